From an optimization exercise on the open Yosys and OpenROAD flow, aimed at small area and a short achievable clock period; shortcuts taken in it are not production practice.
At most, simulation tests tie the RTL to the original design; equivalence was not proved.
Runs are listed by start time; runs that overlapped did not see each other's results, and the first one shown may already differ from the original design.
Some runs may be left out. An edit can pass the tests and still lose a function that they never use.
For runs 2 to 9, 14, 15, 21, 29 to 32, 35, 37, 42 and 43, only the layout was checked, not whether the RTL still works.
No activity file was given, so power comes from the tool's default toggle rates.

<file path="config.mk">
export PLATFORM = sky130hd
export DESIGN_NAME = fp_multiplier
export DESIGN_NICKNAME = fp_multiplier
export VERILOG_FILES = /design/flow/design.v
export SDC_FILE = /design/flow/constraint.sdc
export NUM_CORES = 4
export LEC_CHECK = 0
export CAP_MARGIN = 20
export CORE_MARGIN = 2
export CORE_UTILIZATION = 40
export SLEW_MARGIN = 20
</file>
<file path="constraint.sdc">
create_clock -name core_clock -period 8.0 [get_ports {clk}]
set_input_delay 1.6000 -clock core_clock [delete_from_list [all_inputs] [get_ports {clk}]]
set_output_delay 1.6000 -clock core_clock [all_outputs]
set_load 0.01 [all_outputs]
</file>
<file path="design.v">
module fp_multiplier #(parameter
   INTEGER_WIDTH_A = 3,
   FRACTION_WIDTH_A = 14,
   INTEGER_WIDTH_B = 3,
   FRACTION_WIDTH_B = 14,
   TEMP_INT_WIDTH = 6,
   TEMP_FRAC_WIDTH = 28,
   O_INT_WIDTH = 4,
   O_FRAC_WIDTH = 14
    )(input sign,
      input clk,
      input rst,
      input [((INTEGER_WIDTH_A+FRACTION_WIDTH_A)-1):0]a,
      input [((INTEGER_WIDTH_B+FRACTION_WIDTH_B)-1):0]b,
      output [((O_INT_WIDTH+O_FRAC_WIDTH)-1):0]out, 
      output reg overflow,
      output reg underflow);
      reg [((TEMP_INT_WIDTH+TEMP_FRAC_WIDTH)-1):0]temp_out;
      reg signed [((INTEGER_WIDTH_A+FRACTION_WIDTH_A)-1):0]a_sign;
      reg signed [((INTEGER_WIDTH_A+FRACTION_WIDTH_A)-1):0]b_sign;
      reg [O_INT_WIDTH-1:0]mult_i;
      reg [O_FRAC_WIDTH-1:0]mult_f;
      localparam I_EXT = (O_INT_WIDTH>TEMP_INT_WIDTH) ? (O_INT_WIDTH-TEMP_INT_WIDTH) : 1;
      localparam F_EXT = (O_FRAC_WIDTH>TEMP_FRAC_WIDTH) ? (O_FRAC_WIDTH-TEMP_FRAC_WIDTH) : 1;
      reg sign_s1;
      reg sign_s2;
      always@(posedge clk)begin
        a_sign<=a;
        b_sign<=b;
        sign_s1<=sign;
      end
      always@(posedge clk)begin
        if(rst) begin
            temp_out<=0;
            sign_s2<=0;
        end
        else begin
            sign_s2<=sign_s1;
            if(sign_s1)
                temp_out<=$signed(a_sign) * $signed(b_sign);
            else
                temp_out<=$unsigned(a_sign)*$unsigned(b_sign);
        end
     end
     always@(posedge clk)begin
        if(rst)
            overflow<=0;
        else begin
            if(sign_s2)begin
                if(O_INT_WIDTH>=TEMP_INT_WIDTH)
                    overflow<=0;
                else begin
                    if(temp_out[(TEMP_INT_WIDTH+TEMP_FRAC_WIDTH)-1])
                        overflow<= ~(&temp_out[(TEMP_INT_WIDTH+TEMP_FRAC_WIDTH)-1:(((TEMP_INT_WIDTH+TEMP_FRAC_WIDTH)-1)+(TEMP_INT_WIDTH))-(O_FRAC_WIDTH)]);
                    else
                        overflow <= (|temp_out[(TEMP_INT_WIDTH+TEMP_FRAC_WIDTH)-1:((TEMP_INT_WIDTH+TEMP_FRAC_WIDTH)-(TEMP_INT_WIDTH)-O_INT_WIDTH)]);
                end
           end
           else begin
                if(O_INT_WIDTH>=TEMP_INT_WIDTH)
                    overflow<=0;
                else
                    overflow <= (|temp_out[(TEMP_INT_WIDTH+TEMP_FRAC_WIDTH)-1:((TEMP_INT_WIDTH+TEMP_FRAC_WIDTH)-(TEMP_INT_WIDTH)-O_INT_WIDTH)]);
          end
      end    
   end
   always@(posedge clk) begin
    if(rst)
        underflow<=0;
    else begin
        if(sign_s2)begin
            if(O_FRAC_WIDTH>=TEMP_FRAC_WIDTH)
                underflow<=0;
            else if(temp_out[(TEMP_INT_WIDTH+TEMP_FRAC_WIDTH)-1]==1)
                underflow <= ~(&temp_out[TEMP_FRAC_WIDTH-(O_FRAC_WIDTH-1):0]);
            else if(temp_out[(TEMP_INT_WIDTH+TEMP_FRAC_WIDTH)-1]==0)
                underflow <= |temp_out[TEMP_FRAC_WIDTH-(O_FRAC_WIDTH-1):0];
        end
        else begin
            if(O_FRAC_WIDTH>=TEMP_FRAC_WIDTH)
                underflow<=0;
            else
                underflow <= |temp_out[TEMP_FRAC_WIDTH-(O_FRAC_WIDTH-1):0];
        end
    end
  end
  always@(posedge clk)begin
  if(rst)
    mult_i<=0;
  else begin
    if(sign_s2)begin
        if(O_INT_WIDTH == TEMP_INT_WIDTH)
            mult_i<=temp_out[(TEMP_INT_WIDTH+TEMP_FRAC_WIDTH)-1:TEMP_FRAC_WIDTH];
        else if(O_INT_WIDTH>TEMP_INT_WIDTH)
            mult_i<={{I_EXT{temp_out[(TEMP_INT_WIDTH+TEMP_FRAC_WIDTH)-1]}},temp_out[((TEMP_INT_WIDTH+TEMP_FRAC_WIDTH)-1):TEMP_FRAC_WIDTH]};
        else if(O_INT_WIDTH<TEMP_INT_WIDTH)
            mult_i<=temp_out[INTEGER_WIDTH_A+TEMP_FRAC_WIDTH:TEMP_FRAC_WIDTH];
    end
    else begin
        if(O_INT_WIDTH == TEMP_INT_WIDTH)
            mult_i<=temp_out[(TEMP_INT_WIDTH+TEMP_FRAC_WIDTH)-1:TEMP_FRAC_WIDTH];
        else if(O_INT_WIDTH>TEMP_INT_WIDTH)
            mult_i<={{I_EXT{1'b0}},temp_out[((TEMP_INT_WIDTH+TEMP_FRAC_WIDTH)-1):TEMP_FRAC_WIDTH]};
        else if(O_INT_WIDTH<TEMP_INT_WIDTH)
            mult_i<=temp_out[INTEGER_WIDTH_A+TEMP_FRAC_WIDTH:TEMP_FRAC_WIDTH];
    end
  end
  end
  always@(posedge clk)begin
    if(rst)
        mult_f<=0;
    else begin
        if(O_FRAC_WIDTH>TEMP_FRAC_WIDTH)
            mult_f <= {temp_out[TEMP_FRAC_WIDTH-1:0],{F_EXT{1'b0}}};
        else if(O_FRAC_WIDTH<TEMP_FRAC_WIDTH)
            mult_f <= temp_out[(TEMP_FRAC_WIDTH-1):(TEMP_FRAC_WIDTH-O_FRAC_WIDTH)];
        else if(O_FRAC_WIDTH==TEMP_FRAC_WIDTH)
            mult_f <= temp_out[TEMP_FRAC_WIDTH-1:0];
    end
 end
 assign out = {mult_i,mult_f};
endmodule
</file>
<file path="run.sh">
#!/bin/bash
# synth_recipe.tcl (not shown) runs the flow's synth.tcl, then flattens the netlist and writes it again
# the make line also repeats each setting of config.mk as NAME=value (left out here)
make -C /OpenROAD-flow-scripts/flow DESIGN_CONFIG=/design/flow/config.mk WORK_HOME=/design/flow/orfs CLKGATE_MAP_FILE= SYNTH_SCRIPT=/design/flow/synth_recipe.tcl finish
</file>
==> qor.csv, run 1 <==
metric,value,unit
total vias in the final route,12983,
"FFs w/ async S/R, synth",0,%
proportion of layout cells with a drive suffix above 1,2.21,%
largest area contributor in the netlist,fa_1,
IO Port Bufs,56,
share of the yosys chip area belonging to registers,9.59,%
hold crit path type,reg2reg,
die area,48700,um^2
"Setup violations, final",0,
Post-Syn Instances,2004,
Slew HR,44.9,%
Starting Density,40.4,%
Total GRT Usage,20.7,%
Die Ht,221,um
antenna-violating nets left,0,
DIE WIDTH,221,um
worst skew pair latency,0.40,ns
fmax,145,MHz
crit path DAT,7.21,ns
Bufs on Longest Clock Path,2,
clk slew on worst S/H paths,0.08,ns
number of global-route vias before repair,15304,
Layout area overhead,8.25,%
first-pass GRT wire length,77000,um
Final period util,86.3,%
Synth cell types,64,
Antenna Cells,0,
hold buffer count at cts,0,
post-CTS setup repair buffer count,0,
Worst-Margin Slew,0.825,ns
total congestion overflow,0,
RSZ-0062 raised after global routing,no,
GP Congestion,0.840,
Synth Warn #,1,
"Top FF cell, synth",dfxtp_1,
"Req. time, crit path",8.30,ns
final WL,45100,um
Setup Skew,0.0253,ns
maximum fanout along the worst path,18,
number of max-cap violations,0,
Synth Cell Area,18800,um^2
Final min period,6.90,ns
First DRT Iteration DRCs,631,
Critical Path End Type,flip-flop,
Routed WL per cell,17.1,um
root buffer cell,clkbuf_16,
Row Count,79,
CTS buffer count,9,
CP Launch Type,flip-flop,
DRT Pass-1 Iters,5,
CTS tree,built,
Final Max Tran Viols,0,
post-synthesis average cell area,9.37,um^2
status,finished clean,
initial antenna violation count,0,
Sink Count,90,
Layout Nets,2649,
endpoints failing hold,0,
critical path class,reg2reg,
setup TNS,0,ns
"Gates resized, CTS repair",0,
Core Area,46500,um^2
# DRC,0,
filler cell count,4574,
vias per cell,4.92,
synth cell count leaders,"inv_1 (537), fa_1 (421), nand2_1 (188)",
area share of the largest cell type after synthesis,44.9,%
# IOs,57,
hpwl dp,38800,um
most frequent cell after synthesis,inv_1,
Area contributors post-synth,"fa_1 (45%), ha_1 (11%), inv_1 (11%)",
post-synthesis register bit count,90,
Post-synth EDFFs,0,
largest net degree at the start of global routing,58,
H-tree Lvls,3,
[critical path, stage by stage (launching register included)]
cell     delay (ns)
dfxtp_1        0.82
nand2_1        0.18
fa_1           0.56
fa_1           0.56
inv_1          0.06
fa_1           0.50
inv_1          0.06
fa_1           0.60
inv_1          0.07
fa_1           0.48
inv_1          0.05
fa_1           0.48
inv_1          0.04
ha_1           0.38
nand2_1        0.14
or3_1          0.40
nor3_1         0.44
or2_4          0.24
a221o_1        0.19
a21oi_1        0.09
xnor2_1        0.24
nand2_1        0.09
a21oi_1        0.16
[cell families after synthesis]
| group | synth area share [%] |
|---|---|
| flip-flops | 9.59 |
| AO/OA/AOI/OAI | 6.62 |
| adder cells (fa/ha/maj) | 55.8 |
| XOR/XNOR | 2.61 |
| buffers and inverters | 11.9 |
| multiplexers | 0.480 |
| AND/OR/NAND/NOR | 13.0 |
[registers in the layout (all words and copies together), names as in the netlist]
name       flops
a_sign        17
b_sign        17
mult_f        14
mult_i         4
overflow       1
sign_s1        1
sign_s2        1
temp_out      34
underflow      1
[layer usage]
| layer | GRT usage (%) | wire length, um | vias up |
|---|---|---|---|
| met2 | 40.4 | 25200 | 185 |
| met4 | 8.33 | 1860 | 0 |
| li1 | - | - | 6022 |
| met5 | 0 | 0 | - |
| met3 | 2.75 | 1060 | 81 |
| met1 | 22.3 | 17000 | 6695 |
[through the flow]
step                cells  utilization (%)  hold slack (ns)  setup WS, ns  area, um^2
finish               2639             43.8            0.439          1.10       20300
global placement     2623             43.0            0.433          1.18       20000
detailed placement   2623             43.0            0.429          1.10       20000
global route         2639             43.8            0.462         0.634       20300
floorplan            2004                -            0.414          1.64       18800
CTS                  2639             43.8            0.446          1.09       20300
[placed cells by master (no fill, tap or decap), drive strengths merged, types with 36 or more instances in the layout]
cell type	count
fa	421
clkdlybuf4s50	55
nor2	71
xnor2	36
ha	164
and2	132
dfxtp	90
a21oi	48
nand2	188
inv	539
[layout make-up]
class                   instances  area (um^2)  area share (%)
clock buffers                   9          225            1.11
clock inverters                 7          124           0.609
inverters                     538         2020            9.93
flip-flops and latches         90         1800            8.87
multi-input cells            1319        14700            72.5
repair buffers                 69          653            3.21
well taps                     607          759            3.74
[final timing paths]
check	start	endpoint	slack [ns]	cells past startpoint
worst min register to register	temp_out[17]	mult_f[3]	0.44	1
worst min-delay path	temp_out[17]	mult_f[3]	0.44	1
worst max-delay path	a_sign[11]	temp_out[29]	1.10	22
worst max register to register	a_sign[11]	temp_out[29]	1.10	22
Power of run 1 is left out: the tool's default activity adds up to more than one toggle a clock period on the data nets, which glitch-free logic cannot reach.
==> run 2, diff against run 1 <==
==> design.v (replaced) <==
module fp_multiplier (
    input         sign,
    input         clk,
    input         rst,
    input  [16:0] a,
    input  [16:0] b,
    output [17:0] out,
    output reg    overflow,
    output reg    underflow
);
  reg [17:0] xr, yr;
  reg        s1, s2, rst_d;
  reg [19:0] p2;
  reg [1:0]  lo2;
  reg [17:0] out_r;
  always @(posedge clk) begin
    xr <= {sign & a[16], a};
    yr <= {sign & b[16], b};
    s1 <= sign;
  end
  wire signed [35:0] pf = $signed(xr) * $signed(yr);
  wire [33:0] p = pf[33:0];
  always @(posedge clk) begin
    s2    <= s1;
    rst_d <= rst;
    p2    <= p[33:14];
    lo2   <= {|p[13:0], &p[13:0]};
  end
  wire neg   = s2 & p2[19];
  wire ovf_w = neg ? ~&p2[19:11] : |p2[19:10];
  wire unf_w = neg ? ~(&p2[1:0] & lo2[0]) : (|p2[1:0] | lo2[1]);
  wire clr   = rst | rst_d;
  always @(posedge clk) begin
    out_r     <= clr ? 18'd0 : p2[17:0];
    overflow  <= clr ? 1'b0 : ovf_w;
    underflow <= clr ? 1'b0 : unf_w;
  end
  assign out = out_r;
endmodule
==> qor.csv, run 2 <==
metric,value,unit,change
critical path class,reg2reg,,
H-tree Lvls,3,,unchanged
# IOs,57,,unchanged
"Req. time, crit path",8.23,ns,-0.07 ns
Setup Skew,0.00773,ns,-0.0175 ns
post-synthesis register bit count,81,,-10%
final WL,31500,um,-30%
most frequent cells in the layout,"inv_1 (351), fa_1 (315), and2_1 (184)",,
"FFs w/ async S/R, synth",0,%,unchanged
most frequent cell after synthesis,inv_1,,
post-CTS setup repair buffer count,0,,unchanged
fmax,151,MHz,+4.5%
first-pass GRT wire length,54200,um,-30%
"most used cell, CP",fa_1,,
maximum fanout along the worst path,18,,unchanged
RSZ-0062 raised after global routing,no,,
largest area contributor in the netlist,fa_1,,
Worst-Margin Slew,0.920,ns,+0.0958 ns
worst skew pair latency,0.35,ns,-0.05 ns
# DRC,0,,unchanged
largest net degree at the start of global routing,21,,-64%
clk slew on worst S/H paths,0.06,ns,-0.02 ns
Post-Syn Instances,1437,,-28%
Die Ht,189,um,-15%
"leading cell type in the layout, fill and taps excluded",inv_1,,
Final min period,6.61,ns,-0.295 ns
"Top FF cell, synth",dfxtp_1,,
max reg flops,20,,-41%
total vias in the final route,9299,,-28%
Layout Nets,1901,,-28%
Bufs on Longest Clock Path,2,,unchanged
Biggest register,p2,,
synth cell count leaders,"inv_1 (351), fa_1 (315), and2_1 (184)",,
"Gates resized, CTS repair",0,,unchanged
hold crit path type,reg2reg,,
CP Launch Type,flip-flop,,
Starting Density,40.7,%,+0.25 points
hold buffer count at cts,0,,unchanged
Antenna Cells,0,,unchanged
status,finished clean,,
Final period util,82.6,%,-3.7 points
DRT Pass-1 Iters,5,,unchanged
Routed WL per cell,16.5,um,-3.4%
hpwl dp,26300,um,-32%
Critical Path End Type,flip-flop,,
number of global-route vias before repair,10611,,-31%
Synth Warn #,1,,unchanged
GP Congestion,0.859,,+2.2%
crit path DAT,6.84,ns,-0.37 ns
crit path max-delay cell type,dfxtp_1,,
setup TNS,0,ns,unchanged
antenna-violating nets left,0,,unchanged
IO Port Bufs,56,,unchanged
DIE WIDTH,189,um,-15%
number of max-cap violations,0,,unchanged
Post-synth EDFFs,0,,unchanged
Row Count,67,,-15%
proportion of layout cells with a drive suffix above 1,1.64,%,-0.58 points
Synth Cell Area,13600,um^2,-27%
endpoints failing hold,0,,unchanged
CP Cell Sequence,nand2_1 > fa_1 > fa_1 > inv_1 > fa_1 > fa_1 > fa_1 > fa_1 > ha_1 > a21o_1 > a221o_1 > o21bai_1 > a31o_2 > a21oi_1 > o21ai_0 > xnor2_1,,
post-synthesis average cell area,9.49,um^2,+1.3%
initial antenna violation count,0,,unchanged
total congestion overflow,0,,unchanged
share of the yosys chip area belonging to registers,11.9,%,+2.3 points
vias per cell,4.86,,-1.1%
area share of the largest cell type after synthesis,46.2,%,+1.4 points
CTS tree,built,,
"Setup violations, final",0,,unchanged
CTS buffer count,9,,unchanged
Area contributors post-synth,"fa_1 (46%), dfxtp_1 (12%), inv_1 (9.7%)",,
Core Area,33500,um^2,-28%
Slew HR,38.1,%,-6.8 points
filler cell count,3300,,-28%
Synth cell types,44,,-31%
CP max stage delay,0.80,ns,-0.02 ns
Sink Count,81,,-10%
First DRT Iteration DRCs,304,,-52%
Final Max Tran Viols,0,,unchanged
Total GRT Usage,19.6,%,-1.1 points
Layout area overhead,9.37,%,
die area,35600,um^2,-27%
root buffer cell,clkbuf_16,,
[run 2: cell count changes after synthesis, moves of 9 or more]
cell / before / now
a21o_1: 24 / 9
nor2_1: 70 / 32
xor2_1: 20 / 10
nand2_1: 188 / 156
inv_1: 537 / 351
and2_1: 132 / 184
dfxtp_1: 90 / 81
a21oi_1: 48 / 31
nor2b_1: 27 / 5
fa_1: 421 / 315
ha_1: 164 / 90
[run 2: worst paths after layout]
path                            start     end  slack, ns  cells past startpoint
worst max-delay path            yr[3]  p2[19]       1.39                     16
worst max register to register  yr[3]  p2[19]       1.39                     16
worst min-delay path               s1      s2       0.33                      0
worst min register to register     s1      s2       0.33                      0
[run 2: area by class of cell]
cell class | instances | area (um^2) | share of cell area (%)
Tap cell | 448 | 561 | 3.76
Clock inverter | 3 | 47.5 | 0.319
Timing Repair Buffer | 60 | 591 | 3.96
Clock buffer | 13 | 260 | 1.74
Multi-Input combinational cell | 956 | 10500 | 70.5
Inverter | 351 | 1320 | 8.83
Sequential cell | 81 | 1620 | 10.9
[run 2: cell families after synthesis]
| kind of cell | count (synthesis) | synth area share (%) |
|---|---|---|
| adder cells (fa/ha/maj) | 405 | 54.5 |
| flip-flops | 81 | 11.9 |
| XOR/XNOR | 38 | 2.44 |
| AND/OR/NAND/NOR | 431 | 16.3 |
| buffers and inverters | 400 | 11.0 |
| multiplexers | 1 | 0.0734 |
| AO/OA/AOI/OAI | 81 | 3.79 |
[run 2: metal layers]
layer	up-vias	global-route usage (%)	wire (um)	part of all wire, %
li1	4235	-	-	-
met1	4818	23.0	12500	40
met2	180	35.6	16500	52
met3	66	2.33	1040	3.3
met4	0	9.31	1520	4.8
met5	-	0	0	0
[run 2: critical path, delay by kind of cell (launching register included)]
| family | cells | cell delay [ns] |
|---|---|---|
| simple gates | 1 | 0.28 |
| compound gates | 6 | 1.36 |
| xor+xnor | 1 | 0.14 |
| buf+inv | 1 | 0.19 |
| fa+ha+maj | 7 | 3.70 |
| flops | 1 | 0.80 |
[run 2: metrics by stage]
stage               instance area [um^2]  hold WS [ns]  utilization (%)  setup WS, ns  instances
global route                       14900         0.347             44.5          1.05       1912
CTS                                14900         0.338             44.5          1.40       1912
global placement                   14600         0.322             43.6          1.54       1896
finish                             14900         0.334             44.5          1.39       1912
detailed placement                 14600         0.323             43.6          1.41       1896
floorplan                          13600         0.310                -          2.05       1437
Power of run 2 is left out for the same reason.
==> run 3, diff against run 2 <==
==> design.v (replaced) <==
module fp_multiplier (
    input         sign,
    input         clk,
    input         rst,
    input  [16:0] a,
    input  [16:0] b,
    output [17:0] out,
    output reg    overflow,
    output reg    underflow
);
  wire [17:0] xa = {sign & a[16], a};
  wire [17:0] yb = {sign & b[16], b};
  wire [8:0] neg_d, one_d, two_d;
  wire [18:0] ybz = {yb, 1'b0};
  genvar gi;
  generate for (gi = 0; gi < 9; gi = gi + 1) begin : benc
    wire y2 = ybz[2*gi+2], y1 = ybz[2*gi+1], y0 = ybz[2*gi];
    assign neg_d[gi] = y2 & ~(y1 & y0);
    assign one_d[gi] = y1 ^ y0;
    assign two_d[gi] = (y2 & ~y1 & ~y0) | (~y2 & y1 & y0);
  end endgenerate
  reg [17:0] xr;
  reg [8:0] negr, oner, twor;
  reg s1;
  always @(posedge clk) begin
    xr <= xa; negr <= neg_d; oner <= one_d; twor <= two_d; s1 <= sign;
  end
  wire pp1, pp2, pp3, pp4, pp5, pp6, pp7, pp8, pp9, pp10, pp11, pp12;
  wire pp13, pp14, pp15, pp16, pp17, pp18, pp19, pp20, pp21, pp22, pp23, pp24;
  wire pp25, pp26, pp27, pp28, pp29, pp30, pp31, pp32, pp33, pp34, pp35, pp36;
  wire pp37, pp38, pp39, pp40, pp41, pp42, pp43, pp44, pp45, pp46, pp47, pp48;
  wire pp49, pp50, pp51, pp52, pp53, pp54, pp55, pp56, pp57, pp58, pp59, pp60;
  wire pp61, pp62, pp63, pp64, pp65, pp66, pp67, pp68, pp69, pp70, pp71, pp72;
  wire pp73, pp74, pp75, pp76, pp77, pp78, pp79, pp80, pp81, pp82, pp83, pp84;
  wire pp85, pp86, pp87, pp88, pp89, pp90, pp91, pp92, pp93, pp94, pp95, pp96;
  wire pp97, pp98, pp99, pp100, pp101, pp102, pp103, pp104, pp105, pp106, pp107, pp108;
  wire pp109, pp110, pp111, pp112, pp113, pp114, pp115, pp116, pp117, pp118, pp119, pp120;
  wire pp121, pp122, pp123, pp124, pp125, pp126, pp127, pp128, pp129, pp130, pp131, pp132;
  wire pp133, pp134, pp135, pp136, pp137, pp138, pp139, pp140, pp141, pp142, pp143, pp144;
  wire pp145, pp146, pp147, pp148, pp149, pp150, pp151, pp152, pp153, pp154, pp155, pp156;
  wire pp157, pp158, pp159, pp160, pp161, pp162, pp163, pp164, pp165, pp166, pp167, pp168;
  wire pp169, pp170, s171, c172, s173, c174, s175, c176, s177, c178, s179, c180;
  wire s181, c182, s183, c184, s185, c186, s187, c188, s189, c190, s191, c192;
  wire s193, c194, s195, c196, s197, c198, s199, c200, s201, c202, s203, c204;
  wire s205, c206, s207, c208, s209, c210, s211, c212, s213, c214, s215, c216;
  wire s217, c218, s219, c220, s221, c222, s223, c224, s225, c226, s227, c228;
  wire s229, c230, s231, c232, s233, c234, s235, c236, s237, c238, s239, c240;
  wire s241, c242, s243, c244, s245, c246, s247, c248, s249, c250, s251, c252;
  wire s253, c254, s255, c256, s257, c258, s259, c260, s261, c262, s263, c264;
  wire s265, c266, s267, c268, s269, c270, s271, c272, s273, c274, s275, c276;
  wire s277, c278, s279, c280, s281, c282, s283, c284, s285, c286, s287, c288;
  wire s289, c290, s291, c292, s293, c294, s295, c296, s297, c298, s299, c300;
  wire s301, c302, s303, c304, s305, c306, s307, c308, s309, c310, s311, c312;
  wire s313, c314, s315, c316, s317, c318, s319, c320, s321, c322, s323, c324;
  wire s325, c326, s327, c328, s329, c330, s331, c332, s333, c334, s335, c336;
  wire s337, c338, s339, c340, s341, c342, s343, c344, s345, c346, s347, c348;
  wire s349, c350, s351, c352, s353, c354, s355, c356, s357, c358, s359, c360;
  wire s361, c362, s363, c364, s365, c366, s367, c368, s369, c370, s371, c372;
  wire s373, c374, s375, c376, s377, c378, s379, c380, s381, c382, s383, c384;
  wire s385, c386, s387, c388, s389, c390, s391, c392, s393, c394, s395, c396;
  wire s397, c398, s399, c400, s401, c402, s403, c404, s405, c406, s407, c408;
  wire s409, c410, s411, c412, s413, c414, s415, c416, s417, c418, s419, c420;
  wire s421, c422, s423, c424, s425, c426, s427, c428, s429, c430, s431, c432;
  wire s433, c434, s435, c436, s437, c438, s439, c440, s441, c442, s443, c444;
  wire s445, c446, s447, c448, s449, c450, s451, c452, s453, c454, s455, c456;
  wire s457, c458, lg459, lp460, lg461, lp462, lg463, lp464, lg465, lp466, lg467, lp468;
  wire lg469, lp470, lg471, lp472, lg473, lp474, lg475, lp476, lg477, lp478, lg479, lp480;
  wire lg481, lp482, lG483, lP484, lG485, lP486, lG487, lP488, lG489, lP490, lG491, lP492;
  wire lG493, lP494, lG495, lP496, lG497, lP498, lG499, lP500, lG501, lP502, lG503, lP504;
  wire lG505, lP506, lG507, lP508, lG509, lP510, lG511, lP512, lG513, lP514, lG515, lP516;
  wire lG517, lP518, lG519, lP520, lG521, lP522, hg524, hp525, hg526, hp527, hg528, hp529;
  wire hg530, hp531, hg532, hp533, hg534, hp535, hg536, hp537, hg538, hp539, hg540, hp541;
  wire hg542, hp543, hg544, hp545, hg546, hp547, hg548, hp549, hg550, hp551, hg552, hp553;
  wire hg554, hp555, hg556, hp557, hg558, hp559, hg560, hp561, hg562, hp563, hg564, hp565;
  wire hg566, hp567, hg568, hp569, hG570, hP571, hG572, hP573, hG574, hP575, hG576, hP577;
  wire hG578, hP579, hG580, hP581, hG582, hP583, hG584, hP585, hG586, hP587, hG588, hP589;
  wire hG590, hP591, hG592, hP593, hG594, hP595, hG596, hP597, hG598, hP599, hG600, hP601;
  wire hG602, hP603, hG604, hP605, hG606, hP607, hG608, hP609, hG610, hP611, hG612, hP613;
  wire hG614, hP615, hG616, hP617, hG618, hP619, hG620, hP621, hG622, hP623, hG624, hP625;
  wire hG626, hP627, hG628, hP629, hG630, hP631, hG632, hP633, hG634, hP635, hG636, hP637;
  wire hG638, hP639, hG640, hP641, hG642, hP643, hG644, hP645, hG646, hP647, hG648, hP649;
  wire hG650, hP651, hG652, hP653, hG654, hP655, hG656, hP657, hG658, hP659, hG660, hP661;
  wire hG662, hP663, hG664, hP665;
  assign pp1 = ((oner[0] & xr[0])) ^ negr[0];
  assign pp2 = ((oner[0] & xr[1]) | (twor[0] & xr[0])) ^ negr[0];
  assign pp3 = ((oner[0] & xr[2]) | (twor[0] & xr[1])) ^ negr[0];
  assign pp4 = ((oner[0] & xr[3]) | (twor[0] & xr[2])) ^ negr[0];
  assign pp5 = ((oner[0] & xr[4]) | (twor[0] & xr[3])) ^ negr[0];
  assign pp6 = ((oner[0] & xr[5]) | (twor[0] & xr[4])) ^ negr[0];
  assign pp7 = ((oner[0] & xr[6]) | (twor[0] & xr[5])) ^ negr[0];
  assign pp8 = ((oner[0] & xr[7]) | (twor[0] & xr[6])) ^ negr[0];
  assign pp9 = ((oner[0] & xr[8]) | (twor[0] & xr[7])) ^ negr[0];
  assign pp10 = ((oner[0] & xr[9]) | (twor[0] & xr[8])) ^ negr[0];
  assign pp11 = ((oner[0] & xr[10]) | (twor[0] & xr[9])) ^ negr[0];
  assign pp12 = ((oner[0] & xr[11]) | (twor[0] & xr[10])) ^ negr[0];
  assign pp13 = ((oner[0] & xr[12]) | (twor[0] & xr[11])) ^ negr[0];
  assign pp14 = ((oner[0] & xr[13]) | (twor[0] & xr[12])) ^ negr[0];
  assign pp15 = ((oner[0] & xr[14]) | (twor[0] & xr[13])) ^ negr[0];
  assign pp16 = ((oner[0] & xr[15]) | (twor[0] & xr[14])) ^ negr[0];
  assign pp17 = ((oner[0] & xr[16]) | (twor[0] & xr[15])) ^ negr[0];
  assign pp18 = ((oner[0] & xr[17]) | (twor[0] & xr[16])) ^ negr[0];
  assign pp19 = ~(((oner[0] & xr[17]) | (twor[0] & xr[17])) ^ negr[0]);
  assign pp20 = ((oner[1] & xr[0])) ^ negr[1];
  assign pp21 = ((oner[1] & xr[1]) | (twor[1] & xr[0])) ^ negr[1];
  assign pp22 = ((oner[1] & xr[2]) | (twor[1] & xr[1])) ^ negr[1];
  assign pp23 = ((oner[1] & xr[3]) | (twor[1] & xr[2])) ^ negr[1];
  assign pp24 = ((oner[1] & xr[4]) | (twor[1] & xr[3])) ^ negr[1];
  assign pp25 = ((oner[1] & xr[5]) | (twor[1] & xr[4])) ^ negr[1];
  assign pp26 = ((oner[1] & xr[6]) | (twor[1] & xr[5])) ^ negr[1];
  assign pp27 = ((oner[1] & xr[7]) | (twor[1] & xr[6])) ^ negr[1];
  assign pp28 = ((oner[1] & xr[8]) | (twor[1] & xr[7])) ^ negr[1];
  assign pp29 = ((oner[1] & xr[9]) | (twor[1] & xr[8])) ^ negr[1];
  assign pp30 = ((oner[1] & xr[10]) | (twor[1] & xr[9])) ^ negr[1];
  assign pp31 = ((oner[1] & xr[11]) | (twor[1] & xr[10])) ^ negr[1];
  assign pp32 = ((oner[1] & xr[12]) | (twor[1] & xr[11])) ^ negr[1];
  assign pp33 = ((oner[1] & xr[13]) | (twor[1] & xr[12])) ^ negr[1];
  assign pp34 = ((oner[1] & xr[14]) | (twor[1] & xr[13])) ^ negr[1];
  assign pp35 = ((oner[1] & xr[15]) | (twor[1] & xr[14])) ^ negr[1];
  assign pp36 = ((oner[1] & xr[16]) | (twor[1] & xr[15])) ^ negr[1];
  assign pp37 = ((oner[1] & xr[17]) | (twor[1] & xr[16])) ^ negr[1];
  assign pp38 = ~(((oner[1] & xr[17]) | (twor[1] & xr[17])) ^ negr[1]);
  assign pp39 = ((oner[2] & xr[0])) ^ negr[2];
  assign pp40 = ((oner[2] & xr[1]) | (twor[2] & xr[0])) ^ negr[2];
  assign pp41 = ((oner[2] & xr[2]) | (twor[2] & xr[1])) ^ negr[2];
  assign pp42 = ((oner[2] & xr[3]) | (twor[2] & xr[2])) ^ negr[2];
  assign pp43 = ((oner[2] & xr[4]) | (twor[2] & xr[3])) ^ negr[2];
  assign pp44 = ((oner[2] & xr[5]) | (twor[2] & xr[4])) ^ negr[2];
  assign pp45 = ((oner[2] & xr[6]) | (twor[2] & xr[5])) ^ negr[2];
  assign pp46 = ((oner[2] & xr[7]) | (twor[2] & xr[6])) ^ negr[2];
  assign pp47 = ((oner[2] & xr[8]) | (twor[2] & xr[7])) ^ negr[2];
  assign pp48 = ((oner[2] & xr[9]) | (twor[2] & xr[8])) ^ negr[2];
  assign pp49 = ((oner[2] & xr[10]) | (twor[2] & xr[9])) ^ negr[2];
  assign pp50 = ((oner[2] & xr[11]) | (twor[2] & xr[10])) ^ negr[2];
  assign pp51 = ((oner[2] & xr[12]) | (twor[2] & xr[11])) ^ negr[2];
  assign pp52 = ((oner[2] & xr[13]) | (twor[2] & xr[12])) ^ negr[2];
  assign pp53 = ((oner[2] & xr[14]) | (twor[2] & xr[13])) ^ negr[2];
  assign pp54 = ((oner[2] & xr[15]) | (twor[2] & xr[14])) ^ negr[2];
  assign pp55 = ((oner[2] & xr[16]) | (twor[2] & xr[15])) ^ negr[2];
  assign pp56 = ((oner[2] & xr[17]) | (twor[2] & xr[16])) ^ negr[2];
  assign pp57 = ~(((oner[2] & xr[17]) | (twor[2] & xr[17])) ^ negr[2]);
  assign pp58 = ((oner[3] & xr[0])) ^ negr[3];
  assign pp59 = ((oner[3] & xr[1]) | (twor[3] & xr[0])) ^ negr[3];
  assign pp60 = ((oner[3] & xr[2]) | (twor[3] & xr[1])) ^ negr[3];
  assign pp61 = ((oner[3] & xr[3]) | (twor[3] & xr[2])) ^ negr[3];
  assign pp62 = ((oner[3] & xr[4]) | (twor[3] & xr[3])) ^ negr[3];
  assign pp63 = ((oner[3] & xr[5]) | (twor[3] & xr[4])) ^ negr[3];
  assign pp64 = ((oner[3] & xr[6]) | (twor[3] & xr[5])) ^ negr[3];
  assign pp65 = ((oner[3] & xr[7]) | (twor[3] & xr[6])) ^ negr[3];
  assign pp66 = ((oner[3] & xr[8]) | (twor[3] & xr[7])) ^ negr[3];
  assign pp67 = ((oner[3] & xr[9]) | (twor[3] & xr[8])) ^ negr[3];
  assign pp68 = ((oner[3] & xr[10]) | (twor[3] & xr[9])) ^ negr[3];
  assign pp69 = ((oner[3] & xr[11]) | (twor[3] & xr[10])) ^ negr[3];
  assign pp70 = ((oner[3] & xr[12]) | (twor[3] & xr[11])) ^ negr[3];
  assign pp71 = ((oner[3] & xr[13]) | (twor[3] & xr[12])) ^ negr[3];
  assign pp72 = ((oner[3] & xr[14]) | (twor[3] & xr[13])) ^ negr[3];
  assign pp73 = ((oner[3] & xr[15]) | (twor[3] & xr[14])) ^ negr[3];
  assign pp74 = ((oner[3] & xr[16]) | (twor[3] & xr[15])) ^ negr[3];
  assign pp75 = ((oner[3] & xr[17]) | (twor[3] & xr[16])) ^ negr[3];
  assign pp76 = ~(((oner[3] & xr[17]) | (twor[3] & xr[17])) ^ negr[3]);
  assign pp77 = ((oner[4] & xr[0])) ^ negr[4];
  assign pp78 = ((oner[4] & xr[1]) | (twor[4] & xr[0])) ^ negr[4];
  assign pp79 = ((oner[4] & xr[2]) | (twor[4] & xr[1])) ^ negr[4];
  assign pp80 = ((oner[4] & xr[3]) | (twor[4] & xr[2])) ^ negr[4];
  assign pp81 = ((oner[4] & xr[4]) | (twor[4] & xr[3])) ^ negr[4];
  assign pp82 = ((oner[4] & xr[5]) | (twor[4] & xr[4])) ^ negr[4];
  assign pp83 = ((oner[4] & xr[6]) | (twor[4] & xr[5])) ^ negr[4];
  assign pp84 = ((oner[4] & xr[7]) | (twor[4] & xr[6])) ^ negr[4];
  assign pp85 = ((oner[4] & xr[8]) | (twor[4] & xr[7])) ^ negr[4];
  assign pp86 = ((oner[4] & xr[9]) | (twor[4] & xr[8])) ^ negr[4];
  assign pp87 = ((oner[4] & xr[10]) | (twor[4] & xr[9])) ^ negr[4];
  assign pp88 = ((oner[4] & xr[11]) | (twor[4] & xr[10])) ^ negr[4];
  assign pp89 = ((oner[4] & xr[12]) | (twor[4] & xr[11])) ^ negr[4];
  assign pp90 = ((oner[4] & xr[13]) | (twor[4] & xr[12])) ^ negr[4];
  assign pp91 = ((oner[4] & xr[14]) | (twor[4] & xr[13])) ^ negr[4];
  assign pp92 = ((oner[4] & xr[15]) | (twor[4] & xr[14])) ^ negr[4];
  assign pp93 = ((oner[4] & xr[16]) | (twor[4] & xr[15])) ^ negr[4];
  assign pp94 = ((oner[4] & xr[17]) | (twor[4] & xr[16])) ^ negr[4];
  assign pp95 = ~(((oner[4] & xr[17]) | (twor[4] & xr[17])) ^ negr[4]);
  assign pp96 = ((oner[5] & xr[0])) ^ negr[5];
  assign pp97 = ((oner[5] & xr[1]) | (twor[5] & xr[0])) ^ negr[5];
  assign pp98 = ((oner[5] & xr[2]) | (twor[5] & xr[1])) ^ negr[5];
  assign pp99 = ((oner[5] & xr[3]) | (twor[5] & xr[2])) ^ negr[5];
  assign pp100 = ((oner[5] & xr[4]) | (twor[5] & xr[3])) ^ negr[5];
  assign pp101 = ((oner[5] & xr[5]) | (twor[5] & xr[4])) ^ negr[5];
  assign pp102 = ((oner[5] & xr[6]) | (twor[5] & xr[5])) ^ negr[5];
  assign pp103 = ((oner[5] & xr[7]) | (twor[5] & xr[6])) ^ negr[5];
  assign pp104 = ((oner[5] & xr[8]) | (twor[5] & xr[7])) ^ negr[5];
  assign pp105 = ((oner[5] & xr[9]) | (twor[5] & xr[8])) ^ negr[5];
  assign pp106 = ((oner[5] & xr[10]) | (twor[5] & xr[9])) ^ negr[5];
  assign pp107 = ((oner[5] & xr[11]) | (twor[5] & xr[10])) ^ negr[5];
  assign pp108 = ((oner[5] & xr[12]) | (twor[5] & xr[11])) ^ negr[5];
  assign pp109 = ((oner[5] & xr[13]) | (twor[5] & xr[12])) ^ negr[5];
  assign pp110 = ((oner[5] & xr[14]) | (twor[5] & xr[13])) ^ negr[5];
  assign pp111 = ((oner[5] & xr[15]) | (twor[5] & xr[14])) ^ negr[5];
  assign pp112 = ((oner[5] & xr[16]) | (twor[5] & xr[15])) ^ negr[5];
  assign pp113 = ((oner[5] & xr[17]) | (twor[5] & xr[16])) ^ negr[5];
  assign pp114 = ~(((oner[5] & xr[17]) | (twor[5] & xr[17])) ^ negr[5]);
  assign pp115 = ((oner[6] & xr[0])) ^ negr[6];
  assign pp116 = ((oner[6] & xr[1]) | (twor[6] & xr[0])) ^ negr[6];
  assign pp117 = ((oner[6] & xr[2]) | (twor[6] & xr[1])) ^ negr[6];
  assign pp118 = ((oner[6] & xr[3]) | (twor[6] & xr[2])) ^ negr[6];
  assign pp119 = ((oner[6] & xr[4]) | (twor[6] & xr[3])) ^ negr[6];
  assign pp120 = ((oner[6] & xr[5]) | (twor[6] & xr[4])) ^ negr[6];
  assign pp121 = ((oner[6] & xr[6]) | (twor[6] & xr[5])) ^ negr[6];
  assign pp122 = ((oner[6] & xr[7]) | (twor[6] & xr[6])) ^ negr[6];
  assign pp123 = ((oner[6] & xr[8]) | (twor[6] & xr[7])) ^ negr[6];
  assign pp124 = ((oner[6] & xr[9]) | (twor[6] & xr[8])) ^ negr[6];
  assign pp125 = ((oner[6] & xr[10]) | (twor[6] & xr[9])) ^ negr[6];
  assign pp126 = ((oner[6] & xr[11]) | (twor[6] & xr[10])) ^ negr[6];
  assign pp127 = ((oner[6] & xr[12]) | (twor[6] & xr[11])) ^ negr[6];
  assign pp128 = ((oner[6] & xr[13]) | (twor[6] & xr[12])) ^ negr[6];
  assign pp129 = ((oner[6] & xr[14]) | (twor[6] & xr[13])) ^ negr[6];
  assign pp130 = ((oner[6] & xr[15]) | (twor[6] & xr[14])) ^ negr[6];
  assign pp131 = ((oner[6] & xr[16]) | (twor[6] & xr[15])) ^ negr[6];
  assign pp132 = ((oner[6] & xr[17]) | (twor[6] & xr[16])) ^ negr[6];
  assign pp133 = ~(((oner[6] & xr[17]) | (twor[6] & xr[17])) ^ negr[6]);
  assign pp134 = ((oner[7] & xr[0])) ^ negr[7];
  assign pp135 = ((oner[7] & xr[1]) | (twor[7] & xr[0])) ^ negr[7];
  assign pp136 = ((oner[7] & xr[2]) | (twor[7] & xr[1])) ^ negr[7];
  assign pp137 = ((oner[7] & xr[3]) | (twor[7] & xr[2])) ^ negr[7];
  assign pp138 = ((oner[7] & xr[4]) | (twor[7] & xr[3])) ^ negr[7];
  assign pp139 = ((oner[7] & xr[5]) | (twor[7] & xr[4])) ^ negr[7];
  assign pp140 = ((oner[7] & xr[6]) | (twor[7] & xr[5])) ^ negr[7];
  assign pp141 = ((oner[7] & xr[7]) | (twor[7] & xr[6])) ^ negr[7];
  assign pp142 = ((oner[7] & xr[8]) | (twor[7] & xr[7])) ^ negr[7];
  assign pp143 = ((oner[7] & xr[9]) | (twor[7] & xr[8])) ^ negr[7];
  assign pp144 = ((oner[7] & xr[10]) | (twor[7] & xr[9])) ^ negr[7];
  assign pp145 = ((oner[7] & xr[11]) | (twor[7] & xr[10])) ^ negr[7];
  assign pp146 = ((oner[7] & xr[12]) | (twor[7] & xr[11])) ^ negr[7];
  assign pp147 = ((oner[7] & xr[13]) | (twor[7] & xr[12])) ^ negr[7];
  assign pp148 = ((oner[7] & xr[14]) | (twor[7] & xr[13])) ^ negr[7];
  assign pp149 = ((oner[7] & xr[15]) | (twor[7] & xr[14])) ^ negr[7];
  assign pp150 = ((oner[7] & xr[16]) | (twor[7] & xr[15])) ^ negr[7];
  assign pp151 = ((oner[7] & xr[17]) | (twor[7] & xr[16])) ^ negr[7];
  assign pp152 = ~(((oner[7] & xr[17]) | (twor[7] & xr[17])) ^ negr[7]);
  assign pp153 = ((oner[8] & xr[0])) ^ negr[8];
  assign pp154 = ((oner[8] & xr[1]) | (twor[8] & xr[0])) ^ negr[8];
  assign pp155 = ((oner[8] & xr[2]) | (twor[8] & xr[1])) ^ negr[8];
  assign pp156 = ((oner[8] & xr[3]) | (twor[8] & xr[2])) ^ negr[8];
  assign pp157 = ((oner[8] & xr[4]) | (twor[8] & xr[3])) ^ negr[8];
  assign pp158 = ((oner[8] & xr[5]) | (twor[8] & xr[4])) ^ negr[8];
  assign pp159 = ((oner[8] & xr[6]) | (twor[8] & xr[5])) ^ negr[8];
  assign pp160 = ((oner[8] & xr[7]) | (twor[8] & xr[6])) ^ negr[8];
  assign pp161 = ((oner[8] & xr[8]) | (twor[8] & xr[7])) ^ negr[8];
  assign pp162 = ((oner[8] & xr[9]) | (twor[8] & xr[8])) ^ negr[8];
  assign pp163 = ((oner[8] & xr[10]) | (twor[8] & xr[9])) ^ negr[8];
  assign pp164 = ((oner[8] & xr[11]) | (twor[8] & xr[10])) ^ negr[8];
  assign pp165 = ((oner[8] & xr[12]) | (twor[8] & xr[11])) ^ negr[8];
  assign pp166 = ((oner[8] & xr[13]) | (twor[8] & xr[12])) ^ negr[8];
  assign pp167 = ((oner[8] & xr[14]) | (twor[8] & xr[13])) ^ negr[8];
  assign pp168 = ((oner[8] & xr[15]) | (twor[8] & xr[14])) ^ negr[8];
  assign pp169 = ((oner[8] & xr[16]) | (twor[8] & xr[15])) ^ negr[8];
  assign pp170 = ((oner[8] & xr[17]) | (twor[8] & xr[16])) ^ negr[8];
  assign s171 = negr[8] ^ pp17;
  assign c172 = negr[8] & pp17;
  assign s173 = pp18 ^ pp35;
  assign c174 = pp18 & pp35;
  assign s175 = 1'b1 ^ pp19 ^ pp36;
  assign c176 = (1'b1 & pp19) | (pp36 & (1'b1 ^ pp19));
  assign s177 = 1'b1 ^ pp37;
  assign c178 = 1'b1 & pp37;
  assign s179 = negr[5] ^ pp11;
  assign c180 = negr[5] & pp11;
  assign s181 = pp12 ^ pp29;
  assign c182 = pp12 & pp29;
  assign s183 = negr[6] ^ pp13 ^ pp30;
  assign c184 = (negr[6] & pp13) | (pp30 & (negr[6] ^ pp13));
  assign s185 = pp47 ^ pp64;
  assign c186 = pp47 & pp64;
  assign s187 = pp14 ^ pp31 ^ pp48;
  assign c188 = (pp14 & pp31) | (pp48 & (pp14 ^ pp31));
  assign s189 = pp65 ^ pp82;
  assign c190 = pp65 & pp82;
  assign s191 = negr[7] ^ pp15 ^ pp32;
  assign c192 = (negr[7] & pp15) | (pp32 & (negr[7] ^ pp15));
  assign s193 = pp49 ^ pp66 ^ pp83;
  assign c194 = (pp49 & pp66) | (pp83 & (pp49 ^ pp66));
  assign s195 = pp100 ^ pp117;
  assign c196 = pp100 & pp117;
  assign s197 = pp16 ^ pp33 ^ pp50;
  assign c198 = (pp16 & pp33) | (pp50 & (pp16 ^ pp33));
  assign s199 = pp67 ^ pp84 ^ pp101;
  assign c200 = (pp67 & pp84) | (pp101 & (pp67 ^ pp84));
  assign s201 = pp118 ^ pp135;
  assign c202 = pp118 & pp135;
  assign s203 = pp34 ^ pp51 ^ pp68;
  assign c204 = (pp34 & pp51) | (pp68 & (pp34 ^ pp51));
  assign s205 = pp85 ^ pp102 ^ pp119;
  assign c206 = (pp85 & pp102) | (pp119 & (pp85 ^ pp102));
  assign s207 = pp136 ^ pp153 ^ s171;
  assign c208 = (pp136 & pp153) | (s171 & (pp136 ^ pp153));
  assign s209 = pp52 ^ pp69 ^ pp86;
  assign c210 = (pp52 & pp69) | (pp86 & (pp52 ^ pp69));
  assign s211 = pp103 ^ pp120 ^ pp137;
  assign c212 = (pp103 & pp120) | (pp137 & (pp103 ^ pp120));
  assign s213 = pp154 ^ c172 ^ s173;
  assign c214 = (pp154 & c172) | (s173 & (pp154 ^ c172));
  assign s215 = pp53 ^ pp70 ^ pp87;
  assign c216 = (pp53 & pp70) | (pp87 & (pp53 ^ pp70));
  assign s217 = pp104 ^ pp121 ^ pp138;
  assign c218 = (pp104 & pp121) | (pp138 & (pp104 ^ pp121));
  assign s219 = pp155 ^ c174 ^ s175;
  assign c220 = (pp155 & c174) | (s175 & (pp155 ^ c174));
  assign s221 = pp54 ^ pp71 ^ pp88;
  assign c222 = (pp54 & pp71) | (pp88 & (pp54 ^ pp71));
  assign s223 = pp105 ^ pp122 ^ pp139;
  assign c224 = (pp105 & pp122) | (pp139 & (pp105 ^ pp122));
  assign s225 = pp156 ^ s177 ^ c176;
  assign c226 = (pp156 & s177) | (c176 & (pp156 ^ s177));
  assign s227 = pp38 ^ pp55 ^ pp72;
  assign c228 = (pp38 & pp55) | (pp72 & (pp38 ^ pp55));
  assign s229 = pp89 ^ pp106 ^ pp123;
  assign c230 = (pp89 & pp106) | (pp123 & (pp89 ^ pp106));
  assign s231 = pp140 ^ pp157 ^ c178;
  assign c232 = (pp140 & pp157) | (c178 & (pp140 ^ pp157));
  assign s233 = 1'b1 ^ pp56 ^ pp73;
  assign c234 = (1'b1 & pp56) | (pp73 & (1'b1 ^ pp56));
  assign s235 = pp90 ^ pp107 ^ pp124;
  assign c236 = (pp90 & pp107) | (pp124 & (pp90 ^ pp107));
  assign s237 = pp141 ^ pp158;
  assign c238 = pp141 & pp158;
  assign s239 = pp57 ^ pp74 ^ pp91;
  assign c240 = (pp57 & pp74) | (pp91 & (pp57 ^ pp74));
  assign s241 = pp108 ^ pp125 ^ pp142;
  assign c242 = (pp108 & pp125) | (pp142 & (pp108 ^ pp125));
  assign s243 = 1'b1 ^ pp75 ^ pp92;
  assign c244 = (1'b1 & pp75) | (pp92 & (1'b1 ^ pp75));
  assign s245 = pp109 ^ pp126;
  assign c246 = pp109 & pp126;
  assign s247 = pp76 ^ pp93 ^ pp110;
  assign c248 = (pp76 & pp93) | (pp110 & (pp76 ^ pp93));
  assign s249 = 1'b1 ^ pp94;
  assign c250 = 1'b1 & pp94;
  assign s251 = negr[3] ^ pp7;
  assign c252 = negr[3] & pp7;
  assign s253 = pp8 ^ pp25;
  assign c254 = pp8 & pp25;
  assign s255 = negr[4] ^ pp9 ^ pp26;
  assign c256 = (negr[4] & pp9) | (pp26 & (negr[4] ^ pp9));
  assign s257 = pp43 ^ pp60;
  assign c258 = pp43 & pp60;
  assign s259 = pp10 ^ pp27 ^ pp44;
  assign c260 = (pp10 & pp27) | (pp44 & (pp10 ^ pp27));
  assign s261 = pp61 ^ pp78;
  assign c262 = pp61 & pp78;
  assign s263 = pp28 ^ pp45 ^ pp62;
  assign c264 = (pp28 & pp45) | (pp62 & (pp28 ^ pp45));
  assign s265 = pp79 ^ pp96 ^ s179;
  assign c266 = (pp79 & pp96) | (s179 & (pp79 ^ pp96));
  assign s267 = pp46 ^ pp63 ^ pp80;
  assign c268 = (pp46 & pp63) | (pp80 & (pp46 ^ pp63));
  assign s269 = pp97 ^ c180 ^ s181;
  assign c270 = (pp97 & c180) | (s181 & (pp97 ^ c180));
  assign s271 = pp81 ^ pp98 ^ pp115;
  assign c272 = (pp81 & pp98) | (pp115 & (pp81 ^ pp98));
  assign s273 = c182 ^ s185 ^ s183;
  assign c274 = (c182 & s185) | (s183 & (c182 ^ s185));
  assign s275 = pp99 ^ pp116 ^ c186;
  assign c276 = (pp99 & pp116) | (c186 & (pp99 ^ pp116));
  assign s277 = s189 ^ c184 ^ s187;
  assign c278 = (s189 & c184) | (s187 & (s189 ^ c184));
  assign s279 = pp134 ^ c190 ^ s195;
  assign c280 = (pp134 & c190) | (s195 & (pp134 ^ c190));
  assign s281 = c188 ^ s191 ^ s193;
  assign c282 = (c188 & s191) | (s193 & (c188 ^ s191));
  assign s283 = c196 ^ s201 ^ c192;
  assign c284 = (c196 & s201) | (c192 & (c196 ^ s201));
  assign s285 = c194 ^ s197 ^ s199;
  assign c286 = (c194 & s197) | (s199 & (c194 ^ s197));
  assign s287 = c202 ^ c198 ^ c200;
  assign c288 = (c202 & c198) | (c200 & (c202 ^ c198));
  assign s289 = s203 ^ s205 ^ s207;
  assign c290 = (s203 & s205) | (s207 & (s203 ^ s205));
  assign s291 = c204 ^ c206 ^ s209;
  assign c292 = (c204 & c206) | (s209 & (c204 ^ c206));
  assign s293 = s211 ^ c208 ^ s213;
  assign c294 = (s211 & c208) | (s213 & (s211 ^ c208));
  assign s295 = c210 ^ c212 ^ s215;
  assign c296 = (c210 & c212) | (s215 & (c210 ^ c212));
  assign s297 = s217 ^ c214 ^ s219;
  assign c298 = (s217 & c214) | (s219 & (s217 ^ c214));
  assign s299 = c216 ^ c218 ^ s221;
  assign c300 = (c216 & c218) | (s221 & (c216 ^ c218));
  assign s301 = s223 ^ c220 ^ s225;
  assign c302 = (s223 & c220) | (s225 & (s223 ^ c220));
  assign s303 = c222 ^ c224 ^ s227;
  assign c304 = (c222 & c224) | (s227 & (c222 ^ c224));
  assign s305 = s229 ^ s231 ^ c226;
  assign c306 = (s229 & s231) | (c226 & (s229 ^ s231));
  assign s307 = s237 ^ c228 ^ c230;
  assign c308 = (s237 & c228) | (c230 & (s237 ^ c228));
  assign s309 = s233 ^ s235 ^ c232;
  assign c310 = (s233 & s235) | (c232 & (s233 ^ s235));
  assign s311 = pp159 ^ c238 ^ c234;
  assign c312 = (pp159 & c238) | (c234 & (pp159 ^ c238));
  assign s313 = c236 ^ s239 ^ s241;
  assign c314 = (c236 & s239) | (s241 & (c236 ^ s239));
  assign s315 = pp143 ^ pp160 ^ s245;
  assign c316 = (pp143 & pp160) | (s245 & (pp143 ^ pp160));
  assign s317 = c240 ^ c242 ^ s243;
  assign c318 = (c240 & c242) | (s243 & (c240 ^ c242));
  assign s319 = pp127 ^ pp144 ^ pp161;
  assign c320 = (pp127 & pp144) | (pp161 & (pp127 ^ pp144));
  assign s321 = c246 ^ c244 ^ s247;
  assign c322 = (c246 & c244) | (s247 & (c246 ^ c244));
  assign s323 = pp111 ^ pp128 ^ pp145;
  assign c324 = (pp111 & pp128) | (pp145 & (pp111 ^ pp128));
  assign s325 = pp162 ^ s249 ^ c248;
  assign c326 = (pp162 & s249) | (c248 & (pp162 ^ s249));
  assign s327 = pp95 ^ pp112 ^ pp129;
  assign c328 = (pp95 & pp112) | (pp129 & (pp95 ^ pp112));
  assign s329 = pp146 ^ pp163 ^ c250;
  assign c330 = (pp146 & pp163) | (c250 & (pp146 ^ pp163));
  assign s331 = 1'b1 ^ pp113 ^ pp130;
  assign c332 = (1'b1 & pp113) | (pp130 & (1'b1 ^ pp113));
  assign s333 = pp147 ^ pp164;
  assign c334 = pp147 & pp164;
  assign s335 = pp114 ^ pp131 ^ pp148;
  assign c336 = (pp114 & pp131) | (pp148 & (pp114 ^ pp131));
  assign s337 = 1'b1 ^ pp132;
  assign c338 = 1'b1 & pp132;
  assign s339 = negr[2] ^ pp5;
  assign c340 = negr[2] & pp5;
  assign s341 = pp6 ^ pp23;
  assign c342 = pp6 & pp23;
  assign s343 = pp24 ^ pp41 ^ pp58;
  assign c344 = (pp24 & pp41) | (pp58 & (pp24 ^ pp41));
  assign s345 = pp42 ^ pp59 ^ c252;
  assign c346 = (pp42 & pp59) | (c252 & (pp42 ^ pp59));
  assign s347 = pp77 ^ c254 ^ s257;
  assign c348 = (pp77 & c254) | (s257 & (pp77 ^ c254));
  assign s349 = c258 ^ s261 ^ c256;
  assign c350 = (c258 & s261) | (c256 & (c258 ^ s261));
  assign s351 = c262 ^ c260 ^ s263;
  assign c352 = (c262 & c260) | (s263 & (c262 ^ c260));
  assign s353 = c264 ^ s267 ^ c266;
  assign c354 = (c264 & s267) | (c266 & (c264 ^ s267));
  assign s355 = c268 ^ s271 ^ c270;
  assign c356 = (c268 & s271) | (c270 & (c268 ^ s271));
  assign s357 = c272 ^ s275 ^ c274;
  assign c358 = (c272 & s275) | (c274 & (c272 ^ s275));
  assign s359 = c276 ^ s279 ^ c278;
  assign c360 = (c276 & s279) | (c278 & (c276 ^ s279));
  assign s361 = c280 ^ c282 ^ s283;
  assign c362 = (c280 & c282) | (s283 & (c280 ^ c282));
  assign s363 = c284 ^ c286 ^ s287;
  assign c364 = (c284 & c286) | (s287 & (c284 ^ c286));
  assign s365 = c288 ^ s291 ^ c290;
  assign c366 = (c288 & s291) | (c290 & (c288 ^ s291));
  assign s367 = c292 ^ s295 ^ c294;
  assign c368 = (c292 & s295) | (c294 & (c292 ^ s295));
  assign s369 = c296 ^ s299 ^ c298;
  assign c370 = (c296 & s299) | (c298 & (c296 ^ s299));
  assign s371 = c300 ^ s303 ^ s305;
  assign c372 = (c300 & s303) | (s305 & (c300 ^ s303));
  assign s373 = c304 ^ s307 ^ s309;
  assign c374 = (c304 & s307) | (s309 & (c304 ^ s307));
  assign s375 = c308 ^ s311 ^ s313;
  assign c376 = (c308 & s311) | (s313 & (c308 ^ s311));
  assign s377 = s315 ^ c312 ^ c314;
  assign c378 = (s315 & c312) | (c314 & (s315 ^ c312));
  assign s379 = s319 ^ c316 ^ c318;
  assign c380 = (s319 & c316) | (c318 & (s319 ^ c316));
  assign s381 = c320 ^ s323 ^ c322;
  assign c382 = (c320 & s323) | (c322 & (c320 ^ s323));
  assign s383 = c324 ^ s327 ^ s329;
  assign c384 = (c324 & s327) | (s329 & (c324 ^ s327));
  assign s385 = s333 ^ c328 ^ s331;
  assign c386 = (s333 & c328) | (s331 & (s333 ^ c328));
  assign s387 = pp165 ^ c334 ^ c332;
  assign c388 = (pp165 & c334) | (c332 & (pp165 ^ c334));
  assign s389 = pp149 ^ pp166 ^ s337;
  assign c390 = (pp149 & pp166) | (s337 & (pp149 ^ pp166));
  assign s391 = pp133 ^ pp150 ^ pp167;
  assign c392 = (pp133 & pp150) | (pp167 & (pp133 ^ pp150));
  assign s393 = 1'b1 ^ pp151;
  assign c394 = 1'b1 & pp151;
  assign s395 = negr[1] ^ pp3;
  assign c396 = negr[1] & pp3;
  assign s397 = pp4 ^ pp21;
  assign c398 = pp4 & pp21;
  assign s399 = pp22 ^ pp39 ^ s339;
  assign c400 = (pp22 & pp39) | (s339 & (pp22 ^ pp39));
  assign s401 = pp40 ^ c340 ^ s341;
  assign c402 = (pp40 & c340) | (s341 & (pp40 ^ c340));
  assign s403 = c342 ^ s251 ^ s343;
  assign c404 = (c342 & s251) | (s343 & (c342 ^ s251));
  assign s405 = s253 ^ c344 ^ s345;
  assign c406 = (s253 & c344) | (s345 & (s253 ^ c344));
  assign s407 = s255 ^ c346 ^ s347;
  assign c408 = (s255 & c346) | (s347 & (s255 ^ c346));
  assign s409 = s259 ^ c348 ^ s349;
  assign c410 = (s259 & c348) | (s349 & (s259 ^ c348));
  assign s411 = s265 ^ c350 ^ s351;
  assign c412 = (s265 & c350) | (s351 & (s265 ^ c350));
  assign s413 = s269 ^ c352 ^ s353;
  assign c414 = (s269 & c352) | (s353 & (s269 ^ c352));
  assign s415 = s273 ^ c354 ^ s355;
  assign c416 = (s273 & c354) | (s355 & (s273 ^ c354));
  assign s417 = s277 ^ c356 ^ s357;
  assign c418 = (s277 & c356) | (s357 & (s277 ^ c356));
  assign s419 = s281 ^ c358 ^ s359;
  assign c420 = (s281 & c358) | (s359 & (s281 ^ c358));
  assign s421 = s285 ^ c360 ^ s361;
  assign c422 = (s285 & c360) | (s361 & (s285 ^ c360));
  assign s423 = s289 ^ c362 ^ s363;
  assign c424 = (s289 & c362) | (s363 & (s289 ^ c362));
  assign s425 = s293 ^ c364 ^ s365;
  assign c426 = (s293 & c364) | (s365 & (s293 ^ c364));
  assign s427 = s297 ^ c366 ^ s367;
  assign c428 = (s297 & c366) | (s367 & (s297 ^ c366));
  assign s429 = s301 ^ c368 ^ s369;
  assign c430 = (s301 & c368) | (s369 & (s301 ^ c368));
  assign s431 = c302 ^ s371 ^ c370;
  assign c432 = (c302 & s371) | (c370 & (c302 ^ s371));
  assign s433 = c306 ^ s373 ^ c372;
  assign c434 = (c306 & s373) | (c372 & (c306 ^ s373));
  assign s435 = c310 ^ s375 ^ c374;
  assign c436 = (c310 & s375) | (c374 & (c310 ^ s375));
  assign s437 = s317 ^ c376 ^ s377;
  assign c438 = (s317 & c376) | (s377 & (s317 ^ c376));
  assign s439 = s321 ^ c378 ^ s379;
  assign c440 = (s321 & c378) | (s379 & (s321 ^ c378));
  assign s441 = s325 ^ c380 ^ s381;
  assign c442 = (s325 & c380) | (s381 & (s325 ^ c380));
  assign s443 = c326 ^ s383 ^ c382;
  assign c444 = (c326 & s383) | (c382 & (c326 ^ s383));
  assign s445 = c330 ^ s385 ^ c384;
  assign c446 = (c330 & s385) | (c384 & (c330 ^ s385));
  assign s447 = s335 ^ c386 ^ s387;
  assign c448 = (s335 & c386) | (s387 & (s335 ^ c386));
  assign s449 = c336 ^ s389 ^ c388;
  assign c450 = (c336 & s389) | (c388 & (c336 ^ s389));
  assign s451 = c338 ^ s391 ^ c390;
  assign c452 = (c338 & s391) | (c390 & (c338 ^ s391));
  assign s453 = pp168 ^ s393 ^ c392;
  assign c454 = (pp168 & s393) | (c392 & (pp168 ^ s393));
  assign s455 = pp152 ^ pp169 ^ c394;
  assign c456 = (pp152 & pp169) | (c394 & (pp152 ^ pp169));
  assign s457 = 1'b1 ^ pp170;
  assign c458 = 1'b1 & pp170;
  assign lg459 = (negr[0] & pp1);
  assign lp460 = (negr[0] ^ pp1);
  assign lg461 = (pp2 & 1'b0);
  assign lp462 = (pp2 ^ 1'b0);
  assign lg463 = (s395 & pp20);
  assign lp464 = (s395 ^ pp20);
  assign lg465 = (c396 & s397);
  assign lp466 = (c396 ^ s397);
  assign lg467 = (c398 & s399);
  assign lp468 = (c398 ^ s399);
  assign lg469 = (c400 & s401);
  assign lp470 = (c400 ^ s401);
  assign lg471 = (c402 & s403);
  assign lp472 = (c402 ^ s403);
  assign lg473 = (c404 & s405);
  assign lp474 = (c404 ^ s405);
  assign lg475 = (c406 & s407);
  assign lp476 = (c406 ^ s407);
  assign lg477 = (c408 & s409);
  assign lp478 = (c408 ^ s409);
  assign lg479 = (c410 & s411);
  assign lp480 = (c410 ^ s411);
  assign lg481 = (c412 & s413);
  assign lp482 = (c412 ^ s413);
  assign lG483 = lg461 | (lp462 & lg459);
  assign lP484 = lp462 & lp460;
  assign lG485 = lg465 | (lp466 & lg463);
  assign lP486 = lp466 & lp464;
  assign lG487 = lg469 | (lp470 & lg467);
  assign lP488 = lp470 & lp468;
  assign lG489 = lg473 | (lp474 & lg471);
  assign lP490 = lp474 & lp472;
  assign lG491 = lg477 | (lp478 & lg475);
  assign lP492 = lp478 & lp476;
  assign lG493 = lg481 | (lp482 & lg479);
  assign lP494 = lp482 & lp480;
  assign lG495 = lg463 | (lp464 & lG483);
  assign lP496 = lp464 & lP484;
  assign lG497 = lG485 | (lP486 & lG483);
  assign lP498 = lP486 & lP484;
  assign lG499 = lg471 | (lp472 & lG487);
  assign lP500 = lp472 & lP488;
  assign lG501 = lG489 | (lP490 & lG487);
  assign lP502 = lP490 & lP488;
  assign lG503 = lg479 | (lp480 & lG491);
  assign lP504 = lp480 & lP492;
  assign lG505 = lG493 | (lP494 & lG491);
  assign lP506 = lP494 & lP492;
  assign lG507 = lg467 | (lp468 & lG497);
  assign lP508 = lp468 & lP498;
  assign lG509 = lG487 | (lP488 & lG497);
  assign lP510 = lP488 & lP498;
  assign lG511 = lG499 | (lP500 & lG497);
  assign lP512 = lP500 & lP498;
  assign lG513 = lG501 | (lP502 & lG497);
  assign lP514 = lP502 & lP498;
  assign lG515 = lg475 | (lp476 & lG513);
  assign lP516 = lp476 & lP514;
  assign lG517 = lG491 | (lP492 & lG513);
  assign lP518 = lP492 & lP514;
  assign lG519 = lG503 | (lP504 & lG513);
  assign lP520 = lP504 & lP514;
  assign lG521 = lG505 | (lP506 & lG513);
  assign lP522 = lP506 & lP514;
  wire [11:0] plow = {(lp482 ^ lG519), (lp480 ^ lG517), (lp478 ^ lG515), (lp476 ^ lG513), (lp474 ^ lG511), (lp472 ^ lG509), (lp470 ^ lG507), (lp468 ^ lG497), (lp466 ^ lG495), (lp464 ^ lG483), (lp462 ^ lg459), lp460};
  wire ck_w = lG521;
  wire [21:0] ha_w = {c456, c454, c452, c450, c448, c446, c444, c442, c440, c438, c436, c434, c432, c430, c428, c426, c424, c422, c420, c418, c416, c414};
  wire [21:0] hb_w = {s457, s455, s453, s451, s449, s447, s445, s443, s441, s439, s437, s435, s433, s431, s429, s427, s425, s423, s421, s419, s417, s415};
  reg [21:0] ra, rb;
  reg lor, land, ck, s2, rst_d;
  always @(posedge clk) begin
    ra <= ha_w; rb <= hb_w; s2 <= s1; rst_d <= rst;
    lor <= |plow; land <= &plow; ck <= ck_w;
  end
  assign hg524 = (ck & ck);
  assign hp525 = (ck ^ ck);
  assign hg526 = (ra[0] & rb[0]);
  assign hp527 = (ra[0] ^ rb[0]);
  assign hg528 = (ra[1] & rb[1]);
  assign hp529 = (ra[1] ^ rb[1]);
  assign hg530 = (ra[2] & rb[2]);
  assign hp531 = (ra[2] ^ rb[2]);
  assign hg532 = (ra[3] & rb[3]);
  assign hp533 = (ra[3] ^ rb[3]);
  assign hg534 = (ra[4] & rb[4]);
  assign hp535 = (ra[4] ^ rb[4]);
  assign hg536 = (ra[5] & rb[5]);
  assign hp537 = (ra[5] ^ rb[5]);
  assign hg538 = (ra[6] & rb[6]);
  assign hp539 = (ra[6] ^ rb[6]);
  assign hg540 = (ra[7] & rb[7]);
  assign hp541 = (ra[7] ^ rb[7]);
  assign hg542 = (ra[8] & rb[8]);
  assign hp543 = (ra[8] ^ rb[8]);
  assign hg544 = (ra[9] & rb[9]);
  assign hp545 = (ra[9] ^ rb[9]);
  assign hg546 = (ra[10] & rb[10]);
  assign hp547 = (ra[10] ^ rb[10]);
  assign hg548 = (ra[11] & rb[11]);
  assign hp549 = (ra[11] ^ rb[11]);
  assign hg550 = (ra[12] & rb[12]);
  assign hp551 = (ra[12] ^ rb[12]);
  assign hg552 = (ra[13] & rb[13]);
  assign hp553 = (ra[13] ^ rb[13]);
  assign hg554 = (ra[14] & rb[14]);
  assign hp555 = (ra[14] ^ rb[14]);
  assign hg556 = (ra[15] & rb[15]);
  assign hp557 = (ra[15] ^ rb[15]);
  assign hg558 = (ra[16] & rb[16]);
  assign hp559 = (ra[16] ^ rb[16]);
  assign hg560 = (ra[17] & rb[17]);
  assign hp561 = (ra[17] ^ rb[17]);
  assign hg562 = (ra[18] & rb[18]);
  assign hp563 = (ra[18] ^ rb[18]);
  assign hg564 = (ra[19] & rb[19]);
  assign hp565 = (ra[19] ^ rb[19]);
  assign hg566 = (ra[20] & rb[20]);
  assign hp567 = (ra[20] ^ rb[20]);
  assign hg568 = (ra[21] & rb[21]);
  assign hp569 = (ra[21] ^ rb[21]);
  assign hG570 = hg526 | (hp527 & hg524);
  assign hP571 = hp527 & hp525;
  assign hG572 = hg530 | (hp531 & hg528);
  assign hP573 = hp531 & hp529;
  assign hG574 = hg534 | (hp535 & hg532);
  assign hP575 = hp535 & hp533;
  assign hG576 = hg538 | (hp539 & hg536);
  assign hP577 = hp539 & hp537;
  assign hG578 = hg542 | (hp543 & hg540);
  assign hP579 = hp543 & hp541;
  assign hG580 = hg546 | (hp547 & hg544);
  assign hP581 = hp547 & hp545;
  assign hG582 = hg550 | (hp551 & hg548);
  assign hP583 = hp551 & hp549;
  assign hG584 = hg554 | (hp555 & hg552);
  assign hP585 = hp555 & hp553;
  assign hG586 = hg558 | (hp559 & hg556);
  assign hP587 = hp559 & hp557;
  assign hG588 = hg562 | (hp563 & hg560);
  assign hP589 = hp563 & hp561;
  assign hG590 = hg566 | (hp567 & hg564);
  assign hP591 = hp567 & hp565;
  assign hG592 = hg528 | (hp529 & hG570);
  assign hP593 = hp529 & hP571;
  assign hG594 = hG572 | (hP573 & hG570);
  assign hP595 = hP573 & hP571;
  assign hG596 = hg536 | (hp537 & hG574);
  assign hP597 = hp537 & hP575;
  assign hG598 = hG576 | (hP577 & hG574);
  assign hP599 = hP577 & hP575;
  assign hG600 = hg544 | (hp545 & hG578);
  assign hP601 = hp545 & hP579;
  assign hG602 = hG580 | (hP581 & hG578);
  assign hP603 = hP581 & hP579;
  assign hG604 = hg552 | (hp553 & hG582);
  assign hP605 = hp553 & hP583;
  assign hG606 = hG584 | (hP585 & hG582);
  assign hP607 = hP585 & hP583;
  assign hG608 = hg560 | (hp561 & hG586);
  assign hP609 = hp561 & hP587;
  assign hG610 = hG588 | (hP589 & hG586);
  assign hP611 = hP589 & hP587;
  assign hG612 = hg568 | (hp569 & hG590);
  assign hP613 = hp569 & hP591;
  assign hG614 = hg532 | (hp533 & hG594);
  assign hP615 = hp533 & hP595;
  assign hG616 = hG574 | (hP575 & hG594);
  assign hP617 = hP575 & hP595;
  assign hG618 = hG596 | (hP597 & hG594);
  assign hP619 = hP597 & hP595;
  assign hG620 = hG598 | (hP599 & hG594);
  assign hP621 = hP599 & hP595;
  assign hG622 = hg548 | (hp549 & hG602);
  assign hP623 = hp549 & hP603;
  assign hG624 = hG582 | (hP583 & hG602);
  assign hP625 = hP583 & hP603;
  assign hG626 = hG604 | (hP605 & hG602);
  assign hP627 = hP605 & hP603;
  assign hG628 = hG606 | (hP607 & hG602);
  assign hP629 = hP607 & hP603;
  assign hG630 = hg564 | (hp565 & hG610);
  assign hP631 = hp565 & hP611;
  assign hG632 = hG590 | (hP591 & hG610);
  assign hP633 = hP591 & hP611;
  assign hG634 = hG612 | (hP613 & hG610);
  assign hP635 = hP613 & hP611;
  assign hG636 = hg540 | (hp541 & hG620);
  assign hP637 = hp541 & hP621;
  assign hG638 = hG578 | (hP579 & hG620);
  assign hP639 = hP579 & hP621;
  assign hG640 = hG600 | (hP601 & hG620);
  assign hP641 = hP601 & hP621;
  assign hG642 = hG602 | (hP603 & hG620);
  assign hP643 = hP603 & hP621;
  assign hG644 = hG622 | (hP623 & hG620);
  assign hP645 = hP623 & hP621;
  assign hG646 = hG624 | (hP625 & hG620);
  assign hP647 = hP625 & hP621;
  assign hG648 = hG626 | (hP627 & hG620);
  assign hP649 = hP627 & hP621;
  assign hG650 = hG628 | (hP629 & hG620);
  assign hP651 = hP629 & hP621;
  assign hG652 = hg556 | (hp557 & hG650);
  assign hP653 = hp557 & hP651;
  assign hG654 = hG586 | (hP587 & hG650);
  assign hP655 = hP587 & hP651;
  assign hG656 = hG608 | (hP609 & hG650);
  assign hP657 = hP609 & hP651;
  assign hG658 = hG610 | (hP611 & hG650);
  assign hP659 = hP611 & hP651;
  assign hG660 = hG630 | (hP631 & hG650);
  assign hP661 = hP631 & hP651;
  assign hG662 = hG632 | (hP633 & hG650);
  assign hP663 = hP633 & hP651;
  assign hG664 = hG634 | (hP635 & hG650);
  assign hP665 = hP635 & hP651;
  wire [33:12] ph = {(hp569 ^ hG662), (hp567 ^ hG660), (hp565 ^ hG658), (hp563 ^ hG656), (hp561 ^ hG654), (hp559 ^ hG652), (hp557 ^ hG650), (hp555 ^ hG648), (hp553 ^ hG646), (hp551 ^ hG644), (hp549 ^ hG642), (hp547 ^ hG640), (hp545 ^ hG638), (hp543 ^ hG636), (hp541 ^ hG620), (hp539 ^ hG618), (hp537 ^ hG616), (hp535 ^ hG614), (hp533 ^ hG594), (hp531 ^ hG592), (hp529 ^ hG570), (hp527 ^ hg524)};
  wire neg = s2 & ph[33];
  wire ovf_w = neg ? ~&ph[33:25] : |ph[33:24];
  wire unf_w = neg ? ~(&ph[15:12] & land) : (|ph[15:12] | lor);
  wire clr = rst | rst_d;
  reg [17:0] out_r;
  always @(posedge clk) begin
    out_r     <= clr ? 18'd0 : ph[31:14];
    overflow  <= clr ? 1'b0 : ovf_w;
    underflow <= clr ? 1'b0 : unf_w;
  end
  assign out = out_r;
endmodule
==> qor.csv, run 3 <==
metric,value,unit,change
status,finished clean,,
Die Ht,164,um,-13%
clk slew on worst S/H paths,0.06,ns,about the same
Routed WL per cell,17.7,um,+7.5%
hold buffer count at cts,0,,unchanged
Synth Cell Area,10300,um^2,-25%
synth cell count leaders,"a22oi_1 (153), inv_1 (146), fa_1 (124)",,
proportion of layout cells with a drive suffix above 1,5.09,%,+3.5 points
Worst-Margin Slew,1.06,ns,+0.141 ns
power per standard cell area,368,nW/um^2,
initial antenna violation count,0,,unchanged
Finished Core Util,45.7,%,+1.2 points
final WL,24700,um,-22%
worst reg2reg startpoint,xr[3],,
Setup Skew,0.0144,ns,+0.00669 ns
Starting Density,40.8,%,+0.088 points
"leading cell type in the layout, fill and taps excluded",a22oi_1,,
sw frac,44.0,%,
most frequent cell after synthesis,a22oi_1,,
share of the yosys chip area belonging to registers,22.4,%,+10 points
post-synthesis average cell area,9.72,um^2,+2.4%
Post-Syn Instances,1059,,-26%
Worst R2R Setup Slack,3.67,ns,+2.28 ns
most frequent cells in the layout,"a22oi_1 (153), inv_1 (146), fa_1 (124)",,
Core Area,25300,um^2,-25%
Layout area overhead,12.0,%,
# DRC,0,,unchanged
Row Count,58,,-13%
"Cell Count, Final, Fillers Out",1390,,-27%
RSZ-0062 raised after global routing,no,,
die area,27000,um^2,-24%
clock power share,17.5,%,
DRT Pass-1 Iters,6,,+1
static leakage,4.94,nW,
number of global-route vias before repair,7118,,-33%
Final min period,4.33,ns,-2.28 ns
"Top FF cell, synth",dfxtp_1,,
"Req. time, crit path",8.32,ns,+0.09 ns
Post-synth EDFFs,0,,unchanged
post-CTS setup repair buffer count,0,,unchanged
Power Total,0.00424,W,
"Setup violations, final",0,,unchanged
Hold WS,0.447,ns,+0.112 ns
total vias in the final route,7232,,-22%
busiest grt layer,met1,,
met3 Use GR,4.47,%,+2.1 points
Worst Hold End,s2,,
Bufs on Longest Clock Path,2,,unchanged
worst skew pair latency,0.42,ns,+0.07 ns
met1 Use GR,28.9,%,+5.9 points
area share of the largest cell type after synthesis,24.1,%,-22 points
Layout Nets,1270,,-33%
CTS tree,built,,
IO Port Bufs,56,,unchanged
Final period util,54.2,%,-28 points
CTS buffer count,17,,+8
total congestion overflow,0,,unchanged
"FFs w/ async S/R, synth",0,%,unchanged
Sink Count,115,,+42%
dpl cells,1358,,-28%
endpoints failing hold,0,,unchanged
critical path class,reg2reg,,
GP Congestion,0.860,,+0.20%
Area contributors post-synth,"fa_1 (24%), dfxtp_1 (22%), a22oi_1 (11%)",,
VDD IR max,0.000146,V,
Synth Warn #,1,,unchanged
reg2reg path depth,16,,unchanged
hold_sp,s1,,
Largest regs,"ra x22, rb x22",,
crit path DAT,4.65,ns,-2.19 ns
hold path cells,0,,unchanged
Final Max Tran Viols,0,,unchanged
H-tree Lvls,4,,+1
Critical Path End Type,flip-flop,,
CP Launch Type,flip-flop,,
root buffer cell,clkbuf_16,,
DIE WIDTH,164,um,-13%
Synth cell types,49,,+11%
First DRT Iteration DRCs,756,,+150%
"Gates resized, CTS repair",0,,unchanged
Critical R2R Capture,land,,
Logic pwr share,60.9,%,
hold crit path type,reg2reg,,
maximum fanout along the worst path,18,,unchanged
vias per cell,5.20,,+7.0%
number of max-cap violations,0,,unchanged
Sequential Power Share,21.6,%,
first-pass GRT wire length,39600,um,-27%
hpwl dp,18200,um,-31%
Total GRT Usage,19.2,%,-0.40 points
fmax,231,MHz,+53%
setup TNS,0,ns,unchanged
antenna-violating nets left,0,,unchanged
Slew HR,29.1,%,-9.0 points
Antenna Cells,0,,unchanged
post-synthesis register bit count,115,,+42%
Net Sw Power,0.00187,W,
largest area contributor in the netlist,fa_1,,
M2 GR Usage,27.0,%,-8.6 points
# IOs,57,,unchanged
cell internal pwr,0.00237,W,
largest net degree at the start of global routing,21,,unchanged
## run 3: logic make-up after synthesis
logic type	after synthesis	synth area share (%)
buffers and inverters	238	8.68
DFF	115	22.4
xor gates and xnor gates	194	16.6
adders and majority gates	186	31.7
and+or+nand+nor	116	5.65
AOI/OAI and AO/OA	210	15.1
## run 3: worst max-delay path by stage
stage | from | end | slack [ns] | cells after the start
3_3_place_gp | xr[3] | land | 3.85 | 16
4_1_cts | xr[3] | land | 3.65 | 16
3_5_place_dp | negr[0] | land | 3.66 | 15
5_1_grt | xr[3] | land | 3.26 | 16
2_1_floorplan | negr[4] | land | 3.95 | 13
6_report | xr[3] | land | 3.67 | 16
## run 3: area by class of cell
class / count / area (um^2)
fill: 2435 / 13700
multi-input combinational: 706 / 7100
sequential: 115 / 2310
timing repair buffer: 61 / 598
inverter: 146 / 548
clock buffer: 19 / 443
tap: 330 / 413
clock inverter: 13 / 126
## run 3: power groups by stage
stage	logic [W]	registers, W	clock network [W]
after floorplan	0.00200	0.000837	0
after global placement	0.00254	0.000918	0
after detailed placement	0.00260	0.000923	0
after CTS	0.00261	0.000912	0.000759
after global routing	0.00299	0.000932	0.000786
final	0.00258	0.000915	0.000744
## run 3: metrics by stage
step | cell area, um^2 | setup WS (ns)
floorplan | 10300 | 3.95
global placement | 11000 | 3.85
detailed placement | 11000 | 3.66
CTS | 11500 | 3.65
global route | 11500 | 3.26
finish | 11500 | 3.67
## run 3: critical path, cell delays in order (launching register included)
cell	delay (ns)
dfxtp_1	0.81
a22oi_1	0.21
xnor2_1	0.17
ha_1	0.31
inv_1	0.04
fa_1	0.52
inv_1	0.06
ha_1	0.27
inv_1	0.05
o21bai_1	0.07
a21oi_1	0.30
o21bai_1	0.10
a21oi_1	0.27
fa_1	0.46
nor3_1	0.21
nand4_1	0.11
nor4_1	0.25
## run 3: metal layers
metal | vias up | share of wire [%] | wire length, um
met5 | - | 0 | 0
met4 | 0 | 2.1 | 511
met3 | 35 | 8.8 | 2180
met2 | 329 | 42 | 10400
met1 | 3438 | 47 | 11600
li1 | 3430 | - | -
==> run 4: too many edits to list; what changed since run 3 <==
design.v: 770 -> 797 lines; modules unchanged: 0
  fp_multiplier: edited, 770 -> 797 lines, shown in part
==> module fp_multiplier, changes in run 4, first 12 of 511 lines <==
@@ -63,24 +63,26 @@
   wire s421, c422, s423, c424, s425, c426, s427, c428, s429, c430, s431, c432;
   wire s433, c434, s435, c436, s437, c438, s439, c440, s441, c442, s443, c444;
   wire s445, c446, s447, c448, s449, c450, s451, c452, s453, c454, s455, c456;
-  wire s457, c458, lg459, lp460, lg461, lp462, lg463, lp464, lg465, lp466, lg467, lp468;
-  wire lg469, lp470, lg471, lp472, lg473, lp474, lg475, lp476, lg477, lp478, lg479, lp480;
-  wire lg481, lp482, lG483, lP484, lG485, lP486, lG487, lP488, lG489, lP490, lG491, lP492;
-  wire lG493, lP494, lG495, lP496, lG497, lP498, lG499, lP500, lG501, lP502, lG503, lP504;
-  wire lG505, lP506, lG507, lP508, lG509, lP510, lG511, lP512, lG513, lP514, lG515, lP516;
-  wire lG517, lP518, lG519, lP520, lG521, lP522, hg524, hp525, hg526, hp527, hg528, hp529;
-  wire hg530, hp531, hg532, hp533, hg534, hp535, hg536, hp537, hg538, hp539, hg540, hp541;
-  wire hg542, hp543, hg544, hp545, hg546, hp547, hg548, hp549, hg550, hp551, hg552, hp553;
==> qor.csv, run 4 <==
metric,value,unit,change
Worst-Margin Slew,0.984,ns,-0.0772 ns
post-CTS setup repair buffer count,0,,unchanged
fmax,212,MHz,-8.0%
compound-cell area share of the yosys netlist,15.9,%,+0.82 points
proportion of layout cells with a drive suffix above 1,4.95,%,-0.14 points
crit path launch,ra[5],,
Final min period,4.71,ns,+0.376 ns
Synth Warn #,1,,unchanged
hold buffer count at cts,0,,unchanged
DIE WIDTH,169,um,+2.6%
max reg flops,34,,
DR top layer,met4,,
area share of the largest cell type after synthesis,24.9,%,+0.81 points
GP Congestion,0.855,,-0.64%
largest area contributor in the netlist,dfxtp_1,,
hpwl dp,18400,um,+1.0%
Largest regs,"ra x34, rb x33",,
initial antenna violation count,0,,unchanged
IO Port Bufs,56,,unchanged
VDD IR max,0.000148,V,+1.7%
Area contributors post-synth,"dfxtp_1 (25%), fa_1 (22%), a22oi_1 (11%)",,
hold crit path type,reg2reg,,
total vias in the final route,7656,,+5.9%
worst skew pair latency,0.43,ns,about the same
CTS tree,built,,
Layout area overhead,11.6,%,
Post-Syn Instances,1108,,+4.6%
setup TNS,0,ns,unchanged
clk slew on worst S/H paths,0.07,ns,about the same
H-tree Lvls,4,,unchanged
Core Area,26800,um^2,+6.1%
Post-synth EDFFs,0,,unchanged
share of the yosys chip area belonging to registers,24.9,%,+2.6 points
largest net degree at the start of global routing,21,,unchanged
total congestion overflow,0,,unchanged
adder-cell share of the synthesized area,29.6,%,-2.0 points
maximum fanout along the worst path,5,,-13
"FFs w/ async S/R, synth",0,%,unchanged
"Gates resized, CTS repair",0,,unchanged
area occupied by registers,2700,um^2,+17%
Routed WL per cell,17.9,um,+0.97%
pre-CTS setup slack,3.28,ns,-0.388 ns
most frequent cell after synthesis,a22oi_1,,
antenna-violating nets left,0,,unchanged
number of max-cap violations,0,,unchanged
Worst R2R Setup Slack,3.29,ns,-0.38 ns
critical path class,reg2reg,,
multiplexer area fraction after synthesis,0.0923,%,+0.092 points
Sink Count,135,,+17%
First DRT Iteration DRCs,557,,-26%
"Cell Count, Final, Fillers Out",1452,,+4.5%
largest family of logic cells by synthesized area,adder cells,,
"Req. time, crit path",8.30,ns,-0.02 ns
Final period util,58.9,%,+4.7 points
synth cell count leaders,"a22oi_1 (153), dfxtp_1 (135), inv_1 (132)",,
Final Max Tran Viols,0,,unchanged
met3 routed WL,1910,um,-12%
"Top FF cell, synth",dfxtp_1,,
Critical Path End Type,flip-flop,,
CP Launch Type,flip-flop,,
Multi-input gate area,7280,um^2,+2.5%
static leakage,5.07,nW,+2.6%
RSZ-0062 raised after global routing,no,,
die area,28400,um^2,+5.2%
power per standard cell area,377,nW/um^2,+2.5%
# DRC,0,,unchanged
Synth cell types,58,,+18%
XOR/XNOR Fraction of Synth Area,15.3,%,-1.2 points
Critical path destination,underflow,,
root buffer cell,clkbuf_16,,
Row Count,60,,+3.4%
Bufs on Longest Clock Path,2,,unchanged
Power Total,0.00456,W,+7.6%
Biggest register,ra,,
crit path DAT,5.01,ns,+0.36 ns
Antenna Cells,0,,unchanged
"leading cell type in the layout, fill and taps excluded",a22oi_1,,
Synth Cell Area,10800,um^2,+5.3%
post-synthesis register bit count,135,,+17%
Setup Skew,0.0140,ns,-0.000450 ns
# IOs,57,,unchanged
met2 wire len,11300,um,+8.8%
post-synthesis average cell area,9.79,um^2,+0.69%
worst reg2reg startpoint,ra[5],,
"Setup violations, final",0,,unchanged
first-pass GRT wire length,42700,um,+7.9%
Starting Density,40.5,%,-0.30 points
Total GRT Usage,19.3,%,+0.085 points
number of global-route vias before repair,7817,,+9.8%
vias per cell,5.27,,+1.3%
dpl cells,1420,,+4.6%
Hold WS,0.428,ns,-0.0182 ns
reg2reg path depth,18,,+2
Die Ht,169,um,+2.6%
simple-gate share of the synthesized area,6.18,%,+0.53 points
DRT Pass-1 Iters,5,,-1
wl on met1,12400,um,+7.0%
Critical R2R Capture,underflow,,
final WL,26000,um,+5.5%
filler cell count,2566,,+5.4%
Layout Nets,1319,,+3.9%
Slew HR,34.3,%,+5.2 points
CTS buffer count,17,,unchanged
Final Worst Setup Slack,3.29,ns,-0.376 ns
endpoints failing hold,0,,unchanged
status,finished clean,,
most frequent cells in the layout,"a22oi_1 (153), dfxtp_1 (135), inv_1 (132)",,
run 4: cell families after synthesis:
logic type,after synthesis
compound gates,239
buf+inv,229
xor+xnor,190
fa+ha+maj,184
flops,135
simple gates,130
mux,1
run 4: worst min-delay path by stage:
| stage | from | endpoint | slack [ns] | cells past startpoint |
|---|---|---|---|---|
| 2_1_floorplan | s1 | s2 | 0.31 | 0 |
| 3_3_place_gp | s1 | s2 | 0.40 | 0 |
| 3_5_place_dp | s1 | s2 | 0.39 | 0 |
| 4_1_cts | s1 | s2 | 0.41 | 0 |
| 5_1_grt | s1 | s2 | 0.41 | 0 |
| 6_report | s1 | s2 | 0.43 | 0 |
run 4: final cells by class:
type,count,share of cell area (%)
timing repair buffer,66,5.25
clock inverter,15,1.10
tap,341,3.52
sequential,135,22.3
inverter,134,4.16
multi-input combinational,744,60.1
clock buffer,17,3.51
run 4: where the power goes:
part	switching, W	leakage, nW	total (W)	internal (W)
clock network	0.000347	0.272	0.000756	0.000409
logic	0.00156	3.67	0.00275	0.00119
registers	0.000144	1.13	0.00105	0.000911
total	0.00205	5.07	0.00456	0.00251
run 4: metal layers:
layer  track usage (%)  up-vias
met5                 0        -
met4              5.88        0
met3              3.67       28
met2              29.3      317
met1              27.9     3654
li1                  -     3657
run 4: per-stage QoR:
step / util (%) / cell area [um^2]
after floorplan: - / 10800
after detailed placement: 43.1 / 11500
after global placement: 43.1 / 11500
final: 45.2 / 12100
after CTS: 45.2 / 12100
after global routing: 45.2 / 12100
run 4: critical path, cell delays in order (launching register included):
cell,delay (ns)
dfxtp_1,0.31
ha_1,0.32
o211ai_1,0.14
o211ai_2,0.22
nand4_1,0.23
a211oi_2,0.44
o2111ai_2,0.22
a211oi_2,0.28
nand2_1,0.10
nand2b_1,0.07
a21oi_1,0.07
fa_1,0.38
xor2_1,0.16
xnor2_1,0.17
nand2_1,0.18
or4_1,0.53
or4_1,0.42
o41ai_1,0.27
a31oi_1,0.07
## Run 5: large edit since run 4, in outline
design.v: 797 -> 772 lines; modules unchanged: 0
  fp_multiplier: edited, 797 -> 772 lines, shown in part
==> module fp_multiplier, changes in run 5, first 10 of 513 lines <==
@@ -63,26 +63,24 @@
   wire s421, c422, s423, c424, s425, c426, s427, c428, s429, c430, s431, c432;
   wire s433, c434, s435, c436, s437, c438, s439, c440, s441, c442, s443, c444;
   wire s445, c446, s447, c448, s449, c450, s451, c452, s453, c454, s455, c456;
-  wire s457, c458, hg459, hp460, hg461, hp462, hg463, hp464, hg465, hp466, hg467, hp468;
-  wire hg469, hp470, hg471, hp472, hg473, hp474, hg475, hp476, hg477, hp478, hg479, hp480;
-  wire hg481, hp482, hg483, hp484, hg485, hp486, hg487, hp488, hg489, hp490, hg491, hp492;
-  wire hg493, hp494, hg495, hp496, hg497, hp498, hg499, hp500, hg501, hp502, hg503, hp504;
-  wire hg505, hp506, hg507, hp508, hg509, hp510, hg511, hp512, hg513, hp514, hg515, hp516;
-  wire hg517, hp518, hg519, hp520, hg521, hp522, hg523, hp524, hg525, hp526, hG527, hP528;
--- a/config.mk
+++ b/config.mk
@@ -8,4 +8,5 @@
 export CAP_MARGIN = 20
 export CORE_MARGIN = 2
 export CORE_UTILIZATION = 40
+export SETUP_SLACK_MARGIN = 5
 export SLEW_MARGIN = 20
==> qor.csv, run 5 <==
metric,value,unit,change
Finished Core Util,52.0,%,+6.9 points
"FFs w/ async S/R, synth",0,%,unchanged
number of global-route vias before repair,8199,,+4.9%
dpl cells,1393,,-1.9%
crit path DAT,3.81,ns,-1.20 ns
root buffer cell,clkbuf_16,,
first-pass GRT wire length,44900,um,+5.2%
Routed WL per cell,18.5,um,+3.3%
Setup Skew,0.0151,ns,+0.00115 ns
Post-Syn Instances,1089,,-1.7%
"leading cell type in the layout, fill and taps excluded",inv_1,,
busiest grt layer,met2,,
Final Max Tran Viols,0,,unchanged
Core Area,26000,um^2,-3.0%
proportion of layout cells with a drive suffix above 1,29.9,%,+25 points
most frequent cell after synthesis,a22oi_1,,
hold_sp,s1,,
Slew HR,60.1,%,+26 points
met3 Use GR,5.15,%,+1.5 points
worst reg2reg startpoint,twor[0],,
DRT Pass-1 Iters,6,,+1
Final Worst Setup Slack,4.51,ns,+1.22 ns
Largest regs,"ra x24, rb x24",,
filler cell count,2277,,-11%
Hold WS,0.399,ns,-0.0290 ns
# DRC,0,,unchanged
Layout area overhead,28.4,%,
Worst R2R Setup Slack,4.51,ns,+1.22 ns
met1 Use GR,28.4,%,+0.51 points
clk slew on worst S/H paths,0.07,ns,about the same
Bufs on Longest Clock Path,2,,unchanged
final WL,28200,um,+8.4%
CTS buffer count,17,,unchanged
H-tree Lvls,4,,unchanged
Area contributors post-synth,"fa_1 (24%), dfxtp_1 (23%), a22oi_1 (11%)",,
Die Ht,166,um,-1.4%
die area,27600,um^2,-2.9%
area share of the largest cell type after synthesis,23.6,%,-1.3 points
endpoints failing hold,0,,unchanged
synth cell count leaders,"a22oi_1 (153), inv_1 (148), fa_1 (124)",,
Total GRT Usage,20.7,%,+1.4 points
Worst Hold End,s2,,
Post-synth EDFFs,0,,unchanged
"Req. time, crit path",8.32,ns,+0.02 ns
# IOs,57,,unchanged
hold crit path type,reg2reg,,
area occupied by registers,2530,um^2,-6.5%
Critical Path End Type,flip-flop,,
fmax,286,MHz,+35%
hold path cells,0,,unchanged
post-synthesis register bit count,119,,-12%
critical path class,reg2reg,,
CP Launch Type,flip-flop,,
crit path max-delay cell type,fa_1,,
static leakage,5.64,nW,+11%
VDD IR max,0.000156,V,+5.1%
RSZ-0062 raised after global routing,yes,,
hpwl dp,18400,um,about the same
total congestion overflow,0,,unchanged
crit-path leading delay family,adder cells,,
power per standard cell area,361,nW/um^2,-4.2%
Synth cell types,56,,-3.4%
CTS tree,built,,
most frequent cells in the layout,"inv_1 (115), a22oi_1 (104), xor2_1 (95)",,
pre-CTS setup slack,3.98,ns,+0.701 ns
Layout Nets,1399,,+6.1%
"Cell Count, Final, Fillers Out",1524,,+5.0%
IO Port Bufs,56,,unchanged
total vias in the final route,8010,,+4.6%
post-synthesis average cell area,9.67,um^2,-1.2%
M2 GR Usage,31.7,%,+2.4 points
Synth Warn #,1,,unchanged
"Top FF cell, synth",dfxtp_1,,
largest net degree at the start of global routing,21,,unchanged
setup TNS,0,ns,unchanged
number of max-cap violations,0,,unchanged
Critical R2R Capture,land,,
worst skew pair latency,0.44,ns,about the same
Final period util,43.7,%,-15 points
status,finished clean,,
worst path bufs/invs,3,,+3
CP max stage delay,0.53,ns,about the same
reg2reg path depth,14,,-4
DIE WIDTH,166,um,-1.4%
maximum fanout along the worst path,4,,-1
Row Count,59,,-1.7%
share of the yosys chip area belonging to registers,22.6,%,-2.3 points
"Setup violations, final",0,,unchanged
Antenna Cells,0,,unchanged
Multi-input gate area,7900,um^2,+8.5%
First DRT Iteration DRCs,699,,+25%
Final min period,3.49,ns,-1.22 ns
Sink Count,119,,-12%
initial antenna violation count,0,,unchanged
vias per cell,5.26,,-0.32%
antenna-violating nets left,0,,unchanged
GP Congestion,0.865,,+1.1%
CP Cell Sequence,buf_6 > a22oi_2 > xnor2_1 > ha_2 > inv_2 > fa_1 > fa_1 > inv_2 > ha_4 > a21o_1 > fa_2 > xor2_2 > nand4_1 > nor4_1,,
Worst-Margin Slew,0.591,ns,-0.393 ns
Starting Density,40.5,%,+0.047 points
largest area contributor in the netlist,fa_1,,
Synth Cell Area,10500,um^2,-2.9%
[run 5: cell types whose count changed after synthesis, moves of 4 or more]
| cell | before | now |
|---|---|---|
| buf_1 | 19 | 24 |
| clkbuf_1 | 73 | 69 |
| dfxtp_1 | 135 | 119 |
| a21oi_1 | 23 | 15 |
| nor2_1 | 30 | 35 |
| o21ai_0 | 24 | 17 |
| xnor2_1 | 102 | 85 |
| and3_1 | 0 | 4 |
| inv_1 | 132 | 148 |
| nor2b_1 | 13 | 9 |
| xor2_1 | 88 | 104 |
| nand2b_1 | 7 | 3 |
[run 5: power breakdown]
group          total, W  leakage [nW]  internal [W]  switching [W]
Sequential     0.000927          1.01      0.000805       0.000122
Clock          0.000774         0.298      0.000424       0.000351
Combinational   0.00318          4.33       0.00147        0.00171
[run 5: final cells by class]
type,count,area share (%)
repair buffers,161,11.2
multi-input cells,729,58.4
flip-flops and latches,119,18.7
inverters,148,4.11
clock inverters,15,1.36
clock buffers,17,3.15
well taps,335,3.10
[run 5: timing repair]
action	in CTS	in global routing
cloned	1	0
pin swaps	93	69
hold buffers	0	0
buffers inserted	83	15
setup endpoints to repair	40	38
resized for setup	189	68
[run 5: per-stage QoR]
step | instance area (um^2) | total power [W]
5_1_grt | 13500 | 0.00537
4_1_cts | 13100 | 0.00473
2_1_floorplan | 11100 | 0.00296
6_report | 13500 | 0.00488
3_5_place_dp | 11300 | 0.00369
3_3_place_gp | 11300 | 0.00364
[run 5: cell families after synthesis]
family                     synth area share, %
adders and majority gates                 31.0
buffers and inverters                     8.59
and+or+nand+nor                           6.11
muxes                                    0.190
AOI/OAI and AO/OA                         15.8
xor gates and xnor gates                  15.7
DFF                                       22.6
[run 5: metal layers]
| metal | part of all wire, % | wire length (um) |
|---|---|---|
| met5 | 0 | 0 |
| met4 | 3.0 | 836 |
| met3 | 8.4 | 2360 |
| met2 | 45 | 12600 |
| met1 | 44 | 12400 |
[run 5: how the worst max path moves through the flow]
stage,from,endpoint,slack (ns),depth (start not counted)
after floorplan,xr[4],land,4.57,17
after global placement,negr[0],land,4.12,15
after detailed placement,xr[3],lor,3.98,16
after CTS,twor[2],lor,4.54,12
after global routing,twor[0],land,4.40,14
final,twor[0],land,4.51,14
[run 5: worst reg2reg max path, delay by kind of cell, from the launching register on]
family,cells,cell delay [ns]
AOI/OAI and AO/OA,2,0.33
DFF,1,0.36
and+or+nand+nor,2,0.39
adders and majority gates,5,1.79
buffers and inverters,3,0.21
xor gates and xnor gates,2,0.32
==> run 6, diff against run 5 <==
--- a/config.mk
+++ b/config.mk
@@ -5,8 +5,8 @@
 export SDC_FILE = /design/flow/constraint.sdc
 export NUM_CORES = 4
 export LEC_CHECK = 0
+export ABC_CLOCK_PERIOD_IN_PS = 2500
 export CAP_MARGIN = 20
 export CORE_MARGIN = 2
 export CORE_UTILIZATION = 40
-export SETUP_SLACK_MARGIN = 5
 export SLEW_MARGIN = 20
==> qor.csv, run 6 <==
metric,value,unit,change
share of the yosys chip area belonging to registers,22.6,%,unchanged
Sequential Power Share,21.6,%,+2.6 points
setup TNS,0,ns,unchanged
Setup Skew,0.00963,ns,-0.00551 ns
"Setup violations, final",0,,unchanged
largest area contributor in the netlist,fa_1,,
sw frac,44.1,%,-0.64 points
"FFs w/ async S/R, synth",0,%,unchanged
initial antenna violation count,0,,unchanged
Post-Syn Instances,1089,,unchanged
hold buffer count at cts,0,,unchanged
antenna-violating nets left,0,,unchanged
vias per cell,5.26,,+0.16%
cell internal pwr,0.00246,W,-8.9%
clock power share,17.8,%,+1.9 points
synth cell count leaders,"a22oi_1 (153), inv_1 (148), fa_1 (124)",,
Final min period,4.24,ns,+0.750 ns
Critical Path End Type,flip-flop,,
most frequent cells in the layout,"a22oi_1 (153), inv_1 (148), fa_1 (124)",,
Largest regs,"ra x24, rb x24",,
Hold WS,0.383,ns,-0.0167 ns
crit path DAT,4.55,ns,+0.74 ns
Logic pwr share,60.6,%,-4.5 points
Final Max Tran Viols,0,,unchanged
largest net degree at the start of global routing,21,,unchanged
Synth Cell Area,10500,um^2,unchanged
hpwl dp,18800,um,+2.4%
Final Worst Setup Slack,3.76,ns,-0.750 ns
critical path class,reg2reg,,
Worst-Margin Slew,1.00,ns,+0.410 ns
proportion of layout cells with a drive suffix above 1,4.67,%,-25 points
final WL,25300,um,-10%
Layout Nets,1301,,-7.0%
die area,27600,um^2,unchanged
Starting Density,40.5,%,unchanged
DIE WIDTH,166,um,unchanged
post-synthesis register bit count,119,,unchanged
area occupied by registers,2380,um^2,-5.6%
CTS buffer count,17,,unchanged
maximum fanout along the worst path,19,,+15
RSZ-0062 raised after global routing,no,,
Final period util,53.0,%,+9.4 points
post-CTS setup repair buffer count,0,,-100%
fmax,236,MHz,-18%
GP Congestion,0.873,,+0.96%
filler cell count,2522,,+11%
H-tree Lvls,4,,unchanged
Layout area overhead,12.4,%,
"Cell Count, Final, Fillers Out",1426,,-6.4%
Die Ht,166,um,unchanged
Multi-input gate area,7240,um^2,-8.3%
CTS tree,built,,
Synth cell types,56,,unchanged
# DRC,0,,unchanged
dpl cells,1393,,unchanged
hold crit path type,reg2reg,,
Slew HR,33.2,%,-27 points
most frequent cell after synthesis,a22oi_1,,
Routed WL per cell,17.8,um,-3.9%
"leading cell type in the layout, fill and taps excluded",a22oi_1,,
total congestion overflow,0,,unchanged
First DRT Iteration DRCs,679,,-2.9%
endpoints failing hold,0,,unchanged
number of global-route vias before repair,7850,,-4.3%
Core Area,26000,um^2,unchanged
Bufs on Longest Clock Path,2,,unchanged
Post-synth EDFFs,0,,unchanged
Area contributors post-synth,"fa_1 (24%), dfxtp_1 (23%), a22oi_1 (11%)",,
Row Count,59,,unchanged
Worst R2R Setup Slack,3.76,ns,-0.75 ns
Total GRT Usage,19.2,%,-1.5 points
clk slew on worst S/H paths,0.06,ns,about the same
worst skew pair latency,0.42,ns,-0.02 ns
"Req. time, crit path",8.31,ns,about the same
Synth Warn #,1,,unchanged
DRT Pass-1 Iters,5,,-1
Net Sw Power,0.00194,W,-11%
post-synthesis average cell area,9.67,um^2,unchanged
"Top FF cell, synth",dfxtp_1,,
status,finished clean,,
IO Port Bufs,56,,unchanged
root buffer cell,clkbuf_16,,
first-pass GRT wire length,42200,um,-6.1%
pre-CTS setup slack,3.81,ns,-0.170 ns
area share of the largest cell type after synthesis,23.6,%,unchanged
Sink Count,119,,unchanged
VDD IR max,0.000145,V,-7.4%
CP Launch Type,flip-flop,,
total vias in the final route,7507,,-6.3%
# IOs,57,,unchanged
"Gates resized, CTS repair",0,,-100%
power per standard cell area,372,nW/um^2,+2.9%
static leakage,5.07,nW,-10%
number of max-cap violations,0,,unchanged
Antenna Cells,0,,unchanged
Finished Core Util,45.5,%,-6.5 points
run 6: cell families (layout without fill, tap and decap cells):
logic type,count (synthesis),after routing,synth area share [%]
flops,119,119,22.6
fa+ha+maj,186,186,31.0
compound gates,224,224,15.8
xor+xnor,189,189,15.7
simple gates,128,128,6.11
buf+inv,241,243,8.59
mux,2,2,0.190
run 6: layer usage:
layer | vias to the layer above | global-route usage, % | wire length, um
met2 | 303 | 28.1 | 10800
met4 | 0 | 6.63 | 673
met3 | 48 | 5.17 | 1980
li1 | 3559 | - | -
met1 | 3597 | 27.3 | 11900
met5 | - | 0 | 0
run 6: worst paths after layout:
kind	startpoint	to	cells after the start
worst max-delay path	negr[0]	land	15
worst min register to register	s1	s2	0
worst max register to register	negr[0]	land	15
worst min-delay path	s1	s2	0
run 6: per-stage QoR:
stage	area (um^2)	total power, W
finish	11800	0.00440
global route	11800	0.00489
CTS	11800	0.00444
detailed placement	11200	0.00364
global placement	11200	0.00358
floorplan	10500	0.00289
run 6: power groups by stage:
| stage | combinational [W] | clock, W | sequential (W) |
|---|---|---|---|
| CTS | 0.00269 | 0.000800 | 0.000951 |
| global route | 0.00309 | 0.000826 | 0.000971 |
| global placement | 0.00262 | 0 | 0.000960 |
| finish | 0.00266 | 0.000783 | 0.000950 |
| floorplan | 0.00201 | 0 | 0.000884 |
| detailed placement | 0.00268 | 0 | 0.000963 |
run 6: worst max-delay path, stage by stage, from the launching register on:
cell      delay (ns)
dfxtp_1         0.98
xnor2_1         0.18
ha_1            0.31
inv_1           0.05
fa_1            0.52
inv_1           0.06
ha_1            0.27
inv_1           0.05
o21bai_1        0.06
a21oi_1         0.29
o21bai_1        0.10
a21o_1          0.22
fa_1            0.44
xor2_1          0.20
nand4_1         0.11
nor4_1          0.28
run 6: layout make-up:
cell class	count	area share, %
clock buffers	18	3.71
clock inverters	14	1.37
inverters	148	4.69
multi-input cells	729	61.2
flip-flops and latches	119	20.1
well taps	335	3.54
repair buffers	63	5.35
--- run 7: outline of the changes from run 6 ---
design.v: 772 -> 636 lines; modules unchanged: 0
  fp_multiplier: edited, 772 -> 628 lines, shown in part
  fp_fa: new, 4 lines
  fp_ha: new, 4 lines
==> module fp_multiplier, changes in run 7, first 9 of 439 lines <==
@@ -251,294 +251,150 @@
   assign pp168 = ((oner[8] & xr[15]) | (twor[8] & xr[14])) ^ negr[8];
   assign pp169 = ((oner[8] & xr[16]) | (twor[8] & xr[15])) ^ negr[8];
   assign pp170 = ((oner[8] & xr[17]) | (twor[8] & xr[16])) ^ negr[8];
-  assign s171 = negr[8] ^ pp17;
-  assign c172 = negr[8] & pp17;
-  assign s173 = pp18 ^ pp35;
-  assign c174 = pp18 & pp35;
-  assign s175 = 1'b1 ^ pp19 ^ pp36;
==> module fp_fa as of run 7 <==
module fp_fa (input a, input b, input c, output s, output co);
  assign s = a ^ b ^ c;
  assign co = (a & b) | (c & (a ^ b));
endmodule
==> module fp_ha as of run 7 <==
module fp_ha (input a, input b, output s, output co);
  assign s = a ^ b;
  assign co = a & b;
endmodule
--- a/config.mk
+++ b/config.mk
@@ -5,8 +5,8 @@
 export SDC_FILE = /design/flow/constraint.sdc
 export NUM_CORES = 4
 export LEC_CHECK = 0
-export ABC_CLOCK_PERIOD_IN_PS = 2500
 export CAP_MARGIN = 20
 export CORE_MARGIN = 2
 export CORE_UTILIZATION = 40
 export SLEW_MARGIN = 20
+export SYNTH_HIERARCHICAL = 1
==> qor.csv, run 7 <==
metric,value,unit,change
Synth Cell Area,10000,um^2,-4.6%
worst reg2reg startpoint,xr[5],,
area share of the largest cell type after synthesis,25.5,%,+1.9 points
critical path class,reg2reg,,
vias per cell,5.49,,+4.4%
Net Sw Power,0.00179,W,-7.5%
endpoints failing hold,0,,unchanged
CTS tree,built,,
Synth Warn #,7,,+6
DIE WIDTH,162,um,-2.3%
# DRC,0,,unchanged
Final min period,4.21,ns,-0.0341 ns
Slew HR,30.3,%,-2.9 points
antenna-violating nets left,0,,unchanged
setup TNS,0,ns,unchanged
number of max-cap violations,0,,unchanged
initial antenna violation count,0,,unchanged
CP Cell Sequence,a22oi_1 > xnor2_1 > ha_1 > fa_1 > fa_1 > ha_1 > inv_1 > o21ba_2 > fa_1 > nor4bb_1 > nand3_1 > nor4_1,,
"Gates resized, CTS repair",0,,unchanged
"leading cell type in the layout, fill and taps excluded",xnor2_1,,
sw frac,42.8,%,-1.3 points
Starting Density,41.1,%,+0.54 points
Final period util,52.6,%,-0.43 points
post-synthesis average cell area,10.6,um^2,+10%
number of global-route vias before repair,7113,,-9.4%
hpwl dp,17900,um,-4.9%
total vias in the final route,7021,,-6.5%
H-tree Lvls,4,,unchanged
Bufs on Longest Clock Path,2,,unchanged
hold crit path type,reg2reg,,
final instance area,11300,um^2,-4.2%
post-CTS setup repair buffer count,0,,unchanged
hold_sp,s1,,
worst skew pair latency,0.43,ns,about the same
CP max stage delay,0.80,ns,-0.18 ns
worst path bufs/invs,1,,-2
Routed WL per cell,18.9,um,+6.6%
Logic pwr share,58.8,%,-1.8 points
cell internal pwr,0.00240,W,-2.5%
Worst Hold End,s2,,
"Top FF cell, synth",dfxtp_1,,
clk slew on worst S/H paths,0.06,ns,about the same
largest area contributor in the netlist,fa_1,,
Final Max Tran Viols,0,,unchanged
"Setup violations, final",0,,unchanged
Die Ht,162,um,-2.3%
Multi-input gate area,7290,um^2,+0.66%
post-synthesis register bit count,119,,unchanged
Antenna Cells,0,,unchanged
crit path DAT,4.54,ns,about the same
"most used cell, CP",fa_1,,
proportion of layout cells with a drive suffix above 1,5.03,%,+0.36 points
Area contributors post-synth,"fa_1 (26%), dfxtp_1 (24%), xnor2_1 (15%)",,
fmax,238,MHz,+0.81%
area occupied by registers,2380,um^2,about the same
DRT Pass-1 Iters,5,,unchanged
Critical R2R Capture,land,,
first-pass GRT wire length,39200,um,-7.0%
Largest regs,"ra x24, rb x24",,
static leakage,4.30,nW,-15%
VDD IR max,0.000175,V,+21%
First DRT Iteration DRCs,570,,-16%
Critical Path End Type,flip-flop,,
largest net degree at the start of global routing,21,,unchanged
synth cell count leaders,"xnor2_1 (175), a22oi_1 (153), fa_1 (128)",,
Post-synth EDFFs,0,,unchanged
# IOs,57,,unchanged
"FFs w/ async S/R, synth",0,%,unchanged
root buffer cell,clkbuf_16,,
Worst-Margin Slew,1.04,ns,+0.0432 ns
most frequent cells in the layout,"xnor2_1 (175), a22oi_1 (153), fa_1 (128)",,
final WL,24200,um,-4.5%
GP Congestion,0.844,,-3.3%
maximum fanout along the worst path,18,,-1
Post-Syn Instances,944,,-13%
hold path cells,0,,unchanged
power per standard cell area,370,nW/um^2,-0.55%
total congestion overflow,0,,unchanged
Row Count,57,,-3.4%
Worst R2R Setup Slack,3.79,ns,+0.03 ns
Layout Nets,1169,,-10%
CTS buffer count,17,,unchanged
Synth cell types,49,,-13%
status,finished clean,,
hold buffer count at cts,0,,unchanged
IO Port Bufs,56,,unchanged
die area,26400,um^2,-4.5%
Setup Skew,0.0119,ns,+0.00229 ns
share of the yosys chip area belonging to registers,23.7,%,+1.1 points
Sequential Power Share,22.5,%,+0.9 points
RSZ-0062 raised after global routing,no,,
Post-Place Cell Area,10700,um^2,-4.1%
crit-path leading delay family,adder cells,,
reg2reg path depth,12,,-3
crit path max-delay cell type,dfxtp_1,,
clock power share,18.7,%,+0.9 points
Core Area,24500,um^2,-5.9%
Sink Count,119,,unchanged
CP Launch Type,flip-flop,,
most frequent cell after synthesis,xnor2_1,,
Layout area overhead,12.9,%,
Total GRT Usage,19.2,%,+0.051 points
"Req. time, crit path",8.33,ns,+0.02 ns
filler cell count,2302,,-8.7%
[run 7: cells by family (layout without fill, tap and decap cells)]
group | Yosys count | after routing | synth area share (%)
buffers and inverters | 107 | 109 | 4.01
adders and majority gates | 191 | 191 | 33.4
DFF | 119 | 119 | 23.7
other | 1 | 9 | 0.0373
xor gates and xnor gates | 190 | 190 | 16.6
and+or+nand+nor | 113 | 113 | 5.99
AOI/OAI and AO/OA | 223 | 223 | 16.3
[run 7: layout make-up]
cell class | count | area share [%]
multi-input cells | 726 | 64.3
flip-flops and latches | 119 | 21.0
repair buffers | 63 | 5.41
clock buffers | 17 | 3.75
well taps | 324 | 3.58
clock inverters | 15 | 1.52
inverters | 14 | 0.463
[run 7: worst register-to-register path, stage by stage, from the launching register on]
cell	delay, ns
dfxtp_1	0.80
a22oi_1	0.22
xnor2_1	0.18
ha_1	0.25
fa_1	0.52
fa_1	0.42
ha_1	0.34
inv_1	0.06
o21ba_2	0.23
fa_1	0.45
nor4bb_1	0.28
nand3_1	0.11
nor4_1	0.26
[run 7: Yosys stat by module (local to each module, per instance)]
module	cells inside	area [um^2]	flip-flops and latches	times used
fp_ha	1	12.5	0	24
fp_fa	1	20.0	0	120
fp_multiplier	800	7340	119	1
[run 7: worst max-delay path by stage]
| stage | from | endpoint | slack, ns | cells after the start |
|---|---|---|---|---|
| detailed placement | negr[0] | land | 3.86 | 11 |
| global placement | negr[0] | land | 3.98 | 11 |
| global route | negr[0] | land | 3.66 | 11 |
| CTS | negr[0] | land | 3.85 | 11 |
| floorplan | negr[0] | land | 3.95 | 13 |
| finish | xr[5] | land | 3.79 | 12 |
[run 7: power by group through the flow]
stage,Clock (W),Sequential (W),Combinational (W)
finish,0.000784,0.000941,0.00246
global placement,0,0.000950,0.00243
global route,0.000833,0.000962,0.00283
CTS,0.000806,0.000940,0.00249
floorplan,0,0.000877,0.00186
detailed placement,0,0.000953,0.00247
[run 7: metrics by stage]
| stage | total power, W | util (%) | hold slack, ns | setup slack [ns] | instances |
|---|---|---|---|---|---|
| final | 0.00419 | 46.4 | 0.333 | 3.79 | 1278 |
| after floorplan | 0.00274 | - | 0.310 | 3.95 | 952 |
| after detailed placement | 0.00342 | 43.9 | 0.320 | 3.86 | 1246 |
| after CTS | 0.00424 | 46.4 | 0.334 | 3.85 | 1278 |
| after global placement | 0.00338 | 43.9 | 0.317 | 3.98 | 1246 |
| after global routing | 0.00462 | 46.4 | 0.345 | 3.66 | 1278 |
[run 7: routing by layer]
layer  vias up  part of all wire, %  global-route usage (%)
met5         -                    0                       0
met4         0                  1.3                    5.27
met3        28                  7.6                    3.95
met2       281                   44                    29.5
met1      3450                   47                    27.6
li1       3262                    -                       -
==> run 8, diff against run 7 <==
--- a/config.mk
+++ b/config.mk
@@ -8,5 +8,6 @@
 export CAP_MARGIN = 20
 export CORE_MARGIN = 2
 export CORE_UTILIZATION = 40
+export SETUP_SLACK_MARGIN = 5
 export SLEW_MARGIN = 20
 export SYNTH_HIERARCHICAL = 1
==> qor.csv, run 8 <==
metric,value,unit,change
die area,26400,um^2,unchanged
share of the yosys chip area belonging to registers,23.7,%,unchanged
DRT Pass-1 Iters,5,,unchanged
DIE WIDTH,162,um,unchanged
most frequent cell after synthesis,xnor2_1,,
Core Area,24500,um^2,unchanged
"Cell Count, Final, Fillers Out",1328,,+3.9%
hold_sp,s1,,
largest area contributor in the netlist,fa_1,,
CP Cell Sequence,a22oi_2 > xnor2_1 > ha_2 > fa_1 > fa_1 > ha_4 > inv_1 > o21ba_2 > fa_1 > nor4bb_1 > nand3_1 > nor4_2,,
"most used cell, CP",fa_1,,
crit-path leading delay family,adder cells,,
number of max-cap violations,0,,unchanged
setup TNS,0,ns,unchanged
Total GRT Usage,19.2,%,+0.041 points
CP Launch Type,flip-flop,,
Critical R2R Capture,land,,
fmax,276,MHz,+16%
VDD IR max,0.000147,V,-16%
Sink Count,119,,unchanged
Synth cell types,49,,unchanged
total vias in the final route,7217,,+2.8%
Starting Density,41.1,%,unchanged
Largest regs,"ra x24, rb x24",,
proportion of layout cells with a drive suffix above 1,20.3,%,+15 points
status,finished clean,,
final WL,25100,um,+3.5%
CTS tree,built,,
number of global-route vias before repair,6996,,-1.6%
synth cell count leaders,"xnor2_1 (175), a22oi_1 (153), fa_1 (128)",,
"Req. time, crit path",8.34,ns,about the same
Setup Skew,0.00782,ns,-0.00409 ns
CP max stage delay,0.49,ns,-0.31 ns
crit path DAT,3.96,ns,-0.58 ns
Worst R2R Setup Slack,4.38,ns,+0.59 ns
Synth Warn #,7,,unchanged
most frequent cells in the layout,"xnor2_1 (165), a22oi_1 (133), fa_1 (99)",,
largest net degree at the start of global routing,21,,unchanged
Final period util,45.3,%,-7.3 points
initial antenna violation count,0,,unchanged
H-tree Lvls,4,,unchanged
GP Congestion,0.857,,+1.6%
# DRC,0,,unchanged
"Top FF cell, synth",dfxtp_1,,
Post-synth EDFFs,0,,unchanged
Bufs on Longest Clock Path,2,,unchanged
post-synthesis average cell area,10.6,um^2,unchanged
Worst-Margin Slew,0.666,ns,-0.378 ns
Final Max Tran Viols,0,,unchanged
"FFs w/ async S/R, synth",0,%,unchanged
power per standard cell area,354,nW/um^2,-4.1%
RSZ-0062 raised after global routing,yes,,
CTS buffer count,17,,unchanged
Final min period,3.62,ns,-0.586 ns
first-pass GRT wire length,39200,um,-0.23%
"Setup violations, final",0,,unchanged
hpwl dp,17500,um,-2.1%
endpoints failing hold,0,,unchanged
total congestion overflow,0,,unchanged
"leading cell type in the layout, fill and taps excluded",xnor2_1,,
Worst Hold End,s2,,
# IOs,57,,unchanged
Critical Path End Type,flip-flop,,
Row Count,57,,unchanged
Layout Nets,1219,,+4.3%
Area contributors post-synth,"fa_1 (26%), dfxtp_1 (24%), xnor2_1 (15%)",,
hold path cells,0,,unchanged
reg2reg path depth,12,,unchanged
IO Port Bufs,56,,unchanged
antenna-violating nets left,0,,unchanged
worst path bufs/invs,1,,unchanged
dpl cells,1248,,+0.16%
Routed WL per cell,18.9,um,-0.36%
hold crit path type,reg2reg,,
area share of the largest cell type after synthesis,25.5,%,unchanged
critical path class,reg2reg,,
vias per cell,5.43,,-1.1%
Die Ht,162,um,unchanged
post-synthesis register bit count,119,,unchanged
Slew HR,55.0,%,+25 points
Post-Syn Instances,944,,unchanged
crit path max-delay cell type,fa_1,,
Antenna Cells,0,,unchanged
root buffer cell,clkbuf_16,,
maximum fanout along the worst path,4,,-14
clk slew on worst S/H paths,0.06,ns,about the same
Layout area overhead,21.7,%,
First DRT Iteration DRCs,571,,+0.18%
worst skew pair latency,0.42,ns,about the same
Finished Core Util,50.0,%,+3.6 points
Hold WS,0.341,ns,+0.00814 ns
worst reg2reg startpoint,xr[5],,
Synth Cell Area,10000,um^2,unchanged
static leakage,4.63,nW,+7.6%
==> run 8: per-stage QoR <==
step | total power, W | setup WS [ns] | cell area (um^2)
2_1_floorplan | 0.00277 | 4.43 | 10300
3_3_place_gp | 0.00339 | 3.87 | 10800
3_5_place_dp | 0.00343 | 3.85 | 10800
4_1_cts | 0.00425 | 4.46 | 11800
5_1_grt | 0.00474 | 4.26 | 12200
6_report | 0.00433 | 4.38 | 12200
==> run 8: what timing repair did <==
| item | CTS | global route |
|---|---|---|
| gates resized for setup | 95 | 58 |
| endpoints found under the setup margin | 34 | 25 |
| buffers inserted | 30 | 17 |
| hold buffers | 0 | 0 |
| pin swaps | 19 | 30 |
| gates cloned | 0 | 1 |
==> run 8: routing by layer <==
layer,track usage [%],vias up,wire length [um]
li1,-,3364,-
met1,27.7,3553,11400
met2,29.7,278,11500
met3,3.79,22,1870
met4,5.03,0,327
met5,0,-,0
==> run 8: worst max path at each step <==
stage / from / to / slack, ns / cells past startpoint
finish: xr[5] / land / 4.38 / 12
global placement: negr[0] / land / 3.87 / 11
CTS: xr[5] / land / 4.46 / 12
detailed placement: negr[0] / land / 3.85 / 11
global route: xr[5] / land / 4.26 / 12
floorplan: twor[0] / land / 4.43 / 14
==> run 8: cell type report <==
| type | count | area, um^2 |
|---|---|---|
| clock buffer | 17 | 425 |
| clock inverter | 15 | 156 |
| fill | 2157 | 12200 |
| sequential | 119 | 2510 |
| timing repair buffer | 113 | 1090 |
| inverter | 14 | 52.6 |
| tap | 324 | 405 |
| multi-input combinational | 726 | 7580 |
==> run 8: per-module statistics from Yosys (local to each module, per instance) <==
module | times used | area (um^2)
fp_ha | 24 | 12.5
fp_fa | 120 | 20.0
fp_multiplier | 1 | 7340
==> run 8: report_power, final <==
group | switching (W) | leakage [nW] | internal [W]
Sequential | 0.000123 | 1.01 | 0.000801
Clock | 0.000320 | 0.283 | 0.000441
Combinational | 0.00139 | 3.33 | 0.00126
Total | 0.00183 | 4.63 | 0.00250
==> run 8: cell families (layout without fill, tap and decap cells) <==
group | after synthesis | in the layout | share of synthesized area [%]
fa+ha+maj | 191 | 191 | 33.4
simple gates | 113 | 113 | 5.99
buf+inv | 107 | 159 | 4.01
flops | 119 | 119 | 23.7
compound gates | 223 | 223 | 16.3
other cells | 1 | 9 | 0.0373
xor+xnor | 190 | 190 | 16.6
--- run 9: outline of the changes from run 8 ---
design.v: 636 -> 641 lines; modules unchanged: 2
  fp_multiplier: edited, 628 -> 633 lines, shown in part
==> module fp_multiplier, changes in run 9, first 16 of 1134 lines <==
@@ -25,6 +25,10 @@
   always @(posedge clk) begin
     xr <= xa; negr <= neg_d; oner <= one_d; twor <= two_d; s1 <= sign;
   end
+  wire [4:0] r8sel = one_d[8] ? xa[4:0] : two_d[8] ? {xa[3:0], 1'b0} : 5'd0;
+  wire [5:0] r8sum = {1'b0, r8sel ^ {5{neg_d[8]}}} + neg_d[8];
+  reg [5:0] r8r;
+  always @(posedge clk) r8r <= r8sum;
   wire pp1, pp2, pp3, pp4, pp5, pp6, pp7, pp8, pp9, pp10, pp11, pp12;
   wire pp13, pp14, pp15, pp16, pp17, pp18, pp19, pp20, pp21, pp22, pp23, pp24;
   wire pp25, pp26, pp27, pp28, pp29, pp30, pp31, pp32, pp33, pp34, pp35, pp36;
@@ -38,49 +42,48 @@
   wire pp121, pp122, pp123, pp124, pp125, pp126, pp127, pp128, pp129, pp130, pp131, pp132;
   wire pp133, pp134, pp135, pp136, pp137, pp138, pp139, pp140, pp141, pp142, pp143, pp144;
   wire pp145, pp146, pp147, pp148, pp149, pp150, pp151, pp152, pp153, pp154, pp155, pp156;
-  wire pp157, pp158, pp159, pp160, pp161, pp162, pp163, pp164, pp165, pp166, pp167, pp168;
==> qor.csv, run 9 <==
metric,value,unit,change
Post-Syn Instances,983,,+4.1%
Layout Nets,1285,,+5.4%
total vias in the final route,7527,,+4.3%
area share of the largest cell type after synthesis,25.1,%,-0.40 points
"FFs w/ async S/R, synth",0,%,unchanged
synth cell count leaders,"xnor2_1 (172), a22oi_1 (149), dfxtp_1 (129)",,
Slew HR,69.8,%,+15 points
Synth Warn #,7,,unchanged
antenna-violating nets left,0,,unchanged
endpoints failing hold,0,,unchanged
Starting Density,40.8,%,-0.23 points
DRT Pass-1 Iters,5,,unchanged
"Top FF cell, synth",dfxtp_1,,
setup TNS,0,ns,unchanged
Row Count,58,,+1.8%
Final Max Tran Viols,0,,unchanged
number of global-route vias before repair,7516,,+7.4%
Multi-input gate area,7380,um^2,-2.6%
CTS tree,built,,
IO Port Bufs,56,,unchanged
CTS buffer count,17,,unchanged
largest net degree at the start of global routing,22,,+4.8%
most frequent cells in the layout,"xnor2_1 (167), a22oi_1 (143), fa_1 (116)",,
Area contributors post-synth,"dfxtp_1 (25%), fa_1 (24%), xnor2_1 (15%)",,
die area,27000,um^2,+2.3%
H-tree Lvls,4,,unchanged
total congestion overflow,0,,unchanged
crit-path leading delay family,adder cells,,
filler cell count,2212,,+2.5%
DIE WIDTH,164,um,+1.1%
largest area contributor in the netlist,dfxtp_1,,
Routed WL per cell,19.1,um,+1.3%
Post-synth EDFFs,0,,unchanged
area occupied by registers,2710,um^2,+7.9%
CP max stage delay,0.60,ns,+0.11 ns
Core Area,25200,um^2,+2.9%
worst path bufs/invs,1,,unchanged
# IOs,57,,unchanged
power per standard cell area,345,nW/um^2,-2.5%
static leakage,5.03,nW,+8.7%
maximum fanout along the worst path,7,,+3
initial antenna violation count,0,,unchanged
number of max-cap violations,0,,unchanged
crit path max-delay cell type,fa_1,,
worst skew pair latency,0.44,ns,+0.02 ns
"Req. time, crit path",8.29,ns,-0.05 ns
Layout area overhead,23.7,%,
Synth Cell Area,10300,um^2,+2.4%
VDD IR max,0.000154,V,+4.9%
pre-CTS setup slack,4.34,ns,+0.498 ns
hold crit path type,reg2reg,,
Critical Path End Type,flip-flop,,
RSZ-0062 raised after global routing,yes,,
hpwl dp,17500,um,+0.11%
Worst-Margin Slew,0.454,ns,-0.212 ns
proportion of layout cells with a drive suffix above 1,19.0,%,-1.3 points
status,finished clean,,
first-pass GRT wire length,41600,um,+6.1%
Total GRT Usage,20.2,%,+0.94 points
Bufs on Longest Clock Path,2,,unchanged
"Setup violations, final",0,,unchanged
critical path class,reg2reg,,
fmax,332,MHz,+20%
Final period util,37.7,%,-7.6 points
clk slew on worst S/H paths,0.07,ns,about the same
share of the yosys chip area belonging to registers,25.1,%,+1.4 points
GP Congestion,0.844,,-1.5%
Final min period,3.01,ns,-0.607 ns
crit path DAT,3.31,ns,-0.65 ns
# DRC,0,,unchanged
post-synthesis average cell area,10.5,um^2,-1.7%
Antenna Cells,0,,unchanged
Largest regs,"ra x26, rb x26",,
"leading cell type in the layout, fill and taps excluded",xnor2_1,,
Synth cell types,52,,+6.1%
"most used cell, CP",fa_1,,
vias per cell,5.36,,-1.4%
final WL,26800,um,+7.1%
CP Launch Type,flip-flop,,
First DRT Iteration DRCs,701,,+23%
Sink Count,129,,+8.4%
Final Worst Setup Slack,4.99,ns,+0.607 ns
Setup Skew,0.0230,ns,+0.0152 ns
most frequent cell after synthesis,xnor2_1,,
Die Ht,164,um,+1.1%
post-synthesis register bit count,129,,+8.4%
CP Cell Sequence,buf_4 > a22oi_1 > xnor2_1 > fa_1 > fa_1 > fa_1 > fa_1,,
root buffer cell,clkbuf_16,,
## run 9: changes by cell type in the layout (fill, tap and decap cells not counted), moves of 10 or more
cell     change
buf_4       +34
fa_2        -23
inv_1       +20
fa_1        +17
a22oi_2     -14
dfxtp_1     +11
xor2_1      +11
a22oi_1     +10
## run 9: cell type report
| class | instances | share of cell area [%] |
|---|---|---|
| clock buffer | 18 | 3.38 |
| timing repair buffer | 151 | 11.3 |
| multi-input combinational | 726 | 58.1 |
| sequential | 129 | 21.3 |
| inverter | 36 | 1.06 |
| clock inverter | 14 | 1.60 |
| tap | 330 | 3.25 |
## run 9: metrics by stage
| stage | util [%] | instance area [um^2] | hold slack (ns) | cells | total power, W |
|---|---|---|---|---|---|
| after floorplan | - | 10300 | 0.310 | 983 | 0.00274 |
| after global placement | 43.6 | 11000 | 0.315 | 1285 | 0.00333 |
| after detailed placement | 43.6 | 11000 | 0.314 | 1285 | 0.00341 |
| after CTS | 46.8 | 11800 | 0.329 | 1322 | 0.00429 |
| after global routing | 50.5 | 12700 | 0.335 | 1404 | 0.00482 |
| final | 50.5 | 12700 | 0.327 | 1404 | 0.00439 |
## run 9: per-layer routing
metal / global-route usage, % / part of all wire, %
met2: 30.4 / 45
met5: 0 / 0
met1: 28.9 / 46
met4: 7.38 / 1.5
met3: 3.64 / 7.3
## run 9: per-module statistics from Yosys, one instance, submodules excluded
module | copies in the design | flops+latches | cells
fp_multiplier | 1 | 129 | 850
fp_fa | 117 | 0 | 1
fp_ha | 16 | 0 | 1
## run 9: where the power goes
group	internal, W	total (W)	switching [W]
Combinational	0.00121	0.00256	0.00135
Sequential	0.000866	0.000994	0.000128
Clock	0.000526	0.000841	0.000314
Total	0.00260	0.00439	0.00179
## run 9: cells by family after synthesis
kind of cell             Yosys count  synth area share [%]
buffers and inverters            128                  4.67
multiplexers                       1                0.0974
flip-flops                       129                  25.1
AND/OR/NAND/NOR                  122                  6.21
XOR/XNOR                         198                  16.9
AO/OA/AOI/OAI                    218                  15.4
adder cells (fa/ha/maj)          187                  31.7
## run 9: worst paths after layout
check / start / endpoint / slack [ns] / cells after the start
max reg2reg: xr[4] / rb[10] / 4.99 / 7
min: s1 / s2 / 0.33 / 0
min reg2reg: s1 / s2 / 0.33 / 0
max: xr[4] / rb[10] / 4.99 / 7
## run 9: what timing repair did
item                       CTS  global route
pin swaps                    5            28
setup endpoints to repair   38            23
buffers inserted             5            82
resized for setup           73            51
hold buffers                 0             0
==> run 10: too many edits to list; what changed since run 9 <==
design.v: 641 -> 635 lines; modules unchanged: 2
  fp_multiplier: edited, 633 -> 627 lines, shown in part
==> module fp_multiplier, changes in run 10, first 9 of 448 lines <==
@@ -67,14 +67,14 @@
   wire c421, s422, c423, s424, c425, s426, c427, s428, c429, s430, c431, s432;
   wire c433, s434, c435, s436, c437, s438, c439, s440, c441, s442, lg443, lp444;
   wire lg445, lp446, lg447, lp448, lg449, lp450, lg451, lp452, lg453, lp454, lg455, lp456;
-  wire lg457, lp458, lG459, lP460, lG461, lP462, lG463, lP464, lG465, lP466, lG467, lP468;
+  wire lg457, lp458, lg459, lp460, lg461, lp462, lG463, lP464, lG465, lP466, lG467, lP468;
   wire lG469, lP470, lG471, lP472, lG473, lP474, lG475, lP476, lG477, lP478, lG479, lP480;
-  wire lG481, lP482, hg483, hp484, hg485, hp486, hg487, hp488, hg489, hp490, hg491, hp492;
+  wire lG481, lP482, lG483, lP484, lG485, lP486, lG487, lP488, lG489, lP490, lG491, lP492;
--- a/config.mk
+++ b/config.mk
@@ -5,6 +5,7 @@
 export SDC_FILE = /design/flow/constraint.sdc
 export NUM_CORES = 4
 export LEC_CHECK = 0
+export ABC_AREA = 1
 export CAP_MARGIN = 20
 export CORE_MARGIN = 2
 export CORE_UTILIZATION = 40
==> qor.csv, run 10 <==
metric,value,unit,change
met3 Use GR,5.83,%,+2.2 points
Routed WL per cell,19.5,um,+2.3%
IO Port Bufs,56,,unchanged
DRT Pass-1 Iters,8,,+3
hpwl dp,19100,um,+8.9%
critical path class,reg2reg,,
"FFs w/ async S/R, synth",0,%,unchanged
CTS buffer count,17,,unchanged
CTS tree,built,,
Post-synth EDFFs,0,,unchanged
worst skew pair latency,0.43,ns,about the same
area share of the largest cell type after synthesis,24.4,%,-0.68 points
GP Congestion,0.859,,+1.7%
# DRC,0,,unchanged
final WL,31300,um,+17%
# IOs,57,,unchanged
pre-CTS setup slack,4.37,ns,+0.0239 ns
static leakage,6.09,nW,+21%
crit path DAT,3.43,ns,+0.12 ns
first-pass GRT wire length,44500,um,+7.1%
Core Area,25200,um^2,unchanged
share of the yosys chip area belonging to registers,24.4,%,-0.68 points
Worst-Margin Slew,0.599,ns,+0.145 ns
Area contributors post-synth,"dfxtp_1 (24%), fa_1 (24%), xor2_1 (15%)",,
synth cell count leaders,"xor2_1 (172), o22ai_1 (150), dfxtp_1 (125)",,
die area,26900,um^2,-0.38%
total congestion overflow,0,,unchanged
M2 GR Usage,33.4,%,+3.0 points
endpoints failing hold,0,,unchanged
total vias in the final route,8809,,+17%
number of max-cap violations,0,,unchanged
fmax,319,MHz,-3.8%
Final period util,39.2,%,+1.5 points
Antenna Cells,0,,unchanged
Sink Count,125,,-3.1%
clk slew on worst S/H paths,0.06,ns,about the same
Largest regs,"ra x24, rb x24",,
Total GRT Usage,21.5,%,+1.3 points
post-synthesis register bit count,125,,-3.1%
root buffer cell,clkbuf_16,,
antenna-violating nets left,0,,unchanged
Die Ht,164,um,-0.19%
Synth cell types,41,,-21%
largest net degree at the start of global routing,21,,-4.5%
"Top FF cell, synth",dfxtp_1,,
Final Max Tran Viols,0,,unchanged
VDD IR max,0.000157,V,+2.1%
Post-Syn Instances,1083,,+10%
"leading cell type in the layout, fill and taps excluded",xor2_1,,
maximum fanout along the worst path,5,,-2
CP Launch Type,flip-flop,,
met1 Use GR,28.3,%,-0.60 points
Final Worst Setup Slack,4.87,ns,-0.118 ns
Final min period,3.13,ns,+0.118 ns
most frequent cell after synthesis,xor2_1,,
number of global-route vias before repair,8235,,+9.6%
initial antenna violation count,0,,unchanged
Logic pwr share,62.4,%,+4.2 points
Net Sw Power,0.00197,W,+10%
RSZ-0062 raised after global routing,yes,,
vias per cell,5.50,,+2.6%
H-tree Lvls,4,,unchanged
First DRT Iteration DRCs,1002,,+43%
proportion of layout cells with a drive suffix above 1,30.0,%,+11 points
cell internal pwr,0.00255,W,-2.1%
largest area contributor in the netlist,dfxtp_1,,
busiest grt layer,met2,,
clock power share,16.5,%,-2.6 points
post-synthesis average cell area,9.46,um^2,-9.6%
Row Count,58,,unchanged
"Req. time, crit path",8.30,ns,about the same
Layout area overhead,33.5,%,
DIE WIDTH,164,um,-0.19%
power per standard cell area,331,nW/um^2,-4.2%
Layout Nets,1485,,+16%
Critical Path End Type,flip-flop,,
sw frac,43.6,%,+2.9 points
setup TNS,0,ns,unchanged
Slew HR,60.0,%,-9.8 points
status,finished clean,,
"Setup violations, final",0,,unchanged
most frequent cells in the layout,"xor2_1 (158), buf_4 (128), o22ai_1 (103)",,
Bufs on Longest Clock Path,2,,unchanged
Sequential Power Share,21.0,%,-1.6 points
Synth Warn #,7,,unchanged
Synth Cell Area,10200,um^2,-0.39%
Setup Skew,0.0110,ns,-0.0120 ns
Starting Density,40.7,%,-0.16 points
hold crit path type,reg2reg,,
==> run 10: cell types whose count changed after synthesis, sizes merged, moves of 30 or more <==
cell,change
a22oi,-149
xnor2,-164
clkinv,+30
inv,+52
xor2,+146
nand2,+81
clkbuf,-45
nor2,+32
o22ai,+149
==> run 10: cell type report <==
type | instances | area, um^2
Clock inverter | 13 | 116
Clock buffer | 19 | 453
Tap cell | 330 | 413
Fill cell | 2103 | 11500
Multi-Input combinational cell | 786 | 7660
Timing Repair inverter | 13 | 71.3
Sequential cell | 125 | 2590
Timing Repair Buffer | 198 | 1740
Inverter | 118 | 633
==> run 10: logic make-up (layout without fill, tap and decap cells) <==
group                      after synthesis  in the layout  synth area share [%]
xor gates and xnor gates               180            180                  15.4
AOI/OAI and AO/OA                      201            201                  12.0
and+or+nand+nor                        216            216                  9.67
DFF                                    125            125                  24.4
buffers and inverters                  172            361                  6.46
adders and majority gates              189            189                  32.0
==> run 10: stage by stage <==
step	total power (W)	instance area [um^2]	utilization (%)	hold WS, ns	cells
after CTS	0.00443	12700	50.4	0.341	1531
after detailed placement	0.00352	11100	43.9	0.324	1419
after floorplan	0.00285	10300	-	0.310	1083
final	0.00452	13700	54.3	0.339	1602
after global placement	0.00345	11100	43.9	0.319	1419
after global routing	0.00498	13700	54.3	0.358	1602
==> run 10: final timing paths <==
path	startpoint	to	cells past startpoint	slack, ns
setup / recovery	xr[16]	rb[13]	9	4.87
hold / removal	s1	s2	0	0.34
setup reg to reg	xr[16]	rb[13]	9	4.87
hold reg to reg	s1	s2	0	0.34
==> run 10: worst max-delay path, stage by stage (launching register included) <==
cell and delay [ns]:
dfxtp_4 0.37, clkinv_4 0.09, buf_4 0.14, o22ai_1 0.20, xor2_1 0.41, ha_1 0.32
inv_1 0.08, fa_1 0.43, fa_1 0.54, fa_1 0.41
==> run 10: timing repair <==
| action | CTS | global route |
|---|---|---|
| buffers inserted | 78 | 60 |
| pin swaps | 26 | 46 |
| gates cloned | 2 | 11 |
| hold buffers | 0 | 0 |
| endpoints found under the hold margin | 0 | 0 |
| gates resized for setup | 134 | 104 |
| endpoints found under the setup margin | 40 | 31 |
==> run 10: power groups by stage <==
| stage | registers, W | logic [W] | clock network [W] |
|---|---|---|---|
| floorplan | 0.000937 | 0.00191 | 0 |
| global placement | 0.000950 | 0.00250 | 0 |
| detailed placement | 0.000955 | 0.00257 | 0 |
| CTS | 0.000947 | 0.00272 | 0.000760 |
| global route | 0.000973 | 0.00321 | 0.000790 |
| finish | 0.000951 | 0.00282 | 0.000747 |
==> run 10: layer usage <==
metal | vias to the layer above | share of wire (%) | wire (um)
li1 | 3940 | - | -
met1 | 4204 | 41 | 12700
met2 | 534 | 45 | 14000
met3 | 131 | 10 | 3150
met4 | 0 | 4.8 | 1490
met5 | - | 0 | 0
==> run 10: Yosys stat by module (local to each module, per instance) <==
module	times used	cell area [um^2]
fp_fa	117	20.0
fp_ha	16	12.5
fp_multiplier	1	7700
==> run 11, diff against run 10 <==
--- a/config.mk
+++ b/config.mk
@@ -5,10 +5,11 @@
 export SDC_FILE = /design/flow/constraint.sdc
 export NUM_CORES = 4
 export LEC_CHECK = 0
-export ABC_AREA = 1
 export CAP_MARGIN = 20
 export CORE_MARGIN = 2
 export CORE_UTILIZATION = 40
+export CTS_BUF_LIST = sky130_fd_sc_hd__clkbuf_4 sky130_fd_sc_hd__clkbuf_8
+export CTS_CLUSTER_SIZE = 30
 export SETUP_SLACK_MARGIN = 5
 export SLEW_MARGIN = 20
 export SYNTH_HIERARCHICAL = 1
==> qor.csv, run 11 <==
metric,value,unit,change
Die Ht,164,um,+0.15%
die area,27000,um^2,+0.31%
IO Port Bufs,56,,unchanged
"Setup violations, final",0,,unchanged
synth cell count leaders,"xnor2_1 (173), a22oi_1 (149), dfxtp_1 (125)",,
endpoints failing hold,0,,unchanged
Final period util,39.0,%,-0.19 points
Largest regs,"ra x24, rb x24",,
Worst-Margin Slew,0.548,ns,-0.0510 ns
hold buffer count at cts,0,,unchanged
Post-Syn Instances,980,,-9.5%
static leakage,4.71,nW,-23%
First DRT Iteration DRCs,728,,-27%
root buffer cell,clkbuf_8,,
Core Area,25200,um^2,unchanged
area share of the largest cell type after synthesis,24.4,%,-0.077 points
RSZ-0062 raised after global routing,yes,,
fmax,321,MHz,+0.49%
CP Launch Type,flip-flop,,
Final min period,3.12,ns,-0.0153 ns
Final Max Tran Viols,0,,unchanged
"FFs w/ async S/R, synth",0,%,unchanged
total congestion overflow,0,,unchanged
met2 wire len,11900,um,-15%
Layout area overhead,20.4,%,
"Req. time, crit path",8.40,ns,+0.10 ns
final WL,26400,um,-16%
Final Worst Setup Slack,4.88,ns,+0.0153 ns
Total GRT Usage,19.9,%,-1.5 points
vias per cell,5.38,,-2.1%
Power Total,0.00434,W,-4.0%
status,finished clean,,
Synth Warn #,7,,unchanged
most frequent cell after synthesis,xnor2_1,,
Starting Density,40.8,%,+0.13 points
largest area contributor in the netlist,dfxtp_1,,
hpwl dp,17600,um,-7.7%
Layout Nets,1257,,-15%
most frequent cells in the layout,"xnor2_1 (170), a22oi_1 (137), fa_1 (94)",,
worst skew pair latency,0.47,ns,+0.04 ns
"Top FF cell, synth",dfxtp_1,,
hold crit path type,reg2reg,,
# IOs,57,,unchanged
Sink Count,125,,unchanged
Row Count,58,,unchanged
DR top layer,met4,,
post-synthesis average cell area,10.5,um^2,+11%
Area contributors post-synth,"dfxtp_1 (24%), fa_1 (24%), xnor2_1 (15%)",,
CTS tree,built,,
Synth Cell Area,10300,um^2,+0.32%
maximum fanout along the worst path,6,,+1
power per standard cell area,351,nW/um^2,+6.0%
largest net degree at the start of global routing,21,,unchanged
GP Congestion,0.862,,+0.44%
proportion of layout cells with a drive suffix above 1,20.1,%,-9.9 points
pre-CTS setup slack,4.45,ns,+0.0817 ns
number of max-cap violations,0,,unchanged
setup TNS,0,ns,unchanged
Setup Skew,0.0314,ns,+0.0204 ns
Slew HR,63.2,%,+3.2 points
met3 routed WL,2030,um,-36%
Finished Core Util,49.1,%,-5.2 points
"leading cell type in the layout, fill and taps excluded",xnor2_1,,
clk slew on worst S/H paths,0.10,ns,+0.04 ns
total vias in the final route,7393,,-16%
wl on met1,12100,um,-4.9%
share of the yosys chip area belonging to registers,24.4,%,-0.077 points
first-pass GRT wire length,41300,um,-7.2%
crit path DAT,3.51,ns,+0.08 ns
post-synthesis register bit count,125,,unchanged
Post-synth EDFFs,0,,unchanged
VDD IR max,0.000137,V,-13%
# DRC,0,,unchanged
Bufs on Longest Clock Path,2,,unchanged
initial antenna violation count,0,,unchanged
antenna-violating nets left,0,,unchanged
H-tree Lvls,4,,unchanged
DRT Pass-1 Iters,5,,-3
critical path class,reg2reg,,
CTS buffer count,17,,unchanged
DIE WIDTH,164,um,+0.15%
Synth cell types,51,,+24%
Critical Path End Type,flip-flop,,
number of global-route vias before repair,7447,,-9.6%
Antenna Cells,0,,unchanged
Routed WL per cell,19.2,um,-1.5%
[run 11: changes by cell type in the layout (fill, tap and decap cells not counted), moves of 17 or more]
| cell | delta |
|---|---|
| xor2_1 | -136 |
| clkinv_4 | -27 |
| a22oi_1 | +137 |
| dfxtp_4 | +17 |
| nand2_1 | -72 |
| xnor2_1 | +162 |
| clkbuf_16 | -17 |
| nand3_1 | -19 |
| nor2_1 | -29 |
| o22ai_2 | -44 |
| inv_1 | -44 |
| buf_4 | -76 |
| o22ai_1 | -103 |
[run 11: final timing paths]
path,to,startpoint,slack (ns),depth (start not counted)
worst max-delay path,rb[7],oner[0],4.88,8
worst min-delay path,s2,s1,0.41,0
worst max register to register,rb[7],oner[0],4.88,8
worst min register to register,s2,s1,0.41,0
[run 11: final cells by class]
cell class | instances | area (um^2)
clock buffers | 18 | 248
clock inverters | 14 | 135
fillers | 2277 | 12800
inverters | 36 | 135
multi-input cells | 726 | 7550
flip-flops and latches | 125 | 2640
well taps | 330 | 413
repair buffers | 125 | 1250
[run 11: modules after synthesis, one instance, submodules excluded]
module	cells	flops+latches
fp_fa	1	0
fp_multiplier	847	125
fp_ha	1	0
[run 11: report_power, final]
part           internal [W]  switching, W  total, W
clock network      0.000259      0.000286  0.000545
registers          0.000831      0.000132  0.000963
logic               0.00138       0.00145   0.00283
[run 11: logic make-up after synthesis]
logic type	synth area share, %
AO/OA/AOI/OAI	15.9
XOR/XNOR	16.7
adder cells (fa/ha/maj)	31.9
buffers and inverters	4.71
flip-flops	24.4
AND/OR/NAND/NOR	6.09
multiplexers	0.292
[run 11: what timing repair did]
item	CTS	global route
resized for setup	83	70
buffers inserted	31	28
setup endpoints to repair	37	26
gates cloned	1	0
pin swaps	6	46
[run 11: worst max-delay path: stages, from the launching register on]
cell     delay, ns
dfxtp_2       0.35
buf_8         0.13
buf_4         0.17
a22oi_1       0.23
xnor2_1       0.14
fa_2          0.44
fa_2          0.61
fa_1          0.43
fa_2          0.53
[run 11: through the flow]
step | hold slack, ns | std cells | area [um^2]
finish | 0.407 | 1374 | 12400
global route | 0.400 | 1374 | 12400
CTS | 0.392 | 1346 | 11900
floorplan | 0.310 | 980 | 10400
global placement | 0.401 | 1282 | 11000
detailed placement | 0.399 | 1282 | 11000
[run 11: layer usage]
layer	up-vias	global-route usage [%]
met5	-	0
met4	0	5.38
met3	37	3.41
met2	329	30.6
met1	3582	29.0
li1	3445	-
==> run 12, diff against run 11 <==
--- a/config.mk
+++ b/config.mk
@@ -8,8 +8,5 @@
 export CAP_MARGIN = 20
 export CORE_MARGIN = 2
 export CORE_UTILIZATION = 40
-export CTS_BUF_LIST = sky130_fd_sc_hd__clkbuf_4 sky130_fd_sc_hd__clkbuf_8
-export CTS_CLUSTER_SIZE = 30
-export SETUP_SLACK_MARGIN = 5
 export SLEW_MARGIN = 20
 export SYNTH_HIERARCHICAL = 1
==> qor.csv, run 12 <==
metric,value,unit,change
status,finished clean,,
Synth Warn #,7,,unchanged
endpoints failing hold,0,,unchanged
die area,27000,um^2,unchanged
initial antenna violation count,0,,unchanged
Post-Place Cell Area,11000,um^2,-0.20%
# DRC,0,,unchanged
first-pass GRT wire length,40000,um,-3.2%
hold buffer count at cts,0,,unchanged
Die Ht,164,um,unchanged
Critical R2R Capture,rb[9],,
number of max-cap violations,0,,unchanged
Critical Path End Type,flip-flop,,
Final Max Tran Viols,0,,unchanged
Routed WL per cell,18.9,um,-1.9%
Bufs on Longest Clock Path,2,,unchanged
Power Total,0.00421,W,-3.1%
Worst R2R Setup Slack,4.34,ns,-0.55 ns
"leading cell type in the layout, fill and taps excluded",xnor2_1,,
Sequential Power Share,23.2,%,+1.0 points
static leakage,4.42,nW,-6.1%
critical path class,reg2reg,,
First DRT Iteration DRCs,759,,+4.3%
area share of the largest cell type after synthesis,24.4,%,unchanged
Worst-Margin Slew,0.893,ns,+0.346 ns
total congestion overflow,0,,unchanged
RSZ-0062 raised after global routing,no,,
"FFs w/ async S/R, synth",0,%,unchanged
# IOs,57,,unchanged
power per standard cell area,365,nW/um^2,+4.0%
vias per cell,5.38,,about the same
dpl cells,1282,,unchanged
cell internal pwr,0.00245,W,-0.99%
Slew HR,40.4,%,-23 points
number of global-route vias before repair,7128,,-4.3%
Synth cell types,51,,unchanged
CTS buffer count,17,,unchanged
DIE WIDTH,164,um,unchanged
Logic pwr share,59.3,%,-5.9 points
Total GRT Usage,19.3,%,-0.60 points
worst reg2reg startpoint,oner[0],,
clock power share,17.5,%,+4.9 points
Final period util,45.8,%,+6.8 points
antenna-violating nets left,0,,unchanged
Post-Syn Instances,980,,unchanged
Area contributors post-synth,"dfxtp_1 (24%), fa_1 (24%), xnor2_1 (15%)",,
Setup Skew,0.00780,ns,-0.0236 ns
maximum fanout along the worst path,21,,+15
most frequent cells in the layout,"xnor2_1 (173), a22oi_1 (149), dfxtp_1 (124)",,
share of the yosys chip area belonging to registers,24.4,%,unchanged
VDD IR max,0.000127,V,-7.8%
"Setup violations, final",0,,unchanged
Post-synth EDFFs,0,,unchanged
synth cell count leaders,"xnor2_1 (173), a22oi_1 (149), dfxtp_1 (125)",,
Core Area,25200,um^2,unchanged
largest area contributor in the netlist,dfxtp_1,,
hpwl dp,17600,um,-0.24%
Synth Cell Area,10300,um^2,unchanged
Starting Density,40.8,%,unchanged
final WL,24800,um,-6.3%
final instance area,11500,um^2,-6.8%
proportion of layout cells with a drive suffix above 1,5.70,%,-14 points
crit path DAT,3.97,ns,+0.46 ns
Layout area overhead,12.2,%,
setup TNS,0,ns,unchanged
"Req. time, crit path",8.30,ns,-0.10 ns
Net Sw Power,0.00176,W,-5.8%
Antenna Cells,0,,unchanged
hold crit path type,reg2reg,,
worst skew pair latency,0.43,ns,-0.04 ns
fmax,273,MHz,-15%
reg2reg path depth,6,,-2
post-synthesis register bit count,125,,unchanged
DRT Pass-1 Iters,6,,+1
Row Count,58,,unchanged
most frequent cell after synthesis,xnor2_1,,
"Gates resized, CTS repair",0,,-100%
Final min period,3.66,ns,+0.546 ns
clk slew on worst S/H paths,0.06,ns,-0.04 ns
CP Launch Type,flip-flop,,
Largest regs,"ra x24, rb x24",,
"Cell Count, Final, Fillers Out",1313,,-4.4%
IO Port Bufs,56,,unchanged
post-CTS setup repair buffer count,0,,-100%
Sink Count,125,,unchanged
Layout Nets,1197,,-4.8%
hold_sp,s1,,
H-tree Lvls,4,,unchanged
post-synthesis average cell area,10.5,um^2,unchanged
total vias in the final route,7068,,-4.4%
sw frac,41.8,%,-1.2 points
CTS tree,built,,
Worst Hold End,s2,,
GP Congestion,0.831,,-3.7%
largest net degree at the start of global routing,22,,+4.8%
"Top FF cell, synth",dfxtp_1,,
Hold WS,0.397,ns,-0.0104 ns
hold path cells,0,,unchanged
root buffer cell,clkbuf_16,,
## run 12: cell count changes in the layout (fill, tap and decap cells not counted), moves of 10 or more
cell / delta
a22oi_1: +12
a22oi_2: -12
buf_12: -10
buf_4: -43
clkbuf_16: +17
clkbuf_8: -17
dfxtp_1: +37
dfxtp_4: -34
fa_1: +28
fa_2: -28
## run 12: modules after synthesis (local to each module, per instance)
module | cell area, um^2 | cells | times used
fp_ha | 12.5 | 1 | 16
fp_multiplier | 7730 | 847 | 1
fp_fa | 20.0 | 1 | 117
## run 12: final cells by class
type | count | area [um^2]
Tap cell | 330 | 413
Clock buffer | 18 | 439
Fill cell | 2369 | 13700
Timing Repair Buffer | 65 | 628
Sequential cell | 125 | 2500
Inverter | 36 | 135
Clock inverter | 13 | 120
Multi-Input combinational cell | 726 | 7290
## run 12: cells by family (layout without fill, tap and decap cells)
| logic type | count (synthesis) | count (layout) | share of synthesized area, % |
|---|---|---|---|
| AO/OA/AOI/OAI | 220 | 220 | 15.9 |
| XOR/XNOR | 196 | 196 | 16.7 |
| adder cells (fa/ha/maj) | 189 | 189 | 31.9 |
| buffers and inverters | 129 | 132 | 4.71 |
| flip-flops | 125 | 125 | 24.4 |
| AND/OR/NAND/NOR | 118 | 118 | 6.09 |
| multiplexers | 3 | 3 | 0.292 |
## run 12: critical path, cell delays in order, from the launching register on
cell and delay, ns:
dfxtp_1 0.80, o21ai_0 0.25, xnor2_1 0.52, fa_1 0.56, fa_1 0.46, fa_1 0.53, fa_1 0.40
## run 12: per-stage QoR
| step | util, % | worst slack, ns |
|---|---|---|
| 2_1_floorplan | - | 4.46 |
| 3_3_place_gp | 43.5 | 4.43 |
| 3_5_place_dp | 43.5 | 4.38 |
| 4_1_cts | 45.8 | 4.36 |
| 5_1_grt | 45.8 | 4.18 |
| 6_report | 45.8 | 4.34 |
## run 12: worst max-delay path by stage
stage	start	to	slack (ns)	cells past startpoint
2_1_floorplan	negr[2]	ck	4.46	11
3_3_place_gp	oner[0]	rb[9]	4.43	6
3_5_place_dp	oner[0]	rb[9]	4.38	6
6_report	oner[0]	rb[9]	4.34	6
4_1_cts	oner[0]	rb[9]	4.36	6
5_1_grt	oner[0]	rb[9]	4.18	6
## run 12: power groups by stage
| stage | clock (W) | sequential, W | combinational, W |
|---|---|---|---|
| 6_report | 0.000734 | 0.000976 | 0.00249 |
| 2_1_floorplan | 0 | 0.000910 | 0.00195 |
| 3_3_place_gp | 0 | 0.000987 | 0.00246 |
| 3_5_place_dp | 0 | 0.000988 | 0.00250 |
| 4_1_cts | 0.000752 | 0.000975 | 0.00252 |
| 5_1_grt | 0.000779 | 0.000996 | 0.00286 |
## run 12: per-layer routing
layer | vias to the layer above | global-route usage, % | routed length (um)
li1 | 3330 | - | -
met3 | 35 | 3.79 | 1800
met1 | 3410 | 28.4 | 11900
met5 | - | 0 | 0
met2 | 293 | 28.5 | 10700
met4 | 0 | 5.90 | 386
==> run 13, diff against run 12 <==
--- a/config.mk
+++ b/config.mk
@@ -8,5 +8,6 @@
 export CAP_MARGIN = 20
 export CORE_MARGIN = 2
 export CORE_UTILIZATION = 40
+export SETUP_SLACK_MARGIN = 4.5
 export SLEW_MARGIN = 20
 export SYNTH_HIERARCHICAL = 1
==> qor.csv, run 13 <==
metric,value,unit,change
total congestion overflow,0,,unchanged
Post-Place Cell Area,10900,um^2,-0.21%
"most used cell, CP",fa_1,,
area share of the largest cell type after synthesis,24.4,%,unchanged
Final min period,3.37,ns,-0.295 ns
worst path bufs/invs,0,,unchanged
VDD IR max,0.000134,V,+5.7%
Layout Nets,1194,,-0.25%
Net Sw Power,0.00177,W,+0.74%
Synth cell types,51,,unchanged
first-pass GRT wire length,40700,um,+1.7%
final WL,24900,um,+0.35%
Sequential Power Share,23.1,%,about the same
Core Area,25200,um^2,unchanged
Row Count,58,,unchanged
number of max-cap violations,0,,unchanged
post-CTS setup repair buffer count,0,,unchanged
sw frac,41.5,%,-0.28 points
Area contributors post-synth,"dfxtp_1 (24%), fa_1 (24%), xnor2_1 (15%)",,
synth cell count leaders,"xnor2_1 (173), a22oi_1 (149), dfxtp_1 (125)",,
CP Cell Sequence,a22oi_1 > xnor2_1 > fa_1 > fa_1 > fa_1 > fa_1,,
total vias in the final route,7044,,-0.34%
"Setup violations, final",0,,unchanged
filler cell count,2331,,-1.6%
Worst-Margin Slew,0.890,ns,-0.00284 ns
die area,27000,um^2,unchanged
Antenna Cells,0,,unchanged
clk slew on worst S/H paths,0.06,ns,about the same
power per standard cell area,369,nW/um^2,+1.0%
GP Congestion,0.847,,+1.9%
Layout area overhead,12.6,%,
initial antenna violation count,1,,+1
final instance area,11600,um^2,+0.37%
Sink Count,125,,unchanged
Largest regs,"ra x24, rb x24",,
post-synthesis register bit count,125,,unchanged
"leading cell type in the layout, fill and taps excluded",xnor2_1,,
proportion of layout cells with a drive suffix above 1,8.37,%,+2.7 points
endpoints failing hold,0,,unchanged
status,finished clean,,
crit-path leading delay family,adder cells,,
CP max stage delay,0.85,ns,+0.05 ns
Post-synth EDFFs,0,,unchanged
# IOs,57,,unchanged
vias per cell,5.38,,-0.11%
RSZ-0062 raised after global routing,yes,,
hold crit path type,reg2reg,,
CTS buffer count,17,,unchanged
Routed WL per cell,19.0,um,+0.58%
Post-Syn Instances,980,,unchanged
post-synthesis average cell area,10.5,um^2,unchanged
Critical Path End Type,flip-flop,,
First DRT Iteration DRCs,677,,-11%
"Top FF cell, synth",dfxtp_1,,
most frequent cell after synthesis,xnor2_1,,
worst skew pair latency,0.42,ns,about the same
maximum fanout along the worst path,18,,-14%
"Req. time, crit path",8.29,ns,about the same
Logic pwr share,59.3,%,about the same
crit path max-delay cell type,dfxtp_1,,
"Cell Count, Final, Fillers Out",1310,,-0.23%
Setup Skew,0.0104,ns,+0.00262 ns
Synth Warn #,7,,unchanged
Final period util,42.1,%,-3.7 points
# DRC,0,,unchanged
dpl cells,1279,,-0.23%
hpwl dp,17700,um,+0.59%
fmax,297,MHz,+8.8%
Bufs on Longest Clock Path,2,,unchanged
DIE WIDTH,164,um,unchanged
setup TNS,0,ns,unchanged
clock power share,17.6,%,about the same
root buffer cell,clkbuf_16,,
Total GRT Usage,19.5,%,+0.19 points
Synth Cell Area,10300,um^2,unchanged
Slew HR,40.6,%,+0.19 points
Final Max Tran Viols,0,,unchanged
CTS tree,built,,
H-tree Lvls,4,,unchanged
IO Port Bufs,56,,unchanged
CP Launch Type,flip-flop,,
most frequent cells in the layout,"xnor2_1 (172), a22oi_1 (149), fa_1 (122)",,
static leakage,4.41,nW,-0.29%
antenna-violating nets left,0,,unchanged
Die Ht,164,um,unchanged
largest net degree at the start of global routing,22,,unchanged
crit path DAT,3.66,ns,-0.31 ns
share of the yosys chip area belonging to registers,24.4,%,unchanged
hold buffer count at cts,0,,unchanged
largest area contributor in the netlist,dfxtp_1,,
DRT Pass-1 Iters,5,,-1
Starting Density,40.8,%,unchanged
"FFs w/ async S/R, synth",0,%,unchanged
number of global-route vias before repair,7267,,+2.0%
cell internal pwr,0.00249,W,+1.9%
critical path class,reg2reg,,
run 13: kinds of logic (layout without fill, tap and decap cells):
group / Yosys count / count (layout) / synth area share, %
multiplexers: 3 / 3 / 0.292
buffers and inverters: 129 / 129 / 4.71
adder cells (fa/ha/maj): 189 / 189 / 31.9
XOR/XNOR: 196 / 196 / 16.7
AND/OR/NAND/NOR: 118 / 118 / 6.09
AO/OA/AOI/OAI: 220 / 220 / 15.9
flip-flops: 125 / 125 / 24.4
run 13: final timing paths:
path | from | end | slack (ns) | depth (start not counted)
worst min register to register | s1 | s2 | 0.41 | 0
worst min-delay path | s1 | s2 | 0.41 | 0
worst max-delay path | xr[14] | rb[11] | 4.63 | 6
worst max register to register | xr[14] | rb[11] | 4.63 | 6
run 13: cell type report:
class,instances,area [um^2],area share (%)
Tap cell,330,413,3.57
Timing Repair Buffer,62,606,5.24
Multi-Input combinational cell,726,7300,63.1
Clock inverter,13,145,1.25
Clock buffer,18,429,3.71
Inverter,36,135,1.17
Sequential cell,125,2540,21.9
run 13: power groups by stage:
stage	Combinational [W]	Sequential (W)	Clock, W
2_1_floorplan	0.00195	0.000910	0
3_3_place_gp	0.00246	0.000993	0
3_5_place_dp	0.00253	0.000994	0
4_1_cts	0.00254	0.000981	0.000770
5_1_grt	0.00290	0.00100	0.000799
6_report	0.00253	0.000984	0.000750
run 13: what timing repair did:
action | CTS | global route
setup endpoints to repair | 11 | 14
resized for setup | 7 | 24
pin swaps | 0 | 1
run 13: per-stage QoR:
stage / power [W] / setup slack [ns] / utilization [%] / hold slack, ns
2_1_floorplan: 0.00286 / 4.52 / - / 0.310
3_3_place_gp: 0.00345 / 4.41 / 43.5 / 0.400
3_5_place_dp: 0.00353 / 4.30 / 43.5 / 0.402
4_1_cts: 0.00429 / 4.52 / 45.8 / 0.404
5_1_grt: 0.00471 / 4.46 / 45.9 / 0.406
6_report: 0.00426 / 4.63 / 45.9 / 0.409
run 13: Yosys stat by module, one instance, submodules excluded:
module,flops+latches,cells inside,times used,area [um^2]
fp_fa,0,1,117,20.0
fp_ha,0,1,16,12.5
fp_multiplier,125,847,1,7730
run 13: metal layers:
layer | global-route usage (%) | part of all wire, %
met1 | 28.5 | 47
met2 | 29.3 | 44
met3 | 4.24 | 7.2
met4 | 4.94 | 1.2
met5 | 0 | 0.040
run 13: worst reg2reg max path, stage by stage, from the launching register on:
cell	delay (ns)
dfxtp_1	0.85
a22oi_1	0.23
xnor2_1	0.19
fa_1	0.44
fa_1	0.55
fa_1	0.56
fa_1	0.41
==> run 14, diff against run 13 <==
--- a/design.v
+++ b/design.v
@@ -70,20 +70,22 @@
   wire lg457, lp458, lg459, lp460, lg461, lp462, lG463, lP464, lG465, lP466, lG467, lP468;
   wire lG469, lP470, lG471, lP472, lG473, lP474, lG475, lP476, lG477, lP478, lG479, lP480;
   wire lG481, lP482, lG483, lP484, lG485, lP486, lG487, lP488, lG489, lP490, lG491, lP492;
-  wire hg493, hp494, hg495, hp496, hg497, hp498, hg499, hp500, hg501, hp502, hg503, hp504;
-  wire hg505, hp506, hg507, hp508, hg509, hp510, hg511, hp512, hg513, hp514, hg515, hp516;
-  wire hg517, hp518, hg519, hp520, hg521, hp522, hg523, hp524, hg525, hp526, hg527, hp528;
+  wire tg493, tp494, tg495, tp496, tg497, tp498, tg499, tp500, tg501, tp502, tg503, tp504;
+  wire tG505, tP506, tG507, tP508, tG509, tP510, tG511, tP512, tG513, tP514, tG515, tP516;
+  wire tG517, tP518, hg519, hp520, hg521, hp522, hg523, hp524, hg525, hp526, hg527, hp528;
   wire hg529, hp530, hg531, hp532, hg533, hp534, hg535, hp536, hg537, hp538, hg539, hp540;
-  wire hg541, hp542, hG543, hP544, hG545, hP546, hG547, hP548, hG549, hP550, hG551, hP552;
-  wire hG553, hP554, hG555, hP556, hG557, hP558, hG559, hP560, hG561, hP562, hG563, hP564;
-  wire hG565, hP566, hG567, hP568, hG569, hP570, hG571, hP572, hG573, hP574, hG575, hP576;
+  wire hg541, hp542, hg543, hp544, hg545, hp546, hg547, hp548, hg549, hp550, hg551, hp552;
+  wire hg553, hp554, hg555, hp556, hg557, hp558, hg559, hp560, hg561, hp562, hg563, hp564;
+  wire hg565, hp566, hg567, hp568, hG569, hP570, hG571, hP572, hG573, hP574, hG575, hP576;
   wire hG577, hP578, hG579, hP580, hG581, hP582, hG583, hP584, hG585, hP586, hG587, hP588;
   wire hG589, hP590, hG591, hP592, hG593, hP594, hG595, hP596, hG597, hP598, hG599, hP600;
   wire hG601, hP602, hG603, hP604, hG605, hP606, hG607, hP608, hG609, hP610, hG611, hP612;
   wire hG613, hP614, hG615, hP616, hG617, hP618, hG619, hP620, hG621, hP622, hG623, hP624;
   wire hG625, hP626, hG627, hP628, hG629, hP630, hG631, hP632, hG633, hP634, hG635, hP636;
   wire hG637, hP638, hG639, hP640, hG641, hP642, hG643, hP644, hG645, hP646, hG647, hP648;
-  wire hG649, hP650;
+  wire hG649, hP650, hG651, hP652, hG653, hP654, hG655, hP656, hG657, hP658, hG659, hP660;
+  wire hG661, hP662, hG663, hP664, hG665, hP666, hG667, hP668, hG669, hP670, hG671, hP672;
+  wire hG673, hP674, hG675, hP676;
   assign pp1 = ((oner[0] & xr[0])) ^ negr[0];
   assign pp2 = ((oner[0] & xr[1]) | (twor[0] & xr[0])) ^ negr[0];
   assign pp3 = ((oner[0] & xr[2]) | (twor[0] & xr[1])) ^ negr[0];
@@ -446,173 +448,200 @@
   wire ck_w = lG491;
   wire [9:0] lzt = {((c393 ^ s394) ~^ (c391 | s392)), ((c391 ^ s392) ~^ (c389 | s390)), ((c389 ^ s390) ~^ (c387 | s388)), ((c387 ^ s388) ~^ (c385 | s386)), ((c385 ^ s386) ~^ (c383 | s384)), ((c383 ^ s384) ~^ (c381 | s382)), ((c381 ^ s382) ~^ (s380 | pp21)), ((s380 ^ pp21) ~^ (pp2 | 1'b0)), ((pp2 ^ 1'b0) ~^ (negr[0] | pp1)), ~(negr[0] ^ pp1)};
   wire [9:0] lot = {(c393 ^ s394), (c391 ^ s392), (c389 ^ s390), (c387 ^ s388), (c385 ^ s386), (c383 ^ s384), (c381 ^ s382), (s380 ^ pp21), (pp2 ^ 1'b0), (negr[0] ^ pp1)};
-  wire [23:0] ha_w = {c441, c439, c437, c435, c433, c431, c429, c427, c425, c423, c421, c419, c417, c415, c413, c411, c409, c407, c405, c403, c401, c399, c397, c395};
-  wire [23:0] hb_w = {s442, s440, s438, s436, s434, s432, s430, s428, s426, s424, s422, s420, s418, s416, s414, s412, s410, s408, s406, s404, s402, s400, s398, s396};
-  reg [23:0] ra, rb;
+  assign tg493 = (c431 & s432);
+  assign tp494 = (c431 ^ s432);
+  assign tg495 = (c433 & s434);
+  assign tp496 = (c433 ^ s434);
+  assign tg497 = (c435 & s436);
+  assign tp498 = (c435 ^ s436);
+  assign tg499 = (c437 & s438);
+  assign tp500 = (c437 ^ s438);
+  assign tg501 = (c439 & s440);
+  assign tp502 = (c439 ^ s440);
+  assign tg503 = (c441 & s442);
+  assign tp504 = (c441 ^ s442);
+  assign tG505 = tg495 | (tp496 & tg493);
+  assign tP506 = tp496 & tp494;
+  assign tG507 = tg499 | (tp500 & tg497);
+  assign tP508 = tp500 & tp498;
+  assign tG509 = tg503 | (tp504 & tg501);
+  assign tP510 = tp504 & tp502;
+  assign tG511 = tg497 | (tp498 & tG505);
+  assign tP512 = tp498 & tP506;
+  assign tG513 = tG507 | (tP508 & tG505);
+  assign tP514 = tP508 & tP506;
+  assign tG515 = tg501 | (tp502 & tG513);
+  assign tP516 = tp502 & tP514;
+  assign tG517 = tG509 | (tP510 & tG513);
+  assign tP518 = tP510 & tP514;
+  wire [23:0] ha_w = {(tp504 ^ tG515), (tp502 ^ tG513), (tp500 ^ tG511), (tp498 ^ tG505), (tp496 ^ tg493), tp494, c429, c427, c425, c423, c421, c419, c417, c415, c413, c411, c409, c407, c405, c403, c401, c399, c397, c395};
+  wire [17:0] hb_w = {s430, s428, s426, s424, s422, s420, s418, s416, s414, s412, s410, s408, s406, s404, s402, s400, s398, s396};
+  reg [23:0] ra;
+  reg [17:0] rb;
   reg lor, land, ck, s2, rst_d;
   always @(posedge clk) begin
     ra <= ha_w; rb <= hb_w; s2 <= s1; rst_d <= rst;
     lor <= ~&lzt; land <= &lot; ck <= ck_w;
   end
-  assign hg493 = (ck & ck);
-  assign hp494 = (ck ^ ck);
-  assign hg495 = (ra[0] & rb[0]);
-  assign hp496 = (ra[0] ^ rb[0]);
-  assign hg497 = (ra[1] & rb[1]);
-  assign hp498 = (ra[1] ^ rb[1]);
-  assign hg499 = (ra[2] & rb[2]);
-  assign hp500 = (ra[2] ^ rb[2]);
-  assign hg501 = (ra[3] & rb[3]);
-  assign hp502 = (ra[3] ^ rb[3]);
-  assign hg503 = (ra[4] & rb[4]);
-  assign hp504 = (ra[4] ^ rb[4]);
-  assign hg505 = (ra[5] & rb[5]);
-  assign hp506 = (ra[5] ^ rb[5]);
-  assign hg507 = (ra[6] & rb[6]);
-  assign hp508 = (ra[6] ^ rb[6]);
-  assign hg509 = (ra[7] & rb[7]);
-  assign hp510 = (ra[7] ^ rb[7]);
-  assign hg511 = (ra[8] & rb[8]);
-  assign hp512 = (ra[8] ^ rb[8]);
-  assign hg513 = (ra[9] & rb[9]);
-  assign hp514 = (ra[9] ^ rb[9]);
-  assign hg515 = (ra[10] & rb[10]);
-  assign hp516 = (ra[10] ^ rb[10]);
-  assign hg517 = (ra[11] & rb[11]);
-  assign hp518 = (ra[11] ^ rb[11]);
-  assign hg519 = (ra[12] & rb[12]);
-  assign hp520 = (ra[12] ^ rb[12]);
-  assign hg521 = (ra[13] & rb[13]);
-  assign hp522 = (ra[13] ^ rb[13]);
-  assign hg523 = (ra[14] & rb[14]);
-  assign hp524 = (ra[14] ^ rb[14]);
-  assign hg525 = (ra[15] & rb[15]);
-  assign hp526 = (ra[15] ^ rb[15]);
-  assign hg527 = (ra[16] & rb[16]);
-  assign hp528 = (ra[16] ^ rb[16]);
-  assign hg529 = (ra[17] & rb[17]);
-  assign hp530 = (ra[17] ^ rb[17]);
-  assign hg531 = (ra[18] & rb[18]);
-  assign hp532 = (ra[18] ^ rb[18]);
-  assign hg533 = (ra[19] & rb[19]);
-  assign hp534 = (ra[19] ^ rb[19]);
-  assign hg535 = (ra[20] & rb[20]);
-  assign hp536 = (ra[20] ^ rb[20]);
-  assign hg537 = (ra[21] & rb[21]);
-  assign hp538 = (ra[21] ^ rb[21]);
-  assign hg539 = (ra[22] & rb[22]);
-  assign hp540 = (ra[22] ^ rb[22]);
-  assign hg541 = (ra[23] & rb[23]);
-  assign hp542 = (ra[23] ^ rb[23]);
-  assign hG543 = hg495 | (hp496 & hg493);
-  assign hP544 = hp496 & hp494;
-  assign hG545 = hg499 | (hp500 & hg497);
-  assign hP546 = hp500 & hp498;
-  assign hG547 = hg503 | (hp504 & hg501);
-  assign hP548 = hp504 & hp502;
-  assign hG549 = hg507 | (hp508 & hg505);
-  assign hP550 = hp508 & hp506;
-  assign hG551 = hg511 | (hp512 & hg509);
-  assign hP552 = hp512 & hp510;
-  assign hG553 = hg515 | (hp516 & hg513);
-  assign hP554 = hp516 & hp514;
-  assign hG555 = hg519 | (hp520 & hg517);
-  assign hP556 = hp520 & hp518;
-  assign hG557 = hg523 | (hp524 & hg521);
-  assign hP558 = hp524 & hp522;
-  assign hG559 = hg527 | (hp528 & hg525);
-  assign hP560 = hp528 & hp526;
-  assign hG561 = hg531 | (hp532 & hg529);
-  assign hP562 = hp532 & hp530;
-  assign hG563 = hg535 | (hp536 & hg533);
-  assign hP564 = hp536 & hp534;
-  assign hG565 = hg539 | (hp540 & hg537);
-  assign hP566 = hp540 & hp538;
-  assign hG567 = hg497 | (hp498 & hG543);
-  assign hP568 = hp498 & hP544;
-  assign hG569 = hG545 | (hP546 & hG543);
-  assign hP570 = hP546 & hP544;
-  assign hG571 = hg505 | (hp506 & hG547);
-  assign hP572 = hp506 & hP548;
-  assign hG573 = hG549 | (hP550 & hG547);
-  assign hP574 = hP550 & hP548;
-  assign hG575 = hg513 | (hp514 & hG551);
-  assign hP576 = hp514 & hP552;
-  assign hG577 = hG553 | (hP554 & hG551);
-  assign hP578 = hP554 & hP552;
-  assign hG579 = hg521 | (hp522 & hG555);
-  assign hP580 = hp522 & hP556;
-  assign hG581 = hG557 | (hP558 & hG555);
-  assign hP582 = hP558 & hP556;
-  assign hG583 = hg529 | (hp530 & hG559);
-  assign hP584 = hp530 & hP560;
-  assign hG585 = hG561 | (hP562 & hG559);
-  assign hP586 = hP562 & hP560;
-  assign hG587 = hg537 | (hp538 & hG563);
-  assign hP588 = hp538 & hP564;
-  assign hG589 = hG565 | (hP566 & hG563);
-  assign hP590 = hP566 & hP564;
-  assign hG591 = hg501 | (hp502 & hG569);
-  assign hP592 = hp502 & hP570;
-  assign hG593 = hG547 | (hP548 & hG569);
-  assign hP594 = hP548 & hP570;
+  assign hg519 = (ck & ck);
+  assign hp520 = (ck ^ ck);
+  assign hg521 = (ra[0] & rb[0]);
+  assign hp522 = (ra[0] ^ rb[0]);
+  assign hg523 = (ra[1] & rb[1]);
+  assign hp524 = (ra[1] ^ rb[1]);
+  assign hg525 = (ra[2] & rb[2]);
+  assign hp526 = (ra[2] ^ rb[2]);
+  assign hg527 = (ra[3] & rb[3]);
+  assign hp528 = (ra[3] ^ rb[3]);
+  assign hg529 = (ra[4] & rb[4]);
+  assign hp530 = (ra[4] ^ rb[4]);
+  assign hg531 = (ra[5] & rb[5]);
+  assign hp532 = (ra[5] ^ rb[5]);
+  assign hg533 = (ra[6] & rb[6]);
+  assign hp534 = (ra[6] ^ rb[6]);
+  assign hg535 = (ra[7] & rb[7]);
+  assign hp536 = (ra[7] ^ rb[7]);
+  assign hg537 = (ra[8] & rb[8]);
+  assign hp538 = (ra[8] ^ rb[8]);
+  assign hg539 = (ra[9] & rb[9]);
+  assign hp540 = (ra[9] ^ rb[9]);
+  assign hg541 = (ra[10] & rb[10]);
+  assign hp542 = (ra[10] ^ rb[10]);
+  assign hg543 = (ra[11] & rb[11]);
+  assign hp544 = (ra[11] ^ rb[11]);
+  assign hg545 = (ra[12] & rb[12]);
+  assign hp546 = (ra[12] ^ rb[12]);
+  assign hg547 = (ra[13] & rb[13]);
+  assign hp548 = (ra[13] ^ rb[13]);
+  assign hg549 = (ra[14] & rb[14]);
+  assign hp550 = (ra[14] ^ rb[14]);
+  assign hg551 = (ra[15] & rb[15]);
+  assign hp552 = (ra[15] ^ rb[15]);
+  assign hg553 = (ra[16] & rb[16]);
+  assign hp554 = (ra[16] ^ rb[16]);
+  assign hg555 = (ra[17] & rb[17]);
+  assign hp556 = (ra[17] ^ rb[17]);
+  assign hg557 = (ra[18] & 1'b0);
+  assign hp558 = (ra[18] ^ 1'b0);
+  assign hg559 = (ra[19] & 1'b0);
+  assign hp560 = (ra[19] ^ 1'b0);
+  assign hg561 = (ra[20] & 1'b0);
+  assign hp562 = (ra[20] ^ 1'b0);
+  assign hg563 = (ra[21] & 1'b0);
+  assign hp564 = (ra[21] ^ 1'b0);
+  assign hg565 = (ra[22] & 1'b0);
+  assign hp566 = (ra[22] ^ 1'b0);
+  assign hg567 = (ra[23] & 1'b0);
+  assign hp568 = (ra[23] ^ 1'b0);
+  assign hG569 = hg521 | (hp522 & hg519);
+  assign hP570 = hp522 & hp520;
+  assign hG571 = hg525 | (hp526 & hg523);
+  assign hP572 = hp526 & hp524;
+  assign hG573 = hg529 | (hp530 & hg527);
+  assign hP574 = hp530 & hp528;
+  assign hG575 = hg533 | (hp534 & hg531);
+  assign hP576 = hp534 & hp532;
+  assign hG577 = hg537 | (hp538 & hg535);
+  assign hP578 = hp538 & hp536;
+  assign hG579 = hg541 | (hp542 & hg539);
+  assign hP580 = hp542 & hp540;
+  assign hG581 = hg545 | (hp546 & hg543);
+  assign hP582 = hp546 & hp544;
+  assign hG583 = hg549 | (hp550 & hg547);
+  assign hP584 = hp550 & hp548;
+  assign hG585 = hg553 | (hp554 & hg551);
+  assign hP586 = hp554 & hp552;
+  assign hG587 = hg557 | (hp558 & hg555);
+  assign hP588 = hp558 & hp556;
+  assign hG589 = hg561 | (hp562 & hg559);
+  assign hP590 = hp562 & hp560;
+  assign hG591 = hg565 | (hp566 & hg563);
+  assign hP592 = hp566 & hp564;
+  assign hG593 = hg523 | (hp524 & hG569);
+  assign hP594 = hp524 & hP570;
   assign hG595 = hG571 | (hP572 & hG569);
   assign hP596 = hP572 & hP570;
-  assign hG597 = hG573 | (hP574 & hG569);
-  assign hP598 = hP574 & hP570;
-  assign hG599 = hg517 | (hp518 & hG577);
-  assign hP600 = hp518 & hP578;
-  assign hG601 = hG555 | (hP556 & hG577);
-  assign hP602 = hP556 & hP578;
+  assign hG597 = hg531 | (hp532 & hG573);
+  assign hP598 = hp532 & hP574;
+  assign hG599 = hG575 | (hP576 & hG573);
+  assign hP600 = hP576 & hP574;
+  assign hG601 = hg539 | (hp540 & hG577);
+  assign hP602 = hp540 & hP578;
   assign hG603 = hG579 | (hP580 & hG577);
   assign hP604 = hP580 & hP578;
-  assign hG605 = hG581 | (hP582 & hG577);
-  assign hP606 = hP582 & hP578;
-  assign hG607 = hg533 | (hp534 & hG585);
-  assign hP608 = hp534 & hP586;
-  assign hG609 = hG563 | (hP564 & hG585);
-  assign hP610 = hP564 & hP586;
+  assign hG605 = hg547 | (hp548 & hG581);
+  assign hP606 = hp548 & hP582;
+  assign hG607 = hG583 | (hP584 & hG581);
+  assign hP608 = hP584 & hP582;
+  assign hG609 = hg555 | (hp556 & hG585);
+  assign hP610 = hp556 & hP586;
   assign hG611 = hG587 | (hP588 & hG585);
   assign hP612 = hP588 & hP586;
-  assign hG613 = hG589 | (hP590 & hG585);
-  assign hP614 = hP590 & hP586;
-  assign hG615 = hg509 | (hp510 & hG597);
-  assign hP616 = hp510 & hP598;
-  assign hG617 = hG551 | (hP552 & hG597);
-  assign hP618 = hP552 & hP598;
-  assign hG619 = hG575 | (hP576 & hG597);
-  assign hP620 = hP576 & hP598;
-  assign hG621 = hG577 | (hP578 & hG597);
-  assign hP622 = hP578 & hP598;
-  assign hG623 = hG599 | (hP600 & hG597);
-  assign hP624 = hP600 & hP598;
-  assign hG625 = hG601 | (hP602 & hG597);
-  assign hP626 = hP602 & hP598;
-  assign hG627 = hG603 | (hP604 & hG597);
-  assign hP628 = hP604 & hP598;
-  assign hG629 = hG605 | (hP606 & hG597);
-  assign hP630 = hP606 & hP598;
-  assign hG631 = hg541 | (hp542 & hG613);
-  assign hP632 = hp542 & hP614;
-  assign hG633 = hg525 | (hp526 & hG629);
-  assign hP634 = hp526 & hP630;
-  assign hG635 = hG559 | (hP560 & hG629);
-  assign hP636 = hP560 & hP630;
-  assign hG637 = hG583 | (hP584 & hG629);
-  assign hP638 = hP584 & hP630;
-  assign hG639 = hG585 | (hP586 & hG629);
-  assign hP640 = hP586 & hP630;
-  assign hG641 = hG607 | (hP608 & hG629);
-  assign hP642 = hP608 & hP630;
-  assign hG643 = hG609 | (hP610 & hG629);
-  assign hP644 = hP610 & hP630;
-  assign hG645 = hG611 | (hP612 & hG629);
-  assign hP646 = hP612 & hP630;
-  assign hG647 = hG613 | (hP614 & hG629);
-  assign hP648 = hP614 & hP630;
-  assign hG649 = hG631 | (hP632 & hG629);
-  assign hP650 = hP632 & hP630;
-  wire [33:10] ph = {(hp542 ^ hG647), (hp540 ^ hG645), (hp538 ^ hG643), (hp536 ^ hG641), (hp534 ^ hG639), (hp532 ^ hG637), (hp530 ^ hG635), (hp528 ^ hG633), (hp526 ^ hG629), (hp524 ^ hG627), (hp522 ^ hG625), (hp520 ^ hG623), (hp518 ^ hG621), (hp516 ^ hG619), (hp514 ^ hG617), (hp512 ^ hG615), (hp510 ^ hG597), (hp508 ^ hG595), (hp506 ^ hG593), (hp504 ^ hG591), (hp502 ^ hG569), (hp500 ^ hG567), (hp498 ^ hG543), (hp496 ^ hg493)};
+  assign hG613 = hg563 | (hp564 & hG589);
+  assign hP614 = hp564 & hP590;
+  assign hG615 = hG591 | (hP592 & hG589);
+  assign hP616 = hP592 & hP590;
+  assign hG617 = hg527 | (hp528 & hG595);
+  assign hP618 = hp528 & hP596;
+  assign hG619 = hG573 | (hP574 & hG595);
+  assign hP620 = hP574 & hP596;
+  assign hG621 = hG597 | (hP598 & hG595);
+  assign hP622 = hP598 & hP596;
+  assign hG623 = hG599 | (hP600 & hG595);
+  assign hP624 = hP600 & hP596;
+  assign hG625 = hg543 | (hp544 & hG603);
+  assign hP626 = hp544 & hP604;
+  assign hG627 = hG581 | (hP582 & hG603);
+  assign hP628 = hP582 & hP604;
+  assign hG629 = hG605 | (hP606 & hG603);
+  assign hP630 = hP606 & hP604;
+  assign hG631 = hG607 | (hP608 & hG603);
+  assign hP632 = hP608 & hP604;
+  assign hG633 = hg559 | (hp560 & hG611);
+  assign hP634 = hp560 & hP612;
+  assign hG635 = hG589 | (hP590 & hG611);
+  assign hP636 = hP590 & hP612;
+  assign hG637 = hG613 | (hP614 & hG611);
+  assign hP638 = hP614 & hP612;
+  assign hG639 = hG615 | (hP616 & hG611);
+  assign hP640 = hP616 & hP612;
+  assign hG641 = hg535 | (hp536 & hG623);
+  assign hP642 = hp536 & hP624;
+  assign hG643 = hG577 | (hP578 & hG623);
+  assign hP644 = hP578 & hP624;
+  assign hG645 = hG601 | (hP602 & hG623);
+  assign hP646 = hP602 & hP624;
+  assign hG647 = hG603 | (hP604 & hG623);
+  assign hP648 = hP604 & hP624;
+  assign hG649 = hG625 | (hP626 & hG623);
+  assign hP650 = hP626 & hP624;
+  assign hG651 = hG627 | (hP628 & hG623);
+  assign hP652 = hP628 & hP624;
+  assign hG653 = hG629 | (hP630 & hG623);
+  assign hP654 = hP630 & hP624;
+  assign hG655 = hG631 | (hP632 & hG623);
+  assign hP656 = hP632 & hP624;
+  assign hG657 = hg567 | (hp568 & hG639);
+  assign hP658 = hp568 & hP640;
+  assign hG659 = hg551 | (hp552 & hG655);
+  assign hP660 = hp552 & hP656;
+  assign hG661 = hG585 | (hP586 & hG655);
+  assign hP662 = hP586 & hP656;
+  assign hG663 = hG609 | (hP610 & hG655);
+  assign hP664 = hP610 & hP656;
+  assign hG665 = hG611 | (hP612 & hG655);
+  assign hP666 = hP612 & hP656;
+  assign hG667 = hG633 | (hP634 & hG655);
+  assign hP668 = hP634 & hP656;
+  assign hG669 = hG635 | (hP636 & hG655);
+  assign hP670 = hP636 & hP656;
+  assign hG671 = hG637 | (hP638 & hG655);
+  assign hP672 = hP638 & hP656;
+  assign hG673 = hG639 | (hP640 & hG655);
+  assign hP674 = hP640 & hP656;
+  assign hG675 = hG657 | (hP658 & hG655);
+  assign hP676 = hP658 & hP656;
+  wire [33:10] ph = {(hp568 ^ hG673), (hp566 ^ hG671), (hp564 ^ hG669), (hp562 ^ hG667), (hp560 ^ hG665), (hp558 ^ hG663), (hp556 ^ hG661), (hp554 ^ hG659), (hp552 ^ hG655), (hp550 ^ hG653), (hp548 ^ hG651), (hp546 ^ hG649), (hp544 ^ hG647), (hp542 ^ hG645), (hp540 ^ hG643), (hp538 ^ hG641), (hp536 ^ hG623), (hp534 ^ hG621), (hp532 ^ hG619), (hp530 ^ hG617), (hp528 ^ hG595), (hp526 ^ hG593), (hp524 ^ hG569), (hp522 ^ hg519)};
   wire neg = s2 & ph[33];
   wire ovf_w = neg ? ~&ph[33:25] : |ph[33:24];
   wire unf_w = neg ? ~(&ph[15:10] & land) : (|ph[15:10] | lor);
--- a/config.mk
+++ b/config.mk
@@ -8,6 +8,6 @@
 export CAP_MARGIN = 20
 export CORE_MARGIN = 2
 export CORE_UTILIZATION = 40
-export SETUP_SLACK_MARGIN = 4.5
+export SETUP_SLACK_MARGIN = 5
 export SLEW_MARGIN = 20
 export SYNTH_HIERARCHICAL = 1
==> qor.csv, run 14 <==
metric,value,unit,change
synth cell count leaders,"xnor2_1 (175), a22oi_1 (149), fa_1 (125)",,
Slew HR,70.3,%,+30 points
Worst-Margin Slew,0.443,ns,-0.448 ns
post-synthesis register bit count,119,,-4.8%
worst skew pair latency,0.43,ns,about the same
hpwl dp,18700,um,+5.9%
setup TNS,0,ns,unchanged
share of the yosys chip area belonging to registers,23.5,%,-0.81 points
final instance area,12700,um^2,+10%
H-tree Lvls,4,,unchanged
Starting Density,40.4,%,-0.39 points
most frequent cells in the layout,"xnor2_1 (167), a22oi_1 (126), fa_1 (82), dfxtp_1 (82), buf_4 (65)",,
area share of the largest cell type after synthesis,24.7,%,+0.38 points
max reg flops,24,,
dpl cells,1274,,-0.39%
Post-Place Cell Area,10900,um^2,-0.15%
Post-Syn Instances,970,,-1.0%
DRT Pass-1 Iters,6,,+1
Final Worst Setup Slack,4.36,ns,-0.276 ns
first-pass GRT wire length,41900,um,+2.9%
DIE WIDTH,163,um,-0.75%
Synth cell types,50,,-2.0%
filler cell count,2258,,-3.1%
Setup Skew,0.0159,ns,+0.00549 ns
Row Count,58,,unchanged
# DRC,0,,unchanged
Area contributors post-synth,"fa_1 (25%), dfxtp_1 (24%), xnor2_1 (15%)",,
Routed WL per cell,19.4,um,+2.3%
critical path class,reg2reg,,
root buffer cell,clkbuf_16,,
proportion of layout cells with a drive suffix above 1,24.5,%,+16 points
IO Port Bufs,56,,unchanged
maximum fanout along the worst path,18,,unchanged
Synth Warn #,7,,unchanged
status,finished clean,,
CTS buffer count,17,,unchanged
CP Cell Sequence,a22oi_2 > xnor2_2 > fa_1 > fa_2 > fa_2 > ha_2 > inv_2 > fa_2 > inv_2 > a21o_1 > a21o_1 > fa_2 > xor2_1 > xnor2_1 > xnor2_1,,
Final period util,45.6,%,+3.5 points
largest area contributor in the netlist,fa_1,,
# IOs,57,,unchanged
Antenna Cells,0,,unchanged
most frequent cell after synthesis,xnor2_1,,
Layout area overhead,25.7,%,
Total GRT Usage,20.7,%,+1.2 points
die area,26600,um^2,-1.5%
hold buffer count at cts,0,,unchanged
number of max-cap violations,0,,unchanged
CP Launch Type,flip-flop,,
CP max stage delay,0.53,ns,-0.32 ns
crit path DAT,3.95,ns,+0.29 ns
GP Congestion,0.876,,+3.4%
RSZ-0062 raised after global routing,yes,,
antenna-violating nets left,0,,unchanged
"most used cell, CP",fa_2,,
crit path max-delay cell type,fa_1,,
"FFs w/ async S/R, synth",0,%,unchanged
Layout Nets,1269,,+6.3%
Synth Cell Area,10100,um^2,-1.5%
static leakage,4.86,nW,+10%
hold crit path type,reg2reg,,
area occupied by registers,2510,um^2,-1.1%
fmax,274,MHz,-7.6%
clk slew on worst S/H paths,0.07,ns,about the same
First DRT Iteration DRCs,618,,-8.7%
"Setup violations, final",0,,unchanged
"leading cell type in the layout, fill and taps excluded",xnor2_1,,
Biggest register,ra,,
number of global-route vias before repair,7395,,+1.8%
vias per cell,5.30,,-1.4%
post-synthesis average cell area,10.4,um^2,-0.51%
total congestion overflow,0,,unchanged
VDD IR max,0.000139,V,+3.9%
pre-CTS setup slack,3.88,ns,-0.426 ns
total vias in the final route,7342,,+4.2%
Critical Path End Type,flip-flop,,
largest net degree at the start of global routing,21,,-4.5%
"Req. time, crit path",8.31,ns,+0.02 ns
Multi-input gate area,7600,um^2,+4.1%
"Top FF cell, synth",dfxtp_1,,
Bufs on Longest Clock Path,2,,unchanged
final WL,26900,um,+8.1%
Final Max Tran Viols,0,,unchanged
Post-synth EDFFs,0,,unchanged
Die Ht,163,um,-0.75%
CTS tree,built,,
Final min period,3.64,ns,+0.276 ns
Sink Count,119,,-4.8%
endpoints failing hold,0,,unchanged
Core Area,25000,um^2,-0.58%
initial antenna violation count,0,,-1
power per standard cell area,346,nW/um^2,-6.1%
"Cell Count, Final, Fillers Out",1385,,+5.7%
## run 14: cell families after synthesis
family	count (synthesis)	share of synthesized area (%)
buffers and inverters	131	4.90
adders and majority gates	190	32.8
AOI/OAI and AO/OA	215	15.6
and+or+nand+nor	116	5.94
DFF	119	23.5
xor gates and xnor gates	199	17.2
## run 14: metrics by stage
| stage | hold slack (ns) | util, % | total power, W |
|---|---|---|---|
| final | 0.449 | 50.8 | 0.00440 |
| after global routing | 0.439 | 50.8 | 0.00486 |
| after CTS | 0.421 | 48.8 | 0.00432 |
| after detailed placement | 0.408 | 43.6 | 0.00342 |
| after global placement | 0.405 | 43.6 | 0.00336 |
| after floorplan | 0.310 | - | 0.00277 |
## run 14: cell type report
cell class                 instances  area share, %
inverter                          37           1.09
sequential                       119           19.7
tap                              330           3.25
clock inverter                    15           1.31
multi-input combinational        720           59.7
timing repair buffer             147           11.5
clock buffer                      17           3.34
## run 14: final timing paths
kind                            depth (start not counted)  slack (ns)    start  endpoint
worst max register to register                         15        4.36  twor[6]    ra[23]
worst min register to register                          0        0.45       s1        s2
worst max-delay path                                   15        4.36  twor[6]    ra[23]
worst min-delay path                                    0        0.45       s1        s2
## run 14: repair_timing
action | in CTS | in global routing
setup buffers | 37 | 40
pin swaps | 37 | 52
resized for setup | 123 | 55
cloned | 1 | 1
endpoints found under the setup margin | 41 | 33
## run 14: layer usage
| metal | part of all wire [%] | vias up | track usage (%) |
|---|---|---|---|
| li1 | - | 3453 | - |
| met1 | 46 | 3552 | 29.2 |
| met2 | 45 | 300 | 31.4 |
| met3 | 7.6 | 37 | 5.28 |
| met4 | 1.5 | 0 | 6.40 |
| met5 | 0 | - | 0 |
## run 14: per-module statistics from Yosys (local to each module, per instance)
module	cells inside	times used	area, um^2
fp_multiplier	837	1	7570
fp_ha	1	16	12.5
fp_fa	1	117	20.0
## run 14: power by group
group	internal, W	switching (W)	total [W]
registers	0.000797	0.000135	0.000932
logic	0.00130	0.00138	0.00268
clock network	0.000466	0.000323	0.000789
## run 14: worst max-delay path: cells and delay by family, from the launching register on
family | cells | cell delay, ns
AOI/OAI and AO/OA | 3 | 0.43
buffers and inverters | 2 | 0.09
adders and majority gates | 6 | 1.95
DFF | 1 | 0.48
xor gates and xnor gates | 4 | 0.58
==> run 15, diff against run 14 <==
--- a/config.mk
+++ b/config.mk
@@ -7,7 +7,8 @@
 export LEC_CHECK = 0
 export CAP_MARGIN = 20
 export CORE_MARGIN = 2
-export CORE_UTILIZATION = 40
+export CORE_UTILIZATION = 65
+export PLACE_DENSITY = 0.75
 export SETUP_SLACK_MARGIN = 5
 export SLEW_MARGIN = 20
 export SYNTH_HIERARCHICAL = 1
==> qor.csv, run 15 <==
metric,value,unit,change
Row Count,45,,-22%
area occupied by registers,2520,um^2,+0.40%
most frequent cells in the layout,"xnor2_1 (150), a22oi_1 (96), dfxtp_1 (80)",,
Die Ht,129,um,-21%
post-synthesis average cell area,10.4,um^2,unchanged
XOR/XNOR Fraction of Synth Area,17.2,%,unchanged
largest family of logic cells by synthesized area,adder cells,,
crit-path leading delay family,adder cells,,
H-tree Lvls,4,,unchanged
DIE WIDTH,129,um,-21%
Synth Warn #,7,,unchanged
Setup Skew,0.00893,ns,-0.00699 ns
crit path max-delay cell type,fa_2,,
post-synthesis register bit count,119,,unchanged
Layout Nets,1273,,+0.32%
first-pass GRT wire length,45200,um,+7.8%
Biggest register,ra,,
multiplexer area fraction after synthesis,0,%,unchanged
"Top FF cell, synth",dfxtp_1,,
synth cell count leaders,"xnor2_1 (175), a22oi_1 (149), fa_1 (125)",,
GP Congestion,0.945,,+7.9%
hold_sp,s1,,
endpoints failing hold,0,,unchanged
# IOs,57,,unchanged
worst reg2reg startpoint,xr[17],,
"leading cell type in the layout, fill and taps excluded",xnor2_1,,
Starting Density,66.5,%,+26 points
static leakage,5.00,nW,+2.9%
fmax,266,MHz,-3.0%
Worst-Margin Slew,0.497,ns,+0.0544 ns
Final min period,3.76,ns,+0.114 ns
Worst R2R Setup Slack,4.24,ns,-0.11 ns
reg2reg path depth,16,,+1
final WL,30900,um,+15%
"most used cell, CP",fa_2,,
share of the yosys chip area belonging to registers,23.5,%,unchanged
CP max stage delay,0.43,ns,-0.10 ns
Layout area overhead,27.7,%,
max reg flops,24,,unchanged
worst path bufs/invs,3,,+1
Routed WL per cell,24.8,um,+28%
First DRT Iteration DRCs,699,,+13%
hold path cells,0,,unchanged
power per standard cell area,351,nW/um^2,+1.4%
root buffer cell,clkbuf_16,,
crit path DAT,4.12,ns,+0.17 ns
Critical Path End Type,flip-flop,,
initial antenna violation count,1,,+1
maximum fanout along the worst path,5,,-13
DRT Pass-1 Iters,7,,+1
Multi-input gate area,7930,um^2,+4.4%
IO Port Bufs,56,,unchanged
critical path class,reg2reg,,
Final Max Tran Viols,0,,unchanged
VDD IR max,0.000230,V,+66%
vias per cell,6.60,,+25%
setup TNS,0,ns,unchanged
antenna-violating nets left,0,,unchanged
hold crit path type,reg2reg,,
Core Area,15200,um^2,-39%
hpwl dp,18800,um,+0.26%
simple-gate share of the synthesized area,5.94,%,unchanged
most frequent cell after synthesis,xnor2_1,,
CTS buffer count,17,,unchanged
number of max-cap violations,0,,unchanged
Final period util,47.0,%,+1.4 points
Post-Syn Instances,970,,unchanged
Total GRT Usage,36.5,%,+16 points
worst skew pair latency,0.43,ns,about the same
Finished Core Util,85.0,%,+34 points
status,finished clean,,
number of global-route vias before repair,8233,,+11%
largest area contributor in the netlist,fa_1,,
total vias in the final route,8232,,+12%
largest net degree at the start of global routing,21,,unchanged
CTS tree,built,,
compound-cell area share of the yosys netlist,15.6,%,unchanged
Antenna Cells,0,,unchanged
Synth Cell Area,10100,um^2,unchanged
Critical R2R Capture,ra[23],,
Area contributors post-synth,"fa_1 (25%), dfxtp_1 (24%), xnor2_1 (15%)",,
RSZ-0062 raised after global routing,yes,,
hold buffer count at cts,0,,unchanged
Post-synth EDFFs,0,,unchanged
Synth cell types,50,,unchanged
area share of the largest cell type after synthesis,24.7,%,unchanged
CP Cell Sequence,a22oi_2 > xor2_1 > ha_2 > inv_1 > fa_2 > fa_2 > ha_2 > inv_2 > fa_2 > inv_2 > a21o_1 > a21o_1 > fa_2 > xor2_1 > xnor2_1 > xnor2_1,,
# DRC,0,,unchanged
adder-cell share of the synthesized area,32.8,%,unchanged
Sink Count,119,,unchanged
"Setup violations, final",0,,unchanged
filler cell count,747,,-67%
CP Launch Type,flip-flop,,
Bufs on Longest Clock Path,2,,unchanged
proportion of layout cells with a drive suffix above 1,29.8,%,+5.4 points
Slew HR,66.9,%,-3.4 points
clk slew on worst S/H paths,0.06,ns,about the same
Worst Hold End,s2,,
"FFs w/ async S/R, synth",0,%,unchanged
die area,16600,um^2,-38%
"Req. time, crit path",8.36,ns,+0.05 ns
total congestion overflow,0,,unchanged
run 15: cell counts after synthesis:
Identical to the previous run, type by type.
run 15: area by class of cell:
cell class              count  share of cell area, %
clock inverters             8                  0.939
well taps                 188                   1.82
clock buffers              24                   3.65
inverters                  37                   1.08
repair buffers            151                   11.6
flip-flops and latches    119                   19.5
multi-input cells         720                   61.4
run 15: logic make-up (layout without fill, tap and decap cells):
logic type      count (synthesis)  in the layout
fa+ha+maj                     190            190
flops                         119            119
simple gates                  116            116
buf+inv                       131            220
xor+xnor                      199            199
compound gates                215            215
run 15: what timing repair did:
item,CTS,global route
resized for setup,170,80
pin swaps,71,57
setup endpoints to repair,44,35
gates cloned,1,1
setup buffers,68,16
run 15: metal layers:
layer	vias to the layer above	track usage, %	routed length, um
met3	123	8.32	2790
met5	-	0	0
met1	4100	47.5	11900
met4	0	11.8	1080
met2	539	60.8	15100
li1	3470	-	-
run 15: how the worst max path moves through the flow:
stage	to	slack, ns	start	cells after the start
3_5_place_dp	ra[23]	3.75	negr[6]	14
6_report	ra[23]	4.24	xr[17]	16
4_1_cts	ra[23]	4.37	xr[17]	15
2_1_floorplan	ra[23]	4.35	xr[10]	17
3_3_place_gp	ra[23]	3.83	negr[6]	14
5_1_grt	ra[23]	4.14	xr[17]	16
run 15: modules after synthesis, one instance, submodules excluded:
module	times used	area, um^2
fp_ha	16	12.5
fp_multiplier	1	7570
fp_fa	117	20.0
run 15: where the power goes:
group | switching, W | internal, W | total [W]
Sequential | 0.000130 | 0.000798 | 0.000928
Clock | 0.000276 | 0.000504 | 0.000781
Combinational | 0.00150 | 0.00133 | 0.00283
run 15: metrics by stage:
step / hold slack, ns / area, um^2 / power [W] / cells / setup WS (ns)
6_report: 0.409 / 12900 / 0.00453 / 1247 / 4.24
5_1_grt: 0.403 / 12900 / 0.00487 / 1247 / 4.14
4_1_cts: 0.397 / 12400 / 0.00437 / 1230 / 4.37
3_5_place_dp: 0.388 / 10700 / 0.00344 / 1129 / 3.75
3_3_place_gp: 0.380 / 10700 / 0.00329 / 1129 / 3.83
2_1_floorplan: 0.310 / 10500 / 0.00277 / 970 / 4.35
==> run 16, diff against run 15 <==
==> design.v: back to that of run 10 <==
--- a/config.mk
+++ b/config.mk
@@ -7,8 +7,7 @@
 export LEC_CHECK = 0
 export CAP_MARGIN = 20
 export CORE_MARGIN = 2
-export CORE_UTILIZATION = 65
-export PLACE_DENSITY = 0.75
+export CORE_UTILIZATION = 40
 export SETUP_SLACK_MARGIN = 5
 export SLEW_MARGIN = 20
 export SYNTH_HIERARCHICAL = 1
==> qor.csv, run 16 <==
metric,value,unit,change
status,finished clean,,
M2 GR Usage,29.9,%,-31 points
Synth cell types,51,,+2.0%
Area contributors post-synth,"dfxtp_1 (24%), fa_1 (24%), xnor2_1 (15%)",,
worst skew pair latency,0.43,ns,about the same
# IOs,57,,unchanged
Layout Nets,1245,,-2.2%
RSZ-0062 raised after global routing,yes,,
Final min period,3.03,ns,-0.723 ns
setup TNS,0,ns,unchanged
most frequent cells in the layout,"xnor2_1 (170), a22oi_1 (140), fa_1 (107)",,
crit path DAT,3.33,ns,-0.79 ns
most frequent cell after synthesis,xnor2_1,,
fmax,330,MHz,+24%
synth cell count leaders,"xnor2_1 (173), a22oi_1 (149), dfxtp_1 (125)",,
Post-synth EDFFs,0,,unchanged
Hold WS,0.418,ns,+0.00916 ns
total vias in the final route,7390,,-10%
Die Ht,164,um,+28%
largest area contributor in the netlist,dfxtp_1,,
hold buffer count at cts,0,,unchanged
Row Count,58,,+29%
vias per cell,5.43,,-18%
IO Port Bufs,56,,unchanged
Power Total,0.00446,W,-1.7%
clk slew on worst S/H paths,0.07,ns,about the same
endpoints failing hold,0,,unchanged
die area,27000,um^2,+63%
Final period util,37.9,%,-9.0 points
Critical Path End Type,flip-flop,,
total congestion overflow,0,,unchanged
Synth Warn #,7,,unchanged
Layout area overhead,20.6,%,
share of the yosys chip area belonging to registers,24.4,%,+0.81 points
Antenna Cells,0,,unchanged
hold crit path type,reg2reg,,
first-pass GRT wire length,41100,um,-9.0%
hold_sp,s1,,
First DRT Iteration DRCs,798,,+14%
"Top FF cell, synth",dfxtp_1,,
Largest regs,"ra x24, rb x24",,
Setup Skew,0.0165,ns,+0.00756 ns
number of global-route vias before repair,7449,,-9.5%
largest net degree at the start of global routing,21,,unchanged
critical path class,reg2reg,,
"Setup violations, final",0,,unchanged
final instance area,12400,um^2,-4.1%
Starting Density,40.8,%,-26 points
VDD IR max,0.000148,V,-36%
CTS tree,built,,
post-synthesis average cell area,10.5,um^2,+0.51%
antenna-violating nets left,0,,unchanged
proportion of layout cells with a drive suffix above 1,17.2,%,-13 points
"leading cell type in the layout, fill and taps excluded",xnor2_1,,
worst reg2reg startpoint,oner[2],,
number of max-cap violations,0,,unchanged
Worst-Margin Slew,0.549,ns,+0.0520 ns
Post-Place Cell Area,11000,um^2,+2.4%
DRT Pass-1 Iters,6,,-1
Sink Count,125,,+5.0%
static leakage,4.75,nW,-5.0%
Final Max Tran Viols,0,,unchanged
maximum fanout along the worst path,7,,+2
CTS buffer count,17,,unchanged
area share of the largest cell type after synthesis,24.4,%,-0.38 points
# DRC,0,,unchanged
met3 Use GR,5.13,%,-3.2 points
H-tree Lvls,4,,unchanged
power per standard cell area,360,nW/um^2,+2.5%
crit path launch,oner[2],,
DIE WIDTH,164,um,+28%
final WL,26100,um,-16%
initial antenna violation count,0,,-1
Routed WL per cell,19.2,um,-23%
Post-Syn Instances,980,,+1.0%
Bufs on Longest Clock Path,2,,unchanged
Slew HR,63.1,%,-3.8 points
busiest grt layer,met2,,
post-synthesis register bit count,125,,+5.0%
CP Launch Type,flip-flop,,
"FFs w/ async S/R, synth",0,%,unchanged
GP Congestion,0.862,,-8.7%
met1 Use GR,28.2,%,-19 points
"Req. time, crit path",8.29,ns,-0.07 ns
Synth Cell Area,10300,um^2,+1.5%
Core Area,25200,um^2,+66%
root buffer cell,clkbuf_16,,
Total GRT Usage,19.8,%,-17 points
hpwl dp,17600,um,-6.2%
## run 16: worst max-delay path, stage by stage, from the launching register on
cell,delay (ns)
dfxtp_4,0.39
buf_12,0.14
buf_4,0.13
a22oi_1,0.21
xnor2_1,0.17
fa_1,0.49
fa_1,0.44
fa_1,0.52
fa_1,0.41
## run 16: layer usage
layer | up-vias | routed length [um]
li1 | 3426 | -
met1 | 3582 | 11800
met2 | 332 | 11500
met3 | 50 | 2250
met4 | 0 | 484
met5 | - | 0
## run 16: cells by family after synthesis
kind of cell	Yosys count	share of synthesized area, %
muxes	3	0.292
xor gates and xnor gates	196	16.7
AOI/OAI and AO/OA	220	15.9
adders and majority gates	189	31.9
and+or+nand+nor	118	6.09
DFF	125	24.4
buffers and inverters	129	4.71
## run 16: final timing paths
| kind | endpoint | slack (ns) | depth (start not counted) |
|---|---|---|---|
| min | s2 | 0.42 | 0 |
| min reg2reg | s2 | 0.42 | 0 |
| max | rb[4] | 4.97 | 8 |
| max reg2reg | rb[4] | 4.97 | 8 |
## run 16: power breakdown
part	switching (W)	internal [W]	total (W)
Combinational	0.00142	0.00133	0.00275
Clock	0.000308	0.000441	0.000749
Sequential	0.000132	0.000833	0.000965
## run 16: cell type report
cell class / count / area [um^2]
multi-input cells: 726 / 7470
clock inverters: 14 / 135
well taps: 330 / 413
flip-flops and latches: 125 / 2630
fillers: 2260 / 12800
inverters: 36 / 135
clock buffers: 18 / 439
repair buffers: 113 / 1160
## run 16: timing repair
item | 4_1_cts | 5_1_grt
cloned | 1 | 0
pin swaps | 7 | 24
resized for setup | 86 | 40
setup buffers | 32 | 15
endpoints found under the setup margin | 37 | 21
## run 16: modules after synthesis (local to each module, per instance)
module | copies in the design | flip-flops and latches | cells inside | cell area (um^2)
fp_ha | 16 | 0 | 1 | 12.5
fp_fa | 117 | 0 | 1 | 20.0
fp_multiplier | 1 | 125 | 847 | 7730
## run 16: through the flow
stage	utilization, %	std cells	setup slack, ns
2_1_floorplan	-	980	4.99
3_3_place_gp	43.6	1282	4.49
3_5_place_dp	43.6	1282	4.45
4_1_cts	48.0	1347	5.00
5_1_grt	49.2	1362	4.90
6_report	49.2	1362	4.97
==> run 17, diff against run 16 <==
--- a/config.mk
+++ b/config.mk
@@ -5,9 +5,9 @@
 export SDC_FILE = /design/flow/constraint.sdc
 export NUM_CORES = 4
 export LEC_CHECK = 0
-export CAP_MARGIN = 20
+export CAP_MARGIN = 0
 export CORE_MARGIN = 2
 export CORE_UTILIZATION = 40
 export SETUP_SLACK_MARGIN = 5
-export SLEW_MARGIN = 20
+export SLEW_MARGIN = 0
 export SYNTH_HIERARCHICAL = 1
==> qor.csv, run 17 <==
metric,value,unit,change
Total GRT Usage,19.8,%,unchanged
# DRC,0,,unchanged
Area contributors post-synth,"dfxtp_1 (24%), fa_1 (24%), xnor2_1 (15%)",,
proportion of layout cells with a drive suffix above 1,17.2,%,unchanged
Largest regs,"ra x24, rb x24",,
Power Total,0.00446,W,unchanged
RSZ-0062 raised after global routing,yes,,
Antenna Cells,0,,unchanged
met1 Use GR,28.2,%,unchanged
most frequent cells in the layout,"xnor2_1 (170), a22oi_1 (140), fa_1 (107)",,
Layout Nets,1245,,unchanged
worst skew pair latency,0.43,ns,about the same
final WL,26100,um,unchanged
area share of the largest cell type after synthesis,24.4,%,unchanged
die area,27000,um^2,unchanged
CTS tree,built,,
Starting Density,40.8,%,unchanged
Slew HR,63.1,%,unchanged
first-pass GRT wire length,41100,um,unchanged
hold buffer count at cts,0,,unchanged
hold path cells,0,,unchanged
hpwl dp,17600,um,unchanged
share of the yosys chip area belonging to registers,24.4,%,unchanged
"Top FF cell, synth",dfxtp_1,,
simple-gate share of the synthesized area,6.09,%,unchanged
post-synthesis average cell area,10.5,um^2,unchanged
IO Port Bufs,56,,unchanged
Bufs on Longest Clock Path,2,,unchanged
total vias in the final route,7390,,unchanged
"Setup violations, final",0,,unchanged
fmax,330,MHz,unchanged
GP Congestion,0.862,,unchanged
met3 Use GR,5.13,%,unchanged
DRT Pass-1 Iters,6,,unchanged
hold crit path type,reg2reg,,
CP Launch Type,flip-flop,,
maximum fanout along the worst path,7,,unchanged
clk slew on worst S/H paths,0.07,ns,about the same
largest area contributor in the netlist,dfxtp_1,,
VDD IR max,0.000148,V,unchanged
Row Count,58,,unchanged
worst reg2reg startpoint,oner[2],,
post-synthesis register bit count,125,,unchanged
status,finished clean,,
synth cell count leaders,"xnor2_1 (173), a22oi_1 (149), dfxtp_1 (125)",,
Final Max Tran Viols,0,,unchanged
Post-synth EDFFs,0,,unchanged
# IOs,57,,unchanged
critical path class,reg2reg,,
initial antenna violation count,0,,unchanged
busiest grt layer,met2,,
root buffer cell,clkbuf_16,,
"Req. time, crit path",8.29,ns,about the same
Die Ht,164,um,unchanged
Core Area,25200,um^2,unchanged
H-tree Lvls,4,,unchanged
total congestion overflow,0,,unchanged
Post-Syn Instances,980,,unchanged
antenna-violating nets left,0,,unchanged
hold_sp,s1,,
adder-cell share of the synthesized area,31.9,%,unchanged
Setup Skew,0.0165,ns,unchanged
"leading cell type in the layout, fill and taps excluded",xnor2_1,,
M2 GR Usage,29.9,%,unchanged
"FFs w/ async S/R, synth",0,%,unchanged
number of max-cap violations,0,,unchanged
largest net degree at the start of global routing,21,,unchanged
Critical R2R Capture,rb[4],,
crit path DAT,3.33,ns,about the same
Worst-Margin Slew,0.549,ns,unchanged
endpoints failing hold,0,,unchanged
Worst R2R Setup Slack,4.97,ns,about the same
largest family of logic cells by synthesized area,adder cells,,
Final period util,37.9,%,unchanged
setup TNS,0,ns,unchanged
Routed WL per cell,19.2,um,unchanged
power per standard cell area,360,nW/um^2,unchanged
Synth cell types,51,,unchanged
Layout area overhead,20.6,%,unchanged
Synth Warn #,7,,unchanged
static leakage,4.75,nW,unchanged
Sink Count,125,,unchanged
compound-cell area share of the yosys netlist,15.9,%,unchanged
Synth Cell Area,10300,um^2,unchanged
First DRT Iteration DRCs,798,,unchanged
Critical Path End Type,flip-flop,,
Final min period,3.03,ns,unchanged
most frequent cell after synthesis,xnor2_1,,
reg2reg path depth,8,,unchanged
vias per cell,5.43,,unchanged
XOR/XNOR Fraction of Synth Area,16.7,%,unchanged
CTS buffer count,17,,unchanged
multiplexer area fraction after synthesis,0.292,%,unchanged
number of global-route vias before repair,7449,,unchanged
DIE WIDTH,164,um,unchanged
Worst Hold End,s2,,
-- run 17: cell counts after synthesis --
No cell type changed its count.
-- run 17: stage by stage --
stage | worst slack, ns | utilization (%) | hold WS [ns] | area, um^2 | cells
global placement | 4.49 | 43.6 | 0.401 | 11000 | 1282
finish | 4.97 | 49.2 | 0.418 | 12400 | 1362
global route | 4.90 | 49.2 | 0.407 | 12400 | 1362
CTS | 5.00 | 48.0 | 0.397 | 12100 | 1347
detailed placement | 4.45 | 43.6 | 0.399 | 11000 | 1282
floorplan | 4.99 | - | 0.310 | 10400 | 980
-- run 17: modules after synthesis, one instance, submodules excluded --
module,cell area [um^2],cells inside,flops+latches,times used
fp_fa,20.0,1,0,117
fp_ha,12.5,1,0,16
fp_multiplier,7730,847,125,1
-- run 17: final cells by class --
cell class	count	area, um^2
clock inverters	14	135
repair buffers	113	1160
clock buffers	18	439
inverters	36	135
well taps	330	413
fillers	2260	12800
multi-input cells	726	7470
flip-flops and latches	125	2630
-- run 17: repair_timing --
action | 4_1_cts | 5_1_grt
gates resized for setup | 86 | 40
pin swaps | 7 | 24
setup endpoints to repair | 37 | 21
cloned | 1 | 0
setup buffers | 32 | 15
-- run 17: layer usage --
layer  wire length, um  up-vias  share of wire (%)
li1                  -     3426                  -
met1             11800     3582                 45
met2             11500      332                 44
met3              2250       50                8.6
met4               484        0                1.9
met5                 0        -                  0
-- run 17: cells by family (layout without fill, tap and decap cells) --
family	Yosys count	in the layout
compound gates	220	220
fa+ha+maj	189	189
mux	3	3
flops	125	125
simple gates	118	118
xor+xnor	196	196
buf+inv	129	181
-- run 17: critical path, cell delays in order, from the launching register on --
cell	delay, ns
dfxtp_4	0.39
buf_12	0.14
buf_4	0.13
a22oi_1	0.21
xnor2_1	0.17
fa_1	0.49
fa_1	0.44
fa_1	0.52
fa_1	0.41
-- run 17: worst max path at each step --
stage          startpoint     end  slack, ns  cells after the start
2_1_floorplan       xr[3]      ck       4.99                     12
3_3_place_gp      twor[0]  rb[12]       4.49                      7
3_5_place_dp      negr[0]     lor       4.45                      8
4_1_cts           oner[0]  rb[12]       5.00                      8
5_1_grt           oner[2]   rb[5]       4.90                      8
6_report          oner[2]   rb[4]       4.97                      8
-- run 17: power by group --
part           internal (W)  switching [W]  total (W)
Clock              0.000441       0.000308   0.000749
Sequential         0.000833       0.000132   0.000965
Combinational       0.00133        0.00142    0.00275
Total               0.00260        0.00186    0.00446
==> run 18, diff against run 17 <==
--- a/config.mk
+++ b/config.mk
@@ -5,9 +5,11 @@
 export SDC_FILE = /design/flow/constraint.sdc
 export NUM_CORES = 4
 export LEC_CHECK = 0
-export CAP_MARGIN = 0
+export CAP_MARGIN = 20
 export CORE_MARGIN = 2
 export CORE_UTILIZATION = 40
+export CTS_CLUSTER_DIAMETER = 150
+export CTS_CLUSTER_SIZE = 60
 export SETUP_SLACK_MARGIN = 5
-export SLEW_MARGIN = 0
+export SLEW_MARGIN = 20
 export SYNTH_HIERARCHICAL = 1
==> qor.csv, run 18 <==
metric,value,unit,change
worst reg2reg startpoint,oner[2],,
GP Congestion,0.862,,unchanged
Hold WS,0.418,ns,unchanged
proportion of layout cells with a drive suffix above 1,17.2,%,unchanged
Worst R2R Setup Slack,4.97,ns,about the same
hold crit path type,reg2reg,,
clk slew on worst S/H paths,0.07,ns,about the same
Final Max Tran Viols,0,,unchanged
post-synthesis register bit count,125,,unchanged
final WL,26100,um,unchanged
critical path class,reg2reg,,
Worst-Margin Slew,0.549,ns,unchanged
Finished Core Util,49.2,%,unchanged
share of the yosys chip area belonging to registers,24.4,%,unchanged
compound-cell area share of the yosys netlist,15.9,%,unchanged
largest net degree at the start of global routing,21,,unchanged
most frequent cell after synthesis,xnor2_1,,
Antenna Cells,0,,unchanged
total vias in the final route,7390,,unchanged
power per standard cell area,360,nW/um^2,unchanged
Post-Syn Instances,980,,unchanged
largest area contributor in the netlist,dfxtp_1,,
Starting Density,40.8,%,unchanged
die area,27000,um^2,unchanged
synth cell count leaders,"xnor2_1 (173), a22oi_1 (149), dfxtp_1 (125)",,
Critical R2R Capture,rb[4],,
Sink Count,125,,unchanged
Largest regs,"ra x24, rb x24",,
"Top FF cell, synth",dfxtp_1,,
DIE WIDTH,164,um,unchanged
crit path launch,oner[2],,
Die Ht,164,um,unchanged
worst skew pair latency,0.43,ns,about the same
initial antenna violation count,0,,unchanged
static leakage,4.75,nW,unchanged
"Cell Count, Final, Fillers Out",1362,,unchanged
vias per cell,5.43,,unchanged
Final period util,37.9,%,unchanged
Final min period,3.03,ns,unchanged
Slew HR,63.1,%,unchanged
crit path DAT,3.33,ns,about the same
DRT Pass-1 Iters,6,,unchanged
Synth Cell Area,10300,um^2,unchanged
dpl cells,1282,,unchanged
Bufs on Longest Clock Path,2,,unchanged
number of max-cap violations,0,,unchanged
Critical Path End Type,flip-flop,,
reg2reg path depth,8,,unchanged
Routed WL per cell,19.2,um,unchanged
"most used cell, CP",fa_1,,
"leading cell type in the layout, fill and taps excluded",xnor2_1,,
multiplexer area fraction after synthesis,0.292,%,unchanged
Layout Nets,1245,,unchanged
status,finished clean,,
hpwl dp,17600,um,unchanged
CTS tree,built,,
VDD IR max,0.000148,V,unchanged
Row Count,58,,unchanged
hold buffer count at cts,0,,unchanged
Area contributors post-synth,"dfxtp_1 (24%), fa_1 (24%), xnor2_1 (15%)",,
antenna-violating nets left,0,,unchanged
H-tree Lvls,4,,unchanged
"Req. time, crit path",8.29,ns,about the same
adder-cell share of the synthesized area,31.9,%,unchanged
filler cell count,2260,,unchanged
number of global-route vias before repair,7449,,unchanged
# IOs,57,,unchanged
Core Area,25200,um^2,unchanged
Critical Path Stages,8,,unchanged
post-synthesis average cell area,10.5,um^2,unchanged
total congestion overflow,0,,unchanged
fmax,330,MHz,unchanged
CP max stage delay,0.52,ns,about the same
IO Port Bufs,56,,unchanged
"FFs w/ async S/R, synth",0,%,unchanged
First DRT Iteration DRCs,798,,unchanged
most frequent cells in the layout,"xnor2_1 (170), a22oi_1 (140), fa_1 (107)",,
"Setup violations, final",0,,unchanged
CP Launch Type,flip-flop,,
endpoints failing hold,0,,unchanged
Critical path destination,rb[4],,
Synth cell types,51,,unchanged
maximum fanout along the worst path,7,,unchanged
Layout area overhead,20.6,%,unchanged
Total GRT Usage,19.8,%,unchanged
XOR/XNOR Fraction of Synth Area,16.7,%,unchanged
CP Cell Sequence,buf_12 > buf_4 > a22oi_1 > xnor2_1 > fa_1 > fa_1 > fa_1 > fa_1,,
RSZ-0062 raised after global routing,yes,,
CTS buffer count,17,,unchanged
worst path bufs/invs,2,,unchanged
first-pass GRT wire length,41100,um,unchanged
area share of the largest cell type after synthesis,24.4,%,unchanged
# DRC,0,,unchanged
Post-synth EDFFs,0,,unchanged
largest family of logic cells by synthesized area,adder cells,,
crit path max-delay cell type,fa_1,,
Synth Warn #,7,,unchanged
Setup Skew,0.0165,ns,unchanged
crit-path leading delay family,adder cells,,
simple-gate share of the synthesized area,6.09,%,unchanged
setup TNS,0,ns,unchanged
root buffer cell,clkbuf_16,,
Power Total,0.00446,W,unchanged
run 18: cell counts after synthesis:
Identical to the previous run, type by type.
run 18: timing repair:
item	in CTS	in global routing
setup endpoints to repair	37	21
pin swaps	7	24
resized for setup	86	40
setup buffers	32	15
cloned	1	0
run 18: worst min path at each step:
stage | slack, ns | endpoint | depth (start not counted) | startpoint
after floorplan | 0.31 | s2 | 0 | s1
after global placement | 0.40 | s2 | 0 | s1
after detailed placement | 0.40 | s2 | 0 | s1
after CTS | 0.40 | s2 | 0 | s1
after global routing | 0.41 | s2 | 0 | s1
final | 0.42 | s2 | 0 | s1
run 18: stage by stage:
step | setup slack [ns] | area, um^2
6_report | 4.97 | 12400
4_1_cts | 5.00 | 12100
2_1_floorplan | 4.99 | 10400
5_1_grt | 4.90 | 12400
3_5_place_dp | 4.45 | 11000
3_3_place_gp | 4.49 | 11000
run 18: report_power, final:
group	switching (W)	total, W	internal [W]
sequential	0.000132	0.000965	0.000833
combinational	0.00142	0.00275	0.00133
clock	0.000308	0.000749	0.000441
run 18: per-module statistics from Yosys (local to each module, per instance):
module | times used | flip-flops and latches | cells | cell area [um^2]
fp_fa | 117 | 0 | 1 | 20.0
fp_ha | 16 | 0 | 1 | 12.5
fp_multiplier | 1 | 125 | 847 | 7730
run 18: layer usage:
layer / part of all wire [%] / vias up / GRT usage [%]
met5: 0 / - / 0
met2: 44 / 332 / 29.9
met3: 8.6 / 50 / 5.13
met1: 45 / 3582 / 28.2
met4: 1.9 / 0 / 5.02
li1: - / 3426 / -
run 18: final cells by class:
cell class / count / area [um^2] / share of cell area (%)
Tap cell: 330 / 413 / 3.33
Timing Repair Buffer: 113 / 1160 / 9.37
Inverter: 36 / 135 / 1.09
Sequential cell: 125 / 2630 / 21.2
Clock inverter: 14 / 135 / 1.09
Multi-Input combinational cell: 726 / 7470 / 60.3
Clock buffer: 18 / 439 / 3.54
run 18: kinds of logic after synthesis:
| group | count (synthesis) |
|---|---|
| multiplexers | 3 |
| buffers and inverters | 129 |
| XOR/XNOR | 196 |
| flip-flops | 125 |
| AND/OR/NAND/NOR | 118 |
| adder cells (fa/ha/maj) | 189 |
| AO/OA/AOI/OAI | 220 |
==> run 19, diff against run 18 <==
==> flow/run.sh (new file) <==
#!/bin/bash
# Standard layout, with a plain buffer (buf_2) on every input and output port.
set -euo pipefail
bash standard.sh "BUFFER_PORTS_ARGS=-buffer_cell sky130_fd_sc_hd__buf_2" finish > make_finish.log 2>&1
==> standard.sh (new file) <==
#!/bin/bash
# synth_recipe.tcl (not shown) runs the flow's synth.tcl, then flattens the netlist and writes it again
# the make line also repeats each setting of config.mk as NAME=value (left out here)
make -C /OpenROAD-flow-scripts/flow DESIGN_CONFIG=/design/flow/config.mk WORK_HOME=/design/flow/orfs CLKGATE_MAP_FILE= SYNTH_SCRIPT=/design/flow/synth_recipe.tcl "${@:-finish}"
--- a/config.mk
+++ b/config.mk
@@ -8,8 +8,6 @@
 export CAP_MARGIN = 20
 export CORE_MARGIN = 2
 export CORE_UTILIZATION = 40
-export CTS_CLUSTER_DIAMETER = 150
-export CTS_CLUSTER_SIZE = 60
 export SETUP_SLACK_MARGIN = 5
 export SLEW_MARGIN = 20
 export SYNTH_HIERARCHICAL = 1
removed: run.sh
==> qor.csv, run 19 <==
metric,value,unit,change
fmax,337,MHz,+2.4%
DIE WIDTH,164,um,unchanged
final instance area,12200,um^2,-1.4%
# DRC,0,,unchanged
"Cell Count, Final, Fillers Out",1368,,+0.44%
Worst R2R Setup Slack,5.04,ns,+0.07 ns
first-pass GRT wire length,40100,um,-2.5%
post-synthesis average cell area,10.5,um^2,unchanged
static leakage,4.83,nW,+1.6%
Die Ht,164,um,unchanged
setup TNS,0,ns,unchanged
area share of the largest cell type after synthesis,24.4,%,unchanged
worst skew pair latency,0.42,ns,about the same
Synth Warn #,7,,unchanged
endpoints failing hold,0,,unchanged
number of global-route vias before repair,7152,,-4.0%
power per standard cell area,367,nW/um^2,+2.0%
largest area contributor in the netlist,dfxtp_1,,
post-synthesis register bit count,125,,unchanged
share of the yosys chip area belonging to registers,24.4,%,unchanged
CTS tree,built,,
Worst-Margin Slew,0.501,ns,-0.0483 ns
Setup Skew,0.00808,ns,-0.00840 ns
Post-Syn Instances,980,,unchanged
final WL,25900,um,-0.65%
RSZ-0062 raised after global routing,yes,,
hpwl dp,17600,um,-0.34%
reg2reg path depth,7,,-1
Area contributors post-synth,"dfxtp_1 (24%), fa_1 (24%), xnor2_1 (15%)",,
CP Cell Sequence,buf_4 > a22oi_1 > xnor2_1 > fa_1 > fa_1 > fa_1 > fa_1,,
hold buffer count at cts,0,,unchanged
Total GRT Usage,19.3,%,-0.55 points
Worst Hold End,s2,,
Layout area overhead,18.9,%,
Final min period,2.96,ns,-0.0705 ns
worst reg2reg startpoint,twor[3],,
Critical Path End Type,flip-flop,,
total vias in the final route,7370,,-0.27%
proportion of layout cells with a drive suffix above 1,23.5,%,+6.3 points
Synth Cell Area,10300,um^2,unchanged
maximum fanout along the worst path,7,,unchanged
Largest regs,"ra x24, rb x24",,
total congestion overflow,0,,unchanged
Post-synth EDFFs,0,,unchanged
Routed WL per cell,19.0,um,-1.1%
IO Port Bufs,56,,unchanged
"Top FF cell, synth",dfxtp_1,,
hold crit path type,reg2reg,,
vias per cell,5.39,,-0.71%
root buffer cell,clkbuf_16,,
status,finished clean,,
Layout Nets,1252,,+0.56%
critical path class,reg2reg,,
Row Count,58,,unchanged
clk slew on worst S/H paths,0.06,ns,about the same
CTS buffer count,17,,unchanged
Antenna Cells,0,,unchanged
Synth cell types,51,,unchanged
CP Launch Type,flip-flop,,
First DRT Iteration DRCs,604,,-24%
Sink Count,125,,unchanged
"most used cell, CP",fa_1,,
VDD IR max,0.000157,V,+6.0%
most frequent cells in the layout,"xnor2_1 (168), a22oi_1 (138), fa_1 (105)",,
Final Max Tran Viols,0,,unchanged
die area,27000,um^2,unchanged
crit path DAT,3.27,ns,-0.06 ns
CP max stage delay,0.52,ns,about the same
initial antenna violation count,0,,unchanged
Critical R2R Capture,rb[13],,
DRT Pass-1 Iters,6,,unchanged
Bufs on Longest Clock Path,2,,unchanged
dpl cells,1280,,-0.16%
"Setup violations, final",0,,unchanged
Starting Density,40.8,%,unchanged
GP Congestion,0.829,,-3.9%
largest net degree at the start of global routing,22,,+4.8%
Final period util,37.0,%,-0.88 points
"FFs w/ async S/R, synth",0,%,unchanged
Slew HR,66.3,%,+3.3 points
Core Area,25200,um^2,unchanged
synth cell count leaders,"xnor2_1 (173), a22oi_1 (149), dfxtp_1 (125)",,
number of max-cap violations,0,,unchanged
most frequent cell after synthesis,xnor2_1,,
H-tree Lvls,4,,unchanged
"leading cell type in the layout, fill and taps excluded",xnor2_1,,
hold path cells,0,,unchanged
crit path max-delay cell type,fa_1,,
"Req. time, crit path",8.30,ns,about the same
# IOs,57,,unchanged
antenna-violating nets left,0,,unchanged
Post-Place Cell Area,10700,um^2,-2.7%
hold_sp,s1,,
[run 19: cell counts after synthesis]
No cell type changed its count.
[run 19: worst max path at each step]
stage                  from     end  depth (start not counted)
finish              twor[3]  rb[13]                          7
global route        twor[3]  rb[13]                          7
CTS                   xr[3]      ck                         10
detailed placement  negr[2]      ck                          9
global placement    negr[2]      ck                          9
floorplan             xr[3]      ck                         12
[run 19: cells by family after synthesis]
logic type	after synthesis	synth area share [%]
and+or+nand+nor	118	6.09
muxes	3	0.292
AOI/OAI and AO/OA	220	15.9
DFF	125	24.4
buffers and inverters	129	4.71
xor gates and xnor gates	196	16.7
adders and majority gates	189	31.9
[run 19: cell type report]
| type | count | area [um^2] |
|---|---|---|
| flip-flops and latches | 125 | 2640 |
| inverters | 36 | 135 |
| fillers | 2281 | 13000 |
| well taps | 330 | 413 |
| repair buffers | 120 | 902 |
| clock buffers | 22 | 474 |
| clock inverters | 9 | 136 |
| multi-input cells | 726 | 7510 |
[run 19: modules after synthesis (local to each module, per instance)]
module / cells / cell area (um^2) / flip-flops and latches
fp_ha: 1 / 12.5 / 0
fp_fa: 1 / 20.0 / 0
fp_multiplier: 847 / 7730 / 125
[run 19: through the flow]
| step | total power (W) | hold slack (ns) | utilization [%] | worst slack [ns] |
|---|---|---|---|---|
| after global placement | 0.00343 | 0.397 | 42.5 | 4.46 |
| after floorplan | 0.00288 | 0.310 | - | 4.99 |
| final | 0.00448 | 0.402 | 48.5 | 5.04 |
| after global routing | 0.00491 | 0.418 | 48.5 | 4.95 |
| after detailed placement | 0.00347 | 0.398 | 42.5 | 4.39 |
| after CTS | 0.00435 | 0.397 | 45.9 | 4.98 |
[run 19: critical path, delay by kind of cell, from the launching register on]
kind | cells | cell delay, ns
flip-flops | 1 | 0.43
AO/OA/AOI/OAI | 1 | 0.09
buffers and inverters | 1 | 0.18
adder cells (fa/ha/maj) | 4 | 1.88
XOR/XNOR | 1 | 0.26
[run 19: timing repair]
item | CTS | global route
resized for setup | 73 | 58
endpoints found under the setup margin | 34 | 21
pin swaps | 3 | 42
endpoints found under the hold margin | 0 | 0
buffers inserted | 10 | 47
[run 19: layer usage]
| metal | GRT usage (%) | vias up | wire length [um] |
|---|---|---|---|
| li1 | - | 3439 | - |
| met1 | 28.1 | 3620 | 11900 |
| met2 | 28.3 | 288 | 11500 |
| met3 | 4.87 | 23 | 2230 |
| met4 | 5.30 | 0 | 299 |
| met5 | 0 | - | 0 |
[run 19: report_power, final]
part | switching (W) | internal [W]
clock | 0.000284 | 0.000514
combinational | 0.00142 | 0.00130
sequential | 0.000129 | 0.000833
total | 0.00183 | 0.00265
==> run 20, diff against run 19 <==
==> flow/run.sh (replaced) <==
#!/bin/bash
# Standard layout, with a plain buffer (buf_2) on every input and output port
# and no dummy clock loads in the clock tree.
set -euo pipefail
bash standard.sh "BUFFER_PORTS_ARGS=-buffer_cell sky130_fd_sc_hd__buf_2" \
  "CTS_ARGS=-sink_clustering_enable -repair_clock_nets -dont_use_dummy_load" finish > make_finish.log 2>&1
==> qor.csv, run 20 <==
metric,value,unit,change
"most used cell, CP",fa_1,,
hpwl dp,17600,um,unchanged
hold crit path type,reg2reg,,
Post-synth EDFFs,0,,unchanged
status,finished clean,,
"Top FF cell, synth",dfxtp_1,,
first-pass GRT wire length,39800,um,-0.65%
crit-path leading delay family,adder cells,,
Layout area overhead,17.2,%,
Critical path destination,rb[9],,
post-synthesis register bit count,125,,unchanged
largest area contributor in the netlist,dfxtp_1,,
"FFs w/ async S/R, synth",0,%,unchanged
Die Ht,164,um,unchanged
Post-Place Cell Area,10700,um^2,unchanged
Worst R2R Setup Slack,5.04,ns,about the same
# DRC,0,,unchanged
final instance area,12000,um^2,-1.4%
Post-Syn Instances,980,,unchanged
IO Port Bufs,56,,unchanged
CP Cell Sequence,buf_4 > a22oi_1 > xnor2_1 > fa_1 > fa_2 > fa_1 > fa_1,,
Critical Path Stages,7,,unchanged
Synth Cell Area,10300,um^2,unchanged
H-tree Lvls,4,,unchanged
Final period util,37.0,%,-0.079 points
area share of the largest cell type after synthesis,24.4,%,unchanged
crit path max-delay cell type,fa_1,,
Synth Warn #,7,,unchanged
Starting Density,40.8,%,unchanged
final WL,25900,um,-0.17%
endpoints failing hold,0,,unchanged
Synth cell types,51,,unchanged
DIE WIDTH,164,um,unchanged
Antenna Cells,0,,unchanged
CTS buffer count,17,,unchanged
hold buffer count at cts,0,,unchanged
# IOs,57,,unchanged
total congestion overflow,0,,unchanged
Routed WL per cell,19.1,um,+0.49%
post-synthesis average cell area,10.5,um^2,unchanged
die area,27000,um^2,unchanged
proportion of layout cells with a drive suffix above 1,23.0,%,-0.47 points
Worst-Margin Slew,0.533,ns,+0.0321 ns
static leakage,4.75,nW,-1.6%
antenna-violating nets left,0,,unchanged
fmax,338,MHz,+0.21%
Sink Count,125,,unchanged
Critical R2R Capture,rb[9],,
DRT Pass-1 Iters,5,,-1
RSZ-0062 raised after global routing,yes,,
total vias in the final route,7339,,-0.42%
Largest regs,"ra x24, rb x24",,
largest net degree at the start of global routing,22,,unchanged
Slew HR,64.1,%,-2.2 points
critical path class,reg2reg,,
VDD IR max,0.000135,V,-14%
clk slew on worst S/H paths,0.06,ns,about the same
CP Launch Type,flip-flop,,
root buffer cell,clkbuf_16,,
First DRT Iteration DRCs,583,,-3.5%
number of global-route vias before repair,7116,,-0.50%
GP Congestion,0.829,,unchanged
area occupied by registers,2640,um^2,about the same
Bufs on Longest Clock Path,2,,unchanged
setup TNS,0,ns,unchanged
"Req. time, crit path",8.28,ns,-0.02 ns
Hold WS,0.401,ns,-0.00148 ns
Multi-input gate area,7510,um^2,unchanged
most frequent cells in the layout,"xnor2_1 (169), a22oi_1 (137), fa_1 (104)",,
CTS tree,built,,
Total GRT Usage,19.1,%,-0.18 points
"Setup violations, final",0,,unchanged
reg2reg path depth,7,,unchanged
number of max-cap violations,0,,unchanged
synth cell count leaders,"xnor2_1 (173), a22oi_1 (149), dfxtp_1 (125)",,
CP max stage delay,0.53,ns,about the same
crit path DAT,3.24,ns,-0.03 ns
Final Max Tran Viols,0,,unchanged
share of the yosys chip area belonging to registers,24.4,%,unchanged
worst reg2reg startpoint,oner[1],,
maximum fanout along the worst path,9,,+2
crit path launch,oner[1],,
Row Count,58,,unchanged
Critical Path End Type,flip-flop,,
Setup Skew,0.0182,ns,+0.0101 ns
worst skew pair latency,0.41,ns,about the same
Final min period,2.96,ns,-0.00634 ns
Final Worst Setup Slack,5.04,ns,+0.00634 ns
power per standard cell area,356,nW/um^2,-3.0%
worst path bufs/invs,1,,unchanged
pre-CTS setup slack,4.39,ns,unchanged
Area contributors post-synth,"dfxtp_1 (24%), fa_1 (24%), xnor2_1 (15%)",,
Core Area,25200,um^2,unchanged
initial antenna violation count,0,,unchanged
Layout Nets,1257,,+0.40%
"leading cell type in the layout, fill and taps excluded",xnor2_1,,
filler cell count,2304,,+1.0%
vias per cell,5.40,,+0.24%
most frequent cell after synthesis,xnor2_1,,
## run 20: cell counts after synthesis
Identical to the previous run, type by type.
## run 20: kinds of logic after synthesis
kind of cell	share of synthesized area [%]
multiplexers	0.292
adder cells (fa/ha/maj)	31.9
buffers and inverters	4.71
flip-flops	24.4
AO/OA/AOI/OAI	15.9
XOR/XNOR	16.7
AND/OR/NAND/NOR	6.09
## run 20: area by class of cell
class                      count  area share, %
clock buffer                  17           3.53
inverter                      36           1.12
multi-input combinational    726           62.4
sequential                   125           21.9
tap                          330           3.43
timing repair buffer         125           7.60
## run 20: where the power goes
| group | switching [W] | internal, W |
|---|---|---|
| clock network | 0.000236 | 0.000366 |
| registers | 0.000131 | 0.000833 |
| logic | 0.00142 | 0.00130 |
| total | 0.00178 | 0.00250 |
## run 20: worst min path at each step
| stage | startpoint | to | slack (ns) | cells after the start |
|---|---|---|---|---|
| 4_1_cts | s1 | s2 | 0.38 | 0 |
| 5_1_grt | s1 | s2 | 0.39 | 0 |
| 2_1_floorplan | s1 | s2 | 0.31 | 0 |
| 3_5_place_dp | s1 | s2 | 0.40 | 0 |
| 3_3_place_gp | s1 | s2 | 0.40 | 0 |
| 6_report | s1 | s2 | 0.40 | 0 |
## run 20: through the flow
stage	utilization (%)	std cells	total power, W
2_1_floorplan	-	980	0.00288
3_3_place_gp	42.5	1280	0.00343
3_5_place_dp	42.5	1280	0.00347
4_1_cts	45.3	1311	0.00416
5_1_grt	47.8	1359	0.00471
6_report	47.8	1359	0.00429
## run 20: timing repair
item | 4_1_cts | 5_1_grt
endpoints found under the setup margin | 34 | 21
hold endpoints to repair | 0 | 0
resized for setup | 71 | 60
buffers inserted | 14 | 48
pin swaps | 3 | 43
## run 20: per-module statistics from Yosys, one instance, submodules excluded
module | cells inside | flip-flops and latches | times used | area (um^2)
fp_multiplier | 847 | 125 | 1 | 7730
fp_ha | 1 | 0 | 16 | 12.5
fp_fa | 1 | 0 | 117 | 20.0
## run 20: routing by layer
metal | track usage [%] | share of wire [%]
met2 | 28.4 | 44
met4 | 4.15 | 0.87
met3 | 4.65 | 8.4
met5 | 0 | 0
met1 | 28.1 | 47
==> run 21, diff against run 20 <==
--- a/design.v
+++ b/design.v
@@ -5,8 +5,8 @@
     input  [16:0] a,
     input  [16:0] b,
     output [17:0] out,
-    output reg    overflow,
-    output reg    underflow
+    output        overflow,
+    output        underflow
 );
   wire [17:0] xa = {sign & a[16], a};
   wire [17:0] yb = {sign & b[16], b};
@@ -448,7 +448,8 @@
   wire [9:0] lot = {(c393 ^ s394), (c391 ^ s392), (c389 ^ s390), (c387 ^ s388), (c385 ^ s386), (c383 ^ s384), (c381 ^ s382), (s380 ^ pp21), (pp2 ^ 1'b0), (negr[0] ^ pp1)};
   wire [23:0] ha_w = {c441, c439, c437, c435, c433, c431, c429, c427, c425, c423, c421, c419, c417, c415, c413, c411, c409, c407, c405, c403, c401, c399, c397, c395};
   wire [23:0] hb_w = {s442, s440, s438, s436, s434, s432, s430, s428, s426, s424, s422, s420, s418, s416, s414, s412, s410, s408, s406, s404, s402, s400, s398, s396};
-  reg [23:0] ra, rb;
+  reg [23:0] ra;
+  reg [23:0] rb;
   reg lor, land, ck, s2, rst_d;
   always @(posedge clk) begin
     ra <= ha_w; rb <= hb_w; s2 <= s1; rst_d <= rst;
@@ -618,11 +619,21 @@
   wire unf_w = neg ? ~(&ph[15:10] & land) : (|ph[15:10] | lor);
   wire clr = rst | rst_d;
   reg [17:0] out_r;
+  wire ovf0_w = |ph[32:24];
+  wire ovf1_w = ~s2 | ~&ph[32:25];
+  wire unf0_w = (|ph[15:10] | lor);
+  wire unf1_w = s2 ? ~(&ph[15:10] & land) : (|ph[15:10] | lor);
+  reg ovf0_r, ovf1_r, unf0_r, unf1_r, p33_r;
   always @(posedge clk) begin
-    out_r     <= clr ? 18'd0 : ph[31:14];
-    overflow  <= clr ? 1'b0 : ovf_w;
-    underflow <= clr ? 1'b0 : unf_w;
+    out_r  <= clr ? 18'd0 : ph[31:14];
+    ovf0_r <= clr ? 1'b0 : ovf0_w;
+    ovf1_r <= clr ? 1'b0 : ovf1_w;
+    unf0_r <= clr ? 1'b0 : unf0_w;
+    unf1_r <= clr ? 1'b0 : unf1_w;
+    p33_r  <= ph[33];
   end
+  assign overflow = p33_r ? ovf1_r : ovf0_r;
+  assign underflow = p33_r ? unf1_r : unf0_r;
   assign out = out_r;
 endmodule
 module fp_fa (input a, input b, input c, output s, output co);
==> flow/run.sh (replaced) <==
#!/bin/bash
# Standard layout, with a plain buffer (buf_2) on every input and output port.
set -euo pipefail
bash standard.sh "BUFFER_PORTS_ARGS=-buffer_cell sky130_fd_sc_hd__buf_2" finish > make_finish.log 2>&1
==> qor.csv, run 21 <==
metric,value,unit,change
IO Port Bufs,56,,unchanged
hpwl dp,17700,um,+0.88%
Sequential Power Share,22.9,%,+0.4 points
Sink Count,128,,+2.4%
"Setup violations, final",0,,unchanged
DR top layer,met4,,
Die Ht,164,um,about the same
final WL,25800,um,-0.37%
post-synthesis average cell area,10.5,um^2,+0.21%
met2 wire len,11300,um,-0.82%
Net Sw Power,0.00181,W,+1.6%
Largest regs,"ra x24, rb x24",,
met3 routed WL,2230,um,+2.1%
H-tree Lvls,4,,unchanged
multiplexer area fraction after synthesis,0.220,%,-0.073 points
share of the yosys chip area belonging to registers,25.0,%,+0.63 points
Synth Warn #,7,,unchanged
total vias in the final route,7336,,-0.041%
"Req. time, crit path",8.28,ns,about the same
"leading cell type in the layout, fill and taps excluded",xnor2_1,,
setup TNS,0,ns,unchanged
largest family of logic cells by synthesized area,adder cells,,
filler cell count,2275,,-1.3%
status,finished clean,,
DRT Pass-1 Iters,5,,unchanged
area share of the largest cell type after synthesis,25.0,%,+0.63 points
Area contributors post-synth,"dfxtp_1 (25%), fa_1 (24%), xnor2_1 (15%)",,
XOR/XNOR Fraction of Synth Area,16.7,%,+0.033 points
simple-gate share of the synthesized area,5.91,%,-0.18 points
total congestion overflow,0,,unchanged
Antenna Cells,0,,unchanged
Slew HR,69.9,%,+5.8 points
GP Congestion,0.847,,+2.2%
CP Launch Type,flip-flop,,
VDD IR max,0.000146,V,+7.8%
DIE WIDTH,164,um,about the same
Synth Cell Area,10300,um^2,-0.19%
Core Area,25200,um^2,unchanged
die area,26900,um^2,-0.19%
power per standard cell area,356,nW/um^2,about the same
most frequent cells in the layout,"xnor2_1 (169), a22oi_1 (135), fa_1 (105)",,
largest area contributor in the netlist,dfxtp_1,,
Setup Skew,0.0105,ns,-0.00769 ns
Final min period,3.07,ns,+0.110 ns
fmax,326,MHz,-3.6%
worst skew pair latency,0.43,ns,+0.02 ns
Logic pwr share,59.3,%,-4.2 points
clock power share,17.8,%,+3.8 points
endpoints failing hold,0,,unchanged
vias per cell,5.41,,+0.25%
number of max-cap violations,0,,unchanged
Synth cell types,47,,-7.8%
Row Count,58,,unchanged
cell internal pwr,0.00249,W,-0.54%
CTS buffer count,17,,unchanged
"Top FF cell, synth",dfxtp_1,,
crit path DAT,3.34,ns,+0.10 ns
sw frac,42.1,%,+0.53 points
Final Max Tran Viols,0,,unchanged
initial antenna violation count,0,,unchanged
First DRT Iteration DRCs,619,,+6.2%
Layout area overhead,17.8,%,
Hold WS,0.428,ns,+0.0272 ns
most frequent cell after synthesis,xnor2_1,,
Post-synth EDFFs,0,,unchanged
Final Worst Setup Slack,4.93,ns,-0.110 ns
first-pass GRT wire length,40500,um,+1.9%
wl on met1,11900,um,-1.4%
critical path class,reg2reg,,
Bufs on Longest Clock Path,2,,unchanged
Critical Path End Type,flip-flop,,
Total GRT Usage,19.5,%,+0.39 points
Layout Nets,1238,,-1.5%
"FFs w/ async S/R, synth",0,%,unchanged
static leakage,4.75,nW,-0.11%
Final period util,38.3,%,+1.4 points
Worst-Margin Slew,0.445,ns,-0.0881 ns
adder-cell share of the synthesized area,32.0,%,+0.062 points
# IOs,57,,unchanged
number of global-route vias before repair,7315,,+2.8%
clk slew on worst S/H paths,0.06,ns,about the same
maximum fanout along the worst path,7,,-2
Routed WL per cell,19.0,um,about the same
antenna-violating nets left,0,,unchanged
hold crit path type,reg2reg,,
pre-CTS setup slack,4.38,ns,-0.00729 ns
Post-Syn Instances,976,,-0.41%
RSZ-0062 raised after global routing,yes,,
compound-cell area share of the yosys netlist,15.6,%,-0.34 points
CTS tree,built,,
root buffer cell,clkbuf_16,,
hold buffer count at cts,0,,unchanged
synth cell count leaders,"xnor2_1 (175), a22oi_1 (149), dfxtp_1 (128)",,
post-synthesis register bit count,128,,+2.4%
# DRC,0,,unchanged
largest net degree at the start of global routing,21,,-4.5%
proportion of layout cells with a drive suffix above 1,23.7,%,+0.68 points
Starting Density,40.7,%,-0.079 points
## run 21: cell types whose count changed after synthesis, sizes merged, moves of 3 or more
cell	change
nand2	+5
clkbuf	+4
o21bai	-5
nor2b	-3
inv	-3
dfxtp	+3
and2	+5
buf	-5
mux2i	-3
## run 21: timing repair
| action | CTS | global route |
|---|---|---|
| pin swaps | 1 | 32 |
| buffers inserted | 15 | 32 |
| endpoints found under the setup margin | 35 | 24 |
| resized for setup | 75 | 63 |
| hold endpoints to repair | 0 | 0 |
## run 21: critical path, stage by stage (launching register included)
cell and delay [ns]:
dfxtp_4 0.38, a22oi_2 0.21, xnor2_1 0.12, fa_2 0.37, fa_1 0.49, fa_1 0.57
ha_4 0.23, xnor2_2 0.14, nor4_2 0.26, nand3_1 0.13
## run 21: final timing paths
kind,startpoint,endpoint,slack [ns],depth (start not counted)
setup / recovery,twor[1],lor,4.93,9
hold / removal,s1,s2,0.43,0
setup reg to reg,twor[1],lor,4.93,9
hold reg to reg,s1,s2,0.43,0
## run 21: per-module statistics from Yosys (local to each module, per instance)
module / cell area, um^2 / cells / copies in the design / flip-flops and latches
fp_fa: 20.0 / 1 / 117 / 0
fp_ha: 12.5 / 1 / 16 / 0
fp_multiplier: 7710 / 843 / 1 / 128
## run 21: power by group through the flow
stage	logic [W]	registers [W]	clock network, W
2_1_floorplan	0.00189	0.000930	0
3_3_place_gp	0.00234	0.00102	0
3_5_place_dp	0.00241	0.00102	0
4_1_cts	0.00244	0.000999	0.000784
5_1_grt	0.00293	0.00100	0.000812
6_report	0.00255	0.000985	0.000766
## run 21: cell families after synthesis
family	Yosys count
compound gates	218
xor+xnor	196
fa+ha+maj	189
flops	128
buf+inv	125
simple gates	118
mux	2
## run 21: through the flow
step | cell area [um^2] | total power, W | utilization, % | std cells
after global placement | 10700 | 0.00336 | 42.4 | 1276
final | 12100 | 0.00430 | 48.0 | 1355
after detailed placement | 10700 | 0.00343 | 42.4 | 1276
after global routing | 12100 | 0.00475 | 48.0 | 1355
after floorplan | 10400 | 0.00282 | - | 976
after CTS | 11600 | 0.00422 | 45.9 | 1323
## run 21: per-layer routing
metal  vias to the layer above  GRT usage [%]
met5                         -              0
met4                         0           5.50
met3                        36           5.38
met2                       334           29.0
met1                      3553           27.7
li1                       3413              -
## run 21: cell type report
cell class	count	area, um^2	area share (%)
Sequential cell	128	2700	22.4
Tap cell	330	413	3.42
Multi-Input combinational cell	723	7440	61.6
Timing Repair Buffer	109	825	6.82
Clock buffer	17	425	3.52
Clock inverter	15	150	1.24
Inverter	33	124	1.03
==> run 22, diff against run 21 <==
--- a/design.v
+++ b/design.v
@@ -5,8 +5,8 @@
     input  [16:0] a,
     input  [16:0] b,
     output [17:0] out,
-    output        overflow,
-    output        underflow
+    output reg    overflow,
+    output reg    underflow
 );
   wire [17:0] xa = {sign & a[16], a};
   wire [17:0] yb = {sign & b[16], b};
@@ -448,8 +448,7 @@
   wire [9:0] lot = {(c393 ^ s394), (c391 ^ s392), (c389 ^ s390), (c387 ^ s388), (c385 ^ s386), (c383 ^ s384), (c381 ^ s382), (s380 ^ pp21), (pp2 ^ 1'b0), (negr[0] ^ pp1)};
   wire [23:0] ha_w = {c441, c439, c437, c435, c433, c431, c429, c427, c425, c423, c421, c419, c417, c415, c413, c411, c409, c407, c405, c403, c401, c399, c397, c395};
   wire [23:0] hb_w = {s442, s440, s438, s436, s434, s432, s430, s428, s426, s424, s422, s420, s418, s416, s414, s412, s410, s408, s406, s404, s402, s400, s398, s396};
-  reg [23:0] ra;
-  reg [23:0] rb;
+  reg [23:0] ra, rb;
   reg lor, land, ck, s2, rst_d;
   always @(posedge clk) begin
     ra <= ha_w; rb <= hb_w; s2 <= s1; rst_d <= rst;
@@ -619,21 +618,11 @@
   wire unf_w = neg ? ~(&ph[15:10] & land) : (|ph[15:10] | lor);
   wire clr = rst | rst_d;
   reg [17:0] out_r;
-  wire ovf0_w = |ph[32:24];
-  wire ovf1_w = ~s2 | ~&ph[32:25];
-  wire unf0_w = (|ph[15:10] | lor);
-  wire unf1_w = s2 ? ~(&ph[15:10] & land) : (|ph[15:10] | lor);
-  reg ovf0_r, ovf1_r, unf0_r, unf1_r, p33_r;
   always @(posedge clk) begin
-    out_r  <= clr ? 18'd0 : ph[31:14];
-    ovf0_r <= clr ? 1'b0 : ovf0_w;
-    ovf1_r <= clr ? 1'b0 : ovf1_w;
-    unf0_r <= clr ? 1'b0 : unf0_w;
-    unf1_r <= clr ? 1'b0 : unf1_w;
-    p33_r  <= ph[33];
+    out_r     <= clr ? 18'd0 : ph[31:14];
+    overflow  <= clr ? 1'b0 : ovf_w;
+    underflow <= clr ? 1'b0 : unf_w;
   end
-  assign overflow = p33_r ? ovf1_r : ovf0_r;
-  assign underflow = p33_r ? unf1_r : unf0_r;
   assign out = out_r;
 endmodule
 module fp_fa (input a, input b, input c, output s, output co);
==> flow/run.sh (replaced) <==
#!/bin/bash
# Standard layout, with a plain buffer (buf_2) on every input and output port
# and no dummy clock loads in the clock tree.
set -euo pipefail
bash standard.sh "BUFFER_PORTS_ARGS=-buffer_cell sky130_fd_sc_hd__buf_2" \
  "SETUP_SLACK_MARGIN=5.3" "CTS_ARGS=-sink_clustering_enable -repair_clock_nets -dont_use_dummy_load" finish > make_finish.log 2>&1
==> qor.csv, run 22 <==
metric,value,unit,change
power per standard cell area,340,nW/um^2,-4.6%
"Setup violations, final",0,,unchanged
maximum fanout along the worst path,7,,unchanged
multiplexer area fraction after synthesis,0.292,%,+0.073 points
worst reg2reg startpoint,twor[1],,
Row Count,58,,unchanged
Layout area overhead,31.5,%,
Layout Nets,1316,,+6.3%
Multi-input gate area,8310,um^2,+12%
crit path DAT,3.25,ns,-0.09 ns
Synth Warn #,7,,unchanged
Starting Density,40.8,%,+0.079 points
root buffer cell,clkbuf_16,,
Bufs on Longest Clock Path,2,,unchanged
Synth Cell Area,10300,um^2,+0.20%
crit path max-delay cell type,fa_2,,
Total GRT Usage,21.4,%,+1.9 points
Critical path destination,rb[3],,
CTS buffer count,17,,unchanged
crit path launch,twor[1],,
clk slew on worst S/H paths,0.05,ns,about the same
status,finished clean,,
DIE WIDTH,164,um,about the same
most frequent cell after synthesis,xnor2_1,,
Worst R2R Setup Slack,5.04,ns,+0.10 ns
setup TNS,0,ns,unchanged
adder-cell share of the synthesized area,31.9,%,-0.062 points
final WL,29200,um,+13%
Critical Path End Type,flip-flop,,
Routed WL per cell,20.6,um,+8.1%
number of global-route vias before repair,7773,,+6.3%
worst skew pair latency,0.42,ns,about the same
RSZ-0062 raised after global routing,yes,,
"FFs w/ async S/R, synth",0,%,unchanged
hpwl dp,18000,um,+1.6%
post-synthesis register bit count,125,,-2.3%
"most used cell, CP",fa_2,,
hold buffer count at cts,0,,unchanged
"Req. time, crit path",8.29,ns,about the same
Critical Path Stages,8,,-1
total congestion overflow,0,,unchanged
# DRC,0,,unchanged
CTS tree,built,,
area share of the largest cell type after synthesis,24.4,%,-0.63 points
crit-path leading delay family,adder cells,,
Final Max Tran Viols,0,,unchanged
GP Congestion,0.831,,-1.9%
largest net degree at the start of global routing,21,,unchanged
total vias in the final route,7822,,+6.6%
Post-synth EDFFs,0,,unchanged
Final min period,2.96,ns,-0.104 ns
largest area contributor in the netlist,dfxtp_1,,
endpoints failing hold,0,,unchanged
First DRT Iteration DRCs,819,,+32%
post-synthesis average cell area,10.5,um^2,-0.21%
Antenna Cells,0,,unchanged
largest family of logic cells by synthesized area,adder cells,,
dpl cells,1280,,+0.31%
VDD IR max,0.000161,V,+11%
fmax,337,MHz,+3.5%
# IOs,57,,unchanged
simple-gate share of the synthesized area,6.09,%,+0.18 points
DRT Pass-1 Iters,5,,unchanged
Post-Syn Instances,980,,+0.41%
CP max stage delay,0.54,ns,-0.03 ns
hold_sp,s1,,
critical path class,reg2reg,,
CP Launch Type,flip-flop,,
reg2reg path depth,8,,-1
compound-cell area share of the yosys netlist,15.9,%,+0.34 points
die area,27000,um^2,+0.19%
proportion of layout cells with a drive suffix above 1,42.7,%,+19 points
vias per cell,5.52,,+1.9%
H-tree Lvls,4,,unchanged
Setup Skew,0.0150,ns,+0.00454 ns
share of the yosys chip area belonging to registers,24.4,%,-0.63 points
number of max-cap violations,0,,unchanged
Slew HR,56.4,%,-14 points
worst path bufs/invs,2,,+2
XOR/XNOR Fraction of Synth Area,16.7,%,-0.033 points
Sink Count,125,,-2.3%
Final period util,37.0,%,-1.3 points
"Cell Count, Final, Fillers Out",1418,,+4.6%
filler cell count,2128,,-6.5%
Worst-Margin Slew,0.648,ns,+0.204 ns
static leakage,5.30,nW,+12%
most frequent cells in the layout,"xnor2_1 (136), buf_4 (87), dfxtp_1 (84)",,
Area contributors post-synth,"dfxtp_1 (24%), fa_1 (24%), xnor2_1 (15%)",,
Critical R2R Capture,rb[3],,
Largest regs,"ra x24, rb x24",,
synth cell count leaders,"xnor2_1 (173), a22oi_1 (149), dfxtp_1 (125)",,
Core Area,25200,um^2,unchanged
Synth cell types,51,,+8.5%
IO Port Bufs,56,,unchanged
hold crit path type,reg2reg,,
Finished Core Util,53.7,%,+5.7 points
"Top FF cell, synth",dfxtp_1,,
CP Cell Sequence,buf_6 > buf_6 > a22oi_2 > xnor2_2 > fa_2 > fa_2 > fa_2 > fa_2,,
first-pass GRT wire length,43500,um,+7.3%
antenna-violating nets left,0,,unchanged
Die Ht,164,um,about the same
"leading cell type in the layout, fill and taps excluded",xnor2_1,,
initial antenna violation count,0,,unchanged
area occupied by registers,2640,um^2,-2.3%
## run 22: worst reg2reg max path, cell delays in order, from the launching register on
cell     delay [ns]
dfxtp_4        0.39
buf_6          0.15
buf_6          0.12
a22oi_2        0.21
xnor2_2        0.16
fa_2           0.48
fa_2           0.37
fa_2           0.54
fa_2           0.42
## run 22: per-layer routing
layer	track usage, %	vias up	routed length [um]
li1	-	3553	-
met1	29.1	3791	12800
met2	32.6	407	13100
met3	5.56	71	2480
met4	7.97	0	869
met5	0	-	0
## run 22: kinds of logic after synthesis
group	Yosys count
compound gates	220
simple gates	118
buf+inv	129
xor+xnor	196
mux	3
fa+ha+maj	189
flops	125
## run 22: worst min-delay path by stage
stage / end / slack (ns) / cells after the start
4_1_cts: s2 / 0.42 / 0
6_report: s2 / 0.43 / 0
2_1_floorplan: s2 / 0.31 / 0
3_5_place_dp: s2 / 0.40 / 0
3_3_place_gp: s2 / 0.40 / 0
5_1_grt: s2 / 0.44 / 0
## run 22: modules after synthesis, one instance, submodules excluded
module         copies in the design  cell area [um^2]  flip-flops and latches
fp_multiplier                     1              7730                     125
fp_fa                           117              20.0                       0
fp_ha                            16              12.5                       0
## run 22: cell type report
class | count | share of cell area (%)
Inverter | 36 | 1.00
Timing Repair Buffer | 184 | 11.8
Tap cell | 330 | 3.06
Sequential cell | 125 | 19.5
Multi-Input combinational cell | 726 | 61.5
Clock buffer | 17 | 3.15
## run 22: power by group
group / internal [W] / switching [W] / total [W] / leakage, nW
Sequential: 0.000834 / 0.000131 / 0.000965 / 1.06
Combinational: 0.00148 / 0.00154 / 0.00302 / 4.03
Clock: 0.000366 / 0.000242 / 0.000608 / 0.209
## run 22: through the flow
stage	area [um^2]	setup WS [ns]	total power (W)	hold slack, ns
finish	13500	5.04	0.00459	0.426
global route	13500	4.92	0.00501	0.442
CTS	12800	5.07	0.00447	0.417
detailed placement	11000	4.44	0.00359	0.401
global placement	11000	4.45	0.00354	0.405
floorplan	11000	5.03	0.00298	0.310
## run 22: repair_timing
item,CTS,global route
pin swaps,74,56
resized for setup,179,84
setup endpoints to repair,44,39
setup buffers,82,37
gates cloned,0,2
==> run 23, diff against run 22 <==
==> flow/run.sh (replaced) <==
#!/bin/bash
# Standard layout, with a plain buffer (buf_1) on every input and output port,
# a clock tree of clkbuf_8 cells and no dummy clock loads.
set -euo pipefail
bash standard.sh "BUFFER_PORTS_ARGS=-buffer_cell sky130_fd_sc_hd__buf_1" \
  "CTS_ARGS=-sink_clustering_enable -repair_clock_nets -dont_use_dummy_load -buf_list sky130_fd_sc_hd__clkbuf_8" \
  finish > make_finish.log 2>&1
==> qor.csv, run 23 <==
metric,value,unit,change
DRT Pass-1 Iters,6,,+1
largest net degree at the start of global routing,22,,+4.8%
power per standard cell area,343,nW/um^2,+0.98%
"Cell Count, Final, Fillers Out",1351,,-4.7%
GP Congestion,0.849,,+2.3%
root buffer cell,clkbuf_8,,
VDD IR max,0.000131,V,-19%
CP Launch Type,flip-flop,,
# DRC,0,,unchanged
final WL,25500,um,-13%
First DRT Iteration DRCs,553,,-32%
H-tree Lvls,4,,unchanged
Layout Nets,1249,,-5.1%
hold crit path type,reg2reg,,
area share of the largest cell type after synthesis,24.4,%,unchanged
proportion of layout cells with a drive suffix above 1,15.2,%,-28 points
Worst-Margin Slew,0.555,ns,-0.0938 ns
RSZ-0062 raised after global routing,yes,,
worst skew pair latency,0.46,ns,+0.04 ns
# IOs,57,,unchanged
Starting Density,40.8,%,unchanged
hold buffer count at cts,0,,unchanged
most frequent cell after synthesis,xnor2_1,,
Setup Skew,0.0325,ns,+0.0174 ns
Bufs on Longest Clock Path,2,,unchanged
vias per cell,5.40,,-2.1%
crit path DAT,3.34,ns,+0.09 ns
Slew HR,62.7,%,+6.3 points
Post-synth EDFFs,0,,unchanged
maximum fanout along the worst path,10,,+3
"Top FF cell, synth",dfxtp_1,,
die area,27000,um^2,unchanged
Synth Cell Area,10300,um^2,unchanged
Row Count,58,,unchanged
"FFs w/ async S/R, synth",0,%,unchanged
pre-CTS setup slack,4.40,ns,-0.0404 ns
Synth Warn #,7,,unchanged
Layout area overhead,13.2,%,
Antenna Cells,0,,unchanged
Final min period,3.04,ns,+0.0739 ns
endpoints failing hold,0,,unchanged
post-synthesis average cell area,10.5,um^2,unchanged
Synth cell types,51,,unchanged
setup TNS,0,ns,unchanged
Sink Count,125,,unchanged
"leading cell type in the layout, fill and taps excluded",xnor2_1,,
CTS buffer count,17,,unchanged
Final period util,38.0,%,+0.92 points
Routed WL per cell,18.8,um,-8.4%
DIE WIDTH,164,um,unchanged
most frequent cells in the layout,"xnor2_1 (171), a22oi_1 (142), fa_1 (111)",,
first-pass GRT wire length,40400,um,-7.0%
Area contributors post-synth,"dfxtp_1 (24%), fa_1 (24%), xnor2_1 (15%)",,
"Req. time, crit path",8.30,ns,about the same
largest area contributor in the netlist,dfxtp_1,,
antenna-violating nets left,0,,unchanged
synth cell count leaders,"xnor2_1 (173), a22oi_1 (149), dfxtp_1 (125)",,
"Setup violations, final",0,,unchanged
critical path class,reg2reg,,
Final Max Tran Viols,0,,unchanged
fmax,329,MHz,-2.4%
number of max-cap violations,0,,unchanged
total congestion overflow,0,,unchanged
clk slew on worst S/H paths,0.08,ns,+0.03 ns
Post-Place Cell Area,10600,um^2,-3.3%
total vias in the final route,7298,,-6.7%
Post-Syn Instances,980,,unchanged
number of global-route vias before repair,7394,,-4.9%
CTS tree,built,,
Final Worst Setup Slack,4.96,ns,-0.0739 ns
dpl cells,1280,,unchanged
Core Area,25200,um^2,unchanged
status,finished clean,,
Largest regs,"ra x24, rb x24",,
static leakage,4.45,nW,-16%
Total GRT Usage,19.4,%,-1.9 points
initial antenna violation count,0,,unchanged
hpwl dp,17600,um,-2.2%
Die Ht,164,um,unchanged
Finished Core Util,46.2,%,-7.5 points
Critical Path End Type,flip-flop,,
IO Port Bufs,56,,unchanged
post-synthesis register bit count,125,,unchanged
final instance area,11600,um^2,-14%
share of the yosys chip area belonging to registers,24.4,%,unchanged
## run 23: cell counts after synthesis
Identical to the previous run, type by type.
## run 23: final timing paths
check / slack, ns / startpoint / end / cells past startpoint
max reg2reg: 4.96 / twor[1] / rb[11] / 7
min reg2reg: 0.38 / s1 / s2 / 0
max: 4.96 / twor[1] / rb[11] / 7
min: 0.38 / s1 / s2 / 0
## run 23: logic make-up after synthesis
family	count (synthesis)	synth area share, %
AOI/OAI and AO/OA	220	15.9
xor gates and xnor gates	196	16.7
adders and majority gates	189	31.9
buffers and inverters	129	4.71
DFF	125	24.4
and+or+nand+nor	118	6.09
muxes	3	0.292
## run 23: final cells by class
cell class              count  area [um^2]
multi-input cells         726         7410
flip-flops and latches    125         2640
repair buffers            117          798
inverters                  36          135
fillers                  2361        13600
clock buffers              17          234
well taps                 330          413
## run 23: per-stage QoR
stage | total power [W] | hold WS [ns]
after floorplan | 0.00288 | 0.310
after global placement | 0.00342 | 0.397
after detailed placement | 0.00346 | 0.396
after CTS | 0.00395 | 0.377
after global routing | 0.00441 | 0.380
final | 0.00399 | 0.384
## run 23: worst max-delay path, stage by stage (launching register included)
cell and delay, ns:
dfxtp_4 0.40, buf_12 0.15, o21ai_0 0.18, xor2_1 0.22, fa_1 0.53, fa_1 0.48
fa_1 0.52, fa_1 0.40
## run 23: repair_timing
| item | CTS | global route |
|---|---|---|
| endpoints found under the setup margin | 34 | 23 |
| pin swaps | 7 | 12 |
| endpoints found under the hold margin | 0 | 0 |
| gates resized for setup | 73 | 35 |
| setup buffers | 30 | 24 |
## run 23: Yosys stat by module, one instance, submodules excluded
| module | times used | flops+latches |
|---|---|---|
| fp_multiplier | 1 | 125 |
| fp_fa | 117 | 0 |
| fp_ha | 16 | 0 |
## run 23: where the power goes
| group | internal (W) | switching (W) | total [W] |
|---|---|---|---|
| combinational | 0.00125 | 0.00138 | 0.00263 |
| clock | 0.000186 | 0.000216 | 0.000402 |
| sequential | 0.000832 | 0.000128 | 0.000960 |
## run 23: routing by layer
| metal | share of wire [%] | wire length [um] | GRT usage (%) |
|---|---|---|---|
| met1 | 46 | 11800 | 27.5 |
| met4 | 1.9 | 476 | 5.86 |
| met3 | 8.2 | 2090 | 5.08 |
| met2 | 44 | 11100 | 29.1 |
| met5 | 0 | 0 | 0 |
==> run 24, diff against run 23 <==
==> flow/run.sh (replaced) <==
#!/bin/bash
# Standard layout, with a plain buffer (buf_2) on every input and output port,
# a clock tree of clkbuf_8 cells and no dummy clock loads.
set -euo pipefail
bash standard.sh "BUFFER_PORTS_ARGS=-buffer_cell sky130_fd_sc_hd__buf_2" \
  "CTS_ARGS=-sink_clustering_enable -repair_clock_nets -dont_use_dummy_load -buf_list sky130_fd_sc_hd__clkbuf_8" \
  finish > make_finish.log 2>&1
==> qor.csv, run 24 <==
metric,value,unit,change
status,finished clean,,
total congestion overflow,0,,unchanged
worst skew pair latency,0.44,ns,-0.02 ns
CP max stage delay,0.54,ns,about the same
sw frac,43.0,%,-0.22 points
most frequent cell after synthesis,xnor2_1,,
Setup Skew,0.0242,ns,-0.00830 ns
largest net degree at the start of global routing,22,,unchanged
compound-cell area share of the yosys netlist,15.9,%,unchanged
crit-path leading delay family,adder cells,,
Total GRT Usage,19.1,%,-0.32 points
M2 GR Usage,28.7,%,-0.36 points
Synth Warn #,7,,unchanged
CP Cell Sequence,buf_12 > a22oi_2 > xnor2_1 > fa_1 > fa_1 > fa_1 > fa_1,,
Core Area,25200,um^2,unchanged
die area,27000,um^2,unchanged
vias per cell,5.39,,-0.17%
final WL,25600,um,+0.66%
Synth Cell Area,10300,um^2,unchanged
Antenna Cells,0,,unchanged
busiest grt layer,met2,,
fmax,337,MHz,+2.3%
Final min period,2.97,ns,-0.0678 ns
total vias in the final route,7302,,+0.055%
Logic pwr share,66.5,%,+0.6 points
largest area contributor in the netlist,dfxtp_1,,
synth cell count leaders,"xnor2_1 (173), a22oi_1 (149), dfxtp_1 (125)",,
antenna-violating nets left,0,,unchanged
clk slew on worst S/H paths,0.07,ns,about the same
number of max-cap violations,0,,unchanged
proportion of layout cells with a drive suffix above 1,22.6,%,+7.4 points
H-tree Lvls,4,,unchanged
met3 Use GR,4.39,%,-0.68 points
Bufs on Longest Clock Path,2,,unchanged
adder-cell share of the synthesized area,31.9,%,unchanged
Layout Nets,1252,,+0.24%
static leakage,4.64,nW,+4.4%
"FFs w/ async S/R, synth",0,%,unchanged
Worst-Margin Slew,0.490,ns,-0.0645 ns
First DRT Iteration DRCs,628,,+14%
most frequent cells in the layout,"xnor2_1 (170), a22oi_1 (134), fa_1 (108)",,
Sink Count,125,,unchanged
number of global-route vias before repair,7118,,-3.7%
VDD IR max,0.000123,V,-5.9%
Critical Path End Type,flip-flop,,
"Top FF cell, synth",dfxtp_1,,
simple-gate share of the synthesized area,6.09,%,unchanged
crit path DAT,3.28,ns,-0.06 ns
# DRC,0,,unchanged
hpwl dp,17600,um,-0.18%
RSZ-0062 raised after global routing,yes,,
area share of the largest cell type after synthesis,24.4,%,unchanged
Power Total,0.00406,W,+1.7%
Slew HR,67.0,%,+4.3 points
cell internal pwr,0.00231,W,+2.1%
DRT Pass-1 Iters,6,,unchanged
CTS buffer count,17,,unchanged
met1 Use GR,28.0,%,+0.45 points
maximum fanout along the worst path,12,,+2
clock power share,9.7,%,-0.4 points
hold crit path type,reg2reg,,
final instance area,11800,um^2,+1.7%
largest family of logic cells by synthesized area,adder cells,,
worst path bufs/invs,1,,unchanged
endpoints failing hold,0,,unchanged
post-synthesis average cell area,10.5,um^2,unchanged
"Setup violations, final",0,,unchanged
GP Congestion,0.829,,-2.4%
"most used cell, CP",fa_1,,
first-pass GRT wire length,39800,um,-1.5%
"leading cell type in the layout, fill and taps excluded",xnor2_1,,
XOR/XNOR Fraction of Synth Area,16.7,%,unchanged
Die Ht,164,um,unchanged
initial antenna violation count,0,,unchanged
post-synthesis register bit count,125,,unchanged
power per standard cell area,343,nW/um^2,about the same
Starting Density,40.8,%,unchanged
CP Launch Type,flip-flop,,
Synth cell types,51,,unchanged
CTS tree,built,,
crit path max-delay cell type,fa_1,,
DIE WIDTH,164,um,unchanged
Layout area overhead,15.1,%,
# IOs,57,,unchanged
Final Max Tran Viols,0,,unchanged
Row Count,58,,unchanged
Largest regs,"ra x24, rb x24",,
share of the yosys chip area belonging to registers,24.4,%,unchanged
Final period util,37.1,%,-0.85 points
Post-Place Cell Area,10700,um^2,+0.66%
Post-synth EDFFs,0,,unchanged
hold buffer count at cts,0,,unchanged
IO Port Bufs,56,,unchanged
Sequential Power Share,23.8,%,-0.3 points
Net Sw Power,0.00175,W,+1.2%
critical path class,reg2reg,,
root buffer cell,clkbuf_8,,
setup TNS,0,ns,unchanged
Area contributors post-synth,"dfxtp_1 (24%), fa_1 (24%), xnor2_1 (15%)",,
Post-Syn Instances,980,,unchanged
Routed WL per cell,18.9,um,+0.43%
"Req. time, crit path",8.31,ns,about the same
multiplexer area fraction after synthesis,0.292,%,unchanged
[run 24: cell count changes in the layout (fill, tap and decap cells not counted), sizes merged]
cell	change
buf	+3
[run 24: kinds of logic after synthesis]
group,after synthesis
compound gates,220
fa+ha+maj,189
mux,3
buf+inv,129
flops,125
simple gates,118
xor+xnor,196
[run 24: timing repair]
item                                    4_1_cts  5_1_grt
resized for setup                            72       56
pin swaps                                     3       32
endpoints found under the setup margin       34       23
setup buffers                                14       43
[run 24: final timing paths]
check | startpoint | end | slack (ns) | cells after the start
worst max-delay path | twor[1] | rb[10] | 5.03 | 7
worst min-delay path | s1 | s2 | 0.37 | 0
worst max register to register | twor[1] | rb[10] | 5.03 | 7
worst min register to register | s1 | s2 | 0.37 | 0
[run 24: cell type report]
type                    count  area, um^2
fillers                  2341       13400
repair buffers            120         892
flip-flops and latches    125        2640
clock buffers              17         234
well taps                 330         413
inverters                  36         135
multi-input cells         726        7510
[run 24: per-stage QoR]
stage               utilization [%]  std cells  hold slack, ns  setup WS (ns)
finish                         46.9       1354           0.371           5.03
floorplan                         -        980           0.310           4.99
detailed placement             42.5       1280           0.398           4.39
global placement               42.5       1280           0.397           4.46
global route                   46.9       1354           0.389           4.95
CTS                            44.6       1311           0.370           4.98
[run 24: modules after synthesis, one instance, submodules excluded]
module         times used  cells  area [um^2]
fp_multiplier           1    847         7730
fp_fa                 117      1         20.0
fp_ha                  16      1         12.5
[run 24: power groups by stage]
stage | Clock (W) | Sequential [W] | Combinational (W)
final | 0.000394 | 0.000965 | 0.00270
after global routing | 0.000438 | 0.000985 | 0.00306
after CTS | 0.000415 | 0.000975 | 0.00256
after detailed placement | 0 | 0.000993 | 0.00248
after global placement | 0 | 0.000991 | 0.00243
after floorplan | 0 | 0.000910 | 0.00197
[run 24: layer usage]
layer  vias to the layer above  wire length (um)
met5                         -                 0
met1                      3541             11700
met3                        28              2330
li1                       3418                 -
met2                       315             11300
met4                         0               277
==> run 25, diff against run 24 <==
--- a/config.mk
+++ b/config.mk
@@ -8,6 +8,6 @@
 export CAP_MARGIN = 20
 export CORE_MARGIN = 2
 export CORE_UTILIZATION = 40
-export SETUP_SLACK_MARGIN = 5
+export SETUP_SLACK_MARGIN = 4.9
 export SLEW_MARGIN = 20
 export SYNTH_HIERARCHICAL = 1
==> qor.csv, run 25 <==
metric,value,unit,change
largest net degree at the start of global routing,22,,unchanged
critical path class,reg2reg,,
vias per cell,5.40,,about the same
Core Area,25200,um^2,unchanged
antenna-violating nets left,0,,unchanged
wl on met1,12100,um,+3.0%
post-synthesis average cell area,10.5,um^2,unchanged
Area contributors post-synth,"dfxtp_1 (24%), fa_1 (24%), xnor2_1 (15%)",,
most frequent cells in the layout,"xnor2_1 (171), a22oi_1 (142), fa_1 (118)",,
First DRT Iteration DRCs,574,,-8.6%
dpl cells,1280,,unchanged
Die Ht,164,um,unchanged
crit path DAT,3.33,ns,+0.05 ns
Synth Warn #,7,,unchanged
"Req. time, crit path",8.30,ns,about the same
initial antenna violation count,0,,unchanged
IO Port Bufs,56,,unchanged
Layout area overhead,13.6,%,
worst skew pair latency,0.45,ns,about the same
final WL,25900,um,+0.89%
hold crit path type,reg2reg,,
Bufs on Longest Clock Path,2,,unchanged
met3 routed WL,2100,um,-9.8%
status,finished clean,,
hold_sp,s1,,
Total GRT Usage,19.3,%,+0.19 points
H-tree Lvls,4,,unchanged
total vias in the final route,7290,,-0.16%
number of max-cap violations,0,,unchanged
share of the yosys chip area belonging to registers,24.4,%,unchanged
Post-Syn Instances,980,,unchanged
Starting Density,40.8,%,unchanged
"FFs w/ async S/R, synth",0,%,unchanged
Worst R2R Setup Slack,4.97,ns,-0.06 ns
CTS buffer count,17,,unchanged
root buffer cell,clkbuf_8,,
Final min period,3.03,ns,+0.0565 ns
Critical R2R Capture,rb[7],,
"Top FF cell, synth",dfxtp_1,,
filler cell count,2328,,-0.56%
power per standard cell area,344,nW/um^2,+0.11%
pre-CTS setup slack,4.41,ns,+0.0168 ns
Slew HR,61.0,%,-6.0 points
Worst-Margin Slew,0.579,ns,+0.0894 ns
Post-Place Cell Area,10700,um^2,-0.21%
hold buffer count at cts,0,,unchanged
synth cell count leaders,"xnor2_1 (173), a22oi_1 (149), dfxtp_1 (125)",,
DIE WIDTH,164,um,unchanged
worst reg2reg startpoint,xr[3],,
first-pass GRT wire length,40100,um,+0.63%
maximum fanout along the worst path,8,,-4
largest area contributor in the netlist,dfxtp_1,,
final instance area,11700,um^2,-1.3%
"leading cell type in the layout, fill and taps excluded",xnor2_1,,
RSZ-0062 raised after global routing,yes,,
# DRC,0,,unchanged
Worst Hold End,s2,,
most frequent cell after synthesis,xnor2_1,,
"Setup violations, final",0,,unchanged
Routed WL per cell,19.1,um,+1.1%
post-synthesis register bit count,125,,unchanged
CP Launch Type,flip-flop,,
number of global-route vias before repair,7195,,+1.1%
GP Congestion,0.830,,+0.19%
Final period util,37.8,%,+0.71 points
Final Max Tran Viols,0,,unchanged
# IOs,57,,unchanged
VDD IR max,0.000114,V,-7.9%
Post-synth EDFFs,0,,unchanged
Final Worst Setup Slack,4.97,ns,-0.0565 ns
Synth cell types,51,,unchanged
Antenna Cells,0,,unchanged
Finished Core Util,46.3,%,-0.61 points
endpoints failing hold,0,,unchanged
fmax,330,MHz,-1.9%
CTS tree,built,,
Sink Count,125,,unchanged
die area,27000,um^2,unchanged
Setup Skew,0.0316,ns,+0.00745 ns
clk slew on worst S/H paths,0.08,ns,about the same
reg2reg path depth,8,,+1
proportion of layout cells with a drive suffix above 1,20.1,%,-2.5 points
Largest regs,"ra x24, rb x24",,
area share of the largest cell type after synthesis,24.4,%,unchanged
total congestion overflow,0,,unchanged
DRT Pass-1 Iters,5,,-1
hpwl dp,18000,um,+2.7%
static leakage,4.62,nW,-0.46%
DR top layer,met4,,
met2 wire len,11400,um,+1.2%
setup TNS,0,ns,unchanged
"Cell Count, Final, Fillers Out",1351,,-0.22%
Synth Cell Area,10300,um^2,unchanged
hold path cells,0,,unchanged
Critical Path End Type,flip-flop,,
Row Count,58,,unchanged
Layout Nets,1249,,-0.24%
[run 25: cell count changes in the layout (fill, tap and decap cells not counted), sizes merged]
cell	before	now
buf	119	115
clkbuf	18	19
[run 25: how the worst max path moves through the flow]
stage	depth (start not counted)	slack, ns	start	endpoint
floorplan	12	4.90	xr[3]	ck
global placement	7	4.44	oner[0]	rb[12]
detailed placement	6	4.41	oner[0]	rb[9]
CTS	12	4.92	ra[0]	overflow
global route	12	4.86	ra[0]	overflow
finish	8	4.97	xr[3]	rb[7]
[run 25: cells by family after synthesis]
family | after synthesis | share of synthesized area, %
compound gates | 220 | 15.9
buf+inv | 129 | 4.71
fa+ha+maj | 189 | 31.9
xor+xnor | 196 | 16.7
mux | 3 | 0.292
simple gates | 118 | 6.09
flops | 125 | 24.4
[run 25: metal layers]
layer,global-route usage (%),vias to the layer above
li1,-,3413
met2,28.8,301
met5,0,-
met4,4.63,0
met1,28.0,3553
met3,4.92,23
[run 25: Yosys stat by module, one instance, submodules excluded]
module / flip-flops and latches / cell area (um^2)
fp_fa: 0 / 20.0
fp_ha: 0 / 12.5
fp_multiplier: 125 / 7730
[run 25: metrics by stage]
stage / hold slack (ns) / total power [W]
global placement: 0.403 / 0.00340
CTS: 0.386 / 0.00392
detailed placement: 0.397 / 0.00347
floorplan: 0.310 / 0.00286
global route: 0.416 / 0.00446
finish: 0.406 / 0.00401
[run 25: power by group]
part	internal [W]	total [W]	switching [W]
Clock	0.000186	0.000397	0.000211
Combinational	0.00125	0.00265	0.00141
Sequential	0.000832	0.000958	0.000126
[run 25: timing repair]
action,in CTS,in global routing
pin swaps,1,20
endpoints found under the setup margin,32,15
gates resized for setup,60,47
buffers inserted,2,52
hold endpoints to repair,0,0
[run 25: cell type report]
class | instances | area, um^2 | share of cell area [%]
Clock buffer | 17 | 234 | 2.01
Inverter | 36 | 135 | 1.16
Multi-Input combinational cell | 726 | 7410 | 63.5
Sequential cell | 125 | 2640 | 22.6
Tap cell | 330 | 413 | 3.54
Timing Repair Buffer | 117 | 841 | 7.21
[run 25: critical path, stage by stage, from the launching register on]
cell and delay, ns:
dfxtp_4 0.37, buf_4 0.15, buf_4 0.16, a22oi_1 0.21, xnor2_1 0.17, fa_1 0.47, fa_1 0.40, fa_1 0.53
fa_1 0.41
==> run 26, diff against run 25 <==
--- a/config.mk
+++ b/config.mk
@@ -8,6 +8,6 @@
 export CAP_MARGIN = 20
 export CORE_MARGIN = 2
 export CORE_UTILIZATION = 40
-export SETUP_SLACK_MARGIN = 4.9
+export SETUP_SLACK_MARGIN = 4.6
 export SLEW_MARGIN = 20
 export SYNTH_HIERARCHICAL = 1
==> qor.csv, run 26 <==
metric,value,unit,change
Final Worst Setup Slack,4.71,ns,-0.260 ns
hold crit path type,reg2reg,,
Post-Syn Instances,980,,unchanged
First DRT Iteration DRCs,532,,-7.3%
Layout Nets,1194,,-4.4%
hold path cells,0,,unchanged
Die Ht,164,um,unchanged
power per standard cell area,350,nW/um^2,+1.7%
post-synthesis register bit count,125,,unchanged
# IOs,57,,unchanged
reg2reg path depth,6,,-2
share of the yosys chip area belonging to registers,24.4,%,unchanged
"Req. time, crit path",8.30,ns,about the same
die area,27000,um^2,unchanged
CTS buffer count,17,,unchanged
"FFs w/ async S/R, synth",0,%,unchanged
Routed WL per cell,18.6,um,-2.7%
first-pass GRT wire length,39800,um,-0.78%
setup TNS,0,ns,unchanged
Bufs on Longest Clock Path,2,,unchanged
most frequent cell after synthesis,xnor2_1,,
"leading cell type in the layout, fill and taps excluded",xnor2_1,,
IO Port Bufs,56,,unchanged
maximum fanout along the worst path,19,,+11
proportion of layout cells with a drive suffix above 1,13.6,%,-6.5 points
clk slew on worst S/H paths,0.07,ns,about the same
Final min period,3.29,ns,+0.260 ns
pre-CTS setup slack,4.40,ns,-0.00513 ns
Starting Density,40.8,%,unchanged
Area contributors post-synth,"dfxtp_1 (24%), fa_1 (24%), xnor2_1 (15%)",,
Worst-Margin Slew,0.862,ns,+0.282 ns
worst path bufs/invs,0,,-2
hpwl dp,17800,um,-1.4%
largest net degree at the start of global routing,22,,unchanged
Row Count,58,,unchanged
status,finished clean,,
H-tree Lvls,4,,unchanged
CP max stage delay,0.86,ns,+0.33 ns
Post-Place Cell Area,10700,um^2,about the same
Antenna Cells,0,,unchanged
Synth cell types,51,,unchanged
post-CTS setup repair buffer count,0,,-2
crit path max-delay cell type,dfxtp_1,,
worst skew pair latency,0.45,ns,about the same
Post-synth EDFFs,0,,unchanged
Core Area,25200,um^2,unchanged
vias per cell,5.36,,-0.73%
Setup Skew,0.0254,ns,-0.00625 ns
Layout area overhead,6.67,%,
"Setup violations, final",0,,unchanged
VDD IR max,0.000136,V,+20%
fmax,304,MHz,-7.9%
number of global-route vias before repair,7092,,-1.4%
initial antenna violation count,0,,unchanged
Total GRT Usage,19.0,%,-0.26 points
RSZ-0062 raised after global routing,yes,,
# DRC,0,,unchanged
post-synthesis average cell area,10.5,um^2,unchanged
static leakage,4.30,nW,-6.9%
GP Congestion,0.809,,-2.6%
crit path DAT,3.59,ns,+0.26 ns
Final Max Tran Viols,0,,unchanged
Slew HR,42.5,%,-19 points
"Top FF cell, synth",dfxtp_1,,
Synth Warn #,7,,unchanged
final WL,24100,um,-6.7%
Final period util,41.1,%,+3.3 points
total congestion overflow,0,,unchanged
Sink Count,125,,unchanged
number of max-cap violations,0,,unchanged
root buffer cell,clkbuf_8,,
Critical Path Stages,6,,-2
total vias in the final route,6942,,-4.8%
synth cell count leaders,"xnor2_1 (173), a22oi_1 (149), dfxtp_1 (125)",,
crit-path leading delay family,adder cells,,
DRT Pass-1 Iters,5,,unchanged
Synth Cell Area,10300,um^2,unchanged
CP Cell Sequence,a22oi_1 > xnor2_1 > fa_1 > fa_1 > fa_1 > fa_1,,
antenna-violating nets left,0,,unchanged
DIE WIDTH,164,um,unchanged
endpoints failing hold,0,,unchanged
CP Launch Type,flip-flop,,
final instance area,11000,um^2,-6.1%
Largest regs,"ra x24, rb x24",,
CTS tree,built,,
largest area contributor in the netlist,dfxtp_1,,
Critical Path End Type,flip-flop,,
"most used cell, CP",fa_1,,
most frequent cells in the layout,"xnor2_1 (172), a22oi_1 (149), fa_1 (122)",,
area share of the largest cell type after synthesis,24.4,%,unchanged
critical path class,reg2reg,,
run 26: stage by stage:
step / utilization [%] / total power [W] / hold slack [ns] / instances
floorplan: - / 0.00286 / 0.310 / 980
global placement: 42.3 / 0.00339 / 0.405 / 1279
detailed placement: 42.3 / 0.00345 / 0.397 / 1279
CTS: 43.3 / 0.00387 / 0.404 / 1296
global route: 43.5 / 0.00428 / 0.418 / 1296
finish: 43.5 / 0.00383 / 0.408 / 1296
run 26: final cells by class:
cell class                 instances  area, um^2
multi-input combinational        726        7300
sequential                       125        2550
timing repair buffer              62         325
fill                            2435       14200
tap                              330         413
inverter                          36         135
clock buffer                      17         234
run 26: metal layers:
layer  vias to the layer above  track usage, %  share of wire, %
li1                       3304               -                 -
met1                      3344            28.5                48
met2                       266            27.0                42
met3                        28            4.57               7.8
met4                         0            5.70               1.5
met5                         -               0                 0
run 26: worst paths after layout:
kind / end / slack [ns] / start
worst max register to register: rb[7] / 4.71 / oner[6]
worst max-delay path: rb[7] / 4.71 / oner[6]
worst min-delay path: s2 / 0.41 / s1
worst min register to register: s2 / 0.41 / s1
run 26: repair_timing:
| item | in CTS | in global routing |
|---|---|---|
| endpoints found under the setup margin | 14 | 16 |
| hold endpoints to repair | 0 | 0 |
| hold buffers | 0 | 0 |
| resized for setup | 16 | 23 |
| pin swaps | 0 | 1 |
run 26: Yosys stat by module (local to each module, per instance):
module | cell area, um^2 | times used | cells
fp_multiplier | 7730 | 1 | 847
fp_fa | 20.0 | 117 | 1
fp_ha | 12.5 | 16 | 1
run 26: power by group:
part	internal (W)	switching [W]	leakage, nW
Clock	0.000186	0.000212	0.122
Combinational	0.00115	0.00130	3.13
Sequential	0.000836	0.000147	1.05
run 26: logic make-up (layout without fill, tap and decap cells):
family | after synthesis | in the layout | synth area share [%]
compound gates | 220 | 220 | 15.9
flops | 125 | 125 | 24.4
xor+xnor | 196 | 196 | 16.7
buf+inv | 129 | 115 | 4.71
mux | 3 | 3 | 0.292
fa+ha+maj | 189 | 189 | 31.9
simple gates | 118 | 118 | 6.09
==> run 27, diff against run 26 <==
--- a/config.mk
+++ b/config.mk
@@ -8,6 +8,6 @@
 export CAP_MARGIN = 20
 export CORE_MARGIN = 2
 export CORE_UTILIZATION = 40
-export SETUP_SLACK_MARGIN = 4.6
+export SETUP_SLACK_MARGIN = 4.7
 export SLEW_MARGIN = 20
 export SYNTH_HIERARCHICAL = 1
==> qor.csv, run 27 <==
metric,value,unit,change
status,finished clean,,
CTS buffer count,17,,unchanged
post-synthesis register bit count,125,,unchanged
DIE WIDTH,164,um,unchanged
IO Port Bufs,56,,unchanged
largest net degree at the start of global routing,22,,unchanged
Total GRT Usage,19.1,%,+0.037 points
Layout Nets,1194,,unchanged
# DRC,0,,unchanged
Core Area,25200,um^2,unchanged
# IOs,57,,unchanged
final WL,24600,um,+1.8%
post-synthesis average cell area,10.5,um^2,unchanged
clk slew on worst S/H paths,0.07,ns,about the same
Synth cell types,51,,unchanged
"Setup violations, final",0,,unchanged
VDD IR max,0.000126,V,-7.7%
hold crit path type,reg2reg,,
most frequent cells in the layout,"xnor2_1 (172), a22oi_1 (149), fa_1 (122)",,
number of max-cap violations,0,,unchanged
GP Congestion,0.816,,+0.88%
most frequent cell after synthesis,xnor2_1,,
worst skew pair latency,0.45,ns,about the same
RSZ-0062 raised after global routing,yes,,
crit path max-delay cell type,dfxtp_2,,
CP max stage delay,0.54,ns,-0.32 ns
first-pass GRT wire length,39700,um,-0.12%
root buffer cell,clkbuf_8,,
area share of the largest cell type after synthesis,24.4,%,unchanged
hpwl dp,17900,um,+0.67%
"Top FF cell, synth",dfxtp_1,,
Starting Density,40.8,%,unchanged
Largest regs,"ra x24, rb x24",,
Post-Syn Instances,980,,unchanged
CTS tree,built,,
setup TNS,0,ns,unchanged
filler cell count,2445,,+0.41%
proportion of layout cells with a drive suffix above 1,13.7,%,+0.10 points
Bufs on Longest Clock Path,2,,unchanged
largest area contributor in the netlist,dfxtp_1,,
Final min period,3.16,ns,-0.127 ns
synth cell count leaders,"xnor2_1 (173), a22oi_1 (149), dfxtp_1 (125)",,
Multi-input gate area,7300,um^2,unchanged
simple-gate share of the synthesized area,6.09,%,unchanged
Row Count,58,,unchanged
Finished Core Util,43.7,%,+0.16 points
Worst R2R Setup Slack,4.84,ns,+0.13 ns
H-tree Lvls,4,,unchanged
crit path DAT,3.46,ns,-0.13 ns
Synth Cell Area,10300,um^2,unchanged
dpl cells,1279,,unchanged
"Req. time, crit path",8.30,ns,about the same
Worst-Margin Slew,0.801,ns,-0.0603 ns
compound-cell area share of the yosys netlist,15.9,%,unchanged
multiplexer area fraction after synthesis,0.292,%,unchanged
Final Max Tran Viols,0,,unchanged
critical path class,reg2reg,,
Sink Count,125,,unchanged
CP Cell Sequence,a22oi_1 > xnor2_1 > ha_1 > fa_1 > fa_1 > inv_1 > ha_1 > xnor2_1 > nor4_1 > nand3_1,,
area occupied by registers,2590,um^2,+1.6%
XOR/XNOR Fraction of Synth Area,16.7,%,unchanged
share of the yosys chip area belonging to registers,24.4,%,unchanged
fmax,317,MHz,+4.0%
Hold WS,0.396,ns,-0.0117 ns
Synth Warn #,7,,unchanged
Antenna Cells,0,,unchanged
"leading cell type in the layout, fill and taps excluded",xnor2_1,,
hold buffer count at cts,0,,unchanged
endpoints failing hold,0,,unchanged
maximum fanout along the worst path,16,,-3
CP Launch Type,flip-flop,,
Area contributors post-synth,"dfxtp_1 (24%), fa_1 (24%), xnor2_1 (15%)",,
total congestion overflow,0,,unchanged
number of global-route vias before repair,7126,,+0.48%
static leakage,4.31,nW,+0.12%
Critical Path End Type,flip-flop,,
total vias in the final route,7004,,+0.89%
initial antenna violation count,0,,unchanged
Final period util,39.5,%,-1.6 points
Layout area overhead,7.08,%,
DRT Pass-1 Iters,5,,unchanged
Setup Skew,0.0263,ns,+0.000929 ns
worst path bufs/invs,1,,+1
crit-path leading delay family,adder cells,,
vias per cell,5.40,,+0.89%
largest family of logic cells by synthesized area,adder cells,,
Routed WL per cell,18.9,um,+1.8%
Die Ht,164,um,unchanged
die area,27000,um^2,unchanged
power per standard cell area,349,nW/um^2,-0.30%
Post-synth EDFFs,0,,unchanged
"Cell Count, Final, Fillers Out",1296,,unchanged
adder-cell share of the synthesized area,31.9,%,unchanged
antenna-violating nets left,0,,unchanged
First DRT Iteration DRCs,766,,+44%
"FFs w/ async S/R, synth",0,%,unchanged
Slew HR,46.5,%,+4.0 points
run 27: final timing paths:
path	from	to	cells past startpoint
worst max register to register	xr[2]	lor	10
worst min register to register	s1	s2	0
worst max-delay path	xr[2]	lor	10
worst min-delay path	s1	s2	0
run 27: area by class of cell:
type,instances,area share [%]
clock buffer,17,2.13
inverter,36,1.23
multi-input combinational,726,66.4
sequential,125,23.5
tap,330,3.75
timing repair buffer,62,2.96
run 27: routing by layer:
metal / GRT usage [%] / wire length (um) / up-vias
met1: 28.4 / 11800 / 3368
li1: - / - / 3302
met2: 27.7 / 10500 / 307
met5: 0 / 0 / -
met4: 4.74 / 285 / 0
met3: 4.44 / 1920 / 27
run 27: logic make-up after synthesis:
logic type / after synthesis
AO/OA/AOI/OAI: 220
XOR/XNOR: 196
adder cells (fa/ha/maj): 189
buffers and inverters: 129
flip-flops: 125
AND/OR/NAND/NOR: 118
multiplexers: 3
run 27: per-module statistics from Yosys (local to each module, per instance):
module / times used / flip-flops and latches / cell area [um^2]
fp_multiplier: 1 / 125 / 7730
fp_fa: 117 / 0 / 20.0
fp_ha: 16 / 0 / 12.5
run 27: metrics by stage:
stage          cell area (um^2)  setup WS, ns  power, W
5_1_grt                   11000          4.56   0.00427
2_1_floorplan             10300          4.71   0.00286
3_3_place_gp              10700          4.44   0.00338
3_5_place_dp              10700          4.38   0.00345
6_report                  11000          4.84   0.00383
4_1_cts                   10900          4.71   0.00387
run 27: worst register-to-register path, delay by kind of cell, from the launching register on:
family	cells	cell delay (ns)
compound gates	1	0.14
simple gates	2	0.40
fa+ha+maj	4	1.59
buf+inv	1	0.05
flops	1	0.54
xor+xnor	2	0.30
run 27: what timing repair did:
action	4_1_cts	5_1_grt
setup endpoints to repair	23	30
gates resized for setup	27	29
pin swaps	1	0
setup buffers	0	0
run 27: report_power, final:
group | total (W) | switching [W] | internal (W)
combinational | 0.00245 | 0.00130 | 0.00115
sequential | 0.000982 | 0.000148 | 0.000834
clock | 0.000402 | 0.000216 | 0.000186
total | 0.00383 | 0.00167 | 0.00217
==> run 28, diff against run 27 <==
--- a/config.mk
+++ b/config.mk
@@ -8,6 +8,6 @@
 export CAP_MARGIN = 20
 export CORE_MARGIN = 2
 export CORE_UTILIZATION = 40
-export SETUP_SLACK_MARGIN = 4.7
+export SETUP_SLACK_MARGIN = 4.8
 export SLEW_MARGIN = 20
 export SYNTH_HIERARCHICAL = 1
==> qor.csv, run 28 <==
metric,value,unit,change
setup TNS,0,ns,unchanged
Setup Skew,0.0233,ns,-0.00296 ns
most frequent cells in the layout,"xnor2_1 (172), a22oi_1 (148), fa_1 (122)",,
reg2reg path depth,9,,-1
filler cell count,2437,,-0.33%
Synth cell types,51,,unchanged
Sink Count,125,,unchanged
# DRC,0,,unchanged
Critical Path Stages,9,,-1
"Req. time, crit path",8.29,ns,about the same
root buffer cell,clkbuf_8,,
endpoints failing hold,0,,unchanged
total vias in the final route,7072,,+0.97%
Final Max Tran Viols,0,,unchanged
Finished Core Util,44.1,%,+0.43 points
CTS buffer count,17,,unchanged
"Top FF cell, synth",dfxtp_1,,
synth cell count leaders,"xnor2_1 (173), a22oi_1 (149), dfxtp_1 (125)",,
Layout Nets,1205,,+0.92%
final WL,24200,um,-1.5%
die area,27000,um^2,unchanged
Die Ht,164,um,unchanged
initial antenna violation count,1,,+1
CP Launch Type,flip-flop,,
DIE WIDTH,164,um,unchanged
Worst Hold End,s2,,
"Setup violations, final",0,,unchanged
proportion of layout cells with a drive suffix above 1,14.9,%,+1.3 points
Critical Path End Type,flip-flop,,
antenna-violating nets left,0,,unchanged
Final period util,38.8,%,-0.66 points
GP Congestion,0.861,,+5.5%
largest area contributor in the netlist,dfxtp_1,,
"leading cell type in the layout, fill and taps excluded",xnor2_1,,
worst skew pair latency,0.45,ns,about the same
hpwl dp,17700,um,-1.1%
post-synthesis register bit count,125,,unchanged
CP Cell Sequence,a22oi_1 > xnor2_1 > ha_1 > fa_1 > fa_1 > ha_1 > xnor2_1 > nor4_1 > nand3_1,,
fmax,322,MHz,+1.7%
Synth Warn #,7,,unchanged
maximum fanout along the worst path,18,,+2
crit-path leading delay family,adder cells,,
hold_sp,s1,,
Post-Syn Instances,980,,unchanged
Slew HR,44.5,%,-2.0 points
Row Count,58,,unchanged
critical path class,reg2reg,,
post-synthesis average cell area,10.5,um^2,unchanged
hold crit path type,reg2reg,,
IO Port Bufs,56,,unchanged
Layout area overhead,8.14,%,
Starting Density,40.8,%,unchanged
Worst-Margin Slew,0.832,ns,+0.0302 ns
Post-synth EDFFs,0,,unchanged
Bufs on Longest Clock Path,2,,unchanged
Total GRT Usage,18.9,%,-0.22 points
crit path max-delay cell type,dfxtp_2,,
Core Area,25200,um^2,unchanged
Critical R2R Capture,lor,,
crit path DAT,3.40,ns,-0.06 ns
clk slew on worst S/H paths,0.07,ns,about the same
Worst R2R Setup Slack,4.89,ns,+0.05 ns
hold buffer count at cts,0,,unchanged
CP max stage delay,0.59,ns,+0.05 ns
Antenna Cells,0,,unchanged
share of the yosys chip area belonging to registers,24.4,%,unchanged
largest net degree at the start of global routing,22,,unchanged
# IOs,57,,unchanged
power per standard cell area,346,nW/um^2,-0.65%
RSZ-0062 raised after global routing,yes,,
worst reg2reg startpoint,twor[4],,
status,finished clean,,
first-pass GRT wire length,39100,um,-1.5%
hold path cells,0,,unchanged
Largest regs,"ra x24, rb x24",,
most frequent cell after synthesis,xnor2_1,,
Routed WL per cell,18.5,um,-2.4%
"FFs w/ async S/R, synth",0,%,unchanged
total congestion overflow,0,,unchanged
CTS tree,built,,
VDD IR max,0.000117,V,-6.5%
Synth Cell Area,10300,um^2,unchanged
number of global-route vias before repair,7143,,+0.24%
static leakage,4.37,nW,+1.4%
number of max-cap violations,0,,unchanged
First DRT Iteration DRCs,664,,-13%
Final min period,3.11,ns,-0.0525 ns
area share of the largest cell type after synthesis,24.4,%,unchanged
Area contributors post-synth,"dfxtp_1 (24%), fa_1 (24%), xnor2_1 (15%)",,
H-tree Lvls,4,,unchanged
worst path bufs/invs,0,,-1
vias per cell,5.41,,+0.12%
DRT Pass-1 Iters,5,,unchanged
-- run 28: cell counts after synthesis --
Identical to the previous run, type by type.
-- run 28: per-module statistics from Yosys (local to each module, per instance) --
| module | cells | area, um^2 |
|---|---|---|
| fp_fa | 1 | 20.0 |
| fp_ha | 1 | 12.5 |
| fp_multiplier | 847 | 7730 |
-- run 28: what timing repair did --
action,in CTS,in global routing
setup buffers,0,11
pin swaps,1,1
gates resized for setup,40,24
endpoints found under the setup margin,31,10
-- run 28: area by class of cell --
type / instances / area [um^2] / area share (%)
Timing Repair Buffer: 73 / 415 / 3.74
Tap cell: 330 / 413 / 3.72
Clock buffer: 17 / 234 / 2.11
Inverter: 36 / 135 / 1.22
Multi-Input combinational cell: 726 / 7310 / 65.8
Sequential cell: 125 / 2600 / 23.4
-- run 28: power breakdown --
| group | total [W] | switching, W | leakage, nW | internal, W |
|---|---|---|---|---|
| registers | 0.000978 | 0.000144 | 1.06 | 0.000834 |
| logic | 0.00247 | 0.00131 | 3.19 | 0.00116 |
| clock network | 0.000395 | 0.000209 | 0.122 | 0.000186 |
| total | 0.00385 | 0.00167 | 4.37 | 0.00218 |
-- run 28: worst max path at each step --
| stage | end | start | slack (ns) |
|---|---|---|---|
| floorplan | ck | xr[7] | 4.80 |
| global placement | rb[9] | oner[0] | 4.44 |
| detailed placement | rb[10] | oner[0] | 4.38 |
| CTS | lor | negr[3] | 4.80 |
| global route | overflow | ra[0] | 4.72 |
| finish | lor | twor[4] | 4.89 |
-- run 28: per-layer routing --
metal,global-route usage [%],vias up,share of wire [%]
met3,4.19,16,7.1
met4,4.78,0,0.89
met1,28.0,3474,49
li1,-,3324,-
met5,0,-,0
met2,27.7,258,43
-- run 28: through the flow --
stage	cells	setup WS [ns]	total power, W	instance area (um^2)	hold WS (ns)
2_1_floorplan	980	4.80	0.00286	10300	0.310
3_3_place_gp	1279	4.44	0.00340	10700	0.401
3_5_place_dp	1279	4.38	0.00345	10700	0.406
4_1_cts	1296	4.80	0.00387	11000	0.414
5_1_grt	1307	4.72	0.00429	11100	0.426
6_report	1307	4.89	0.00385	11100	0.415
-- run 28: cells by family after synthesis --
logic type	synth area share (%)
multiplexers	0.292
XOR/XNOR	16.7
AO/OA/AOI/OAI	15.9
adder cells (fa/ha/maj)	31.9
buffers and inverters	4.71
AND/OR/NAND/NOR	6.09
flip-flops	24.4
--- run 29: outline of the changes from run 28 ---
design.v: 635 -> 522 lines; modules unchanged: 2
  fp_multiplier: edited, 627 -> 514 lines, shown in part
==> module fp_multiplier, changes in run 29, first 26 of 1107 lines <==
@@ -5,623 +5,510 @@
     input  [16:0] a,
     input  [16:0] b,
     output [17:0] out,
-    output reg    overflow,
-    output reg    underflow
+    output        overflow,
+    output        underflow
 );
   wire [17:0] xa = {sign & a[16], a};
   wire [17:0] yb = {sign & b[16], b};
-  wire [8:0] neg_d, one_d, two_d;
+  wire [19:0] x3 = {{2{xa[17]}}, xa} + {xa[17], xa, 1'b0};
+  wire [5:0] neg_d, m1_d, m2_d, m3_d, m4_d;
   wire [18:0] ybz = {yb, 1'b0};
   genvar gi;
-  generate for (gi = 0; gi < 9; gi = gi + 1) begin : benc
-    wire y2 = ybz[2*gi+2], y1 = ybz[2*gi+1], y0 = ybz[2*gi];
-    assign neg_d[gi] = y2 & ~(y1 & y0);
-    assign one_d[gi] = y1 ^ y0;
-    assign two_d[gi] = (y2 & ~y1 & ~y0) | (~y2 & y1 & y0);
+  generate for (gi = 0; gi < 6; gi = gi + 1) begin : benc
+    wire y2 = ybz[3*gi+3], y1 = ybz[3*gi+2], y0 = ybz[3*gi+1], ym = ybz[3*gi];
+    assign neg_d[gi] = y2 & ~(y1 & y0 & ym);
+    assign m1_d[gi] = ~(y2 ^ y1) & (y0 ^ ym);
+    assign m2_d[gi] = ~(y0 ^ ym) & (y1 ^ y0);
==> qor.csv, run 29 <==
metric,value,unit,change
area share of the largest cell type after synthesis,27.8,%,+3.4 points
Final period util,44.3,%,+5.5 points
hpwl dp,20200,um,+14%
DRT Pass-1 Iters,7,,+2
post-synthesis average cell area,10.0,um^2,-4.5%
static leakage,4.73,nW,+8.3%
number of global-route vias before repair,8003,,+12%
Total GRT Usage,19.3,%,+0.39 points
Antenna Cells,0,,unchanged
antenna-violating nets left,0,,unchanged
critical path class,in2reg,,
pre-CTS setup slack,3.70,ns,-0.687 ns
Layout area overhead,10.2,%,
Area contributors post-synth,"dfxtp_1 (28%), fa_1 (14%), xnor2_1 (11%)",,
crit path DAT,3.89,ns,+0.49 ns
Die Ht,168,um,+2.2%
worst path bufs/invs,2,,+2
VDD IR max,0.000111,V,-5.3%
Final Worst Setup Slack,4.45,ns,-0.439 ns
dpl cells,1379,,+7.8%
maximum fanout along the worst path,6,,-12
CTS buffer count,17,,unchanged
Synth cell types,61,,+20%
setup TNS,0,ns,unchanged
crit-path leading delay family,compound AO/OA/AOI/OAI gates,,
RSZ-0062 raised after global routing,yes,,
most frequent cell after synthesis,dfxtp_1,,
Routed WL per cell,18.7,um,+1.1%
"FFs w/ async S/R, synth",0,%,unchanged
area occupied by registers,3020,um^2,+16%
Starting Density,41.0,%,+0.16 points
post-synthesis register bit count,149,,+19%
"Top FF cell, synth",dfxtp_1,,
proportion of layout cells with a drive suffix above 1,15.3,%,+0.38 points
endpoints failing hold,0,,unchanged
Post-synth EDFFs,0,,unchanged
total vias in the final route,8108,,+15%
number of max-cap violations,0,,unchanged
initial antenna violation count,0,,-1
share of the yosys chip area belonging to registers,27.8,%,+3.4 points
Core Area,26200,um^2,+4.1%
CP Launch Type,input pin,,
first-pass GRT wire length,43800,um,+12%
"most used cell, CP",a21oi_2,,
H-tree Lvls,4,,unchanged
Worst-Margin Slew,0.854,ns,+0.0230 ns
worst skew pair latency,0.45,ns,about the same
# IOs,57,,unchanged
First DRT Iteration DRCs,743,,+12%
die area,28200,um^2,+4.4%
Row Count,59,,+1.7%
crit path max-delay cell type,or3_1,,
Final Max Tran Viols,0,,unchanged
DIE WIDTH,168,um,+2.2%
clk slew on worst S/H paths,0.08,ns,about the same
CP max stage delay,0.39,ns,-0.20 ns
Slew HR,43.0,%,-1.5 points
Setup Skew,0.0404,ns,+0.0171 ns
status,finished clean,,
vias per cell,5.72,,+5.7%
root buffer cell,clkbuf_8,,
largest net degree at the start of global routing,22,,unchanged
# DRC,0,,unchanged
CTS tree,built,,
power per standard cell area,318,nW/um^2,-8.2%
"Req. time, crit path",8.35,ns,+0.06 ns
hold crit path type,reg2reg,,
Final min period,3.55,ns,+0.439 ns
CP Cell Sequence,buf_12 > buf_6 > fa_2 > a21o_1 > a21oi_2 > o21bai_1 > a211o_1 > a31oi_4 > a211oi_2 > or3_1 > a21oi_2 > xnor2_1,,
most frequent cells in the layout,"xnor2_1 (130), dfxtp_1 (128), a22o_1 (88)",,
Finished Core Util,45.1,%,+1.0 points
Sink Count,149,,+19%
Post-Syn Instances,1072,,+9.4%
largest area contributor in the netlist,dfxtp_1,,
"leading cell type in the layout, fill and taps excluded",xnor2_1,,
Bufs on Longest Clock Path,2,,unchanged
GP Congestion,0.870,,+1.1%
Multi-input gate area,7510,um^2,+2.7%
Largest regs,"ra x24, rb x24, tr x19",,
Critical Path End Type,flip-flop,,
IO Port Bufs,56,,unchanged
Synth Warn #,7,,unchanged
synth cell count leaders,"dfxtp_1 (149), xnor2_1 (135), a221oi_1 (88), a22o_1 (88)",,
"Cell Count, Final, Fillers Out",1418,,+8.5%
"Setup violations, final",0,,unchanged
total congestion overflow,0,,unchanged
Layout Nets,1273,,+5.6%
fmax,282,MHz,-12%
Synth Cell Area,10700,um^2,+4.5%
filler cell count,2474,,+1.5%
final WL,26500,um,+9.7%
## run 29: changes by cell type in the layout (fill, tap and decap cells not counted), moves of 40 or more
cell | before | now
fa_1 | 122 | 70
a221oi_1 | 0 | 84
a22o_1 | 0 | 88
dfxtp_1 | 88 | 128
a22oi_1 | 148 | 13
xnor2_1 | 172 | 130
## run 29: cell families (layout without fill, tap and decap cells)
group | count (synthesis) | count (layout) | synth area share [%]
buffers and inverters | 125 | 136 | 4.38
flip-flops | 149 | 149 | 27.8
multiplexers | 6 | 6 | 0.560
AO/OA/AOI/OAI | 309 | 309 | 22.9
adder cells (fa/ha/maj) | 151 | 151 | 22.7
AND/OR/NAND/NOR | 160 | 160 | 7.62
XOR/XNOR | 172 | 172 | 14.0
## run 29: worst reg2reg max path, delay by kind of cell (launching register included)
kind                       cells  cell delay (ns)
AOI/OAI and AO/OA              2             0.65
DFF                            1             0.45
and+or+nand+nor                2             0.38
buffers and inverters          1             0.05
xor gates and xnor gates       2             0.32
adders and majority gates      3             1.08
## run 29: cell type report
cell class	instances	area share (%)
Sequential cell	149	25.5
Multi-Input combinational cell	798	63.5
Tap cell	335	3.54
Timing Repair Buffer	84	4.39
Inverter	35	1.11
Clock buffer	17	1.98
## run 29: worst paths after layout
check | from | end | slack (ns) | cells after the start
min | s1 | s2 | 0.40 | 0
max | a[1] | tr[17] | 4.45 | 12
min reg2reg | s1 | s2 | 0.40 | 0
max reg2reg | m3r[0] | lor | 4.92 | 10
## run 29: power breakdown
group	switching, W	internal, W	leakage (nW)
registers	0.000205	0.000970	1.25
logic	0.00114	0.00102	3.36
clock network	0.000237	0.000187	0.122
## run 29: timing repair
item,4_1_cts,5_1_grt
setup endpoints to repair,15,26
hold buffers,0,0
gates resized for setup,35,30
pin swaps,21,22
setup buffers,11,11
gates cloned,0,0
## run 29: stage by stage
step	total power, W	area, um^2	hold slack (ns)
global placement	0.00323	11200	0.401
detailed placement	0.00327	11200	0.395
floorplan	0.00275	10800	0.310
global route	0.00416	11800	0.403
finish	0.00376	11800	0.402
CTS	0.00375	11600	0.397
## run 29: layer usage
layer / GRT usage, % / vias to the layer above / wire length, um
li1: - / 3910 / -
met1: 27.8 / 3859 / 12800
met2: 30.3 / 299 / 11500
met3: 3.13 / 40 / 1830
met4: 4.23 / 0 / 368
met5: 0 / - / 0
## run 29: per-module statistics from Yosys (local to each module, per instance)
module         cells  copies in the design  flip-flops and latches  area, um^2
fp_multiplier    992                     1                     149        9230
fp_fa              1                    67                       0        20.0
fp_ha              1                    13                       0        12.5
==> run 30: too many edits to list; what changed since run 29 <==
design.v: 522 -> 645 lines; modules unchanged: 2
  fp_multiplier: edited, 514 -> 637 lines, not shown
==> qor.csv, run 30 <==
metric,value,unit,change
status,finished clean,,
Post-Syn Instances,1063,,-0.84%
post-synthesis register bit count,149,,unchanged
Largest regs,"ra x24, rb x24, tr x19",,
die area,27900,um^2,-0.75%
DRT Pass-1 Iters,16,,+9
GP Congestion,0.898,,+3.2%
proportion of layout cells with a drive suffix above 1,16.5,%,+1.2 points
root buffer cell,clkbuf_8,,
Slew HR,46.7,%,+3.7 points
power per standard cell area,324,nW/um^2,+1.8%
# IOs,57,,unchanged
worst reg2reg startpoint,ck,,
CTS tree,built,,
CP max stage delay,0.39,ns,about the same
"Top FF cell, synth",dfxtp_1,,
Worst-Margin Slew,0.799,ns,-0.0559 ns
hold path cells,0,,unchanged
Final min period,3.60,ns,+0.0582 ns
Worst Hold End,s2,,
met3 routed WL,1630,um,-11%
most frequent cells in the layout,"xnor2_1 (126), dfxtp_1 (126), a22o_1 (87)",,
antenna-violating nets left,0,,unchanged
share of the yosys chip area belonging to registers,28.0,%,+0.22 points
# DRC,0,,unchanged
post-synthesis average cell area,10.0,um^2,about the same
Final Max Tran Viols,0,,unchanged
total vias in the final route,8049,,-0.73%
Critical R2R Capture,overflow_r,,
crit path DAT,3.95,ns,+0.06 ns
area share of the largest cell type after synthesis,28.0,%,+0.22 points
Starting Density,40.7,%,-0.20 points
worst skew pair latency,0.46,ns,about the same
First DRT Iteration DRCs,762,,+2.6%
IO Port Bufs,56,,unchanged
filler cell count,2571,,+3.9%
most frequent cell after synthesis,dfxtp_1,,
first-pass GRT wire length,42100,um,-3.8%
RSZ-0062 raised after global routing,yes,,
Bufs on Longest Clock Path,2,,unchanged
endpoints failing hold,0,,unchanged
number of max-cap violations,0,,unchanged
Synth cell types,59,,-3.3%
DIE WIDTH,167,um,-0.38%
critical path class,in2reg,,
largest net degree at the start of global routing,22,,unchanged
H-tree Lvls,4,,unchanged
maximum fanout along the worst path,3,,-3
fmax,278,MHz,-1.6%
total congestion overflow,0,,unchanged
number of global-route vias before repair,7921,,-1.0%
vias per cell,5.73,,+0.19%
wl on met1,12400,um,-3.4%
Worst R2R Setup Slack,4.90,ns,-0.02 ns
CTS buffer count,17,,unchanged
Total GRT Usage,18.5,%,-0.72 points
Setup Skew,0.0346,ns,-0.00577 ns
reg2reg path depth,11,,+1
final WL,25700,um,-3.1%
Final period util,45.0,%,+0.73 points
"Req. time, crit path",8.35,ns,about the same
Layout Nets,1263,,-0.79%
crit path max-delay cell type,o41a_1,,
hold_sp,s1,,
CP Launch Type,input pin,,
synth cell count leaders,"dfxtp_1 (149), xnor2_1 (130), a221oi_1 (87), a22o_1 (87), ha_1 (78)",,
Sink Count,149,,unchanged
static leakage,4.66,nW,-1.6%
Hold WS,0.371,ns,-0.0305 ns
"FFs w/ async S/R, synth",0,%,unchanged
Area contributors post-synth,"dfxtp_1 (28%), fa_1 (14%), xnor2_1 (11%)",,
clk slew on worst S/H paths,0.09,ns,about the same
Routed WL per cell,18.3,um,-2.2%
Antenna Cells,0,,unchanged
"Setup violations, final",0,,unchanged
setup TNS,0,ns,unchanged
Critical Path End Type,flip-flop,,
initial antenna violation count,0,,unchanged
VDD IR max,0.000116,V,+4.3%
CP Cell Sequence,buf_8 > ha_4 > inv_2 > fa_2 > nor2b_2 > o21ai_2 > a21boi_2 > o41a_1 > o211a_1 > o21ai_2 > a21oi_2 > a41oi_2 > nand2b_1 > ha_2 > or2_4,,
largest area contributor in the netlist,dfxtp_1,,
Synth Warn #,7,,unchanged
"most used cell, CP",o21ai_2,,
Row Count,59,,unchanged
Die Ht,167,um,-0.38%
Post-synth EDFFs,0,,unchanged
Core Area,26100,um^2,-0.28%
DR top layer,met4,,
Synth Cell Area,10600,um^2,-0.77%
Layout area overhead,9.98,%,
met2 wire len,11100,um,-3.5%
hpwl dp,19700,um,-2.7%
hold crit path type,reg2reg,,
==> run 30: cell count changes in the layout (fill, tap and decap cells not counted), moves of 5 or more <==
cell / previous run / this run
inv_1: 35 / 41
a21o_1: 13 / 4
mux2i_1: 6 / 0
o21a_1: 2 / 10
nand2_1: 39 / 33
nor2_1: 37 / 42
==> run 30: routing by layer <==
metal,vias up,GRT usage [%]
met5,-,0
li1,3844,-
met3,47,3.62
met2,314,28.2
met4,0,6.47
met1,3844,26.3
==> run 30: kinds of logic after synthesis <==
kind of cell / after synthesis / synth area share (%)
AND/OR/NAND/NOR: 163 / 7.72
AO/OA/AOI/OAI: 294 / 22.1
adder cells (fa/ha/maj): 154 / 23.5
flip-flops: 149 / 28.0
XOR/XNOR: 167 / 13.7
buffers and inverters: 136 / 4.93
==> run 30: worst max-delay path by stage <==
| stage | startpoint | end | depth (start not counted) |
|---|---|---|---|
| after detailed placement | a[1] | tr[18] | 15 |
| final | a[1] | tr[18] | 15 |
| after global routing | a[1] | tr[18] | 15 |
| after global placement | a[1] | tr[18] | 15 |
| after CTS | a[0] | tr[18] | 15 |
| after floorplan | a[0] | tr[18] | 14 |
==> run 30: critical path, delay by kind of cell <==
family                   cells  cell delay (ns)
buffers and inverters        2             0.14
adder cells (fa/ha/maj)      3             0.53
AO/OA/AOI/OAI                7             1.34
AND/OR/NAND/NOR              3             0.35
==> run 30: where the power goes <==
part           leakage [nW]  switching [W]  internal (W)  total, W
clock                 0.122       0.000238      0.000187  0.000425
sequential             1.25       0.000193      0.000964   0.00116
combinational          3.28        0.00116       0.00105   0.00221
total                  4.66        0.00159       0.00220   0.00379
==> run 30: metrics by stage <==
stage               area, um^2  cells  worst slack, ns  power (W)  utilization, %
floorplan                10700   1063             4.12    0.00276               -
global placement         11000   1366             3.71    0.00322            42.3
detailed placement       11000   1366             3.69    0.00325            42.3
CTS                      11500   1391             4.38    0.00373            43.8
global route             11700   1405             4.32    0.00418            44.8
finish                   11700   1405             4.40    0.00379            44.8
==> run 30: final cells by class <==
class	instances	area, um^2	share of cell area [%]
inverter	43	161	1.38
timing repair buffer	83	505	4.32
clock buffer	17	234	2.00
sequential	149	3020	25.8
multi-input combinational	778	7370	62.9
tap	335	419	3.58
==> run 30: timing repair <==
action / 4_1_cts / 5_1_grt
endpoints found under the setup margin: 18 / 28
gates cloned: 0 / 0
hold endpoints to repair: 0 / 0
setup buffers: 8 / 14
gates resized for setup: 38 / 35
hold buffers: 0 / 0
pin swaps: 20 / 30
==> run 30: modules after synthesis (local to each module, per instance) <==
module | cell area (um^2) | copies in the design | flops+latches
fp_multiplier | 9150 | 1 | 149
fp_fa | 20.0 | 67 | 0
fp_ha | 12.5 | 13 | 0
==> run 31: too many edits to list; what changed since run 30 <==
design.v: 645 -> 647 lines; modules unchanged: 2
  fp_multiplier: edited, 637 -> 639 lines, shown in part
==> module fp_multiplier, changes in run 31, first 22 of 1233 lines <==
@@ -10,450 +10,444 @@
 );
   wire [17:0] xa = {sign & a[16], a};
   wire [17:0] yb = {sign & b[16], b};
-  wire [19:0] x3;
-  wire [5:0] neg_d, m1_d, m2_d, m3_d, m4_d;
+  wire [8:0] neg_d, one_d, two_d;
   wire [18:0] ybz = {yb, 1'b0};
   genvar gi;
-  generate for (gi = 0; gi < 6; gi = gi + 1) begin : benc
-    wire y2 = ybz[3*gi+3], y1 = ybz[3*gi+2], y0 = ybz[3*gi+1], ym = ybz[3*gi];
-    assign neg_d[gi] = y2 & ~(y1 & y0 & ym);
-    assign m1_d[gi] = ~(y2 ^ y1) & (y0 ^ ym);
-    assign m2_d[gi] = ~(y0 ^ ym) & (y1 ^ y0);
-    assign m3_d[gi] = (y2 ^ y1) & (y0 ^ ym);
-    assign m4_d[gi] = (y2 ^ y1) & ~(y1 ^ y0) & ~(y0 ^ ym);
+  generate for (gi = 0; gi < 9; gi = gi + 1) begin : benc
+    wire y2 = ybz[2*gi+2], y1 = ybz[2*gi+1], y0 = ybz[2*gi];
+    assign neg_d[gi] = y2 & ~(y1 & y0);
+    assign one_d[gi] = y1 ^ y0;
+    assign two_d[gi] = (y2 & ~y1 & ~y0) | (~y2 & y1 & y0);
   end endgenerate
==> qor.csv, run 31 <==
metric,value,unit,change
first-pass GRT wire length,38300,um,-9.2%
H-tree Lvls,4,,unchanged
Layout Nets,1213,,-4.0%
Finished Core Util,44.5,%,-0.28 points
clk slew on worst S/H paths,0.09,ns,about the same
Total GRT Usage,18.6,%,+0.032 points
Routed WL per cell,18.3,um,about the same
most frequent cell after synthesis,xnor2_1,,
Row Count,58,,-1.7%
Starting Density,40.7,%,about the same
fmax,322,MHz,+16%
CTS tree,built,,
proportion of layout cells with a drive suffix above 1,15.8,%,-0.70 points
crit path DAT,3.43,ns,-0.52 ns
Post-Syn Instances,976,,-8.2%
"Req. time, crit path",8.32,ns,-0.03 ns
DIE WIDTH,164,um,-1.8%
status,finished clean,,
hold path cells,0,,unchanged
Multi-input gate area,7230,um^2,-1.8%
VDD IR max,0.000113,V,-2.9%
Layout area overhead,9.40,%,
power per standard cell area,337,nW/um^2,+4.1%
number of global-route vias before repair,6871,,-13%
DRT Pass-1 Iters,6,,-10
Synth cell types,47,,-20%
endpoints failing hold,0,,unchanged
total vias in the final route,7008,,-13%
"FFs w/ async S/R, synth",0,%,unchanged
# DRC,0,,unchanged
Post-synth EDFFs,0,,unchanged
hold buffer count at cts,0,,unchanged
"leading cell type in the layout, fill and taps excluded",xnor2_1,,
CTS buffer count,17,,unchanged
vias per cell,5.33,,-7.0%
hold crit path type,reg2reg,,
compound-cell area share of the yosys netlist,15.6,%,-6.6 points
setup TNS,0,ns,unchanged
# IOs,57,,unchanged
Final Max Tran Viols,0,,unchanged
XOR/XNOR Fraction of Synth Area,16.7,%,+3.0 points
worst skew pair latency,0.45,ns,about the same
total congestion overflow,0,,unchanged
Synth Cell Area,10300,um^2,-3.7%
Worst Hold End,s2,,
Setup Skew,0.0358,ns,+0.00111 ns
post-synthesis register bit count,128,,-14%
adder-cell share of the synthesized area,32.0,%,+8.5 points
root buffer cell,clkbuf_8,,
final WL,24000,um,-6.4%
critical path class,reg2reg,,
simple-gate share of the synthesized area,5.91,%,-1.8 points
antenna-violating nets left,0,,unchanged
largest net degree at the start of global routing,22,,unchanged
Largest regs,"ra x24, rb x24",,
area share of the largest cell type after synthesis,25.0,%,-3.0 points
Power Total,0.00378,W,-0.35%
Synth Warn #,7,,unchanged
most frequent cells in the layout,"xnor2_1 (174), a22oi_1 (148), fa_1 (122)",,
Final min period,3.11,ns,-0.495 ns
reg2reg path depth,6,,-5
CP Launch Type,flip-flop,,
Sink Count,128,,-14%
Critical R2R Capture,rb[9],,
RSZ-0062 raised after global routing,no,,
largest area contributor in the netlist,dfxtp_1,,
Bufs on Longest Clock Path,2,,unchanged
Worst-Margin Slew,0.823,ns,+0.0244 ns
Slew HR,45.1,%,-1.6 points
share of the yosys chip area belonging to registers,25.0,%,-3.0 points
Antenna Cells,0,,unchanged
IO Port Bufs,56,,unchanged
worst reg2reg startpoint,xr[15],,
Core Area,25200,um^2,-3.6%
post-synthesis average cell area,10.5,um^2,+4.9%
Worst R2R Setup Slack,4.89,ns,about the same
synth cell count leaders,"xnor2_1 (175), a22oi_1 (149), dfxtp_1 (128)",,
First DRT Iteration DRCs,643,,-16%
initial antenna violation count,0,,unchanged
"Setup violations, final",0,,unchanged
Final period util,38.9,%,-6.2 points
number of max-cap violations,0,,unchanged
hold_sp,s1,,
hpwl dp,17700,um,-10%
maximum fanout along the worst path,18,,+15
GP Congestion,0.844,,-6.0%
Area contributors post-synth,"dfxtp_1 (25%), fa_1 (24%), xnor2_1 (15%)",,
"Top FF cell, synth",dfxtp_1,,
Critical Path End Type,flip-flop,,
static leakage,4.42,nW,-5.1%
die area,26900,um^2,-3.6%
largest family of logic cells by synthesized area,adder cells,,
multiplexer area fraction after synthesis,0.220,%,+0.22 points
area occupied by registers,2670,um^2,-12%
Die Ht,164,um,-1.8%
filler cell count,2372,,-7.7%
run 31: cell types whose count changed after synthesis, sizes merged, moves of 8 or more:
cell / before / now
xnor2: 130 / 175
a221oi: 87 / 1
ha: 78 / 67
nor2: 42 / 22
a22o: 87 / 0
nor3: 15 / 7
o21a: 10 / 2
xor2: 37 / 21
inv: 43 / 33
a21oi: 25 / 15
a22oi: 15 / 149
dfxtp: 149 / 128
fa: 76 / 122
run 31: modules after synthesis (local to each module, per instance):
module,cell area (um^2),cells,flip-flops and latches,times used
fp_ha,12.5,1,0,16
fp_fa,20.0,1,0,117
fp_multiplier,7710,843,128,1
run 31: per-layer routing:
metal	wire, um	track usage [%]
met1	11300	26.9
met2	10400	27.8
met3	2070	5.03
met4	209	3.63
met5	0	0
run 31: cell type report:
type | instances | share of cell area [%]
timing repair buffer | 84 | 4.85
sequential | 128 | 23.8
inverter | 33 | 1.10
clock buffer | 17 | 2.09
multi-input combinational | 723 | 64.5
tap | 330 | 3.68
run 31: where the power goes:
group          internal (W)  switching (W)  leakage [nW]
sequential         0.000852       0.000142          1.08
clock              0.000186       0.000214         0.122
combinational       0.00111        0.00127          3.21
total               0.00215        0.00163          4.42
run 31: cells by family (layout without fill, tap and decap cells):
group                      count (synthesis)  after routing
DFF                                      128            128
AOI/OAI and AO/OA                        218            218
buffers and inverters                    125            134
and+or+nand+nor                          118            118
adders and majority gates                189            189
xor gates and xnor gates                 196            196
muxes                                      2              2
run 31: how the worst max path moves through the flow:
stage / to / slack [ns] / cells after the start / from
floorplan: ck / 4.77 / 12 / xr[6]
global placement: rb[9] / 4.43 / 6 / oner[0]
detailed placement: lor / 4.41 / 9 / negr[3]
CTS: ck / 4.76 / 9 / twor[0]
global route: rb[12] / 4.80 / 5 / negr[8]
finish: rb[9] / 4.89 / 6 / xr[15]
run 31: per-stage QoR:
step / cell area (um^2) / cells / setup WS, ns / hold WS, ns
2_1_floorplan: 10300 / 976 / 4.77 / 0.310
3_3_place_gp: 10600 / 1276 / 4.43 / 0.413
3_5_place_dp: 10600 / 1276 / 4.41 / 0.409
4_1_cts: 10900 / 1293 / 4.76 / 0.390
5_1_grt: 11200 / 1315 / 4.80 / 0.417
6_report: 11200 / 1315 / 4.89 / 0.398
run 31: critical path: stages (launching register included):
cell and delay [ns]:
dfxtp_2 0.61, a22oi_1 0.15, xnor2_1 0.33, fa_1 0.51, fa_1 0.46, fa_1 0.54
fa_1 0.40
run 31: what timing repair did:
action,CTS,global route
pin swaps,0,1
resized for setup,43,27
setup buffers,0,22
setup endpoints to repair,29,9
--- run 32: outline of the changes from run 31 ---
design.v: 647 -> 638 lines; modules unchanged: 2
  fp_multiplier: edited, 639 -> 630 lines, not shown
==> qor.csv, run 32 <==
metric,value,unit,change
"leading cell type in the layout, fill and taps excluded",xnor2_1,,
Post-Syn Instances,972,,-0.41%
largest area contributor in the netlist,dfxtp_1,,
CTS buffer count,17,,unchanged
pre-CTS setup slack,4.13,ns,-0.280 ns
Layout area overhead,11.8,%,
Final Worst Setup Slack,4.79,ns,-0.0978 ns
H-tree Lvls,4,,unchanged
DRT Pass-1 Iters,6,,unchanged
Routed WL per cell,18.9,um,+3.6%
die area,26400,um^2,-1.8%
Total GRT Usage,19.5,%,+0.95 points
VDD IR max,0.000130,V,+15%
First DRT Iteration DRCs,655,,+1.9%
post-synthesis average cell area,10.3,um^2,-1.5%
critical path class,reg2reg,,
endpoints failing hold,0,,unchanged
worst path bufs/invs,0,,unchanged
maximum fanout along the worst path,6,,-12
Setup Skew,0.0289,ns,-0.00686 ns
# IOs,57,,unchanged
static leakage,4.36,nW,-1.4%
setup TNS,0,ns,unchanged
RSZ-0062 raised after global routing,yes,,
CP max stage delay,0.57,ns,-0.04 ns
Core Area,25000,um^2,-0.86%
Synth cell types,49,,+4.3%
Row Count,58,,unchanged
Largest regs,"ra x22, rb x22",,
power per standard cell area,334,nW/um^2,-0.91%
CP Cell Sequence,a22oi_2 > xnor2_1 > ha_1 > fa_2 > fa_1 > fa_1 > ha_4 > and4_1 > a221oi_2 > o21ai_1,,
IO Port Bufs,56,,unchanged
crit path DAT,3.51,ns,+0.08 ns
Antenna Cells,0,,unchanged
crit-path leading delay family,adder cells,,
total vias in the final route,7247,,+3.4%
DIE WIDTH,163,um,-0.92%
initial antenna violation count,0,,unchanged
final instance area,11200,um^2,+0.30%
Bufs on Longest Clock Path,2,,unchanged
"Top FF cell, synth",dfxtp_1,,
Worst-Margin Slew,0.763,ns,-0.0603 ns
Synth Warn #,7,,unchanged
Slew HR,49.1,%,+4.0 points
proportion of layout cells with a drive suffix above 1,18.6,%,+2.8 points
number of global-route vias before repair,7110,,+3.5%
Starting Density,40.3,%,-0.42 points
Sink Count,122,,-4.7%
largest net degree at the start of global routing,21,,-4.5%
GP Congestion,0.880,,+4.2%
CTS tree,built,,
total congestion overflow,0,,unchanged
hpwl dp,18100,um,+2.3%
Final min period,3.21,ns,+0.0978 ns
hold crit path type,reg2reg,,
antenna-violating nets left,0,,unchanged
post-synthesis register bit count,122,,-4.7%
fmax,312,MHz,-3.1%
Hold WS,0.396,ns,-0.00258 ns
final WL,25200,um,+4.7%
CP Launch Type,flip-flop,,
"Setup violations, final",0,,unchanged
Post-synth EDFFs,0,,unchanged
Final Max Tran Viols,0,,unchanged
synth cell count leaders,"xnor2_1 (165), a22oi_1 (148), dfxtp_1 (122), fa_1 (122), clkbuf_1 (74)",,
clk slew on worst S/H paths,0.08,ns,about the same
"Req. time, crit path",8.30,ns,-0.02 ns
# DRC,0,,unchanged
"FFs w/ async S/R, synth",0,%,unchanged
Die Ht,163,um,-0.92%
Layout Nets,1218,,+0.41%
Worst R2R Setup Slack,4.79,ns,-0.10 ns
vias per cell,5.45,,+2.3%
filler cell count,2392,,+0.84%
Final period util,40.1,%,+1.2 points
crit path max-delay cell type,fa_1,,
number of max-cap violations,0,,unchanged
worst skew pair latency,0.45,ns,about the same
area share of the largest cell type after synthesis,24.3,%,-0.72 points
most frequent cell after synthesis,xnor2_1,,
Critical Path End Type,flip-flop,,
status,finished clean,,
first-pass GRT wire length,39700,um,+3.6%
Post-Place Cell Area,10500,um^2,-1.8%
Synth Cell Area,10100,um^2,-1.9%
root buffer cell,clkbuf_8,,
most frequent cells in the layout,"xnor2_1 (163), a22oi_1 (143), fa_1 (118)",,
Area contributors post-synth,"dfxtp_1 (24%), fa_1 (24%), xnor2_1 (14%)",,
share of the yosys chip area belonging to registers,24.3,%,-0.72 points
"most used cell, CP",fa_1,,
==> run 32: changes by cell type after synthesis, moves of 4 or more <==
cell / previous run / this run
nor2_1: 22 / 33
a21oi_1: 12 / 20
inv_1: 33 / 19
a211oi_1: 1 / 8
dfxtp_1: 128 / 122
xnor2_1: 175 / 165
ha_1: 67 / 58
o21ai_0: 26 / 30
or3_1: 0 / 5
==> run 32: logic make-up after synthesis <==
| logic type | count (synthesis) | share of synthesized area [%] |
|---|---|---|
| multiplexers | 2 | 0.211 |
| flip-flops | 122 | 24.3 |
| XOR/XNOR | 183 | 15.9 |
| adder cells (fa/ha/maj) | 180 | 31.5 |
| buffers and inverters | 113 | 4.29 |
| AO/OA/AOI/OAI | 241 | 17.2 |
| AND/OR/NAND/NOR | 131 | 6.62 |
==> run 32: report_power, final <==
part | internal [W] | switching (W)
registers | 0.000807 | 0.000122
clock network | 0.000187 | 0.000217
logic | 0.00112 | 0.00130
total | 0.00212 | 0.00164
==> run 32: area by class of cell <==
class / count / area [um^2] / area share (%)
clock buffers: 17 / 234 / 2.08
inverters: 19 / 71.3 / 0.634
multi-input cells: 737 / 7300 / 64.9
flip-flops and latches: 122 / 2550 / 22.6
well taps: 330 / 413 / 3.67
repair buffers: 104 / 681 / 6.05
==> run 32: path summary, 6_finish.rpt <==
path                start  endpoint  depth (start not counted)
setup / recovery  twor[0]        ck                         10
hold / removal         s1        s2                          0
setup reg to reg  twor[0]        ck                         10
hold reg to reg        s1        s2                          0
==> run 32: what timing repair did <==
action                                 4_1_cts  5_1_grt
pin swaps                                    4        9
gates cloned                                 0        0
setup endpoints to repair                   30        5
buffers inserted                            25       15
endpoints found under the hold margin        0        0
gates resized for setup                     71       21
hold buffers                                 0        0
==> run 32: through the flow <==
stage	total power (W)	cells	util (%)
floorplan	0.00265	972	-
global placement	0.00320	1272	41.9
detailed placement	0.00323	1272	41.9
CTS	0.00374	1314	44.2
global route	0.00415	1329	45.1
finish	0.00375	1329	45.1
==> run 32: metal layers <==
metal  GRT usage, %  share of wire, %  up-vias
met4           5.99               1.7        0
met1           28.2                48     3495
met3           5.35               8.5       25
met2           28.4                42      315
met5              0                 0        -
li1               -                 -     3412
==> run 32: per-module statistics from Yosys, one instance, submodules excluded <==
module,copies in the design,cells,flip-flops and latches
fp_multiplier,1,839,122
fp_fa,117,1,0
fp_ha,16,1,0
## Run 33: large edit since run 32, in outline
design.v: 638 -> 641 lines; modules unchanged: 2
  fp_multiplier: edited, 630 -> 633 lines, not shown
==> qor.csv, run 33 <==
metric,value,unit,change
maximum fanout along the worst path,18,,+12
synth cell count leaders,"xnor2_1 (167), a22oi_1 (149), dfxtp_1 (126)",,
critical path class,reg2reg,,
Hold WS,0.375,ns,-0.0207 ns
hold_sp,s1,,
"leading cell type in the layout, fill and taps excluded",xnor2_1,,
final WL,25200,um,about the same
"Req. time, crit path",8.30,ns,about the same
Net Sw Power,0.00157,W,-3.9%
setup TNS,0,ns,unchanged
hold path cells,0,,unchanged
Core Area,25100,um^2,+0.58%
GP Congestion,0.858,,-2.4%
vias per cell,5.56,,+2.0%
CTS buffer count,17,,unchanged
Antenna Cells,0,,unchanged
most frequent cell after synthesis,xnor2_1,,
largest area contributor in the netlist,dfxtp_1,,
dpl cells,1272,,unchanged
"Setup violations, final",0,,unchanged
endpoints failing hold,0,,unchanged
hold crit path type,reg2reg,,
Synth Warn #,7,,unchanged
Critical Path End Type,flip-flop,,
# IOs,57,,unchanged
Slew HR,46.9,%,-2.2 points
number of max-cap violations,0,,unchanged
Post-Syn Instances,973,,+0.10%
status,finished clean,,
area share of the largest cell type after synthesis,24.8,%,+0.48 points
cell internal pwr,0.00209,W,-1.4%
First DRT Iteration DRCs,572,,-13%
Area contributors post-synth,"dfxtp_1 (25%), fa_1 (24%), xnor2_1 (14%)",,
hpwl dp,17700,um,-2.2%
Bufs on Longest Clock Path,2,,unchanged
"Top FF cell, synth",dfxtp_1,,
met2 wire len,10900,um,+2.8%
Power Total,0.00366,W,-2.5%
Synth cell types,61,,+24%
post-synthesis average cell area,10.5,um^2,+1.2%
Worst Hold End,s2,,
first-pass GRT wire length,40600,um,+2.4%
static leakage,4.24,nW,-2.7%
proportion of layout cells with a drive suffix above 1,13.8,%,-4.9 points
VDD IR max,0.000109,V,-16%
initial antenna violation count,0,,unchanged
Starting Density,40.6,%,+0.27 points
clock power share,11.1,%,+0.3 points
RSZ-0062 raised after global routing,no,,
CTS tree,built,,
sw frac,43.0,%,-0.63 points
antenna-violating nets left,0,,unchanged
crit path DAT,3.39,ns,-0.12 ns
Synth Cell Area,10200,um^2,+1.3%
DRT Pass-1 Iters,6,,unchanged
post-synthesis register bit count,126,,+3.3%
reg2reg path depth,6,,-4
Routed WL per cell,19.5,um,+3.0%
total vias in the final route,7174,,-1.0%
met3 routed WL,2070,um,-3.7%
Row Count,58,,unchanged
IO Port Bufs,56,,unchanged
Layout Nets,1179,,-3.2%
Final min period,3.09,ns,-0.118 ns
# DRC,0,,unchanged
Largest regs,"ra x24, rb x24",,
Worst R2R Setup Slack,4.91,ns,+0.12 ns
Setup Skew,0.0250,ns,-0.00391 ns
Final period util,38.6,%,-1.5 points
Sink Count,126,,+3.3%
H-tree Lvls,4,,unchanged
worst skew pair latency,0.45,ns,about the same
Layout area overhead,7.21,%,
Post-synth EDFFs,0,,unchanged
Logic pwr share,61.7,%,-2.8 points
CP Launch Type,flip-flop,,
die area,26800,um^2,+1.2%
wl on met1,11600,um,-2.8%
number of global-route vias before repair,7165,,+0.77%
"Cell Count, Final, Fillers Out",1290,,-2.9%
largest net degree at the start of global routing,21,,unchanged
total congestion overflow,0,,unchanged
Worst-Margin Slew,0.795,ns,+0.0324 ns
Total GRT Usage,19.7,%,+0.14 points
clk slew on worst S/H paths,0.08,ns,about the same
Critical R2R Capture,rb[8],,
share of the yosys chip area belonging to registers,24.8,%,+0.48 points
root buffer cell,clkbuf_8,,
"FFs w/ async S/R, synth",0,%,unchanged
most frequent cells in the layout,"xnor2_1 (165), a22oi_1 (149), fa_1 (121)",,
Multi-input gate area,7260,um^2,-0.62%
power per standard cell area,335,nW/um^2,+0.41%
filler cell count,2483,,+3.8%
fmax,324,MHz,+3.8%
DR top layer,met4,,
Finished Core Util,43.5,%,-1.6 points
worst reg2reg startpoint,xr[15],,
area occupied by registers,2610,um^2,+2.4%
Sequential Power Share,27.2,%,+2.5 points
Die Ht,164,um,+0.61%
DIE WIDTH,164,um,+0.61%
Final Max Tran Viols,0,,unchanged
-- run 33: logic make-up after synthesis --
| logic type | share of synthesized area (%) |
|---|---|
| flip-flops | 24.8 |
| adder cells (fa/ha/maj) | 31.1 |
| XOR/XNOR | 15.9 |
| multiplexers | 0.418 |
| buffers and inverters | 4.16 |
| AND/OR/NAND/NOR | 6.69 |
| AO/OA/AOI/OAI | 17.0 |
-- run 33: what timing repair did --
action,in CTS,in global routing
hold buffers,0,0
setup endpoints to repair,28,7
pin swaps,0,3
buffers inserted,0,1
gates resized for setup,36,20
-- run 33: power by group through the flow --
stage                     clock [W]  combinational, W  sequential (W)
final                      0.000406           0.00226        0.000994
after global routing       0.000453           0.00261         0.00101
after CTS                  0.000426           0.00227        0.000995
after detailed placement          0           0.00226         0.00101
after global placement            0           0.00220         0.00101
after floorplan                   0           0.00176        0.000920
-- run 33: stage by stage --
stage / setup slack, ns / area (um^2)
floorplan: 4.78 / 10200
global placement: 4.53 / 10600
detailed placement: 4.51 / 10600
CTS: 4.84 / 10900
global route: 4.80 / 10900
finish: 4.91 / 10900
-- run 33: area by class of cell --
cell class / instances / area share [%]
Multi-Input combinational cell: 734 / 66.5
Sequential cell: 126 / 23.9
Tap cell: 330 / 3.78
Timing Repair Buffer: 63 / 3.05
Clock buffer: 17 / 2.14
Inverter: 20 / 0.687
-- run 33: worst max-delay path by stage --
stage	cells after the start	endpoint	from	slack, ns
6_report	6	rb[8]	xr[15]	4.91
3_3_place_gp	9	ck	negr[1]	4.53
5_1_grt	6	rb[8]	xr[6]	4.80
3_5_place_dp	5	rb[10]	negr[0]	4.51
4_1_cts	13	overflow_r	ra[0]	4.84
2_1_floorplan	11	ck	negr[1]	4.78
-- run 33: critical path, stage by stage, from the launching register on --
cell	delay (ns)
dfxtp_2	0.60
a22oi_1	0.18
xnor2_1	0.20
fa_1	0.47
fa_1	0.47
fa_1	0.60
fa_1	0.42
-- run 33: layer usage --
metal  vias to the layer above  global-route usage [%]
li1                       3330                       -
met1                      3508                    27.9
met2                       292                    29.3
met3                        44                    4.85
met4                         0                    6.46
met5                         -                       0
-- run 33: per-module statistics from Yosys, one instance, submodules excluded --
module | copies in the design | area, um^2
fp_multiplier | 1 | 7640
fp_ha | 16 | 12.5
fp_fa | 117 | 20.0
==> run 34, diff against run 33 <==
--- a/config.mk
+++ b/config.mk
@@ -8,6 +8,6 @@
 export CAP_MARGIN = 20
 export CORE_MARGIN = 2
 export CORE_UTILIZATION = 40
-export SETUP_SLACK_MARGIN = 4.8
+export SETUP_SLACK_MARGIN = 5
 export SLEW_MARGIN = 20
 export SYNTH_HIERARCHICAL = 1
==> qor.csv, run 34 <==
metric,value,unit,change
most frequent cells in the layout,"xnor2_1 (164), a22oi_1 (144), fa_1 (113)",,
Final min period,2.99,ns,-0.0950 ns
Setup Skew,0.0270,ns,+0.00199 ns
Worst-Margin Slew,0.484,ns,-0.311 ns
maximum fanout along the worst path,8,,-10
"Setup violations, final",0,,unchanged
total vias in the final route,7421,,+3.4%
critical path class,reg2reg,,
hpwl dp,18100,um,+2.1%
Core Area,25100,um^2,unchanged
DIE WIDTH,164,um,unchanged
RSZ-0062 raised after global routing,yes,,
"Top FF cell, synth",dfxtp_1,,
largest net degree at the start of global routing,21,,unchanged
Final period util,37.4,%,-1.2 points
"Cell Count, Final, Fillers Out",1334,,+3.4%
"most used cell, CP",fa_1,,
endpoints failing hold,0,,unchanged
status,finished clean,,
# DRC,0,,unchanged
Final Max Tran Viols,0,,unchanged
post-synthesis register bit count,126,,unchanged
share of the yosys chip area belonging to registers,24.8,%,unchanged
Layout area overhead,12.5,%,
adder-cell share of the synthesized area,31.1,%,unchanged
root buffer cell,clkbuf_8,,
total congestion overflow,0,,unchanged
sw frac,43.0,%,about the same
initial antenna violation count,0,,unchanged
Net Sw Power,0.00161,W,+2.4%
fmax,334,MHz,+3.2%
IO Port Bufs,56,,unchanged
clk slew on worst S/H paths,0.08,ns,about the same
synth cell count leaders,"xnor2_1 (167), a22oi_1 (149), dfxtp_1 (126)",,
Starting Density,40.6,%,unchanged
crit path DAT,3.30,ns,-0.09 ns
Worst R2R Setup Slack,5.01,ns,+0.10 ns
CP Cell Sequence,buf_2 > a22oi_1 > xnor2_1 > fa_1 > fa_1 > fa_1 > fa_1,,
largest area contributor in the netlist,dfxtp_1,,
worst reg2reg startpoint,twor[0],,
dpl cells,1272,,unchanged
"Req. time, crit path",8.30,ns,about the same
GP Congestion,0.858,,about the same
Row Count,58,,unchanged
"leading cell type in the layout, fill and taps excluded",xnor2_1,,
Routed WL per cell,20.0,um,+2.3%
first-pass GRT wire length,41200,um,+1.4%
simple-gate share of the synthesized area,6.69,%,unchanged
crit path launch,twor[0],,
Finished Core Util,45.6,%,+2.2 points
"FFs w/ async S/R, synth",0,%,unchanged
pre-CTS setup slack,4.41,ns,-0.0954 ns
antenna-violating nets left,0,,unchanged
CTS tree,built,,
cell internal pwr,0.00214,W,+2.4%
hold buffer count at cts,0,,unchanged
met3 Use GR,5.69,%,+0.84 points
Post-synth EDFFs,0,,unchanged
filler cell count,2428,,-2.2%
Die Ht,164,um,unchanged
number of global-route vias before repair,7288,,+1.7%
static leakage,4.50,nW,+6.2%
compound-cell area share of the yosys netlist,17.0,%,unchanged
CTS buffer count,17,,unchanged
area share of the largest cell type after synthesis,24.8,%,unchanged
M2 GR Usage,30.3,%,+1.1 points
First DRT Iteration DRCs,627,,+9.6%
XOR/XNOR Fraction of Synth Area,15.9,%,unchanged
Critical Path End Type,flip-flop,,
# IOs,57,,unchanged
most frequent cell after synthesis,xnor2_1,,
Synth Warn #,7,,unchanged
final WL,26600,um,+5.8%
Worst Hold End,s2,,
met1 Use GR,27.9,%,-0.064 points
busiest grt layer,met2,,
power per standard cell area,327,nW/um^2,-2.4%
die area,26800,um^2,unchanged
Logic pwr share,63.1,%,+1.4 points
post-synthesis average cell area,10.5,um^2,unchanged
VDD IR max,0.000120,V,+9.9%
CP max stage delay,0.59,ns,about the same
Sequential Power Share,26.2,%,-1.0 points
vias per cell,5.56,,about the same
Slew HR,67.3,%,+20 points
Synth cell types,61,,unchanged
reg2reg path depth,7,,+1
DRT Pass-1 Iters,6,,unchanged
H-tree Lvls,4,,unchanged
crit path max-delay cell type,fa_1,,
Post-Syn Instances,973,,unchanged
Total GRT Usage,20.1,%,+0.43 points
Synth Cell Area,10200,um^2,unchanged
Antenna Cells,0,,unchanged
Largest regs,"ra x24, rb x24",,
hold path cells,0,,unchanged
number of max-cap violations,0,,unchanged
multiplexer area fraction after synthesis,0.418,%,unchanged
CP Launch Type,flip-flop,,
hold crit path type,reg2reg,,
proportion of layout cells with a drive suffix above 1,19.6,%,+5.9 points
Critical R2R Capture,rb[7],,
setup TNS,0,ns,unchanged
Final Worst Setup Slack,5.01,ns,+0.0950 ns
Layout Nets,1223,,+3.7%
Area contributors post-synth,"dfxtp_1 (25%), fa_1 (24%), xnor2_1 (14%)",,
largest family of logic cells by synthesized area,adder cells,,
Sink Count,126,,unchanged
worst skew pair latency,0.44,ns,about the same
clock power share,10.7,%,-0.4 points
hold_sp,s1,,
Bufs on Longest Clock Path,2,,unchanged
[run 34: cell counts after synthesis]
No cell type changed its count.
[run 34: Yosys stat by module (local to each module, per instance)]
module / cells / flip-flops and latches / area (um^2) / times used
fp_multiplier: 840 / 126 / 7640 / 1
fp_fa: 1 / 0 / 20.0 / 117
fp_ha: 1 / 0 / 12.5 / 16
[run 34: cell type report]
cell class / instances / area, um^2 / share of cell area [%]
well taps: 330 / 413 / 3.60
clock buffers: 17 / 234 / 2.04
repair buffers: 107 / 739 / 6.45
inverters: 20 / 75.1 / 0.655
flip-flops and latches: 126 / 2660 / 23.2
multi-input cells: 734 / 7340 / 64.0
[run 34: cell families (layout without fill, tap and decap cells)]
family / Yosys count / in the layout
AND/OR/NAND/NOR: 132 / 132
buffers and inverters: 113 / 144
flip-flops: 126 / 126
AO/OA/AOI/OAI: 233 / 233
XOR/XNOR: 185 / 185
adder cells (fa/ha/maj): 180 / 180
multiplexers: 4 / 4
[run 34: how the worst max path moves through the flow]
stage / endpoint / slack, ns / cells past startpoint
global route: rb[3] / 4.95 / 7
floorplan: ck / 4.97 / 12
global placement: land / 4.41 / 8
CTS: rb[6] / 5.01 / 6
finish: rb[7] / 5.01 / 7
detailed placement: land / 4.41 / 8
[run 34: worst max-delay path, delay by kind of cell, from the launching register on]
kind,cells,cell delay [ns]
compound gates,1,0.11
xor+xnor,1,0.17
fa+ha+maj,4,1.94
buf+inv,1,0.22
flops,1,0.42
[run 34: metrics by stage]
step	cell area (um^2)	total power [W]	hold WS, ns
5_1_grt	11500	0.00416	0.388
3_5_place_dp	10600	0.00328	0.384
4_1_cts	11000	0.00372	0.384
2_1_floorplan	10300	0.00269	0.310
6_report	11500	0.00375	0.384
3_3_place_gp	10600	0.00322	0.383
[run 34: metal layers]
| layer | wire length [um] | part of all wire (%) | vias up |
|---|---|---|---|
| met2 | 11500 | 43 | 397 |
| met3 | 2560 | 9.6 | 57 |
| met1 | 11900 | 45 | 3548 |
| met4 | 664 | 2.5 | 0 |
| li1 | - | - | 3419 |
| met5 | 0 | 0 | - |
[run 34: what timing repair did]
action,CTS,global route
resized for setup,75,31
buffers inserted,7,38
pin swaps,2,15
setup endpoints to repair,36,16
[run 34: power by group through the flow]
stage                     combinational, W  sequential [W]  clock, W
final                              0.00236        0.000982  0.000401
after global routing               0.00271         0.00100  0.000445
after CTS                          0.00231        0.000989  0.000418
after detailed placement           0.00227         0.00101         0
after global placement             0.00222         0.00100         0
after floorplan                    0.00177        0.000920         0
## Run 35: large edit since run 34, in outline
design.v: 641 -> 647 lines; modules unchanged: 2
  fp_multiplier: edited, 633 -> 639 lines, not shown
--- a/config.mk
+++ b/config.mk
@@ -8,6 +8,6 @@
 export CAP_MARGIN = 20
 export CORE_MARGIN = 2
 export CORE_UTILIZATION = 40
-export SETUP_SLACK_MARGIN = 5
+export SETUP_SLACK_MARGIN = 4.9
 export SLEW_MARGIN = 20
 export SYNTH_HIERARCHICAL = 1
==> qor.csv, run 35 <==
metric,value,unit,change
status,finished clean,,
dpl cells,1277,,+0.39%
GP Congestion,0.844,,-1.6%
total congestion overflow,0,,unchanged
crit path DAT,3.31,ns,about the same
VDD IR max,0.000117,V,-2.6%
Synth Cell Area,10200,um^2,about the same
Largest regs,"ra x26, rb x26",,
Setup Skew,0.0243,ns,-0.00270 ns
DIE WIDTH,164,um,about the same
Layout Nets,1188,,-2.9%
First DRT Iteration DRCs,635,,+1.3%
Final period util,37.6,%,+0.18 points
first-pass GRT wire length,41100,um,-0.30%
CTS buffer count,17,,unchanged
Total GRT Usage,20.2,%,+0.087 points
area share of the largest cell type after synthesis,25.6,%,+0.81 points
proportion of layout cells with a drive suffix above 1,15.6,%,-4.0 points
"Cell Count, Final, Fillers Out",1299,,-2.6%
Sink Count,130,,+3.2%
# DRC,0,,unchanged
"Setup violations, final",0,,unchanged
Final Max Tran Viols,0,,unchanged
total vias in the final route,7169,,-3.4%
RSZ-0062 raised after global routing,yes,,
Final min period,3.01,ns,+0.0145 ns
number of global-route vias before repair,7290,,+0.027%
vias per cell,5.52,,-0.79%
Bufs on Longest Clock Path,2,,unchanged
initial antenna violation count,0,,unchanged
static leakage,4.29,nW,-4.7%
power per standard cell area,338,nW/um^2,+3.5%
"Req. time, crit path",8.30,ns,about the same
hpwl dp,17900,um,-0.79%
fmax,333,MHz,-0.48%
Starting Density,40.5,%,about the same
Die Ht,164,um,about the same
post-synthesis register bit count,130,,+3.2%
Slew HR,55.2,%,-12 points
DRT Pass-1 Iters,5,,-1
# IOs,57,,unchanged
endpoints failing hold,0,,unchanged
Post-Place Cell Area,10600,um^2,about the same
share of the yosys chip area belonging to registers,25.6,%,+0.81 points
worst skew pair latency,0.44,ns,about the same
setup TNS,0,ns,unchanged
Synth Warn #,7,,unchanged
Critical Path End Type,flip-flop,,
Post-Syn Instances,975,,+0.21%
Antenna Cells,0,,unchanged
Row Count,58,,unchanged
Core Area,25100,um^2,unchanged
Area contributors post-synth,"dfxtp_1 (26%), fa_1 (24%), xnor2_1 (14%)",,
"leading cell type in the layout, fill and taps excluded",xnor2_1,,
post-synthesis average cell area,10.4,um^2,-0.30%
number of max-cap violations,0,,unchanged
Synth cell types,50,,-18%
maximum fanout along the worst path,18,,+10
Post-synth EDFFs,0,,unchanged
hold crit path type,reg2reg,,
CTS tree,built,,
"FFs w/ async S/R, synth",0,%,unchanged
CP Launch Type,flip-flop,,
IO Port Bufs,56,,unchanged
"Top FF cell, synth",dfxtp_1,,
Routed WL per cell,19.8,um,-0.84%
largest area contributor in the netlist,dfxtp_1,,
critical path class,reg2reg,,
synth cell count leaders,"xnor2_1 (162), a22oi_1 (148), dfxtp_1 (130)",,
reg2reg path depth,6,,-1
root buffer cell,clkbuf_8,,
largest net degree at the start of global routing,21,,unchanged
most frequent cells in the layout,"xnor2_1 (161), a22oi_1 (148), fa_1 (120)",,
antenna-violating nets left,0,,unchanged
most frequent cell after synthesis,xnor2_1,,
final WL,25700,um,-3.4%
clk slew on worst S/H paths,0.07,ns,about the same
hold path cells,0,,unchanged
Worst-Margin Slew,0.671,ns,+0.187 ns
Layout area overhead,9.06,%,
die area,26700,um^2,about the same
H-tree Lvls,4,,unchanged
final instance area,11100,um^2,-3.2%
==> run 35: cell type report <==
type | instances | area, um^2
fillers | 2474 | 14000
multi-input cells | 725 | 7240
flip-flops and latches | 130 | 2720
well taps | 330 | 413
repair buffers | 69 | 389
clock buffers | 17 | 234
inverters | 28 | 105
==> run 35: worst paths after layout <==
path         startpoint  slack, ns  endpoint
max               xr[6]       4.99    rb[10]
min                  s1       0.37        s2
max reg2reg       xr[6]       4.99    rb[10]
min reg2reg          s1       0.37        s2
==> run 35: routing by layer <==
metal / wire [um] / share of wire, % / track usage (%) / vias up
met1: 11800 / 46 / 28.6 / 3488
met5: 0 / 0 / 0 / -
met3: 2130 / 8.3 / 4.09 / 53
li1: - / - / - / 3326
met4: 609 / 2.4 / 6.82 / 0
met2: 11200 / 43 / 30.8 / 302
==> run 35: cells by family after synthesis <==
kind of cell,share of synthesized area [%]
AOI/OAI and AO/OA,15.9
xor gates and xnor gates,16.1
adders and majority gates,31.1
buffers and inverters,4.43
DFF,25.6
muxes,0.221
and+or+nand+nor,6.63
==> run 35: what timing repair did <==
| action | 4_1_cts | 5_1_grt |
|---|---|---|
| gates resized for setup | 48 | 40 |
| endpoints found under the setup margin | 31 | 18 |
| setup buffers | 2 | 3 |
| pin swaps | 10 | 6 |
| hold buffers | 0 | 0 |
==> run 35: through the flow <==
step | power (W) | hold slack (ns) | setup slack, ns | utilization [%]
final | 0.00376 | 0.374 | 4.99 | 44.2
after global placement | 0.00317 | 0.386 | 4.49 | 42.2
after floorplan | 0.00266 | 0.310 | 4.90 | -
after global routing | 0.00414 | 0.381 | 4.90 | 44.2
after CTS | 0.00370 | 0.371 | 4.90 | 43.5
after detailed placement | 0.00325 | 0.388 | 4.42 | 42.2
==> run 35: Yosys stat by module, one instance, submodules excluded <==
| module | cells | cell area, um^2 | times used |
|---|---|---|---|
| fp_fa | 1 | 20.0 | 117 |
| fp_ha | 1 | 12.5 | 16 |
| fp_multiplier | 842 | 7630 | 1 |
==> run 35: where the power goes <==
part / internal, W / switching [W]
Combinational: 0.00109 / 0.00123
Sequential: 0.000876 / 0.000162
Clock: 0.000187 / 0.000217
Total: 0.00215 / 0.00161
==> run 35: worst max-delay path: stages (launching register included) <==
cell     delay, ns
dfxtp_2       0.58
a22oi_1       0.17
xnor2_1       0.17
fa_1          0.51
fa_1          0.40
fa_1          0.60
fa_1          0.44
==> run 36, diff against run 35 <==
==> design.v: back to that of run 33 <==
==> qor.csv, run 36 <==
metric,value,unit,change
"Top FF cell, synth",dfxtp_1,,
Post-Syn Instances,973,,-0.21%
sw frac,42.9,%,+0.11 points
die area,26800,um^2,about the same
IO Port Bufs,56,,unchanged
Antenna Cells,0,,unchanged
number of global-route vias before repair,7192,,-1.3%
cell internal pwr,0.00210,W,-2.2%
post-synthesis register bit count,126,,-3.1%
largest net degree at the start of global routing,21,,unchanged
Die Ht,164,um,about the same
antenna-violating nets left,0,,unchanged
initial antenna violation count,0,,unchanged
share of the yosys chip area belonging to registers,24.8,%,-0.81 points
number of max-cap violations,0,,unchanged
"Setup violations, final",0,,unchanged
Finished Core Util,43.9,%,-0.34 points
fmax,333,MHz,about the same
Synth Warn #,7,,unchanged
vias per cell,5.51,,-0.24%
largest area contributor in the netlist,dfxtp_1,,
Post-Place Cell Area,10600,um^2,unchanged
Row Count,58,,unchanged
total congestion overflow,0,,unchanged
"leading cell type in the layout, fill and taps excluded",xnor2_1,,
"Req. time, crit path",8.31,ns,about the same
Slew HR,48.0,%,-7.2 points
most frequent cell after synthesis,xnor2_1,,
DRT Pass-1 Iters,6,,+1
Worst-Margin Slew,0.780,ns,+0.108 ns
Bufs on Longest Clock Path,2,,unchanged
Total GRT Usage,19.6,%,-0.55 points
power per standard cell area,334,nW/um^2,-1.3%
hold crit path type,reg2reg,,
# DRC,0,,unchanged
post-synthesis average cell area,10.5,um^2,+0.30%
Critical Path End Type,flip-flop,,
root buffer cell,clkbuf_8,,
Routed WL per cell,19.5,um,-1.4%
Sequential Power Share,27.0,%,-0.6 points
area occupied by registers,2650,um^2,-2.4%
clk slew on worst S/H paths,0.08,ns,about the same
total vias in the final route,7124,,-0.63%
maximum fanout along the worst path,18,,unchanged
Setup Skew,0.0218,ns,-0.00250 ns
final instance area,11000,um^2,-0.78%
area share of the largest cell type after synthesis,24.8,%,-0.81 points
Post-synth EDFFs,0,,unchanged
CTS tree,built,,
critical path class,reg2reg,,
Net Sw Power,0.00158,W,-1.8%
Largest regs,"ra x24, rb x24",,
CP Launch Type,flip-flop,,
# IOs,57,,unchanged
H-tree Lvls,4,,unchanged
setup TNS,0,ns,unchanged
first-pass GRT wire length,40300,um,-1.9%
proportion of layout cells with a drive suffix above 1,14.3,%,-1.3 points
Final period util,37.6,%,about the same
First DRT Iteration DRCs,632,,-0.47%
clock power share,10.7,%,about the same
Hold WS,0.383,ns,+0.00924 ns
Synth cell types,61,,+22%
Final min period,3.01,ns,-0.000410 ns
filler cell count,2479,,+0.20%
pre-CTS setup slack,4.49,ns,+0.0697 ns
VDD IR max,0.000108,V,-8.1%
Final Max Tran Viols,0,,unchanged
Area contributors post-synth,"dfxtp_1 (25%), fa_1 (24%), xnor2_1 (14%)",,
Logic pwr share,62.3,%,+0.7 points
Starting Density,40.6,%,about the same
worst skew pair latency,0.45,ns,about the same
DIE WIDTH,164,um,about the same
Synth Cell Area,10200,um^2,about the same
final WL,25300,um,-1.8%
RSZ-0062 raised after global routing,yes,,
synth cell count leaders,"xnor2_1 (167), a22oi_1 (149), dfxtp_1 (126)",,
Layout area overhead,8.11,%,
GP Congestion,0.856,,+1.5%
"FFs w/ async S/R, synth",0,%,unchanged
Multi-input gate area,7270,um^2,+0.38%
hpwl dp,18100,um,+0.80%
Layout Nets,1183,,-0.42%
CTS buffer count,17,,unchanged
Sink Count,126,,-3.1%
static leakage,4.27,nW,-0.52%
Final Worst Setup Slack,4.99,ns,+0.000410 ns
most frequent cells in the layout,"xnor2_1 (165), a22oi_1 (149), fa_1 (121)",,
status,finished clean,,
Core Area,25100,um^2,unchanged
endpoints failing hold,0,,unchanged
crit path DAT,3.32,ns,about the same
## run 36: cell count changes in the layout (fill, tap and decap cells not counted), moves of 5 or more
cell     before  now
dfxtp_1      94   88
dfxtp_4      28   33
inv_1        28   20
nor2_1       23   32
o21a_1        5    0
o21ai_0      26   20
## run 36: final timing paths
check          end  cells past startpoint   start  slack (ns)
min             s2                      0      s1        0.38
min reg2reg     s2                      0      s1        0.38
max reg2reg  rb[6]                      6  xr[15]        4.99
max          rb[6]                      6  xr[15]        4.99
## run 36: final cells by class
type	count	share of cell area [%]
multi-input combinational	734	66.0
timing repair buffer	67	3.36
clock buffer	17	2.12
sequential	126	24.1
inverter	20	0.682
tap	330	3.75
## run 36: modules after synthesis, one instance, submodules excluded
module	copies in the design	cells
fp_ha	16	1
fp_multiplier	1	840
fp_fa	117	1
## run 36: per-stage QoR
stage,cells,power (W)
after floorplan,973,0.00268
after global placement,1273,0.00322
after detailed placement,1273,0.00328
after CTS,1291,0.00370
after global routing,1294,0.00405
final,1294,0.00368
## run 36: critical path, stage by stage (launching register included)
cell	delay [ns]
dfxtp_4	0.51
a22oi_1	0.15
xnor2_1	0.37
fa_1	0.49
fa_1	0.43
fa_1	0.53
fa_1	0.40
## run 36: repair_timing
item,CTS,global route
setup endpoints to repair,33,23
hold buffers,0,0
pin swaps,2,2
gates resized for setup,38,40
buffers inserted,1,3
gates cloned,0,0
## run 36: metal layers
metal,global-route usage (%),vias to the layer above,share of wire [%]
met5,0,-,0
met4,6.58,0,2.1
met3,3.45,49,7.4
met2,30.5,311,45
met1,27.6,3428,46
li1,-,3336,-
## run 36: logic make-up after synthesis
family	after synthesis	synth area share (%)
adders and majority gates	180	31.1
muxes	4	0.418
and+or+nand+nor	132	6.69
AOI/OAI and AO/OA	233	17.0
buffers and inverters	113	4.16
xor gates and xnor gates	185	15.9
DFF	126	24.8
## run 36: power by group through the flow
stage	Clock [W]	Sequential (W)	Combinational [W]
after detailed placement	0	0.00100	0.00228
after global placement	0	0.00100	0.00221
after global routing	0.000434	0.00101	0.00261
after floorplan	0	0.000920	0.00176
after CTS	0.000412	0.000994	0.00230
final	0.000394	0.000993	0.00229
==> run 37, diff against run 36 <==
--- a/design.v
+++ b/design.v
@@ -73,11 +73,11 @@
   wire lg457, lp458, lg459, lp460, lg461, lp462, lG463, lP464, lG465, lP466, lG467, lP468;
   wire lG469, lP470, lG471, lP472, lG473, lP474, lG475, lP476, lG477, lP478, lG479, lP480;
   wire lG481, lP482, lG483, lP484, lG485, lP486, lG487, lP488, lG489, lP490, lG491, lP492;
-  wire hg493, hp494, hg495, hp496, hg497, hp498, hg499, hp500, hg501, hp502, hg503, hp504;
+  wire tg493, tp494, tg495, tp496, tg497, tp498, tG499, tP500, tG501, tP502, hg503, hp504;
   wire hg505, hp506, hg507, hp508, hg509, hp510, hg511, hp512, hg513, hp514, hg515, hp516;
   wire hg517, hp518, hg519, hp520, hg521, hp522, hg523, hp524, hg525, hp526, hg527, hp528;
   wire hg529, hp530, hg531, hp532, hg533, hp534, hg535, hp536, hg537, hp538, hg539, hp540;
-  wire hg541, hp542, hG543, hP544, hG545, hP546, hG547, hP548, hG549, hP550, hG551, hP552;
+  wire hg541, hp542, hg543, hp544, hg545, hp546, hg547, hp548, hg549, hp550, hg551, hp552;
   wire hG553, hP554, hG555, hP556, hG557, hP558, hG559, hP560, hG561, hP562, hG563, hP564;
   wire hG565, hP566, hG567, hP568, hG569, hP570, hG571, hP572, hG573, hP574, hG575, hP576;
   wire hG577, hP578, hG579, hP580, hG581, hP582, hG583, hP584, hG585, hP586, hG587, hP588;
@@ -86,7 +86,7 @@
   wire hG613, hP614, hG615, hP616, hG617, hP618, hG619, hP620, hG621, hP622, hG623, hP624;
   wire hG625, hP626, hG627, hP628, hG629, hP630, hG631, hP632, hG633, hP634, hG635, hP636;
   wire hG637, hP638, hG639, hP640, hG641, hP642, hG643, hP644, hG645, hP646, hG647, hP648;
-  wire hG649, hP650;
+  wire hG649, hP650, hG651, hP652, hG653, hP654, hG655, hP656, hG657, hP658, hG659, hP660;
   assign pp1 = ((oner[0] & xr[0])) ^ negr[0];
   assign pp2 = ((oner[0] & xr[1]) | (twor[0] & xr[0])) ^ negr[0];
   assign pp3 = ((oner[0] & xr[2]) | (twor[0] & xr[1])) ^ negr[0];
@@ -448,174 +448,184 @@
   assign lP492 = lP472 & lP488;
   wire ck_w = lG491;
   wire [9:0] lot = {lp462, lp460, lp458, lp456, lp454, lp452, lp450, lp448, lp446, lp444};
-  wire [23:0] ha_w = {c441, c439, c437, c435, c433, c431, c429, c427, c425, c423, c421, c419, c417, c415, c413, c411, c409, c407, c405, c403, c401, c399, c397, c395};
-  wire [23:0] hb_w = {s442, s440, s438, s436, s434, s432, s430, s428, s426, s424, s422, s420, s418, s416, s414, s412, s410, s408, s406, s404, s402, s400, s398, s396};
+  assign tg493 = (c437 & s438);
+  assign tp494 = (c437 ^ s438);
+  assign tg495 = (c439 & s440);
+  assign tp496 = (c439 ^ s440);
+  assign tg497 = (c441 & s442);
+  assign tp498 = (c441 ^ s442);
+  assign tG499 = tg495 | (tp496 & tg493);
+  assign tP500 = tp496 & tp494;
+  assign tG501 = tg497 | (tp498 & tG499);
+  assign tP502 = tp498 & tP500;
+  wire [23:0] ha_w = {(tp498 ^ tG499), (tp496 ^ tg493), tp494, c435, c433, c431, c429, c427, c425, c423, c421, c419, c417, c415, c413, c411, c409, c407, c405, c403, c401, c399, c397, c395};
+  wire [20:0] hb_w = {s436, s434, s432, s430, s428, s426, s424, s422, s420, s418, s416, s414, s412, s410, s408, s406, s404, s402, s400, s398, s396};
   reg [23:0] ra;
-  reg [23:0] rb;
+  reg [20:0] rb;
   reg lor, land, ck, s2, rst_d;
   always @(posedge clk) begin
     ra <= ha_w; rb <= hb_w; s2 <= s1; rst_d <= rst;
     lor <= ~lz1; land <= &lot; ck <= ck_w;
   end
-  assign hg493 = (ck & ck);
-  assign hp494 = (ck ^ ck);
-  assign hg495 = (ra[0] & rb[0]);
-  assign hp496 = (ra[0] ^ rb[0]);
-  assign hg497 = (ra[1] & rb[1]);
-  assign hp498 = (ra[1] ^ rb[1]);
-  assign hg499 = (ra[2] & rb[2]);
-  assign hp500 = (ra[2] ^ rb[2]);
-  assign hg501 = (ra[3] & rb[3]);
-  assign hp502 = (ra[3] ^ rb[3]);
-  assign hg503 = (ra[4] & rb[4]);
-  assign hp504 = (ra[4] ^ rb[4]);
-  assign hg505 = (ra[5] & rb[5]);
-  assign hp506 = (ra[5] ^ rb[5]);
-  assign hg507 = (ra[6] & rb[6]);
-  assign hp508 = (ra[6] ^ rb[6]);
-  assign hg509 = (ra[7] & rb[7]);
-  assign hp510 = (ra[7] ^ rb[7]);
-  assign hg511 = (ra[8] & rb[8]);
-  assign hp512 = (ra[8] ^ rb[8]);
-  assign hg513 = (ra[9] & rb[9]);
-  assign hp514 = (ra[9] ^ rb[9]);
-  assign hg515 = (ra[10] & rb[10]);
-  assign hp516 = (ra[10] ^ rb[10]);
-  assign hg517 = (ra[11] & rb[11]);
-  assign hp518 = (ra[11] ^ rb[11]);
-  assign hg519 = (ra[12] & rb[12]);
-  assign hp520 = (ra[12] ^ rb[12]);
-  assign hg521 = (ra[13] & rb[13]);
-  assign hp522 = (ra[13] ^ rb[13]);
-  assign hg523 = (ra[14] & rb[14]);
-  assign hp524 = (ra[14] ^ rb[14]);
-  assign hg525 = (ra[15] & rb[15]);
-  assign hp526 = (ra[15] ^ rb[15]);
-  assign hg527 = (ra[16] & rb[16]);
-  assign hp528 = (ra[16] ^ rb[16]);
-  assign hg529 = (ra[17] & rb[17]);
-  assign hp530 = (ra[17] ^ rb[17]);
-  assign hg531 = (ra[18] & rb[18]);
-  assign hp532 = (ra[18] ^ rb[18]);
-  assign hg533 = (ra[19] & rb[19]);
-  assign hp534 = (ra[19] ^ rb[19]);
-  assign hg535 = (ra[20] & rb[20]);
-  assign hp536 = (ra[20] ^ rb[20]);
-  assign hg537 = (ra[21] & rb[21]);
-  assign hp538 = (ra[21] ^ rb[21]);
-  assign hg539 = (ra[22] & rb[22]);
-  assign hp540 = (ra[22] ^ rb[22]);
-  assign hg541 = (ra[23] & rb[23]);
-  assign hp542 = (ra[23] ^ rb[23]);
-  assign hG543 = hg495 | (hp496 & hg493);
-  assign hP544 = hp496 & hp494;
-  assign hG545 = hg499 | (hp500 & hg497);
-  assign hP546 = hp500 & hp498;
-  assign hG547 = hg503 | (hp504 & hg501);
-  assign hP548 = hp504 & hp502;
-  assign hG549 = hg507 | (hp508 & hg505);
-  assign hP550 = hp508 & hp506;
-  assign hG551 = hg511 | (hp512 & hg509);
-  assign hP552 = hp512 & hp510;
-  assign hG553 = hg515 | (hp516 & hg513);
-  assign hP554 = hp516 & hp514;
-  assign hG555 = hg519 | (hp520 & hg517);
-  assign hP556 = hp520 & hp518;
-  assign hG557 = hg523 | (hp524 & hg521);
-  assign hP558 = hp524 & hp522;
-  assign hG559 = hg527 | (hp528 & hg525);
-  assign hP560 = hp528 & hp526;
-  assign hG561 = hg531 | (hp532 & hg529);
-  assign hP562 = hp532 & hp530;
-  assign hG563 = hg535 | (hp536 & hg533);
-  assign hP564 = hp536 & hp534;
-  assign hG565 = hg539 | (hp540 & hg537);
-  assign hP566 = hp540 & hp538;
-  assign hG567 = hg497 | (hp498 & hG543);
-  assign hP568 = hp498 & hP544;
-  assign hG569 = hG545 | (hP546 & hG543);
-  assign hP570 = hP546 & hP544;
-  assign hG571 = hg505 | (hp506 & hG547);
-  assign hP572 = hp506 & hP548;
-  assign hG573 = hG549 | (hP550 & hG547);
-  assign hP574 = hP550 & hP548;
-  assign hG575 = hg513 | (hp514 & hG551);
-  assign hP576 = hp514 & hP552;
-  assign hG577 = hG553 | (hP554 & hG551);
-  assign hP578 = hP554 & hP552;
-  assign hG579 = hg521 | (hp522 & hG555);
-  assign hP580 = hp522 & hP556;
-  assign hG581 = hG557 | (hP558 & hG555);
-  assign hP582 = hP558 & hP556;
-  assign hG583 = hg529 | (hp530 & hG559);
-  assign hP584 = hp530 & hP560;
-  assign hG585 = hG561 | (hP562 & hG559);
-  assign hP586 = hP562 & hP560;
-  assign hG587 = hg537 | (hp538 & hG563);
-  assign hP588 = hp538 & hP564;
-  assign hG589 = hG565 | (hP566 & hG563);
-  assign hP590 = hP566 & hP564;
-  assign hG591 = hg501 | (hp502 & hG569);
-  assign hP592 = hp502 & hP570;
-  assign hG593 = hG547 | (hP548 & hG569);
-  assign hP594 = hP548 & hP570;
+  assign hg503 = (ck & ck);
+  assign hp504 = (ck ^ ck);
+  assign hg505 = (ra[0] & rb[0]);
+  assign hp506 = (ra[0] ^ rb[0]);
+  assign hg507 = (ra[1] & rb[1]);
+  assign hp508 = (ra[1] ^ rb[1]);
+  assign hg509 = (ra[2] & rb[2]);
+  assign hp510 = (ra[2] ^ rb[2]);
+  assign hg511 = (ra[3] & rb[3]);
+  assign hp512 = (ra[3] ^ rb[3]);
+  assign hg513 = (ra[4] & rb[4]);
+  assign hp514 = (ra[4] ^ rb[4]);
+  assign hg515 = (ra[5] & rb[5]);
+  assign hp516 = (ra[5] ^ rb[5]);
+  assign hg517 = (ra[6] & rb[6]);
+  assign hp518 = (ra[6] ^ rb[6]);
+  assign hg519 = (ra[7] & rb[7]);
+  assign hp520 = (ra[7] ^ rb[7]);
+  assign hg521 = (ra[8] & rb[8]);
+  assign hp522 = (ra[8] ^ rb[8]);
+  assign hg523 = (ra[9] & rb[9]);
+  assign hp524 = (ra[9] ^ rb[9]);
+  assign hg525 = (ra[10] & rb[10]);
+  assign hp526 = (ra[10] ^ rb[10]);
+  assign hg527 = (ra[11] & rb[11]);
+  assign hp528 = (ra[11] ^ rb[11]);
+  assign hg529 = (ra[12] & rb[12]);
+  assign hp530 = (ra[12] ^ rb[12]);
+  assign hg531 = (ra[13] & rb[13]);
+  assign hp532 = (ra[13] ^ rb[13]);
+  assign hg533 = (ra[14] & rb[14]);
+  assign hp534 = (ra[14] ^ rb[14]);
+  assign hg535 = (ra[15] & rb[15]);
+  assign hp536 = (ra[15] ^ rb[15]);
+  assign hg537 = (ra[16] & rb[16]);
+  assign hp538 = (ra[16] ^ rb[16]);
+  assign hg539 = (ra[17] & rb[17]);
+  assign hp540 = (ra[17] ^ rb[17]);
+  assign hg541 = (ra[18] & rb[18]);
+  assign hp542 = (ra[18] ^ rb[18]);
+  assign hg543 = (ra[19] & rb[19]);
+  assign hp544 = (ra[19] ^ rb[19]);
+  assign hg545 = (ra[20] & rb[20]);
+  assign hp546 = (ra[20] ^ rb[20]);
+  assign hg547 = (ra[21] & 1'b0);
+  assign hp548 = (ra[21] ^ 1'b0);
+  assign hg549 = (ra[22] & 1'b0);
+  assign hp550 = (ra[22] ^ 1'b0);
+  assign hg551 = (ra[23] & 1'b0);
+  assign hp552 = (ra[23] ^ 1'b0);
+  assign hG553 = hg505 | (hp506 & hg503);
+  assign hP554 = hp506 & hp504;
+  assign hG555 = hg509 | (hp510 & hg507);
+  assign hP556 = hp510 & hp508;
+  assign hG557 = hg513 | (hp514 & hg511);
+  assign hP558 = hp514 & hp512;
+  assign hG559 = hg517 | (hp518 & hg515);
+  assign hP560 = hp518 & hp516;
+  assign hG561 = hg521 | (hp522 & hg519);
+  assign hP562 = hp522 & hp520;
+  assign hG563 = hg525 | (hp526 & hg523);
+  assign hP564 = hp526 & hp524;
+  assign hG565 = hg529 | (hp530 & hg527);
+  assign hP566 = hp530 & hp528;
+  assign hG567 = hg533 | (hp534 & hg531);
+  assign hP568 = hp534 & hp532;
+  assign hG569 = hg537 | (hp538 & hg535);
+  assign hP570 = hp538 & hp536;
+  assign hG571 = hg541 | (hp542 & hg539);
+  assign hP572 = hp542 & hp540;
+  assign hG573 = hg545 | (hp546 & hg543);
+  assign hP574 = hp546 & hp544;
+  assign hG575 = hg549 | (hp550 & hg547);
+  assign hP576 = hp550 & hp548;
+  assign hG577 = hg507 | (hp508 & hG553);
+  assign hP578 = hp508 & hP554;
+  assign hG579 = hG555 | (hP556 & hG553);
+  assign hP580 = hP556 & hP554;
+  assign hG581 = hg515 | (hp516 & hG557);
+  assign hP582 = hp516 & hP558;
+  assign hG583 = hG559 | (hP560 & hG557);
+  assign hP584 = hP560 & hP558;
+  assign hG585 = hg523 | (hp524 & hG561);
+  assign hP586 = hp524 & hP562;
+  assign hG587 = hG563 | (hP564 & hG561);
+  assign hP588 = hP564 & hP562;
+  assign hG589 = hg531 | (hp532 & hG565);
+  assign hP590 = hp532 & hP566;
+  assign hG591 = hG567 | (hP568 & hG565);
+  assign hP592 = hP568 & hP566;
+  assign hG593 = hg539 | (hp540 & hG569);
+  assign hP594 = hp540 & hP570;
   assign hG595 = hG571 | (hP572 & hG569);
   assign hP596 = hP572 & hP570;
-  assign hG597 = hG573 | (hP574 & hG569);
-  assign hP598 = hP574 & hP570;
-  assign hG599 = hg517 | (hp518 & hG577);
-  assign hP600 = hp518 & hP578;
-  assign hG601 = hG555 | (hP556 & hG577);
-  assign hP602 = hP556 & hP578;
-  assign hG603 = hG579 | (hP580 & hG577);
-  assign hP604 = hP580 & hP578;
-  assign hG605 = hG581 | (hP582 & hG577);
-  assign hP606 = hP582 & hP578;
-  assign hG607 = hg533 | (hp534 & hG585);
-  assign hP608 = hp534 & hP586;
-  assign hG609 = hG563 | (hP564 & hG585);
-  assign hP610 = hP564 & hP586;
-  assign hG611 = hG587 | (hP588 & hG585);
-  assign hP612 = hP588 & hP586;
-  assign hG613 = hG589 | (hP590 & hG585);
-  assign hP614 = hP590 & hP586;
-  assign hG615 = hg509 | (hp510 & hG597);
-  assign hP616 = hp510 & hP598;
-  assign hG617 = hG551 | (hP552 & hG597);
-  assign hP618 = hP552 & hP598;
-  assign hG619 = hG575 | (hP576 & hG597);
-  assign hP620 = hP576 & hP598;
-  assign hG621 = hG577 | (hP578 & hG597);
-  assign hP622 = hP578 & hP598;
-  assign hG623 = hG599 | (hP600 & hG597);
-  assign hP624 = hP600 & hP598;
-  assign hG625 = hG601 | (hP602 & hG597);
-  assign hP626 = hP602 & hP598;
-  assign hG627 = hG603 | (hP604 & hG597);
-  assign hP628 = hP604 & hP598;
-  assign hG629 = hG605 | (hP606 & hG597);
-  assign hP630 = hP606 & hP598;
-  assign hG631 = hg541 | (hp542 & hG613);
-  assign hP632 = hp542 & hP614;
-  assign hG633 = hg525 | (hp526 & hG629);
-  assign hP634 = hp526 & hP630;
-  assign hG635 = hG559 | (hP560 & hG629);
-  assign hP636 = hP560 & hP630;
-  assign hG637 = hG583 | (hP584 & hG629);
-  assign hP638 = hP584 & hP630;
-  assign hG639 = hG585 | (hP586 & hG629);
-  assign hP640 = hP586 & hP630;
-  assign hG641 = hG607 | (hP608 & hG629);
-  assign hP642 = hP608 & hP630;
-  assign hG643 = hG609 | (hP610 & hG629);
-  assign hP644 = hP610 & hP630;
-  assign hG645 = hG611 | (hP612 & hG629);
-  assign hP646 = hP612 & hP630;
-  assign hG647 = hG613 | (hP614 & hG629);
-  assign hP648 = hP614 & hP630;
-  assign hG649 = hG631 | (hP632 & hG629);
-  assign hP650 = hP632 & hP630;
-  wire [33:10] ph = {(hp542 ^ hG647), (hp540 ^ hG645), (hp538 ^ hG643), (hp536 ^ hG641), (hp534 ^ hG639), (hp532 ^ hG637), (hp530 ^ hG635), (hp528 ^ hG633), (hp526 ^ hG629), (hp524 ^ hG627), (hp522 ^ hG625), (hp520 ^ hG623), (hp518 ^ hG621), (hp516 ^ hG619), (hp514 ^ hG617), (hp512 ^ hG615), (hp510 ^ hG597), (hp508 ^ hG595), (hp506 ^ hG593), (hp504 ^ hG591), (hp502 ^ hG569), (hp500 ^ hG567), (hp498 ^ hG543), (hp496 ^ hg493)};
+  assign hG597 = hg547 | (hp548 & hG573);
+  assign hP598 = hp548 & hP574;
+  assign hG599 = hG575 | (hP576 & hG573);
+  assign hP600 = hP576 & hP574;
+  assign hG601 = hg511 | (hp512 & hG579);
+  assign hP602 = hp512 & hP580;
+  assign hG603 = hG557 | (hP558 & hG579);
+  assign hP604 = hP558 & hP580;
+  assign hG605 = hG581 | (hP582 & hG579);
+  assign hP606 = hP582 & hP580;
+  assign hG607 = hG583 | (hP584 & hG579);
+  assign hP608 = hP584 & hP580;
+  assign hG609 = hg527 | (hp528 & hG587);
+  assign hP610 = hp528 & hP588;
+  assign hG611 = hG565 | (hP566 & hG587);
+  assign hP612 = hP566 & hP588;
+  assign hG613 = hG589 | (hP590 & hG587);
+  assign hP614 = hP590 & hP588;
+  assign hG615 = hG591 | (hP592 & hG587);
+  assign hP616 = hP592 & hP588;
+  assign hG617 = hg543 | (hp544 & hG595);
+  assign hP618 = hp544 & hP596;
+  assign hG619 = hG573 | (hP574 & hG595);
+  assign hP620 = hP574 & hP596;
+  assign hG621 = hG597 | (hP598 & hG595);
+  assign hP622 = hP598 & hP596;
+  assign hG623 = hG599 | (hP600 & hG595);
+  assign hP624 = hP600 & hP596;
+  assign hG625 = hg519 | (hp520 & hG607);
+  assign hP626 = hp520 & hP608;
+  assign hG627 = hG561 | (hP562 & hG607);
+  assign hP628 = hP562 & hP608;
+  assign hG629 = hG585 | (hP586 & hG607);
+  assign hP630 = hP586 & hP608;
+  assign hG631 = hG587 | (hP588 & hG607);
+  assign hP632 = hP588 & hP608;
+  assign hG633 = hG609 | (hP610 & hG607);
+  assign hP634 = hP610 & hP608;
+  assign hG635 = hG611 | (hP612 & hG607);
+  assign hP636 = hP612 & hP608;
+  assign hG637 = hG613 | (hP614 & hG607);
+  assign hP638 = hP614 & hP608;
+  assign hG639 = hG615 | (hP616 & hG607);
+  assign hP640 = hP616 & hP608;
+  assign hG641 = hg551 | (hp552 & hG623);
+  assign hP642 = hp552 & hP624;
+  assign hG643 = hg535 | (hp536 & hG639);
+  assign hP644 = hp536 & hP640;
+  assign hG645 = hG569 | (hP570 & hG639);
+  assign hP646 = hP570 & hP640;
+  assign hG647 = hG593 | (hP594 & hG639);
+  assign hP648 = hP594 & hP640;
+  assign hG649 = hG595 | (hP596 & hG639);
+  assign hP650 = hP596 & hP640;
+  assign hG651 = hG617 | (hP618 & hG639);
+  assign hP652 = hP618 & hP640;
+  assign hG653 = hG619 | (hP620 & hG639);
+  assign hP654 = hP620 & hP640;
+  assign hG655 = hG621 | (hP622 & hG639);
+  assign hP656 = hP622 & hP640;
+  assign hG657 = hG623 | (hP624 & hG639);
+  assign hP658 = hP624 & hP640;
+  assign hG659 = hG641 | (hP642 & hG639);
+  assign hP660 = hP642 & hP640;
+  wire [33:10] ph = {(hp552 ^ hG657), (hp550 ^ hG655), (hp548 ^ hG653), (hp546 ^ hG651), (hp544 ^ hG649), (hp542 ^ hG647), (hp540 ^ hG645), (hp538 ^ hG643), (hp536 ^ hG639), (hp534 ^ hG637), (hp532 ^ hG635), (hp530 ^ hG633), (hp528 ^ hG631), (hp526 ^ hG629), (hp524 ^ hG627), (hp522 ^ hG625), (hp520 ^ hG607), (hp518 ^ hG605), (hp516 ^ hG603), (hp514 ^ hG601), (hp512 ^ hG579), (hp510 ^ hG577), (hp508 ^ hG553), (hp506 ^ hg503)};
   wire neg = s2 & ph[33];
   wire ovf_w = neg ? ~&ph[33:25] : |ph[33:24];
   wire unf_w = neg ? ~(&ph[15:10] & land) : (|ph[15:10] | lor);
==> qor.csv, run 37 <==
metric,value,unit,change
most frequent cells in the layout,"xnor2_1 (166), a22oi_1 (149), fa_1 (121)",,
VDD IR max,0.000155,V,+44%
vias per cell,5.52,,+0.35%
Routed WL per cell,19.2,um,-1.8%
critical path class,reg2reg,,
"Setup violations, final",0,,unchanged
Net Sw Power,0.00174,W,+11%
Layout area overhead,9.33,%,
CP Launch Type,flip-flop,,
hpwl dp,18400,um,+1.6%
"Req. time, crit path",8.29,ns,-0.02 ns
DIE WIDTH,165,um,+0.69%
Setup Skew,0.0215,ns,-0.000282 ns
endpoints failing hold,0,,unchanged
die area,27100,um^2,+1.4%
met1 Use GR,28.4,%,+0.71 points
static leakage,4.34,nW,+1.8%
Sink Count,123,,-2.4%
Synth Cell Area,10300,um^2,+1.4%
antenna-violating nets left,0,,unchanged
initial antenna violation count,0,,unchanged
"Top FF cell, synth",dfxtp_1,,
Bufs on Longest Clock Path,2,,unchanged
First DRT Iteration DRCs,677,,+7.1%
total vias in the final route,7392,,+3.8%
Biggest register,ra,,
M2 GR Usage,29.9,%,-0.65 points
Final min period,3.27,ns,+0.263 ns
worst skew pair latency,0.43,ns,-0.02 ns
Critical Path End Type,flip-flop,,
clock power share,9.8,%,-0.9 points
post-synthesis average cell area,10.2,um^2,-2.1%
Post-synth EDFFs,0,,unchanged
root buffer cell,clkbuf_8,,
setup TNS,0,ns,unchanged
Total GRT Usage,19.9,%,+0.32 points
Synth cell types,59,,-3.3%
clk slew on worst S/H paths,0.07,ns,about the same
RSZ-0062 raised after global routing,yes,,
Final period util,40.9,%,+3.3 points
number of global-route vias before repair,7441,,+3.5%
proportion of layout cells with a drive suffix above 1,15.8,%,+1.5 points
Sequential Power Share,25.4,%,-1.6 points
most frequent cell after synthesis,xnor2_1,,
largest net degree at the start of global routing,21,,unchanged
area share of the largest cell type after synthesis,23.8,%,-0.93 points
Layout Nets,1227,,+3.7%
busiest grt layer,met2,,
crit path DAT,3.56,ns,+0.24 ns
IO Port Bufs,56,,unchanged
Largest regs,"ra x24, rb x21",,
Area contributors post-synth,"dfxtp_1 (24%), fa_1 (24%), xnor2_1 (14%)",,
synth cell count leaders,"xnor2_1 (168), a22oi_1 (149), dfxtp_1 (123), fa_1 (123), clkbuf_1 (79)",,
cell internal pwr,0.00215,W,+2.3%
post-synthesis register bit count,123,,-2.4%
Post-Syn Instances,1008,,+3.6%
hold crit path type,reg2reg,,
Row Count,58,,unchanged
Final Max Tran Viols,0,,unchanged
max reg flops,24,,
power per standard cell area,345,nW/um^2,+3.2%
met3 Use GR,5.58,%,+2.1 points
largest area contributor in the netlist,dfxtp_1,,
share of the yosys chip area belonging to registers,23.8,%,-0.93 points
sw frac,44.8,%,+1.9 points
Slew HR,45.0,%,-3.0 points
final WL,25700,um,+1.6%
H-tree Lvls,4,,unchanged
number of max-cap violations,0,,unchanged
# IOs,57,,unchanged
Die Ht,165,um,+0.69%
Antenna Cells,0,,unchanged
GP Congestion,0.855,,-0.19%
status,finished clean,,
# DRC,0,,unchanged
Synth Warn #,7,,unchanged
Starting Density,40.9,%,+0.34 points
Core Area,25300,um^2,+0.58%
total congestion overflow,0,,unchanged
pre-CTS setup slack,4.44,ns,-0.0494 ns
Logic pwr share,64.8,%,+2.5 points
DRT Pass-1 Iters,6,,unchanged
fmax,306,MHz,-8.0%
Final Worst Setup Slack,4.73,ns,-0.263 ns
Worst-Margin Slew,0.824,ns,+0.0443 ns
"FFs w/ async S/R, synth",0,%,unchanged
first-pass GRT wire length,41300,um,+2.5%
CTS tree,built,,
CTS buffer count,17,,unchanged
"leading cell type in the layout, fill and taps excluded",xnor2_1,,
maximum fanout along the worst path,4,,-14
run 37: logic make-up after synthesis:
group	share of synthesized area (%)
AOI/OAI and AO/OA	17.3
xor gates and xnor gates	15.7
adders and majority gates	30.7
buffers and inverters	4.58
DFF	23.8
muxes	0.630
and+or+nand+nor	7.23
run 37: critical path, cell delays in order, from the launching register on:
cell and delay (ns):
dfxtp_1 0.32, fa_2 0.42, a211oi_4 0.33, nor3_4 0.09, o211ai_1 0.21, nand2_1 0.14
fa_2 0.41, xnor2_4 0.17, nor4_4 0.27, or3b_4 0.42, a2111oi_4 0.31, a211oi_2 0.05
run 37: final cells by class:
type | instances | area [um^2]
fill | 2445 | 14000
multi-input combinational | 759 | 7450
sequential | 123 | 2610
timing repair buffer | 78 | 470
tap | 330 | 413
clock buffer | 17 | 234
inverter | 31 | 116
run 37: metrics by stage:
step                      util (%)  cells  hold WS [ns]  area [um^2]  power (W)
final                         44.7   1338         0.423        11300    0.00390
after global routing          44.7   1338         0.416        11300    0.00434
after CTS                     43.8   1324         0.407        11100    0.00386
after detailed placement      42.4   1303         0.396        10700    0.00344
after global placement        42.4   1303         0.397        10700    0.00338
after floorplan                  -   1008         0.310        10400    0.00280
run 37: repair_timing:
item	4_1_cts	5_1_grt
setup endpoints to repair	35	19
gates cloned	0	0
pin swaps	7	9
hold buffers	0	0
setup buffers	4	14
resized for setup	49	37
run 37: routing by layer:
metal / wire length [um] / share of wire (%)
met1: 11900 / 46
met2: 11100 / 43
met3: 2410 / 9.4
met4: 302 / 1.2
met5: 0 / 0
run 37: power by group through the flow:
stage	logic (W)	registers, W	clock network (W)
after detailed placement	0.00244	0.00100	0
after floorplan	0.00189	0.000906	0
after global placement	0.00238	0.00100	0
final	0.00253	0.000989	0.000381
after CTS	0.00247	0.000994	0.000401
after global routing	0.00291	0.00101	0.000426
run 37: worst paths after layout:
path	startpoint	end	slack [ns]	cells past startpoint
worst max-delay path	rb[0]	overflow_r	4.73	11
worst max register to register	rb[0]	overflow_r	4.73	11
worst min-delay path	s1	s2	0.42	0
worst min register to register	s1	s2	0.42	0
run 37: Yosys stat by module (local to each module, per instance):
module,flops+latches,cells,times used
fp_multiplier,123,875,1
fp_ha,0,1,16
fp_fa,0,1,117
==> run 38, diff against run 37 <==
==> design.v: back to that of run 33 <==
==> flow/run.sh (replaced) <==
#!/bin/bash
# Standard layout, with a plain buffer (buf_1) on every input and output port,
# a clock tree of clkbuf_8 cells and no dummy clock loads.
set -euo pipefail
bash standard.sh "BUFFER_PORTS_ARGS=-buffer_cell sky130_fd_sc_hd__buf_1" \
  "CTS_ARGS=-sink_clustering_enable -repair_clock_nets -dont_use_dummy_load -buf_list sky130_fd_sc_hd__clkbuf_8" \
  finish > make_finish.log 2>&1
==> qor.csv, run 38 <==
metric,value,unit,change
Worst-Margin Slew,0.798,ns,-0.0259 ns
initial antenna violation count,0,,unchanged
DRT Pass-1 Iters,5,,-1
VDD IR max,0.000118,V,-24%
Routed WL per cell,19.4,um,+1.3%
H-tree Lvls,4,,unchanged
proportion of layout cells with a drive suffix above 1,8.11,%,-7.7 points
Final period util,37.7,%,-3.2 points
largest net degree at the start of global routing,21,,unchanged
# IOs,57,,unchanged
setup TNS,0,ns,unchanged
Bufs on Longest Clock Path,2,,unchanged
GP Congestion,0.865,,+1.2%
post-synthesis average cell area,10.5,um^2,+2.2%
hold_sp,s1,,
Post-Place Cell Area,10500,um^2,-1.8%
Die Ht,164,um,-0.68%
DR top layer,met4,,
fmax,332,MHz,+8.5%
total congestion overflow,0,,unchanged
crit path max-delay cell type,fa_1,,
crit-path leading delay family,adder cells,,
Hold WS,0.388,ns,-0.0352 ns
"Setup violations, final",0,,unchanged
Synth Warn #,7,,unchanged
CP Cell Sequence,buf_6 > o21ai_1 > xnor2_2 > buf_4 > fa_1 > fa_1 > fa_1 > fa_1,,
Largest regs,"ra x24, rb x24",,
area occupied by registers,2650,um^2,+1.6%
static leakage,4.08,nW,-6.1%
number of global-route vias before repair,7414,,-0.36%
"FFs w/ async S/R, synth",0,%,unchanged
number of max-cap violations,0,,unchanged
crit path DAT,3.31,ns,-0.25 ns
filler cell count,2453,,+0.33%
Sink Count,126,,+2.4%
"most used cell, CP",fa_1,,
# DRC,0,,unchanged
CTS buffer count,17,,unchanged
root buffer cell,clkbuf_8,,
Layout Nets,1181,,-3.7%
status,finished clean,,
crit path launch,xr[17],,
"leading cell type in the layout, fill and taps excluded",xnor2_1,,
power per standard cell area,336,nW/um^2,-2.7%
largest area contributor in the netlist,dfxtp_1,,
Synth cell types,61,,+3.4%
final instance area,10900,um^2,-3.3%
Synth Cell Area,10200,um^2,-1.4%
met3 routed WL,1850,um,-23%
most frequent cell after synthesis,xnor2_1,,
hold crit path type,reg2reg,,
final WL,25100,um,-2.2%
Area contributors post-synth,"dfxtp_1 (25%), fa_1 (24%), xnor2_1 (14%)",,
endpoints failing hold,0,,unchanged
first-pass GRT wire length,40800,um,-1.3%
Final min period,3.01,ns,-0.257 ns
Multi-input gate area,7270,um^2,-2.5%
Post-synth EDFFs,0,,unchanged
Slew HR,46.7,%,+1.7 points
Core Area,25100,um^2,-0.57%
CP max stage delay,0.54,ns,+0.12 ns
Critical Path End Type,flip-flop,,
die area,26800,um^2,-1.4%
worst path bufs/invs,2,,+2
Setup Skew,0.0365,ns,+0.0150 ns
share of the yosys chip area belonging to registers,24.8,%,+0.93 points
Antenna Cells,0,,unchanged
synth cell count leaders,"xnor2_1 (167), a22oi_1 (149), dfxtp_1 (126)",,
RSZ-0062 raised after global routing,yes,,
antenna-violating nets left,0,,unchanged
vias per cell,5.50,,-0.39%
IO Port Bufs,56,,unchanged
CP Launch Type,flip-flop,,
DIE WIDTH,164,um,-0.68%
area share of the largest cell type after synthesis,24.8,%,+0.93 points
most frequent cells in the layout,"xnor2_1 (165), a22oi_1 (149), fa_1 (121)",,
critical path class,reg2reg,,
First DRT Iteration DRCs,659,,-2.7%
Starting Density,40.6,%,-0.34 points
Final Max Tran Viols,0,,unchanged
CTS tree,built,,
maximum fanout along the worst path,17,,+13
wl on met1,11700,um,-1.9%
Layout area overhead,7.21,%,
"Req. time, crit path",8.30,ns,about the same
clk slew on worst S/H paths,0.07,ns,about the same
Total GRT Usage,19.7,%,-0.20 points
worst skew pair latency,0.45,ns,+0.02 ns
hpwl dp,17900,um,-2.3%
Post-Syn Instances,973,,-3.5%
post-synthesis register bit count,126,,+2.4%
total vias in the final route,7110,,-3.8%
Row Count,58,,unchanged
met2 wire len,11200,um,+1.6%
"Top FF cell, synth",dfxtp_1,,
worst reg2reg startpoint,xr[17],,
-- run 38: modules after synthesis, one instance, submodules excluded --
module         flip-flops and latches  cells inside  copies in the design
fp_fa                               0             1                   117
fp_ha                               0             1                    16
fp_multiplier                     126           840                     1
-- run 38: timing repair --
| action | CTS | global route |
|---|---|---|
| buffers inserted | 1 | 1 |
| hold buffers | 0 | 0 |
| pin swaps | 2 | 3 |
| resized for setup | 37 | 38 |
| setup endpoints to repair | 31 | 19 |
-- run 38: metrics by stage --
step	cells	setup WS (ns)	power (W)	utilization, %
6_report	1292	4.99	0.00367	43.5
3_5_place_dp	1273	4.52	0.00327	41.9
5_1_grt	1292	4.89	0.00407	43.5
2_1_floorplan	973	4.86	0.00268	-
3_3_place_gp	1273	4.49	0.00321	41.9
4_1_cts	1291	4.89	0.00369	43.1
-- run 38: cell families after synthesis --
| group | share of synthesized area [%] |
|---|---|
| AOI/OAI and AO/OA | 17.0 |
| adders and majority gates | 31.1 |
| DFF | 24.8 |
| and+or+nand+nor | 6.69 |
| xor gates and xnor gates | 15.9 |
| buffers and inverters | 4.16 |
| muxes | 0.418 |
-- run 38: worst paths after layout --
check | to | slack [ns] | cells past startpoint
min reg2reg | s2 | 0.39 | 0
min | s2 | 0.39 | 0
max | rb[9] | 4.99 | 8
max reg2reg | rb[9] | 4.99 | 8
-- run 38: final cells by class --
cell class / instances / share of cell area, %
multi-input cells: 734 / 66.5
flip-flops and latches: 126 / 24.3
well taps: 330 / 3.78
repair buffers: 65 / 2.58
clock buffers: 17 / 2.14
inverters: 20 / 0.687
-- run 38: power breakdown --
part | switching, W | internal [W]
clock network | 0.000210 | 0.000186
registers | 0.000152 | 0.000839
logic | 0.00121 | 0.00106
total | 0.00158 | 0.00209
-- run 38: worst register-to-register path, delay by kind of cell, from the launching register on --
| family | cells | cell delay (ns) |
|---|---|---|
| adders and majority gates | 4 | 1.91 |
| buffers and inverters | 2 | 0.35 |
| DFF | 1 | 0.32 |
| xor gates and xnor gates | 1 | 0.15 |
| AOI/OAI and AO/OA | 1 | 0.13 |
-- run 38: metal layers --
layer / vias up / global-route usage (%)
met5: - / 0
met4: 0 / 6.06
met3: 31 / 3.91
met2: 274 / 30.5
met1: 3472 / 28.0
li1: 3333 / -
==> run 39, diff against run 38 <==
--- a/config.mk
+++ b/config.mk
@@ -7,7 +7,7 @@
 export LEC_CHECK = 0
 export CAP_MARGIN = 20
 export CORE_MARGIN = 2
-export CORE_UTILIZATION = 40
+export CORE_UTILIZATION = 50
 export SETUP_SLACK_MARGIN = 4.9
 export SLEW_MARGIN = 20
 export SYNTH_HIERARCHICAL = 1
==> qor.csv, run 39 <==
metric,value,unit,change
status,finished clean,,
filler cell count,1838,,-25%
crit path DAT,3.36,ns,+0.05 ns
Layout Nets,1182,,+0.085%
"leading cell type in the layout, fill and taps excluded",xnor2_1,,
power per standard cell area,338,nW/um^2,+0.84%
Worst R2R Setup Slack,4.95,ns,-0.04 ns
clock power share,10.8,%,about the same
first-pass GRT wire length,40500,um,-0.61%
die area,21500,um^2,-20%
Post-synth EDFFs,0,,unchanged
number of global-route vias before repair,7308,,-1.4%
CTS tree,built,,
total vias in the final route,7107,,-0.042%
RSZ-0062 raised after global routing,yes,,
Starting Density,50.7,%,+10 points
reg2reg path depth,7,,-1
# IOs,57,,unchanged
worst skew pair latency,0.43,ns,-0.02 ns
Final Max Tran Viols,0,,unchanged
largest net degree at the start of global routing,21,,unchanged
VDD IR max,0.000163,V,+38%
number of max-cap violations,0,,unchanged
worst reg2reg startpoint,xr[17],,
clk slew on worst S/H paths,0.08,ns,about the same
H-tree Lvls,4,,unchanged
Total GRT Usage,24.3,%,+4.6 points
hold crit path type,reg2reg,,
Critical path destination,rb[9],,
Worst-Margin Slew,0.482,ns,-0.316 ns
# DRC,0,,unchanged
Sink Count,126,,unchanged
fmax,328,MHz,-1.3%
Post-Place Cell Area,10400,um^2,-0.65%
Core Area,20100,um^2,-20%
setup TNS,0,ns,unchanged
DRT Pass-1 Iters,6,,+1
antenna-violating nets left,0,,unchanged
sw frac,43.0,%,about the same
proportion of layout cells with a drive suffix above 1,8.52,%,+0.41 points
Synth Warn #,7,,unchanged
cell internal pwr,0.00209,W,+0.24%
First DRT Iteration DRCs,638,,-3.2%
Critical R2R Capture,rb[9],,
final WL,25000,um,-0.27%
critical path class,reg2reg,,
initial antenna violation count,0,,unchanged
largest area contributor in the netlist,dfxtp_1,,
Routed WL per cell,20.3,um,+4.5%
GP Congestion,0.869,,+0.51%
Synth Cell Area,10200,um^2,unchanged
vias per cell,5.76,,+4.7%
hpwl dp,17800,um,-0.76%
Post-Syn Instances,973,,unchanged
Logic pwr share,62.1,%,about the same
maximum fanout along the worst path,6,,-11
Setup Skew,0.0193,ns,-0.0172 ns
Antenna Cells,0,,unchanged
Largest regs,"ra x24, rb x24",,
post-synthesis average cell area,10.5,um^2,unchanged
"Req. time, crit path",8.31,ns,about the same
most frequent cell after synthesis,xnor2_1,,
area share of the largest cell type after synthesis,24.8,%,unchanged
Die Ht,147,um,-10%
share of the yosys chip area belonging to registers,24.8,%,unchanged
Area contributors post-synth,"dfxtp_1 (25%), fa_1 (24%), xnor2_1 (14%)",,
most frequent cells in the layout,"xnor2_1 (165), a22oi_1 (149), fa_1 (121)",,
"Setup violations, final",0,,unchanged
endpoints failing hold,0,,unchanged
Synth cell types,61,,unchanged
Final min period,3.05,ns,+0.0397 ns
IO Port Bufs,56,,unchanged
Final period util,38.2,%,+0.50 points
post-synthesis register bit count,126,,unchanged
Sequential Power Share,27.0,%,about the same
crit path launch,xr[17],,
Net Sw Power,0.00158,W,+0.38%
root buffer cell,clkbuf_8,,
CTS buffer count,17,,unchanged
final instance area,10900,um^2,-0.54%
"Top FF cell, synth",dfxtp_1,,
Layout area overhead,6.63,%,
"FFs w/ async S/R, synth",0,%,unchanged
Critical Path End Type,flip-flop,,
DIE WIDTH,147,um,-10%
static leakage,4.08,nW,+0.13%
Row Count,52,,-10%
total congestion overflow,0,,unchanged
Bufs on Longest Clock Path,2,,unchanged
Slew HR,67.9,%,+21 points
synth cell count leaders,"xnor2_1 (167), a22oi_1 (149), dfxtp_1 (126)",,
hold buffer count at cts,0,,unchanged
Hold WS,0.378,ns,-0.00961 ns
CP Launch Type,flip-flop,,
## run 39: cell families after synthesis
logic type | count (synthesis) | synth area share, %
fa+ha+maj | 180 | 31.1
buf+inv | 113 | 4.16
compound gates | 233 | 17.0
flops | 126 | 24.8
xor+xnor | 185 | 15.9
mux | 4 | 0.418
simple gates | 132 | 6.69
## run 39: per-stage QoR
stage	instances	utilization [%]	setup WS (ns)	total power, W
finish	1233	54.0	4.95	0.00368
global placement	1214	52.0	4.54	0.00322
CTS	1231	53.4	4.88	0.00370
global route	1233	54.0	4.86	0.00407
detailed placement	1214	52.0	4.52	0.00328
floorplan	973	-	4.86	0.00268
## run 39: repair_timing
| action | 4_1_cts | 5_1_grt |
|---|---|---|
| pin swaps | 0 | 2 |
| resized for setup | 38 | 41 |
| setup buffers | 0 | 2 |
| endpoints found under the setup margin | 33 | 15 |
## run 39: worst max-delay path, cell delays in order, from the launching register on
cell	delay [ns]
dfxtp_1	0.50
o21ai_1	0.17
xnor2_2	0.25
buf_4	0.15
fa_1	0.44
fa_1	0.45
fa_1	0.54
fa_1	0.42
## run 39: Yosys stat by module (local to each module, per instance)
module | area [um^2] | times used | flip-flops and latches | cells inside
fp_ha | 12.5 | 16 | 0 | 1
fp_fa | 20.0 | 117 | 0 | 1
fp_multiplier | 7640 | 1 | 126 | 840
## run 39: layout make-up
cell class / instances / area, um^2 / share of cell area (%)
multi-input combinational: 734 / 7270 / 66.9
sequential: 126 / 2660 / 24.4
tap: 270 / 338 / 3.11
timing repair buffer: 66 / 289 / 2.66
clock buffer: 17 / 234 / 2.15
inverter: 20 / 75.1 / 0.691
## run 39: how the worst min path moves through the flow
stage,slack (ns),depth (start not counted),endpoint,from
2_1_floorplan,0.31,0,s2,s1
3_3_place_gp,0.39,0,s2,s1
3_5_place_dp,0.38,0,s2,s1
4_1_cts,0.38,0,s2,s1
5_1_grt,0.39,0,s2,s1
6_report,0.38,0,s2,s1
## run 39: layer usage
metal	up-vias	GRT usage (%)	part of all wire (%)
met5	-	0	0
met4	0	9.61	2.3
met3	50	4.60	7.3
met2	302	38.1	45
met1	3423	33.5	45
li1	3332	-	-
## run 39: power groups by stage
stage	Sequential [W]	Clock (W)	Combinational (W)
finish	0.000993	0.000399	0.00228
global route	0.00101	0.000445	0.00262
CTS	0.000995	0.000415	0.00229
detailed placement	0.00101	0	0.00227
global placement	0.00100	0	0.00222
floorplan	0.000920	0	0.00176
==> run 40, diff against run 39 <==
--- a/config.mk
+++ b/config.mk
@@ -7,7 +7,7 @@
 export LEC_CHECK = 0
 export CAP_MARGIN = 20
 export CORE_MARGIN = 2
-export CORE_UTILIZATION = 50
+export CORE_UTILIZATION = 30
 export SETUP_SLACK_MARGIN = 4.9
 export SLEW_MARGIN = 20
 export SYNTH_HIERARCHICAL = 1
==> qor.csv, run 40 <==
metric,value,unit,change
status,finished clean,,
hpwl dp,18800,um,+5.4%
number of global-route vias before repair,7569,,+3.6%
Largest regs,"ra x24, rb x24",,
die area,35400,um^2,+65%
number of max-cap violations,0,,unchanged
VDD IR max,0.000123,V,-24%
crit path DAT,3.38,ns,+0.02 ns
first-pass GRT wire length,42200,um,+4.0%
met2 wire len,11800,um,+4.2%
Synth Cell Area,10200,um^2,unchanged
Row Count,67,,+29%
static leakage,4.09,nW,+0.24%
Final period util,38.2,%,+0.078 points
Final Max Tran Viols,0,,unchanged
Synth cell types,61,,unchanged
CP Launch Type,flip-flop,,
clk slew on worst S/H paths,0.07,ns,about the same
sw frac,43.3,%,+0.28 points
final WL,26100,um,+4.2%
Post-synth EDFFs,0,,unchanged
# DRC,0,,unchanged
Post-Syn Instances,973,,unchanged
post-synthesis average cell area,10.5,um^2,unchanged
Routed WL per cell,18.5,um,-9.0%
power per standard cell area,333,nW/um^2,-1.7%
hold crit path type,reg2reg,,
Bufs on Longest Clock Path,2,,unchanged
First DRT Iteration DRCs,597,,-6.4%
setup TNS,0,ns,unchanged
"Top FF cell, synth",dfxtp_1,,
Core Area,33400,um^2,+66%
fmax,327,MHz,-0.20%
H-tree Lvls,4,,unchanged
Slew HR,66.5,%,-1.4 points
"Req. time, crit path",8.32,ns,about the same
share of the yosys chip area belonging to registers,24.8,%,unchanged
critical path class,reg2reg,,
Antenna Cells,0,,unchanged
GP Congestion,0.847,,-2.6%
met3 routed WL,1830,um,-0.16%
cell internal pwr,0.00209,W,-0.11%
Logic pwr share,62.2,%,about the same
clock power share,10.9,%,about the same
"Setup violations, final",0,,unchanged
Final Worst Setup Slack,4.94,ns,-0.00626 ns
Critical Path End Type,flip-flop,,
most frequent cells in the layout,"xnor2_1 (165), a22oi_1 (149), fa_1 (121)",,
Hold WS,0.326,ns,-0.0529 ns
worst skew pair latency,0.44,ns,about the same
IO Port Bufs,56,,unchanged
total vias in the final route,7156,,+0.69%
largest area contributor in the netlist,dfxtp_1,,
wl on met1,11900,um,+6.1%
Area contributors post-synth,"dfxtp_1 (25%), fa_1 (24%), xnor2_1 (14%)",,
synth cell count leaders,"xnor2_1 (167), a22oi_1 (149), dfxtp_1 (126)",,
"FFs w/ async S/R, synth",0,%,unchanged
Die Ht,188,um,+28%
CTS buffer count,17,,unchanged
Total GRT Usage,15.1,%,-9.2 points
Post-Place Cell Area,10700,um^2,+2.1%
total congestion overflow,0,,unchanged
endpoints failing hold,0,,unchanged
most frequent cell after synthesis,xnor2_1,,
final instance area,11100,um^2,+2.2%
largest net degree at the start of global routing,21,,unchanged
Layout Nets,1183,,+0.085%
initial antenna violation count,0,,unchanged
CTS tree,built,,
Final min period,3.06,ns,+0.00626 ns
antenna-violating nets left,0,,unchanged
Layout area overhead,8.93,%,
Starting Density,30.5,%,-20 points
Sequential Power Share,26.8,%,-0.2 points
proportion of layout cells with a drive suffix above 1,8.51,%,-0.0088 points
Worst-Margin Slew,0.502,ns,+0.0196 ns
Net Sw Power,0.00160,W,+1.0%
"leading cell type in the layout, fill and taps excluded",xnor2_1,,
vias per cell,5.07,,-12%
DIE WIDTH,188,um,+28%
post-synthesis register bit count,126,,unchanged
hold buffer count at cts,0,,unchanged
area share of the largest cell type after synthesis,24.8,%,unchanged
Synth Warn #,7,,unchanged
pre-CTS setup slack,4.18,ns,-0.334 ns
DRT Pass-1 Iters,5,,-1
Sink Count,126,,unchanged
RSZ-0062 raised after global routing,yes,,
Setup Skew,0.0259,ns,+0.00664 ns
root buffer cell,clkbuf_8,,
DR top layer,met4,,
# IOs,57,,unchanged
maximum fanout along the worst path,18,,+12
[run 40: cell count changes in the layout (fill, tap and decap cells not counted), sizes merged]
cell	before	now
buf	66	67
[run 40: metal layers]
| metal | track usage, % | vias to the layer above |
|---|---|---|
| li1 | - | 3335 |
| met1 | 20.6 | 3543 |
| met2 | 23.8 | 243 |
| met3 | 3.18 | 35 |
| met4 | 5.36 | 0 |
| met5 | 0 | - |
[run 40: repair_timing]
item / 4_1_cts / 5_1_grt
buffers inserted: 1 / 3
setup endpoints to repair: 31 / 19
pin swaps: 2 / 1
gates resized for setup: 44 / 32
[run 40: worst max-delay path, cell delays in order (launching register included)]
cell	delay [ns]
dfxtp_4	0.51
a22oi_1	0.13
xnor2_1	0.18
fa_1	0.43
fa_1	0.51
fa_1	0.44
ha_1	0.31
nand2_1	0.09
nor4_4	0.30
[run 40: final cells by class]
| class | instances | area (um^2) |
|---|---|---|
| well taps | 448 | 561 |
| clock buffers | 17 | 234 |
| fillers | 3430 | 22400 |
| inverters | 20 | 75.1 |
| multi-input cells | 734 | 7280 |
| flip-flops and latches | 126 | 2650 |
| repair buffers | 67 | 293 |
[run 40: logic make-up (layout without fill, tap and decap cells)]
logic type | count (synthesis) | after routing | synth area share (%)
AND/OR/NAND/NOR | 132 | 132 | 6.69
adder cells (fa/ha/maj) | 180 | 180 | 31.1
flip-flops | 126 | 126 | 24.8
XOR/XNOR | 185 | 185 | 15.9
buffers and inverters | 113 | 104 | 4.16
multiplexers | 4 | 4 | 0.418
AO/OA/AOI/OAI | 233 | 233 | 17.0
[run 40: path summary, 6_finish.rpt]
| path | from | to | cells past startpoint | slack, ns |
|---|---|---|---|---|
| max | xr[8] | land | 8 | 4.94 |
| min | s1 | s2 | 0 | 0.33 |
| max reg2reg | xr[8] | land | 8 | 4.94 |
| min reg2reg | s1 | s2 | 0 | 0.33 |
[run 40: modules after synthesis (local to each module, per instance)]
module	flops+latches	cell area, um^2	cells inside	copies in the design
fp_ha	0	12.5	1	16
fp_fa	0	20.0	1	117
fp_multiplier	126	7640	840	1
[run 40: metrics by stage]
stage,power (W),instances,util (%)
final,0.00369,1412,33.2
after global placement,0.00323,1391,31.9
after floorplan,0.00268,973,-
after CTS,0.00372,1409,32.8
after detailed placement,0.00328,1391,31.9
after global routing,0.00407,1412,33.2
[run 40: power groups by stage]
stage                     combinational (W)  clock [W]  sequential, W
after CTS                           0.00230   0.000422       0.000996
after detailed placement            0.00227          0        0.00101
after global placement              0.00222          0        0.00101
after floorplan                     0.00176          0       0.000920
after global routing                0.00262   0.000442        0.00101
final                               0.00230   0.000403       0.000990
==> run 41, diff against run 40 <==
--- a/config.mk
+++ b/config.mk
@@ -7,7 +7,7 @@
 export LEC_CHECK = 0
 export CAP_MARGIN = 20
 export CORE_MARGIN = 2
-export CORE_UTILIZATION = 30
-export SETUP_SLACK_MARGIN = 4.9
+export CORE_UTILIZATION = 40
+export SETUP_SLACK_MARGIN = 4.8
 export SLEW_MARGIN = 20
 export SYNTH_HIERARCHICAL = 1
==> qor.csv, run 41 <==
metric,value,unit,change
largest net degree at the start of global routing,21,,unchanged
first-pass GRT wire length,40500,um,-3.9%
Synth cell types,61,,unchanged
area share of the largest cell type after synthesis,24.8,%,unchanged
Setup Skew,0.0283,ns,+0.00237 ns
Worst-Margin Slew,0.821,ns,+0.319 ns
Synth Cell Area,10200,um^2,unchanged
Bufs on Longest Clock Path,2,,unchanged
Slew HR,45.2,%,-21 points
"Setup violations, final",0,,unchanged
die area,26800,um^2,-25%
initial antenna violation count,0,,unchanged
Antenna Cells,0,,unchanged
power per standard cell area,338,nW/um^2,+1.6%
static leakage,4.06,nW,-0.80%
DIE WIDTH,164,um,-13%
setup TNS,0,ns,unchanged
worst skew pair latency,0.44,ns,about the same
Final period util,39.1,%,+0.82 points
total vias in the final route,7175,,+0.27%
CTS buffer count,17,,unchanged
largest area contributor in the netlist,dfxtp_1,,
Total GRT Usage,19.6,%,+4.4 points
root buffer cell,clkbuf_8,,
Final min period,3.12,ns,+0.0660 ns
dpl cells,1274,,-8.4%
Core Area,25100,um^2,-25%
"Top FF cell, synth",dfxtp_1,,
synth cell count leaders,"xnor2_1 (167), a22oi_1 (149), dfxtp_1 (126)",,
fmax,320,MHz,-2.1%
final WL,25100,um,-3.8%
Area contributors post-synth,"dfxtp_1 (25%), fa_1 (24%), xnor2_1 (14%)",,
"Req. time, crit path",8.32,ns,about the same
Hold WS,0.375,ns,+0.0493 ns
vias per cell,5.56,,+9.7%
Starting Density,40.6,%,+10 points
M2 GR Usage,30.2,%,+6.4 points
"FFs w/ async S/R, synth",0,%,unchanged
maximum fanout along the worst path,5,,-13
busiest grt layer,met2,,
Layout area overhead,6.29,%,
Die Ht,164,um,-13%
share of the yosys chip area belonging to registers,24.8,%,unchanged
crit path DAT,3.44,ns,+0.06 ns
worst path bufs/invs,0,,unchanged
status,finished clean,,
clk slew on worst S/H paths,0.08,ns,about the same
antenna-violating nets left,0,,unchanged
CP Cell Sequence,fa_1 > a211oi_2 > nor3_2 > o21ai_2 > and2_1 > nand2_1 > fa_1 > xnor2_2 > nor2_1 > nand4_1 > nor3_1 > a41oi_1 > a21boi_1,,
CP max stage delay,0.49,ns,-0.02 ns
Final Max Tran Viols,0,,unchanged
total congestion overflow,0,,unchanged
met1 Use GR,27.5,%,+6.9 points
IO Port Bufs,56,,unchanged
CTS tree,built,,
filler cell count,2438,,-29%
Post-Syn Instances,973,,unchanged
"Gates resized, CTS repair",32,,-27%
# IOs,57,,unchanged
most frequent cells in the layout,"xnor2_1 (165), a22oi_1 (149), fa_1 (122)",,
post-CTS setup repair buffer count,0,,-1
# DRC,0,,unchanged
"leading cell type in the layout, fill and taps excluded",xnor2_1,,
hold crit path type,reg2reg,,
post-synthesis register bit count,126,,unchanged
number of max-cap violations,0,,unchanged
Largest regs,"ra x24, rb x24",,
proportion of layout cells with a drive suffix above 1,7.60,%,-0.91 points
post-synthesis average cell area,10.5,um^2,unchanged
crit path max-delay cell type,fa_1,,
Row Count,58,,-13%
Post-synth EDFFs,0,,unchanged
First DRT Iteration DRCs,626,,+4.9%
RSZ-0062 raised after global routing,yes,,
critical path class,reg2reg,,
"most used cell, CP",fa_1,,
CP Launch Type,flip-flop,,
Routed WL per cell,19.4,um,+5.2%
crit-path leading delay family,adder cells,,
GP Congestion,0.883,,+4.3%
Sink Count,126,,unchanged
Worst R2R Setup Slack,4.88,ns,-0.07 ns
DRT Pass-1 Iters,5,,unchanged
VDD IR max,0.000129,V,+4.6%
most frequent cell after synthesis,xnor2_1,,
hpwl dp,17900,um,-4.6%
Layout Nets,1180,,-0.25%
endpoints failing hold,0,,unchanged
Critical Path End Type,flip-flop,,
H-tree Lvls,4,,unchanged
"Cell Count, Final, Fillers Out",1291,,-8.6%
hold buffer count at cts,0,,unchanged
number of global-route vias before repair,7297,,-3.6%
met3 Use GR,4.27,%,+1.1 points
Synth Warn #,7,,unchanged
-- run 41: cell counts after synthesis --
No cell type changed its count.
-- run 41: Yosys stat by module (local to each module, per instance) --
module         times used  cell area (um^2)
fp_fa                 117              20.0
fp_ha                  16              12.5
fp_multiplier           1              7640
-- run 41: final cells by class --
class                      instances  area, um^2  area share [%]
tap                              330         413            3.81
timing repair buffer              64         270            2.50
multi-input combinational        734        7250            67.0
clock buffer                      17         234            2.16
inverter                          20        75.1           0.693
sequential                       126        2580            23.8
-- run 41: routing by layer --
layer  share of wire [%]  vias up  wire length, um
li1                    -     3331                -
met1                  47     3489            11700
met2                  44      313            11100
met3                 7.6       42             1920
met4                 1.7        0              433
met5                   0        -                0
-- run 41: cell families (layout without fill, tap and decap cells) --
logic type / Yosys count / count (layout) / share of synthesized area (%)
AOI/OAI and AO/OA: 233 / 233 / 17.0
xor gates and xnor gates: 185 / 185 / 15.9
adders and majority gates: 180 / 180 / 31.1
and+or+nand+nor: 132 / 132 / 6.69
DFF: 126 / 126 / 24.8
buffers and inverters: 113 / 101 / 4.16
muxes: 4 / 4 / 0.418
-- run 41: report_power, final --
part,switching [W],total (W),internal (W)
clock network,0.000216,0.000403,0.000187
registers,0.000151,0.000993,0.000842
logic,0.00121,0.00226,0.00105
-- run 41: worst paths after layout --
kind | from | end | depth (start not counted)
max | ra[0] | overflow_r | 13
min | s1 | s2 | 0
min reg2reg | s1 | s2 | 0
max reg2reg | ra[0] | overflow_r | 13
-- run 41: metrics by stage --
| stage | utilization (%) | worst slack [ns] | cell area [um^2] | total power (W) |
|---|---|---|---|---|
| after floorplan | - | 4.78 | 10200 | 0.00268 |
| after global placement | 41.9 | 4.46 | 10500 | 0.00320 |
| after detailed placement | 41.9 | 4.51 | 10500 | 0.00327 |
| after CTS | 43.0 | 4.77 | 10800 | 0.00368 |
| after global routing | 43.1 | 4.66 | 10800 | 0.00404 |
| final | 43.1 | 4.88 | 10800 | 0.00366 |
--- run 42: outline of the changes from run 41 ---
design.v: 641 -> 643 lines; modules unchanged: 2
  fp_multiplier: edited, 633 -> 635 lines, not shown
--- a/config.mk
+++ b/config.mk
@@ -8,6 +8,6 @@
 export CAP_MARGIN = 20
 export CORE_MARGIN = 2
 export CORE_UTILIZATION = 40
-export SETUP_SLACK_MARGIN = 4.8
+export SETUP_SLACK_MARGIN = 4.9
 export SLEW_MARGIN = 20
 export SYNTH_HIERARCHICAL = 1
==> qor.csv, run 42 <==
metric,value,unit,change
Post-Syn Instances,982,,+0.92%
Starting Density,40.6,%,about the same
DRT Pass-1 Iters,5,,unchanged
hold buffer count at cts,0,,unchanged
CP Cell Sequence,a22oi_1 > xnor2_1 > fa_1 > fa_1 > fa_1 > fa_1,,
# IOs,57,,unchanged
vias per cell,5.47,,-1.6%
die area,26800,um^2,about the same
critical path class,reg2reg,,
Layout area overhead,6.91,%,
Critical Path End Type,flip-flop,,
pre-CTS setup slack,4.51,ns,-0.00272 ns
maximum fanout along the worst path,18,,+13
status,finished clean,,
proportion of layout cells with a drive suffix above 1,7.84,%,+0.24 points
filler cell count,2450,,+0.49%
Largest regs,"ra x25, rb x25",,
Post-synth EDFFs,0,,unchanged
crit path DAT,3.37,ns,-0.07 ns
post-synthesis register bit count,128,,+1.6%
worst skew pair latency,0.44,ns,about the same
clk slew on worst S/H paths,0.08,ns,about the same
Worst Hold End,s2,,
"Req. time, crit path",8.31,ns,about the same
hold_sp,s1,,
area share of the largest cell type after synthesis,25.1,%,+0.37 points
"most used cell, CP",fa_1,,
Routed WL per cell,19.1,um,-1.9%
H-tree Lvls,4,,unchanged
reg2reg path depth,6,,-7
crit path max-delay cell type,dfxtp_2,,
hold path cells,0,,unchanged
CP max stage delay,0.64,ns,+0.15 ns
most frequent cell after synthesis,xnor2_1,,
First DRT Iteration DRCs,560,,-11%
setup TNS,0,ns,unchanged
Area contributors post-synth,"dfxtp_1 (25%), fa_1 (24%), xnor2_1 (14%)",,
power per standard cell area,330,nW/um^2,-2.4%
static leakage,4.07,nW,+0.17%
# DRC,0,,unchanged
post-synthesis average cell area,10.4,um^2,-0.84%
total vias in the final route,7108,,-0.93%
fmax,327,MHz,+2.3%
Layout Nets,1188,,+0.68%
Synth Warn #,7,,unchanged
Final period util,38.2,%,-0.87 points
first-pass GRT wire length,40200,um,-0.80%
most frequent cells in the layout,"xnor2_1 (164), a22oi_1 (149), fa_1 (121)",,
worst reg2reg startpoint,xr[5],,
final WL,24800,um,-1.2%
antenna-violating nets left,0,,unchanged
Setup Skew,0.0274,ns,-0.000876 ns
IO Port Bufs,56,,unchanged
Bufs on Longest Clock Path,2,,unchanged
endpoints failing hold,0,,unchanged
Core Area,25100,um^2,unchanged
Critical R2R Capture,rb[9],,
number of max-cap violations,0,,unchanged
Final Worst Setup Slack,4.95,ns,+0.0699 ns
CTS tree,built,,
share of the yosys chip area belonging to registers,25.1,%,+0.37 points
number of global-route vias before repair,7388,,+1.2%
Sink Count,128,,+1.6%
crit-path leading delay family,adder cells,,
DIE WIDTH,164,um,about the same
"Setup violations, final",0,,unchanged
CP Launch Type,flip-flop,,
Synth cell types,53,,-13%
Synth Cell Area,10200,um^2,about the same
largest net degree at the start of global routing,21,,unchanged
"Top FF cell, synth",dfxtp_1,,
RSZ-0062 raised after global routing,no,,
Final Max Tran Viols,0,,unchanged
Final min period,3.05,ns,-0.0699 ns
Worst-Margin Slew,0.514,ns,-0.306 ns
hpwl dp,17500,um,-2.3%
Total GRT Usage,19.5,%,-0.021 points
worst path bufs/invs,0,,unchanged
CTS buffer count,17,,unchanged
"FFs w/ async S/R, synth",0,%,unchanged
hold crit path type,reg2reg,,
"leading cell type in the layout, fill and taps excluded",xnor2_1,,
largest area contributor in the netlist,dfxtp_1,,
Antenna Cells,0,,unchanged
total congestion overflow,0,,unchanged
Row Count,58,,unchanged
root buffer cell,clkbuf_8,,
GP Congestion,0.814,,-7.8%
Worst R2R Setup Slack,4.95,ns,+0.07 ns
Die Ht,164,um,about the same
Slew HR,65.5,%,+20 points
VDD IR max,0.000124,V,-4.2%
initial antenna violation count,1,,+1
synth cell count leaders,"xnor2_1 (165), a22oi_1 (149), dfxtp_1 (128)",,
run 42: modules after synthesis, one instance, submodules excluded:
module / cell area (um^2) / flip-flops and latches / cells / copies in the design
fp_multiplier: 7650 / 128 / 849 / 1
fp_fa: 20.0 / 0 / 1 / 117
fp_ha: 12.5 / 0 / 1 / 16
run 42: metrics by stage:
step                      power, W  instance area, um^2  utilization [%]  hold WS [ns]  instances
after floorplan            0.00267                10200                -         0.310        982
after global placement     0.00316                10500             41.9         0.394       1280
after detailed placement   0.00322                10500             41.9         0.393       1280
after CTS                  0.00363                10800             43.0         0.385       1297
after global routing       0.00399                10900             43.4         0.387       1300
final                      0.00359                10900             43.4         0.391       1300
run 42: what timing repair did:
action,4_1_cts,5_1_grt
buffers inserted,0,3
setup endpoints to repair,31,17
pin swaps,1,3
resized for setup,36,32
run 42: area by class of cell:
class | count | area, um^2 | area share [%]
clock buffers | 17 | 234 | 2.15
inverters | 20 | 75.1 | 0.689
multi-input cells | 738 | 7200 | 66.1
flip-flops and latches | 128 | 2680 | 24.6
well taps | 330 | 413 | 3.79
repair buffers | 67 | 293 | 2.69
run 42: worst reg2reg max path, delay by kind of cell, from the launching register on:
kind / cells / cell delay [ns]
AO/OA/AOI/OAI: 1 / 0.15
XOR/XNOR: 1 / 0.27
adder cells (fa/ha/maj): 4 / 1.87
flip-flops: 1 / 0.64
run 42: layer usage:
layer	part of all wire (%)	global-route usage (%)	vias to the layer above
met5	0	0	-
met4	1.6	6.22	0
met3	8.1	3.91	30
met2	45	30.4	293
met1	46	27.4	3440
li1	-	-	3345
run 42: worst max-delay path by stage:
stage | startpoint | end | slack, ns | cells after the start
global route | xr[5] | rb[9] | 4.91 | 6
detailed placement | oner[0] | rb[13] | 4.51 | 7
global placement | oner[0] | rb[10] | 4.50 | 6
floorplan | xr[15] | rb[8] | 4.90 | 8
finish | xr[5] | rb[9] | 4.95 | 6
CTS | ra[0] | overflow_r | 4.91 | 10
run 42: cell families (layout without fill, tap and decap cells):
logic type | count (synthesis) | after routing | share of synthesized area [%]
AOI/OAI and AO/OA | 235 | 235 | 16.5
xor gates and xnor gates | 191 | 191 | 16.4
adders and majority gates | 179 | 179 | 30.9
and+or+nand+nor | 130 | 130 | 6.49
DFF | 128 | 128 | 25.1
buffers and inverters | 116 | 104 | 4.28
muxes | 3 | 3 | 0.319
run 42: where the power goes:
group / internal (W) / switching [W] / total (W)
sequential: 0.000852 / 0.000142 / 0.000994
clock: 0.000186 / 0.000211 / 0.000397
combinational: 0.00103 / 0.00117 / 0.00220
total: 0.00207 / 0.00153 / 0.00359
--- run 43: outline of the changes from run 42 ---
design.v: 643 -> 641 lines; modules unchanged: 2
  fp_multiplier: edited, 635 -> 633 lines, not shown
==> qor.csv, run 43 <==
metric,value,unit,change
power per standard cell area,329,nW/um^2,-0.19%
most frequent cells in the layout,"xnor2_1 (162), a22oi_1 (145), fa_1 (121)",,
pre-CTS setup slack,4.35,ns,-0.156 ns
root buffer cell,clkbuf_8,,
hold_sp,s1,,
Bufs on Longest Clock Path,2,,unchanged
"Cell Count, Final, Fillers Out",1322,,+1.7%
Setup Skew,0.0345,ns,+0.00707 ns
DRT Pass-1 Iters,6,,+1
crit path DAT,3.40,ns,+0.03 ns
area share of the largest cell type after synthesis,24.6,%,-0.50 points
synth cell count leaders,"xnor2_1 (163), a22oi_1 (148), dfxtp_1 (124)",,
"leading cell type in the layout, fill and taps excluded",xnor2_1,,
largest net degree at the start of global routing,21,,unchanged
filler cell count,2423,,-1.1%
Post-Syn Instances,969,,-1.3%
Final period util,38.1,%,-0.090 points
worst reg2reg startpoint,oner[0],,
vias per cell,5.46,,-0.10%
# DRC,0,,unchanged
Sequential Power Share,26.1,%,-1.6 points
clock power share,10.9,%,-0.2 points
CP Launch Type,flip-flop,,
Layout Nets,1211,,+1.9%
Final min period,3.05,ns,-0.00724 ns
First DRT Iteration DRCs,660,,+18%
endpoints failing hold,0,,unchanged
antenna-violating nets left,0,,unchanged
post-synthesis register bit count,124,,-3.1%
crit path launch,oner[0],,
"most used cell, CP",fa_1,,
"Req. time, crit path",8.35,ns,+0.04 ns
Net Sw Power,0.00158,W,+3.7%
final WL,24300,um,-2.1%
Logic pwr share,63.1,%,+1.8 points
worst skew pair latency,0.45,ns,about the same
first-pass GRT wire length,38600,um,-3.8%
initial antenna violation count,0,,-1
# IOs,57,,unchanged
VDD IR max,0.000125,V,+0.81%
Finished Core Util,44.4,%,+1.0 points
Multi-input gate area,7200,um^2,about the same
critical path class,reg2reg,,
cell internal pwr,0.00207,W,about the same
area occupied by registers,2590,um^2,-3.3%
Worst-Margin Slew,0.816,ns,+0.301 ns
status,finished clean,,
"Top FF cell, synth",dfxtp_1,,
number of max-cap violations,0,,unchanged
die area,26500,um^2,-1.1%
CTS buffer count,17,,unchanged
total vias in the final route,7221,,+1.6%
Layout area overhead,10.1,%,
most frequent cell after synthesis,xnor2_1,,
maximum fanout along the worst path,9,,-9
Final Worst Setup Slack,4.95,ns,+0.00724 ns
Largest regs,"ra x23, rb x23",,
Antenna Cells,0,,unchanged
Total GRT Usage,18.6,%,-0.90 points
H-tree Lvls,4,,unchanged
"FFs w/ async S/R, synth",0,%,unchanged
dpl cells,1267,,-1.0%
CP max stage delay,0.52,ns,-0.12 ns
crit path max-delay cell type,fa_1,,
IO Port Bufs,56,,unchanged
Die Ht,163,um,-0.56%
hold buffer count at cts,0,,unchanged
CTS tree,built,,
Synth cell types,59,,+11%
largest area contributor in the netlist,dfxtp_1,,
Routed WL per cell,18.4,um,-3.7%
static leakage,4.14,nW,+1.9%
Slew HR,45.6,%,-20 points
Synth Warn #,7,,unchanged
total congestion overflow,0,,unchanged
Power Total,0.00365,W,+1.6%
Row Count,58,,unchanged
DIE WIDTH,163,um,-0.56%
hpwl dp,17600,um,+0.46%
fmax,328,MHz,+0.24%
post-synthesis average cell area,10.4,um^2,+0.18%
"Setup violations, final",0,,unchanged
Core Area,25000,um^2,-0.58%
GP Congestion,0.857,,+5.3%
Critical Path End Type,flip-flop,,
Sink Count,124,,-3.1%
clk slew on worst S/H paths,0.08,ns,about the same
Final Max Tran Viols,0,,unchanged
RSZ-0062 raised after global routing,yes,,
Post-synth EDFFs,0,,unchanged
Synth Cell Area,10100,um^2,-1.1%
Starting Density,40.4,%,-0.23 points
CP Cell Sequence,buf_4 > a22oi_1 > xnor2_1 > fa_1 > fa_1 > fa_1 > ha_1 > nand4_1 > nor4_2,,
number of global-route vias before repair,7003,,-5.2%
hold crit path type,reg2reg,,
sw frac,43.3,%,+0.89 points
proportion of layout cells with a drive suffix above 1,12.1,%,+4.3 points
share of the yosys chip area belonging to registers,24.6,%,-0.50 points
Area contributors post-synth,"dfxtp_1 (25%), fa_1 (24%), xnor2_1 (14%)",,
setup TNS,0,ns,unchanged
-- run 43: changes by cell type after synthesis, sizes merged, moves of 3 or more --
cell | before | now
a21o | 12 | 4
dfxtp | 128 | 124
nand2b | 10 | 6
nor2 | 31 | 36
nor4 | 2 | 6
or2 | 4 | 1
xor2 | 26 | 21
-- run 43: timing repair --
action                                  in CTS  in global routing
endpoints found under the setup margin      32                 15
resized for setup                           41                 33
pin swaps                                    0                  7
setup buffers                                0                 38
-- run 43: worst paths after layout --
| kind | end | slack, ns | depth (start not counted) |
|---|---|---|---|
| min reg2reg | s2 | 0.36 | 0 |
| max reg2reg | land | 4.95 | 9 |
| max | land | 4.95 | 9 |
| min | s2 | 0.36 | 0 |
-- run 43: layout make-up --
class,count,share of cell area (%)
multi-input cells,730,64.9
flip-flops and latches,124,23.4
repair buffers,99,5.13
well taps,330,3.72
clock buffers,17,2.11
inverters,22,0.745
-- run 43: logic make-up (layout without fill, tap and decap cells) --
kind of cell | Yosys count | count (layout) | synth area share [%]
buf+inv | 115 | 138 | 4.36
fa+ha+maj | 180 | 180 | 31.4
flops | 124 | 124 | 24.6
compound gates | 230 | 230 | 16.5
xor+xnor | 184 | 184 | 16.0
mux | 2 | 2 | 0.223
simple gates | 134 | 134 | 6.87
-- run 43: per-stage QoR --
| step | area [um^2] | hold slack (ns) |
|---|---|---|
| final | 11100 | 0.359 |
| after detailed placement | 10400 | 0.380 |
| after floorplan | 10100 | 0.310 |
| after CTS | 10700 | 0.350 |
| after global placement | 10400 | 0.377 |
| after global routing | 11100 | 0.350 |
-- run 43: power groups by stage --
stage,Combinational (W),Clock (W),Sequential (W)
floorplan,0.00177,0,0.000896
global placement,0.00220,0,0.000978
detailed placement,0.00226,0,0.000980
CTS,0.00228,0.000417,0.000969
global route,0.00266,0.000440,0.000969
finish,0.00230,0.000396,0.000951
-- run 43: worst max-delay path: cells and delay by family, from the launching register on --
kind	cells	cell delay, ns
adder cells (fa/ha/maj)	4	1.69
flip-flops	1	0.40
AND/OR/NAND/NOR	2	0.42
AO/OA/AOI/OAI	1	0.20
XOR/XNOR	1	0.12
buffers and inverters	1	0.14
-- run 43: layer usage --
layer | track usage (%) | routed length (um)
met3 | 4.15 | 1960
met1 | 27.3 | 11400
met4 | 5.03 | 208
met5 | 0 | 0
met2 | 27.7 | 10700
-- run 43: per-module statistics from Yosys, one instance, submodules excluded --
module         flip-flops and latches  cell area, um^2
fp_fa                               0             20.0
fp_ha                               0             12.5
fp_multiplier                     124             7530

==> separate check: timing with driven ports <==
In the flow no input, the clock included, has a driving cell. The finished layouts below were timed again as built, in two steps. Step 1 assumes that a clkbuf_16 drives the clock port and a buf_2 every other input. Step 2, shift: input delay + t, output delay - t, t = (earliest + latest rising clock arrival at the registers) / 2. This alone moves slack from input paths to output paths. Slacks: ideal / step 1 / step 2; pairs: ideal / step 1.
run	t, ns	slack for setup (ns)	worst setup path at the end	clock arrival spread, ns
run 1	0.440	1.095 / 1.095 / 1.095	register to register	0.026 / 0.025
run 2	0.396	1.390 / 1.390 / 1.390	register to register	0.008 / 0.008
run 3	0.462	3.667 / 3.667 / 3.667	register to register	0.015 / 0.014
run 4	0.475	3.290 / 3.290 / 3.290	register to register	0.018 / 0.018
run 5	0.471	4.507 / 4.507 / 4.507	register to register	0.016 / 0.017
run 6	0.467	3.758 / 3.758 / 3.758	register to register	0.010 / 0.010
run 7	0.469	3.792 / 3.792 / 3.792	register to register	0.012 / 0.012
run 8	0.467	4.379 / 4.379 / 4.379	register to register	0.008 / 0.008
run 9	0.475	4.985 / 4.985 / 4.681	input to register	0.023 / 0.023
run 10	0.468	4.868 / 4.868 / 4.690	input to register	0.011 / 0.011
run 11	0.496	4.883 / 4.883 / 4.601	input to register	0.031 / 0.032
run 12	0.477	4.337 / 4.337 / 4.337	register to register	0.008 / 0.008
run 13	0.463	4.632 / 4.632 / 4.504	input to register	0.011 / 0.010
run 14	0.464	4.356 / 4.356 / 4.356	register to register	0.016 / 0.016
run 15	0.466	4.242 / 4.242 / 4.242	register to register	0.010 / 0.009
run 16	0.464	4.966 / 4.966 / 4.659	input to register	0.017 / 0.017
run 17	0.464	4.966 / 4.966 / 4.659	input to register	0.017 / 0.017
run 18	0.464	4.966 / 4.966 / 4.659	input to register	0.017 / 0.017
run 19	0.468	5.036 / 5.036 / 4.887	input to register	0.009 / 0.009
run 20	0.450	5.043 / 5.043 / 4.887	input to register	0.018 / 0.018
run 21	0.468	4.933 / 4.933 / 4.892	input to register	0.011 / 0.011
run 22	0.458	5.037 / 5.037 / 5.037	register to register	0.015 / 0.015
run 23	0.481	4.963 / 4.963 / 4.871	input to register	0.033 / 0.033
run 24	0.471	5.031 / 5.031 / 4.887	input to register	0.025 / 0.025
run 25	0.474	4.974 / 4.974 / 4.861	input to register	0.031 / 0.031
run 26	0.478	4.714 / 4.714 / 4.714	register to register	0.025 / 0.025
run 27	0.478	4.841 / 4.841 / 4.841	register to register	0.026 / 0.026
run 28	0.477	4.894 / 4.894 / 4.882	input to register	0.023 / 0.023
run 29	0.472	4.455 / 4.443 / 3.972	input to register	0.041 / 0.041
run 30	0.483	4.397 / 4.399 / 3.917	input to register	0.037 / 0.037
run 31	0.474	4.892 / 4.892 / 4.892	register to register	0.040 / 0.040
run 32	0.473	4.794 / 4.794 / 4.725	input to register	0.031 / 0.031
run 33	0.477	4.912 / 4.912 / 4.747	input to register	0.029 / 0.029
run 34	0.473	5.007 / 5.007 / 4.761	input to register	0.027 / 0.027
run 35	0.474	4.993 / 4.993 / 4.753	input to register	0.025 / 0.025
run 36	0.482	4.993 / 4.993 / 4.753	input to register	0.029 / 0.029
run 37	0.468	4.730 / 4.730 / 4.730	register to register	0.025 / 0.024
run 38	0.469	4.988 / 4.988 / 4.686	input to register	0.037 / 0.037
run 39	0.461	4.948 / 4.948 / 4.748	input to register	0.023 / 0.022
run 40	0.479	4.942 / 4.942 / 4.758	input to register	0.027 / 0.027
run 41	0.462	4.876 / 4.876 / 4.725	input to register	0.028 / 0.028
run 42	0.474	4.945 / 4.945 / 4.736	input to register	0.028 / 0.028
run 43	0.466	4.953 / 4.953 / 4.695	input to register	0.034 / 0.035
After both steps every run listed still meets setup and hold. The setup slack of run 29, which loses most, moves by -0.012 ns with the drivers and by -0.483 ns with both steps.
